This design comes from an exercise in tuning for small area on the open sky130 flow, not from production work. Where RTL was checked, it was by simulation tests only, not by an equivalence proof against the original. Runs are listed by start time; runs that overlapped did not see each other's results, and the first one shown may already differ from the original design. Not every run is shown, and edits may drop behaviour that the tests do not exercise. Only the layout flow was run in runs 6, 9 to 11 and 16 to 20; the RTL was not checked for function there. No activity file was given, so power comes from the tool's default toggle rates.

==> design.v <==
module tcp_parser (
    input  wire        clk,
    input  wire        rst,
    input  wire        ip_payload_valid,
    input  wire [7:0]  ip_payload_data,
    input  wire        ip_payload_start,    
    input  wire        ip_payload_end,      
    output wire [15:0] tcp_src_port,
    output wire [15:0] tcp_dst_port,
    output wire [31:0] tcp_seq_num,
    output wire [31:0] tcp_ack_num,
    output wire [3:0]  tcp_data_offset,
    output wire [7:0]  tcp_flags,
    output wire [15:0] tcp_window,
    output wire        tcp_flag_syn,
    output wire        tcp_flag_ack,
    output wire        tcp_flag_fin,
    output wire        tcp_flag_rst,
    output wire        tcp_flag_psh,
    output reg         tcp_payload_valid,
    output reg  [7:0]  tcp_payload_data,
    output reg         tcp_payload_start,
    output reg         tcp_payload_end,
    output reg         tcp_header_valid,
    output reg         tcp_parse_error
);
    localparam [2:0] IDLE         = 3'd0,
                     PARSE_HEADER = 3'd1,
                     SKIP_OPTIONS = 3'd2,
                     PAYLOAD      = 3'd3,
                     ERROR_STATE  = 3'd4;
    reg [2:0]  state;
    reg [5:0]  byte_cnt;
    reg [15:0] src_port_reg;
    reg [15:0] dst_port_reg;
    reg [31:0] seq_num_reg;
    reg [31:0] ack_num_reg;
    reg [3:0]  data_offset_reg;
    reg [7:0]  flags_reg;
    reg [15:0] window_reg;
    reg [5:0]  header_len;
    reg        header_done;
    reg        payload_active;
    always @(posedge clk) begin
        if (rst) begin
            state           <= IDLE;
            byte_cnt        <= 6'd0;
            src_port_reg    <= 16'd0;
            dst_port_reg    <= 16'd0;
            seq_num_reg     <= 32'd0;
            ack_num_reg     <= 32'd0;
            data_offset_reg <= 4'd0;
            flags_reg       <= 8'd0;
            window_reg      <= 16'd0;
            header_len      <= 6'd0;
            header_done     <= 1'b0;
            payload_active  <= 1'b0;
            tcp_header_valid  <= 1'b0;
            tcp_parse_error   <= 1'b0;
            tcp_payload_start <= 1'b0;
            tcp_payload_end   <= 1'b0;
            tcp_payload_valid <= 1'b0;
        end else begin
            tcp_header_valid  <= 1'b0;
            tcp_parse_error   <= 1'b0;
            tcp_payload_start <= 1'b0;
            tcp_payload_end   <= 1'b0;
            tcp_payload_valid <= 1'b0;
            case (state)
                IDLE: begin
                    header_done    <= 1'b0;
                    payload_active <= 1'b0;
                    if (ip_payload_start && ip_payload_valid) begin
                        src_port_reg[15:8] <= ip_payload_data;
                        byte_cnt <= 6'd1;
                        state <= PARSE_HEADER;
                    end
                end
                PARSE_HEADER: begin
                    if (ip_payload_valid) begin
                        case (byte_cnt)
                            6'd1:  src_port_reg[7:0]   <= ip_payload_data;
                            6'd2:  dst_port_reg[15:8]  <= ip_payload_data;
                            6'd3:  dst_port_reg[7:0]   <= ip_payload_data;
                            6'd4:  seq_num_reg[31:24]  <= ip_payload_data;
                            6'd5:  seq_num_reg[23:16]  <= ip_payload_data;
                            6'd6:  seq_num_reg[15:8]   <= ip_payload_data;
                            6'd7:  seq_num_reg[7:0]    <= ip_payload_data;
                            6'd8:  ack_num_reg[31:24]  <= ip_payload_data;
                            6'd9:  ack_num_reg[23:16]  <= ip_payload_data;
                            6'd10: ack_num_reg[15:8]   <= ip_payload_data;
                            6'd11: ack_num_reg[7:0]    <= ip_payload_data;
                            6'd12: begin
                                data_offset_reg <= ip_payload_data[7:4];
                                header_len <= {ip_payload_data[7:4], 2'b00};
                            end
                            6'd13: flags_reg          <= ip_payload_data;
                            6'd14: window_reg[15:8]   <= ip_payload_data;
                            6'd15: window_reg[7:0]    <= ip_payload_data;
                            6'd19: begin
                                if (header_len > 6'd20) begin
                                    state <= SKIP_OPTIONS;
                                end else begin
                                    header_done <= 1'b1;
                                    tcp_header_valid <= 1'b1;
                                    state <= PAYLOAD;
                                end
                            end
                            default: ;
                        endcase
                        byte_cnt <= byte_cnt + 6'd1;
                        if (ip_payload_end && byte_cnt < 6'd19) begin
                            tcp_parse_error <= 1'b1;
                            state <= ERROR_STATE;
                        end
                    end
                end
                SKIP_OPTIONS: begin
                    if (ip_payload_valid) begin
                        byte_cnt <= byte_cnt + 6'd1;
                        if (byte_cnt >= header_len - 6'd1) begin
                            header_done <= 1'b1;
                            tcp_header_valid <= 1'b1;
                            state <= PAYLOAD;
                        end
                        if (ip_payload_end && byte_cnt < header_len - 6'd1) begin
                            tcp_parse_error <= 1'b1;
                            state <= ERROR_STATE;
                        end
                    end
                end
                PAYLOAD: begin
                    if (ip_payload_valid) begin
                        tcp_payload_valid <= 1'b1;
                        tcp_payload_data <= ip_payload_data;
                        if (!payload_active) begin
                            tcp_payload_start <= 1'b1;
                            payload_active <= 1'b1;
                        end
                        if (ip_payload_end) begin
                            tcp_payload_end <= 1'b1;
                            payload_active <= 1'b0;
                            state <= IDLE;
                        end
                    end
                end
                ERROR_STATE: begin
                    if (ip_payload_end)
                        state <= IDLE;
                end
                default: state <= IDLE;
            endcase
            if (ip_payload_end && state != IDLE && state != PAYLOAD) begin
                tcp_parse_error <= 1'b1;
                state <= IDLE;
            end
        end
    end
    assign tcp_src_port    = src_port_reg;
    assign tcp_dst_port    = dst_port_reg;
    assign tcp_seq_num     = seq_num_reg;
    assign tcp_ack_num     = ack_num_reg;
    assign tcp_data_offset = data_offset_reg;
    assign tcp_flags       = flags_reg;
    assign tcp_window      = window_reg;
    assign tcp_flag_fin = flags_reg[0];
    assign tcp_flag_syn = flags_reg[1];
    assign tcp_flag_rst = flags_reg[2];
    assign tcp_flag_psh = flags_reg[3];
    assign tcp_flag_ack = flags_reg[4];
endmodule
module soupbintcp_handler (
    input  wire        clk,
    input  wire        rst,
    input  wire        tcp_payload_valid,
    input  wire [7:0]  tcp_payload_data,
    input  wire        tcp_payload_start,
    input  wire        tcp_payload_end,
    output reg         itch_msg_valid,
    output reg  [7:0]  itch_msg_data,
    output reg         itch_msg_start,
    output reg         itch_msg_end,
    output wire        session_active,
    output wire [63:0] session_sequence,
    output wire [7:0]  pkt_type,
    output reg         pkt_type_valid,
    output reg         pkt_heartbeat,
    output reg         pkt_login_accepted,
    output reg         pkt_login_rejected,
    output reg         pkt_end_session,
    output wire [31:0] seq_data_count,
    output wire [31:0] heartbeat_count,
    output reg         parse_error
);
    localparam [7:0] SOUP_DEBUG          = 8'h2B;   
    localparam [7:0] SOUP_LOGIN_ACCEPTED = 8'h41;   
    localparam [7:0] SOUP_HEARTBEAT      = 8'h48;   
    localparam [7:0] SOUP_LOGIN_REJECTED = 8'h4A;   
    localparam [7:0] SOUP_SEQ_DATA       = 8'h53;   
    localparam [7:0] SOUP_UNSEQ_DATA     = 8'h55;   
    localparam [7:0] SOUP_END_SESSION    = 8'h5A;   
    localparam [2:0] IDLE            = 3'd0,
                     READ_LENGTH_MSB = 3'd1,
                     READ_LENGTH_LSB = 3'd2,
                     READ_TYPE       = 3'd3,
                     READ_PAYLOAD    = 3'd4,
                     SKIP_PAYLOAD    = 3'd5,
                     ERROR_STATE     = 3'd6;
    reg [2:0]  state;
    reg [15:0] pkt_length;
    reg [7:0]  pkt_type_reg;
    reg [15:0] payload_cnt;
    reg [15:0] payload_len;      
    reg        session_active_reg;
    reg [63:0] session_seq_reg;
    reg [31:0] seq_data_cnt;
    reg [31:0] heartbeat_cnt;
    reg        is_seq_data;
    reg        first_payload;
    always @(posedge clk) begin
        if (rst) begin
            state              <= IDLE;
            pkt_length         <= 16'd0;
            pkt_type_reg       <= 8'd0;
            payload_cnt        <= 16'd0;
            payload_len        <= 16'd0;
            session_active_reg <= 1'b0;
            session_seq_reg    <= 64'd0;
            seq_data_cnt       <= 32'd0;
            heartbeat_cnt      <= 32'd0;
            is_seq_data        <= 1'b0;
            first_payload      <= 1'b0;
            itch_msg_valid     <= 1'b0;
            itch_msg_start     <= 1'b0;
            itch_msg_end       <= 1'b0;
            pkt_type_valid     <= 1'b0;
            pkt_heartbeat      <= 1'b0;
            pkt_login_accepted <= 1'b0;
            pkt_login_rejected <= 1'b0;
            pkt_end_session    <= 1'b0;
            parse_error        <= 1'b0;
        end else begin
            itch_msg_valid     <= 1'b0;
            itch_msg_start     <= 1'b0;
            itch_msg_end       <= 1'b0;
            pkt_type_valid     <= 1'b0;
            pkt_heartbeat      <= 1'b0;
            pkt_login_accepted <= 1'b0;
            pkt_login_rejected <= 1'b0;
            pkt_end_session    <= 1'b0;
            parse_error        <= 1'b0;
            case (state)
                IDLE: begin
                    is_seq_data   <= 1'b0;
                    first_payload <= 1'b0;
                    if (tcp_payload_start && tcp_payload_valid) begin
                        pkt_length[15:8] <= tcp_payload_data;
                        state <= READ_LENGTH_LSB;
                    end else if (tcp_payload_valid) begin
                        pkt_length[15:8] <= tcp_payload_data;
                        state <= READ_LENGTH_LSB;
                    end
                end
                READ_LENGTH_MSB: begin
                    if (tcp_payload_valid) begin
                        pkt_length[15:8] <= tcp_payload_data;
                        state <= READ_LENGTH_LSB;
                    end
                end
                READ_LENGTH_LSB: begin
                    if (tcp_payload_valid) begin
                        pkt_length[7:0] <= tcp_payload_data;
                        state <= READ_TYPE;
                    end
                end
                READ_TYPE: begin
                    if (tcp_payload_valid) begin
                        pkt_type_reg <= tcp_payload_data;
                        pkt_type_valid <= 1'b1;
                        payload_len <= pkt_length - 16'd1;
                        payload_cnt <= 16'd0;
                        case (tcp_payload_data)
                            SOUP_HEARTBEAT: begin
                                pkt_heartbeat <= 1'b1;
                                heartbeat_cnt <= heartbeat_cnt + 32'd1;
                                state <= IDLE;
                            end
                            SOUP_LOGIN_ACCEPTED: begin
                                pkt_login_accepted <= 1'b1;
                                session_active_reg <= 1'b1;
                                if (pkt_length > 16'd1) state <= SKIP_PAYLOAD;
                                else                    state <= IDLE;
                            end
                            SOUP_LOGIN_REJECTED: begin
                                pkt_login_rejected <= 1'b1;
                                session_active_reg <= 1'b0;
                                if (pkt_length > 16'd1) state <= SKIP_PAYLOAD;
                                else                    state <= IDLE;
                            end
                            SOUP_END_SESSION: begin
                                pkt_end_session <= 1'b1;
                                session_active_reg <= 1'b0;
                                state <= IDLE;
                            end
                            SOUP_SEQ_DATA: begin
                                is_seq_data <= 1'b1;
                                first_payload <= 1'b1;
                                seq_data_cnt <= seq_data_cnt + 32'd1;
                                session_seq_reg <= session_seq_reg + 64'd1;
                                if (pkt_length > 16'd1) state <= READ_PAYLOAD;
                                else                    state <= IDLE;
                            end
                            SOUP_UNSEQ_DATA: begin
                                if (pkt_length > 16'd1) state <= SKIP_PAYLOAD;
                                else                    state <= IDLE;
                            end
                            SOUP_DEBUG: begin
                                if (pkt_length > 16'd1) state <= SKIP_PAYLOAD;
                                else                    state <= IDLE;
                            end
                            default: begin
                                parse_error <= 1'b1;
                                if (pkt_length > 16'd1) state <= SKIP_PAYLOAD;
                                else                    state <= IDLE;
                            end
                        endcase
                    end
                end
                READ_PAYLOAD: begin
                    if (tcp_payload_valid) begin
                        itch_msg_valid <= 1'b1;
                        itch_msg_data <= tcp_payload_data;
                        if (first_payload) begin
                            itch_msg_start <= 1'b1;
                            first_payload <= 1'b0;
                        end
                        payload_cnt <= payload_cnt + 16'd1;
                        if (payload_cnt >= payload_len - 16'd1) begin
                            itch_msg_end <= 1'b1;
                            state <= IDLE;
                        end
                        if (tcp_payload_end) begin
                            if (payload_cnt < payload_len - 16'd1)
                                itch_msg_end <= 1'b1;
                            state <= IDLE;
                        end
                    end
                end
                SKIP_PAYLOAD: begin
                    if (tcp_payload_valid) begin
                        payload_cnt <= payload_cnt + 16'd1;
                        if (payload_cnt >= payload_len - 16'd1)
                            state <= IDLE;
                        if (tcp_payload_end)
                            state <= IDLE;
                    end
                end
                ERROR_STATE: begin
                    if (tcp_payload_end)
                        state <= IDLE;
                end
                default: state <= IDLE;
            endcase
            if (tcp_payload_end && state != IDLE) begin
                if (state == READ_PAYLOAD && is_seq_data)
                    itch_msg_end <= 1'b1;
                state <= IDLE;
            end
        end
    end
    assign session_active   = session_active_reg;
    assign session_sequence = session_seq_reg;
    assign pkt_type         = pkt_type_reg;
    assign seq_data_count   = seq_data_cnt;
    assign heartbeat_count  = heartbeat_cnt;
endmodule
module asx_itch_parser (
    input  wire        clk,
    input  wire        rst,
    input  wire        itch_msg_valid,
    input  wire [7:0]  itch_msg_data,
    input  wire        itch_msg_start,
    input  wire        itch_msg_end,
    output reg         msg_valid,
    output wire [7:0]  msg_type,
    output reg         msg_error,
    output wire [31:0] timestamp,
    output wire [63:0] order_id,
    output wire [31:0] orderbook_id,
    output wire        side,
    output reg         add_order_valid,
    output reg         add_order_start,
    output wire [63:0] quantity,
    output wire [31:0] price,
    output wire [15:0] order_attributes,
    output reg         order_executed_valid,
    output wire [63:0] exec_quantity,
    output wire [63:0] match_id,
    output wire [31:0] combo_group_id,
    output reg         order_cancel_valid,
    output wire [63:0] cancel_quantity,
    output reg         order_delete_valid,
    output reg         order_replace_valid,
    output wire [63:0] new_order_id,
    output wire [63:0] new_quantity,
    output wire [31:0] new_price,
    output reg         directory_valid,
    output wire [63:0] symbol,
    output wire [95:0] isin,
    output wire [7:0]  price_decimals,
    output wire [31:0] round_lot_size,
    output reg         system_event_valid,
    output wire [7:0]  event_code,
    output wire [31:0] total_messages,
    output wire [31:0] parse_errors
);
    localparam [2:0] IDLE        = 3'd0,
                     READ_TYPE   = 3'd1,
                     COUNT_BYTES = 3'd2,
                     COMPLETE    = 3'd3,
                     ERROR_STATE = 3'd4;
    localparam [7:0] ASX_MSG_TIMESTAMP         = 8'h54;   
    localparam [7:0] ASX_MSG_SYSTEM_EVENT      = 8'h53;   
    localparam [7:0] ASX_MSG_ORDER_BOOK_DIR    = 8'h52;   
    localparam [7:0] ASX_MSG_COMBINATION_LEG   = 8'h4D;   
    localparam [7:0] ASX_MSG_TICK_SIZE         = 8'h4C;   
    localparam [7:0] ASX_MSG_ORDER_BOOK_STATE  = 8'h4F;   
    localparam [7:0] ASX_MSG_ADD_ORDER         = 8'h41;   
    localparam [7:0] ASX_MSG_ADD_ORDER_ATTRIB  = 8'h46;   
    localparam [7:0] ASX_MSG_ORDER_EXECUTED    = 8'h45;   
    localparam [7:0] ASX_MSG_ORDER_EXEC_PRICE  = 8'h43;   
    localparam [7:0] ASX_MSG_ORDER_CANCEL      = 8'h58;   
    localparam [7:0] ASX_MSG_ORDER_DELETE      = 8'h44;   
    localparam [7:0] ASX_MSG_ORDER_REPLACE     = 8'h55;   
    localparam [7:0] ASX_MSG_TRADE             = 8'h50;   
    localparam [7:0] ASX_MSG_CROSS_TRADE       = 8'h51;   
    localparam [7:0] ASX_MSG_BROKEN_TRADE      = 8'h42;   
    function [7:0] get_asx_msg_length;
        input [7:0] t;
        begin
            case (t)
                ASX_MSG_TIMESTAMP:        get_asx_msg_length = 8'd5;
                ASX_MSG_SYSTEM_EVENT:     get_asx_msg_length = 8'd6;
                ASX_MSG_ORDER_BOOK_DIR:   get_asx_msg_length = 8'd57;
                ASX_MSG_COMBINATION_LEG:  get_asx_msg_length = 8'd21;
                ASX_MSG_TICK_SIZE:        get_asx_msg_length = 8'd22;
                ASX_MSG_ORDER_BOOK_STATE: get_asx_msg_length = 8'd10;
                ASX_MSG_ADD_ORDER:        get_asx_msg_length = 8'd39;
                ASX_MSG_ADD_ORDER_ATTRIB: get_asx_msg_length = 8'd40;
                ASX_MSG_ORDER_EXECUTED:   get_asx_msg_length = 8'd31;
                ASX_MSG_ORDER_EXEC_PRICE: get_asx_msg_length = 8'd40;
                ASX_MSG_ORDER_CANCEL:     get_asx_msg_length = 8'd19;
                ASX_MSG_ORDER_DELETE:     get_asx_msg_length = 8'd15;
                ASX_MSG_ORDER_REPLACE:    get_asx_msg_length = 8'd45;
                ASX_MSG_TRADE:            get_asx_msg_length = 8'd37;
                ASX_MSG_CROSS_TRADE:      get_asx_msg_length = 8'd41;
                ASX_MSG_BROKEN_TRADE:     get_asx_msg_length = 8'd15;
                default:                  get_asx_msg_length = 8'd0;
            endcase
        end
    endfunction
    reg [2:0]  state;
    reg [7:0]  current_msg_type;
    reg [7:0]  expected_length;
    reg [7:0]  byte_counter;
    reg [31:0] timestamp_reg;
    reg [63:0] order_id_reg;
    reg [31:0] orderbook_id_reg;
    reg        side_reg;
    reg [63:0] quantity_reg;
    reg [31:0] price_reg;
    reg [15:0] order_attributes_reg;
    reg [63:0] exec_quantity_reg;
    reg [7:0]  event_code_reg;
    reg [31:0] msg_counter;
    reg [31:0] error_counter;
    wire [7:0] new_len = get_asx_msg_length(itch_msg_data);
    wire [8:0] byte_counter_p1 = {1'b0, byte_counter} + 9'd1;
    wire       last_byte       = byte_counter_p1 >= {1'b0, expected_length};
    always @(posedge clk) begin
        if (rst) begin
            state                <= IDLE;
            current_msg_type     <= 8'd0;
            expected_length      <= 8'd0;
            byte_counter         <= 8'd0;
            msg_counter          <= 32'd0;
            error_counter        <= 32'd0;
            msg_valid            <= 1'b0;
            msg_error            <= 1'b0;
            add_order_valid      <= 1'b0;
            add_order_start      <= 1'b0;
            order_executed_valid <= 1'b0;
            order_cancel_valid   <= 1'b0;
            order_delete_valid   <= 1'b0;
            order_replace_valid  <= 1'b0;
            directory_valid      <= 1'b0;
            system_event_valid   <= 1'b0;
        end else begin
            msg_valid            <= 1'b0;
            msg_error            <= 1'b0;
            add_order_valid      <= 1'b0;
            add_order_start      <= 1'b0;
            order_executed_valid <= 1'b0;
            order_cancel_valid   <= 1'b0;
            order_delete_valid   <= 1'b0;
            order_replace_valid  <= 1'b0;
            directory_valid      <= 1'b0;
            system_event_valid   <= 1'b0;
            case (state)
                IDLE: begin
                    if (itch_msg_start && itch_msg_valid) begin
                        current_msg_type <= itch_msg_data;
                        expected_length  <= new_len;
                        byte_counter     <= 8'd1;
                        if (itch_msg_data == ASX_MSG_ADD_ORDER)
                            add_order_start <= 1'b1;
                        if (new_len == 8'd0)
                            state <= ERROR_STATE;
                        else
                            state <= COUNT_BYTES;
                    end
                end
                READ_TYPE: begin
                    state <= IDLE;
                end
                COUNT_BYTES: begin
                    if (itch_msg_valid) begin
                        if (current_msg_type == ASX_MSG_ADD_ORDER) begin
                            case (byte_counter)
                            8'd1: timestamp_reg[31:24] <= itch_msg_data;
                            8'd2: timestamp_reg[23:16] <= itch_msg_data;
                            8'd3: timestamp_reg[15:8] <= itch_msg_data;
                            8'd4: timestamp_reg[7:0] <= itch_msg_data;
                            8'd5: order_id_reg[63:56] <= itch_msg_data;
                            8'd6: order_id_reg[55:48] <= itch_msg_data;
                            8'd7: order_id_reg[47:40] <= itch_msg_data;
                            8'd8: order_id_reg[39:32] <= itch_msg_data;
                            8'd9: order_id_reg[31:24] <= itch_msg_data;
                            8'd10: order_id_reg[23:16] <= itch_msg_data;
                            8'd11: order_id_reg[15:8] <= itch_msg_data;
                            8'd12: order_id_reg[7:0] <= itch_msg_data;
                            8'd13: orderbook_id_reg[31:24] <= itch_msg_data;
                            8'd14: orderbook_id_reg[23:16] <= itch_msg_data;
                            8'd15: orderbook_id_reg[15:8] <= itch_msg_data;
                            8'd16: orderbook_id_reg[7:0] <= itch_msg_data;
                            8'd17: side_reg <= (itch_msg_data == 8'h42);
                            8'd18: quantity_reg[63:56] <= itch_msg_data;
                            8'd19: quantity_reg[55:48] <= itch_msg_data;
                            8'd20: quantity_reg[47:40] <= itch_msg_data;
                            8'd21: quantity_reg[39:32] <= itch_msg_data;
                            8'd22: quantity_reg[31:24] <= itch_msg_data;
                            8'd23: quantity_reg[23:16] <= itch_msg_data;
                            8'd24: quantity_reg[15:8] <= itch_msg_data;
                            8'd25: quantity_reg[7:0] <= itch_msg_data;
                            8'd26: price_reg[31:24] <= itch_msg_data;
                            8'd27: price_reg[23:16] <= itch_msg_data;
                            8'd28: price_reg[15:8] <= itch_msg_data;
                            8'd29: price_reg[7:0] <= itch_msg_data;
                            8'd30: order_attributes_reg[15:8] <= itch_msg_data;
                            8'd31: order_attributes_reg[7:0] <= itch_msg_data;
                            default: ;
                            endcase
                        end else if (current_msg_type == ASX_MSG_ORDER_EXECUTED) begin
                            case (byte_counter)
                            8'd1: timestamp_reg[31:24] <= itch_msg_data;
                            8'd2: timestamp_reg[23:16] <= itch_msg_data;
                            8'd3: timestamp_reg[15:8] <= itch_msg_data;
                            8'd4: timestamp_reg[7:0] <= itch_msg_data;
                            8'd5: order_id_reg[63:56] <= itch_msg_data;
                            8'd6: order_id_reg[55:48] <= itch_msg_data;
                            8'd7: order_id_reg[47:40] <= itch_msg_data;
                            8'd8: order_id_reg[39:32] <= itch_msg_data;
                            8'd9: order_id_reg[31:24] <= itch_msg_data;
                            8'd10: order_id_reg[23:16] <= itch_msg_data;
                            8'd11: order_id_reg[15:8] <= itch_msg_data;
                            8'd12: order_id_reg[7:0] <= itch_msg_data;
                            8'd13: orderbook_id_reg[31:24] <= itch_msg_data;
                            8'd14: orderbook_id_reg[23:16] <= itch_msg_data;
                            8'd15: orderbook_id_reg[15:8] <= itch_msg_data;
                            8'd16: orderbook_id_reg[7:0] <= itch_msg_data;
                            8'd17: side_reg <= (itch_msg_data == 8'h42);
                            8'd18: exec_quantity_reg[63:56] <= itch_msg_data;
                            8'd19: exec_quantity_reg[55:48] <= itch_msg_data;
                            8'd20: exec_quantity_reg[47:40] <= itch_msg_data;
                            8'd21: exec_quantity_reg[39:32] <= itch_msg_data;
                            8'd22: exec_quantity_reg[31:24] <= itch_msg_data;
                            8'd23: exec_quantity_reg[23:16] <= itch_msg_data;
                            8'd24: exec_quantity_reg[15:8] <= itch_msg_data;
                            8'd25: exec_quantity_reg[7:0] <= itch_msg_data;
                            default: ;
                            endcase
                        end else if (current_msg_type == ASX_MSG_ORDER_DELETE) begin
                            case (byte_counter)
                            8'd1: timestamp_reg[31:24] <= itch_msg_data;
                            8'd2: timestamp_reg[23:16] <= itch_msg_data;
                            8'd3: timestamp_reg[15:8] <= itch_msg_data;
                            8'd4: timestamp_reg[7:0] <= itch_msg_data;
                            8'd5: order_id_reg[63:56] <= itch_msg_data;
                            8'd6: order_id_reg[55:48] <= itch_msg_data;
                            8'd7: order_id_reg[47:40] <= itch_msg_data;
                            8'd8: order_id_reg[39:32] <= itch_msg_data;
                            8'd9: order_id_reg[31:24] <= itch_msg_data;
                            8'd10: order_id_reg[23:16] <= itch_msg_data;
                            8'd11: order_id_reg[15:8] <= itch_msg_data;
                            8'd12: order_id_reg[7:0] <= itch_msg_data;
                            8'd13: orderbook_id_reg[31:24] <= itch_msg_data;
                            8'd14: orderbook_id_reg[23:16] <= itch_msg_data;
                            default: ;
                            endcase
                        end else if (current_msg_type == ASX_MSG_SYSTEM_EVENT) begin
                            case (byte_counter)
                            8'd1: timestamp_reg[31:24] <= itch_msg_data;
                            8'd2: timestamp_reg[23:16] <= itch_msg_data;
                            8'd3: timestamp_reg[15:8] <= itch_msg_data;
                            8'd4: timestamp_reg[7:0] <= itch_msg_data;
                            8'd5: event_code_reg <= itch_msg_data;
                            default: ;
                            endcase
                        end
                        if (last_byte)
                            state <= COMPLETE;
                        byte_counter <= byte_counter + 8'd1;
                        if (itch_msg_end) begin
                            if (!last_byte)
                                state <= ERROR_STATE;
                            else
                                state <= COMPLETE;
                        end
                    end
                end
                COMPLETE: begin
                    msg_counter <= msg_counter + 32'd1;
                    msg_valid <= 1'b1;
                    case (current_msg_type)
                        ASX_MSG_ADD_ORDER:      add_order_valid <= 1'b1;
                        ASX_MSG_ORDER_EXECUTED: order_executed_valid <= 1'b1;
                        ASX_MSG_ORDER_CANCEL:   order_cancel_valid <= 1'b1;
                        ASX_MSG_ORDER_DELETE:   order_delete_valid <= 1'b1;
                        ASX_MSG_ORDER_REPLACE:  order_replace_valid <= 1'b1;
                        ASX_MSG_ORDER_BOOK_DIR: directory_valid <= 1'b1;
                        ASX_MSG_SYSTEM_EVENT:   system_event_valid <= 1'b1;
                        default: ;
                    endcase
                    state <= IDLE;
                end
                ERROR_STATE: begin
                    msg_error <= 1'b1;
                    error_counter <= error_counter + 32'd1;
                    state <= IDLE;
                end
                default: state <= IDLE;
            endcase
        end
    end
    assign msg_type         = current_msg_type;
    assign timestamp        = timestamp_reg;
    assign order_id         = order_id_reg;
    assign orderbook_id     = orderbook_id_reg;
    assign side             = side_reg;
    assign quantity         = quantity_reg;
    assign price            = price_reg;
    assign order_attributes = order_attributes_reg;
    assign exec_quantity    = exec_quantity_reg;
    assign match_id         = 64'd0;
    assign combo_group_id   = 32'd0;
    assign cancel_quantity  = 64'd0;
    assign new_order_id     = 64'd0;
    assign new_quantity     = 64'd0;
    assign new_price        = 32'd0;
    assign symbol           = 64'd0;
    assign isin             = 96'd0;
    assign price_decimals   = 8'd0;
    assign round_lot_size   = 32'd0;
    assign event_code       = event_code_reg;
    assign total_messages   = msg_counter;
    assign parse_errors     = error_counter;
endmodule
module asx_soupbintcp_itch (
    input  wire        clk,
    input  wire        rst,
    input  wire        ip_payload_valid,
    input  wire [7:0]  ip_payload_data,
    input  wire        ip_payload_start,
    input  wire        ip_payload_end,
    output wire [15:0] tcp_src_port,
    output wire [15:0] tcp_dst_port,
    output wire [31:0] tcp_seq_num,
    output wire [31:0] tcp_ack_num,
    output wire [3:0] tcp_data_offset,
    output wire [7:0] tcp_flags,
    output wire [15:0] tcp_window,
    output wire tcp_flag_syn,
    output wire tcp_flag_ack,
    output wire tcp_flag_fin,
    output wire tcp_flag_rst,
    output wire tcp_flag_psh,
    output wire tcp_header_valid,
    output wire tcp_parse_error,
    output wire session_active,
    output wire [63:0] session_sequence,
    output wire [7:0] pkt_type,
    output wire pkt_type_valid,
    output wire pkt_heartbeat,
    output wire pkt_login_accepted,
    output wire pkt_login_rejected,
    output wire pkt_end_session,
    output wire [31:0] seq_data_count,
    output wire [31:0] heartbeat_count,
    output wire parse_error,
    output wire msg_valid,
    output wire [7:0] msg_type,
    output wire msg_error,
    output wire [31:0] timestamp,
    output wire [63:0] order_id,
    output wire [31:0] orderbook_id,
    output wire side,
    output wire add_order_valid,
    output wire add_order_start,
    output wire [63:0] quantity,
    output wire [31:0] price,
    output wire [15:0] order_attributes,
    output wire order_executed_valid,
    output wire [63:0] exec_quantity,
    output wire order_cancel_valid,
    output wire order_delete_valid,
    output wire order_replace_valid,
    output wire directory_valid,
    output wire system_event_valid,
    output wire [7:0] event_code,
    output wire [31:0] total_messages,
    output wire [31:0] parse_errors
);
    wire       tcp_payload_valid;
    wire [7:0] tcp_payload_data;
    wire       tcp_payload_start;
    wire       tcp_payload_end;
    wire       itch_tcp_valid;
    wire [7:0] itch_tcp_data;
    wire       itch_tcp_start;
    wire       itch_tcp_end;
    wire [63:0] unused_match_id;
    wire [31:0] unused_combo_group_id;
    wire [63:0] unused_cancel_quantity;
    wire [63:0] unused_new_order_id;
    wire [63:0] unused_new_quantity;
    wire [31:0] unused_new_price;
    wire [63:0] unused_symbol;
    wire [95:0] unused_isin;
    wire [7:0] unused_price_decimals;
    wire [31:0] unused_round_lot_size;
    tcp_parser tcp_parser_inst (
        .clk               (clk),
        .rst               (rst),
        .ip_payload_valid  (ip_payload_valid),
        .ip_payload_data   (ip_payload_data),
        .ip_payload_start  (ip_payload_start),
        .ip_payload_end    (ip_payload_end),
        .tcp_src_port      (tcp_src_port),
        .tcp_dst_port      (tcp_dst_port),
        .tcp_seq_num       (tcp_seq_num),
        .tcp_ack_num       (tcp_ack_num),
        .tcp_data_offset   (tcp_data_offset),
        .tcp_flags         (tcp_flags),
        .tcp_window        (tcp_window),
        .tcp_flag_syn      (tcp_flag_syn),
        .tcp_flag_ack      (tcp_flag_ack),
        .tcp_flag_fin      (tcp_flag_fin),
        .tcp_flag_rst      (tcp_flag_rst),
        .tcp_flag_psh      (tcp_flag_psh),
        .tcp_header_valid  (tcp_header_valid),
        .tcp_parse_error   (tcp_parse_error),
        .tcp_payload_valid (tcp_payload_valid),
        .tcp_payload_data  (tcp_payload_data),
        .tcp_payload_start (tcp_payload_start),
        .tcp_payload_end   (tcp_payload_end)
    );
    soupbintcp_handler soupbintcp_inst (
        .clk                (clk),
        .rst                (rst),
        .tcp_payload_valid  (tcp_payload_valid),
        .tcp_payload_data   (tcp_payload_data),
        .tcp_payload_start  (tcp_payload_start),
        .tcp_payload_end    (tcp_payload_end),
        .itch_msg_valid     (itch_tcp_valid),
        .itch_msg_data      (itch_tcp_data),
        .itch_msg_start     (itch_tcp_start),
        .itch_msg_end       (itch_tcp_end),
        .session_active     (session_active),
        .session_sequence   (session_sequence),
        .pkt_type           (pkt_type),
        .pkt_type_valid     (pkt_type_valid),
        .pkt_heartbeat      (pkt_heartbeat),
        .pkt_login_accepted (pkt_login_accepted),
        .pkt_login_rejected (pkt_login_rejected),
        .pkt_end_session    (pkt_end_session),
        .seq_data_count     (seq_data_count),
        .heartbeat_count    (heartbeat_count),
        .parse_error        (parse_error)
    );
    asx_itch_parser asx_itch_inst (
        .clk                  (clk),
        .rst                  (rst),
        .itch_msg_valid       (itch_tcp_valid),
        .itch_msg_data        (itch_tcp_data),
        .itch_msg_start       (itch_tcp_start),
        .itch_msg_end         (itch_tcp_end),
        .msg_valid            (msg_valid),
        .msg_type             (msg_type),
        .msg_error            (msg_error),
        .timestamp            (timestamp),
        .order_id             (order_id),
        .orderbook_id         (orderbook_id),
        .side                 (side),
        .add_order_valid      (add_order_valid),
        .add_order_start      (add_order_start),
        .quantity             (quantity),
        .price                (price),
        .order_attributes     (order_attributes),
        .order_executed_valid (order_executed_valid),
        .exec_quantity        (exec_quantity),
        .order_cancel_valid   (order_cancel_valid),
        .order_delete_valid   (order_delete_valid),
        .order_replace_valid  (order_replace_valid),
        .directory_valid      (directory_valid),
        .system_event_valid   (system_event_valid),
        .event_code           (event_code),
        .total_messages       (total_messages),
        .parse_errors         (parse_errors),
        .match_id             (unused_match_id),
        .combo_group_id       (unused_combo_group_id),
        .cancel_quantity      (unused_cancel_quantity),
        .new_order_id         (unused_new_order_id),
        .new_quantity         (unused_new_quantity),
        .new_price            (unused_new_price),
        .symbol               (unused_symbol),
        .isin                 (unused_isin),
        .price_decimals       (unused_price_decimals),
        .round_lot_size       (unused_round_lot_size)
    );
endmodule
==> run.sh <==
#!/bin/bash
# synth_recipe.tcl (not shown) runs the flow's synth.tcl, then flattens the netlist and writes it again
# the make line also repeats each setting of config.mk as NAME=value (left out here)
make -C /OpenROAD-flow-scripts/flow DESIGN_CONFIG=/design/flow/config.mk WORK_HOME=/design/flow/orfs CLKGATE_MAP_FILE= SYNTH_SCRIPT=/design/flow/synth_recipe.tcl finish
==> config.mk <==
export PLATFORM = sky130hd
export DESIGN_NAME = asx_soupbintcp_itch
export DESIGN_NICKNAME = asx_soupbintcp_itch
export VERILOG_FILES = /design/flow/design.v
export SDC_FILE = /design/flow/constraint.sdc
export NUM_CORES = 4
export LEC_CHECK = 0
export CAP_MARGIN = 20
export CORE_MARGIN = 2
export CORE_UTILIZATION = 40
export SLEW_MARGIN = 20
==> constraint.sdc <==
create_clock -name core_clock -period 5.0 [get_ports {clk}]
set_input_delay 1.0000 -clock core_clock [delete_from_list [all_inputs] [get_ports {clk}]]
set_output_delay 1.0000 -clock core_clock [all_outputs]
set_load 0.01 [all_outputs]
==> results.py, run 1 <==
metrics = {
    "clock_tree": {
        "clock_tree.htree_level_count": 3,
        "cts-resized-gates": 0,
        "cts_tree": "built",
        "cts_buf_count": 82,
        "insertion_delay_ns": 0.63,
        "cts_buffer_depth": 3,
        "cts.sinks": 764,
        "path_clk_slew_ns": 0.06,
        "cts_post_setup_buffers_inserted": 0,
        "hold_buffers": 0,
        "cts_root_buf": "sky130_fd_sc_hd__clkbuf_16",
    },
    "yosys": {
        "synth.avg_cell_area_um2": 10.9,
        "synth_warnings": 3,
        "edff_count_synth": 329,
        "synth.cell_area_mm2": 0.0299,
        "post_synth_num_cell_types": 77,
        "post_synthesis_cell_count": 2758,
        "sequential_element_share_of_the_synthesized_area": 0.621,
        "dominantRegCellSynth": "sky130_fd_sc_hd__dfxtp_1",
        "asyncSetResetFlopFracSynth": 0,
        "synthesis_stage_register_bit_count": 764,
    },
    "finish": {
        "area_delta_synth_final_pct": 34.5,
        "mostFrequentLayoutCells": "sky130_fd_sc_hd__clkdlybuf4s50_1 (680), sky130_fd_sc_hd__dfxtp_1 (435), sky130_fd_sc_hd__nor2_1 (361), sky130_fd_sc_hd__edfxtp_1 (329), sky130_fd_sc_hd__nand2_1 (269)",
        "fill_cells": 6454,
        "share_of_post_route_cells_with_drive_strength_above_1": 0.0548,
        "finalNetCount": 3457,
        "layout_commonest_cell": "sky130_fd_sc_hd__clkdlybuf4s50_1",
        "final_cell_area_mm2": 0.0403,
    },
    "grt": {
        "overflow": 0,
        "grt_max_degree": 165,
        "grt_first_pass_wirelength_um": 145000,
        "via_count_of_the_first_global_routing_pass": 22900,
        "antenna_found_initial": 3,
        "aggregate_global_route_resource_usage": 0.243,
    },
    "route": {
        "detail_route.vias_per_cell": 5.28,
        "drt-wirelength-per-cell_um": 21.7,
        "postRouteWirelength_um": 96300,
        "detail_route.drc_violations": 0,
        "vias": 23400,
        "detail-route-antenna-nets": 0,
        "number_of_design_rule_violations_left_by_the_first_detailed_router_iteration": 1714,
        "drt-pass1-iter-count": 6,
    },
    "power_and_ir_drop": {
        "part_of_the_power_in_the_clock_network": 0.477,
        "p_seq_frac": 0.509,
        "p_int_w": 0.00998,
        "peakVddDrop_mv": 0.250,
        "switching_share": 0.216,
        "net-switching-power_w": 0.00274,
        "power_density_cells_mw_per_mm2": 316,
        "comb_power_share": 0.014,
        "p_leak_nw": 13.8,
    },
    "timing": {
        "slew_headroom": 0.241,
        "period_needed_ns": 3.60,
        "finalHoldViolCount": 0,
        "slew_viol_final": 0,
        "fin_tns_setup_ns": 0,
        "clock-skew-final_ns": 0.0205,
        "grt_setup_unrepaired": "no",
        "clock.fmax_mhz": 278,
        "final.period_utilization": 0.721,
        "setup_violations": 0,
        "max_slew.worst_pin.slew_ns": 1.13,
        "final.setup.worst_slack_ns": 1.40,
    },
    "floorplanning": {
        "area_of_the_placeable_core_mm2": 0.0743,
        "fp.dieW_um": 278,
        "ios": 682,
        "dieArea_mm2": 0.0770,
        "initial_core_util": 0.403,
        "placement_rows": 100,
        "floorplan.die.height_um": 278,
    },
    "critical_path": {
        "timing.critical_path.slowest_cell_delay_ns": 0.74,
        "timing_worst_setup_path_type": "reg -> reg",
        "critical_path_buf_inv_count": 1,
        "crit_path_end_kind": "flop",
        "worst-path-max-fanout": 40,
        "worst-endpoint-arrival_ns": 4.10,
        "worstPathCellList": "and4b_1 > buf_4 > and4_1 > nand4_1 > nor4_1 > xnor2_1 > nor2_1",
        "worstPathRequired_ns": 5.49,
        "path_delay_family": "simple AND/OR/NAND/NOR gates",
        "setup.worst_path.start_class": "flop",
        "timing.critical_path.slowest_stage_cell": "sky130_fd_sc_hd__dfxtp_1",
    },
    "run_status": {
        "outcome": "complete, no violations",
    },
    "placed_design": {
        "place.port_buffers": 681,
        "place_area_mm2": 0.0375,
        "detailedPlace.worstSlack_ns": 0.911,
        "globalplace.congestion": 0.844,
        "dpl.hpwl_um": 67700,
    },
    "worst_hold_path": {
        "hold_class": "reg -> reg",
    },
    "run": {
        "maxCapViolCount": 0,
    },
}
-- cell usage after synthesis, types with 4 or more instances --
library cell | count | area (µm²)
sky130_fd_sc_hd__and3_1 | 35 | 219
sky130_fd_sc_hd__a311oi_1 | 5 | 43.8
sky130_fd_sc_hd__edfxtp_1 | 329 | 9880
sky130_fd_sc_hd__or4_1 | 12 | 90.1
sky130_fd_sc_hd__nor2b_1 | 13 | 81.3
sky130_fd_sc_hd__or2_2 | 17 | 106
sky130_fd_sc_hd__o21a_1 | 9 | 67.6
sky130_fd_sc_hd__nor2_1 | 362 | 1360
sky130_fd_sc_hd__xnor2_1 | 114 | 998
sky130_fd_sc_hd__inv_1 | 61 | 229
sky130_fd_sc_hd__o2111ai_1 | 4 | 35.0
sky130_fd_sc_hd__nand3_1 | 163 | 816
sky130_fd_sc_hd__a31oi_1 | 5 | 31.3
sky130_fd_sc_hd__dfxtp_1 | 435 | 8710
sky130_fd_sc_hd__nand4_1 | 55 | 344
sky130_fd_sc_hd__nand3b_1 | 7 | 52.6
sky130_fd_sc_hd__nand2_1 | 269 | 1010
sky130_fd_sc_hd__o211ai_1 | 7 | 52.6
sky130_fd_sc_hd__a21oi_1 | 153 | 766
sky130_fd_sc_hd__a21o_1 | 7 | 52.6
sky130_fd_sc_hd__ha_1 | 45 | 563
sky130_fd_sc_hd__o22ai_1 | 4 | 25.0
sky130_fd_sc_hd__nor4_1 | 53 | 332
sky130_fd_sc_hd__a211oi_1 | 23 | 173
sky130_fd_sc_hd__a22oi_1 | 7 | 52.6
sky130_fd_sc_hd__clkbuf_1 | 128 | 480
sky130_fd_sc_hd__nand2b_1 | 17 | 106
sky130_fd_sc_hd__o21ai_0 | 50 | 250
sky130_fd_sc_hd__buf_1 | 5 | 18.8
sky130_fd_sc_hd__nor3b_1 | 5 | 37.5
sky130_fd_sc_hd__or3_1 | 27 | 169
sky130_fd_sc_hd__o41ai_1 | 7 | 61.3
sky130_fd_sc_hd__and2_1 | 24 | 150
sky130_fd_sc_hd__xor2_1 | 94 | 823
sky130_fd_sc_hd__o311ai_0 | 6 | 52.6
sky130_fd_sc_hd__buf_4 | 5 | 37.5
sky130_fd_sc_hd__mux2i_1 | 62 | 621
sky130_fd_sc_hd__and4_1 | 23 | 201
sky130_fd_sc_hd__nor3_1 | 61 | 305
-- cell families (layout without fill, tap and decap cells) --
logic type | Yosys count | after routing | share of synthesized area
buf+inv | 207 | 915 | 0.0297
compound gates | 305 | 305 | 0.0608
other cells | 0 | 3 | 0
simple gates | 1167 | 1167 | 0.188
flops | 764 | 764 | 0.621
xor+xnor | 208 | 208 | 0.0609
mux | 62 | 62 | 0.0207
fa+ha+maj | 45 | 45 | 0.0188
-- final timing paths --
check / endpoint / cells past startpoint / slack (ns) / from
worst max-delay path: soupbintcp_inst.session_seq_reg[34]$_SDFFE_PP0P_ / 7 / 1.40 / tcp_parser_inst.tcp_payload_valid$_SDFF_PP0_
worst min-delay path: soupbintcp_inst.pkt_type_reg[3]$_SDFFE_PP0P_ / 2 / 0.45 / soupbintcp_inst.pkt_type_reg[3]$_SDFFE_PP0P_
worst max register to register: soupbintcp_inst.session_seq_reg[34]$_SDFFE_PP0P_ / 7 / 1.40 / tcp_parser_inst.tcp_payload_valid$_SDFF_PP0_
worst min register to register: soupbintcp_inst.pkt_type_reg[3]$_SDFFE_PP0P_ / 2 / 0.45 / soupbintcp_inst.pkt_type_reg[3]$_SDFFE_PP0P_
-- power by group through the flow --
stage               clock (W)  combinational (W)  sequential (W)
floorplan                   0           0.000113         0.00661
global placement            0           0.000170         0.00661
detailed placement          0           0.000172         0.00661
CTS                   0.00619           0.000173         0.00648
global route          0.00646           0.000188         0.00648
finish                0.00607           0.000174         0.00648
-- worst min-delay path, cell delays in order, from the launching register on --
cell	delay, ns
sky130_fd_sc_hd__dfxtp_1	0.31
sky130_fd_sc_hd__nand2_1	0.05
sky130_fd_sc_hd__a21oi_1	0.05
-- through the flow --
step / hold slack [ns] / utilization / power [W] / instances
6_report: 0.453 / 0.542 / 0.0127 / 4438
5_1_grt: 0.471 / 0.542 / 0.0131 / 4437
4_1_cts: 0.454 / 0.542 / 0.0128 / 4435
3_5_place_dp: 0.437 / 0.505 / 0.00678 / 4284
3_3_place_gp: 0.440 / 0.504 / 0.00678 / 4283
2_1_floorplan: 0.423 / - / 0.00672 / 2758
-- cell type report --
cell class / count / area, µm² / area share
clock buffer: 110 / 2250 / 0.0558
sequential: 764 / 18600 / 0.462
antenna: 3 / 7.51 / 0.000186
multi-input combinational: 1787 / 10500 / 0.261
inverter: 61 / 229 / 0.00569
timing repair buffer: 703 / 7010 / 0.174
tap: 969 / 1210 / 0.0301
clock inverter: 41 / 482 / 0.0120
-- routing by layer --
metal / part of all wire / GRT usage
met3: 0.076 / 0.0677
met5: 0 / 0
met1: 0.39 / 0.286
met2: 0.50 / 0.424
met4: 0.029 / 0.0839
==> run 2, diff against run 1 <==
--- a/config.mk
+++ b/config.mk
@@ -8,4 +8,5 @@
 export CAP_MARGIN = 20
 export CORE_MARGIN = 2
 export CORE_UTILIZATION = 40
+export CTS_BUF_LIST = sky130_fd_sc_hd__clkbuf_4 sky130_fd_sc_hd__clkbuf_8
 export SLEW_MARGIN = 20
==> results.py, run 2 <==
metrics = {
    "floorplanning": {
        "fp.dieW_um": 278,
        "placement_rows": 100,
        "initial_core_util": 0.403,
        "floorplan.die.height_um": 278,
        "area_of_the_placeable_core_mm2": 0.0743,
        "dieArea_mm2": 0.0770,
        "ios": 682,
    },
    "critical_path": {
        "timing.critical_path.slowest_cell_delay_ns": 0.73,
        "worstPathRequired_ns": 5.62,
        "worst-path-max-fanout": 40,
        "crit-reg2reg-launch": "tcp_parser_inst.tcp_payload_valid$_SDFF_PP0_",
        "reg2reg_to": "soupbintcp_inst.session_seq_reg[38]$_SDFFE_PP0P_",
        "worst-r2r-cell-count": 7,
        "timing.critical_path.slowest_stage_cell": "sky130_fd_sc_hd__dfxtp_1",
        "worst-endpoint-arrival_ns": 4.17,
        "worstPathCellList": "and4b_1 > buf_4 > and4_1 > nand4_1 > nor4_1 > xnor2_1 > nor2_1",
        "setup.worst_path.start_class": "flop",
        "ff2ff_setup_slack_ns": 1.45,
        "timing_worst_setup_path_type": "reg -> reg",
        "crit_path_end_kind": "flop",
        "critical_path_buf_inv_count": 1,
        "path_delay_family": "simple AND/OR/NAND/NOR gates",
    },
    "timing": {
        "clock.fmax_mhz": 282,
        "setup_violations": 0,
        "finalHoldViolCount": 0,
        "clock-skew-final_ns": 0.0419,
        "max_slew.worst_pin.slew_ns": 1.16,
        "fin_tns_setup_ns": 0,
        "fin_worst_hold_slack_ns": 0.453,
        "final.period_utilization": 0.709,
        "period_needed_ns": 3.55,
        "grt_setup_unrepaired": "no",
        "slew_headroom": 0.222,
        "slew_viol_final": 0,
    },
    "clock_tree": {
        "cts_buffer_depth": 3,
        "cts_buf_count": 131,
        "cts-resized-gates": 0,
        "cts_tree": "built",
        "path_clk_slew_ns": 0.06,
        "cts_post_setup_buffers_inserted": 0,
        "clock_tree.htree_level_count": 4,
        "insertion_delay_ns": 0.78,
        "cts_root_buf": "sky130_fd_sc_hd__clkbuf_8",
        "hold_buffers": 0,
        "cts.sinks": 764,
    },
    "worst_hold_path": {
        "min_delay_worst_endpoint": "soupbintcp_inst.pkt_type_reg[3]$_SDFFE_PP0P_",
        "hold_class": "reg -> reg",
        "hp_start": "soupbintcp_inst.pkt_type_reg[3]$_SDFFE_PP0P_",
        "worst_hold_path.num_cells": 2,
    },
    "power_and_ir_drop": {
        "p_leak_nw": 14.0,
        "peakVddDrop_mv": 0.201,
        "total_power_w": 0.0126,
        "power_density_cells_mw_per_mm2": 312,
    },
    "route": {
        "detail_route.vias_per_cell": 5.22,
        "postRouteWirelength_um": 96600,
        "drt-pass1-iter-count": 5,
        "detail-route-antenna-nets": 0,
        "number_of_design_rule_violations_left_by_the_first_detailed_router_iteration": 1657,
        "detail_route.drc_violations": 0,
        "drt-wirelength-per-cell_um": 21.3,
        "vias": 23600,
    },
    "finish": {
        "utilization": 0.543,
        "layout_commonest_cell": "sky130_fd_sc_hd__clkdlybuf4s50_1",
        "share_of_post_route_cells_with_drive_strength_above_1": 0.0819,
        "mostFrequentLayoutCells": "sky130_fd_sc_hd__clkdlybuf4s50_1 (680), sky130_fd_sc_hd__dfxtp_1 (435), sky130_fd_sc_hd__nor2_1 (361), sky130_fd_sc_hd__edfxtp_1 (329), sky130_fd_sc_hd__nand2_1 (269)",
        "finalNetCount": 3506,
        "area_delta_synth_final_pct": 34.7,
    },
    "yosys": {
        "synthesis_stage_register_bit_count": 764,
        "synth.cell_area_mm2": 0.0299,
        "synth_largest_area_cell": "sky130_fd_sc_hd__edfxtp_1",
        "sequential_element_share_of_the_synthesized_area": 0.621,
        "post_synthesis_cell_count": 2758,
        "dominantRegCellSynth": "sky130_fd_sc_hd__dfxtp_1",
        "yosys.area.top_type_share": 0.330,
        "edff_count_synth": 329,
        "synth.avg_cell_area_um2": 10.9,
        "post_synth_most_frequent_cells": "sky130_fd_sc_hd__dfxtp_1 (435), sky130_fd_sc_hd__nor2_1 (362), sky130_fd_sc_hd__edfxtp_1 (329), sky130_fd_sc_hd__nand2_1 (269), sky130_fd_sc_hd__nand3_1 (163)",
        "synth.top_cells.by_area": "sky130_fd_sc_hd__edfxtp_1 (33%), sky130_fd_sc_hd__dfxtp_1 (29%), sky130_fd_sc_hd__nor2_1 (4.5%)",
        "synth_most_common_cell": "sky130_fd_sc_hd__dfxtp_1",
        "post_synth_num_cell_types": 77,
        "asyncSetResetFlopFracSynth": 0,
        "synth_warnings": 3,
    },
    "placed_design": {
        "globalplace.congestion": 0.844,
        "dpl.hpwl_um": 67700,
        "place.port_buffers": 681,
    },
    "grt": {
        "grt_first_pass_wirelength_um": 145000,
        "grt_max_degree": 165,
        "via_count_of_the_first_global_routing_pass": 23300,
        "aggregate_global_route_resource_usage": 0.245,
        "overflow": 0,
        "antenna_found_initial": 4,
    },
    "run_status": {
        "outcome": "complete, no violations",
    },
    "run": {
        "maxCapViolCount": 0,
    },
}
## run 2: cell counts after synthesis
No cell type changed its count.
## run 2: metal layers
metal / routed length (µm) / up-vias / share of wire / global-route usage
met5: 0 / - / 0 / 0
met4: 2940 / 0 / 0.030 / 0.0909
met3: 7620 / 150 / 0.079 / 0.0772
met2: 48200 / 845 / 0.50 / 0.428
met1: 37800 / 11500 / 0.39 / 0.280
li1: - / 11100 / - / -
## run 2: layout make-up
cell class / count / area [µm²]
antenna: 3 / 7.51
timing repair buffer: 703 / 7010
fill: 6460 / 34000
sequential: 764 / 18600
clock buffer: 189 / 2340
inverter: 61 / 229
clock inverter: 47 / 452
multi-input combinational: 1787 / 10500
tap: 969 / 1210
## run 2: worst reg2reg max path: stages, from the launching register on
cell and delay (ns):
sky130_fd_sc_hd__dfxtp_1 0.73, sky130_fd_sc_hd__and4b_1 0.28, sky130_fd_sc_hd__buf_4 0.36, sky130_fd_sc_hd__and4_1 0.65
sky130_fd_sc_hd__nand4_1 0.65, sky130_fd_sc_hd__nor4_1 0.53, sky130_fd_sc_hd__xnor2_1 0.17, sky130_fd_sc_hd__nor2_1 0.05
## run 2: stage by stage
step / worst slack [ns] / cell area [µm²] / instances
after floorplan: 1.79 / 29900 / 2758
after global placement: 1.01 / 37500 / 4283
after detailed placement: 0.911 / 37500 / 4284
after CTS: 1.46 / 40300 / 4520
after global routing: 1.19 / 40300 / 4523
final: 1.45 / 40300 / 4523
## run 2: worst max-delay path by stage
stage / from / endpoint / cells past startpoint
after global routing: tcp_parser_inst.tcp_payload_valid$_SDFF_PP0_ / soupbintcp_inst.session_seq_reg[34]$_SDFFE_PP0P_ / 7
after detailed placement: ip_payload_valid / tcp_parser_inst.flags_reg[7]$_SDFFE_PP0P_ / 8
after CTS: tcp_parser_inst.tcp_payload_valid$_SDFF_PP0_ / soupbintcp_inst.session_seq_reg[35]$_SDFFE_PP0P_ / 7
final: tcp_parser_inst.tcp_payload_valid$_SDFF_PP0_ / soupbintcp_inst.session_seq_reg[38]$_SDFFE_PP0P_ / 7
after global placement: ip_payload_valid / tcp_parser_inst.window_reg[2]$_SDFFE_PP0P_ / 8
after floorplan: rst / asx_itch_inst.price_reg[24]$_DFFE_PP_ / 6
## run 2: report_power, final
group	total, W	leakage, nW	switching (W)	internal, W
clock	0.00593	1.48	0.00265	0.00328
sequential	0.00648	6.46	0.0000149	0.00646
combinational	0.000174	6.07	0.000130	0.0000440
## run 2: kinds of logic (layout without fill, tap and decap cells)
group | after synthesis | count (layout) | share of synthesized area
fa+ha+maj | 45 | 45 | 0.0188
buf+inv | 207 | 1000 | 0.0297
mux | 62 | 62 | 0.0207
other cells | 0 | 3 | 0
compound gates | 305 | 305 | 0.0608
flops | 764 | 764 | 0.621
xor+xnor | 208 | 208 | 0.0609
simple gates | 1167 | 1167 | 0.188
==> run 3, diff against run 2 <==
==> flow/run.sh (new file) <==
#!/bin/bash
# Standard layout, but with the smallest buffer cell on the ports.
set -euo pipefail
export BUFFER_PORTS_ARGS="-buffer_cell sky130_fd_sc_hd__buf_1"
bash standard.sh > standard_flow.log 2>&1
==> standard.sh (new file) <==
#!/bin/bash
# synth_recipe.tcl (not shown) runs the flow's synth.tcl, then flattens the netlist and writes it again
# the make line also repeats each setting of config.mk as NAME=value (left out here)
make -C /OpenROAD-flow-scripts/flow DESIGN_CONFIG=/design/flow/config.mk WORK_HOME=/design/flow/orfs CLKGATE_MAP_FILE= SYNTH_SCRIPT=/design/flow/synth_recipe.tcl "${@:-finish}"
removed: run.sh
==> results.py, run 3 <==
metrics = {
    "finish": {
        "mostFrequentLayoutCells": "sky130_fd_sc_hd__buf_1 (680), sky130_fd_sc_hd__dfxtp_1 (435), sky130_fd_sc_hd__nor2_1 (361), sky130_fd_sc_hd__edfxtp_1 (329), sky130_fd_sc_hd__nand2_1 (269)",
        "layout_commonest_cell": "sky130_fd_sc_hd__buf_1",
        "fill_cells": 6964,
        "finalNetCount": 3523,
        "area_delta_synth_final_pct": 20.7,
        "share_of_post_route_cells_with_drive_strength_above_1": 0.0829,
    },
    "yosys": {
        "synth.mux.area_fraction": 0.0207,
        "synth-adder-area-share": 0.0188,
        "synth.top_cells.by_area": "sky130_fd_sc_hd__edfxtp_1 (33%), sky130_fd_sc_hd__dfxtp_1 (29%), sky130_fd_sc_hd__nor2_1 (4.5%)",
        "post_synthesis_cell_count": 2758,
        "synth.avg_cell_area_um2": 10.9,
        "synthSimpleGateAreaFrac": 0.188,
        "edff_count_synth": 329,
        "synth_warnings": 3,
        "asyncSetResetFlopFracSynth": 0,
        "synthXorXnorAreaFrac": 0.0609,
        "synthesis_stage_register_bit_count": 764,
        "synth.cell_area_mm2": 0.0299,
        "synth_compound_gate_area_share": 0.0608,
        "post_synth_most_frequent_cells": "sky130_fd_sc_hd__dfxtp_1 (435), sky130_fd_sc_hd__nor2_1 (362), sky130_fd_sc_hd__edfxtp_1 (329), sky130_fd_sc_hd__nand2_1 (269), sky130_fd_sc_hd__nand3_1 (163)",
        "sequential_element_share_of_the_synthesized_area": 0.621,
        "synth_largest_area_cell": "sky130_fd_sc_hd__edfxtp_1",
        "largest_family_of_logic_cells_by_synthesized_area": "simple AND/OR/NAND/NOR gates",
        "yosys.area.top_type_share": 0.330,
        "synth_most_common_cell": "sky130_fd_sc_hd__dfxtp_1",
        "post_synth_num_cell_types": 77,
        "dominantRegCellSynth": "sky130_fd_sc_hd__dfxtp_1",
    },
    "worst_hold_path": {
        "hold_class": "reg -> reg",
        "worst_hold_path.num_cells": 2,
        "hp_start": "tcp_parser_inst.seq_num_reg[5]$_SDFFE_PP0P_",
        "min_delay_worst_endpoint": "tcp_parser_inst.seq_num_reg[5]$_SDFFE_PP0P_",
    },
    "route": {
        "drt-pass1-iter-count": 7,
        "drt-wirelength-per-cell_um": 19.8,
        "number_of_design_rule_violations_left_by_the_first_detailed_router_iteration": 1604,
        "postRouteWirelength_um": 89700,
        "detailed_route_wire_length_on_metal_1_um": 36500,
        "detail-route-antenna-nets": 0,
        "met2_wirelength_um": 43900,
        "detail_route.drc_violations": 0,
        "vias": 23300,
        "detail_route.vias_per_cell": 5.14,
        "detailroute.wirelength.met3_um": 6860,
        "top_layer_used": "met4",
    },
    "critical_path": {
        "crit-reg2reg-launch": "tcp_parser_inst.tcp_payload_valid$_SDFF_PP0_",
        "worst-r2r-cell-count": 6,
        "crit_path_end_kind": "flop",
        "reg2reg_to": "soupbintcp_inst.session_seq_reg[54]$_SDFFE_PP0P_",
        "worstPathRequired_ns": 5.64,
        "setup.worst_path.start_class": "flop",
        "worst-endpoint-arrival_ns": 4.03,
        "worst-path-max-fanout": 17,
        "ff2ff_setup_slack_ns": 1.61,
        "timing_worst_setup_path_type": "reg -> reg",
    },
    "floorplanning": {
        "dieArea_mm2": 0.0770,
        "ios": 682,
        "floorplan.die.height_um": 278,
        "fp.dieW_um": 278,
        "initial_core_util": 0.403,
        "placement_rows": 100,
        "area_of_the_placeable_core_mm2": 0.0743,
    },
    "placed_design": {
        "globalplace.congestion": 0.867,
        "place.port_buffers": 681,
        "dpl.hpwl_um": 62100,
    },
    "grt": {
        "grt_max_degree": 142,
        "antenna_found_initial": 2,
        "aggregate_global_route_resource_usage": 0.228,
        "via_count_of_the_first_global_routing_pass": 22000,
        "grt_first_pass_wirelength_um": 136000,
        "overflow": 0,
    },
    "timing": {
        "slew_headroom": 0.290,
        "slew_viol_final": 0,
        "fin_tns_setup_ns": 0,
        "period_needed_ns": 3.39,
        "final.period_utilization": 0.679,
        "max_slew.worst_pin.slew_ns": 1.06,
        "clock-skew-final_ns": 0.0557,
        "finalHoldViolCount": 0,
        "grt_setup_unrepaired": "no",
        "setup_violations": 0,
        "clock.fmax_mhz": 295,
    },
    "clock_tree": {
        "insertion_delay_ns": 0.80,
        "cts_root_buf": "sky130_fd_sc_hd__clkbuf_8",
        "path_clk_slew_ns": 0.06,
        "clock_tree.htree_level_count": 4,
        "cts_buffer_depth": 3,
        "cts.sinks": 764,
        "cts_tree": "built",
        "cts_post_setup_buffers_inserted": 0,
        "cts-resized-gates": 0,
        "cts_buf_count": 132,
        "hold_buffers": 0,
    },
    "run_status": {
        "outcome": "complete, no violations",
    },
    "power_and_ir_drop": {
        "p_leak_nw": 12.4,
        "power_density_cells_mw_per_mm2": 347,
        "peakVddDrop_mv": 0.223,
        "total_power_w": 0.0125,
    },
    "run": {
        "maxCapViolCount": 0,
    },
}
run 3: cell counts after synthesis:
No cell type changed its count.
run 3: per-stage QoR:
stage               instance area (µm²)  hold WS (ns)  instances  setup WS [ns]  utilization
finish                            36100         0.451       4531           1.61        0.486
floorplan                         29900         0.423       2758           1.79            -
global placement                  33400         0.441       4299           1.18        0.449
detailed placement                33400         0.445       4300           1.10        0.449
global route                      36100         0.472       4529           1.33        0.486
CTS                               36100         0.453       4527           1.65        0.486
run 3: metal layers:
metal  GRT usage  vias to the layer above
li1            -                    11200
met3      0.0648                      154
met4      0.0848                        0
met5           0                        -
met2       0.384                      843
met1       0.277                    11200
run 3: report_power, final:
part	total, W	switching (W)	internal, W
Sequential	0.00648	0.0000147	0.00647
Combinational	0.000168	0.000131	0.0000366
Clock	0.00589	0.00268	0.00321
Total	0.0125	0.00283	0.00971
run 3: worst max path at each step:
stage / start / to / slack [ns]
after floorplan: rst / asx_itch_inst.price_reg[24]$_DFFE_PP_ / 1.79
final: tcp_parser_inst.tcp_payload_valid$_SDFF_PP0_ / soupbintcp_inst.session_seq_reg[54]$_SDFFE_PP0P_ / 1.61
after global placement: rst / asx_itch_inst.order_id_reg[29]$_DFFE_PP_ / 1.18
after CTS: asx_itch_inst.current_msg_type[5]$_SDFFE_PP0P_ / asx_itch_inst.order_id_reg[29]$_DFFE_PP_ / 1.65
after global routing: tcp_parser_inst.tcp_payload_valid$_SDFF_PP0_ / soupbintcp_inst.session_seq_reg[54]$_SDFFE_PP0P_ / 1.33
after detailed placement: rst / asx_itch_inst.order_id_reg[31]$_DFFE_PP_ / 1.10
run 3: critical path: stages, from the launching register on:
cell	delay [ns]
sky130_fd_sc_hd__dfxtp_1	0.74
sky130_fd_sc_hd__nand4b_4	0.38
sky130_fd_sc_hd__nor4_4	0.74
sky130_fd_sc_hd__nand3_1	0.66
sky130_fd_sc_hd__nor4_1	0.52
sky130_fd_sc_hd__xnor2_1	0.17
sky130_fd_sc_hd__nor2_1	0.05
run 3: area by class of cell:
type | count | area (µm²) | area share
multi-input cells | 1787 | 10500 | 0.290
diodes | 4 | 10.0 | 0.000277
inverters | 61 | 229 | 0.00634
well taps | 969 | 1210 | 0.0336
clock buffers | 187 | 2310 | 0.0640
flip-flops and latches | 764 | 18600 | 0.515
clock inverters | 40 | 424 | 0.0117
repair buffers | 719 | 2870 | 0.0793
run 3: kinds of logic (layout without fill, tap and decap cells):
group | Yosys count | after routing
compound gates | 305 | 305
buf+inv | 207 | 1007
other cells | 0 | 4
flops | 764 | 764
mux | 62 | 62
fa+ha+maj | 45 | 45
xor+xnor | 208 | 208
simple gates | 1167 | 1167
==> run 4, diff against run 3 <==
==> design.v (replaced) <==
module asx_soupbintcp_itch (
    input  wire        clk,
    input  wire        rst,
    input  wire        ip_payload_valid,
    input  wire [7:0]  ip_payload_data,
    input  wire        ip_payload_start,
    input  wire        ip_payload_end,
    output wire [15:0] tcp_src_port,
    output wire [15:0] tcp_dst_port,
    output wire [31:0] tcp_seq_num,
    output wire [31:0] tcp_ack_num,
    output wire [3:0] tcp_data_offset,
    output wire [7:0] tcp_flags,
    output wire [15:0] tcp_window,
    output wire tcp_flag_syn,
    output wire tcp_flag_ack,
    output wire tcp_flag_fin,
    output wire tcp_flag_rst,
    output wire tcp_flag_psh,
    output wire tcp_header_valid,
    output wire tcp_parse_error,
    output wire session_active,
    output wire [63:0] session_sequence,
    output wire [7:0] pkt_type,
    output wire pkt_type_valid,
    output wire pkt_heartbeat,
    output wire pkt_login_accepted,
    output wire pkt_login_rejected,
    output wire pkt_end_session,
    output wire [31:0] seq_data_count,
    output wire [31:0] heartbeat_count,
    output wire parse_error,
    output wire msg_valid,
    output wire [7:0] msg_type,
    output wire msg_error,
    output wire [31:0] timestamp,
    output wire [63:0] order_id,
    output wire [31:0] orderbook_id,
    output wire side,
    output wire add_order_valid,
    output wire add_order_start,
    output wire [63:0] quantity,
    output wire [31:0] price,
    output wire [15:0] order_attributes,
    output wire order_executed_valid,
    output wire [63:0] exec_quantity,
    output wire order_cancel_valid,
    output wire order_delete_valid,
    output wire order_replace_valid,
    output wire directory_valid,
    output wire system_event_valid,
    output wire [7:0] event_code,
    output wire [31:0] total_messages,
    output wire [31:0] parse_errors
);
    reg [7:0] d1, d2;
    always @(posedge clk) begin
        d1 <= ip_payload_data;
        d2 <= d1;
    end
    localparam [1:0] T_IDLE = 2'd0, T_HDR = 2'd1, T_OPT = 2'd2, T_PAY = 2'd3;
    reg [1:0] t_state;
    reg [5:0] byte_cnt;
    reg       hw1;       
    reg       v1, e1;    
    reg       hdr_valid_r, tcp_err_r;
    wire [7:0] fb12;     
    wire [3:0] doff = fb12[7:4];
    wire [5:0] byte_cnt_inc = byte_cnt + 6'd1;
    always @(posedge clk) begin
        if (rst) begin
            t_state     <= T_IDLE;
            hw1         <= 1'b0;
            v1          <= 1'b0;
            e1          <= 1'b0;
            hdr_valid_r <= 1'b0;
            tcp_err_r   <= 1'b0;
        end else begin
            hw1         <= 1'b0;
            v1          <= 1'b0;
            e1          <= 1'b0;
            hdr_valid_r <= 1'b0;
            tcp_err_r   <= 1'b0;
            case (t_state)
                T_IDLE:
                    if (ip_payload_valid && ip_payload_start) begin
                        hw1     <= 1'b1;
                        t_state <= T_HDR;
                    end
                T_HDR:
                    if (ip_payload_valid) begin
                        hw1 <= 1'b1;
                        if (byte_cnt == 6'd19) begin
                            if (doff > 4'd5) begin
                                t_state <= T_OPT;
                            end else begin
                                hdr_valid_r <= 1'b1;
                                t_state     <= T_PAY;
                            end
                        end
                        if (ip_payload_end) begin
                            tcp_err_r <= 1'b1;
                            t_state   <= T_IDLE;
                        end
                    end
                T_OPT:
                    if (ip_payload_valid) begin
                        if (byte_cnt_inc == {doff, 2'b00}) begin
                            hdr_valid_r <= 1'b1;
                            t_state     <= T_PAY;
                        end
                        if (ip_payload_end) begin
                            tcp_err_r <= 1'b1;
                            t_state   <= T_IDLE;
                        end
                    end
                default:
                    if (ip_payload_valid) begin
                        v1 <= 1'b1;
                        e1 <= ip_payload_end;
                        if (ip_payload_end)
                            t_state <= T_IDLE;
                    end
            endcase
        end
    end
    always @(posedge clk) begin
        if (t_state == T_IDLE)
            byte_cnt <= 6'd1;
        else if (ip_payload_valid)
            byte_cnt <= byte_cnt_inc;
    end
    assign tcp_header_valid = hdr_valid_r;
    assign tcp_parse_error  = tcp_err_r;
    localparam [2:0] S_IDLE = 3'd0, S_LSB = 3'd1, S_TYPE = 3'd2,
                     S_PAYF = 3'd3, S_PAY = 3'd4, S_SKIP = 3'd5;
    reg [2:0]  s_state;
    reg [15:0] cnt;      
    reg        sa;
    reg        v2, s2, e2;
    reg        ptv;
    reg [63:0] seq_cnt;
    reg [31:0] hb_cnt;
    wire s_pay    = (s_state == S_PAYF) || (s_state == S_PAY);
    wire cnt_last = (cnt == 16'd2);
    wire gt1      = |cnt[15:1];
    wire d1_H = (d1 == 8'h48);
    wire d1_A = (d1 == 8'h41);
    wire d1_J = (d1 == 8'h4A);
    wire d1_Z = (d1 == 8'h5A);
    wire d1_S = (d1 == 8'h53);
    always @(posedge clk) begin
        if (rst) begin
            s_state <= S_IDLE;
            sa      <= 1'b0;
            v2      <= 1'b0;
            s2      <= 1'b0;
            e2      <= 1'b0;
            ptv     <= 1'b0;
        end else begin
            v2  <= v1 && s_pay;
            s2  <= v1 && (s_state == S_PAYF);
            e2  <= v1 && s_pay && (cnt_last || e1);
            ptv <= v1 && (s_state == S_TYPE);
            if (v1) begin
                case (s_state)
                    S_IDLE: s_state <= S_LSB;
                    S_LSB:  s_state <= e1 ? S_IDLE : S_TYPE;
                    S_TYPE: begin
                        if (d1_A)
                            sa <= 1'b1;
                        else if (d1_J || d1_Z)
                            sa <= 1'b0;
                        if (e1 || d1_H || d1_Z || !gt1)
                            s_state <= S_IDLE;
                        else if (d1_S)
                            s_state <= S_PAYF;
                        else
                            s_state <= S_SKIP;
                    end
                    S_PAYF, S_PAY, S_SKIP:
                        if (cnt_last || e1)
                            s_state <= S_IDLE;
                        else if (s_state == S_PAYF)
                            s_state <= S_PAY;
                    default: s_state <= S_IDLE;
                endcase
            end
        end
    end
    always @(posedge clk) begin
        if (v1) begin
            if (s_state == S_IDLE)
                cnt[15:8] <= d1;
            else if (s_state == S_LSB)
                cnt[7:0] <= d1;
            else if (s_state != S_TYPE)
                cnt <= cnt - 16'd1;
        end
    end
    always @(posedge clk) begin
        if (rst)
            seq_cnt <= 64'd0;
        else if (v1 && (s_state == S_TYPE) && d1_S)
            seq_cnt <= seq_cnt + 64'd1;
    end
    always @(posedge clk) begin
        if (rst)
            hb_cnt <= 32'd0;
        else if (v1 && (s_state == S_TYPE) && d1_H)
            hb_cnt <= hb_cnt + 32'd1;
    end
    assign session_active     = sa;
    assign session_sequence   = seq_cnt;
    assign seq_data_count     = seq_cnt[31:0];
    assign heartbeat_count    = hb_cnt;
    assign pkt_type           = d2;
    assign pkt_type_valid     = ptv;
    assign pkt_heartbeat      = ptv && (d2 == 8'h48);
    assign pkt_login_accepted = ptv && (d2 == 8'h41);
    assign pkt_login_rejected = ptv && (d2 == 8'h4A);
    assign pkt_end_session    = ptv && (d2 == 8'h5A);
    assign parse_error        = ptv && !((d2 == 8'h48) || (d2 == 8'h41) ||
                                         (d2 == 8'h4A) || (d2 == 8'h5A) ||
                                         (d2 == 8'h53) || (d2 == 8'h55) ||
                                         (d2 == 8'h2B));
    localparam [1:0] I_IDLE = 2'd0, I_COUNT = 2'd1, I_DONE = 2'd2, I_ERR = 2'd3;
    reg [1:0]  i_state;
    reg [5:0]  bc;       
    reg [7:0]  mt;       
    reg        msg_valid_r, msg_error_r, aos_r;
    reg [31:0] msg_cnt, err_cnt;
    reg [5:0] len_m1;
    always @* begin
        case (mt)
            8'h54: len_m1 = 6'd4;
            8'h53: len_m1 = 6'd5;
            8'h52: len_m1 = 6'd56;
            8'h4D: len_m1 = 6'd20;
            8'h4C: len_m1 = 6'd21;
            8'h4F: len_m1 = 6'd9;
            8'h41: len_m1 = 6'd38;
            8'h46: len_m1 = 6'd39;
            8'h45: len_m1 = 6'd30;
            8'h43: len_m1 = 6'd39;
            8'h58: len_m1 = 6'd18;
            8'h44: len_m1 = 6'd14;
            8'h55: len_m1 = 6'd44;
            8'h50: len_m1 = 6'd36;
            8'h51: len_m1 = 6'd40;
            8'h42: len_m1 = 6'd14;
            default: len_m1 = 6'd0;
        endcase
    end
    wire known = (len_m1 != 6'd0);
    wire last  = (bc == len_m1);
    reg [1:0] i_next;
    reg [5:0] bc_next;
    always @* begin
        i_next  = i_state;
        bc_next = bc;
        case (i_state)
            I_IDLE:
                if (s2) begin
                    bc_next = 6'd1;
                    i_next  = known ? I_COUNT : I_ERR;
                end
            I_COUNT:
                if (v2) begin
                    bc_next = bc + 6'd1;
                    if (last)
                        i_next = I_DONE;
                    else if (e2)
                        i_next = I_ERR;
                end
            default: i_next = I_IDLE;
        endcase
    end
    always @(posedge clk) begin
        bc <= bc_next;
        if (rst) begin
            i_state     <= I_IDLE;
            msg_valid_r <= 1'b0;
            msg_error_r <= 1'b0;
            aos_r       <= 1'b0;
        end else begin
            i_state     <= i_next;
            msg_valid_r <= (i_state == I_DONE);
            msg_error_r <= (i_state == I_ERR);
            aos_r       <= (i_state == I_IDLE) && s2 && (mt == 8'h41);
        end
    end
    always @(posedge clk) begin
        if ((i_next == I_IDLE) && v1 && (s_state == S_PAYF))
            mt <= d1;
    end
    always @(posedge clk) begin
        if (rst)
            msg_cnt <= 32'd0;
        else if (i_state == I_DONE)
            msg_cnt <= msg_cnt + 32'd1;
    end
    always @(posedge clk) begin
        if (rst)
            err_cnt <= 32'd0;
        else if (i_state == I_ERR)
            err_cnt <= err_cnt + 32'd1;
    end
    assign msg_valid            = msg_valid_r;
    assign msg_error            = msg_error_r;
    assign msg_type             = mt;
    assign add_order_start      = aos_r;
    assign add_order_valid      = msg_valid_r && (mt == 8'h41);
    assign order_executed_valid = msg_valid_r && (mt == 8'h45);
    assign order_cancel_valid   = msg_valid_r && (mt == 8'h58);
    assign order_delete_valid   = msg_valid_r && (mt == 8'h44);
    assign order_replace_valid  = msg_valid_r && (mt == 8'h55);
    assign directory_valid      = msg_valid_r && (mt == 8'h52);
    assign system_event_valid   = msg_valid_r && (mt == 8'h53);
    assign total_messages       = msg_cnt;
    assign parse_errors         = err_cnt;
    wire       wi = (i_next == I_COUNT) && v1 && s_pay;   
    reg [7:0]  fb [0:31];
    reg        side_r;
    genvar k;
    generate
        for (k = 0; k < 32; k = k + 1) begin : g_fb
            if (k != 17) begin : g_byte
                wire we_t = (k < 16) && (k != 1) && hw1 && (byte_cnt == k + 1);
                wire we_i = (k > 0) && wi && (bc_next == k);
                always @(posedge clk)
                    if (we_t || we_i)
                        fb[k] <= d1;
            end
        end
    endgenerate
    reg [7:0] src_lo;
    always @(posedge clk)
        if (hw1 && (byte_cnt == 6'd2))
            src_lo <= d1;
    always @(posedge clk)
        if (wi && (bc_next == 6'd17))
            side_r <= (d1 == 8'h42);
    assign fb12 = fb[12];
    assign tcp_src_port    = {fb[0], src_lo};
    assign tcp_dst_port    = {fb[2], fb[3]};
    assign tcp_seq_num     = {fb[4], fb[5], fb[6], fb[7]};
    assign tcp_ack_num     = {fb[8], fb[9], fb[10], fb[11]};
    assign tcp_data_offset = fb[12][7:4];
    assign tcp_flags       = fb[13];
    assign tcp_window      = {fb[14], fb[15]};
    assign tcp_flag_fin    = fb[13][0];
    assign tcp_flag_syn    = fb[13][1];
    assign tcp_flag_rst    = fb[13][2];
    assign tcp_flag_psh    = fb[13][3];
    assign tcp_flag_ack    = fb[13][4];
    assign timestamp        = {fb[1], fb[2], fb[3], fb[4]};
    assign order_id         = {fb[5], fb[6], fb[7], fb[8], fb[9], fb[10], fb[11], fb[12]};
    assign orderbook_id     = {fb[13], fb[14], fb[15], fb[16]};
    assign side             = side_r;
    assign quantity         = {fb[18], fb[19], fb[20], fb[21], fb[22], fb[23], fb[24], fb[25]};
    assign exec_quantity    = {fb[18], fb[19], fb[20], fb[21], fb[22], fb[23], fb[24], fb[25]};
    assign price            = {fb[26], fb[27], fb[28], fb[29]};
    assign order_attributes = {fb[30], fb[31]};
    assign event_code       = fb[5];
endmodule
==> flow/run.sh (replaced) <==
#!/bin/bash
# The standard layout (standard.sh), with the smallest buffer cell on the
# ports instead of the one buffer_ports picks by default.
set -euo pipefail
export BUFFER_PORTS_ARGS="-buffer_cell sky130_fd_sc_hd__buf_1"
bash standard.sh > standard_flow.log 2>&1
--- a/config.mk
+++ b/config.mk
@@ -8,5 +8,4 @@
 export CAP_MARGIN = 20
 export CORE_MARGIN = 2
 export CORE_UTILIZATION = 40
-export CTS_BUF_LIST = sky130_fd_sc_hd__clkbuf_4 sky130_fd_sc_hd__clkbuf_8
 export SLEW_MARGIN = 20
==> results.py, run 4 <==
metrics = {
    "run_status": {
        "outcome": "complete, no violations",
    },
    "critical_path": {
        "worstPathRequired_ns": 5.21,
        "worst-r2r-cell-count": 8,
        "setup.worst_path.start_class": "flop",
        "timing.critical_path.slowest_stage_cell": "sky130_fd_sc_hd__nor4_2",
        "reg2reg_to": "fb[21][4]$_DFFE_PP_",
        "timing_worst_setup_path_type": "reg -> reg",
        "worstPathCellList": "nor2b_1 > nor3_1 > or4_1 > nand4_1 > nor4_1 > o21a_1 > buf_4 > nor4_2",
        "crit_path_end_kind": "flop",
        "timing.critical_path.slowest_cell_delay_ns": 0.77,
        "worst-path-max-fanout": 24,
        "ff2ff_setup_slack_ns": 0.91,
        "worst-endpoint-arrival_ns": 4.31,
        "path_delay_family": "simple AND/OR/NAND/NOR gates",
        "critical_path_buf_inv_count": 1,
        "crit-reg2reg-launch": "mt[2]$_DFFE_PP_",
    },
    "route": {
        "top_layer_used": "met5",
        "met2_wirelength_um": 32000,
        "detail_route.vias_per_cell": 5.15,
        "detail-route-antenna-nets": 0,
        "detailroute.wirelength.met3_um": 4750,
        "postRouteWirelength_um": 63500,
        "drt-pass1-iter-count": 6,
        "detailed_route_wire_length_on_metal_1_um": 25400,
        "number_of_design_rule_violations_left_by_the_first_detailed_router_iteration": 1121,
        "detail_route.drc_violations": 0,
        "vias": 15700,
        "drt-wirelength-per-cell_um": 20.8,
    },
    "yosys": {
        "synth_most_common_cell": "sky130_fd_sc_hd__edfxtp_1",
        "synth_compound_gate_area_share": 0.0486,
        "post_synth_num_cell_types": 74,
        "synthXorXnorAreaFrac": 0.0658,
        "synth_warnings": 2,
        "post_synth_most_frequent_cells": "sky130_fd_sc_hd__edfxtp_1 (281), sky130_fd_sc_hd__nor2_1 (221), sky130_fd_sc_hd__buf_4 (218), sky130_fd_sc_hd__dfxtp_1 (208), sky130_fd_sc_hd__nand2_1 (114)",
        "synth-adder-area-share": 0.00900,
        "asyncSetResetFlopFracSynth": 0,
        "largest_family_of_logic_cells_by_synthesized_area": "simple AND/OR/NAND/NOR gates",
        "sequential_element_share_of_the_synthesized_area": 0.604,
        "post_synthesis_cell_count": 1834,
        "dominantRegCellSynth": "sky130_fd_sc_hd__edfxtp_1",
        "synth.avg_cell_area_um2": 11.4,
        "synth.top_cells.by_area": "sky130_fd_sc_hd__edfxtp_1 (40%), sky130_fd_sc_hd__dfxtp_1 (20%), sky130_fd_sc_hd__buf_4 (7.8%)",
        "synthSimpleGateAreaFrac": 0.173,
        "synth.mux.area_fraction": 0.00348,
        "yosys.area.top_type_share": 0.405,
        "synth.cell_area_mm2": 0.0208,
        "edff_count_synth": 281,
        "synthesis_stage_register_bit_count": 489,
        "synth_largest_area_cell": "sky130_fd_sc_hd__edfxtp_1",
    },
    "timing": {
        "clock-skew-final_ns": 0.0258,
        "fin_worst_hold_slack_ns": 0.461,
        "slew_viol_final": 0,
        "max_slew.worst_pin.slew_ns": 1.11,
        "fin_tns_setup_ns": 0,
        "clock.fmax_mhz": 244,
        "period_needed_ns": 4.09,
        "final.period_utilization": 0.819,
        "finalHoldViolCount": 0,
        "slew_headroom": 0.255,
        "setup_violations": 0,
        "grt_setup_unrepaired": "no",
    },
    "placed_design": {
        "place.detailed.instances": 2947,
        "place_area_mm2": 0.0227,
        "place.port_buffers": 681,
        "globalplace.congestion": 0.966,
        "dpl.hpwl_um": 46100,
    },
    "power_and_ir_drop": {
        "total_power_w": 0.00863,
        "peakVddDrop_mv": 0.259,
        "power_density_cells_mw_per_mm2": 350,
        "part_of_the_power_in_the_clock_network": 0.484,
        "p_leak_nw": 8.01,
        "net-switching-power_w": 0.00178,
        "p_seq_frac": 0.497,
        "comb_power_share": 0.019,
        "p_int_w": 0.00685,
        "switching_share": 0.206,
    },
    "finish": {
        "area_delta_synth_final_pct": 18.2,
        "mostFrequentLayoutCells": "sky130_fd_sc_hd__buf_1 (680), sky130_fd_sc_hd__edfxtp_1 (281), sky130_fd_sc_hd__nor2_1 (221), sky130_fd_sc_hd__dfxtp_1 (200), sky130_fd_sc_hd__nand2_1 (114)",
        "max_flop_register": "fb",
        "finalNetCount": 2350,
        "antennaDiodeCount": 0,
        "top_regs": "fb (248), seq_cnt (64)",
        "largest_register_ffs": 248,
        "layout_commonest_cell": "sky130_fd_sc_hd__buf_1",
        "fill_cells": 4784,
        "share_of_post_route_cells_with_drive_strength_above_1": 0.0736,
        "post_layout_nonfiller_instances": 3045,
        "final_cell_area_mm2": 0.0246,
    },
    "clock_tree": {
        "cts_buf_count": 53,
        "insertion_delay_ns": 0.60,
        "path_clk_slew_ns": 0.06,
        "cts_tree": "built",
        "cts.sinks": 489,
        "clock_tree.htree_level_count": 2,
        "cts-resized-gates": 0,
        "cts_buffer_depth": 3,
        "cts_root_buf": "sky130_fd_sc_hd__clkbuf_16",
        "cts_post_setup_buffers_inserted": 0,
        "hold_buffers": 0,
    },
    "worst_hold_path": {
        "min_delay_worst_endpoint": "sa$_SDFFE_PP0P_",
        "hp_start": "sa$_SDFFE_PP0P_",
        "hold_class": "reg -> reg",
        "worst_hold_path.num_cells": 2,
    },
    "grt": {
        "grt_max_degree": 99,
        "overflow": 0,
        "antenna_found_initial": 1,
        "aggregate_global_route_resource_usage": 0.222,
        "via_count_of_the_first_global_routing_pass": 14300,
        "grt_first_pass_wirelength_um": 90000,
    },
    "floorplanning": {
        "initial_core_util": 0.406,
        "fp.dieW_um": 232,
        "placement_rows": 83,
        "area_of_the_placeable_core_mm2": 0.0514,
        "ios": 682,
        "floorplan.die.height_um": 232,
        "dieArea_mm2": 0.0540,
    },
    "run": {
        "maxCapViolCount": 0,
    },
}
[run 4: cell count changes after synthesis, sizes merged, moves of 48 or more]
cell,previous run,this run
xnor2,114,59
nor2,362,221
edfxtp,329,281
clkbuf,129,48
a21oi,153,54
mux2i,62,5
dfxtp,435,208
nand3,163,60
buf,14,229
nand2,269,114
[run 4: kinds of logic after synthesis]
family	Yosys count
XOR/XNOR	155
buffers and inverters	313
multiplexers	7
AO/OA/AOI/OAI	164
AND/OR/NAND/NOR	691
adder cells (fa/ha/maj)	15
flip-flops	489
[run 4: layer usage]
metal / vias to the layer above / GRT usage
li1: 7254 / -
met1: 7729 / 0.272
met2: 616 / 0.387
met3: 92 / 0.0562
met4: 2 / 0.0541
met5: - / 0.0101
[run 4: layout make-up]
cell class	count	area, µm²	share of cell area
Inverter	36	135	0.00549
Multi-Input combinational cell	1032	6370	0.258
Timing Repair Buffer	710	2790	0.113
Clock buffer	62	1450	0.0590
Clock inverter	36	430	0.0175
Tap cell	680	851	0.0345
Sequential cell	489	12600	0.512
[run 4: worst max-delay path by stage]
| stage | from | endpoint | slack, ns | cells past startpoint |
|---|---|---|---|---|
| floorplan | mt[3]$_DFFE_PP_ | fb[22][0]$_DFFE_PP_ | 1.51 | 7 |
| global placement | mt[2]$_DFFE_PP_ | fb[6][1]$_DFFE_PP_ | 0.86 | 7 |
| detailed placement | mt[2]$_DFFE_PP_ | fb[14][6]$_DFFE_PP_ | 0.90 | 7 |
| CTS | mt[2]$_DFFE_PP_ | fb[14][7]$_DFFE_PP_ | 0.87 | 7 |
| global route | mt[2]$_DFFE_PP_ | fb[10][7]$_DFFE_PP_ | 0.46 | 7 |
| finish | mt[2]$_DFFE_PP_ | fb[21][4]$_DFFE_PP_ | 0.91 | 8 |
[run 4: metrics by stage]
step	utilization	worst slack [ns]
CTS	0.479	0.874
floorplan	-	1.51
detailed placement	0.442	0.900
global route	0.479	0.459
finish	0.479	0.906
global placement	0.442	0.860
[run 4: tightest hold or removal path: cells and delay by family, from the launching register on]
kind             cells  cell delay (ns)
AND/OR/NAND/NOR      1             0.05
flip-flops           1             0.31
AO/OA/AOI/OAI        1             0.05
[run 4: power by group through the flow]
stage	Sequential (W)	Combinational [W]	Clock [W]
finish	0.00429	0.000166	0.00418
global route	0.00429	0.000183	0.00443
CTS	0.00429	0.000168	0.00426
detailed placement	0.00438	0.000168	0
global placement	0.00438	0.000167	0
floorplan	0.00439	0.0000776	0
==> run 5, diff against run 4 <==
==> flow/run.sh (replaced) <==
#!/bin/bash
# The standard layout (standard.sh), with the smallest buffer cell on the
# ports and no dummy loads in the clock tree.
set -euo pipefail
export BUFFER_PORTS_ARGS="-buffer_cell sky130_fd_sc_hd__buf_1"
export CTS_ARGS="-sink_clustering_enable -repair_clock_nets -dont_use_dummy_load"
bash standard.sh > standard_flow.log 2>&1
--- a/config.mk
+++ b/config.mk
@@ -5,6 +5,7 @@
 export SDC_FILE = /design/flow/constraint.sdc
 export NUM_CORES = 4
 export LEC_CHECK = 0
+export ABC_AREA = 1
 export CAP_MARGIN = 20
 export CORE_MARGIN = 2
 export CORE_UTILIZATION = 40
==> results.py, run 5 <==
metrics = {
    "placed_design": {
        "dpl.hpwl_um": 56200,
        "place.port_buffers": 681,
        "place.detailed.instances": 3622,
        "globalplace.congestion": 0.981,
        "detailedPlace.worstSlack_ns": 1.57,
    },
    "timing": {
        "slew_headroom": 0.291,
        "period_needed_ns": 3.54,
        "clock-skew-final_ns": 0.0666,
        "fin_tns_setup_ns": 0,
        "final.setup.worst_slack_ns": 1.46,
        "final.period_utilization": 0.708,
        "setup_violations": 0,
        "max_slew.worst_pin.slew_ns": 1.06,
        "clock.fmax_mhz": 282,
        "slew_viol_final": 0,
        "grt_setup_unrepaired": "no",
        "finalHoldViolCount": 0,
    },
    "power_and_ir_drop": {
        "total_power_w": 0.00811,
        "power_density_cells_mw_per_mm2": 315,
        "p_leak_nw": 8.56,
        "peakVddDrop_mv": 0.251,
    },
    "yosys": {
        "synth.avg_cell_area_um2": 9.32,
        "synth_warnings": 2,
        "post_synth_most_frequent_cells": "sky130_fd_sc_hd__nand2_1 (384), sky130_fd_sc_hd__edfxtp_1 (281), sky130_fd_sc_hd__nor2_1 (272), sky130_fd_sc_hd__inv_1 (254), sky130_fd_sc_hd__buf_4 (217)",
        "post_synth_num_cell_types": 53,
        "synth_largest_area_cell": "sky130_fd_sc_hd__edfxtp_1",
        "edff_count_synth": 281,
        "yosys.area.top_type_share": 0.374,
        "synth.top_cells.by_area": "sky130_fd_sc_hd__edfxtp_1 (37%), sky130_fd_sc_hd__dfxtp_1 (18%), sky130_fd_sc_hd__buf_4 (7.2%)",
        "synth_most_common_cell": "sky130_fd_sc_hd__nand2_1",
        "synth.cell_area_mm2": 0.0226,
        "asyncSetResetFlopFracSynth": 0,
        "sequential_element_share_of_the_synthesized_area": 0.558,
        "synthXorXnorAreaFrac": 0.0283,
        "largest_family_of_logic_cells_by_synthesized_area": "simple AND/OR/NAND/NOR gates",
        "synth_compound_gate_area_share": 0.0615,
        "post_synthesis_cell_count": 2423,
        "synthesis_stage_register_bit_count": 489,
        "synth-adder-area-share": 0.00831,
        "synth.mux.area_fraction": 0,
        "dominantRegCellSynth": "sky130_fd_sc_hd__edfxtp_1",
        "synthSimpleGateAreaFrac": 0.217,
    },
    "critical_path": {
        "timing.critical_path.slowest_stage_cell": "sky130_fd_sc_hd__nor2_1",
        "timing.critical_path.slowest_cell_delay_ns": 0.65,
        "critical_path_buf_inv_count": 3,
        "crit_path_frequent_cell": "sky130_fd_sc_hd__nand2_1",
        "worst-endpoint-arrival_ns": 3.72,
        "crit-reg2reg-launch": "mt[5]$_DFFE_PP_",
        "setup.worst_path.start_class": "flop",
        "worstPathRequired_ns": 5.18,
        "path_delay_family": "simple AND/OR/NAND/NOR gates",
        "timing_worst_setup_path_type": "reg -> reg",
        "reg2reg_to": "fb[1][2]$_DFFE_PP_",
        "worst-path-max-fanout": 16,
        "ff2ff_setup_slack_ns": 1.46,
        "worst-r2r-cell-count": 15,
        "worstPathCellList": "inv_1 > nand2_1 > nor2_2 > nand2_1 > nand2_1 > inv_1 > nand2_1 > nand2_1 > nand2_1 > nor2_2 > nand3_2 > nand3_2 > inv_2 > nand3_1 > nor2_1",
        "crit_path_end_kind": "flop",
    },
    "route": {
        "detail_route.vias_per_cell": 5.15,
        "drt-pass1-iter-count": 7,
        "postRouteWirelength_um": 75100,
        "number_of_design_rule_violations_left_by_the_first_detailed_router_iteration": 1389,
        "vias": 18900,
        "detail-route-antenna-nets": 0,
        "detail_route.drc_violations": 0,
        "drt-wirelength-per-cell_um": 20.4,
    },
    "finish": {
        "largest_register_ffs": 248,
        "fill_cells": 5445,
        "mostFrequentLayoutCells": "sky130_fd_sc_hd__buf_1 (680), sky130_fd_sc_hd__nand2_1 (384), sky130_fd_sc_hd__edfxtp_1 (281), sky130_fd_sc_hd__nor2_1 (272), sky130_fd_sc_hd__inv_1 (253)",
        "top_regs": "fb (248), seq_cnt (64)",
        "post_layout_nonfiller_instances": 3678,
        "max_flop_register": "fb",
        "finalNetCount": 2949,
        "share_of_post_route_cells_with_drive_strength_above_1": 0.0654,
        "area_delta_synth_final_pct": 14.2,
        "layout_commonest_cell": "sky130_fd_sc_hd__buf_1",
    },
    "run": {
        "maxCapViolCount": 0,
    },
    "worst_hold_path": {
        "min_delay_worst_endpoint": "s_state[0]$_SDFFE_PP0P_",
        "worst_hold_path.num_cells": 2,
        "hp_start": "s_state[0]$_SDFFE_PP0P_",
        "hold_class": "reg -> reg",
    },
    "grt": {
        "grt_max_degree": 61,
        "aggregate_global_route_resource_usage": 0.247,
        "via_count_of_the_first_global_routing_pass": 17700,
        "overflow": 0,
        "antenna_found_initial": 4,
        "grt_first_pass_wirelength_um": 111000,
    },
    "clock_tree": {
        "cts_buffer_depth": 3,
        "cts_post_setup_buffers_inserted": 0,
        "insertion_delay_ns": 0.61,
        "cts_buf_count": 53,
        "cts_tree": "built",
        "cts.sinks": 489,
        "path_clk_slew_ns": 0.05,
        "clock_tree.htree_level_count": 2,
        "cts-resized-gates": 0,
        "cts_root_buf": "sky130_fd_sc_hd__clkbuf_16",
        "hold_buffers": 0,
    },
    "floorplanning": {
        "ios": 682,
        "fp.dieW_um": 242,
        "placement_rows": 87,
        "initial_core_util": 0.403,
        "dieArea_mm2": 0.0584,
        "area_of_the_placeable_core_mm2": 0.0561,
        "floorplan.die.height_um": 242,
    },
    "run_status": {
        "outcome": "complete, no violations",
    },
}
run 5: cell count changes after synthesis, sizes merged, moves of 23 or more:
cell    change
nor2       +81
o21ai      +38
nand2     +279
a21oi      +72
or3        -36
clkbuf     -23
xnor2      -38
and3       -30
xor2       -43
nor3       +80
inv       +244
nand3      +51
run 5: how the worst max path moves through the flow:
stage | from | to | slack (ns) | cells after the start
CTS | mt[5]$_DFFE_PP_ | fb[1][6]$_DFFE_PP_ | 1.53 | 15
global route | mt[7]$_DFFE_PP_ | fb[1][6]$_DFFE_PP_ | 1.05 | 15
detailed placement | mt[7]$_DFFE_PP_ | fb[1][6]$_DFFE_PP_ | 1.57 | 15
global placement | mt[7]$_DFFE_PP_ | fb[1][2]$_DFFE_PP_ | 1.65 | 15
finish | mt[5]$_DFFE_PP_ | fb[1][2]$_DFFE_PP_ | 1.46 | 15
floorplan | mt[7]$_DFFE_PP_ | fb[16][0]$_DFFE_PP_ | 2.30 | 14
run 5: power by group:
group	total [W]	switching (W)	leakage (nW)	internal [W]
clock	0.00331	0.00146	0.653	0.00185
sequential	0.00438	0.0000541	4.21	0.00432
combinational	0.000427	0.000317	3.69	0.000110
total	0.00811	0.00183	8.56	0.00628
run 5: routing by layer:
layer | vias up | GRT usage | wire [µm] | share of wire
met3 | 144 | 0.0602 | 5940 | 0.079
li1 | 8833 | - | - | -
met4 | 6 | 0.0740 | 2170 | 0.029
met5 | - | 0.0131 | 135 | 0.0018
met1 | 9080 | 0.307 | 30300 | 0.40
met2 | 861 | 0.424 | 36500 | 0.49
run 5: kinds of logic after synthesis:
| logic type | Yosys count |
|---|---|
| compound gates | 254 |
| xor+xnor | 73 |
| fa+ha+maj | 15 |
| buf+inv | 536 |
| flops | 489 |
| simple gates | 1056 |
run 5: worst register-to-register path: stages, from the launching register on:
cell and delay [ns]:
sky130_fd_sc_hd__edfxtp_1 0.41, sky130_fd_sc_hd__inv_1 0.13, sky130_fd_sc_hd__nand2_1 0.08, sky130_fd_sc_hd__nor2_2 0.22, sky130_fd_sc_hd__nand2_1 0.14, sky130_fd_sc_hd__nand2_1 0.15
sky130_fd_sc_hd__inv_1 0.09, sky130_fd_sc_hd__nand2_1 0.07, sky130_fd_sc_hd__nand2_1 0.04, sky130_fd_sc_hd__nand2_1 0.06, sky130_fd_sc_hd__nor2_2 0.05, sky130_fd_sc_hd__nand3_2 0.08
sky130_fd_sc_hd__nand3_2 0.41, sky130_fd_sc_hd__inv_2 0.40, sky130_fd_sc_hd__nand3_1 0.15, sky130_fd_sc_hd__nor2_1 0.65
run 5: area by class of cell:
type / instances / area, µm² / area share
Clock buffer: 53 / 1330 / 0.0514
Tap cell: 756 / 946 / 0.0367
Multi-Input combinational cell: 1398 / 7160 / 0.277
Sequential cell: 489 / 12600 / 0.489
Timing Repair Buffer: 697 / 2680 / 0.104
Inverter: 282 / 1060 / 0.0411
Antenna cell: 3 / 7.51 / 0.000291
run 5: metrics by stage:
stage | utilization | instance area, µm² | hold WS [ns]
final | 0.460 | 25800 | 0.462
after CTS | 0.459 | 25700 | 0.448
after detailed placement | 0.435 | 24400 | 0.458
after global routing | 0.460 | 25800 | 0.468
after global placement | 0.435 | 24400 | 0.459
after floorplan | - | 22600 | 0.445
==> run 6, diff against run 5 <==
--- a/design.v
+++ b/design.v
@@ -53,17 +53,16 @@
     output wire [31:0] total_messages,
     output wire [31:0] parse_errors
 );
-    reg [7:0] d1, d2;
-    always @(posedge clk) begin
+    reg [7:0] d1;
+    always @(posedge clk)
         d1 <= ip_payload_data;
-        d2 <= d1;
-    end
     localparam [1:0] T_IDLE = 2'd0, T_HDR = 2'd1, T_OPT = 2'd2, T_PAY = 2'd3;
     reg [1:0] t_state;
     reg [5:0] byte_cnt;
     reg       hw1;       
     reg       v1, e1;    
     reg       hdr_valid_r, tcp_err_r;
+    wire [7:0] fb0;      
     wire [7:0] fb12;     
     wire [3:0] doff = fb12[7:4];
     wire [5:0] byte_cnt_inc = byte_cnt + 6'd1;
@@ -127,7 +126,7 @@
     always @(posedge clk) begin
         if (t_state == T_IDLE)
             byte_cnt <= 6'd1;
-        else if (ip_payload_valid)
+        else if (ip_payload_valid && (t_state != T_PAY))
             byte_cnt <= byte_cnt_inc;
     end
     assign tcp_header_valid = hdr_valid_r;
@@ -214,16 +213,17 @@
     assign session_sequence   = seq_cnt;
     assign seq_data_count     = seq_cnt[31:0];
     assign heartbeat_count    = hb_cnt;
-    assign pkt_type           = d2;
+    wire [7:0] pt = fb0;
+    assign pkt_type           = pt;
     assign pkt_type_valid     = ptv;
-    assign pkt_heartbeat      = ptv && (d2 == 8'h48);
-    assign pkt_login_accepted = ptv && (d2 == 8'h41);
-    assign pkt_login_rejected = ptv && (d2 == 8'h4A);
-    assign pkt_end_session    = ptv && (d2 == 8'h5A);
-    assign parse_error        = ptv && !((d2 == 8'h48) || (d2 == 8'h41) ||
-                                         (d2 == 8'h4A) || (d2 == 8'h5A) ||
-                                         (d2 == 8'h53) || (d2 == 8'h55) ||
-                                         (d2 == 8'h2B));
+    assign pkt_heartbeat      = ptv && (pt == 8'h48);
+    assign pkt_login_accepted = ptv && (pt == 8'h41);
+    assign pkt_login_rejected = ptv && (pt == 8'h4A);
+    assign pkt_end_session    = ptv && (pt == 8'h5A);
+    assign parse_error        = ptv && !((pt == 8'h48) || (pt == 8'h41) ||
+                                         (pt == 8'h4A) || (pt == 8'h5A) ||
+                                         (pt == 8'h53) || (pt == 8'h55) ||
+                                         (pt == 8'h2B));
     localparam [1:0] I_IDLE = 2'd0, I_COUNT = 2'd1, I_DONE = 2'd2, I_ERR = 2'd3;
     reg [1:0]  i_state;
     reg [5:0]  bc;       
@@ -328,8 +328,9 @@
             if (k != 17) begin : g_byte
                 wire we_t = (k < 16) && (k != 1) && hw1 && (byte_cnt == k + 1);
                 wire we_i = (k > 0) && wi && (bc_next == k);
+                wire we_p = (k == 0) && v1 && (s_state == S_TYPE);
                 always @(posedge clk)
-                    if (we_t || we_i)
+                    if (we_t || we_i || we_p)
                         fb[k] <= d1;
             end
         end
@@ -341,6 +342,7 @@
     always @(posedge clk)
         if (wi && (bc_next == 6'd17))
             side_r <= (d1 == 8'h42);
+    assign fb0  = fb[0];
     assign fb12 = fb[12];
     assign tcp_src_port    = {fb[0], src_lo};
     assign tcp_dst_port    = {fb[2], fb[3]};
==> flow/run.sh (replaced) <==
#!/bin/bash
# The standard layout (standard.sh) with: the smallest buffer cell on the
# ports, synthesis buffers removed at floorplan, no dummy clock-tree loads.
set -euo pipefail
export BUFFER_PORTS_ARGS="-buffer_cell sky130_fd_sc_hd__buf_1"
export REMOVE_ABC_BUFFERS=1
export CTS_ARGS="-sink_clustering_enable -repair_clock_nets -dont_use_dummy_load"
bash standard.sh > standard_flow.log 2>&1
--- a/config.mk
+++ b/config.mk
@@ -5,7 +5,6 @@
 export SDC_FILE = /design/flow/constraint.sdc
 export NUM_CORES = 4
 export LEC_CHECK = 0
-export ABC_AREA = 1
 export CAP_MARGIN = 20
 export CORE_MARGIN = 2
 export CORE_UTILIZATION = 40
==> results.py, run 6 <==
metrics = {
    "worst_hold_path": {
        "worst_hold_path.num_cells": 2,
        "hp_start": "seq_cnt[63]$_SDFFE_PP0P_",
        "min_delay_worst_endpoint": "seq_cnt[63]$_SDFFE_PP0P_",
        "hold_class": "reg -> reg",
    },
    "clock_tree": {
        "cts_buf_count": 50,
        "cts_buffer_depth": 3,
        "cts_tree": "built",
        "path_clk_slew_ns": 0.06,
        "cts.sinks": 481,
        "clock_tree.htree_level_count": 2,
        "cts_post_setup_buffers_inserted": 0,
        "cts_root_buf": "sky130_fd_sc_hd__clkbuf_16",
        "insertion_delay_ns": 0.63,
        "hold_buffers": 0,
        "cts-resized-gates": 0,
    },
    "floorplanning": {
        "dieArea_mm2": 0.0530,
        "fp.dieW_um": 230,
        "floorplan.die.height_um": 230,
        "ios": 682,
        "area_of_the_placeable_core_mm2": 0.0504,
        "initial_core_util": 0.407,
        "placement_rows": 82,
    },
    "critical_path": {
        "worst-r2r-cell-count": 8,
        "crit_path_end_kind": "flop",
        "worst-path-max-fanout": 29,
        "worst-endpoint-arrival_ns": 3.79,
        "crit-reg2reg-launch": "mt[4]$_DFFE_PP_",
        "worstPathRequired_ns": 5.18,
        "reg2reg_to": "fb[16][2]$_DFFE_PP_",
        "setup.worst_path.start_class": "flop",
        "timing_worst_setup_path_type": "reg -> reg",
        "ff2ff_setup_slack_ns": 1.38,
    },
    "route": {
        "detail_route.drc_violations": 0,
        "drt-pass1-iter-count": 5,
        "detail-route-antenna-nets": 0,
        "postRouteWirelength_um": 72600,
        "detail_route.vias_per_cell": 5.20,
        "vias": 15400,
        "number_of_design_rule_violations_left_by_the_first_detailed_router_iteration": 1074,
        "drt-wirelength-per-cell_um": 24.6,
    },
    "power_and_ir_drop": {
        "power_density_cells_mw_per_mm2": 323,
        "peakVddDrop_mv": 0.253,
        "p_leak_nw": 7.55,
    },
    "yosys": {
        "synth.cell_area_mm2": 0.0205,
        "post_synthesis_cell_count": 1804,
        "synth_largest_area_cell": "sky130_fd_sc_hd__edfxtp_1",
        "asyncSetResetFlopFracSynth": 0,
        "synth.avg_cell_area_um2": 11.4,
        "largest_family_of_logic_cells_by_synthesized_area": "simple AND/OR/NAND/NOR gates",
        "synth.mux.area_fraction": 0.00312,
        "synthesis_stage_register_bit_count": 481,
        "edff_count_synth": 281,
        "synth_compound_gate_area_share": 0.0466,
        "post_synth_most_frequent_cells": "sky130_fd_sc_hd__edfxtp_1 (281), sky130_fd_sc_hd__nor2_1 (229), sky130_fd_sc_hd__buf_4 (225), sky130_fd_sc_hd__dfxtp_1 (200), sky130_fd_sc_hd__nand2_1 (122)",
        "synth_warnings": 2,
        "synth_most_common_cell": "sky130_fd_sc_hd__edfxtp_1",
        "synth-adder-area-share": 0.00916,
        "sequential_element_share_of_the_synthesized_area": 0.607,
        "synth.top_cells.by_area": "sky130_fd_sc_hd__edfxtp_1 (41%), sky130_fd_sc_hd__dfxtp_1 (20%), sky130_fd_sc_hd__buf_4 (8.2%)",
        "yosys.area.top_type_share": 0.412,
        "synthSimpleGateAreaFrac": 0.167,
        "dominantRegCellSynth": "sky130_fd_sc_hd__edfxtp_1",
        "post_synth_num_cell_types": 70,
        "synthXorXnorAreaFrac": 0.0687,
    },
    "placed_design": {
        "dpl.hpwl_um": 56300,
        "globalplace.congestion": 0.999,
        "place.port_buffers": 681,
        "place_area_mm2": 0.0222,
    },
    "timing": {
        "final.period_utilization": 0.723,
        "setup_violations": 0,
        "period_needed_ns": 3.62,
        "clock.fmax_mhz": 277,
        "finalHoldViolCount": 0,
        "slew_headroom": 0.244,
        "max_slew.worst_pin.slew_ns": 1.13,
        "slew_viol_final": 0,
        "clock-skew-final_ns": 0.104,
        "fin_tns_setup_ns": 0,
        "grt_setup_unrepaired": "no",
    },
    "grt": {
        "via_count_of_the_first_global_routing_pass": 13800,
        "aggregate_global_route_resource_usage": 0.263,
        "grt_max_degree": 85,
        "overflow": 0,
        "antenna_found_initial": 4,
        "grt_first_pass_wirelength_um": 100000,
    },
    "finish": {
        "share_of_post_route_cells_with_drive_strength_above_1": 0.0522,
        "finalNetCount": 2310,
        "top_regs": "fb (248), seq_cnt (64)",
        "final_cell_area_mm2": 0.0235,
        "largest_register_ffs": 248,
        "area_delta_synth_final_pct": 14.9,
        "max_flop_register": "fb",
        "layout_commonest_cell": "sky130_fd_sc_hd__buf_1",
        "mostFrequentLayoutCells": "sky130_fd_sc_hd__buf_1 (680), sky130_fd_sc_hd__edfxtp_1 (281), sky130_fd_sc_hd__nor2_1 (229), sky130_fd_sc_hd__dfxtp_1 (192), sky130_fd_sc_hd__nand2_1 (122)",
    },
    "run_status": {
        "outcome": "complete, no violations",
    },
    "run": {
        "maxCapViolCount": 0,
    },
}
run 6: cell types whose count changed in the layout (fill, tap and decap cells not counted), moves of 39 or more:
cell / change
sky130_fd_sc_hd__nor3_1: -71
sky130_fd_sc_hd__xor2_1: +46
sky130_fd_sc_hd__xnor2_1: +39
sky130_fd_sc_hd__nor2_1: -43
sky130_fd_sc_hd__a21oi_1: -71
sky130_fd_sc_hd__inv_1: -226
sky130_fd_sc_hd__nand2_1: -262
run 6: layer usage:
layer / GRT usage / up-vias / routed length (µm)
met1: 0.334 / 7560 / 29500
met4: 0.0897 / 2 / 2480
met3: 0.0781 / 102 / 6130
li1: - / 7046 / -
met2: 0.424 / 664 / 34300
met5: 0.0276 / - / 203
run 6: cell families (layout without fill, tap and decap cells):
kind of cell / after synthesis / count (layout)
other cells: 0 / 4
compound gates: 154 / 154
xor+xnor: 159 / 159
buf+inv: 307 / 783
simple gates: 682 / 682
fa+ha+maj: 15 / 15
mux: 6 / 6
flops: 481 / 481
run 6: worst max path at each step:
| stage | start | end | slack [ns] | cells past startpoint |
|---|---|---|---|---|
| 2_1_floorplan | mt[0]$_DFFE_PP_ | fb[14][0]$_DFFE_PP_ | -0.1 | 7 |
| 3_3_place_gp | i_state[0]$_SDFF_PP0_ | fb[6][2]$_DFFE_PP_ | 1.34 | 6 |
| 3_5_place_dp | i_state[0]$_SDFF_PP0_ | fb[2][7]$_DFFE_PP_ | 1.21 | 6 |
| 4_1_cts | i_state[0]$_SDFF_PP0_ | fb[2][7]$_DFFE_PP_ | 1.26 | 6 |
| 5_1_grt | i_state[0]$_SDFF_PP0_ | fb[25][1]$_DFFE_PP_ | 1.10 | 6 |
| 6_report | mt[4]$_DFFE_PP_ | fb[16][2]$_DFFE_PP_ | 1.38 | 8 |
run 6: metrics by stage:
stage / instances / utilization / hold WS (ns) / power [W] / setup slack (ns)
2_1_floorplan: 1524 / - / 0.459 / 0.00440 / -0.0983
3_3_place_gp: 2902 / 0.441 / 0.463 / 0.00451 / 1.34
3_5_place_dp: 2902 / 0.441 / 0.491 / 0.00452 / 1.21
4_1_cts: 2952 / 0.466 / 0.499 / 0.00766 / 1.26
5_1_grt: 2954 / 0.467 / 0.516 / 0.00780 / 1.10
6_report: 2956 / 0.467 / 0.496 / 0.00759 / 1.38
run 6: critical path: stages (launching register included):
cell	delay (ns)
sky130_fd_sc_hd__edfxtp_1	0.70
sky130_fd_sc_hd__mux2_2	0.39
sky130_fd_sc_hd__a21oi_1	0.24
sky130_fd_sc_hd__nand2_1	0.10
sky130_fd_sc_hd__xor2_1	0.16
sky130_fd_sc_hd__a32oi_1	0.28
sky130_fd_sc_hd__nor4_2	0.08
sky130_fd_sc_hd__buf_4	0.26
sky130_fd_sc_hd__nor4b_2	1.00
run 6: cell type report:
cell class	count	area, µm²
sequential	481	12500
inverter	27	101
fill	4716	26800
tap	672	841
multi-input combinational	1016	6130
timing repair buffer	706	2760
clock buffer	50	1250
antenna	4	10.0
run 6: power breakdown:
part / total (W) / switching (W) / internal (W)
clock network: 0.00316 / 0.00142 / 0.00174
registers: 0.00425 / 0.0000413 / 0.00421
logic: 0.000182 / 0.000133 / 0.0000482
total: 0.00759 / 0.00160 / 0.00600
==> run 7, diff against run 6 <==
--- a/design.v
+++ b/design.v
@@ -138,8 +138,8 @@
     reg        sa;
     reg        v2, s2, e2;
     reg        ptv;
-    reg [63:0] seq_cnt;
-    reg [31:0] hb_cnt;
+    wire [63:0] seq_cnt;
+    wire [31:0] hb_cnt;
     wire s_pay    = (s_state == S_PAYF) || (s_state == S_PAY);
     wire cnt_last = (cnt == 16'd2);
     wire gt1      = |cnt[15:1];
@@ -197,18 +197,10 @@
                 cnt <= cnt - 16'd1;
         end
     end
-    always @(posedge clk) begin
-        if (rst)
-            seq_cnt <= 64'd0;
-        else if (v1 && (s_state == S_TYPE) && d1_S)
-            seq_cnt <= seq_cnt + 64'd1;
-    end
-    always @(posedge clk) begin
-        if (rst)
-            hb_cnt <= 32'd0;
-        else if (v1 && (s_state == S_TYPE) && d1_H)
-            hb_cnt <= hb_cnt + 32'd1;
-    end
+    event_counter #(.W(64)) seq_counter (
+        .clk(clk), .rst(rst), .inc(v1 && (s_state == S_TYPE) && d1_S), .count(seq_cnt));
+    event_counter #(.W(32)) hb_counter (
+        .clk(clk), .rst(rst), .inc(v1 && (s_state == S_TYPE) && d1_H), .count(hb_cnt));
     assign session_active     = sa;
     assign session_sequence   = seq_cnt;
     assign seq_data_count     = seq_cnt[31:0];
@@ -229,7 +221,7 @@
     reg [5:0]  bc;       
     reg [7:0]  mt;       
     reg        msg_valid_r, msg_error_r, aos_r;
-    reg [31:0] msg_cnt, err_cnt;
+    wire [31:0] msg_cnt, err_cnt;
     reg [5:0] len_m1;
     always @* begin
         case (mt)
@@ -294,18 +286,10 @@
         if ((i_next == I_IDLE) && v1 && (s_state == S_PAYF))
             mt <= d1;
     end
-    always @(posedge clk) begin
-        if (rst)
-            msg_cnt <= 32'd0;
-        else if (i_state == I_DONE)
-            msg_cnt <= msg_cnt + 32'd1;
-    end
-    always @(posedge clk) begin
-        if (rst)
-            err_cnt <= 32'd0;
-        else if (i_state == I_ERR)
-            err_cnt <= err_cnt + 32'd1;
-    end
+    event_counter #(.W(32)) msg_counter (
+        .clk(clk), .rst(rst), .inc(i_state == I_DONE), .count(msg_cnt));
+    event_counter #(.W(32)) err_counter (
+        .clk(clk), .rst(rst), .inc(i_state == I_ERR), .count(err_cnt));
     assign msg_valid            = msg_valid_r;
     assign msg_error            = msg_error_r;
     assign msg_type             = mt;
@@ -366,3 +350,27 @@
     assign order_attributes = {fb[30], fb[31]};
     assign event_code       = fb[5];
 endmodule
+module event_counter #(
+    parameter W = 32
+) (
+    input  wire         clk,
+    input  wire         rst,
+    input  wire         inc,
+    output reg  [W-1:0] count
+);
+    wire [W-1:0] carry;
+    genvar i;
+    generate
+        for (i = 0; i < W; i = i + 1) begin : g_bit
+            if (i == 0) begin : g_first
+                assign carry[i] = inc;
+            end else if (i % 8 == 0) begin : g_byte
+                assign carry[i] = inc & (&count[i-1:0]);
+            end else begin : g_ripple
+                assign carry[i] = carry[i-1] & count[i-1];
+            end
+            always @(posedge clk)
+                count[i] <= ~rst & (count[i] ^ carry[i]);
+        end
+    endgenerate
+endmodule
==> results.py, run 7 <==
metrics = {
    "clock_tree": {
        "cts.sinks": 481,
        "clock_tree.htree_level_count": 2,
        "hold_buffers": 0,
        "cts_post_setup_buffers_inserted": 0,
        "cts_root_buf": "sky130_fd_sc_hd__clkbuf_16",
        "cts_buf_count": 50,
        "cts-resized-gates": 0,
        "insertion_delay_ns": 0.59,
        "path_clk_slew_ns": 0.06,
        "cts_buffer_depth": 3,
        "cts_tree": "built",
    },
    "placed_design": {
        "place.port_buffers": 681,
        "dpl.hpwl_um": 48300,
        "globalplace.congestion": 0.886,
    },
    "finish": {
        "mostFrequentLayoutCells": "sky130_fd_sc_hd__buf_1 (680), sky130_fd_sc_hd__edfxtp_1 (281), sky130_fd_sc_hd__dfxtp_1 (192), sky130_fd_sc_hd__nor2b_1 (153), sky130_fd_sc_hd__ha_1 (151)",
        "antennaDiodeCount": 0,
        "area_delta_synth_final_pct": 14.9,
        "top_regs": "fb (248), seq_counter.count (64)",
        "largest_register_ffs": 248,
        "share_of_post_route_cells_with_drive_strength_above_1": 0.0592,
        "layout_commonest_cell": "sky130_fd_sc_hd__buf_1",
        "finalNetCount": 2261,
        "max_flop_register": "fb",
    },
    "yosys": {
        "synth.avg_cell_area_um2": 12.6,
        "synth-adder-area-share": 0.0930,
        "largest_family_of_logic_cells_by_synthesized_area": "simple AND/OR/NAND/NOR gates",
        "synthXorXnorAreaFrac": 0.0215,
        "synth_most_common_cell": "sky130_fd_sc_hd__edfxtp_1",
        "synthSimpleGateAreaFrac": 0.138,
        "synth.top_cells.by_area": "sky130_fd_sc_hd__edfxtp_1 (42%), sky130_fd_sc_hd__dfxtp_1 (20%), sky130_fd_sc_hd__ha_1 (9.3%)",
        "post_synth_most_frequent_cells": "sky130_fd_sc_hd__edfxtp_1 (281), sky130_fd_sc_hd__buf_4 (227), sky130_fd_sc_hd__dfxtp_1 (200), sky130_fd_sc_hd__nor2b_1 (153), sky130_fd_sc_hd__ha_1 (151)",
        "synthesis_stage_register_bit_count": 481,
        "post_synthesis_cell_count": 1606,
        "synth_largest_area_cell": "sky130_fd_sc_hd__edfxtp_1",
        "dominantRegCellSynth": "sky130_fd_sc_hd__edfxtp_1",
        "yosys.area.top_type_share": 0.416,
        "asyncSetResetFlopFracSynth": 0,
        "edff_count_synth": 281,
        "synth_compound_gate_area_share": 0.0327,
        "synth.mux.area_fraction": 0.000986,
        "sequential_element_share_of_the_synthesized_area": 0.613,
        "post_synth_num_cell_types": 72,
        "synth_warnings": 4,
        "synth.cell_area_mm2": 0.0203,
    },
    "timing": {
        "period_needed_ns": 3.97,
        "fin_worst_hold_slack_ns": 0.483,
        "grt_setup_unrepaired": "no",
        "finalHoldViolCount": 0,
        "max_slew.worst_pin.slew_ns": 1.06,
        "slew_headroom": 0.290,
        "final.period_utilization": 0.794,
        "clock-skew-final_ns": 0.0669,
        "clock.fmax_mhz": 252,
        "fin_tns_setup_ns": 0,
        "slew_viol_final": 0,
        "setup_violations": 0,
    },
    "route": {
        "drt-pass1-iter-count": 5,
        "postRouteWirelength_um": 64100,
        "vias": 14000,
        "detail-route-antenna-nets": 0,
        "detail_route.drc_violations": 0,
        "number_of_design_rule_violations_left_by_the_first_detailed_router_iteration": 1003,
        "detail_route.vias_per_cell": 5.06,
        "drt-wirelength-per-cell_um": 23.2,
    },
    "grt": {
        "via_count_of_the_first_global_routing_pass": 13200,
        "aggregate_global_route_resource_usage": 0.233,
        "antenna_found_initial": 0,
        "overflow": 0,
        "grt_max_degree": 68,
        "grt_first_pass_wirelength_um": 89600,
    },
    "critical_path": {
        "worst-path-max-fanout": 14,
        "crit-reg2reg-launch": "s_state[1]$_SDFFE_PP0P_",
        "reg2reg_to": "seq_counter.count[62]$_DFF_P_",
        "crit_path_frequent_cell": "sky130_fd_sc_hd__ha_1",
        "ff2ff_setup_slack_ns": 1.03,
        "worstPathRequired_ns": 5.46,
        "timing_worst_setup_path_type": "reg -> reg",
        "worst-endpoint-arrival_ns": 4.43,
        "crit_path_end_kind": "flop",
        "worst-r2r-cell-count": 16,
        "timing.critical_path.slowest_cell_delay_ns": 0.58,
        "worstPathCellList": "and4bb_1 > nand3_1 > or4_4 > nor3_4 > nand2_1 > nor3_2 > nand3_1 > nor3_1 > ha_1 > ha_1 > ha_1 > ha_1 > ha_1 > ha_1 > ha_1 > nor2b_1",
        "timing.critical_path.slowest_stage_cell": "sky130_fd_sc_hd__dfxtp_1",
        "setup.worst_path.start_class": "flop",
        "worstSetupStartpoint": "s_state[1]$_SDFFE_PP0P_",
        "worst_setup_path_endpoint": "seq_counter.count[62]$_DFF_P_",
    },
    "run_status": {
        "outcome": "complete, no violations",
    },
    "power_and_ir_drop": {
        "p_leak_nw": 8.69,
        "total_power_w": 0.00755,
        "power_density_cells_mw_per_mm2": 324,
        "peakVddDrop_mv": 0.215,
    },
    "floorplanning": {
        "ios": 682,
        "fp.dieW_um": 229,
        "floorplan.die.height_um": 229,
        "dieArea_mm2": 0.0526,
        "placement_rows": 82,
        "initial_core_util": 0.405,
        "area_of_the_placeable_core_mm2": 0.0502,
    },
    "run": {
        "maxCapViolCount": 0,
    },
    "worst_hold_path": {
        "hold_class": "reg -> reg",
    },
}
## run 7: cell types whose count changed after synthesis, moves of 15 or more
cell                       change
sky130_fd_sc_hd__and4_1       -15
sky130_fd_sc_hd__nor2b_1     +142
sky130_fd_sc_hd__ha_1        +136
sky130_fd_sc_hd__xnor2_1      -22
sky130_fd_sc_hd__or3_1        -30
sky130_fd_sc_hd__nor2_1      -127
sky130_fd_sc_hd__nand3_1      -55
sky130_fd_sc_hd__and3_1       -25
sky130_fd_sc_hd__clkbuf_1     -19
sky130_fd_sc_hd__xor2_1       -88
sky130_fd_sc_hd__a21oi_1      -18
sky130_fd_sc_hd__nand2_1      -41
## run 7: kinds of logic (layout without fill, tap and decap cells)
group                      Yosys count  in the layout
DFF                                481            481
adders and majority gates          151            151
and+or+nand+nor                    517            517
AOI/OAI and AO/OA                  103            103
buffers and inverters              303            792
muxes                                2              2
xor gates and xnor gates            49             49
## run 7: layout make-up
class	count	area, µm²
well taps	672	841
clock buffers	50	1250
repair buffers	714	2820
fillers	4728	26800
multi-input cells	822	5870
inverters	28	105
flip-flops and latches	481	12500
## run 7: worst min-delay path by stage
stage,from,end,cells after the start
final,sa$_SDFFE_PP0P_,sa$_SDFFE_PP0P_,2
after CTS,ip_payload_data[3],d1[3]$_DFF_P_,1
after global routing,ip_payload_data[0],d1[0]$_DFF_P_,1
after detailed placement,sa$_SDFFE_PP0P_,sa$_SDFFE_PP0P_,2
after floorplan,t_state[1]$_SDFFE_PP0P_,t_state[1]$_SDFFE_PP0P_,2
after global placement,sa$_SDFFE_PP0P_,sa$_SDFFE_PP0P_,2
## run 7: critical path: cells and delay by family, from the launching register on
family,cells,cell delay [ns]
adders and majority gates,7,1.11
DFF,1,0.58
and+or+nand+nor,9,2.16
## run 7: power breakdown
part	switching (W)	internal [W]	total [W]
clock network	0.00140	0.00174	0.00315
registers	0.0000297	0.00420	0.00423
logic	0.000130	0.0000401	0.000170
## run 7: per-layer routing
metal  vias up  share of wire  track usage
li1       6354              -            -
met1      6954           0.41        0.295
met2       592           0.48        0.385
met3        94          0.085       0.0732
met4         0          0.025       0.0643
met5         -              0            0
## run 7: stage by stage
stage / utilization / setup WS (ns) / area (µm²) / std cells
after floorplan: - / 1.20 / 18400 / 1331
after global placement: 0.440 / 1.15 / 22100 / 2717
after detailed placement: 0.440 / 1.04 / 22100 / 2717
after CTS: 0.465 / 1.02 / 23300 / 2767
after global routing: 0.465 / 0.748 / 23300 / 2767
final: 0.465 / 1.03 / 23300 / 2767
==> run 8, diff against run 7 <==
--- a/flow/run.sh
+++ b/flow/run.sh
@@ -4,5 +4,5 @@
 set -euo pipefail
 export BUFFER_PORTS_ARGS="-buffer_cell sky130_fd_sc_hd__buf_1"
 export REMOVE_ABC_BUFFERS=1
-export CTS_ARGS="-sink_clustering_enable -repair_clock_nets -dont_use_dummy_load"
+export CTS_ARGS="-sink_clustering_enable -repair_clock_nets -dont_use_dummy_load -sink_clustering_size 25 -sink_clustering_max_diameter 100"
 bash standard.sh > standard_flow.log 2>&1
==> results.py, run 8 <==
metrics = {
    "critical_path": {
        "reg2reg_to": "seq_counter.count[62]$_DFF_P_",
        "timing.critical_path.slowest_cell_delay_ns": 0.61,
        "setup.worst_path.start_class": "flop",
        "critical_path_buf_inv_count": 0,
        "ff2ff_setup_slack_ns": 0.99,
        "worst-endpoint-arrival_ns": 4.45,
        "timing.critical_path.slowest_stage_cell": "sky130_fd_sc_hd__dfxtp_1",
        "path_delay_family": "simple AND/OR/NAND/NOR gates",
        "worstPathRequired_ns": 5.44,
        "cp.depth": 16,
        "worst-r2r-cell-count": 16,
        "crit_path_frequent_cell": "sky130_fd_sc_hd__ha_1",
        "crit-reg2reg-launch": "s_state[1]$_SDFFE_PP0P_",
        "worstPathCellList": "and4bb_1 > nand3_1 > or4_4 > nor3_4 > nand2_1 > nor3_2 > nand3_1 > nor3_1 > ha_1 > ha_1 > ha_1 > ha_1 > ha_1 > ha_1 > ha_1 > nor2b_1",
        "timing_worst_setup_path_type": "reg -> reg",
        "worst-path-max-fanout": 14,
        "crit_path_end_kind": "flop",
    },
    "yosys": {
        "synthSimpleGateAreaFrac": 0.138,
        "synthesis_stage_register_bit_count": 481,
        "asyncSetResetFlopFracSynth": 0,
        "edff_count_synth": 281,
        "yosys.area.top_type_share": 0.416,
        "synth.avg_cell_area_um2": 12.6,
        "synth_compound_gate_area_share": 0.0327,
        "synth_largest_area_cell": "sky130_fd_sc_hd__edfxtp_1",
        "synth.top_cells.by_area": "sky130_fd_sc_hd__edfxtp_1 (42%), sky130_fd_sc_hd__dfxtp_1 (20%), sky130_fd_sc_hd__ha_1 (9.3%)",
        "synth.mux.area_fraction": 0.000986,
        "synthXorXnorAreaFrac": 0.0215,
        "synth_most_common_cell": "sky130_fd_sc_hd__edfxtp_1",
        "sequential_element_share_of_the_synthesized_area": 0.613,
        "synth_warnings": 4,
        "synth-adder-area-share": 0.0930,
        "post_synthesis_cell_count": 1606,
        "dominantRegCellSynth": "sky130_fd_sc_hd__edfxtp_1",
        "post_synth_most_frequent_cells": "sky130_fd_sc_hd__edfxtp_1 (281), sky130_fd_sc_hd__buf_4 (227), sky130_fd_sc_hd__dfxtp_1 (200), sky130_fd_sc_hd__nor2b_1 (153), sky130_fd_sc_hd__ha_1 (151)",
        "synth.cell_area_mm2": 0.0203,
        "largest_family_of_logic_cells_by_synthesized_area": "simple AND/OR/NAND/NOR gates",
        "post_synth_num_cell_types": 72,
    },
    "placed_design": {
        "place.detailed.instances": 2717,
        "detailedPlace.worstSlack_ns": 1.04,
        "globalplace.congestion": 0.886,
        "place.port_buffers": 681,
        "dpl.hpwl_um": 48300,
    },
    "worst_hold_path": {
        "hold_class": "reg -> reg",
        "worst_hold_path.num_cells": 2,
        "hp_start": "sa$_SDFFE_PP0P_",
        "min_delay_worst_endpoint": "sa$_SDFFE_PP0P_",
    },
    "grt": {
        "antenna_found_initial": 1,
        "use_met2": 0.379,
        "aggregate_global_route_resource_usage": 0.228,
        "via_count_of_the_first_global_routing_pass": 13000,
        "overflow": 0,
        "grt_max_degree": 68,
        "gr_layer_usage_met3": 0.0656,
        "global_route.peak_usage_layer": "met2",
        "grt_first_pass_wirelength_um": 88000,
        "gr-usage-met1": 0.290,
    },
    "clock_tree": {
        "cts_post_setup_buffers_inserted": 0,
        "clock_tree.htree_level_count": 1,
        "cts_tree": "built",
        "cts_buf_count": 23,
        "hold_buffers": 0,
        "cts-resized-gates": 0,
        "path_clk_slew_ns": 0.10,
        "cts.sinks": 481,
        "cts_root_buf": "sky130_fd_sc_hd__clkbuf_16",
        "cts_buffer_depth": 3,
        "insertion_delay_ns": 0.58,
    },
    "route": {
        "drt-wirelength-per-cell_um": 23.2,
        "number_of_design_rule_violations_left_by_the_first_detailed_router_iteration": 1065,
        "detail-route-antenna-nets": 0,
        "detail_route.drc_violations": 0,
        "detail_route.vias_per_cell": 5.04,
        "postRouteWirelength_um": 63500,
        "vias": 13800,
        "drt-pass1-iter-count": 5,
    },
    "floorplanning": {
        "dieArea_mm2": 0.0526,
        "ios": 682,
        "placement_rows": 82,
        "floorplan.die.height_um": 229,
        "initial_core_util": 0.405,
        "fp.dieW_um": 229,
        "area_of_the_placeable_core_mm2": 0.0502,
    },
    "power_and_ir_drop": {
        "comb_power_share": 0.027,
        "power_density_cells_mw_per_mm2": 283,
        "p_int_w": 0.00506,
        "p_seq_frac": 0.658,
        "net-switching-power_w": 0.00136,
        "switching_share": 0.212,
        "part_of_the_power_in_the_clock_network": 0.315,
        "p_leak_nw": 8.35,
        "peakVddDrop_mv": 0.227,
        "total_power_w": 0.00642,
    },
    "timing": {
        "period_needed_ns": 4.01,
        "clock-skew-final_ns": 0.0451,
        "grt_setup_unrepaired": "no",
        "clock.fmax_mhz": 249,
        "fin_worst_hold_slack_ns": 0.490,
        "fin_tns_setup_ns": 0,
        "setup_violations": 0,
        "final.period_utilization": 0.802,
        "finalHoldViolCount": 0,
        "slew_headroom": 0.289,
        "final.setup.worst_slack_ns": 0.990,
        "slew_viol_final": 0,
        "max_slew.worst_pin.slew_ns": 1.06,
    },
    "finish": {
        "largest_register_ffs": 248,
        "share_of_post_route_cells_with_drive_strength_above_1": 0.0469,
        "max_flop_register": "fb",
        "antennaDiodeCount": 0,
        "area_delta_synth_final_pct": 11.6,
        "post_layout_nonfiller_instances": 2740,
        "mostFrequentLayoutCells": "sky130_fd_sc_hd__buf_1 (680), sky130_fd_sc_hd__edfxtp_1 (281), sky130_fd_sc_hd__dfxtp_1 (192), sky130_fd_sc_hd__nor2b_1 (153), sky130_fd_sc_hd__ha_1 (151)",
        "layout_commonest_cell": "sky130_fd_sc_hd__buf_1",
        "finalNetCount": 2234,
        "fill_cells": 4792,
        "top_regs": "fb (248), seq_counter.count (64)",
    },
    "run": {
        "maxCapViolCount": 0,
    },
    "run_status": {
        "outcome": "complete, no violations",
    },
}
==> run 8: cell counts after synthesis <==
Identical to the previous run, type by type.
==> run 8: kinds of logic (layout without fill, tap and decap cells) <==
logic type	Yosys count	after routing
muxes	2	2
AOI/OAI and AO/OA	103	103
DFF	481	481
adders and majority gates	151	151
and+or+nand+nor	517	517
xor gates and xnor gates	49	49
buffers and inverters	303	765
==> run 8: power groups by stage <==
stage                     clock network [W]  logic (W)  registers [W]
after global placement                    0   0.000168        0.00432
after CTS                           0.00209   0.000172        0.00423
final                               0.00203   0.000171        0.00423
after detailed placement                  0   0.000171        0.00432
after global routing                0.00220   0.000186        0.00423
after floorplan                           0  0.0000595        0.00432
==> run 8: worst min-delay path, cell delays in order, from the launching register on <==
cell and delay [ns]:
sky130_fd_sc_hd__dfxtp_1 0.32, sky130_fd_sc_hd__o21ai_0 0.07, sky130_fd_sc_hd__a21oi_1 0.06
==> run 8: how the worst max path moves through the flow <==
stage / start / end / slack (ns)
after floorplan: d1[6]$_DFF_P_ / seq_counter.count[62]$_DFF_P_ / 1.20
after CTS: v1$_SDFF_PP0_ / seq_counter.count[62]$_DFF_P_ / 0.98
after global placement: v1$_SDFF_PP0_ / seq_counter.count[63]$_DFF_P_ / 1.15
after global routing: s_state[1]$_SDFFE_PP0P_ / seq_counter.count[63]$_DFF_P_ / 0.74
after detailed placement: s_state[1]$_SDFFE_PP0P_ / seq_counter.count[62]$_DFF_P_ / 1.04
final: s_state[1]$_SDFFE_PP0P_ / seq_counter.count[62]$_DFF_P_ / 0.99
==> run 8: final cells by class <==
class | count | area, µm² | area share
flip-flops and latches | 481 | 12500 | 0.550
multi-input cells | 822 | 5870 | 0.259
repair buffers | 714 | 2820 | 0.124
well taps | 672 | 841 | 0.0371
clock buffers | 23 | 576 | 0.0254
inverters | 28 | 105 | 0.00464
==> run 8: layer usage <==
metal / vias up / routed length, µm
li1: 6296 / -
met5: - / 0
met2: 599 / 30400
met3: 84 / 5680
met4: 0 / 1740
met1: 6844 / 25600
==> run 8: per-stage QoR <==
stage / instance area, µm² / util
floorplan: 18400 / -
global placement: 22100 / 0.440
detailed placement: 22100 / 0.440
CTS: 22600 / 0.451
global route: 22700 / 0.452
finish: 22700 / 0.452
==> run 9, diff against run 8 <==
--- a/design.v
+++ b/design.v
@@ -58,14 +58,13 @@
         d1 <= ip_payload_data;
     localparam [1:0] T_IDLE = 2'd0, T_HDR = 2'd1, T_OPT = 2'd2, T_PAY = 2'd3;
     reg [1:0] t_state;
-    reg [5:0] byte_cnt;
+    reg [5:0] tpos;      
     reg       hw1;       
     reg       v1, e1;    
     reg       hdr_valid_r, tcp_err_r;
     wire [7:0] fb0;      
     wire [7:0] fb12;     
     wire [3:0] doff = fb12[7:4];
-    wire [5:0] byte_cnt_inc = byte_cnt + 6'd1;
     always @(posedge clk) begin
         if (rst) begin
             t_state     <= T_IDLE;
@@ -89,7 +88,7 @@
                 T_HDR:
                     if (ip_payload_valid) begin
                         hw1 <= 1'b1;
-                        if (byte_cnt == 6'd19) begin
+                        if (tpos == 6'd18) begin
                             if (doff > 4'd5) begin
                                 t_state <= T_OPT;
                             end else begin
@@ -104,7 +103,7 @@
                     end
                 T_OPT:
                     if (ip_payload_valid) begin
-                        if (byte_cnt_inc == {doff, 2'b00}) begin
+                        if (tpos == {doff - 4'd1, 2'b10}) begin
                             hdr_valid_r <= 1'b1;
                             t_state     <= T_PAY;
                         end
@@ -125,9 +124,9 @@
     end
     always @(posedge clk) begin
         if (t_state == T_IDLE)
-            byte_cnt <= 6'd1;
+            tpos <= 6'd0;
         else if (ip_payload_valid && (t_state != T_PAY))
-            byte_cnt <= byte_cnt_inc;
+            tpos <= tpos + 6'd1;
     end
     assign tcp_header_valid = hdr_valid_r;
     assign tcp_parse_error  = tcp_err_r;
@@ -303,28 +302,30 @@
     assign system_event_valid   = msg_valid_r && (mt == 8'h53);
     assign total_messages       = msg_cnt;
     assign parse_errors         = err_cnt;
-    wire       wi = (i_next == I_COUNT) && v1 && s_pay;   
+    wire       wi  = (i_next == I_COUNT) && v1 && s_pay;   
+    wire       wr  = hw1 || wi;
+    wire [5:0] pos = hw1 ? tpos : bc_next;
     reg [7:0]  fb [0:31];
     reg        side_r;
     genvar k;
     generate
         for (k = 0; k < 32; k = k + 1) begin : g_fb
             if (k != 17) begin : g_byte
-                wire we_t = (k < 16) && (k != 1) && hw1 && (byte_cnt == k + 1);
-                wire we_i = (k > 0) && wi && (bc_next == k);
-                wire we_p = (k == 0) && v1 && (s_state == S_TYPE);
+                wire we = (k == 1) ? (wi && (pos == 6'd1))
+                        : (k == 0) ? ((hw1 && (pos == 6'd0)) || (v1 && (s_state == S_TYPE)))
+                        : (wr && (pos == k));
                 always @(posedge clk)
-                    if (we_t || we_i || we_p)
+                    if (we)
                         fb[k] <= d1;
             end
         end
     endgenerate
     reg [7:0] src_lo;
     always @(posedge clk)
-        if (hw1 && (byte_cnt == 6'd2))
+        if (hw1 && (pos == 6'd1))
             src_lo <= d1;
     always @(posedge clk)
-        if (wi && (bc_next == 6'd17))
+        if (wr && (pos == 6'd17))
             side_r <= (d1 == 8'h42);
     assign fb0  = fb[0];
     assign fb12 = fb[12];
==> results.py, run 9 <==
metrics = {
    "critical_path": {
        "path_delay_family": "simple AND/OR/NAND/NOR gates",
        "timing.critical_path.slowest_cell_delay_ns": 0.71,
        "worst-r2r-cell-count": 9,
        "timing.critical_path.slowest_stage_cell": "sky130_fd_sc_hd__edfxtp_1",
        "worst-endpoint-arrival_ns": 4.48,
        "critical_path_buf_inv_count": 1,
        "worst-path-max-fanout": 23,
        "setup.worst_path.start_class": "flop",
        "worstSetupStartpoint": "mt[0]$_DFFE_PP_",
        "timing_worst_setup_path_type": "reg -> reg",
        "crit-reg2reg-launch": "mt[0]$_DFFE_PP_",
        "worstPathRequired_ns": 5.33,
        "reg2reg_to": "fb[12][4]$_DFFE_PP_",
        "ff2ff_setup_slack_ns": 0.85,
        "cp.depth": 9,
        "crit_path_end_kind": "flop",
        "worstPathCellList": "nor3b_1 > nand2_1 > o2111a_1 > or4_1 > nor4_2 > a21oi_1 > a21oi_2 > nor2_1 > buf_4",
        "worst_setup_path_endpoint": "fb[12][4]$_DFFE_PP_",
    },
    "finish": {
        "layout_commonest_cell": "sky130_fd_sc_hd__buf_1",
        "antennaDiodeCount": 0,
        "max_flop_register": "fb",
        "top_regs": "fb (248), seq_counter.count (64)",
        "post_layout_nonfiller_instances": 2682,
        "finalNetCount": 2176,
        "share_of_post_route_cells_with_drive_strength_above_1": 0.0358,
        "largest_register_ffs": 248,
        "area_delta_synth_final_pct": 11.3,
        "mostFrequentLayoutCells": "sky130_fd_sc_hd__buf_1 (680), sky130_fd_sc_hd__edfxtp_1 (281), sky130_fd_sc_hd__dfxtp_1 (192), sky130_fd_sc_hd__ha_1 (151), sky130_fd_sc_hd__nor2b_1 (150)",
        "utilization": 0.449,
    },
    "timing": {
        "clock.fmax_mhz": 241,
        "period_needed_ns": 4.15,
        "fin_tns_setup_ns": 0,
        "final.period_utilization": 0.830,
        "max_slew.worst_pin.slew_ns": 1.08,
        "grt_setup_unrepaired": "no",
        "slew_headroom": 0.274,
        "setup_violations": 0,
        "fin_worst_hold_slack_ns": 0.504,
        "slew_viol_final": 0,
        "finalHoldViolCount": 0,
        "final.setup.worst_slack_ns": 0.851,
        "clock-skew-final_ns": 0.0251,
    },
    "floorplanning": {
        "dieArea_mm2": 0.0520,
        "floorplan.die.height_um": 228,
        "area_of_the_placeable_core_mm2": 0.0499,
        "placement_rows": 82,
        "initial_core_util": 0.403,
        "ios": 682,
        "fp.dieW_um": 228,
    },
    "worst_hold_path": {
        "hp_start": "s2$_SDFF_PP0_",
        "hold_class": "reg -> reg",
    },
    "yosys": {
        "edff_count_synth": 281,
        "yosys.area.top_type_share": 0.420,
        "synth_largest_area_cell": "sky130_fd_sc_hd__edfxtp_1",
        "sequential_element_share_of_the_synthesized_area": 0.619,
        "synth.top_cells.by_area": "sky130_fd_sc_hd__edfxtp_1 (42%), sky130_fd_sc_hd__dfxtp_1 (20%), sky130_fd_sc_hd__ha_1 (9.4%)",
        "synth.avg_cell_area_um2": 12.9,
        "post_synth_most_frequent_cells": "sky130_fd_sc_hd__edfxtp_1 (281), sky130_fd_sc_hd__buf_4 (225), sky130_fd_sc_hd__dfxtp_1 (200), sky130_fd_sc_hd__ha_1 (151), sky130_fd_sc_hd__nor2b_1 (150)",
        "post_synth_num_cell_types": 70,
        "synth_most_common_cell": "sky130_fd_sc_hd__edfxtp_1",
        "synth.cell_area_mm2": 0.0201,
        "synthesis_stage_register_bit_count": 481,
        "post_synthesis_cell_count": 1558,
        "dominantRegCellSynth": "sky130_fd_sc_hd__edfxtp_1",
        "asyncSetResetFlopFracSynth": 0,
        "synth_warnings": 4,
    },
    "clock_tree": {
        "cts_tree": "built",
        "insertion_delay_ns": 0.58,
        "cts_post_setup_buffers_inserted": 0,
        "cts_root_buf": "sky130_fd_sc_hd__clkbuf_16",
        "hold_buffers": 0,
        "cts-resized-gates": 0,
        "cts_buffer_depth": 3,
        "cts_buf_count": 23,
        "cts.sinks": 481,
        "path_clk_slew_ns": 0.10,
        "clock_tree.htree_level_count": 1,
    },
    "route": {
        "detail_route.drc_violations": 0,
        "postRouteWirelength_um": 66700,
        "detail-route-antenna-nets": 0,
        "detailed_route_wire_length_on_metal_1_um": 25400,
        "drt-wirelength-per-cell_um": 24.9,
        "detailroute.wirelength.met3_um": 7050,
        "number_of_design_rule_violations_left_by_the_first_detailed_router_iteration": 817,
        "drt-pass1-iter-count": 5,
        "detail_route.vias_per_cell": 4.99,
        "top_layer_used": "met5",
        "vias": 13400,
        "met2_wirelength_um": 32500,
    },
    "power_and_ir_drop": {
        "p_seq_frac": 0.653,
        "peakVddDrop_mv": 0.201,
        "power_density_cells_mw_per_mm2": 289,
        "net-switching-power_w": 0.00139,
        "part_of_the_power_in_the_clock_network": 0.316,
        "switching_share": 0.215,
        "comb_power_share": 0.031,
        "p_int_w": 0.00508,
        "p_leak_nw": 8.29,
    },
    "grt": {
        "overflow": 0,
        "antenna_found_initial": 5,
        "grt_first_pass_wirelength_um": 93400,
        "grt_max_degree": 121,
        "via_count_of_the_first_global_routing_pass": 12900,
        "aggregate_global_route_resource_usage": 0.246,
    },
    "run": {
        "maxCapViolCount": 0,
    },
    "placed_design": {
        "dpl.hpwl_um": 50700,
        "globalplace.congestion": 1.01,
        "detailedPlace.worstSlack_ns": 0.852,
        "place.port_buffers": 681,
        "place.detailed.instances": 2659,
    },
    "run_status": {
        "outcome": "complete, no violations",
    },
}
run 9: stage by stage:
step	power [W]	instance area (µm²)
floorplan	0.00440	18200
global placement	0.00451	21800
detailed placement	0.00452	21800
CTS	0.00653	22400
global route	0.00668	22400
finish	0.00647	22400
run 9: power groups by stage:
stage	registers, W	logic (W)	clock network (W)
floorplan	0.00433	0.0000739	0
finish	0.00423	0.000198	0.00205
global placement	0.00431	0.000198	0
detailed placement	0.00432	0.000201	0
CTS	0.00422	0.000201	0.00210
global route	0.00423	0.000216	0.00223
run 9: worst register-to-register path, cell delays in order (launching register included):
cell and delay, ns:
sky130_fd_sc_hd__edfxtp_1 0.71, sky130_fd_sc_hd__nor3b_1 0.43, sky130_fd_sc_hd__nand2_1 0.10, sky130_fd_sc_hd__o2111a_1 0.16, sky130_fd_sc_hd__or4_1 0.55, sky130_fd_sc_hd__nor4_2 0.54, sky130_fd_sc_hd__a21oi_1 0.19, sky130_fd_sc_hd__a21oi_2 0.65
sky130_fd_sc_hd__nor2_1 0.33, sky130_fd_sc_hd__buf_4 0.26
run 9: cell families (layout without fill, tap and decap cells):
kind of cell / after synthesis / count (layout) / share of synthesized area
AO/OA/AOI/OAI: 100 / 100 / 0.0321
XOR/XNOR: 49 / 49 / 0.0214
adder cells (fa/ha/maj): 151 / 151 / 0.0940
buffers and inverters: 296 / 748 / 0.0975
flip-flops: 481 / 481 / 0.619
multiplexers: 9 / 9 / 0.00461
AND/OR/NAND/NOR: 472 / 472 / 0.131
run 9: per-layer routing:
metal  vias up  track usage
li1       6142            -
met5         -            0
met3        72        0.102
met1      6611        0.284
met2       553        0.424
met4         6       0.0594
run 9: how the worst min path moves through the flow:
| stage | endpoint | slack, ns | cells after the start |
|---|---|---|---|
| 2_1_floorplan | i_state[1]$_SDFF_PP0_ | 0.45 | 2 |
| 3_3_place_gp | i_state[1]$_SDFF_PP0_ | 0.48 | 2 |
| 3_5_place_dp | i_state[1]$_SDFF_PP0_ | 0.49 | 2 |
| 4_1_cts | d1[6]$_DFF_P_ | 0.48 | 1 |
| 5_1_grt | d1[6]$_DFF_P_ | 0.48 | 1 |
| 6_report | i_state[1]$_SDFF_PP0_ | 0.50 | 2 |
run 9: cell type report:
class	count	area [µm²]
clock buffer	23	576
sequential	481	12500
fill	4699	27500
multi-input combinational	781	5710
timing repair buffer	696	2690
tap	672	841
inverter	29	109
==> run 10, diff against run 9 <==
--- a/config.mk
+++ b/config.mk
@@ -5,7 +5,7 @@
 export SDC_FILE = /design/flow/constraint.sdc
 export NUM_CORES = 4
 export LEC_CHECK = 0
-export CAP_MARGIN = 20
+export CAP_MARGIN = 10
 export CORE_MARGIN = 2
 export CORE_UTILIZATION = 40
-export SLEW_MARGIN = 20
+export SLEW_MARGIN = 10
==> results.py, run 10 <==
metrics = {
    "run_status": {
        "outcome": "complete, no violations",
    },
    "critical_path": {
        "setup.worst_path.start_class": "flop",
        "worstPathCellList": "nor3b_1 > nand2_1 > o2111a_1 > or4_1 > nor4_2 > a21oi_1 > a21oi_2 > nor2_1 > buf_4",
        "path_delay_family": "simple AND/OR/NAND/NOR gates",
        "worst-endpoint-arrival_ns": 4.48,
        "worstPathRequired_ns": 5.33,
        "timing.critical_path.slowest_cell_delay_ns": 0.71,
        "critical_path_buf_inv_count": 1,
        "worst-path-max-fanout": 23,
        "timing_worst_setup_path_type": "reg -> reg",
        "reg2reg_to": "fb[12][4]$_DFFE_PP_",
        "crit-reg2reg-launch": "mt[0]$_DFFE_PP_",
        "worst-r2r-cell-count": 9,
        "ff2ff_setup_slack_ns": 0.85,
        "timing.critical_path.slowest_stage_cell": "sky130_fd_sc_hd__edfxtp_1",
        "crit_path_end_kind": "flop",
    },
    "yosys": {
        "asyncSetResetFlopFracSynth": 0,
        "synth_most_common_cell": "sky130_fd_sc_hd__edfxtp_1",
        "synth.top_cells.by_area": "sky130_fd_sc_hd__edfxtp_1 (42%), sky130_fd_sc_hd__dfxtp_1 (20%), sky130_fd_sc_hd__ha_1 (9.4%)",
        "synthesis_stage_register_bit_count": 481,
        "edff_count_synth": 281,
        "post_synthesis_cell_count": 1558,
        "sequential_element_share_of_the_synthesized_area": 0.619,
        "synth.cell_area_mm2": 0.0201,
        "post_synth_num_cell_types": 70,
        "synth.avg_cell_area_um2": 12.9,
        "synth_warnings": 4,
        "yosys.area.top_type_share": 0.420,
        "dominantRegCellSynth": "sky130_fd_sc_hd__edfxtp_1",
        "synth_largest_area_cell": "sky130_fd_sc_hd__edfxtp_1",
        "post_synth_most_frequent_cells": "sky130_fd_sc_hd__edfxtp_1 (281), sky130_fd_sc_hd__buf_4 (225), sky130_fd_sc_hd__dfxtp_1 (200), sky130_fd_sc_hd__ha_1 (151), sky130_fd_sc_hd__nor2b_1 (150)",
    },
    "timing": {
        "fin_tns_setup_ns": 0,
        "max_slew.worst_pin.slew_ns": 1.08,
        "period_needed_ns": 4.15,
        "final.period_utilization": 0.830,
        "setup_violations": 0,
        "slew_viol_final": 0,
        "finalHoldViolCount": 0,
        "grt_setup_unrepaired": "no",
        "slew_headroom": 0.274,
        "fin_worst_hold_slack_ns": 0.504,
        "clock.fmax_mhz": 241,
        "clock-skew-final_ns": 0.0251,
    },
    "grt": {
        "grt_max_degree": 121,
        "antenna_found_initial": 5,
        "grt_first_pass_wirelength_um": 93400,
        "aggregate_global_route_resource_usage": 0.246,
        "via_count_of_the_first_global_routing_pass": 12900,
        "overflow": 0,
    },
    "clock_tree": {
        "cts_buffer_depth": 3,
        "hold_buffers": 0,
        "path_clk_slew_ns": 0.10,
        "cts.sinks": 481,
        "clock_tree.htree_level_count": 1,
        "insertion_delay_ns": 0.58,
        "cts_post_setup_buffers_inserted": 0,
        "cts_tree": "built",
        "cts_root_buf": "sky130_fd_sc_hd__clkbuf_16",
        "cts-resized-gates": 0,
        "cts_buf_count": 23,
    },
    "finish": {
        "top_regs": "fb (248), seq_counter.count (64)",
        "area_delta_synth_final_pct": 11.3,
        "antennaDiodeCount": 0,
        "largest_register_ffs": 248,
        "mostFrequentLayoutCells": "sky130_fd_sc_hd__buf_1 (680), sky130_fd_sc_hd__edfxtp_1 (281), sky130_fd_sc_hd__dfxtp_1 (192), sky130_fd_sc_hd__ha_1 (151), sky130_fd_sc_hd__nor2b_1 (150)",
        "finalNetCount": 2176,
        "max_flop_register": "fb",
        "share_of_post_route_cells_with_drive_strength_above_1": 0.0358,
        "layout_commonest_cell": "sky130_fd_sc_hd__buf_1",
    },
    "floorplanning": {
        "placement_rows": 82,
        "dieArea_mm2": 0.0520,
        "initial_core_util": 0.403,
        "fp.dieW_um": 228,
        "ios": 682,
        "area_of_the_placeable_core_mm2": 0.0499,
        "floorplan.die.height_um": 228,
    },
    "power_and_ir_drop": {
        "p_leak_nw": 8.29,
        "power_density_cells_mw_per_mm2": 289,
        "peakVddDrop_mv": 0.201,
    },
    "worst_hold_path": {
        "hold_class": "reg -> reg",
        "worst_hold_path.num_cells": 2,
        "min_delay_worst_endpoint": "i_state[1]$_SDFF_PP0_",
        "hp_start": "s2$_SDFF_PP0_",
    },
    "route": {
        "detail_route.drc_violations": 0,
        "number_of_design_rule_violations_left_by_the_first_detailed_router_iteration": 817,
        "drt-pass1-iter-count": 5,
        "postRouteWirelength_um": 66700,
        "detail-route-antenna-nets": 0,
        "drt-wirelength-per-cell_um": 24.9,
        "detail_route.vias_per_cell": 4.99,
        "vias": 13400,
    },
    "placed_design": {
        "globalplace.congestion": 1.01,
        "dpl.hpwl_um": 50700,
        "place.port_buffers": 681,
    },
    "run": {
        "maxCapViolCount": 0,
    },
}
-- run 10: cell counts after synthesis --
No cell type changed its count.
-- run 10: final cells by class --
class | instances | area, µm²
Clock buffer | 23 | 576
Multi-Input combinational cell | 781 | 5710
Tap cell | 672 | 841
Timing Repair Buffer | 696 | 2690
Inverter | 29 | 109
Sequential cell | 481 | 12500
Fill cell | 4699 | 27500
-- run 10: tightest hold or removal path: stages, from the launching register on --
cell and delay (ns):
sky130_fd_sc_hd__dfxtp_1 0.33, sky130_fd_sc_hd__nand3_1 0.07, sky130_fd_sc_hd__a21oi_1 0.06
-- run 10: cells by family (layout without fill, tap and decap cells) --
family,count (synthesis),count (layout),share of synthesized area
buf+inv,296,748,0.0975
fa+ha+maj,151,151,0.0940
mux,9,9,0.00461
xor+xnor,49,49,0.0214
flops,481,481,0.619
compound gates,100,100,0.0321
simple gates,472,472,0.131
-- run 10: worst max-delay path by stage --
stage,start,to,slack [ns],depth (start not counted)
floorplan,d1[4]$_DFF_P_,seq_counter.count[62]$_DFF_P_,0.87,16
global placement,mt[0]$_DFFE_PP_,fb[12][0]$_DFFE_PP_,0.98,9
detailed placement,mt[0]$_DFFE_PP_,fb[12][4]$_DFFE_PP_,0.85,9
CTS,mt[0]$_DFFE_PP_,fb[12][4]$_DFFE_PP_,0.82,9
global route,mt[0]$_DFFE_PP_,fb[12][4]$_DFFE_PP_,0.57,9
finish,mt[0]$_DFFE_PP_,fb[12][4]$_DFFE_PP_,0.85,9
-- run 10: through the flow --
stage | cells | setup slack (ns) | area [µm²] | util | power (W)
after floorplan | 1291 | 0.865 | 18200 | - | 0.00440
after global placement | 2659 | 0.979 | 21800 | 0.437 | 0.00451
after detailed placement | 2659 | 0.852 | 21800 | 0.437 | 0.00452
after CTS | 2682 | 0.822 | 22400 | 0.449 | 0.00653
after global routing | 2682 | 0.571 | 22400 | 0.449 | 0.00668
final | 2682 | 0.851 | 22400 | 0.449 | 0.00647
-- run 10: metal layers --
| layer | vias up | wire length, µm | GRT usage |
|---|---|---|---|
| met5 | - | 32 | 0 |
| li1 | 6142 | - | - |
| met1 | 6611 | 25400 | 0.284 |
| met4 | 6 | 1710 | 0.0594 |
| met3 | 72 | 7050 | 0.102 |
| met2 | 553 | 32500 | 0.424 |
-- run 10: report_power, final --
| part | internal [W] | leakage [nW] | switching (W) |
|---|---|---|---|
| registers | 0.00420 | 4.14 | 0.0000248 |
| clock network | 0.000826 | 0.283 | 0.00122 |
| logic | 0.0000495 | 3.87 | 0.000148 |
==> run 11, diff against run 10 <==
--- a/config.mk
+++ b/config.mk
@@ -5,7 +5,7 @@
 export SDC_FILE = /design/flow/constraint.sdc
 export NUM_CORES = 4
 export LEC_CHECK = 0
-export CAP_MARGIN = 10
+export CAP_MARGIN = 0
 export CORE_MARGIN = 2
 export CORE_UTILIZATION = 40
-export SLEW_MARGIN = 10
+export SLEW_MARGIN = 0
==> results.py, run 11 <==
metrics = {
    "route": {
        "detail-route-antenna-nets": 0,
        "vias": 13400,
        "drt-pass1-iter-count": 5,
        "detail_route.drc_violations": 0,
        "drt-wirelength-per-cell_um": 24.9,
        "detail_route.vias_per_cell": 4.99,
        "number_of_design_rule_violations_left_by_the_first_detailed_router_iteration": 817,
        "postRouteWirelength_um": 66700,
    },
    "power_and_ir_drop": {
        "power_density_cells_mw_per_mm2": 289,
        "p_leak_nw": 8.29,
        "peakVddDrop_mv": 0.201,
    },
    "critical_path": {
        "worstPathRequired_ns": 5.33,
        "timing.critical_path.slowest_cell_delay_ns": 0.71,
        "worst-endpoint-arrival_ns": 4.48,
        "timing.critical_path.slowest_stage_cell": "sky130_fd_sc_hd__edfxtp_1",
        "worstPathCellList": "nor3b_1 > nand2_1 > o2111a_1 > or4_1 > nor4_2 > a21oi_1 > a21oi_2 > nor2_1 > buf_4",
        "setup.worst_path.start_class": "flop",
        "timing_worst_setup_path_type": "reg -> reg",
        "worst-path-max-fanout": 23,
        "crit_path_end_kind": "flop",
    },
    "worst_hold_path": {
        "hold_class": "reg -> reg",
    },
    "yosys": {
        "synth-adder-area-share": 0.0940,
        "synth.cell_area_mm2": 0.0201,
        "post_synth_num_cell_types": 70,
        "asyncSetResetFlopFracSynth": 0,
        "synth.avg_cell_area_um2": 12.9,
        "synthSimpleGateAreaFrac": 0.131,
        "yosys.area.top_type_share": 0.420,
        "synthXorXnorAreaFrac": 0.0214,
        "sequential_element_share_of_the_synthesized_area": 0.619,
        "synth.mux.area_fraction": 0.00461,
        "synth.top_cells.by_area": "sky130_fd_sc_hd__edfxtp_1 (42%), sky130_fd_sc_hd__dfxtp_1 (20%), sky130_fd_sc_hd__ha_1 (9.4%)",
        "synth_largest_area_cell": "sky130_fd_sc_hd__edfxtp_1",
        "largest_family_of_logic_cells_by_synthesized_area": "simple AND/OR/NAND/NOR gates",
        "synth_most_common_cell": "sky130_fd_sc_hd__edfxtp_1",
        "dominantRegCellSynth": "sky130_fd_sc_hd__edfxtp_1",
        "synthesis_stage_register_bit_count": 481,
        "post_synth_most_frequent_cells": "sky130_fd_sc_hd__edfxtp_1 (281), sky130_fd_sc_hd__buf_4 (225), sky130_fd_sc_hd__dfxtp_1 (200), sky130_fd_sc_hd__ha_1 (151), sky130_fd_sc_hd__nor2b_1 (150)",
        "synth_compound_gate_area_share": 0.0321,
        "post_synthesis_cell_count": 1558,
        "edff_count_synth": 281,
        "synth_warnings": 4,
    },
    "finish": {
        "multi_input_comb_area_mm2": 0.00571,
        "layout_commonest_cell": "sky130_fd_sc_hd__buf_1",
        "largest_register_ffs": 248,
        "top_regs": "fb (248), seq_counter.count (64)",
        "max_flop_register": "fb",
        "mostFrequentLayoutCells": "sky130_fd_sc_hd__buf_1 (680), sky130_fd_sc_hd__edfxtp_1 (281), sky130_fd_sc_hd__dfxtp_1 (192), sky130_fd_sc_hd__ha_1 (151), sky130_fd_sc_hd__nor2b_1 (150)",
        "antennaDiodeCount": 0,
        "finalNetCount": 2176,
        "area_delta_synth_final_pct": 11.3,
        "fill_cells": 4699,
        "share_of_post_route_cells_with_drive_strength_above_1": 0.0358,
        "sequential_cell_area_mm2": 0.0125,
    },
    "timing": {
        "grt_setup_unrepaired": "no",
        "period_needed_ns": 4.15,
        "slew_headroom": 0.274,
        "clock.fmax_mhz": 241,
        "final.setup.worst_slack_ns": 0.851,
        "slew_viol_final": 0,
        "setup_violations": 0,
        "final.period_utilization": 0.830,
        "finalHoldViolCount": 0,
        "fin_worst_hold_slack_ns": 0.504,
        "clock-skew-final_ns": 0.0251,
        "fin_tns_setup_ns": 0,
        "max_slew.worst_pin.slew_ns": 1.08,
    },
    "floorplanning": {
        "area_of_the_placeable_core_mm2": 0.0499,
        "ios": 682,
        "placement_rows": 82,
        "floorplan.die.height_um": 228,
        "initial_core_util": 0.403,
        "dieArea_mm2": 0.0520,
        "fp.dieW_um": 228,
    },
    "clock_tree": {
        "path_clk_slew_ns": 0.10,
        "cts_buf_count": 23,
        "cts_post_setup_buffers_inserted": 0,
        "cts_root_buf": "sky130_fd_sc_hd__clkbuf_16",
        "clock_tree.htree_level_count": 1,
        "cts-resized-gates": 0,
        "insertion_delay_ns": 0.58,
        "cts.sinks": 481,
        "hold_buffers": 0,
        "cts_buffer_depth": 3,
        "cts_tree": "built",
    },
    "grt": {
        "grt_max_degree": 121,
        "antenna_found_initial": 5,
        "overflow": 0,
        "aggregate_global_route_resource_usage": 0.246,
        "via_count_of_the_first_global_routing_pass": 12900,
        "grt_first_pass_wirelength_um": 93400,
    },
    "placed_design": {
        "dpl.hpwl_um": 50700,
        "globalplace.congestion": 1.01,
        "place.port_buffers": 681,
        "detailedPlace.worstSlack_ns": 0.852,
    },
    "run_status": {
        "outcome": "complete, no violations",
    },
    "run": {
        "maxCapViolCount": 0,
    },
}
-- run 11: cell counts in the layout (fill, tap and decap cells not counted) --
Identical to the previous run, type by type.
-- run 11: final timing paths --
path / startpoint / endpoint / slack [ns] / depth (start not counted)
worst max-delay path: mt[0]$_DFFE_PP_ / fb[12][4]$_DFFE_PP_ / 0.85 / 9
worst min-delay path: s2$_SDFF_PP0_ / i_state[1]$_SDFF_PP0_ / 0.50 / 2
worst max register to register: mt[0]$_DFFE_PP_ / fb[12][4]$_DFFE_PP_ / 0.85 / 9
worst min register to register: s2$_SDFF_PP0_ / i_state[1]$_SDFF_PP0_ / 0.50 / 2
-- run 11: per-layer routing --
metal  GRT usage  wire length [µm]  up-vias
li1            -                 -     6142
met1       0.284             25400     6611
met2       0.424             32500      553
met3       0.102              7050       72
met4      0.0594              1710        6
met5           0                32        -
-- run 11: area by class of cell --
cell class,instances,share of cell area
Sequential cell,481,0.557
Tap cell,672,0.0376
Multi-Input combinational cell,781,0.255
Clock buffer,23,0.0257
Timing Repair Buffer,696,0.120
Inverter,29,0.00486
-- run 11: metrics by stage --
stage,util,power [W],instance area (µm²),std cells
floorplan,-,0.00440,18200,1291
global placement,0.437,0.00451,21800,2659
detailed placement,0.437,0.00452,21800,2659
CTS,0.449,0.00653,22400,2682
global route,0.449,0.00668,22400,2682
finish,0.449,0.00647,22400,2682
-- run 11: cells by family (layout without fill, tap and decap cells) --
group | after synthesis | after routing
xor gates and xnor gates | 49 | 49
and+or+nand+nor | 472 | 472
adders and majority gates | 151 | 151
muxes | 9 | 9
AOI/OAI and AO/OA | 100 | 100
DFF | 481 | 481
buffers and inverters | 296 | 748
-- run 11: power breakdown --
part           total [W]  leakage, nW  internal, W  switching, W
Combinational   0.000198         3.87    0.0000495      0.000148
Clock            0.00205        0.283     0.000826       0.00122
Sequential       0.00423         4.14      0.00420     0.0000248
Total            0.00647         8.29      0.00508       0.00139
-- run 11: critical path: cells and delay by family, from the launching register on --
kind            cells  cell delay (ns)
flops               1             0.71
simple gates        5             1.95
buf+inv             1             0.26
compound gates      3             1.00
==> run 12, diff against run 11 <==
--- a/design.v
+++ b/design.v
@@ -58,7 +58,7 @@
         d1 <= ip_payload_data;
     localparam [1:0] T_IDLE = 2'd0, T_HDR = 2'd1, T_OPT = 2'd2, T_PAY = 2'd3;
     reg [1:0] t_state;
-    reg [5:0] tpos;      
+    wire [5:0] tpos;     
     reg       hw1;       
     reg       v1, e1;    
     reg       hdr_valid_r, tcp_err_r;
@@ -122,12 +122,6 @@
             endcase
         end
     end
-    always @(posedge clk) begin
-        if (t_state == T_IDLE)
-            tpos <= 6'd0;
-        else if (ip_payload_valid && (t_state != T_PAY))
-            tpos <= tpos + 6'd1;
-    end
     assign tcp_header_valid = hdr_valid_r;
     assign tcp_parse_error  = tcp_err_r;
     localparam [2:0] S_IDLE = 3'd0, S_LSB = 3'd1, S_TYPE = 3'd2,
@@ -186,16 +180,29 @@
             end
         end
     end
+    wire [15:0] cnt_dec = cnt - 16'd1;
     always @(posedge clk) begin
         if (v1) begin
             if (s_state == S_IDLE)
                 cnt[15:8] <= d1;
             else if (s_state == S_LSB)
-                cnt[7:0] <= d1;
+                cnt[7:6] <= d1[7:6];
             else if (s_state != S_TYPE)
-                cnt <= cnt - 16'd1;
+                cnt[15:6] <= cnt_dec[15:6];
+        end
+        if (t_state == T_IDLE)
+            cnt[5:0] <= 6'd0;
+        else if (t_state != T_PAY) begin
+            if (ip_payload_valid)
+                cnt[5:0] <= cnt[5:0] + 6'd1;
+        end else if (v1) begin
+            if (s_state == S_LSB)
+                cnt[5:0] <= d1[5:0];
+            else if ((s_state != S_IDLE) && (s_state != S_TYPE))
+                cnt[5:0] <= cnt_dec[5:0];
         end
     end
+    assign tpos = cnt[5:0];
     event_counter #(.W(64)) seq_counter (
         .clk(clk), .rst(rst), .inc(v1 && (s_state == S_TYPE) && d1_S), .count(seq_cnt));
     event_counter #(.W(32)) hb_counter (
--- a/config.mk
+++ b/config.mk
@@ -5,7 +5,8 @@
 export SDC_FILE = /design/flow/constraint.sdc
 export NUM_CORES = 4
 export LEC_CHECK = 0
-export CAP_MARGIN = 0
+export CAP_MARGIN = 20
 export CORE_MARGIN = 2
 export CORE_UTILIZATION = 40
-export SLEW_MARGIN = 0
+export GPL_TIMING_DRIVEN = 0
+export SLEW_MARGIN = 20
==> results.py, run 12 <==
metrics = {
    "run_status": {
        "outcome": "complete, no violations",
    },
    "finish": {
        "mostFrequentLayoutCells": "sky130_fd_sc_hd__buf_1 (680), sky130_fd_sc_hd__edfxtp_1 (275), sky130_fd_sc_hd__dfxtp_1 (192), sky130_fd_sc_hd__nor2b_1 (154), sky130_fd_sc_hd__ha_1 (150)",
        "share_of_post_route_cells_with_drive_strength_above_1": 0.0330,
        "finalNetCount": 2168,
        "largest_register_ffs": 248,
        "multi_input_comb_area_mm2": 0.00572,
        "fill_cells": 4506,
        "max_flop_register": "fb",
        "utilization": 0.455,
        "layout_commonest_cell": "sky130_fd_sc_hd__buf_1",
        "sequential_cell_area_mm2": 0.0123,
        "area_delta_synth_final_pct": 12.0,
        "top_regs": "fb (248), seq_counter.count (64)",
    },
    "yosys": {
        "synthesis_stage_register_bit_count": 475,
        "yosys.area.top_type_share": 0.414,
        "asyncSetResetFlopFracSynth": 0,
        "synth.cell_area_mm2": 0.0199,
        "synth.top_cells.by_area": "sky130_fd_sc_hd__edfxtp_1 (41%), sky130_fd_sc_hd__dfxtp_1 (20%), sky130_fd_sc_hd__ha_1 (9.4%)",
        "sequential_element_share_of_the_synthesized_area": 0.615,
        "edff_count_synth": 275,
        "synth.avg_cell_area_um2": 12.8,
        "synth_warnings": 4,
        "post_synth_num_cell_types": 67,
        "post_synth_most_frequent_cells": "sky130_fd_sc_hd__edfxtp_1 (275), sky130_fd_sc_hd__buf_4 (225), sky130_fd_sc_hd__dfxtp_1 (200), sky130_fd_sc_hd__nor2b_1 (154), sky130_fd_sc_hd__ha_1 (150)",
        "post_synthesis_cell_count": 1560,
        "dominantRegCellSynth": "sky130_fd_sc_hd__edfxtp_1",
        "synth_largest_area_cell": "sky130_fd_sc_hd__edfxtp_1",
        "synth_most_common_cell": "sky130_fd_sc_hd__edfxtp_1",
    },
    "route": {
        "detail_route.vias_per_cell": 5.02,
        "postRouteWirelength_um": 63700,
        "detail-route-antenna-nets": 0,
        "drt-pass1-iter-count": 5,
        "detail_route.drc_violations": 0,
        "drt-wirelength-per-cell_um": 23.9,
        "number_of_design_rule_violations_left_by_the_first_detailed_router_iteration": 864,
        "vias": 13400,
    },
    "timing": {
        "max_slew.worst_pin.slew_ns": 1.17,
        "final.period_utilization": 0.928,
        "clock-skew-final_ns": 0.0211,
        "grt_setup_unrepaired": "no",
        "slew_headroom": 0.221,
        "final.setup.worst_slack_ns": 0.362,
        "finalHoldViolCount": 0,
        "fin_worst_hold_slack_ns": 0.513,
        "setup_violations": 0,
        "slew_viol_final": 0,
        "period_needed_ns": 4.64,
        "clock.fmax_mhz": 216,
    },
    "grt": {
        "aggregate_global_route_resource_usage": 0.234,
        "overflow": 0,
        "grt_first_pass_wirelength_um": 86700,
        "via_count_of_the_first_global_routing_pass": 12600,
        "antenna_found_initial": 1,
        "grt_max_degree": 42,
    },
    "clock_tree": {
        "cts_post_setup_buffers_inserted": 0,
        "cts_tree": "built",
        "cts.sinks": 475,
        "path_clk_slew_ns": 0.10,
        "cts_buf_count": 22,
        "hold_buffers": 0,
        "insertion_delay_ns": 0.57,
        "cts_buffer_depth": 3,
        "clock_tree.htree_level_count": 1,
        "cts-resized-gates": 0,
        "cts_root_buf": "sky130_fd_sc_hd__clkbuf_16",
    },
    "critical_path": {
        "worst-endpoint-arrival_ns": 5.11,
        "worst-r2r-cell-count": 17,
        "crit_path_end_kind": "flop",
        "timing_worst_setup_path_type": "reg -> reg",
        "worst-path-max-fanout": 24,
        "worstPathRequired_ns": 5.47,
        "setup.worst_path.start_class": "flop",
    },
    "placed_design": {
        "place.port_buffers": 681,
        "detailedPlace.worstSlack_ns": 0.338,
        "dpl.hpwl_um": 48500,
        "globalplace.congestion": 0.835,
    },
    "floorplanning": {
        "placement_rows": 81,
        "area_of_the_placeable_core_mm2": 0.0491,
        "dieArea_mm2": 0.0516,
        "floorplan.die.height_um": 227,
        "fp.dieW_um": 227,
        "ios": 682,
        "initial_core_util": 0.406,
    },
    "power_and_ir_drop": {
        "p_leak_nw": 8.28,
        "peakVddDrop_mv": 0.245,
        "power_density_cells_mw_per_mm2": 285,
    },
    "worst_hold_path": {
        "hold_class": "reg -> reg",
        "worst_hold_path.num_cells": 2,
    },
    "run": {
        "maxCapViolCount": 0,
    },
}
[run 12: cell count changes after synthesis, moves of 6 or more]
cell / delta
sky130_fd_sc_hd__nor2_1: +7
sky130_fd_sc_hd__and3_1: +8
sky130_fd_sc_hd__o21ai_0: +8
sky130_fd_sc_hd__edfxtp_1: -6
[run 12: path summary, 6_finish.rpt]
check	startpoint	to	slack [ns]
max	d1[4]$_DFF_P_	seq_counter.count[62]$_DFF_P_	0.36
min	sa$_SDFFE_PP0P_	sa$_SDFFE_PP0P_	0.51
max reg2reg	d1[4]$_DFF_P_	seq_counter.count[62]$_DFF_P_	0.36
min reg2reg	sa$_SDFFE_PP0P_	sa$_SDFFE_PP0P_	0.51
[run 12: power breakdown]
group | total, W | internal (W) | leakage, nW | switching, W
sequential | 0.00420 | 0.00414 | 4.09 | 0.0000538
clock | 0.00198 | 0.000791 | 0.271 | 0.00119
combinational | 0.000186 | 0.0000638 | 3.92 | 0.000122
total | 0.00637 | 0.00500 | 8.28 | 0.00137
[run 12: cell families after synthesis]
| kind of cell | after synthesis | share of synthesized area |
|---|---|---|
| mux | 14 | 0.00754 |
| simple gates | 483 | 0.135 |
| xor+xnor | 41 | 0.0180 |
| buf+inv | 295 | 0.0981 |
| fa+ha+maj | 150 | 0.0942 |
| compound gates | 102 | 0.0313 |
| flops | 475 | 0.615 |
[run 12: critical path, stage by stage, from the launching register on]
cell                        delay (ns)
sky130_fd_sc_hd__dfxtp_2          0.76
sky130_fd_sc_hd__buf_16           0.25
sky130_fd_sc_hd__nand4bb_2        0.19
sky130_fd_sc_hd__or3_1            0.46
sky130_fd_sc_hd__or4_4            0.58
sky130_fd_sc_hd__nor3_4           0.23
sky130_fd_sc_hd__nand2_2          0.09
sky130_fd_sc_hd__or3_4            0.42
sky130_fd_sc_hd__nor3_4           0.19
sky130_fd_sc_hd__and2_1           0.15
sky130_fd_sc_hd__ha_1             0.14
sky130_fd_sc_hd__ha_1             0.16
sky130_fd_sc_hd__ha_1             0.15
sky130_fd_sc_hd__ha_1             0.14
sky130_fd_sc_hd__ha_1             0.14
sky130_fd_sc_hd__ha_1             0.14
sky130_fd_sc_hd__ha_1             0.21
sky130_fd_sc_hd__nor2b_1          0.12
[run 12: metal layers]
layer / vias up / part of all wire / global-route usage
met1: 6659 / 0.40 / 0.287
met4: 0 / 0.037 / 0.0820
met3: 87 / 0.093 / 0.0831
met2: 541 / 0.47 / 0.381
met5: - / 0 / 0
li1: 6115 / - / -
[run 12: area by class of cell]
type                       count  area share
antenna                        1    0.000112
clock buffer                  22      0.0247
inverter                      23     0.00387
multi-input combinational    790       0.256
sequential                   475       0.550
tap                          664      0.0372
timing repair buffer         693       0.127
[run 12: through the flow]
step                setup TNS [ns]  cell area [µm²]  cells  power (W)
finish                           0            22300   2668    0.00637
floorplan                        0            18100   1288    0.00434
detailed placement               0            21800   2645    0.00447
CTS                              0            22300   2667    0.00643
global placement           -331.62            21400   2633    0.00445
global route                     0            22300   2667    0.00657
==> run 13, diff against run 12 <==
--- a/config.mk
+++ b/config.mk
@@ -8,5 +8,4 @@
 export CAP_MARGIN = 20
 export CORE_MARGIN = 2
 export CORE_UTILIZATION = 40
-export GPL_TIMING_DRIVEN = 0
 export SLEW_MARGIN = 20
==> results.py, run 13 <==
metrics = {
    "critical_path": {
        "worst-path-max-fanout": 17,
        "reg2reg_to": "fb[4][6]$_DFFE_PP_",
        "timing_worst_setup_path_type": "reg -> reg",
        "ff2ff_setup_slack_ns": 0.80,
        "setup.worst_path.start_class": "flop",
        "worst-r2r-cell-count": 8,
        "crit_path_end_kind": "flop",
        "worst-endpoint-arrival_ns": 4.40,
        "worstPathRequired_ns": 5.20,
        "crit-reg2reg-launch": "mt[2]$_DFFE_PP_",
    },
    "yosys": {
        "synth-adder-area-share": 0.0942,
        "post_synth_num_cell_types": 67,
        "synthesis_stage_register_bit_count": 475,
        "synthXorXnorAreaFrac": 0.0180,
        "synth_most_common_cell": "sky130_fd_sc_hd__edfxtp_1",
        "yosys.area.top_type_share": 0.414,
        "edff_count_synth": 275,
        "asyncSetResetFlopFracSynth": 0,
        "post_synthesis_cell_count": 1560,
        "dominantRegCellSynth": "sky130_fd_sc_hd__edfxtp_1",
        "sequential_element_share_of_the_synthesized_area": 0.615,
        "synth_compound_gate_area_share": 0.0313,
        "synth_largest_area_cell": "sky130_fd_sc_hd__edfxtp_1",
        "synth.avg_cell_area_um2": 12.8,
        "post_synth_most_frequent_cells": "sky130_fd_sc_hd__edfxtp_1 (275), sky130_fd_sc_hd__buf_4 (225), sky130_fd_sc_hd__dfxtp_1 (200), sky130_fd_sc_hd__nor2b_1 (154), sky130_fd_sc_hd__ha_1 (150)",
        "synth_warnings": 4,
        "synthSimpleGateAreaFrac": 0.135,
        "synth.mux.area_fraction": 0.00754,
        "synth.top_cells.by_area": "sky130_fd_sc_hd__edfxtp_1 (41%), sky130_fd_sc_hd__dfxtp_1 (20%), sky130_fd_sc_hd__ha_1 (9.4%)",
        "largest_family_of_logic_cells_by_synthesized_area": "simple AND/OR/NAND/NOR gates",
        "synth.cell_area_mm2": 0.0199,
    },
    "timing": {
        "clock-skew-final_ns": 0.0240,
        "grt_setup_unrepaired": "no",
        "period_needed_ns": 4.20,
        "finalHoldViolCount": 0,
        "slew_headroom": 0.284,
        "clock.fmax_mhz": 238,
        "max_slew.worst_pin.slew_ns": 1.07,
        "final.period_utilization": 0.840,
        "fin_tns_setup_ns": 0,
        "slew_viol_final": 0,
        "setup_violations": 0,
    },
    "route": {
        "detailroute.wirelength.met3_um": 7060,
        "detailed_route_wire_length_on_metal_1_um": 25600,
        "detail_route.drc_violations": 0,
        "met2_wirelength_um": 31000,
        "top_layer_used": "met5",
        "detail_route.vias_per_cell": 5.03,
        "postRouteWirelength_um": 66000,
        "drt-wirelength-per-cell_um": 24.7,
        "detail-route-antenna-nets": 0,
        "number_of_design_rule_violations_left_by_the_first_detailed_router_iteration": 1056,
        "vias": 13400,
        "drt-pass1-iter-count": 5,
    },
    "power_and_ir_drop": {
        "part_of_the_power_in_the_clock_network": 0.315,
        "net-switching-power_w": 0.00137,
        "total_power_w": 0.00639,
        "p_leak_nw": 8.23,
        "switching_share": 0.215,
        "power_density_cells_mw_per_mm2": 288,
        "p_seq_frac": 0.652,
        "p_int_w": 0.00502,
        "peakVddDrop_mv": 0.232,
        "comb_power_share": 0.032,
    },
    "clock_tree": {
        "cts_buffer_depth": 3,
        "hold_buffers": 0,
        "cts_root_buf": "sky130_fd_sc_hd__clkbuf_16",
        "cts.sinks": 475,
        "insertion_delay_ns": 0.57,
        "cts-resized-gates": 0,
        "cts_post_setup_buffers_inserted": 0,
        "clock_tree.htree_level_count": 1,
        "cts_buf_count": 23,
        "cts_tree": "built",
        "path_clk_slew_ns": 0.10,
    },
    "finish": {
        "share_of_post_route_cells_with_drive_strength_above_1": 0.0339,
        "mostFrequentLayoutCells": "sky130_fd_sc_hd__buf_1 (680), sky130_fd_sc_hd__edfxtp_1 (275), sky130_fd_sc_hd__dfxtp_1 (192), sky130_fd_sc_hd__nor2b_1 (154), sky130_fd_sc_hd__ha_1 (150)",
        "antennaDiodeCount": 0,
        "finalNetCount": 2173,
        "area_delta_synth_final_pct": 11.2,
        "top_regs": "fb (248), seq_counter.count (64)",
        "utilization": 0.452,
        "layout_commonest_cell": "sky130_fd_sc_hd__buf_1",
        "max_flop_register": "fb",
        "largest_register_ffs": 248,
    },
    "grt": {
        "grt_max_degree": 73,
        "antenna_found_initial": 3,
        "via_count_of_the_first_global_routing_pass": 12500,
        "grt_first_pass_wirelength_um": 89200,
        "overflow": 0,
        "aggregate_global_route_resource_usage": 0.243,
    },
    "run_status": {
        "outcome": "complete, no violations",
    },
    "placed_design": {
        "place.port_buffers": 681,
        "globalplace.congestion": 0.932,
        "dpl.hpwl_um": 49000,
    },
    "floorplanning": {
        "initial_core_util": 0.406,
        "floorplan.die.height_um": 227,
        "area_of_the_placeable_core_mm2": 0.0491,
        "fp.dieW_um": 227,
        "dieArea_mm2": 0.0516,
        "ios": 682,
        "placement_rows": 81,
    },
    "worst_hold_path": {
        "hp_start": "sa$_SDFFE_PP0P_",
        "hold_class": "reg -> reg",
        "min_delay_worst_endpoint": "sa$_SDFFE_PP0P_",
        "worst_hold_path.num_cells": 2,
    },
    "run": {
        "maxCapViolCount": 0,
    },
}
-- run 13: changes by cell type in the layout (fill, tap and decap cells not counted), sizes merged --
cell    previous run  this run
buf              693       696
diode              1         0
clkbuf            22        24
-- run 13: logic make-up after synthesis --
logic type	after synthesis
AND/OR/NAND/NOR	483
flip-flops	475
buffers and inverters	295
adder cells (fa/ha/maj)	150
AO/OA/AOI/OAI	102
XOR/XNOR	41
multiplexers	14
-- run 13: routing by layer --
metal,vias to the layer above,global-route usage
met5,-,0
met1,6633,0.292
met2,614,0.395
met4,2,0.0795
li1,6114,-
met3,78,0.0982
-- run 13: power groups by stage --
| stage | combinational [W] | clock (W) | sequential, W |
|---|---|---|---|
| 2_1_floorplan | 0.0000724 | 0 | 0.00427 |
| 6_report | 0.000206 | 0.00201 | 0.00417 |
| 5_1_grt | 0.000225 | 0.00220 | 0.00417 |
| 4_1_cts | 0.000208 | 0.00208 | 0.00417 |
| 3_3_place_gp | 0.000205 | 0 | 0.00426 |
| 3_5_place_dp | 0.000207 | 0 | 0.00426 |
-- run 13: how the worst max path moves through the flow --
stage / from / endpoint / slack [ns] / cells past startpoint
2_1_floorplan: d1[4]$_DFF_P_ / seq_counter.count[62]$_DFF_P_ / 0.84 / 16
3_3_place_gp: mt[2]$_DFFE_PP_ / fb[4][2]$_DFFE_PP_ / 0.88 / 8
3_5_place_dp: s_state[1]$_SDFFE_PP0P_ / seq_counter.count[62]$_DFF_P_ / 0.88 / 16
4_1_cts: mt[2]$_DFFE_PP_ / fb[4][6]$_DFFE_PP_ / 0.87 / 8
5_1_grt: mt[1]$_DFFE_PP_ / fb[4][6]$_DFFE_PP_ / 0.59 / 8
6_report: mt[2]$_DFFE_PP_ / fb[4][6]$_DFFE_PP_ / 0.80 / 8
-- run 13: worst max-delay path: stages, from the launching register on --
cell and delay, ns:
sky130_fd_sc_hd__edfxtp_1 0.64, sky130_fd_sc_hd__nor2b_1 0.36, sky130_fd_sc_hd__o21ai_1 0.15, sky130_fd_sc_hd__mux2_1 0.32, sky130_fd_sc_hd__or4_1 0.49, sky130_fd_sc_hd__o311ai_1 0.11, sky130_fd_sc_hd__nand4_1 0.36, sky130_fd_sc_hd__a21boi_1 0.92
sky130_fd_sc_hd__nor2_1 0.47
-- run 13: cell type report --
cell class | count | area [µm²]
clock buffers | 23 | 576
fillers | 4510 | 26900
inverters | 23 | 86.3
multi-input cells | 790 | 5710
flip-flops and latches | 475 | 12300
well taps | 664 | 831
repair buffers | 697 | 2680
-- run 13: per-stage QoR --
stage	hold WS (ns)	worst slack [ns]	area [µm²]	cells
6_report	0.486	0.801	22200	2672
4_1_cts	0.488	0.867	22200	2672
3_5_place_dp	0.476	0.883	21600	2649
2_1_floorplan	0.472	0.842	18100	1288
3_3_place_gp	0.474	0.877	21600	2649
5_1_grt	0.550	0.594	22200	2672
==> run 14, diff against run 13 <==
--- a/config.mk
+++ b/config.mk
@@ -7,5 +7,5 @@
 export LEC_CHECK = 0
 export CAP_MARGIN = 20
 export CORE_MARGIN = 2
-export CORE_UTILIZATION = 40
+export CORE_UTILIZATION = 65
 export SLEW_MARGIN = 20
==> results.py, run 14 <==
metrics = {
    "yosys": {
        "sequential_element_share_of_the_synthesized_area": 0.615,
        "post_synth_most_frequent_cells": "sky130_fd_sc_hd__edfxtp_1 (275), sky130_fd_sc_hd__buf_4 (225), sky130_fd_sc_hd__dfxtp_1 (200), sky130_fd_sc_hd__nor2b_1 (154), sky130_fd_sc_hd__ha_1 (150)",
        "synthesis_stage_register_bit_count": 475,
        "synth.cell_area_mm2": 0.0199,
        "yosys.area.top_type_share": 0.414,
        "edff_count_synth": 275,
        "synth_warnings": 4,
        "synth_compound_gate_area_share": 0.0313,
        "synth.mux.area_fraction": 0.00754,
        "dominantRegCellSynth": "sky130_fd_sc_hd__edfxtp_1",
        "synth-adder-area-share": 0.0942,
        "largest_family_of_logic_cells_by_synthesized_area": "simple AND/OR/NAND/NOR gates",
        "synth.top_cells.by_area": "sky130_fd_sc_hd__edfxtp_1 (41%), sky130_fd_sc_hd__dfxtp_1 (20%), sky130_fd_sc_hd__ha_1 (9.4%)",
        "asyncSetResetFlopFracSynth": 0,
        "post_synthesis_cell_count": 1560,
        "synth_most_common_cell": "sky130_fd_sc_hd__edfxtp_1",
        "synthXorXnorAreaFrac": 0.0180,
        "synth_largest_area_cell": "sky130_fd_sc_hd__edfxtp_1",
        "synthSimpleGateAreaFrac": 0.135,
        "synth.avg_cell_area_um2": 12.8,
        "post_synth_num_cell_types": 67,
    },
    "floorplanning": {
        "initial_core_util": 0.656,
        "floorplan.die.height_um": 179,
        "placement_rows": 64,
        "fp.dieW_um": 179,
    },
    "run_status": {
        "error": "[ERROR PPL-0024] Number of IO pins (682) exceeds maximum number of available positions (642). Increase the die perimeter from 716.32um to 927.52um.",
        "stop_stage": "I/O pin placement (3_2_place_iop)",
        "outcome": "aborted with a tool error",
    },
}
[run 14: cell counts after synthesis]
Identical to the previous run, type by type.
[run 14: cell families after synthesis]
logic type / Yosys count
flops: 475
simple gates: 483
compound gates: 102
mux: 14
buf+inv: 295
fa+ha+maj: 150
xor+xnor: 41
==> run 15, diff against run 14 <==
==> flow/run.sh (replaced) <==
#!/bin/bash
# The standard layout (standard.sh) with: the smallest buffer cell on the
# ports, synthesis buffers removed at floorplan, no dummy clock-tree loads.
set -euo pipefail
export BUFFER_PORTS_ARGS="-buffer_cell sky130_fd_sc_hd__buf_1"
export REMOVE_ABC_BUFFERS=1
export CTS_ARGS="-sink_clustering_enable -repair_clock_nets -dont_use_dummy_load -sink_clustering_size 30 -sink_clustering_max_diameter 100"
bash standard.sh > standard_flow.log 2>&1
--- a/config.mk
+++ b/config.mk
@@ -7,5 +7,5 @@
 export LEC_CHECK = 0
 export CAP_MARGIN = 20
 export CORE_MARGIN = 2
-export CORE_UTILIZATION = 65
+export CORE_UTILIZATION = 40
 export SLEW_MARGIN = 20
==> results.py, run 15 <==
metrics = {
    "run_status": {
        "outcome": "complete, no violations",
    },
    "critical_path": {
        "worstPathCellList": "nor2b_1 > o21ai_1 > mux2_1 > or4_1 > o311ai_1 > nand4_1 > a21boi_1 > nor2_1",
        "timing.critical_path.slowest_cell_delay_ns": 0.90,
        "ff2ff_setup_slack_ns": 0.83,
        "crit_path_end_kind": "flop",
        "worst-path-max-fanout": 17,
        "worstPathRequired_ns": 5.21,
        "critical_path_buf_inv_count": 0,
        "timing.critical_path.slowest_stage_cell": "sky130_fd_sc_hd__a21boi_1",
        "setup.worst_path.start_class": "flop",
        "timing_worst_setup_path_type": "reg -> reg",
        "worst-endpoint-arrival_ns": 4.38,
        "reg2reg_to": "fb[4][6]$_DFFE_PP_",
        "path_delay_family": "simple AND/OR/NAND/NOR gates",
        "crit-reg2reg-launch": "mt[2]$_DFFE_PP_",
        "worst-r2r-cell-count": 8,
    },
    "clock_tree": {
        "hold_buffers": 0,
        "clock_tree.htree_level_count": 1,
        "path_clk_slew_ns": 0.12,
        "cts.sinks": 475,
        "cts-resized-gates": 0,
        "cts_root_buf": "sky130_fd_sc_hd__clkbuf_16",
        "insertion_delay_ns": 0.57,
        "cts_buffer_depth": 3,
        "cts_buf_count": 20,
        "cts_post_setup_buffers_inserted": 0,
        "cts_tree": "built",
    },
    "worst_hold_path": {
        "min_delay_worst_endpoint": "sa$_SDFFE_PP0P_",
        "worst_hold_path.num_cells": 2,
        "hold_class": "reg -> reg",
        "hp_start": "sa$_SDFFE_PP0P_",
    },
    "power_and_ir_drop": {
        "comb_power_share": 0.033,
        "p_int_w": 0.00492,
        "total_power_w": 0.00626,
        "p_leak_nw": 8.20,
        "part_of_the_power_in_the_clock_network": 0.301,
        "net-switching-power_w": 0.00134,
        "peakVddDrop_mv": 0.191,
        "p_seq_frac": 0.666,
        "power_density_cells_mw_per_mm2": 284,
        "switching_share": 0.215,
    },
    "placed_design": {
        "place.port_buffers": 681,
        "dpl.hpwl_um": 49000,
        "detailedPlace.worstSlack_ns": 0.883,
        "place_area_mm2": 0.0216,
        "globalplace.congestion": 0.932,
    },
    "timing": {
        "clock.fmax_mhz": 240,
        "period_needed_ns": 4.17,
        "finalHoldViolCount": 0,
        "final.setup.worst_slack_ns": 0.833,
        "clock-skew-final_ns": 0.0390,
        "fin_tns_setup_ns": 0,
        "slew_viol_final": 0,
        "slew_headroom": 0.293,
        "final.period_utilization": 0.833,
        "setup_violations": 0,
        "grt_setup_unrepaired": "no",
        "max_slew.worst_pin.slew_ns": 1.06,
    },
    "route": {
        "number_of_design_rule_violations_left_by_the_first_detailed_router_iteration": 956,
        "drt-pass1-iter-count": 7,
        "vias": 13400,
        "detail_route.vias_per_cell": 5.01,
        "postRouteWirelength_um": 65700,
        "detail-route-antenna-nets": 0,
        "detail_route.drc_violations": 0,
        "drt-wirelength-per-cell_um": 24.6,
    },
    "grt": {
        "antenna_found_initial": 2,
        "via_count_of_the_first_global_routing_pass": 12500,
        "aggregate_global_route_resource_usage": 0.242,
        "grt_first_pass_wirelength_um": 88900,
        "overflow": 0,
        "grt_max_degree": 73,
    },
    "finish": {
        "multi_input_comb_area_mm2": 0.00571,
        "largest_register_ffs": 248,
        "final_cell_area_mm2": 0.0221,
        "area_delta_synth_final_pct": 10.8,
        "finalNetCount": 2170,
        "top_regs": "fb (248), seq_counter.count (64)",
        "sequential_cell_area_mm2": 0.0123,
        "mostFrequentLayoutCells": "sky130_fd_sc_hd__buf_1 (680), sky130_fd_sc_hd__edfxtp_1 (275), sky130_fd_sc_hd__dfxtp_1 (192), sky130_fd_sc_hd__nor2b_1 (154), sky130_fd_sc_hd__ha_1 (150)",
        "share_of_post_route_cells_with_drive_strength_above_1": 0.0324,
        "max_flop_register": "fb",
        "fill_cells": 4493,
        "utilization": 0.450,
        "layout_commonest_cell": "sky130_fd_sc_hd__buf_1",
    },
    "floorplanning": {
        "dieArea_mm2": 0.0516,
        "area_of_the_placeable_core_mm2": 0.0491,
        "ios": 682,
        "fp.dieW_um": 227,
        "initial_core_util": 0.406,
        "floorplan.die.height_um": 227,
        "placement_rows": 81,
    },
    "run": {
        "maxCapViolCount": 0,
    },
    "yosys": {
        "yosys.area.top_type_share": 0.414,
        "synth_largest_area_cell": "sky130_fd_sc_hd__edfxtp_1",
        "post_synthesis_cell_count": 1560,
        "sequential_element_share_of_the_synthesized_area": 0.615,
        "synth.avg_cell_area_um2": 12.8,
        "synth.cell_area_mm2": 0.0199,
        "synth.top_cells.by_area": "sky130_fd_sc_hd__edfxtp_1 (41%), sky130_fd_sc_hd__dfxtp_1 (20%), sky130_fd_sc_hd__ha_1 (9.4%)",
        "synth_most_common_cell": "sky130_fd_sc_hd__edfxtp_1",
        "asyncSetResetFlopFracSynth": 0,
        "synthesis_stage_register_bit_count": 475,
        "post_synth_num_cell_types": 67,
        "dominantRegCellSynth": "sky130_fd_sc_hd__edfxtp_1",
        "synth_warnings": 4,
        "edff_count_synth": 275,
        "post_synth_most_frequent_cells": "sky130_fd_sc_hd__edfxtp_1 (275), sky130_fd_sc_hd__buf_4 (225), sky130_fd_sc_hd__dfxtp_1 (200), sky130_fd_sc_hd__nor2b_1 (154), sky130_fd_sc_hd__ha_1 (150)",
    },
}
[run 15: cell counts after synthesis]
Identical to the previous run, type by type.
[run 15: through the flow]
step / hold WS, ns / cells
floorplan: 0.472 / 1288
global placement: 0.474 / 2649
finish: 0.494 / 2670
detailed placement: 0.476 / 2649
global route: 0.555 / 2669
CTS: 0.493 / 2669
[run 15: per-layer routing]
layer | routed length, µm | track usage
met3 | 7210 | 0.0981
met2 | 31000 | 0.395
met5 | 11 | 0
met1 | 25200 | 0.289
met4 | 2280 | 0.0837
[run 15: worst max path at each step]
stage,from,to,slack (ns),cells past startpoint
4_1_cts,mt[2]$_DFFE_PP_,fb[4][6]$_DFFE_PP_,0.86,8
3_3_place_gp,mt[2]$_DFFE_PP_,fb[4][2]$_DFFE_PP_,0.88,8
2_1_floorplan,d1[4]$_DFF_P_,seq_counter.count[62]$_DFF_P_,0.84,16
6_report,mt[2]$_DFFE_PP_,fb[4][6]$_DFFE_PP_,0.83,8
3_5_place_dp,s_state[1]$_SDFFE_PP0P_,seq_counter.count[62]$_DFF_P_,0.88,16
5_1_grt,mt[1]$_DFFE_PP_,fb[4][6]$_DFFE_PP_,0.63,8
[run 15: final cells by class]
class | count | area share
antenna | 1 | 0.000113
multi-input combinational | 790 | 0.259
sequential | 475 | 0.556
inverter | 23 | 0.00391
clock buffer | 20 | 0.0227
tap | 664 | 0.0376
timing repair buffer | 697 | 0.121
[run 15: logic make-up after synthesis]
logic type | after synthesis | synth area share
flip-flops | 475 | 0.615
AND/OR/NAND/NOR | 483 | 0.135
XOR/XNOR | 41 | 0.0180
adder cells (fa/ha/maj) | 150 | 0.0942
AO/OA/AOI/OAI | 102 | 0.0313
multiplexers | 14 | 0.00754
buffers and inverters | 295 | 0.0981
[run 15: power by group through the flow]
stage                     clock [W]  combinational (W)  sequential, W
after floorplan                   0          0.0000724        0.00427
after global placement            0           0.000205        0.00426
after detailed placement          0           0.000207        0.00426
after CTS                   0.00195           0.000208        0.00417
after global routing        0.00206           0.000225        0.00417
final                       0.00189           0.000206        0.00417
[run 15: worst min-delay path: cells and delay by family (launching register included)]
family          cells  cell delay, ns
flops               1            0.33
compound gates      2            0.13
==> run 16, diff against run 15 <==
--- a/design.v
+++ b/design.v
@@ -62,7 +62,6 @@
     reg       hw1;       
     reg       v1, e1;    
     reg       hdr_valid_r, tcp_err_r;
-    wire [7:0] fb0;      
     wire [7:0] fb12;     
     wire [3:0] doff = fb12[7:4];
     always @(posedge clk) begin
@@ -312,37 +311,52 @@
     wire       wi  = (i_next == I_COUNT) && v1 && s_pay;   
     wire       wr  = hw1 || wi;
     wire [5:0] pos = hw1 ? tpos : bc_next;
-    reg [7:0]  fb [0:31];
-    reg        side_r;
+    reg [7:0] fb [1:31];
+    reg [7:0] fb0, src_lo;
+    reg       side_r;
+    wire sh_ts  = (wi && (pos >= 6'd1) && (pos <= 6'd4)) ||
+                  (hw1 && (pos >= 6'd2) && (pos <= 6'd4));
+    wire sh_oid = wr && (pos >= 6'd5) && (pos <= 6'd12);
+    wire sh_obh = wr && ((pos == 6'd13) || (pos == 6'd14));
+    wire sh_obl = (wi && ((pos == 6'd15) || (pos == 6'd16))) || (hw1 && (pos == 6'd15));
+    wire sh_qty = wi && (pos >= 6'd18) && (pos <= 6'd25);
+    wire sh_prc = wi && (pos >= 6'd26) && (pos <= 6'd29);
+    wire sh_att = wi && ((pos == 6'd30) || (pos == 6'd31));
     genvar k;
     generate
-        for (k = 0; k < 32; k = k + 1) begin : g_fb
+        for (k = 1; k < 32; k = k + 1) begin : g_fb
             if (k != 17) begin : g_byte
-                wire we = (k == 1) ? (wi && (pos == 6'd1))
-                        : (k == 0) ? ((hw1 && (pos == 6'd0)) || (v1 && (s_state == S_TYPE)))
-                        : (wr && (pos == k));
+                wire sh = (k <= 4)  ? sh_ts  :
+                          (k <= 12) ? sh_oid :
+                          (k <= 14) ? sh_obh :
+                          (k <= 16) ? sh_obl :
+                          (k <= 25) ? sh_qty :
+                          (k <= 29) ? sh_prc : sh_att;
+                wire top = (k == 4) || (k == 12) || (k == 14) || (k == 16) ||
+                           (k == 25) || (k == 29) || (k == 31);
                 always @(posedge clk)
-                    if (we)
-                        fb[k] <= d1;
+                    if (sh)
+                        fb[k] <= top ? d1 : fb[(k == 31) ? 31 : k + 1];
             end
         end
     endgenerate
-    reg [7:0] src_lo;
+    always @(posedge clk)
+        if ((hw1 && (pos == 6'd0)) || (v1 && (s_state == S_TYPE)))
+            fb0 <= d1;
     always @(posedge clk)
         if (hw1 && (pos == 6'd1))
             src_lo <= d1;
     always @(posedge clk)
-        if (wr && (pos == 6'd17))
+        if (wi && (pos == 6'd17))
             side_r <= (d1 == 8'h42);
-    assign fb0  = fb[0];
     assign fb12 = fb[12];
-    assign tcp_src_port    = {fb[0], src_lo};
+    assign tcp_src_port    = {fb0, src_lo};
     assign tcp_dst_port    = {fb[2], fb[3]};
     assign tcp_seq_num     = {fb[4], fb[5], fb[6], fb[7]};
     assign tcp_ack_num     = {fb[8], fb[9], fb[10], fb[11]};
     assign tcp_data_offset = fb[12][7:4];
     assign tcp_flags       = fb[13];
-    assign tcp_window      = {fb[14], fb[15]};
+    assign tcp_window      = {fb[14], fb[16]};    
     assign tcp_flag_fin    = fb[13][0];
     assign tcp_flag_syn    = fb[13][1];
     assign tcp_flag_rst    = fb[13][2];
@@ -356,7 +370,7 @@
     assign exec_quantity    = {fb[18], fb[19], fb[20], fb[21], fb[22], fb[23], fb[24], fb[25]};
     assign price            = {fb[26], fb[27], fb[28], fb[29]};
     assign order_attributes = {fb[30], fb[31]};
-    assign event_code       = fb[5];
+    assign event_code       = fb[12];    
 endmodule
 module event_counter #(
     parameter W = 32
==> flow/run.sh (replaced) <==
#!/bin/bash
# The standard layout (standard.sh) with: the smallest buffer cell on the
# ports, synthesis buffers removed at floorplan, no dummy clock-tree loads.
set -euo pipefail
export BUFFER_PORTS_ARGS="-buffer_cell sky130_fd_sc_hd__buf_1"
export REMOVE_ABC_BUFFERS=1
export CTS_ARGS="-sink_clustering_enable -repair_clock_nets -dont_use_dummy_load -sink_clustering_size 25 -sink_clustering_max_diameter 100"
bash standard.sh > standard_flow.log 2>&1
==> results.py, run 16 <==
metrics = {
    "critical_path": {
        "reg2reg_to": "hb_counter.count[30]$_DFF_P_",
        "worst-r2r-cell-count": 14,
        "ff2ff_setup_slack_ns": 1.24,
        "worstPathRequired_ns": 5.40,
        "timing_worst_setup_path_type": "reg -> reg",
        "worst-path-max-fanout": 5,
        "crit-reg2reg-launch": "d1[6]$_DFF_P_",
        "setup.worst_path.start_class": "flop",
        "crit_path_end_kind": "flop",
        "worst-endpoint-arrival_ns": 4.16,
    },
    "yosys": {
        "post_synthesis_cell_count": 1547,
        "synth_largest_area_cell": "sky130_fd_sc_hd__edfxtp_1",
        "sequential_element_share_of_the_synthesized_area": 0.613,
        "edff_count_synth": 275,
        "dominantRegCellSynth": "sky130_fd_sc_hd__edfxtp_1",
        "synth.avg_cell_area_um2": 12.9,
        "post_synth_most_frequent_cells": "sky130_fd_sc_hd__edfxtp_1 (275), sky130_fd_sc_hd__buf_4 (227), sky130_fd_sc_hd__dfxtp_1 (200), sky130_fd_sc_hd__nor2b_1 (157), sky130_fd_sc_hd__ha_1 (150)",
        "synthesis_stage_register_bit_count": 475,
        "yosys.area.top_type_share": 0.413,
        "synth.cell_area_mm2": 0.0200,
        "synth_warnings": 4,
        "post_synth_num_cell_types": 73,
        "asyncSetResetFlopFracSynth": 0,
        "synth_most_common_cell": "sky130_fd_sc_hd__edfxtp_1",
        "synth.top_cells.by_area": "sky130_fd_sc_hd__edfxtp_1 (41%), sky130_fd_sc_hd__dfxtp_1 (20%), sky130_fd_sc_hd__ha_1 (9.4%)",
    },
    "timing": {
        "slew_viol_final": 0,
        "grt_setup_unrepaired": "no",
        "clock.fmax_mhz": 266,
        "period_needed_ns": 3.76,
        "final.setup.worst_slack_ns": 1.24,
        "clock-skew-final_ns": 0.0463,
        "setup_violations": 0,
        "final.period_utilization": 0.751,
        "slew_headroom": 0.301,
        "fin_tns_setup_ns": 0,
        "finalHoldViolCount": 0,
        "max_slew.worst_pin.slew_ns": 1.04,
    },
    "route": {
        "number_of_design_rule_violations_left_by_the_first_detailed_router_iteration": 940,
        "detail-route-antenna-nets": 0,
        "detail_route.drc_violations": 0,
        "detail_route.vias_per_cell": 5.16,
        "postRouteWirelength_um": 65400,
        "vias": 13700,
        "drt-wirelength-per-cell_um": 24.7,
        "drt-pass1-iter-count": 5,
    },
    "worst_hold_path": {
        "worst_hold_path.num_cells": 0,
        "hold_class": "reg -> reg",
        "min_delay_worst_endpoint": "fb[30][3]$_DFFE_PP_",
        "hp_start": "fb[31][3]$_DFFE_PP_",
    },
    "clock_tree": {
        "cts-resized-gates": 0,
        "insertion_delay_ns": 0.58,
        "clock_tree.htree_level_count": 1,
        "cts_buffer_depth": 3,
        "cts_buf_count": 24,
        "cts_post_setup_buffers_inserted": 0,
        "cts_tree": "built",
        "cts_root_buf": "sky130_fd_sc_hd__clkbuf_16",
        "hold_buffers": 0,
        "path_clk_slew_ns": 0.11,
        "cts.sinks": 475,
    },
    "floorplanning": {
        "ios": 682,
        "floorplan.die.height_um": 228,
        "initial_core_util": 0.407,
        "area_of_the_placeable_core_mm2": 0.0492,
        "dieArea_mm2": 0.0518,
        "fp.dieW_um": 228,
        "placement_rows": 81,
    },
    "placed_design": {
        "globalplace.congestion": 0.896,
        "place.port_buffers": 681,
        "detailedPlace.worstSlack_ns": 1.25,
        "dpl.hpwl_um": 49800,
    },
    "grt": {
        "overflow": 0,
        "grt_first_pass_wirelength_um": 87500,
        "aggregate_global_route_resource_usage": 0.236,
        "grt_max_degree": 127,
        "antenna_found_initial": 6,
        "via_count_of_the_first_global_routing_pass": 12400,
    },
    "finish": {
        "max_flop_register": "fb",
        "share_of_post_route_cells_with_drive_strength_above_1": 0.0302,
        "sequential_cell_area_mm2": 0.0123,
        "area_delta_synth_final_pct": 11.3,
        "fill_cells": 4584,
        "mostFrequentLayoutCells": "sky130_fd_sc_hd__buf_1 (680), sky130_fd_sc_hd__edfxtp_1 (275), sky130_fd_sc_hd__dfxtp_1 (200), sky130_fd_sc_hd__nor2b_1 (157), sky130_fd_sc_hd__ha_1 (150)",
        "utilization": 0.453,
        "top_regs": "fb (240), seq_counter.count (64)",
        "multi_input_comb_area_mm2": 0.00578,
        "layout_commonest_cell": "sky130_fd_sc_hd__buf_1",
        "largest_register_ffs": 240,
        "finalNetCount": 2153,
    },
    "power_and_ir_drop": {
        "p_leak_nw": 8.18,
        "power_density_cells_mw_per_mm2": 291,
        "peakVddDrop_mv": 0.191,
    },
    "run_status": {
        "outcome": "complete, no violations",
    },
    "run": {
        "maxCapViolCount": 0,
    },
}
-- run 16: power breakdown --
group	internal, W	switching (W)	leakage, nW	total (W)
Combinational	0.0000656	0.000158	3.80	0.000223
Clock	0.000859	0.00120	0.296	0.00206
Sequential	0.00414	0.0000531	4.09	0.00419
-- run 16: worst max-delay path by stage --
stage                     depth (start not counted)                             to             from  slack (ns)
after global placement                           15  seq_counter.count[63]$_DFF_P_    d1[4]$_DFF_P_        1.31
after floorplan                                   7            fb[18][0]$_DFFE_PP_  mt[1]$_DFFE_PP_       -2.34
after global routing                             15  seq_counter.count[62]$_DFF_P_    d1[2]$_DFF_P_        0.95
final                                            14   hb_counter.count[30]$_DFF_P_    d1[6]$_DFF_P_        1.24
after CTS                                        14  seq_counter.count[62]$_DFF_P_    d1[4]$_DFF_P_        1.22
after detailed placement                         14  seq_counter.count[62]$_DFF_P_    d1[4]$_DFF_P_        1.25
-- run 16: final cells by class --
| type | count | share of cell area |
|---|---|---|
| diodes | 2 | 0.000225 |
| flip-flops and latches | 475 | 0.551 |
| clock buffers | 24 | 0.0270 |
| multi-input cells | 771 | 0.260 |
| repair buffers | 694 | 0.121 |
| well taps | 664 | 0.0373 |
| inverters | 24 | 0.00405 |
-- run 16: cells by family (layout without fill, tap and decap cells) --
| kind of cell | after synthesis | in the layout | synth area share |
|---|---|---|---|
| other cells | 0 | 2 | 0 |
| flops | 475 | 475 | 0.613 |
| buf+inv | 301 | 742 | 0.101 |
| mux | 8 | 8 | 0.00407 |
| fa+ha+maj | 150 | 150 | 0.0938 |
| simple gates | 445 | 445 | 0.126 |
| xor+xnor | 46 | 46 | 0.0201 |
| compound gates | 122 | 122 | 0.0419 |
-- run 16: worst max-delay path, cell delays in order (launching register included) --
cell and delay [ns]:
sky130_fd_sc_hd__dfxtp_1 0.35, sky130_fd_sc_hd__nor3b_1 0.50, sky130_fd_sc_hd__nor3b_1 0.32, sky130_fd_sc_hd__nand3_1 0.23, sky130_fd_sc_hd__or3_1 0.45, sky130_fd_sc_hd__nor3_1 0.35
sky130_fd_sc_hd__and2_1 0.19, sky130_fd_sc_hd__ha_1 0.14, sky130_fd_sc_hd__ha_1 0.14, sky130_fd_sc_hd__ha_1 0.13, sky130_fd_sc_hd__ha_1 0.14, sky130_fd_sc_hd__ha_1 0.16
sky130_fd_sc_hd__ha_1 0.15, sky130_fd_sc_hd__ha_1 0.21, sky130_fd_sc_hd__nor2b_1 0.12
-- run 16: layer usage --
metal,vias up,track usage,share of wire
met2,664,0.373,0.46
met3,104,0.0643,0.098
li1,6107,-,-
met1,6805,0.304,0.40
met5,-,0,0.0011
met4,6,0.101,0.043
-- run 16: stage by stage --
stage,std cells,hold slack [ns],area [µm²],total power (W)
after detailed placement,2628,0.437,21700,0.00450
after floorplan,1270,0.453,18100,0.00438
final,2654,0.435,22300,0.00647
after CTS,2652,0.441,22300,0.00653
after global placement,2628,0.433,21700,0.00449
after global routing,2652,0.440,22300,0.00667
==> run 17, diff against run 16 <==
--- a/design.v
+++ b/design.v
@@ -62,6 +62,7 @@
     reg       hw1;       
     reg       v1, e1;    
     reg       hdr_valid_r, tcp_err_r;
+    wire [7:0] fb0;      
     wire [7:0] fb12;     
     wire [3:0] doff = fb12[7:4];
     always @(posedge clk) begin
@@ -133,8 +134,8 @@
     wire [63:0] seq_cnt;
     wire [31:0] hb_cnt;
     wire s_pay    = (s_state == S_PAYF) || (s_state == S_PAY);
-    wire cnt_last = (cnt == 16'd2);
-    wire gt1      = |cnt[15:1];
+    wire cnt_last = (cnt == 16'hFFFD);    
+    wire gt1      = ~&cnt[15:1];          
     wire d1_H = (d1 == 8'h48);
     wire d1_A = (d1 == 8'h41);
     wire d1_J = (d1 == 8'h4A);
@@ -179,26 +180,36 @@
             end
         end
     end
-    wire [15:0] cnt_dec = cnt - 16'd1;
+    wire [15:0] cnt_inc;
+    genvar ci;
+    generate
+        for (ci = 0; ci < 16; ci = ci + 1) begin : g_cnt_inc
+            if (ci == 0) begin : g_first
+                assign cnt_inc[ci] = ~cnt[ci];
+            end else begin : g_rest
+                assign cnt_inc[ci] = cnt[ci] ^ (&cnt[ci-1:0]);
+            end
+        end
+    endgenerate
     always @(posedge clk) begin
         if (v1) begin
             if (s_state == S_IDLE)
-                cnt[15:8] <= d1;
+                cnt[15:8] <= ~d1;
             else if (s_state == S_LSB)
-                cnt[7:6] <= d1[7:6];
+                cnt[7:6] <= ~d1[7:6];
             else if (s_state != S_TYPE)
-                cnt[15:6] <= cnt_dec[15:6];
+                cnt[15:6] <= cnt_inc[15:6];
         end
         if (t_state == T_IDLE)
             cnt[5:0] <= 6'd0;
         else if (t_state != T_PAY) begin
             if (ip_payload_valid)
-                cnt[5:0] <= cnt[5:0] + 6'd1;
+                cnt[5:0] <= cnt_inc[5:0];
         end else if (v1) begin
             if (s_state == S_LSB)
-                cnt[5:0] <= d1[5:0];
+                cnt[5:0] <= ~d1[5:0];
             else if ((s_state != S_IDLE) && (s_state != S_TYPE))
-                cnt[5:0] <= cnt_dec[5:0];
+                cnt[5:0] <= cnt_inc[5:0];
         end
     end
     assign tpos = cnt[5:0];
@@ -311,52 +322,37 @@
     wire       wi  = (i_next == I_COUNT) && v1 && s_pay;   
     wire       wr  = hw1 || wi;
     wire [5:0] pos = hw1 ? tpos : bc_next;
-    reg [7:0] fb [1:31];
-    reg [7:0] fb0, src_lo;
-    reg       side_r;
-    wire sh_ts  = (wi && (pos >= 6'd1) && (pos <= 6'd4)) ||
-                  (hw1 && (pos >= 6'd2) && (pos <= 6'd4));
-    wire sh_oid = wr && (pos >= 6'd5) && (pos <= 6'd12);
-    wire sh_obh = wr && ((pos == 6'd13) || (pos == 6'd14));
-    wire sh_obl = (wi && ((pos == 6'd15) || (pos == 6'd16))) || (hw1 && (pos == 6'd15));
-    wire sh_qty = wi && (pos >= 6'd18) && (pos <= 6'd25);
-    wire sh_prc = wi && (pos >= 6'd26) && (pos <= 6'd29);
-    wire sh_att = wi && ((pos == 6'd30) || (pos == 6'd31));
+    reg [7:0]  fb [0:31];
+    reg        side_r;
     genvar k;
     generate
-        for (k = 1; k < 32; k = k + 1) begin : g_fb
+        for (k = 0; k < 32; k = k + 1) begin : g_fb
             if (k != 17) begin : g_byte
-                wire sh = (k <= 4)  ? sh_ts  :
-                          (k <= 12) ? sh_oid :
-                          (k <= 14) ? sh_obh :
-                          (k <= 16) ? sh_obl :
-                          (k <= 25) ? sh_qty :
-                          (k <= 29) ? sh_prc : sh_att;
-                wire top = (k == 4) || (k == 12) || (k == 14) || (k == 16) ||
-                           (k == 25) || (k == 29) || (k == 31);
+                wire we = (k == 1) ? (wi && (pos == 6'd1))
+                        : (k == 0) ? ((hw1 && (pos == 6'd0)) || (v1 && (s_state == S_TYPE)))
+                        : (wr && (pos == k));
                 always @(posedge clk)
-                    if (sh)
-                        fb[k] <= top ? d1 : fb[(k == 31) ? 31 : k + 1];
+                    if (we)
+                        fb[k] <= d1;
             end
         end
     endgenerate
-    always @(posedge clk)
-        if ((hw1 && (pos == 6'd0)) || (v1 && (s_state == S_TYPE)))
-            fb0 <= d1;
+    reg [7:0] src_lo;
     always @(posedge clk)
         if (hw1 && (pos == 6'd1))
             src_lo <= d1;
     always @(posedge clk)
-        if (wi && (pos == 6'd17))
+        if (wr && (pos == 6'd17))
             side_r <= (d1 == 8'h42);
+    assign fb0  = fb[0];
     assign fb12 = fb[12];
-    assign tcp_src_port    = {fb0, src_lo};
+    assign tcp_src_port    = {fb[0], src_lo};
     assign tcp_dst_port    = {fb[2], fb[3]};
     assign tcp_seq_num     = {fb[4], fb[5], fb[6], fb[7]};
     assign tcp_ack_num     = {fb[8], fb[9], fb[10], fb[11]};
     assign tcp_data_offset = fb[12][7:4];
     assign tcp_flags       = fb[13];
-    assign tcp_window      = {fb[14], fb[16]};    
+    assign tcp_window      = {fb[14], fb[15]};
     assign tcp_flag_fin    = fb[13][0];
     assign tcp_flag_syn    = fb[13][1];
     assign tcp_flag_rst    = fb[13][2];
@@ -370,7 +366,7 @@
     assign exec_quantity    = {fb[18], fb[19], fb[20], fb[21], fb[22], fb[23], fb[24], fb[25]};
     assign price            = {fb[26], fb[27], fb[28], fb[29]};
     assign order_attributes = {fb[30], fb[31]};
-    assign event_code       = fb[12];    
+    assign event_code       = fb[5];
 endmodule
 module event_counter #(
     parameter W = 32
==> results.py, run 17 <==
metrics = {
    "clock_tree": {
        "path_clk_slew_ns": 0.10,
        "cts_buffer_depth": 3,
        "cts-resized-gates": 0,
        "cts_tree": "built",
        "clock_tree.htree_level_count": 1,
        "cts_root_buf": "sky130_fd_sc_hd__clkbuf_16",
        "cts.sinks": 475,
        "cts_buf_count": 24,
        "hold_buffers": 0,
        "cts_post_setup_buffers_inserted": 0,
        "insertion_delay_ns": 0.59,
    },
    "yosys": {
        "synth.mux.area_fraction": 0.00698,
        "edff_count_synth": 275,
        "dominantRegCellSynth": "sky130_fd_sc_hd__edfxtp_1",
        "asyncSetResetFlopFracSynth": 0,
        "synth_most_common_cell": "sky130_fd_sc_hd__edfxtp_1",
        "synthSimpleGateAreaFrac": 0.124,
        "synth.cell_area_mm2": 0.0199,
        "synth_warnings": 4,
        "synth-adder-area-share": 0.0963,
        "largest_family_of_logic_cells_by_synthesized_area": "simple AND/OR/NAND/NOR gates",
        "post_synth_num_cell_types": 75,
        "post_synthesis_cell_count": 1524,
        "post_synth_most_frequent_cells": "sky130_fd_sc_hd__edfxtp_1 (275), sky130_fd_sc_hd__buf_4 (225), sky130_fd_sc_hd__dfxtp_1 (200), sky130_fd_sc_hd__ha_1 (153), sky130_fd_sc_hd__nor2b_1 (152)",
        "yosys.area.top_type_share": 0.415,
        "synthXorXnorAreaFrac": 0.0172,
        "synthesis_stage_register_bit_count": 475,
        "synth_compound_gate_area_share": 0.0395,
        "sequential_element_share_of_the_synthesized_area": 0.617,
        "synth.avg_cell_area_um2": 13.0,
        "synth.top_cells.by_area": "sky130_fd_sc_hd__edfxtp_1 (42%), sky130_fd_sc_hd__dfxtp_1 (20%), sky130_fd_sc_hd__ha_1 (9.6%)",
        "synth_largest_area_cell": "sky130_fd_sc_hd__edfxtp_1",
    },
    "floorplanning": {
        "ios": 682,
        "dieArea_mm2": 0.0515,
        "initial_core_util": 0.405,
        "floorplan.die.height_um": 227,
        "placement_rows": 81,
        "area_of_the_placeable_core_mm2": 0.0491,
        "fp.dieW_um": 227,
    },
    "critical_path": {
        "ff2ff_setup_slack_ns": 1.03,
        "path_delay_family": "simple AND/OR/NAND/NOR gates",
        "crit_path_end_kind": "flop",
        "setup.worst_path.start_class": "flop",
        "timing.critical_path.slowest_cell_delay_ns": 0.90,
        "worstPathCellList": "nor2b_1 > a2bb2oi_1 > o311a_1 > or3b_1 > o31a_1 > nor4_4 > nor3_1",
        "worst-r2r-cell-count": 7,
        "crit-reg2reg-launch": "mt[4]$_DFFE_PP_",
        "critical_path_buf_inv_count": 0,
        "worst-endpoint-arrival_ns": 4.18,
        "worst-path-max-fanout": 16,
        "worstPathRequired_ns": 5.21,
        "timing.critical_path.slowest_stage_cell": "sky130_fd_sc_hd__nor4_4",
        "reg2reg_to": "fb[21][2]$_DFFE_PP_",
        "timing_worst_setup_path_type": "reg -> reg",
    },
    "placed_design": {
        "globalplace.congestion": 0.897,
        "detailedPlace.worstSlack_ns": 1.05,
        "dpl.hpwl_um": 47100,
        "place.port_buffers": 681,
    },
    "route": {
        "detail-route-antenna-nets": 0,
        "drt-wirelength-per-cell_um": 24.4,
        "postRouteWirelength_um": 64400,
        "drt-pass1-iter-count": 5,
        "vias": 13400,
        "detail_route.vias_per_cell": 5.07,
        "number_of_design_rule_violations_left_by_the_first_detailed_router_iteration": 897,
        "detail_route.drc_violations": 0,
    },
    "worst_hold_path": {
        "hp_start": "s2$_SDFF_PP0_",
        "min_delay_worst_endpoint": "i_state[0]$_SDFF_PP0_",
        "hold_class": "reg -> reg",
        "worst_hold_path.num_cells": 2,
    },
    "finish": {
        "finalNetCount": 2141,
        "area_delta_synth_final_pct": 11.5,
        "fill_cells": 4576,
        "mostFrequentLayoutCells": "sky130_fd_sc_hd__buf_1 (680), sky130_fd_sc_hd__edfxtp_1 (275), sky130_fd_sc_hd__dfxtp_1 (192), sky130_fd_sc_hd__ha_1 (153), sky130_fd_sc_hd__nor2b_1 (152)",
        "share_of_post_route_cells_with_drive_strength_above_1": 0.0431,
        "max_flop_register": "fb",
        "top_regs": "fb (248), seq_counter.count (64)",
        "largest_register_ffs": 248,
        "layout_commonest_cell": "sky130_fd_sc_hd__buf_1",
    },
    "power_and_ir_drop": {
        "total_power_w": 0.00641,
        "switching_share": 0.213,
        "net-switching-power_w": 0.00137,
        "part_of_the_power_in_the_clock_network": 0.319,
        "comb_power_share": 0.031,
        "p_leak_nw": 8.17,
        "p_seq_frac": 0.650,
        "p_int_w": 0.00505,
        "power_density_cells_mw_per_mm2": 289,
        "peakVddDrop_mv": 0.206,
    },
    "timing": {
        "period_needed_ns": 3.97,
        "clock-skew-final_ns": 0.0699,
        "final.setup.worst_slack_ns": 1.03,
        "setup_violations": 0,
        "final.period_utilization": 0.794,
        "slew_viol_final": 0,
        "slew_headroom": 0.262,
        "grt_setup_unrepaired": "no",
        "finalHoldViolCount": 0,
        "fin_worst_hold_slack_ns": 0.491,
        "clock.fmax_mhz": 252,
        "max_slew.worst_pin.slew_ns": 1.11,
        "fin_tns_setup_ns": 0,
    },
    "run": {
        "maxCapViolCount": 0,
    },
    "grt": {
        "grt_max_degree": 75,
        "via_count_of_the_first_global_routing_pass": 12600,
        "overflow": 0,
        "grt_first_pass_wirelength_um": 87300,
        "aggregate_global_route_resource_usage": 0.236,
        "antenna_found_initial": 7,
    },
    "run_status": {
        "outcome": "complete, no violations",
    },
}
-- run 17: changes by cell type after synthesis, moves of 6 or more --
cell                       previous run  this run
sky130_fd_sc_hd__a21oi_1             31        42
sky130_fd_sc_hd__nand2_1             36        29
sky130_fd_sc_hd__mux2_2               1         7
sky130_fd_sc_hd__buf_2               10         4
sky130_fd_sc_hd__nor3_1              26        34
sky130_fd_sc_hd__xnor2_1             41        32
sky130_fd_sc_hd__o21ai_0             25        19
sky130_fd_sc_hd__a211oi_1             9         2
sky130_fd_sc_hd__clkbuf_1            34        41
-- run 17: through the flow --
step / utilization / instances / cell area [µm²]
after CTS: 0.451 / 2636 / 22100
after detailed placement: 0.439 / 2612 / 21500
after global routing: 0.452 / 2639 / 22200
final: 0.452 / 2641 / 22200
after global placement: 0.439 / 2612 / 21500
after floorplan: - / 1250 / 18000
-- run 17: final cells by class --
type,instances,area (µm²),share of cell area
clock buffers,24,601,0.0271
flip-flops and latches,475,12300,0.553
well taps,664,831,0.0375
diodes,4,10.0,0.000451
inverters,22,82.6,0.00372
multi-input cells,753,5680,0.256
repair buffers,699,2690,0.121
-- run 17: layer usage --
layer,routed length [µm],global-route usage,part of all wire,vias to the layer above
met5,176,0.0209,0.0027,-
met4,2770,0.0995,0.043,6
met3,5950,0.0839,0.093,110
met2,30000,0.378,0.47,583
met1,25500,0.288,0.40,6631
li1,-,-,-,6049
-- run 17: cell families (layout without fill, tap and decap cells) --
group | after synthesis | in the layout
adder cells (fa/ha/maj) | 153 | 153
other | 0 | 4
multiplexers | 13 | 13
AO/OA/AOI/OAI | 117 | 117
buffers and inverters | 296 | 745
flip-flops | 475 | 475
AND/OR/NAND/NOR | 431 | 431
XOR/XNOR | 39 | 39
-- run 17: tightest hold or removal path, cell delays in order (launching register included) --
cell                      delay (ns)
sky130_fd_sc_hd__dfxtp_1        0.33
sky130_fd_sc_hd__o21ai_0        0.15
sky130_fd_sc_hd__a31oi_1        0.04
-- run 17: how the worst max path moves through the flow --
stage / from / slack [ns] / cells after the start / to
after floorplan: d1[6]$_DFF_P_ / 0.92 / 15 / seq_counter.count[62]$_DFF_P_
after global placement: d1[2]$_DFF_P_ / 1.06 / 15 / seq_counter.count[62]$_DFF_P_
after detailed placement: d1[2]$_DFF_P_ / 1.05 / 15 / seq_counter.count[62]$_DFF_P_
after CTS: d1[2]$_DFF_P_ / 1.04 / 15 / seq_counter.count[62]$_DFF_P_
after global routing: mt[4]$_DFFE_PP_ / 0.86 / 7 / fb[21][2]$_DFFE_PP_
final: mt[4]$_DFFE_PP_ / 1.03 / 7 / fb[21][2]$_DFFE_PP_
-- run 17: power groups by stage --
stage / Sequential (W) / Clock, W / Combinational, W
2_1_floorplan: 0.00427 / 0 / 0.0000710
3_3_place_gp: 0.00426 / 0 / 0.000197
3_5_place_dp: 0.00426 / 0 / 0.000200
4_1_cts: 0.00417 / 0.00213 / 0.000201
5_1_grt: 0.00417 / 0.00224 / 0.000217
6_report: 0.00417 / 0.00205 / 0.000200
==> run 18, diff against run 17 <==
==> flow/run.sh (replaced) <==
#!/bin/bash
# The standard layout (standard.sh) with: the smallest buffer cell on the
# ports, synthesis buffers removed at floorplan, no dummy clock-tree loads.
set -euo pipefail
export BUFFER_PORTS_ARGS="-buffer_cell sky130_fd_sc_hd__buf_1"
export REMOVE_ABC_BUFFERS=1
export CTS_ARGS="-sink_clustering_enable -repair_clock_nets -dont_use_dummy_load -sink_clustering_size 28 -sink_clustering_max_diameter 100"
bash standard.sh > standard_flow.log 2>&1
==> results.py, run 18 <==
metrics = {
    "finish": {
        "finalNetCount": 2138,
        "area_delta_synth_final_pct": 11.1,
        "layout_commonest_cell": "sky130_fd_sc_hd__buf_1",
        "share_of_post_route_cells_with_drive_strength_above_1": 0.0416,
        "fill_cells": 4571,
        "mostFrequentLayoutCells": "sky130_fd_sc_hd__buf_1 (680), sky130_fd_sc_hd__edfxtp_1 (275), sky130_fd_sc_hd__dfxtp_1 (192), sky130_fd_sc_hd__ha_1 (153), sky130_fd_sc_hd__nor2b_1 (152)",
        "multi_input_comb_area_mm2": 0.00568,
        "top_regs": "fb (248), seq_counter.count (64)",
        "max_flop_register": "fb",
        "sequential_cell_area_mm2": 0.0123,
        "largest_register_ffs": 248,
    },
    "critical_path": {
        "worst-path-max-fanout": 18,
        "crit_path_end_kind": "flop",
        "worstPathRequired_ns": 5.20,
        "worst-endpoint-arrival_ns": 4.21,
        "timing_worst_setup_path_type": "reg -> reg",
        "setup.worst_path.start_class": "flop",
    },
    "floorplanning": {
        "area_of_the_placeable_core_mm2": 0.0491,
        "placement_rows": 81,
        "fp.dieW_um": 227,
        "dieArea_mm2": 0.0515,
        "initial_core_util": 0.405,
        "floorplan.die.height_um": 227,
        "ios": 682,
    },
    "route": {
        "drt-pass1-iter-count": 5,
        "postRouteWirelength_um": 64200,
        "detail_route.vias_per_cell": 5.09,
        "detail-route-antenna-nets": 0,
        "detail_route.drc_violations": 0,
        "drt-wirelength-per-cell_um": 24.4,
        "vias": 13400,
        "number_of_design_rule_violations_left_by_the_first_detailed_router_iteration": 874,
    },
    "timing": {
        "slew_headroom": 0.269,
        "setup_violations": 0,
        "slew_viol_final": 0,
        "clock-skew-final_ns": 0.0370,
        "final.period_utilization": 0.803,
        "grt_setup_unrepaired": "no",
        "period_needed_ns": 4.02,
        "clock.fmax_mhz": 249,
        "finalHoldViolCount": 0,
        "max_slew.worst_pin.slew_ns": 1.09,
        "fin_tns_setup_ns": 0,
        "final.setup.worst_slack_ns": 0.984,
    },
    "yosys": {
        "post_synth_most_frequent_cells": "sky130_fd_sc_hd__edfxtp_1 (275), sky130_fd_sc_hd__buf_4 (225), sky130_fd_sc_hd__dfxtp_1 (200), sky130_fd_sc_hd__ha_1 (153), sky130_fd_sc_hd__nor2b_1 (152)",
        "synthesis_stage_register_bit_count": 475,
        "synth_largest_area_cell": "sky130_fd_sc_hd__edfxtp_1",
        "edff_count_synth": 275,
        "sequential_element_share_of_the_synthesized_area": 0.617,
        "synth.cell_area_mm2": 0.0199,
        "yosys.area.top_type_share": 0.415,
        "post_synth_num_cell_types": 75,
        "asyncSetResetFlopFracSynth": 0,
        "post_synthesis_cell_count": 1524,
        "synth.top_cells.by_area": "sky130_fd_sc_hd__edfxtp_1 (42%), sky130_fd_sc_hd__dfxtp_1 (20%), sky130_fd_sc_hd__ha_1 (9.6%)",
        "synth_warnings": 4,
        "synth_most_common_cell": "sky130_fd_sc_hd__edfxtp_1",
        "synth.avg_cell_area_um2": 13.0,
        "dominantRegCellSynth": "sky130_fd_sc_hd__edfxtp_1",
    },
    "placed_design": {
        "globalplace.congestion": 0.897,
        "place.port_buffers": 681,
        "dpl.hpwl_um": 47100,
        "detailedPlace.worstSlack_ns": 1.05,
    },
    "clock_tree": {
        "cts_buffer_depth": 3,
        "path_clk_slew_ns": 0.10,
        "cts_root_buf": "sky130_fd_sc_hd__clkbuf_16",
        "cts_post_setup_buffers_inserted": 0,
        "clock_tree.htree_level_count": 1,
        "cts-resized-gates": 0,
        "hold_buffers": 0,
        "insertion_delay_ns": 0.58,
        "cts.sinks": 475,
        "cts_tree": "built",
        "cts_buf_count": 21,
    },
    "power_and_ir_drop": {
        "power_density_cells_mw_per_mm2": 284,
        "p_leak_nw": 8.13,
        "peakVddDrop_mv": 0.204,
    },
    "grt": {
        "overflow": 0,
        "grt_max_degree": 75,
        "aggregate_global_route_resource_usage": 0.235,
        "antenna_found_initial": 5,
        "grt_first_pass_wirelength_um": 86800,
        "via_count_of_the_first_global_routing_pass": 12600,
    },
    "run": {
        "maxCapViolCount": 0,
    },
    "worst_hold_path": {
        "hold_class": "in -> reg",
    },
    "run_status": {
        "outcome": "complete, no violations",
    },
}
[run 18: cell counts after synthesis]
No cell type changed its count.
[run 18: final timing paths]
check | startpoint | to | slack [ns] | cells past startpoint
setup / recovery | mt[3]$_DFFE_PP_ | fb[21][2]$_DFFE_PP_ | 0.98 | 7
hold / removal | ip_payload_data[5] | d1[5]$_DFF_P_ | 0.52 | 1
setup reg to reg | mt[3]$_DFFE_PP_ | fb[21][2]$_DFFE_PP_ | 0.98 | 7
hold reg to reg | sa$_SDFFE_PP0P_ | sa$_SDFFE_PP0P_ | 0.52 | 2
[run 18: power breakdown]
group	switching [W]	total [W]	leakage, nW	internal (W)
Combinational	0.000154	0.000201	3.79	0.0000468
Clock	0.00116	0.00191	0.259	0.000758
Sequential	0.0000238	0.00417	4.08	0.00414
Total	0.00133	0.00628	8.13	0.00495
[run 18: cells by family (layout without fill, tap and decap cells)]
group / after synthesis / count (layout) / synth area share
simple gates: 431 / 431 / 0.124
fa+ha+maj: 153 / 153 / 0.0963
mux: 13 / 13 / 0.00698
buf+inv: 296 / 742 / 0.0990
other cells: 0 / 1 / 0
xor+xnor: 39 / 39 / 0.0172
flops: 475 / 475 / 0.617
compound gates: 117 / 117 / 0.0395
[run 18: layout make-up]
class	instances	share of cell area
repair buffers	699	0.122
multi-input cells	753	0.257
well taps	664	0.0376
diodes	1	0.000113
flip-flops and latches	475	0.556
inverters	22	0.00374
clock buffers	21	0.0238
[run 18: stage by stage]
stage,total power [W],utilization,instance area (µm²),hold slack (ns),instances
CTS,0.00636,0.450,22100,0.469,2633
floorplan,0.00434,-,18000,0.477,1250
finish,0.00628,0.450,22100,0.515,2635
global placement,0.00445,0.439,21500,0.487,2612
global route,0.00649,0.450,22100,0.495,2635
detailed placement,0.00446,0.439,21500,0.507,2612
[run 18: layer usage]
metal	track usage	vias to the layer above	wire length [µm]
li1	-	6042	-
met1	0.288	6632	25500
met2	0.377	612	30000
met3	0.0774	111	5930
met4	0.103	6	2710
met5	0.0180	-	153
[run 18: worst max-delay path: stages, from the launching register on]
cell and delay (ns):
sky130_fd_sc_hd__edfxtp_1 0.66, sky130_fd_sc_hd__nor2b_1 0.40, sky130_fd_sc_hd__a2bb2oi_1 0.14, sky130_fd_sc_hd__o311a_1 0.30, sky130_fd_sc_hd__or3b_1 0.39, sky130_fd_sc_hd__o31a_1 0.40, sky130_fd_sc_hd__nor4_4 0.91, sky130_fd_sc_hd__nor3_1 0.43
==> run 19, diff against run 18 <==
==> flow/run.sh (replaced) <==
#!/bin/bash
# The standard layout (standard.sh) with: the smallest buffer cell on the
# ports, synthesis buffers removed at floorplan, no dummy clock-tree loads.
set -euo pipefail
export BUFFER_PORTS_ARGS="-buffer_cell sky130_fd_sc_hd__buf_1"
export REMOVE_ABC_BUFFERS=1
export CTS_ARGS="-sink_clustering_enable -repair_clock_nets -dont_use_dummy_load -buf_list sky130_fd_sc_hd__clkbuf_4 -sink_clustering_size 10 -sink_clustering_max_diameter 60"
bash standard.sh > standard_flow.log 2>&1
==> results.py, run 19 <==
metrics = {
    "run_status": {
        "outcome": "complete, no violations",
    },
    "finish": {
        "layout_commonest_cell": "sky130_fd_sc_hd__buf_1",
        "post_layout_nonfiller_instances": 2673,
        "finalNetCount": 2173,
        "largest_register_ffs": 248,
        "share_of_post_route_cells_with_drive_strength_above_1": 0.0584,
        "sequential_cell_area_mm2": 0.0123,
        "area_delta_synth_final_pct": 10.6,
        "max_flop_register": "fb",
        "fill_cells": 4614,
        "final_cell_area_mm2": 0.0220,
        "utilization": 0.448,
        "multi_input_comb_area_mm2": 0.00568,
        "top_regs": "fb (248), seq_counter.count (64)",
        "mostFrequentLayoutCells": "sky130_fd_sc_hd__buf_1 (680), sky130_fd_sc_hd__edfxtp_1 (275), sky130_fd_sc_hd__dfxtp_1 (192), sky130_fd_sc_hd__ha_1 (153), sky130_fd_sc_hd__nor2b_1 (152)",
    },
    "run": {
        "maxCapViolCount": 0,
    },
    "clock_tree": {
        "cts-resized-gates": 0,
        "cts.sinks": 475,
        "cts_buffer_depth": 3,
        "insertion_delay_ns": 0.83,
        "cts_post_setup_buffers_inserted": 0,
        "clock_tree.htree_level_count": 2,
        "cts_root_buf": "sky130_fd_sc_hd__clkbuf_4",
        "cts_tree": "built",
        "hold_buffers": 0,
        "path_clk_slew_ns": 0.12,
        "cts_buf_count": 56,
    },
    "yosys": {
        "dominantRegCellSynth": "sky130_fd_sc_hd__edfxtp_1",
        "post_synth_num_cell_types": 75,
        "asyncSetResetFlopFracSynth": 0,
        "synth_warnings": 4,
        "synthesis_stage_register_bit_count": 475,
        "yosys.area.top_type_share": 0.415,
        "post_synthesis_cell_count": 1524,
        "synth_largest_area_cell": "sky130_fd_sc_hd__edfxtp_1",
        "post_synth_most_frequent_cells": "sky130_fd_sc_hd__edfxtp_1 (275), sky130_fd_sc_hd__buf_4 (225), sky130_fd_sc_hd__dfxtp_1 (200), sky130_fd_sc_hd__ha_1 (153), sky130_fd_sc_hd__nor2b_1 (152)",
        "synth.avg_cell_area_um2": 13.0,
        "synth.top_cells.by_area": "sky130_fd_sc_hd__edfxtp_1 (42%), sky130_fd_sc_hd__dfxtp_1 (20%), sky130_fd_sc_hd__ha_1 (9.6%)",
        "sequential_element_share_of_the_synthesized_area": 0.617,
        "edff_count_synth": 275,
        "synth_most_common_cell": "sky130_fd_sc_hd__edfxtp_1",
        "synth.cell_area_mm2": 0.0199,
    },
    "placed_design": {
        "dpl.hpwl_um": 47100,
        "place.port_buffers": 681,
        "globalplace.congestion": 0.897,
        "place.detailed.instances": 2612,
        "place_area_mm2": 0.0215,
    },
    "grt": {
        "overflow": 0,
        "via_count_of_the_first_global_routing_pass": 12900,
        "grt_first_pass_wirelength_um": 88300,
        "antenna_found_initial": 7,
        "aggregate_global_route_resource_usage": 0.241,
        "grt_max_degree": 75,
    },
    "route": {
        "drt-wirelength-per-cell_um": 24.3,
        "postRouteWirelength_um": 65100,
        "detail-route-antenna-nets": 0,
        "drt-pass1-iter-count": 5,
        "detail_route.vias_per_cell": 5.09,
        "detail_route.drc_violations": 0,
        "vias": 13600,
        "number_of_design_rule_violations_left_by_the_first_detailed_router_iteration": 855,
    },
    "floorplanning": {
        "fp.dieW_um": 227,
        "placement_rows": 81,
        "ios": 682,
        "initial_core_util": 0.405,
        "area_of_the_placeable_core_mm2": 0.0491,
        "dieArea_mm2": 0.0515,
        "floorplan.die.height_um": 227,
    },
    "worst_hold_path": {
        "hold_class": "in -> reg",
    },
    "timing": {
        "clock-skew-final_ns": 0.0884,
        "slew_headroom": 0.240,
        "clock.fmax_mhz": 251,
        "grt_setup_unrepaired": "no",
        "slew_viol_final": 0,
        "max_slew.worst_pin.slew_ns": 1.14,
        "setup_violations": 0,
        "fin_tns_setup_ns": 0,
        "final.period_utilization": 0.797,
        "finalHoldViolCount": 0,
        "period_needed_ns": 3.99,
        "fin_worst_hold_slack_ns": 0.278,
    },
    "critical_path": {
        "setup.worst_path.start_class": "flop",
        "crit_path_end_kind": "flop",
        "ff2ff_setup_slack_ns": 1.01,
        "worstPathRequired_ns": 5.42,
        "timing_worst_setup_path_type": "reg -> reg",
        "worst-path-max-fanout": 18,
        "worst-endpoint-arrival_ns": 4.41,
    },
    "power_and_ir_drop": {
        "p_leak_nw": 8.13,
        "power_density_cells_mw_per_mm2": 278,
        "peakVddDrop_mv": 0.172,
    },
}
-- run 19: cell counts after synthesis --
Identical to the previous run, type by type.
-- run 19: metrics by stage --
step	setup slack, ns	power [W]
after floorplan	0.921	0.00434
after global placement	1.06	0.00445
after detailed placement	1.05	0.00446
final	1.01	0.00610
after global routing	0.752	0.00633
after CTS	0.997	0.00618
-- run 19: area by class of cell --
class | count | share of cell area
timing repair buffer | 699 | 0.122
inverter | 22 | 0.00375
tap | 664 | 0.0378
clock buffer | 56 | 0.0191
sequential | 475 | 0.558
multi-input combinational | 753 | 0.258
antenna | 4 | 0.000455
-- run 19: path summary, 6_finish.rpt --
| kind | from | endpoint | cells past startpoint |
|---|---|---|---|
| max reg2reg | mt[3]$_DFFE_PP_ | fb[21][1]$_DFFE_PP_ | 7 |
| min reg2reg | sa$_SDFFE_PP0P_ | sa$_SDFFE_PP0P_ | 2 |
| max | mt[3]$_DFFE_PP_ | fb[21][1]$_DFFE_PP_ | 7 |
| min | ip_payload_data[2] | d1[2]$_DFF_P_ | 1 |
-- run 19: where the power goes --
| part | total, W | switching (W) | internal, W |
|---|---|---|---|
| clock network | 0.00174 | 0.00122 | 0.000511 |
| registers | 0.00417 | 0.0000240 | 0.00414 |
| logic | 0.000201 | 0.000154 | 0.0000468 |
| total | 0.00610 | 0.00140 | 0.00470 |
-- run 19: critical path, cell delays in order (launching register included) --
cell,delay (ns)
sky130_fd_sc_hd__edfxtp_1,0.66
sky130_fd_sc_hd__nor2b_1,0.39
sky130_fd_sc_hd__a2bb2oi_1,0.14
sky130_fd_sc_hd__o311a_1,0.30
sky130_fd_sc_hd__or3b_1,0.39
sky130_fd_sc_hd__o31a_1,0.39
sky130_fd_sc_hd__nor4_4,0.89
sky130_fd_sc_hd__nor3_1,0.42
-- run 19: per-layer routing --
| layer | GRT usage | vias to the layer above | share of wire |
|---|---|---|---|
| li1 | - | 6135 | - |
| met1 | 0.289 | 6706 | 0.39 |
| met2 | 0.378 | 633 | 0.47 |
| met3 | 0.0906 | 118 | 0.096 |
| met4 | 0.123 | 4 | 0.041 |
| met5 | 0 | - | 0.00041 |
-- run 19: kinds of logic after synthesis --
kind of cell	after synthesis	share of synthesized area
DFF	475	0.617
muxes	13	0.00698
xor gates and xnor gates	39	0.0172
adders and majority gates	153	0.0963
buffers and inverters	296	0.0990
and+or+nand+nor	431	0.124
AOI/OAI and AO/OA	117	0.0395
==> run 20, diff against run 19 <==
==> flow/run.sh (replaced) <==
#!/bin/bash
# The standard layout (standard.sh) with: the smallest buffer cell on the
# ports, synthesis buffers removed at floorplan, no dummy clock-tree loads.
set -euo pipefail
export BUFFER_PORTS_ARGS="-buffer_cell sky130_fd_sc_hd__buf_1"
export REMOVE_ABC_BUFFERS=1
export CTS_ARGS="-sink_clustering_enable -repair_clock_nets -dont_use_dummy_load -buf_list sky130_fd_sc_hd__clkbuf_8 -sink_clustering_size 16 -sink_clustering_max_diameter 80"
bash standard.sh > standard_flow.log 2>&1
==> results.py, run 20 <==
metrics = {
    "run_status": {
        "outcome": "complete, no violations",
    },
    "timing": {
        "finalHoldViolCount": 0,
        "slew_headroom": 0.267,
        "fin_tns_setup_ns": 0,
        "fin_worst_hold_slack_ns": 0.464,
        "grt_setup_unrepaired": "no",
        "max_slew.worst_pin.slew_ns": 1.10,
        "slew_viol_final": 0,
        "clock-skew-final_ns": 0.0754,
        "setup_violations": 0,
        "clock.fmax_mhz": 252,
        "period_needed_ns": 3.96,
        "final.period_utilization": 0.792,
    },
    "floorplanning": {
        "area_of_the_placeable_core_mm2": 0.0491,
        "ios": 682,
        "floorplan.die.height_um": 227,
        "fp.dieW_um": 227,
        "dieArea_mm2": 0.0515,
        "placement_rows": 81,
        "initial_core_util": 0.405,
    },
    "route": {
        "detail_route.vias_per_cell": 5.07,
        "detail_route.drc_violations": 0,
        "detail-route-antenna-nets": 0,
        "drt-pass1-iter-count": 5,
        "drt-wirelength-per-cell_um": 24.3,
        "postRouteWirelength_um": 64400,
        "vias": 13500,
        "number_of_design_rule_violations_left_by_the_first_detailed_router_iteration": 858,
    },
    "yosys": {
        "synth.cell_area_mm2": 0.0199,
        "post_synth_num_cell_types": 75,
        "synth_warnings": 4,
        "synth.top_cells.by_area": "sky130_fd_sc_hd__edfxtp_1 (42%), sky130_fd_sc_hd__dfxtp_1 (20%), sky130_fd_sc_hd__ha_1 (9.6%)",
        "yosys.area.top_type_share": 0.415,
        "synth_most_common_cell": "sky130_fd_sc_hd__edfxtp_1",
        "synth_largest_area_cell": "sky130_fd_sc_hd__edfxtp_1",
        "synthesis_stage_register_bit_count": 475,
        "synth.avg_cell_area_um2": 13.0,
        "dominantRegCellSynth": "sky130_fd_sc_hd__edfxtp_1",
        "post_synthesis_cell_count": 1524,
        "sequential_element_share_of_the_synthesized_area": 0.617,
        "asyncSetResetFlopFracSynth": 0,
        "edff_count_synth": 275,
        "post_synth_most_frequent_cells": "sky130_fd_sc_hd__edfxtp_1 (275), sky130_fd_sc_hd__buf_4 (225), sky130_fd_sc_hd__dfxtp_1 (200), sky130_fd_sc_hd__ha_1 (153), sky130_fd_sc_hd__nor2b_1 (152)",
    },
    "clock_tree": {
        "cts_buf_count": 37,
        "cts_buffer_depth": 3,
        "cts_root_buf": "sky130_fd_sc_hd__clkbuf_8",
        "cts_tree": "built",
        "cts_post_setup_buffers_inserted": 0,
        "cts.sinks": 475,
        "insertion_delay_ns": 0.62,
        "clock_tree.htree_level_count": 2,
        "path_clk_slew_ns": 0.10,
        "cts-resized-gates": 0,
        "hold_buffers": 0,
    },
    "power_and_ir_drop": {
        "p_leak_nw": 8.14,
        "peakVddDrop_mv": 0.179,
        "p_int_w": 0.00486,
        "power_density_cells_mw_per_mm2": 282,
        "switching_share": 0.221,
        "p_seq_frac": 0.669,
        "part_of_the_power_in_the_clock_network": 0.299,
        "comb_power_share": 0.032,
        "total_power_w": 0.00623,
        "net-switching-power_w": 0.00138,
    },
    "critical_path": {
        "worst-endpoint-arrival_ns": 4.21,
        "worstPathRequired_ns": 5.24,
        "crit_path_end_kind": "flop",
        "timing_worst_setup_path_type": "reg -> reg",
        "setup.worst_path.start_class": "flop",
        "worst-path-max-fanout": 18,
    },
    "grt": {
        "overflow": 0,
        "antenna_found_initial": 6,
        "grt_first_pass_wirelength_um": 87400,
        "grt_max_degree": 75,
        "via_count_of_the_first_global_routing_pass": 12700,
        "aggregate_global_route_resource_usage": 0.238,
    },
    "finish": {
        "area_delta_synth_final_pct": 11.0,
        "utilization": 0.450,
        "finalNetCount": 2154,
        "largest_register_ffs": 248,
        "layout_commonest_cell": "sky130_fd_sc_hd__buf_1",
        "fill_cells": 4586,
        "top_regs": "fb (248), seq_counter.count (64)",
        "post_layout_nonfiller_instances": 2652,
        "share_of_post_route_cells_with_drive_strength_above_1": 0.0493,
        "max_flop_register": "fb",
        "mostFrequentLayoutCells": "sky130_fd_sc_hd__buf_1 (680), sky130_fd_sc_hd__edfxtp_1 (275), sky130_fd_sc_hd__dfxtp_1 (192), sky130_fd_sc_hd__ha_1 (153), sky130_fd_sc_hd__nor2b_1 (152)",
    },
    "placed_design": {
        "place.detailed.instances": 2612,
        "dpl.hpwl_um": 47100,
        "place.port_buffers": 681,
        "globalplace.congestion": 0.897,
    },
    "run": {
        "maxCapViolCount": 0,
    },
    "worst_hold_path": {
        "hold_class": "in -> reg",
    },
}
-- run 20: worst max-delay path, cell delays in order (launching register included) --
cell and delay, ns:
sky130_fd_sc_hd__edfxtp_1 0.63, sky130_fd_sc_hd__nor2b_1 0.40, sky130_fd_sc_hd__a2bb2oi_1 0.14, sky130_fd_sc_hd__o311a_1 0.30, sky130_fd_sc_hd__or3b_1 0.39, sky130_fd_sc_hd__o31a_1 0.40
sky130_fd_sc_hd__nor4_4 0.90, sky130_fd_sc_hd__nor3_1 0.42
-- run 20: per-stage QoR --
step / setup WS, ns / area (µm²)
finish: 1.04 / 22100
global route: 0.841 / 22100
CTS: 1.01 / 22000
detailed placement: 1.05 / 21500
global placement: 1.06 / 21500
floorplan: 0.921 / 18000
-- run 20: area by class of cell --
cell class | count | area (µm²) | share of cell area
diodes | 2 | 5.00 | 0.000227
clock buffers | 37 | 509 | 0.0231
inverters | 22 | 82.6 | 0.00374
multi-input cells | 753 | 5680 | 0.257
flip-flops and latches | 475 | 12300 | 0.556
well taps | 664 | 831 | 0.0376
repair buffers | 699 | 2690 | 0.122
-- run 20: routing by layer --
| metal | track usage | up-vias | wire length [µm] |
|---|---|---|---|
| met3 | 0.0884 | 112 | 6200 |
| li1 | - | 6059 | - |
| met1 | 0.286 | 6641 | 25100 |
| met2 | 0.377 | 632 | 30100 |
| met5 | 0.0436 | - | 338 |
| met4 | 0.105 | 8 | 2710 |
-- run 20: final timing paths --
kind	from	endpoint	slack (ns)	cells past startpoint
max	mt[2]$_DFFE_PP_	fb[21][7]$_DFFE_PP_	1.04	7
min reg2reg	sa$_SDFFE_PP0P_	sa$_SDFFE_PP0P_	0.52	2
max reg2reg	mt[2]$_DFFE_PP_	fb[21][7]$_DFFE_PP_	1.04	7
min	ip_payload_data[5]	d1[5]$_DFF_P_	0.46	1
-- run 20: logic make-up after synthesis --
family	count (synthesis)	synth area share
mux	13	0.00698
buf+inv	296	0.0990
xor+xnor	39	0.0172
fa+ha+maj	153	0.0963
simple gates	431	0.124
compound gates	117	0.0395
flops	475	0.617
-- run 20: power groups by stage --
stage / registers [W] / clock network [W] / logic (W)
2_1_floorplan: 0.00427 / 0 / 0.0000710
3_3_place_gp: 0.00426 / 0 / 0.000197
3_5_place_dp: 0.00426 / 0 / 0.000200
4_1_cts: 0.00417 / 0.00194 / 0.000201
5_1_grt: 0.00417 / 0.00206 / 0.000217
6_report: 0.00417 / 0.00187 / 0.000200
==> run 21, diff against run 20 <==
--- a/design.v
+++ b/design.v
@@ -324,13 +324,22 @@
     wire [5:0] pos = hw1 ? tpos : bc_next;
     reg [7:0]  fb [0:31];
     reg        side_r;
+    wire [3:0] pd_hi;
+    wire [7:0] pd_lo;
     genvar k;
     generate
+        for (k = 0; k < 4; k = k + 1) begin : g_pd_hi
+            assign pd_hi[k] = wr && !pos[5] && (pos[4:3] == k);
+        end
+        for (k = 0; k < 8; k = k + 1) begin : g_pd_lo
+            assign pd_lo[k] = (pos[2:0] == k);
+        end
         for (k = 0; k < 32; k = k + 1) begin : g_fb
             if (k != 17) begin : g_byte
-                wire we = (k == 1) ? (wi && (pos == 6'd1))
-                        : (k == 0) ? ((hw1 && (pos == 6'd0)) || (v1 && (s_state == S_TYPE)))
-                        : (wr && (pos == k));
+                wire at = pd_hi[k / 8] && pd_lo[k % 8];
+                wire we = (k == 1) ? (at && !hw1)
+                        : (k == 0) ? (at || (v1 && (s_state == S_TYPE)))
+                        : at;
                 always @(posedge clk)
                     if (we)
                         fb[k] <= d1;
@@ -339,10 +348,10 @@
     endgenerate
     reg [7:0] src_lo;
     always @(posedge clk)
-        if (hw1 && (pos == 6'd1))
+        if (hw1 && pd_hi[0] && pd_lo[1])
             src_lo <= d1;
     always @(posedge clk)
-        if (wr && (pos == 6'd17))
+        if (pd_hi[2] && pd_lo[1])
             side_r <= (d1 == 8'h42);
     assign fb0  = fb[0];
     assign fb12 = fb[12];
==> flow/run.sh (replaced) <==
#!/bin/bash
# The standard layout (standard.sh) with: the smallest buffer cell on the
# ports, synthesis buffers removed at floorplan, no dummy clock-tree loads.
set -euo pipefail
export BUFFER_PORTS_ARGS="-buffer_cell sky130_fd_sc_hd__buf_1"
export REMOVE_ABC_BUFFERS=1
export CTS_ARGS="-sink_clustering_enable -repair_clock_nets -dont_use_dummy_load -buf_list sky130_fd_sc_hd__clkbuf_4 -sink_clustering_size 8 -sink_clustering_max_diameter 50"
bash standard.sh > standard_flow.log 2>&1
==> results.py, run 21 <==
metrics = {
    "timing": {
        "slew_headroom": 0.240,
        "clock.fmax_mhz": 247,
        "grt_setup_unrepaired": "no",
        "slew_viol_final": 0,
        "final.period_utilization": 0.811,
        "period_needed_ns": 4.05,
        "clock-skew-final_ns": 0.0851,
        "fin_tns_setup_ns": 0,
        "finalHoldViolCount": 0,
        "max_slew.worst_pin.slew_ns": 1.13,
        "fin_worst_hold_slack_ns": 0.280,
        "setup_violations": 0,
    },
    "power_and_ir_drop": {
        "p_leak_nw": 8.27,
        "comb_power_share": 0.033,
        "power_density_cells_mw_per_mm2": 286,
        "p_seq_frac": 0.661,
        "switching_share": 0.231,
        "p_int_w": 0.00486,
        "peakVddDrop_mv": 0.152,
        "net-switching-power_w": 0.00146,
        "part_of_the_power_in_the_clock_network": 0.307,
    },
    "clock_tree": {
        "cts_buf_count": 72,
        "cts_post_setup_buffers_inserted": 0,
        "cts-resized-gates": 0,
        "cts.sinks": 475,
        "path_clk_slew_ns": 0.09,
        "cts_root_buf": "sky130_fd_sc_hd__clkbuf_4",
        "cts_tree": "built",
        "cts_buffer_depth": 3,
        "hold_buffers": 0,
        "insertion_delay_ns": 0.83,
        "clock_tree.htree_level_count": 3,
    },
    "critical_path": {
        "crit_path_frequent_cell": "sky130_fd_sc_hd__ha_1",
        "timing_worst_setup_path_type": "reg -> reg",
        "timing.critical_path.slowest_stage_cell": "sky130_fd_sc_hd__or3b_2",
        "worst-endpoint-arrival_ns": 4.68,
        "worstPathCellList": "or3b_2 > nor4_1 > nand4b_1 > nor3_1 > nand2_1 > nor3_1 > and2_1 > ha_1 > ha_1 > ha_1 > ha_1 > ha_1 > ha_1 > ha_1 > nor2b_1",
        "critical_path_buf_inv_count": 0,
        "worst-path-max-fanout": 38,
        "timing.critical_path.slowest_cell_delay_ns": 0.60,
        "setup.worst_path.start_class": "flop",
        "crit_path_end_kind": "flop",
        "worstPathRequired_ns": 5.63,
        "path_delay_family": "simple AND/OR/NAND/NOR gates",
    },
    "yosys": {
        "dominantRegCellSynth": "sky130_fd_sc_hd__edfxtp_1",
        "synthesis_stage_register_bit_count": 475,
        "synth.top_cells.by_area": "sky130_fd_sc_hd__edfxtp_1 (42%), sky130_fd_sc_hd__dfxtp_1 (20%), sky130_fd_sc_hd__ha_1 (9.7%)",
        "synth_largest_area_cell": "sky130_fd_sc_hd__edfxtp_1",
        "post_synth_most_frequent_cells": "sky130_fd_sc_hd__edfxtp_1 (275), sky130_fd_sc_hd__buf_4 (225), sky130_fd_sc_hd__dfxtp_1 (200), sky130_fd_sc_hd__ha_1 (153), sky130_fd_sc_hd__nor2b_1 (149)",
        "yosys.area.top_type_share": 0.417,
        "post_synth_num_cell_types": 68,
        "synth.avg_cell_area_um2": 13.1,
        "edff_count_synth": 275,
        "synth.cell_area_mm2": 0.0198,
        "synth_most_common_cell": "sky130_fd_sc_hd__edfxtp_1",
        "sequential_element_share_of_the_synthesized_area": 0.619,
        "asyncSetResetFlopFracSynth": 0,
        "synth_warnings": 4,
        "post_synthesis_cell_count": 1515,
    },
    "worst_hold_path": {
        "hold_class": "in -> reg",
    },
    "route": {
        "number_of_design_rule_violations_left_by_the_first_detailed_router_iteration": 732,
        "vias": 13600,
        "postRouteWirelength_um": 65600,
        "drt-pass1-iter-count": 5,
        "detail_route.drc_violations": 0,
        "detail_route.vias_per_cell": 5.06,
        "detail-route-antenna-nets": 0,
        "drt-wirelength-per-cell_um": 24.4,
    },
    "floorplanning": {
        "placement_rows": 81,
        "area_of_the_placeable_core_mm2": 0.0490,
        "floorplan.die.height_um": 227,
        "initial_core_util": 0.405,
        "fp.dieW_um": 227,
        "dieArea_mm2": 0.0513,
        "ios": 682,
    },
    "grt": {
        "grt_first_pass_wirelength_um": 89500,
        "via_count_of_the_first_global_routing_pass": 12800,
        "grt_max_degree": 72,
        "overflow": 0,
        "aggregate_global_route_resource_usage": 0.247,
        "antenna_found_initial": 4,
    },
    "finish": {
        "post_layout_nonfiller_instances": 2694,
        "finalNetCount": 2194,
        "mostFrequentLayoutCells": "sky130_fd_sc_hd__buf_1 (680), sky130_fd_sc_hd__edfxtp_1 (275), sky130_fd_sc_hd__dfxtp_1 (192), sky130_fd_sc_hd__ha_1 (153), sky130_fd_sc_hd__nor2b_1 (149)",
        "layout_commonest_cell": "sky130_fd_sc_hd__buf_1",
        "fill_cells": 4541,
        "largest_register_ffs": 248,
        "top_regs": "fb (248), seq_counter.count (64)",
        "utilization": 0.452,
        "area_delta_synth_final_pct": 11.8,
        "max_flop_register": "fb",
        "final_cell_area_mm2": 0.0222,
        "share_of_post_route_cells_with_drive_strength_above_1": 0.0711,
    },
    "placed_design": {
        "place.port_buffers": 681,
        "globalplace.congestion": 0.874,
        "place.detailed.instances": 2616,
        "place_area_mm2": 0.0216,
        "dpl.hpwl_um": 48500,
    },
    "run_status": {
        "outcome": "complete, no violations",
    },
    "run": {
        "maxCapViolCount": 0,
    },
}
run 21: cell count changes after synthesis, sizes merged, moves of 4 or more:
cell    change
nor3        +7
inv         +5
a21oi      -19
clkbuf     -10
mux2i       +4
xor2        +4
buf         +5
nor3b       +5
nand2      +10
run 21: final timing paths:
kind / startpoint / to / slack [ns] / cells after the start
max: d1[3]$_DFF_P_ / seq_counter.count[62]$_DFF_P_ / 0.95 / 15
min: ip_payload_data[1] / d1[1]$_DFF_P_ / 0.28 / 1
min reg2reg: sa$_SDFFE_PP0P_ / sa$_SDFFE_PP0P_ / 0.51 / 2
max reg2reg: d1[3]$_DFF_P_ / seq_counter.count[62]$_DFF_P_ / 0.95 / 15
run 21: cell type report:
| type | instances | area [µm²] | share of cell area |
|---|---|---|---|
| sequential | 475 | 12300 | 0.554 |
| multi-input combinational | 745 | 5640 | 0.255 |
| timing repair buffer | 708 | 2760 | 0.124 |
| tap | 664 | 831 | 0.0375 |
| clock buffer | 72 | 541 | 0.0244 |
| inverter | 26 | 97.6 | 0.00441 |
| antenna | 4 | 10.0 | 0.000452 |
run 21: kinds of logic (layout without fill, tap and decap cells):
| group | count (synthesis) | after routing | share of synthesized area |
|---|---|---|---|
| DFF | 475 | 475 | 0.619 |
| adders and majority gates | 153 | 153 | 0.0966 |
| other | 0 | 4 | 0 |
| xor gates and xnor gates | 43 | 43 | 0.0190 |
| buffers and inverters | 295 | 806 | 0.100 |
| AOI/OAI and AO/OA | 81 | 81 | 0.0290 |
| muxes | 16 | 16 | 0.00846 |
| and+or+nand+nor | 452 | 452 | 0.128 |
run 21: worst reg2reg max path, delay by kind of cell (launching register included):
kind / cells / cell delay, ns
flip-flops: 1 / 0.58
AND/OR/NAND/NOR: 8 / 2.25
adder cells (fa/ha/maj): 7 / 1.05
run 21: per-stage QoR:
step           worst slack (ns)  power, W
2_1_floorplan              1.34   0.00435
3_3_place_gp               1.04   0.00447
3_5_place_dp              0.964   0.00447
4_1_cts                   0.912   0.00641
5_1_grt                   0.646   0.00658
6_report                  0.945   0.00632
run 21: power groups by stage:
stage          combinational, W  sequential (W)  clock, W
2_1_floorplan         0.0000795         0.00427         0
3_3_place_gp           0.000205         0.00427         0
3_5_place_dp           0.000206         0.00427         0
4_1_cts                0.000208         0.00418   0.00202
5_1_grt                0.000226         0.00418   0.00217
6_report               0.000208         0.00418   0.00194
run 21: per-layer routing:
metal  part of all wire  vias to the layer above  global-route usage
li1                   -                     6148                   -
met1               0.36                     6617               0.273
met2               0.47                      739               0.399
met3               0.12                      120               0.108
met4              0.051                        2               0.135
met5             0.0023                        -              0.0225
==> run 22, diff against run 21 <==
==> flow/run.sh (replaced) <==
#!/bin/bash
# The standard layout (standard.sh) with: the smallest buffer cell on the
# ports, synthesis buffers removed at floorplan, no dummy clock-tree loads.
set -euo pipefail
export BUFFER_PORTS_ARGS="-buffer_cell sky130_fd_sc_hd__buf_1"
export REMOVE_ABC_BUFFERS=1
export CTS_ARGS="-sink_clustering_enable -repair_clock_nets -dont_use_dummy_load -buf_list sky130_fd_sc_hd__clkbuf_4 -sink_clustering_size 9 -sink_clustering_max_diameter 60"
bash standard.sh > standard_flow.log 2>&1
==> results.py, run 22 <==
metrics = {
    "yosys": {
        "synth_compound_gate_area_share": 0.0290,
        "asyncSetResetFlopFracSynth": 0,
        "synth_warnings": 4,
        "synth.top_cells.by_area": "sky130_fd_sc_hd__edfxtp_1 (42%), sky130_fd_sc_hd__dfxtp_1 (20%), sky130_fd_sc_hd__ha_1 (9.7%)",
        "post_synthesis_cell_count": 1515,
        "synth-adder-area-share": 0.0966,
        "dominantRegCellSynth": "sky130_fd_sc_hd__edfxtp_1",
        "edff_count_synth": 275,
        "post_synth_most_frequent_cells": "sky130_fd_sc_hd__edfxtp_1 (275), sky130_fd_sc_hd__buf_4 (225), sky130_fd_sc_hd__dfxtp_1 (200), sky130_fd_sc_hd__ha_1 (153), sky130_fd_sc_hd__nor2b_1 (149)",
        "synth_largest_area_cell": "sky130_fd_sc_hd__edfxtp_1",
        "synthSimpleGateAreaFrac": 0.128,
        "synth.cell_area_mm2": 0.0198,
        "post_synth_num_cell_types": 68,
        "largest_family_of_logic_cells_by_synthesized_area": "simple AND/OR/NAND/NOR gates",
        "synth_most_common_cell": "sky130_fd_sc_hd__edfxtp_1",
        "synth.mux.area_fraction": 0.00846,
        "synth.avg_cell_area_um2": 13.1,
        "synthesis_stage_register_bit_count": 475,
        "yosys.area.top_type_share": 0.417,
        "sequential_element_share_of_the_synthesized_area": 0.619,
        "synthXorXnorAreaFrac": 0.0190,
    },
    "critical_path": {
        "reg2reg_to": "seq_counter.count[62]$_DFF_P_",
        "timing_worst_setup_path_type": "reg -> reg",
        "crit_path_end_kind": "flop",
        "worstPathCellList": "or3b_2 > nor4_1 > nand4b_1 > nor3_1 > nand2_1 > nor3_1 > and2_1 > ha_1 > ha_1 > ha_1 > ha_1 > ha_1 > ha_1 > ha_1 > nor2b_1",
        "setup.worst_path.start_class": "flop",
        "worst-path-max-fanout": 38,
        "worstPathRequired_ns": 5.63,
        "timing.critical_path.slowest_stage_cell": "sky130_fd_sc_hd__or3b_2",
        "timing.critical_path.slowest_cell_delay_ns": 0.60,
        "ff2ff_setup_slack_ns": 0.94,
        "worst-r2r-cell-count": 15,
        "critical_path_buf_inv_count": 0,
        "crit-reg2reg-launch": "d1[3]$_DFF_P_",
        "worst-endpoint-arrival_ns": 4.69,
        "crit_path_frequent_cell": "sky130_fd_sc_hd__ha_1",
        "path_delay_family": "simple AND/OR/NAND/NOR gates",
    },
    "finish": {
        "area_delta_synth_final_pct": 11.3,
        "largest_register_ffs": 248,
        "share_of_post_route_cells_with_drive_strength_above_1": 0.0651,
        "finalNetCount": 2181,
        "top_regs": "fb (248), seq_counter.count (64)",
        "fill_cells": 4549,
        "mostFrequentLayoutCells": "sky130_fd_sc_hd__buf_1 (680), sky130_fd_sc_hd__edfxtp_1 (275), sky130_fd_sc_hd__dfxtp_1 (192), sky130_fd_sc_hd__ha_1 (153), sky130_fd_sc_hd__nor2b_1 (149)",
        "layout_commonest_cell": "sky130_fd_sc_hd__buf_1",
        "max_flop_register": "fb",
    },
    "floorplanning": {
        "placement_rows": 81,
        "initial_core_util": 0.405,
        "floorplan.die.height_um": 227,
        "fp.dieW_um": 227,
        "area_of_the_placeable_core_mm2": 0.0490,
        "ios": 682,
        "dieArea_mm2": 0.0513,
    },
    "clock_tree": {
        "cts_buf_count": 59,
        "path_clk_slew_ns": 0.11,
        "cts_buffer_depth": 3,
        "insertion_delay_ns": 0.81,
        "cts_tree": "built",
        "cts_root_buf": "sky130_fd_sc_hd__clkbuf_4",
        "clock_tree.htree_level_count": 2,
        "cts-resized-gates": 0,
        "hold_buffers": 0,
        "cts.sinks": 475,
        "cts_post_setup_buffers_inserted": 0,
    },
    "grt": {
        "overflow": 0,
        "via_count_of_the_first_global_routing_pass": 12800,
        "grt_max_degree": 72,
        "antenna_found_initial": 5,
        "grt_first_pass_wirelength_um": 90200,
        "aggregate_global_route_resource_usage": 0.248,
    },
    "route": {
        "detail_route.drc_violations": 0,
        "postRouteWirelength_um": 66200,
        "detail-route-antenna-nets": 0,
        "number_of_design_rule_violations_left_by_the_first_detailed_router_iteration": 685,
        "drt-wirelength-per-cell_um": 24.7,
        "vias": 13700,
        "detail_route.vias_per_cell": 5.10,
        "drt-pass1-iter-count": 5,
    },
    "timing": {
        "slew_viol_final": 0,
        "fin_tns_setup_ns": 0,
        "grt_setup_unrepaired": "no",
        "setup_violations": 0,
        "slew_headroom": 0.276,
        "final.period_utilization": 0.813,
        "clock-skew-final_ns": 0.0666,
        "period_needed_ns": 4.06,
        "clock.fmax_mhz": 246,
        "finalHoldViolCount": 0,
        "max_slew.worst_pin.slew_ns": 1.08,
    },
    "power_and_ir_drop": {
        "total_power_w": 0.00615,
        "power_density_cells_mw_per_mm2": 279,
        "peakVddDrop_mv": 0.143,
        "p_leak_nw": 8.21,
    },
    "placed_design": {
        "globalplace.congestion": 0.874,
        "dpl.hpwl_um": 48500,
        "place.port_buffers": 681,
    },
    "run": {
        "maxCapViolCount": 0,
    },
    "run_status": {
        "outcome": "complete, no violations",
    },
    "worst_hold_path": {
        "hold_class": "in -> reg",
        "hp_start": "ip_payload_data[6]",
        "min_delay_worst_endpoint": "d1[6]$_DFF_P_",
        "worst_hold_path.num_cells": 1,
    },
}
-- run 22: cell counts after synthesis --
Identical to the previous run, type by type.
-- run 22: layout make-up --
class	count	area [µm²]	share of cell area
repair buffers	708	2760	0.125
flip-flops and latches	475	12300	0.556
clock buffers	59	443	0.0201
multi-input cells	745	5640	0.256
diodes	4	10.0	0.000454
inverters	26	97.6	0.00443
well taps	664	831	0.0377
-- run 22: how the worst max path moves through the flow --
stage | from | endpoint | depth (start not counted)
detailed placement | d1[3]$_DFF_P_ | seq_counter.count[62]$_DFF_P_ | 15
CTS | d1[3]$_DFF_P_ | seq_counter.count[62]$_DFF_P_ | 15
global placement | d1[3]$_DFF_P_ | seq_counter.count[62]$_DFF_P_ | 15
floorplan | d1[0]$_DFF_P_ | seq_counter.count[62]$_DFF_P_ | 15
finish | d1[3]$_DFF_P_ | seq_counter.count[62]$_DFF_P_ | 15
global route | d1[3]$_DFF_P_ | seq_counter.count[62]$_DFF_P_ | 15
-- run 22: report_power, final --
group	internal, W	switching (W)
combinational	0.0000517	0.000156
clock	0.000538	0.00123
sequential	0.00415	0.0000304
-- run 22: per-layer routing --
metal	global-route usage	vias to the layer above	share of wire
met3	0.110	147	0.11
met1	0.282	6640	0.37
li1	-	6107	-
met2	0.387	776	0.46
met4	0.148	2	0.064
met5	0	-	0.00017
-- run 22: cells by family after synthesis --
family	Yosys count
flip-flops	475
AO/OA/AOI/OAI	81
XOR/XNOR	43
adder cells (fa/ha/maj)	153
buffers and inverters	295
multiplexers	16
AND/OR/NAND/NOR	452
-- run 22: through the flow --
stage,hold slack [ns],worst slack [ns],util,area [µm²],std cells
floorplan,0.457,1.34,-,17900,1246
global placement,0.472,1.04,0.441,21600,2616
detailed placement,0.497,0.964,0.441,21600,2616
CTS,0.141,0.883,0.450,22000,2675
global route,0.165,0.598,0.451,22100,2681
finish,0.274,0.937,0.451,22100,2681
==> run 23, diff against run 22 <==
--- a/design.v
+++ b/design.v
@@ -60,7 +60,8 @@
     reg [1:0] t_state;
     wire [5:0] tpos;     
     reg       hw1;       
-    reg       v1, e1;    
+    reg       v1;        
+    wire      e1;        
     reg       hdr_valid_r, tcp_err_r;
     wire [7:0] fb0;      
     wire [7:0] fb12;     
@@ -70,13 +71,11 @@
             t_state     <= T_IDLE;
             hw1         <= 1'b0;
             v1          <= 1'b0;
-            e1          <= 1'b0;
             hdr_valid_r <= 1'b0;
             tcp_err_r   <= 1'b0;
         end else begin
             hw1         <= 1'b0;
             v1          <= 1'b0;
-            e1          <= 1'b0;
             hdr_valid_r <= 1'b0;
             tcp_err_r   <= 1'b0;
             case (t_state)
@@ -115,13 +114,13 @@
                 default:
                     if (ip_payload_valid) begin
                         v1 <= 1'b1;
-                        e1 <= ip_payload_end;
                         if (ip_payload_end)
                             t_state <= T_IDLE;
                     end
             endcase
         end
     end
+    assign e1 = (t_state == T_IDLE);
     assign tcp_header_valid = hdr_valid_r;
     assign tcp_parse_error  = tcp_err_r;
     localparam [2:0] S_IDLE = 3'd0, S_LSB = 3'd1, S_TYPE = 3'd2,
@@ -129,7 +128,8 @@
     reg [2:0]  s_state;
     reg [15:0] cnt;      
     reg        sa;
-    reg        v2, s2, e2;
+    reg        v2, s2;
+    wire       e2;
     reg        ptv;
     wire [63:0] seq_cnt;
     wire [31:0] hb_cnt;
@@ -147,12 +147,10 @@
             sa      <= 1'b0;
             v2      <= 1'b0;
             s2      <= 1'b0;
-            e2      <= 1'b0;
             ptv     <= 1'b0;
         end else begin
             v2  <= v1 && s_pay;
             s2  <= v1 && (s_state == S_PAYF);
-            e2  <= v1 && s_pay && (cnt_last || e1);
             ptv <= v1 && (s_state == S_TYPE);
             if (v1) begin
                 case (s_state)
@@ -217,6 +215,7 @@
         .clk(clk), .rst(rst), .inc(v1 && (s_state == S_TYPE) && d1_S), .count(seq_cnt));
     event_counter #(.W(32)) hb_counter (
         .clk(clk), .rst(rst), .inc(v1 && (s_state == S_TYPE) && d1_H), .count(hb_cnt));
+    assign e2 = (s_state == S_IDLE);
     assign session_active     = sa;
     assign session_sequence   = seq_cnt;
     assign seq_data_count     = seq_cnt[31:0];
==> results.py, run 23 <==
metrics = {
    "yosys": {
        "post_synth_num_cell_types": 72,
        "synth.avg_cell_area_um2": 13.0,
        "asyncSetResetFlopFracSynth": 0,
        "synth_warnings": 4,
        "synth.cell_area_mm2": 0.0199,
        "synth_largest_area_cell": "sky130_fd_sc_hd__edfxtp_1",
        "yosys.area.top_type_share": 0.415,
        "sequential_element_share_of_the_synthesized_area": 0.614,
        "synth_most_common_cell": "sky130_fd_sc_hd__edfxtp_1",
        "synth.top_cells.by_area": "sky130_fd_sc_hd__edfxtp_1 (42%), sky130_fd_sc_hd__dfxtp_1 (20%), sky130_fd_sc_hd__ha_1 (9.6%)",
        "edff_count_synth": 275,
        "dominantRegCellSynth": "sky130_fd_sc_hd__edfxtp_1",
        "synthesis_stage_register_bit_count": 473,
        "post_synth_most_frequent_cells": "sky130_fd_sc_hd__edfxtp_1 (275), sky130_fd_sc_hd__buf_4 (225), sky130_fd_sc_hd__dfxtp_1 (198), sky130_fd_sc_hd__nor2b_1 (157), sky130_fd_sc_hd__ha_1 (153)",
        "post_synthesis_cell_count": 1532,
    },
    "floorplanning": {
        "floorplan.die.height_um": 227,
        "initial_core_util": 0.406,
        "ios": 682,
        "dieArea_mm2": 0.0515,
        "fp.dieW_um": 227,
        "placement_rows": 81,
        "area_of_the_placeable_core_mm2": 0.0491,
    },
    "timing": {
        "finalHoldViolCount": 0,
        "clock-skew-final_ns": 0.0575,
        "setup_violations": 0,
        "period_needed_ns": 3.86,
        "clock.fmax_mhz": 259,
        "final.setup.worst_slack_ns": 1.14,
        "grt_setup_unrepaired": "no",
        "final.period_utilization": 0.773,
        "slew_viol_final": 0,
        "max_slew.worst_pin.slew_ns": 1.06,
        "fin_tns_setup_ns": 0,
        "slew_headroom": 0.291,
    },
    "run": {
        "maxCapViolCount": 0,
    },
    "grt": {
        "antenna_found_initial": 3,
        "grt_max_degree": 85,
        "aggregate_global_route_resource_usage": 0.243,
        "via_count_of_the_first_global_routing_pass": 12800,
        "overflow": 0,
        "grt_first_pass_wirelength_um": 88400,
    },
    "critical_path": {
        "worstPathRequired_ns": 5.70,
        "timing_worst_setup_path_type": "reg -> reg",
        "crit_path_end_kind": "flop",
        "worst-endpoint-arrival_ns": 4.57,
        "worst-path-max-fanout": 13,
        "ff2ff_setup_slack_ns": 1.14,
        "setup.worst_path.start_class": "flop",
        "worst-r2r-cell-count": 15,
        "reg2reg_to": "seq_counter.count[62]$_DFF_P_",
        "crit-reg2reg-launch": "s_state[1]$_SDFFE_PP0P_",
    },
    "finish": {
        "max_flop_register": "fb",
        "top_regs": "fb (248), seq_counter.count (64)",
        "finalNetCount": 2188,
        "share_of_post_route_cells_with_drive_strength_above_1": 0.0535,
        "post_layout_nonfiller_instances": 2687,
        "mostFrequentLayoutCells": "sky130_fd_sc_hd__buf_1 (680), sky130_fd_sc_hd__edfxtp_1 (275), sky130_fd_sc_hd__dfxtp_1 (190), sky130_fd_sc_hd__nor2b_1 (157), sky130_fd_sc_hd__ha_1 (153)",
        "area_delta_synth_final_pct": 10.8,
        "final_cell_area_mm2": 0.0220,
        "largest_register_ffs": 248,
        "layout_commonest_cell": "sky130_fd_sc_hd__buf_1",
    },
    "route": {
        "postRouteWirelength_um": 65400,
        "detail-route-antenna-nets": 0,
        "number_of_design_rule_violations_left_by_the_first_detailed_router_iteration": 814,
        "detail_route.drc_violations": 0,
        "vias": 13500,
        "drt-wirelength-per-cell_um": 24.3,
        "drt-pass1-iter-count": 4,
        "detail_route.vias_per_cell": 5.03,
    },
    "worst_hold_path": {
        "hp_start": "ip_payload_data[1]",
        "worst_hold_path.num_cells": 1,
        "min_delay_worst_endpoint": "d1[1]$_DFF_P_",
        "hold_class": "in -> reg",
    },
    "clock_tree": {
        "hold_buffers": 0,
        "cts-resized-gates": 0,
        "cts_tree": "built",
        "cts.sinks": 473,
        "insertion_delay_ns": 0.84,
        "clock_tree.htree_level_count": 2,
        "cts_post_setup_buffers_inserted": 0,
        "cts_root_buf": "sky130_fd_sc_hd__clkbuf_4",
        "cts_buf_count": 61,
        "path_clk_slew_ns": 0.10,
        "cts_buffer_depth": 3,
    },
    "power_and_ir_drop": {
        "power_density_cells_mw_per_mm2": 279,
        "p_leak_nw": 8.18,
        "peakVddDrop_mv": 0.161,
        "total_power_w": 0.00615,
    },
    "placed_design": {
        "globalplace.congestion": 0.861,
        "dpl.hpwl_um": 48500,
        "place.detailed.instances": 2623,
        "detailedPlace.worstSlack_ns": 1.22,
        "place.port_buffers": 681,
        "place_area_mm2": 0.0216,
    },
    "run_status": {
        "outcome": "complete, no violations",
    },
}
-- run 23: cell types whose count changed after synthesis, moves of 5 or more --
cell | previous run | this run
sky130_fd_sc_hd__nor2b_1 | 149 | 157
sky130_fd_sc_hd__nand3_1 | 20 | 15
sky130_fd_sc_hd__nand2_1 | 39 | 34
sky130_fd_sc_hd__nor3_1 | 43 | 29
sky130_fd_sc_hd__buf_2 | 7 | 12
sky130_fd_sc_hd__nor4_1 | 12 | 7
sky130_fd_sc_hd__nor2_1 | 81 | 103
-- run 23: layer usage --
| layer | GRT usage | share of wire | vias to the layer above | wire length, µm |
|---|---|---|---|---|
| met5 | 0 | 0.00021 | - | 14 |
| met4 | 0.110 | 0.043 | 2 | 2830 |
| met3 | 0.123 | 0.12 | 120 | 8170 |
| met2 | 0.382 | 0.46 | 663 | 29900 |
| met1 | 0.277 | 0.37 | 6601 | 24400 |
| li1 | - | - | 6143 | - |
-- run 23: where the power goes --
group          total (W)  internal [W]  switching [W]
combinational   0.000198     0.0000466       0.000151
sequential       0.00416       0.00413      0.0000312
clock            0.00179      0.000554        0.00124
-- run 23: cell families after synthesis --
logic type                 synth area share
xor gates and xnor gates             0.0176
buffers and inverters                0.0987
DFF                                   0.614
muxes                               0.00585
adders and majority gates            0.0962
and+or+nand+nor                       0.130
AOI/OAI and AO/OA                    0.0373
-- run 23: stage by stage --
stage | utilization | hold WS (ns)
4_1_cts | 0.449 | 0.159
3_5_place_dp | 0.440 | 0.466
2_1_floorplan | - | 0.476
6_report | 0.449 | 0.256
5_1_grt | 0.449 | 0.189
3_3_place_gp | 0.440 | 0.465
-- run 23: critical path, stage by stage (launching register included) --
cell and delay, ns:
sky130_fd_sc_hd__dfxtp_1 0.56, sky130_fd_sc_hd__nand4bb_1 0.46, sky130_fd_sc_hd__nand2b_1 0.33, sky130_fd_sc_hd__nand4bb_1 0.29, sky130_fd_sc_hd__nor3_1 0.32, sky130_fd_sc_hd__and2_1 0.20, sky130_fd_sc_hd__nand3_1 0.13, sky130_fd_sc_hd__nor3_1 0.23
sky130_fd_sc_hd__ha_1 0.18, sky130_fd_sc_hd__ha_1 0.14, sky130_fd_sc_hd__ha_1 0.14, sky130_fd_sc_hd__ha_1 0.14, sky130_fd_sc_hd__ha_1 0.15, sky130_fd_sc_hd__ha_1 0.14, sky130_fd_sc_hd__ha_1 0.21, sky130_fd_sc_hd__nor2b_1 0.12
-- run 23: worst max-delay path by stage --
stage / from / endpoint / slack, ns
3_5_place_dp: s_state[1]$_SDFFE_PP0P_ / seq_counter.count[62]$_DFF_P_ / 1.22
5_1_grt: s_state[1]$_SDFFE_PP0P_ / seq_counter.count[62]$_DFF_P_ / 0.93
3_3_place_gp: s_state[1]$_SDFFE_PP0P_ / seq_counter.count[62]$_DFF_P_ / 1.24
2_1_floorplan: d1[6]$_DFF_P_ / hb_counter.count[30]$_DFF_P_ / 1.49
6_report: s_state[1]$_SDFFE_PP0P_ / seq_counter.count[62]$_DFF_P_ / 1.14
4_1_cts: s_state[1]$_SDFFE_PP0P_ / seq_counter.count[62]$_DFF_P_ / 1.15
-- run 23: cell type report --
| cell class | count | area, µm² |
|---|---|---|
| tap | 664 | 831 |
| sequential | 473 | 12200 |
| multi-input combinational | 765 | 5720 |
| fill | 4574 | 27000 |
| antenna | 3 | 7.51 |
| timing repair buffer | 698 | 2700 |
| clock buffer | 61 | 458 |
| inverter | 23 | 86.3 |
==> run 24, diff against run 23 <==
==> flow/run.sh (replaced) <==
#!/bin/bash
# The standard layout (standard.sh) with: the smallest buffer cell on the
# ports, synthesis buffers removed at floorplan, no dummy clock-tree loads.
set -euo pipefail
export BUFFER_PORTS_ARGS="-buffer_cell sky130_fd_sc_hd__buf_1"
export REMOVE_ABC_BUFFERS=1
export CTS_ARGS="-sink_clustering_enable -repair_clock_nets -dont_use_dummy_load -buf_list sky130_fd_sc_hd__clkbuf_4 -sink_clustering_size 11 -sink_clustering_max_diameter 45"
bash standard.sh > standard_flow.log 2>&1
==> results.py, run 24 <==
metrics = {
    "run_status": {
        "outcome": "complete, no violations",
    },
    "grt": {
        "aggregate_global_route_resource_usage": 0.237,
        "grt_first_pass_wirelength_um": 86100,
        "global_route.peak_usage_layer": "met2",
        "gr-usage-met1": 0.281,
        "overflow": 0,
        "use_met2": 0.381,
        "gr_layer_usage_met3": 0.0972,
        "via_count_of_the_first_global_routing_pass": 12600,
        "antenna_found_initial": 4,
        "grt_max_degree": 85,
    },
    "finish": {
        "mostFrequentLayoutCells": "sky130_fd_sc_hd__buf_1 (680), sky130_fd_sc_hd__edfxtp_1 (275), sky130_fd_sc_hd__dfxtp_1 (190), sky130_fd_sc_hd__nor2b_1 (157), sky130_fd_sc_hd__ha_1 (153)",
        "max_flop_register": "fb",
        "top_regs": "fb (248), seq_counter.count (64)",
        "layout_commonest_cell": "sky130_fd_sc_hd__buf_1",
        "fill_cells": 4590,
        "multi_input_comb_area_mm2": 0.00572,
        "sequential_cell_area_mm2": 0.0122,
        "share_of_post_route_cells_with_drive_strength_above_1": 0.0521,
        "largest_register_ffs": 248,
        "finalNetCount": 2185,
        "area_delta_synth_final_pct": 10.6,
    },
    "clock_tree": {
        "cts_root_buf": "sky130_fd_sc_hd__clkbuf_4",
        "cts_tree": "built",
        "cts_buffer_depth": 3,
        "cts-resized-gates": 0,
        "cts_post_setup_buffers_inserted": 0,
        "hold_buffers": 0,
        "cts_buf_count": 58,
        "cts.sinks": 473,
        "clock_tree.htree_level_count": 2,
        "insertion_delay_ns": 0.84,
        "path_clk_slew_ns": 0.11,
    },
    "worst_hold_path": {
        "min_delay_worst_endpoint": "d1[1]$_DFF_P_",
        "worst_hold_path.num_cells": 1,
        "hp_start": "ip_payload_data[1]",
        "hold_class": "in -> reg",
    },
    "yosys": {
        "sequential_element_share_of_the_synthesized_area": 0.614,
        "asyncSetResetFlopFracSynth": 0,
        "synth_largest_area_cell": "sky130_fd_sc_hd__edfxtp_1",
        "synthesis_stage_register_bit_count": 473,
        "post_synth_num_cell_types": 72,
        "synth_most_common_cell": "sky130_fd_sc_hd__edfxtp_1",
        "post_synthesis_cell_count": 1532,
        "synth.avg_cell_area_um2": 13.0,
        "yosys.area.top_type_share": 0.415,
        "synth_warnings": 4,
        "dominantRegCellSynth": "sky130_fd_sc_hd__edfxtp_1",
        "post_synth_most_frequent_cells": "sky130_fd_sc_hd__edfxtp_1 (275), sky130_fd_sc_hd__buf_4 (225), sky130_fd_sc_hd__dfxtp_1 (198), sky130_fd_sc_hd__nor2b_1 (157), sky130_fd_sc_hd__ha_1 (153)",
        "synth.cell_area_mm2": 0.0199,
        "edff_count_synth": 275,
        "synth.top_cells.by_area": "sky130_fd_sc_hd__edfxtp_1 (42%), sky130_fd_sc_hd__dfxtp_1 (20%), sky130_fd_sc_hd__ha_1 (9.6%)",
    },
    "floorplanning": {
        "placement_rows": 81,
        "fp.dieW_um": 227,
        "area_of_the_placeable_core_mm2": 0.0491,
        "floorplan.die.height_um": 227,
        "dieArea_mm2": 0.0515,
        "initial_core_util": 0.406,
        "ios": 682,
    },
    "critical_path": {
        "crit-reg2reg-launch": "s_state[1]$_SDFFE_PP0P_",
        "setup.worst_path.start_class": "flop",
        "timing.critical_path.slowest_cell_delay_ns": 0.55,
        "ff2ff_setup_slack_ns": 1.21,
        "crit_path_end_kind": "flop",
        "worst-endpoint-arrival_ns": 4.46,
        "reg2reg_to": "seq_counter.count[62]$_DFF_P_",
        "crit_path_frequent_cell": "sky130_fd_sc_hd__ha_1",
        "timing_worst_setup_path_type": "reg -> reg",
        "timing.critical_path.slowest_stage_cell": "sky130_fd_sc_hd__dfxtp_1",
        "path_delay_family": "simple AND/OR/NAND/NOR gates",
        "critical_path_buf_inv_count": 0,
        "worstPathCellList": "nand4bb_1 > nand2b_1 > nand4bb_1 > nor3_1 > and2_1 > nand3_1 > nor3_1 > ha_1 > ha_1 > ha_1 > ha_1 > ha_1 > ha_1 > ha_1 > nor2b_1",
        "worstPathRequired_ns": 5.67,
        "worst-path-max-fanout": 13,
        "worst-r2r-cell-count": 15,
        "cp.depth": 15,
    },
    "timing": {
        "grt_setup_unrepaired": "no",
        "setup_violations": 0,
        "max_slew.worst_pin.slew_ns": 1.02,
        "final.period_utilization": 0.758,
        "slew_viol_final": 0,
        "fin_worst_hold_slack_ns": 0.282,
        "period_needed_ns": 3.79,
        "clock-skew-final_ns": 0.130,
        "finalHoldViolCount": 0,
        "clock.fmax_mhz": 264,
        "fin_tns_setup_ns": 0,
        "slew_headroom": 0.320,
    },
    "route": {
        "number_of_design_rule_violations_left_by_the_first_detailed_router_iteration": 810,
        "postRouteWirelength_um": 64200,
        "detail_route.vias_per_cell": 5.02,
        "drt-wirelength-per-cell_um": 23.9,
        "vias": 13500,
        "detail_route.drc_violations": 0,
        "detail-route-antenna-nets": 0,
        "drt-pass1-iter-count": 5,
    },
    "power_and_ir_drop": {
        "power_density_cells_mw_per_mm2": 276,
        "total_power_w": 0.00608,
        "peakVddDrop_mv": 0.147,
        "p_leak_nw": 8.16,
    },
    "placed_design": {
        "dpl.hpwl_um": 48500,
        "place.port_buffers": 681,
        "globalplace.congestion": 0.861,
    },
    "run": {
        "maxCapViolCount": 0,
    },
}
run 24: final cells by class:
type | instances | area share
Antenna cell | 2 | 0.000227
Multi-Input combinational cell | 765 | 0.260
Clock buffer | 58 | 0.0198
Tap cell | 664 | 0.0377
Sequential cell | 473 | 0.556
Timing Repair Buffer | 698 | 0.123
Inverter | 23 | 0.00392
run 24: layer usage:
layer,routed length [µm],part of all wire
met1,24700,0.38
met4,2530,0.039
met2,29800,0.46
met3,7110,0.11
met5,47,0.00073
run 24: worst max-delay path by stage:
stage | startpoint | to | slack (ns)
detailed placement | s_state[1]$_SDFFE_PP0P_ | seq_counter.count[62]$_DFF_P_ | 1.22
finish | s_state[1]$_SDFFE_PP0P_ | seq_counter.count[62]$_DFF_P_ | 1.21
global route | d1[6]$_DFF_P_ | hb_counter.count[30]$_DFF_P_ | 0.93
global placement | s_state[1]$_SDFFE_PP0P_ | seq_counter.count[62]$_DFF_P_ | 1.24
CTS | s_state[1]$_SDFFE_PP0P_ | seq_counter.count[62]$_DFF_P_ | 1.19
floorplan | d1[6]$_DFF_P_ | hb_counter.count[30]$_DFF_P_ | 1.49
run 24: cell families (layout without fill, tap and decap cells):
logic type / Yosys count / count (layout) / share of synthesized area
compound gates: 101 / 101 / 0.0373
xor+xnor: 40 / 40 / 0.0176
fa+ha+maj: 153 / 153 / 0.0962
buf+inv: 294 / 779 / 0.0987
flops: 473 / 473 / 0.614
mux: 11 / 11 / 0.00585
other cells: 0 / 2 / 0
simple gates: 460 / 460 / 0.130
run 24: metrics by stage:
stage	cell area, µm²	utilization	setup WS, ns	instances
after floorplan	18000	-	1.49	1261
after global placement	21600	0.440	1.24	2623
after CTS	22000	0.449	1.19	2681
after global routing	22000	0.449	0.926	2682
after detailed placement	21600	0.440	1.22	2623
final	22000	0.449	1.21	2683
run 24: power breakdown:
part | internal, W | switching (W) | total [W]
combinational | 0.0000465 | 0.000151 | 0.000198
sequential | 0.00413 | 0.0000309 | 0.00416
clock | 0.000528 | 0.00119 | 0.00172
==> run 25, diff against run 24 <==
==> flow/run.sh (replaced) <==
#!/bin/bash
# The standard layout (standard.sh) with: the smallest buffer cell on the
# ports, synthesis buffers removed at floorplan, no dummy clock-tree loads.
set -euo pipefail
export BUFFER_PORTS_ARGS="-buffer_cell sky130_fd_sc_hd__buf_1"
export REMOVE_ABC_BUFFERS=1
export RECOVER_POWER=100
export CTS_ARGS="-sink_clustering_enable -repair_clock_nets -dont_use_dummy_load -buf_list sky130_fd_sc_hd__clkbuf_4 -sink_clustering_size 9 -sink_clustering_max_diameter 60"
bash standard.sh > standard_flow.log 2>&1
==> results.py, run 25 <==
metrics = {
    "timing": {
        "slew_headroom": -1.28,
        "max_slew.worst_pin.slew_ns": 3.43,
        "fin_worst_hold_slack_ns": 0.251,
        "fin_tns_setup_ns": 0,
        "slew_viol_final": 256,
        "clock.fmax_mhz": 234,
        "final.period_utilization": 0.855,
        "period_needed_ns": 4.28,
        "setup_violations": 0,
        "finalHoldViolCount": 0,
        "clock-skew-final_ns": 0.0579,
        "grt_setup_unrepaired": "no",
    },
    "power_and_ir_drop": {
        "net-switching-power_w": 0.00142,
        "total_power_w": 0.00615,
        "p_leak_nw": 8.11,
        "peakVddDrop_mv": 0.161,
        "power_density_cells_mw_per_mm2": 280,
        "p_int_w": 0.00473,
        "part_of_the_power_in_the_clock_network": 0.291,
        "p_seq_frac": 0.677,
        "switching_share": 0.231,
        "comb_power_share": 0.031,
    },
    "yosys": {
        "yosys.area.top_type_share": 0.415,
        "post_synth_num_cell_types": 72,
        "post_synthesis_cell_count": 1532,
        "synthesis_stage_register_bit_count": 473,
        "synth_warnings": 4,
        "synth_most_common_cell": "sky130_fd_sc_hd__edfxtp_1",
        "edff_count_synth": 275,
        "synth.avg_cell_area_um2": 13.0,
        "synth.top_cells.by_area": "sky130_fd_sc_hd__edfxtp_1 (42%), sky130_fd_sc_hd__dfxtp_1 (20%), sky130_fd_sc_hd__ha_1 (9.6%)",
        "post_synth_most_frequent_cells": "sky130_fd_sc_hd__edfxtp_1 (275), sky130_fd_sc_hd__buf_4 (225), sky130_fd_sc_hd__dfxtp_1 (198), sky130_fd_sc_hd__nor2b_1 (157), sky130_fd_sc_hd__ha_1 (153)",
        "dominantRegCellSynth": "sky130_fd_sc_hd__edfxtp_1",
        "synth_largest_area_cell": "sky130_fd_sc_hd__edfxtp_1",
        "synth.cell_area_mm2": 0.0199,
        "sequential_element_share_of_the_synthesized_area": 0.614,
        "asyncSetResetFlopFracSynth": 0,
    },
    "critical_path": {
        "worst-path-max-fanout": 25,
        "timing.critical_path.slowest_stage_cell": "sky130_fd_sc_hd__a21oi_1",
        "worst-endpoint-arrival_ns": 4.70,
        "crit_path_frequent_cell": "sky130_fd_sc_hd__a21oi_1",
        "worstPathRequired_ns": 5.43,
        "worstPathCellList": "or3b_1 > nor3_1 > a21oi_1 > a311oi_1 > o2111ai_1 > a21oi_1 > nor2_1",
        "setup.worst_path.start_class": "flop",
        "timing.critical_path.slowest_cell_delay_ns": 1.00,
        "timing_worst_setup_path_type": "reg -> reg",
        "crit_path_end_kind": "flop",
    },
    "grt": {
        "grt_first_pass_wirelength_um": 88400,
        "aggregate_global_route_resource_usage": 0.243,
        "overflow": 0,
        "via_count_of_the_first_global_routing_pass": 12800,
        "antenna_found_initial": 3,
        "grt_max_degree": 85,
    },
    "route": {
        "drt-wirelength-per-cell_um": 24.3,
        "detail-route-antenna-nets": 0,
        "postRouteWirelength_um": 65400,
        "detail_route.vias_per_cell": 5.02,
        "vias": 13500,
        "detail_route.drc_violations": 0,
        "drt-pass1-iter-count": 5,
        "number_of_design_rule_violations_left_by_the_first_detailed_router_iteration": 834,
    },
    "floorplanning": {
        "fp.dieW_um": 227,
        "initial_core_util": 0.406,
        "area_of_the_placeable_core_mm2": 0.0491,
        "floorplan.die.height_um": 227,
        "placement_rows": 81,
        "ios": 682,
        "dieArea_mm2": 0.0515,
    },
    "finish": {
        "multi_input_comb_area_mm2": 0.00568,
        "utilization": 0.447,
        "finalNetCount": 2188,
        "fill_cells": 4588,
        "post_layout_nonfiller_instances": 2687,
        "share_of_post_route_cells_with_drive_strength_above_1": 0.0386,
        "mostFrequentLayoutCells": "sky130_fd_sc_hd__buf_1 (637), sky130_fd_sc_hd__edfxtp_1 (275), sky130_fd_sc_hd__dfxtp_1 (198), sky130_fd_sc_hd__nor2b_1 (157), sky130_fd_sc_hd__ha_1 (153)",
        "layout_commonest_cell": "sky130_fd_sc_hd__buf_1",
        "largest_register_ffs": 248,
        "area_delta_synth_final_pct": 10.2,
        "max_flop_register": "fb",
        "sequential_cell_area_mm2": 0.0122,
        "top_regs": "fb (248), seq_counter.count (64)",
    },
    "run_status": {
        "outcome": "complete, but fails checks",
        "check-failures": "max-capacitance violations, max-slew violations",
    },
    "run": {
        "maxCapViolCount": 8,
    },
    "clock_tree": {
        "cts-resized-gates": 0,
        "path_clk_slew_ns": 0.10,
        "hold_buffers": 0,
        "clock_tree.htree_level_count": 2,
        "insertion_delay_ns": 0.84,
        "cts_buffer_depth": 3,
        "cts_buf_count": 61,
        "cts_root_buf": "sky130_fd_sc_hd__clkbuf_4",
        "cts.sinks": 473,
        "cts_tree": "built",
        "cts_post_setup_buffers_inserted": 0,
    },
    "placed_design": {
        "globalplace.congestion": 0.861,
        "place.detailed.instances": 2623,
        "dpl.hpwl_um": 48500,
        "place.port_buffers": 681,
    },
    "worst_hold_path": {
        "hold_class": "in -> reg",
    },
}
## run 25: cell counts after synthesis
No cell type changed its count.
## run 25: final cells by class
type | count | area share
Clock buffer | 61 | 0.0209
Sequential cell | 473 | 0.557
Tap cell | 664 | 0.0379
Multi-Input combinational cell | 765 | 0.259
Antenna cell | 3 | 0.000342
Inverter | 23 | 0.00394
Timing Repair Buffer | 698 | 0.121
## run 25: final timing paths
kind | from | to | slack [ns] | cells after the start
worst max register to register | mt[2]$_DFFE_PP_ | fb[12][7]$_DFFE_PP_ | 0.72 | 7
worst max-delay path | mt[2]$_DFFE_PP_ | fb[12][7]$_DFFE_PP_ | 0.72 | 7
worst min register to register | sa$_SDFFE_PP0P_ | sa$_SDFFE_PP0P_ | 0.49 | 2
worst min-delay path | ip_payload_data[1] | d1[1]$_DFF_P_ | 0.25 | 1
## run 25: cells by family after synthesis
logic type,synth area share
XOR/XNOR,0.0176
adder cells (fa/ha/maj),0.0962
AND/OR/NAND/NOR,0.130
flip-flops,0.614
multiplexers,0.00585
AO/OA/AOI/OAI,0.0373
buffers and inverters,0.0987
## run 25: per-layer routing
metal | GRT usage | part of all wire | vias to the layer above
li1 | - | - | 6149
met1 | 0.277 | 0.38 | 6545
met2 | 0.382 | 0.46 | 663
met3 | 0.123 | 0.12 | 123
met4 | 0.110 | 0.044 | 2
met5 | 0 | 0.00021 | -
## run 25: worst max-delay path: cells and delay by family, from the launching register on
family,cells,cell delay [ns]
AND/OR/NAND/NOR,3,1.11
AO/OA/AOI/OAI,4,1.88
flip-flops,1,0.88
## run 25: through the flow
step	instance area (µm²)	setup slack, ns
after floorplan	18000	1.49
after global placement	21600	1.24
after detailed placement	21600	1.22
after CTS	22000	1.15
after global routing	21900	0.512
final	21900	0.724
## run 25: power groups by stage
stage	logic [W]	clock network, W	registers, W
after floorplan	0.0000729	0	0.00426
after global placement	0.000198	0	0.00425
after detailed placement	0.000201	0	0.00425
after CTS	0.000202	0.00187	0.00416
after global routing	0.000214	0.00200	0.00417
final	0.000194	0.00179	0.00416
==> run 26, diff against run 25 <==
--- a/flow/run.sh
+++ b/flow/run.sh
@@ -4,6 +4,6 @@
 set -euo pipefail
 export BUFFER_PORTS_ARGS="-buffer_cell sky130_fd_sc_hd__buf_1"
 export REMOVE_ABC_BUFFERS=1
-export RECOVER_POWER=100
+export RECOVER_POWER=10
 export CTS_ARGS="-sink_clustering_enable -repair_clock_nets -dont_use_dummy_load -buf_list sky130_fd_sc_hd__clkbuf_4 -sink_clustering_size 9 -sink_clustering_max_diameter 60"
 bash standard.sh > standard_flow.log 2>&1
==> results.py, run 26 <==
metrics = {
    "run_status": {
        "outcome": "complete, but fails checks",
        "check-failures": "max-capacitance violations, max-slew violations",
    },
    "critical_path": {
        "crit_path_end_kind": "flop",
        "setup.worst_path.start_class": "flop",
        "critical_path_buf_inv_count": 0,
        "timing_worst_setup_path_type": "reg -> reg",
        "worst-path-max-fanout": 18,
        "timing.critical_path.slowest_stage_cell": "sky130_fd_sc_hd__dfxtp_1",
        "worstSetupStartpoint": "d1[0]$_DFF_P_",
        "worstPathCellList": "nor3b_1 > nand2b_1 > nand4bb_1 > nor3_1 > and2_1 > nand3_1 > nor3_1 > ha_1 > ha_1 > ha_1 > ha_1 > ha_1 > ha_1 > ha_1 > nor2b_1",
        "reg2reg_to": "seq_counter.count[62]$_DFF_P_",
        "worst-r2r-cell-count": 15,
        "cp.depth": 15,
        "worst-endpoint-arrival_ns": 4.69,
        "crit-reg2reg-launch": "d1[0]$_DFF_P_",
        "path_delay_family": "simple AND/OR/NAND/NOR gates",
        "worstPathRequired_ns": 5.70,
        "ff2ff_setup_slack_ns": 1.01,
        "timing.critical_path.slowest_cell_delay_ns": 0.93,
        "crit_path_frequent_cell": "sky130_fd_sc_hd__ha_1",
    },
    "yosys": {
        "edff_count_synth": 275,
        "post_synth_num_cell_types": 72,
        "sequential_element_share_of_the_synthesized_area": 0.614,
        "synth_warnings": 4,
        "yosys.area.top_type_share": 0.415,
        "synthesis_stage_register_bit_count": 473,
        "synth_most_common_cell": "sky130_fd_sc_hd__edfxtp_1",
        "post_synthesis_cell_count": 1532,
        "synth_largest_area_cell": "sky130_fd_sc_hd__edfxtp_1",
        "synth.top_cells.by_area": "sky130_fd_sc_hd__edfxtp_1 (42%), sky130_fd_sc_hd__dfxtp_1 (20%), sky130_fd_sc_hd__ha_1 (9.6%)",
        "synth.cell_area_mm2": 0.0199,
        "post_synth_most_frequent_cells": "sky130_fd_sc_hd__edfxtp_1 (275), sky130_fd_sc_hd__buf_4 (225), sky130_fd_sc_hd__dfxtp_1 (198), sky130_fd_sc_hd__nor2b_1 (157), sky130_fd_sc_hd__ha_1 (153)",
        "asyncSetResetFlopFracSynth": 0,
        "dominantRegCellSynth": "sky130_fd_sc_hd__edfxtp_1",
        "synth.avg_cell_area_um2": 13.0,
    },
    "clock_tree": {
        "insertion_delay_ns": 0.83,
        "cts-resized-gates": 0,
        "cts_buffer_depth": 3,
        "cts_root_buf": "sky130_fd_sc_hd__clkbuf_4",
        "clock_tree.htree_level_count": 2,
        "cts.sinks": 473,
        "cts_tree": "built",
        "cts_post_setup_buffers_inserted": 0,
        "hold_buffers": 0,
        "path_clk_slew_ns": 0.10,
        "cts_buf_count": 61,
    },
    "timing": {
        "finalHoldViolCount": 0,
        "fin_worst_hold_slack_ns": 0.256,
        "period_needed_ns": 3.99,
        "slew_headroom": -1.30,
        "final.period_utilization": 0.798,
        "grt_setup_unrepaired": "no",
        "clock.fmax_mhz": 251,
        "fin_tns_setup_ns": 0,
        "setup_violations": 0,
        "slew_viol_final": 187,
        "clock-skew-final_ns": 0.0574,
        "max_slew.worst_pin.slew_ns": 3.44,
    },
    "finish": {
        "finalNetCount": 2188,
        "multi_input_comb_area_mm2": 0.00572,
        "max_flop_register": "fb",
        "mostFrequentLayoutCells": "sky130_fd_sc_hd__buf_1 (680), sky130_fd_sc_hd__edfxtp_1 (275), sky130_fd_sc_hd__dfxtp_1 (196), sky130_fd_sc_hd__nor2b_1 (157), sky130_fd_sc_hd__ha_1 (153)",
        "layout_commonest_cell": "sky130_fd_sc_hd__buf_1",
        "sequential_cell_area_mm2": 0.0122,
        "area_delta_synth_final_pct": 10.6,
        "post_layout_nonfiller_instances": 2687,
        "share_of_post_route_cells_with_drive_strength_above_1": 0.0485,
        "fill_cells": 4575,
        "top_regs": "fb (248), seq_counter.count (64)",
        "largest_register_ffs": 248,
    },
    "route": {
        "number_of_design_rule_violations_left_by_the_first_detailed_router_iteration": 816,
        "drt-pass1-iter-count": 4,
        "vias": 13500,
        "detail_route.vias_per_cell": 5.03,
        "detail-route-antenna-nets": 0,
        "postRouteWirelength_um": 65400,
        "drt-wirelength-per-cell_um": 24.3,
        "detail_route.drc_violations": 0,
    },
    "floorplanning": {
        "area_of_the_placeable_core_mm2": 0.0491,
        "placement_rows": 81,
        "initial_core_util": 0.406,
        "fp.dieW_um": 227,
        "ios": 682,
        "floorplan.die.height_um": 227,
        "dieArea_mm2": 0.0515,
    },
    "grt": {
        "global_route.peak_usage_layer": "met2",
        "gr-usage-met1": 0.277,
        "antenna_found_initial": 3,
        "grt_first_pass_wirelength_um": 88400,
        "grt_max_degree": 85,
        "overflow": 0,
        "use_met2": 0.382,
        "gr_layer_usage_met3": 0.123,
        "via_count_of_the_first_global_routing_pass": 12800,
        "aggregate_global_route_resource_usage": 0.243,
    },
    "worst_hold_path": {
        "worst_hold_path.num_cells": 1,
        "min_delay_worst_endpoint": "d1[1]$_DFF_P_",
        "hp_start": "ip_payload_data[1]",
        "hold_class": "in -> reg",
    },
    "placed_design": {
        "dpl.hpwl_um": 48500,
        "place.detailed.instances": 2623,
        "place.port_buffers": 681,
        "globalplace.congestion": 0.861,
    },
    "power_and_ir_drop": {
        "power_density_cells_mw_per_mm2": 279,
        "p_leak_nw": 8.16,
        "peakVddDrop_mv": 0.161,
    },
    "run": {
        "maxCapViolCount": 4,
    },
}
## run 26: cell counts after synthesis
No cell type changed its count.
## run 26: worst max path at each step
stage | slack (ns) | end
finish | 1.01 | seq_counter.count[62]$_DFF_P_
global route | 0.76 | seq_counter.count[62]$_DFF_P_
CTS | 1.15 | seq_counter.count[62]$_DFF_P_
detailed placement | 1.22 | seq_counter.count[62]$_DFF_P_
global placement | 1.24 | seq_counter.count[62]$_DFF_P_
floorplan | 1.49 | hb_counter.count[30]$_DFF_P_
## run 26: where the power goes
| group | switching (W) | total (W) | internal, W |
|---|---|---|---|
| clock network | 0.00124 | 0.00179 | 0.000554 |
| registers | 0.0000312 | 0.00416 | 0.00413 |
| logic | 0.000151 | 0.000196 | 0.0000454 |
| total | 0.00142 | 0.00615 | 0.00473 |
## run 26: stage by stage
stage          power [W]  setup slack, ns  instance area [µm²]   util
3_3_place_gp     0.00445             1.24                21600  0.440
5_1_grt          0.00638            0.758                22000  0.449
3_5_place_dp     0.00445             1.22                21600  0.440
6_report         0.00615             1.01                22000  0.449
4_1_cts          0.00623             1.15                22000  0.449
2_1_floorplan    0.00433             1.49                18000      -
## run 26: kinds of logic after synthesis
logic type | synth area share
adder cells (fa/ha/maj) | 0.0962
XOR/XNOR | 0.0176
buffers and inverters | 0.0987
multiplexers | 0.00585
AO/OA/AOI/OAI | 0.0373
AND/OR/NAND/NOR | 0.130
flip-flops | 0.614
## run 26: area by class of cell
class                           instances  area share
Timing Repair Buffer                  698       0.122
Multi-Input combinational cell        765       0.260
Clock buffer                           61      0.0208
Inverter                               23     0.00392
Antenna cell                            3    0.000341
Tap cell                              664      0.0377
Sequential cell                       473       0.555
## run 26: routing by layer
metal  part of all wire  vias to the layer above
li1                   -                     6143
met1               0.37                     6600
met2               0.46                      663
met3               0.13                      120
met4              0.043                        2
met5            0.00021                        -
==> run 27, diff against run 26 <==
--- a/flow/run.sh
+++ b/flow/run.sh
@@ -4,6 +4,6 @@
 set -euo pipefail
 export BUFFER_PORTS_ARGS="-buffer_cell sky130_fd_sc_hd__buf_1"
 export REMOVE_ABC_BUFFERS=1
-export RECOVER_POWER=10
+export RECOVER_POWER=40
 export CTS_ARGS="-sink_clustering_enable -repair_clock_nets -dont_use_dummy_load -buf_list sky130_fd_sc_hd__clkbuf_4 -sink_clustering_size 9 -sink_clustering_max_diameter 60"
 bash standard.sh > standard_flow.log 2>&1
==> results.py, run 27 <==
metrics = {
    "run_status": {
        "outcome": "complete, but fails checks",
        "check-failures": "max-capacitance violations, max-slew violations",
    },
    "timing": {
        "period_needed_ns": 4.00,
        "slew_headroom": -1.27,
        "finalHoldViolCount": 0,
        "setup_violations": 0,
        "slew_viol_final": 270,
        "fin_tns_setup_ns": 0,
        "clock-skew-final_ns": 0.0593,
        "clock.fmax_mhz": 250,
        "max_slew.worst_pin.slew_ns": 3.41,
        "grt_setup_unrepaired": "no",
        "final.period_utilization": 0.799,
    },
    "yosys": {
        "synthSimpleGateAreaFrac": 0.130,
        "yosys.area.top_type_share": 0.415,
        "synth.top_cells.by_area": "sky130_fd_sc_hd__edfxtp_1 (42%), sky130_fd_sc_hd__dfxtp_1 (20%), sky130_fd_sc_hd__ha_1 (9.6%)",
        "synthXorXnorAreaFrac": 0.0176,
        "synth.cell_area_mm2": 0.0199,
        "synth.avg_cell_area_um2": 13.0,
        "edff_count_synth": 275,
        "asyncSetResetFlopFracSynth": 0,
        "sequential_element_share_of_the_synthesized_area": 0.614,
        "synth_compound_gate_area_share": 0.0373,
        "synth-adder-area-share": 0.0962,
        "post_synthesis_cell_count": 1532,
        "post_synth_num_cell_types": 72,
        "synth_warnings": 4,
        "largest_family_of_logic_cells_by_synthesized_area": "simple AND/OR/NAND/NOR gates",
        "dominantRegCellSynth": "sky130_fd_sc_hd__edfxtp_1",
        "synth_largest_area_cell": "sky130_fd_sc_hd__edfxtp_1",
        "synth_most_common_cell": "sky130_fd_sc_hd__edfxtp_1",
        "synthesis_stage_register_bit_count": 473,
        "synth.mux.area_fraction": 0.00585,
        "post_synth_most_frequent_cells": "sky130_fd_sc_hd__edfxtp_1 (275), sky130_fd_sc_hd__buf_4 (225), sky130_fd_sc_hd__dfxtp_1 (198), sky130_fd_sc_hd__nor2b_1 (157), sky130_fd_sc_hd__ha_1 (153)",
    },
    "clock_tree": {
        "cts_buf_count": 61,
        "cts.sinks": 473,
        "cts_tree": "built",
        "cts_post_setup_buffers_inserted": 0,
        "insertion_delay_ns": 0.84,
        "hold_buffers": 0,
        "cts_root_buf": "sky130_fd_sc_hd__clkbuf_4",
        "clock_tree.htree_level_count": 2,
        "path_clk_slew_ns": 0.11,
        "cts-resized-gates": 0,
        "cts_buffer_depth": 3,
    },
    "finish": {
        "largest_register_ffs": 248,
        "mostFrequentLayoutCells": "sky130_fd_sc_hd__buf_1 (680), sky130_fd_sc_hd__edfxtp_1 (275), sky130_fd_sc_hd__dfxtp_1 (198), sky130_fd_sc_hd__nor2b_1 (157), sky130_fd_sc_hd__ha_1 (153)",
        "layout_commonest_cell": "sky130_fd_sc_hd__buf_1",
        "top_regs": "fb (248), seq_counter.count (64)",
        "max_flop_register": "fb",
        "area_delta_synth_final_pct": 10.5,
        "fill_cells": 4582,
        "final_cell_area_mm2": 0.0220,
        "share_of_post_route_cells_with_drive_strength_above_1": 0.0450,
        "finalNetCount": 2188,
    },
    "floorplanning": {
        "ios": 682,
        "initial_core_util": 0.406,
        "floorplan.die.height_um": 227,
        "dieArea_mm2": 0.0515,
        "area_of_the_placeable_core_mm2": 0.0491,
        "fp.dieW_um": 227,
        "placement_rows": 81,
    },
    "power_and_ir_drop": {
        "power_density_cells_mw_per_mm2": 280,
        "peakVddDrop_mv": 0.161,
        "p_leak_nw": 8.14,
    },
    "placed_design": {
        "place.port_buffers": 681,
        "globalplace.congestion": 0.861,
        "place_area_mm2": 0.0216,
        "dpl.hpwl_um": 48500,
    },
    "critical_path": {
        "timing.critical_path.slowest_cell_delay_ns": 0.93,
        "worst-path-max-fanout": 18,
        "timing.critical_path.slowest_stage_cell": "sky130_fd_sc_hd__dfxtp_1",
        "worst-endpoint-arrival_ns": 4.70,
        "crit_path_frequent_cell": "sky130_fd_sc_hd__ha_1",
        "worstPathRequired_ns": 5.70,
        "timing_worst_setup_path_type": "reg -> reg",
        "worst-r2r-cell-count": 15,
        "cp.depth": 15,
        "path_delay_family": "simple AND/OR/NAND/NOR gates",
        "worstPathCellList": "nor3b_1 > nand2b_1 > nand4bb_1 > nor3_1 > and2_1 > nand3_1 > nor3_1 > ha_1 > ha_1 > ha_1 > ha_1 > ha_1 > ha_1 > ha_1 > nor2b_1",
        "critical_path_buf_inv_count": 0,
        "crit_path_end_kind": "flop",
        "setup.worst_path.start_class": "flop",
    },
    "grt": {
        "grt_first_pass_wirelength_um": 88400,
        "antenna_found_initial": 3,
        "aggregate_global_route_resource_usage": 0.243,
        "overflow": 0,
        "grt_max_degree": 85,
        "via_count_of_the_first_global_routing_pass": 12800,
    },
    "route": {
        "vias": 13500,
        "postRouteWirelength_um": 65400,
        "drt-wirelength-per-cell_um": 24.4,
        "detail-route-antenna-nets": 0,
        "drt-pass1-iter-count": 4,
        "detail_route.drc_violations": 0,
        "detail_route.vias_per_cell": 5.02,
        "number_of_design_rule_violations_left_by_the_first_detailed_router_iteration": 855,
    },
    "worst_hold_path": {
        "hold_class": "in -> reg",
        "worst_hold_path.num_cells": 1,
    },
    "run": {
        "maxCapViolCount": 7,
    },
}
run 27: where the power goes:
group | internal [W] | total, W | switching, W
Combinational | 0.0000440 | 0.000195 | 0.000151
Sequential | 0.00413 | 0.00416 | 0.0000309
Clock | 0.000554 | 0.00179 | 0.00124
Total | 0.00473 | 0.00615 | 0.00142
run 27: stage by stage:
step / std cells / setup WS, ns / util / power, W / hold slack (ns)
after floorplan: 1261 / 1.49 / - / 0.00433 / 0.476
after detailed placement: 2623 / 1.22 / 0.440 / 0.00445 / 0.466
final: 2687 / 1.00 / 0.448 / 0.00615 / 0.254
after CTS: 2684 / 1.15 / 0.449 / 0.00623 / 0.159
after global placement: 2623 / 1.24 / 0.440 / 0.00445 / 0.465
after global routing: 2686 / 0.759 / 0.448 / 0.00638 / 0.190
run 27: cell type report:
| cell class | count | area (µm²) | area share |
|---|---|---|---|
| diodes | 3 | 7.51 | 0.000341 |
| clock buffers | 61 | 458 | 0.0208 |
| inverters | 23 | 86.3 | 0.00393 |
| multi-input cells | 765 | 5720 | 0.260 |
| flip-flops and latches | 473 | 12200 | 0.556 |
| well taps | 664 | 831 | 0.0378 |
| repair buffers | 698 | 2670 | 0.121 |
run 27: logic make-up after synthesis:
logic type / Yosys count
flip-flops: 473
AND/OR/NAND/NOR: 460
buffers and inverters: 294
adder cells (fa/ha/maj): 153
AO/OA/AOI/OAI: 101
XOR/XNOR: 40
multiplexers: 11
run 27: worst paths after layout:
path | start | end | slack (ns)
hold / removal | ip_payload_data[1] | d1[1]$_DFF_P_ | 0.25
setup / recovery | d1[0]$_DFF_P_ | seq_counter.count[62]$_DFF_P_ | 1.00
hold reg to reg | sa$_SDFFE_PP0P_ | sa$_SDFFE_PP0P_ | 0.49
setup reg to reg | d1[0]$_DFF_P_ | seq_counter.count[62]$_DFF_P_ | 1.00
run 27: per-layer routing:
| layer | routed length, µm | global-route usage | vias up |
|---|---|---|---|
| met3 | 8180 | 0.123 | 121 |
| li1 | - | - | 6145 |
| met1 | 24500 | 0.277 | 6543 |
| met2 | 29900 | 0.382 | 689 |
| met4 | 2850 | 0.110 | 2 |
| met5 | 14 | 0 | - |

port drivers added, routing unchanged:
In the flow no input, the clock included, has a driving cell. The finished layouts below were timed again as built, in two steps. Step 1: set_driving_cell puts a clkbuf_16 on clk and a buf_2 on each other input, an assumption about the parent block. Step 2 times the ports against the registers' clock, not the clock port: input delays grow and output delays shrink by t, the midpoint of the rising clock arrivals with the driver on. Slacks: ideal ports / drivers / drivers and shift; pairs: ideal ports / drivers.
run | t, ns | setup WS [ns] | latest minus earliest clock arrival (ns) | worst register clock-pin slew, ns | worst data-port slew with drivers (ns)
run 1 | 0.695 | 1.397 / 1.397 / 0.861 | 0.033 / 0.032 | 0.06 / 0.06 | 0.11
run 2 | 0.820 | 1.453 / 1.453 / 0.831 | 0.049 / 0.049 | 0.07 / 0.07 | 0.11
run 3 | 0.829 | 1.606 / 1.606 / 1.033 | 0.061 / 0.061 | 0.07 / 0.07 | 0.11
run 4 | 0.645 | 0.906 / 0.906 / 0.906 | 0.027 / 0.027 | 0.07 / 0.07 | 0.17
run 5 | 0.635 | 1.460 / 1.460 / 1.460 | 0.067 / 0.067 | 0.06 / 0.06 | 0.11
run 6 | 0.637 | 1.384 / 1.384 / 1.384 | 0.105 / 0.104 | 0.06 / 0.06 | 0.09
run 7 | 0.621 | 1.032 / 1.032 / 1.032 | 0.073 / 0.072 | 0.06 / 0.06 | 0.19
run 8 | 0.611 | 0.990 / 0.990 / 0.990 | 0.046 / 0.045 | 0.11 / 0.11 | 0.22
run 9 | 0.623 | 0.851 / 0.851 / 0.851 | 0.027 / 0.027 | 0.11 / 0.11 | 0.09
run 10 | 0.623 | 0.851 / 0.851 / 0.851 | 0.027 / 0.027 | 0.11 / 0.11 | 0.09
run 11 | 0.623 | 0.851 / 0.851 / 0.851 | 0.027 / 0.027 | 0.11 / 0.11 | 0.09
run 12 | 0.619 | 0.362 / 0.362 / 0.362 | 0.021 / 0.021 | 0.11 / 0.11 | 0.09
run 13 | 0.616 | 0.801 / 0.801 / 0.801 | 0.024 / 0.024 | 0.10 / 0.10 | 0.07
run 15 | 0.603 | 0.833 / 0.833 / 0.833 | 0.040 / 0.040 | 0.12 / 0.12 | 0.07
run 16 | 0.613 | 1.244 / 1.244 / 1.244 | 0.046 / 0.047 | 0.11 / 0.11 | 0.10
run 17 | 0.609 | 1.031 / 1.031 / 1.031 | 0.069 / 0.070 | 0.11 / 0.11 | 0.10
run 18 | 0.613 | 0.984 / 0.984 / 0.984 | 0.042 / 0.042 | 0.11 / 0.11 | 0.10
run 19 | 0.833 | 1.014 / 1.014 / 1.014 | 0.090 / 0.090 | 0.12 / 0.12 | 0.11
run 20 | 0.639 | 1.038 / 1.038 / 1.038 | 0.076 / 0.075 | 0.11 / 0.11 | 0.11
run 21 | 0.831 | 0.945 / 0.945 / 0.945 | 0.090 / 0.090 | 0.10 / 0.10 | 0.11
run 22 | 0.828 | 0.937 / 0.937 / 0.937 | 0.067 / 0.067 | 0.11 / 0.11 | 0.11
run 23 | 0.871 | 1.137 / 1.137 / 1.137 | 0.084 / 0.085 | 0.11 / 0.11 | 0.08
run 24 | 0.825 | 1.209 / 1.209 / 1.209 | 0.130 / 0.130 | 0.12 / 0.12 | 0.07
run 25 | 0.875 | 0.724 / 0.724 / 0.357 | 0.082 / 0.081 | 0.11 / 0.11 | 0.07
run 26 | 0.871 | 1.010 / 1.010 / 0.597 | 0.085 / 0.085 | 0.11 / 0.11 | 0.08
run 27 | 0.871 | 1.004 / 1.004 / 0.376 | 0.086 / 0.086 | 0.11 / 0.11 | 0.08
For run 27, which loses most, drivers alone change the setup slack by 0.000 ns; drivers and shift together by -0.628 ns.
